From an optimization exercise on the open Yosys and OpenROAD flow, aimed at small area, a short achievable clock period and few clock cycles; shortcuts taken in it are not production practice. Where RTL was checked, it was by simulation tests only, not by an equivalence proof against the original. Order is by start time. A run may have started before the one above it ended, and the first run may already hold edits. Not every run is shown, and edits may drop behaviour that the tests do not exercise. No functional check of the RTL was part of runs 5, 9, 10, 12, 16, 17, 20 to 22, 30, 31 and 35.

`design/flow/run.sh`:
```
#!/bin/bash
# synth_recipe.tcl (not shown) runs the flow's synth.tcl, then flattens the netlist and writes it again
# the make line also repeats each setting of config.mk as NAME=value (left out here)
make -C /OpenROAD-flow-scripts/flow DESIGN_CONFIG=/design/flow/config.mk WORK_HOME=/design/flow/orfs CLKGATE_MAP_FILE= SYNTH_SCRIPT=/design/flow/synth_recipe.tcl finish
```
`design/flow/constraint.sdc`:
```
create_clock -name core_clock -period 8.0 [get_ports {clk}]
set_input_delay 1.6000 -clock core_clock [delete_from_list [all_inputs] [get_ports {clk}]]
set_output_delay 1.6000 -clock core_clock [all_outputs]
set_load 0.01 [all_outputs]
```
`design/flow/config.mk`:
```
export PLATFORM = sky130hd
export DESIGN_NAME = qr_decode
export DESIGN_NICKNAME = qr_decode
export VERILOG_FILES = /design/flow/design.v
export SDC_FILE = /design/flow/constraint.sdc
export NUM_CORES = 8
export LEC_CHECK = 0
export CAP_MARGIN = 20
export CORE_MARGIN = 2
export CORE_UTILIZATION = 40
export SLEW_MARGIN = 20
```
`design/flow/design.v`:
```
module search(
    input clk,                           
    input srstn,
    input start,               
    input [15:0] sram_rdata,             
    output reg [9:0] sram_raddr,             
    output reg scale,  
    output reg [3:0] find_pos,
    output reg [9:0] find_addr,
    output reg finish
);
parameter IDLE = 2'b00, READ = 2'b01, FIND = 2'b10;
reg finish_nxt;
reg scale_nxt;
reg [9:0] sram_raddr_nxt;
reg [3:0] find_pos_nxt;
reg [9:0] find_addr_nxt;
reg [1:0] state, state_nxt;
reg [1:0] read_cnt, read_cnt_nxt;
reg [9:0] read_offset, read_offset_nxt;
reg [63:0] sram_buf, sram_buf_nxt;
wire [24:0] small_pattern;
wire [24:0] large_pattern;
assign small_pattern = 25'b11111_00001_11101_11101_11101;
assign large_pattern = 25'b11111_11111_00011_00011_10011;
always@(posedge clk) begin
    if(~srstn) begin
        read_offset <= 0;
        read_cnt <= 0;
        state <= IDLE;
        finish <= 0;
        sram_buf <= 0;
        sram_raddr <= 0;
        scale <= 0;
        find_addr <= 0;
        find_pos <= 0;
    end
    else begin
        read_offset <= read_offset_nxt;
        read_cnt <= read_cnt_nxt;
        state <= state_nxt;
        finish <= finish_nxt;
        sram_buf <= sram_buf_nxt;
        sram_raddr <= sram_raddr_nxt;
        scale <= scale_nxt;
        find_addr <= find_addr_nxt;
        find_pos <= find_pos_nxt;
    end
end
always @(*) begin
    case(state)
    IDLE: state_nxt = (start) ? READ : IDLE;
    READ: state_nxt = (finish) ? IDLE: (read_cnt == 2'd3) ? FIND : READ;
    FIND: state_nxt = READ;
    default: state_nxt = IDLE;
    endcase
end
always @(*) begin
    read_offset_nxt = (state == IDLE) ? 10'd0 : ((read_cnt == 2'b00) && (sram_rdata == 0)) ? read_offset + 1'b1 : (read_cnt == 2'd3) ? read_offset + 1'b1 : read_offset;
    sram_buf_nxt = (state == READ) ? {sram_rdata, sram_buf[63:16]} : 0;
    read_cnt_nxt = (state == READ) ? ((read_cnt == 2'b00) && (sram_rdata == 0)) ? 0 : read_cnt + 1'b1 : 0;
end
always @(*) begin
    if(state == READ)
        case(read_cnt)
        2'b00: sram_raddr_nxt = read_offset + 1'b1;
        2'b01: sram_raddr_nxt = read_offset + 6'd32;
        2'b10: sram_raddr_nxt = read_offset + 6'd33;
        default: sram_raddr_nxt = read_offset;
        endcase
    else
        sram_raddr_nxt = read_offset;
end
always @(*) begin
    if({sram_buf[16], sram_buf[3:0], sram_buf[20], sram_buf[7:4], sram_buf[24], sram_buf[11:8], sram_buf[28], sram_buf[15:12], sram_buf[48], sram_buf[35:32]} == small_pattern) begin
        scale_nxt = 1;
        find_addr_nxt = sram_raddr;
        find_pos_nxt = 0;
        finish_nxt = 1;
    end
    else if({sram_buf[17:16], sram_buf[3:1], sram_buf[21:20], sram_buf[7:5], sram_buf[25:24], sram_buf[11:9], sram_buf[29:28], sram_buf[15:13], sram_buf[49:48], sram_buf[35:33]} == small_pattern) begin
        scale_nxt = 1;
        find_addr_nxt = sram_raddr;
        find_pos_nxt = 4'd1;
        finish_nxt = 1;
    end
    else if({sram_buf[18:16], sram_buf[3:2], sram_buf[22:20], sram_buf[7:6], sram_buf[26:24], sram_buf[11:10], sram_buf[30:28], sram_buf[15:14], sram_buf[50:48], sram_buf[35:34]} == small_pattern) begin
        scale_nxt = 1;
        find_addr_nxt = sram_raddr;
        find_pos_nxt = 4'd2;
        finish_nxt = 1;
    end
    else if({sram_buf[19:16], sram_buf[3], sram_buf[23:20], sram_buf[7], sram_buf[27:24], sram_buf[11], sram_buf[31:28], sram_buf[15], sram_buf[51:48], sram_buf[35]} == small_pattern) begin
        scale_nxt = 1;
        find_addr_nxt = sram_raddr;
        find_pos_nxt = 4'd3;
        finish_nxt = 1;
    end
    else if({sram_buf[20], sram_buf[7:4], sram_buf[24], sram_buf[11:8], sram_buf[28], sram_buf[15:12], sram_buf[48], sram_buf[35:32], sram_buf[52], sram_buf[39:36]} == small_pattern) begin
        scale_nxt = 1;
        find_addr_nxt = sram_raddr;
        find_pos_nxt = 4'd4;
        finish_nxt = 1;
    end
    else if({sram_buf[21:20], sram_buf[7:5], sram_buf[25:24], sram_buf[11:9], sram_buf[29:28], sram_buf[15:13], sram_buf[49:48], sram_buf[35:33], sram_buf[53:52], sram_buf[39:37]} == small_pattern) begin
        scale_nxt = 1;
        find_addr_nxt = sram_raddr;
        find_pos_nxt = 4'd5;
        finish_nxt = 1;
    end
    else if({sram_buf[22:20], sram_buf[7:6], sram_buf[26:24], sram_buf[11:10], sram_buf[30:28], sram_buf[15:14], sram_buf[50:48], sram_buf[35:34], sram_buf[54:52], sram_buf[39:38]} == small_pattern) begin
        scale_nxt = 1;
        find_addr_nxt = sram_raddr;
        find_pos_nxt = 4'd6;
        finish_nxt = 1;
    end
    else if({sram_buf[23:20], sram_buf[7], sram_buf[27:24], sram_buf[11], sram_buf[31:28], sram_buf[15], sram_buf[51:48], sram_buf[35], sram_buf[55:52], sram_buf[39]} == small_pattern) begin
        scale_nxt = 1;
        find_addr_nxt = sram_raddr;
        find_pos_nxt = 4'd7;
        finish_nxt = 1;
    end
    else if({sram_buf[24], sram_buf[11:8], sram_buf[28], sram_buf[15:12], sram_buf[48], sram_buf[35:32], sram_buf[52], sram_buf[39:36], sram_buf[56], sram_buf[43:40]} == small_pattern) begin
        scale_nxt = 1;
        find_addr_nxt = sram_raddr;
        find_pos_nxt = 4'd8;
        finish_nxt = 1;
    end
    else if({sram_buf[25:24], sram_buf[11:9], sram_buf[29:28], sram_buf[15:13], sram_buf[49:48], sram_buf[35:33], sram_buf[53:52], sram_buf[39:37], sram_buf[57:56], sram_buf[43:41]} == small_pattern) begin
        scale_nxt = 1;
        find_addr_nxt = sram_raddr;
        find_pos_nxt = 4'd9;
        finish_nxt = 1;
    end
    else if({sram_buf[26:24], sram_buf[11:10], sram_buf[30:28], sram_buf[15:14], sram_buf[50:48], sram_buf[35:34], sram_buf[54:52], sram_buf[39:38], sram_buf[58:56], sram_buf[43:42]} == small_pattern) begin
        scale_nxt = 1;
        find_addr_nxt = sram_raddr;
        find_pos_nxt = 4'd10;
        finish_nxt = 1;
    end
    else if({sram_buf[27:24], sram_buf[11], sram_buf[31:28], sram_buf[15], sram_buf[51:48], sram_buf[35], sram_buf[55:52], sram_buf[39], sram_buf[59:56], sram_buf[43]} == small_pattern) begin
        scale_nxt = 1;
        find_addr_nxt = sram_raddr;
        find_pos_nxt = 4'd11;
        finish_nxt = 1;
    end
    else if({sram_buf[28], sram_buf[15:12], sram_buf[48], sram_buf[35:32], sram_buf[52], sram_buf[39:36], sram_buf[56], sram_buf[43:40], sram_buf[60], sram_buf[47:44]} == small_pattern) begin
        scale_nxt = 1;
        find_addr_nxt = sram_raddr;
        find_pos_nxt = 4'd12;
        finish_nxt = 1;
    end
    else if({sram_buf[29:28], sram_buf[15:13], sram_buf[49:48], sram_buf[35:33], sram_buf[53:52], sram_buf[39:37], sram_buf[57:56], sram_buf[43:41], sram_buf[61:60], sram_buf[47:45]} == small_pattern) begin
        scale_nxt = 1;
        find_addr_nxt = sram_raddr;
        find_pos_nxt = 4'd13;
        finish_nxt = 1;
    end
    else if({sram_buf[30:28], sram_buf[15:14], sram_buf[50:48], sram_buf[35:34], sram_buf[54:52], sram_buf[39:38], sram_buf[58:56], sram_buf[43:42], sram_buf[62:60], sram_buf[47:46]} == small_pattern) begin
        scale_nxt = 1;
        find_addr_nxt = sram_raddr;
        find_pos_nxt = 4'd14;
        finish_nxt = 1;
    end
    else if({sram_buf[31:28], sram_buf[15], sram_buf[51:48], sram_buf[35], sram_buf[55:52], sram_buf[39], sram_buf[59:56], sram_buf[43], sram_buf[63:60], sram_buf[47]} == small_pattern) begin
        scale_nxt = 1;
        find_addr_nxt = sram_raddr;
        find_pos_nxt = 4'd15;
        finish_nxt = 1;
    end
    else if({sram_buf[16], sram_buf[3:0], sram_buf[20], sram_buf[7:4], sram_buf[24], sram_buf[11:8], sram_buf[28], sram_buf[15:12], sram_buf[48], sram_buf[35:32]} == large_pattern) begin
        scale_nxt = 0;
        find_addr_nxt = sram_raddr;
        find_pos_nxt = 0;
        finish_nxt = 1;
    end
    else if({sram_buf[17:16], sram_buf[3:1], sram_buf[21:20], sram_buf[7:5], sram_buf[25:24], sram_buf[11:9], sram_buf[29:28], sram_buf[15:13], sram_buf[49:48], sram_buf[35:33]} == large_pattern) begin
        scale_nxt = 0;
        find_addr_nxt = sram_raddr;
        find_pos_nxt = 4'd1;
        finish_nxt = 1;
    end
    else if({sram_buf[18:16], sram_buf[3:2], sram_buf[22:20], sram_buf[7:6], sram_buf[26:24], sram_buf[11:10], sram_buf[30:28], sram_buf[15:14], sram_buf[50:48], sram_buf[35:34]} == large_pattern) begin
        scale_nxt = 0;
        find_addr_nxt = sram_raddr;
        find_pos_nxt = 4'd2;
        finish_nxt = 1;
    end
    else if({sram_buf[19:16], sram_buf[3], sram_buf[23:20], sram_buf[7], sram_buf[27:24], sram_buf[11], sram_buf[31:28], sram_buf[15], sram_buf[51:48], sram_buf[35]} == large_pattern) begin
        scale_nxt = 0;
        find_addr_nxt = sram_raddr;
        find_pos_nxt = 4'd3;
        finish_nxt = 1;
    end
    else if({sram_buf[20], sram_buf[7:4], sram_buf[24], sram_buf[11:8], sram_buf[28], sram_buf[15:12], sram_buf[48], sram_buf[35:32], sram_buf[52], sram_buf[39:36]} == large_pattern) begin
        scale_nxt = 0;
        find_addr_nxt = sram_raddr;
        find_pos_nxt = 4'd4;
        finish_nxt = 1;
    end
    else if({sram_buf[21:20], sram_buf[7:5], sram_buf[25:24], sram_buf[11:9], sram_buf[29:28], sram_buf[15:13], sram_buf[49:48], sram_buf[35:33], sram_buf[53:52], sram_buf[39:37]} == large_pattern) begin
        scale_nxt = 0;
        find_addr_nxt = sram_raddr;
        find_pos_nxt = 4'd5;
        finish_nxt = 1;
    end
    else if({sram_buf[22:20], sram_buf[7:6], sram_buf[26:24], sram_buf[11:10], sram_buf[30:28], sram_buf[15:14], sram_buf[50:48], sram_buf[35:34], sram_buf[54:52], sram_buf[39:38]} == large_pattern) begin
        scale_nxt = 0;
        find_addr_nxt = sram_raddr;
        find_pos_nxt = 4'd6;
        finish_nxt = 1;
    end
    else if({sram_buf[23:20], sram_buf[7], sram_buf[27:24], sram_buf[11], sram_buf[31:28], sram_buf[15], sram_buf[51:48], sram_buf[35], sram_buf[55:52], sram_buf[39]} == large_pattern) begin
        scale_nxt = 0;
        find_addr_nxt = sram_raddr;
        find_pos_nxt = 4'd7;
        finish_nxt = 1;
    end
    else if({sram_buf[24], sram_buf[11:8], sram_buf[28], sram_buf[15:12], sram_buf[48], sram_buf[35:32], sram_buf[52], sram_buf[39:36], sram_buf[56], sram_buf[43:40]} == large_pattern) begin
        scale_nxt = 0;
        find_addr_nxt = sram_raddr;
        find_pos_nxt = 4'd8;
        finish_nxt = 1;
    end
    else if({sram_buf[25:24], sram_buf[11:9], sram_buf[29:28], sram_buf[15:13], sram_buf[49:48], sram_buf[35:33], sram_buf[53:52], sram_buf[39:37], sram_buf[57:56], sram_buf[43:41]} == large_pattern) begin
        scale_nxt = 0;
        find_addr_nxt = sram_raddr;
        find_pos_nxt = 4'd9;
        finish_nxt = 1;
    end
    else if({sram_buf[26:24], sram_buf[11:10], sram_buf[30:28], sram_buf[15:14], sram_buf[50:48], sram_buf[35:34], sram_buf[54:52], sram_buf[39:38], sram_buf[58:56], sram_buf[43:42]} == large_pattern) begin
        scale_nxt = 0;
        find_addr_nxt = sram_raddr;
        find_pos_nxt = 4'd10;
        finish_nxt = 1;
    end
    else if({sram_buf[27:24], sram_buf[11], sram_buf[31:28], sram_buf[15], sram_buf[51:48], sram_buf[35], sram_buf[55:52], sram_buf[39], sram_buf[59:56], sram_buf[43]} == large_pattern) begin
        scale_nxt = 0;
        find_addr_nxt = sram_raddr;
        find_pos_nxt = 4'd11;
        finish_nxt = 1;
    end
    else if({sram_buf[28], sram_buf[15:12], sram_buf[48], sram_buf[35:32], sram_buf[52], sram_buf[39:36], sram_buf[56], sram_buf[43:40], sram_buf[60], sram_buf[47:44]} == large_pattern) begin
        scale_nxt = 0;
        find_addr_nxt = sram_raddr;
        find_pos_nxt = 4'd12;
        finish_nxt = 1;
    end
    else if({sram_buf[29:28], sram_buf[15:13], sram_buf[49:48], sram_buf[35:33], sram_buf[53:52], sram_buf[39:37], sram_buf[57:56], sram_buf[43:41], sram_buf[61:60], sram_buf[47:45]} == large_pattern) begin
        scale_nxt = 0;
        find_addr_nxt = sram_raddr;
        find_pos_nxt = 4'd13;
        finish_nxt = 1;
    end
    else if({sram_buf[30:28], sram_buf[15:14], sram_buf[50:48], sram_buf[35:34], sram_buf[54:52], sram_buf[39:38], sram_buf[58:56], sram_buf[43:42], sram_buf[62:60], sram_buf[47:46]} == large_pattern) begin
        scale_nxt = 0;
        find_addr_nxt = sram_raddr;
        find_pos_nxt = 4'd14;
        finish_nxt = 1;
    end
    else if({sram_buf[31:28], sram_buf[15], sram_buf[51:48], sram_buf[35], sram_buf[55:52], sram_buf[39], sram_buf[59:56], sram_buf[43], sram_buf[63:60], sram_buf[47]} == large_pattern) begin
        scale_nxt = 0;
        find_addr_nxt = sram_raddr;
        find_pos_nxt = 4'd15;
        finish_nxt = 1;
    end
    else begin
        scale_nxt = scale;
        find_addr_nxt = find_addr;
        find_pos_nxt = find_pos;
        finish_nxt = 0;
    end
end
endmodule
module rotate(
    input clk,                           
    input srstn,
    input start,               
    input [15:0] sram_rdata,             
    input scale,
    input [3:0] find_pos,
    input [9:0] find_addr,
    output reg [9:0] sram_raddr,
    output reg [3:0] rotate,           
    output reg [9:0] get_addr,
    output reg [3:0] get_pos,
    output reg finish
);
parameter IDLE=1'b0, FIND_ROTATE=1'b1;
reg [9:0] sram_raddr_nxt;
reg [9:0] get_addr_nxt;
reg [3:0] get_pos_nxt;
reg [3:0] rotate_nxt;  
reg finish_nxt;
reg state, state_nxt;
reg [3:0] find_cnt, find_cnt_nxt;
reg [63:0] sram_buf, sram_buf_nxt;
reg start_buf;
wire [9:0] read_left, read_right, read_diag_right, read_diag_left, read_down;
wire [24:0] small_pattern;
wire [24:0] large_pattern;
assign small_pattern = 25'b11111_00001_11101_11101_11101;
assign large_pattern = 25'b11111_11111_00011_00011_10011;
assign read_left  = (scale) ? (find_pos[1]) ? find_addr-3'd4 : find_addr-3'd5 : find_addr-4'd9;
assign read_right = (scale) ? (find_pos[1]) ? find_addr+3'd5 : find_addr+3'd4 : find_addr+4'd9;
assign read_down = (scale) ? (find_pos[3]) ? find_addr+8'd160 : find_addr+8'd128 : find_addr+9'd288;
assign read_diag_left = read_down+read_left-find_addr;
assign read_diag_right = read_down+read_right-find_addr;
always @(posedge clk) begin
    if(~srstn) begin
        rotate <= 0;
        state <= IDLE;
        find_cnt <= 0;
        start_buf <= 0;
        finish <= 0;
        get_addr <= 0;
        get_pos <= 0;
        sram_raddr <= 0;
    end
    else begin
        rotate <= rotate_nxt;
        state <= state_nxt;
        find_cnt <= find_cnt_nxt;
        start_buf <= start;
        finish <= finish_nxt;
        get_addr <= get_addr_nxt;
        get_pos <= get_pos_nxt;
        sram_raddr <= sram_raddr_nxt;
    end
    sram_buf <= sram_buf_nxt;
end
always @(*) begin
    case(state)
    IDLE: state_nxt = (start_buf) ? FIND_ROTATE : IDLE;
    FIND_ROTATE: state_nxt = (find_cnt == 4'd15) ? IDLE : FIND_ROTATE;
    default: state_nxt = IDLE;
    endcase
end
always @(*) begin
    find_cnt_nxt = (state == FIND_ROTATE) ? find_cnt + 1'b1 : 0;
    sram_buf_nxt = {sram_rdata, sram_buf[63:16]};
    finish_nxt =   (find_cnt == 4'd15) ? 1 : 0; 
    get_addr_nxt = (find_cnt == 4'd15)?(rotate == 4'b1100) ? read_left : find_addr : get_addr;
    get_pos_nxt  = (find_cnt == 4'd15)?(rotate == 4'b1100) ? (scale) ? {find_pos[3:2], ~find_pos[1], find_pos[0]} : find_pos: find_pos : get_pos;
end
always @(*) begin
    if(state == FIND_ROTATE)
        case(find_cnt)
        4'd0: sram_raddr_nxt  = read_diag_left+6'd32;
        4'd1: sram_raddr_nxt  = read_diag_left+6'd33;
        4'd2: sram_raddr_nxt  = read_down;
        4'd3: sram_raddr_nxt  = read_down+1'b1;
        4'd4: sram_raddr_nxt  = read_down+6'd32; 
        4'd5: sram_raddr_nxt  = read_down+6'd33; 
        4'd6: sram_raddr_nxt  = read_diag_right;
        4'd7: sram_raddr_nxt  = read_diag_right+1'b1;
        4'd8: sram_raddr_nxt  = read_diag_right+6'd32;
        4'd9: sram_raddr_nxt  = read_diag_right+6'd33;
        4'd10: sram_raddr_nxt = read_right;
        4'd11: sram_raddr_nxt = read_right+1'b1;
        4'd12: sram_raddr_nxt = read_right+6'd32;
        4'd13: sram_raddr_nxt = read_right+6'd33;
        4'd14: sram_raddr_nxt = read_left;
        4'd15: sram_raddr_nxt = read_left;
        endcase
    else if(start_buf)
        sram_raddr_nxt = read_diag_left+1'b1;
    else
        sram_raddr_nxt = read_diag_left;
end
always @(*) begin
    if(state == FIND_ROTATE)
        case(find_cnt[3:2])
        2'b00: begin  
                case({scale, find_pos})
                5'b00000:   if({sram_buf[16], sram_buf[3:0], sram_buf[20], sram_buf[7:4], sram_buf[24], sram_buf[11:8], sram_buf[28], sram_buf[15:12], sram_buf[48], sram_buf[35:32]} == large_pattern)
                                rotate_nxt = {1'b1, rotate[2:0]};
                            else rotate_nxt = rotate;
                5'b00001:   if({sram_buf[17:16], sram_buf[3:1], sram_buf[21:20], sram_buf[7:5], sram_buf[25:24], sram_buf[11:9], sram_buf[29:28], sram_buf[15:13], sram_buf[49:48], sram_buf[35:33]} == large_pattern)
                                rotate_nxt = {1'b1, rotate[2:0]};
                            else rotate_nxt = rotate;
                5'b00010:   if({sram_buf[18:16], sram_buf[3:2], sram_buf[22:20], sram_buf[7:6], sram_buf[26:24], sram_buf[11:10], sram_buf[30:28], sram_buf[15:14], sram_buf[50:48], sram_buf[35:34]} == large_pattern)
                                rotate_nxt = {1'b1, rotate[2:0]};
                            else rotate_nxt = rotate;
                5'b00011:   if({sram_buf[19:16], sram_buf[3], sram_buf[23:20], sram_buf[7], sram_buf[27:24], sram_buf[11], sram_buf[31:28], sram_buf[15], sram_buf[51:48], sram_buf[35]} == large_pattern)
                                rotate_nxt = {1'b1, rotate[2:0]};
                            else rotate_nxt = rotate;
                5'b00100:   if({sram_buf[20], sram_buf[7:4], sram_buf[24], sram_buf[11:8], sram_buf[28], sram_buf[15:12], sram_buf[48], sram_buf[35:32], sram_buf[52], sram_buf[39:36]} == large_pattern) 
                                rotate_nxt = {1'b1, rotate[2:0]};
                            else rotate_nxt = rotate;
                5'b00101:   if({sram_buf[21:20], sram_buf[7:5], sram_buf[25:24], sram_buf[11:9], sram_buf[29:28], sram_buf[15:13], sram_buf[49:48], sram_buf[35:33], sram_buf[53:52], sram_buf[39:37]} == large_pattern) 
                                rotate_nxt = {1'b1, rotate[2:0]};
                            else rotate_nxt = rotate;
                5'b00110:   if({sram_buf[22:20], sram_buf[7:6], sram_buf[26:24], sram_buf[11:10], sram_buf[30:28], sram_buf[15:14], sram_buf[50:48], sram_buf[35:34], sram_buf[54:52], sram_buf[39:38]} == large_pattern) 
                                rotate_nxt = {1'b1, rotate[2:0]};
                            else rotate_nxt = rotate;
                5'b00111:   if({sram_buf[23:20], sram_buf[7], sram_buf[27:24], sram_buf[11], sram_buf[31:28], sram_buf[15], sram_buf[51:48], sram_buf[35], sram_buf[55:52], sram_buf[39]} == large_pattern) 
                                rotate_nxt = {1'b1, rotate[2:0]};
                            else rotate_nxt = rotate;
                5'b01000:   if({sram_buf[24], sram_buf[11:8], sram_buf[28], sram_buf[15:12], sram_buf[48], sram_buf[35:32], sram_buf[52], sram_buf[39:36], sram_buf[56], sram_buf[43:40]} == large_pattern) 
                                rotate_nxt = {1'b1, rotate[2:0]};
                            else rotate_nxt = rotate;
                5'b01001:   if({sram_buf[25:24], sram_buf[11:9], sram_buf[29:28], sram_buf[15:13], sram_buf[49:48], sram_buf[35:33], sram_buf[53:52], sram_buf[39:37], sram_buf[57:56], sram_buf[43:41]} == large_pattern) 
                                rotate_nxt = {1'b1, rotate[2:0]};
                            else rotate_nxt = rotate;
                5'b01010:   if({sram_buf[26:24], sram_buf[11:10], sram_buf[30:28], sram_buf[15:14], sram_buf[50:48], sram_buf[35:34], sram_buf[54:52], sram_buf[39:38], sram_buf[58:56], sram_buf[43:42]} == large_pattern)
                                rotate_nxt = {1'b1, rotate[2:0]};
                            else rotate_nxt = rotate;
                5'b01011:   if({sram_buf[27:24], sram_buf[11], sram_buf[31:28], sram_buf[15], sram_buf[51:48], sram_buf[35], sram_buf[55:52], sram_buf[39], sram_buf[59:56], sram_buf[43]} == large_pattern) 
                                rotate_nxt = {1'b1, rotate[2:0]};
                            else rotate_nxt = rotate;
                5'b01100:   if({sram_buf[28], sram_buf[15:12], sram_buf[48], sram_buf[35:32], sram_buf[52], sram_buf[39:36], sram_buf[56], sram_buf[43:40], sram_buf[60], sram_buf[47:44]} == large_pattern) 
                                rotate_nxt = {1'b1, rotate[2:0]};
                            else rotate_nxt = rotate;
                5'b01101:   if({sram_buf[29:28], sram_buf[15:13], sram_buf[49:48], sram_buf[35:33], sram_buf[53:52], sram_buf[39:37], sram_buf[57:56], sram_buf[43:41], sram_buf[61:60], sram_buf[47:45]} == large_pattern) 
                                rotate_nxt = {1'b1, rotate[2:0]};
                            else rotate_nxt = rotate;
                5'b01110:   if({sram_buf[30:28], sram_buf[15:14], sram_buf[50:48], sram_buf[35:34], sram_buf[54:52], sram_buf[39:38], sram_buf[58:56], sram_buf[43:42], sram_buf[62:60], sram_buf[47:46]} == large_pattern) 
                                rotate_nxt = {1'b1, rotate[2:0]};
                            else rotate_nxt = rotate;
                5'b01111:   if({sram_buf[31:28], sram_buf[15], sram_buf[51:48], sram_buf[35], sram_buf[55:52], sram_buf[39], sram_buf[59:56], sram_buf[43], sram_buf[63:60], sram_buf[47]} == large_pattern) 
                                rotate_nxt = {1'b1, rotate[2:0]};
                            else rotate_nxt = rotate;
                5'b10000:   if({sram_buf[26:24], sram_buf[11:10], sram_buf[30:28], sram_buf[15:14], sram_buf[50:48], sram_buf[35:34], sram_buf[54:52], sram_buf[39:38], sram_buf[58:56], sram_buf[43:42]} == small_pattern)
                                rotate_nxt = {1'b1, rotate[2:0]};  
                            else rotate_nxt = rotate;
                5'b10001:   if({sram_buf[27:24], sram_buf[11], sram_buf[31:28], sram_buf[15], sram_buf[51:48], sram_buf[35], sram_buf[55:52], sram_buf[39], sram_buf[59:56], sram_buf[43]} == small_pattern)
                                rotate_nxt = {1'b1, rotate[2:0]};  
                            else rotate_nxt = rotate;
                5'b10010:   if({sram_buf[24], sram_buf[11:8], sram_buf[28], sram_buf[15:12], sram_buf[48], sram_buf[35:32], sram_buf[52], sram_buf[39:36], sram_buf[56], sram_buf[43:40]} == small_pattern)
                                rotate_nxt = {1'b1, rotate[2:0]};  
                            else rotate_nxt = rotate;
                5'b10011:   if({sram_buf[25:24], sram_buf[11:9], sram_buf[29:28], sram_buf[15:13], sram_buf[49:48], sram_buf[35:33], sram_buf[53:52], sram_buf[39:37], sram_buf[57:56], sram_buf[43:41]} == small_pattern)
                                rotate_nxt = {1'b1, rotate[2:0]};  
                            else rotate_nxt = rotate;
                5'b10100:   if({sram_buf[30:28], sram_buf[15:14], sram_buf[50:48], sram_buf[35:34], sram_buf[54:52], sram_buf[39:38], sram_buf[58:56], sram_buf[43:42], sram_buf[62:60], sram_buf[47:46]} == small_pattern) 
                                rotate_nxt = {1'b1, rotate[2:0]};  
                            else rotate_nxt = rotate;
                5'b10101:   if({sram_buf[31:28], sram_buf[15], sram_buf[51:48], sram_buf[35], sram_buf[55:52], sram_buf[39], sram_buf[59:56], sram_buf[43], sram_buf[63:60], sram_buf[47]} == small_pattern)
                                rotate_nxt = {1'b1, rotate[2:0]};  
                            else rotate_nxt = rotate;
                5'b10110:   if({sram_buf[28], sram_buf[15:12], sram_buf[48], sram_buf[35:32], sram_buf[52], sram_buf[39:36], sram_buf[56], sram_buf[43:40], sram_buf[60], sram_buf[47:44]} == small_pattern)
                                rotate_nxt = {1'b1, rotate[2:0]};  
                            else rotate_nxt = rotate;
                5'b10111:   if({sram_buf[29:28], sram_buf[15:13], sram_buf[49:48], sram_buf[35:33], sram_buf[53:52], sram_buf[39:37], sram_buf[57:56], sram_buf[43:41], sram_buf[61:60], sram_buf[47:45]} == small_pattern)
                                rotate_nxt = {1'b1, rotate[2:0]};  
                            else rotate_nxt = rotate;
                5'b11000:   if({sram_buf[18:16], sram_buf[3:2], sram_buf[22:20], sram_buf[7:6], sram_buf[26:24], sram_buf[11:10], sram_buf[30:28], sram_buf[15:14], sram_buf[50:48], sram_buf[35:34]} == small_pattern)
                                rotate_nxt = {1'b1, rotate[2:0]};  
                            else rotate_nxt = rotate;
                5'b11001:   if({sram_buf[19:16], sram_buf[3], sram_buf[23:20], sram_buf[7], sram_buf[27:24], sram_buf[11], sram_buf[31:28], sram_buf[15], sram_buf[51:48], sram_buf[35]} == small_pattern)
                                rotate_nxt = {1'b1, rotate[2:0]};  
                            else rotate_nxt = rotate;
                5'b11010:   if({sram_buf[16], sram_buf[3:0], sram_buf[20], sram_buf[7:4], sram_buf[24], sram_buf[11:8], sram_buf[28], sram_buf[15:12], sram_buf[48], sram_buf[35:32]} == small_pattern)
                                rotate_nxt = {1'b1, rotate[2:0]};  
                            else rotate_nxt = rotate;
                5'b11011:   if({sram_buf[17:16], sram_buf[3:1], sram_buf[21:20], sram_buf[7:5], sram_buf[25:24], sram_buf[11:9], sram_buf[29:28], sram_buf[15:13], sram_buf[49:48], sram_buf[35:33]} == small_pattern)
                                rotate_nxt = {1'b1, rotate[2:0]};  
                            else rotate_nxt = rotate;
                5'b11100:   if({sram_buf[22:20], sram_buf[7:6], sram_buf[26:24], sram_buf[11:10], sram_buf[30:28], sram_buf[15:14], sram_buf[50:48], sram_buf[35:34], sram_buf[54:52], sram_buf[39:38]} == small_pattern) 
                                rotate_nxt = {1'b1, rotate[2:0]};  
                            else rotate_nxt = rotate;
                5'b11101:   if({sram_buf[23:20], sram_buf[7], sram_buf[27:24], sram_buf[11], sram_buf[31:28], sram_buf[15], sram_buf[51:48], sram_buf[35], sram_buf[55:52], sram_buf[39]} == small_pattern)
                                rotate_nxt = {1'b1, rotate[2:0]};  
                            else rotate_nxt = rotate;
                5'b11110:   if({sram_buf[20], sram_buf[7:4], sram_buf[24], sram_buf[11:8], sram_buf[28], sram_buf[15:12], sram_buf[48], sram_buf[35:32], sram_buf[52], sram_buf[39:36]} == small_pattern)
                                rotate_nxt = {1'b1, rotate[2:0]};  
                            else rotate_nxt = rotate;
                5'b11111:   if({sram_buf[21:20], sram_buf[7:5], sram_buf[25:24], sram_buf[11:9], sram_buf[29:28], sram_buf[15:13], sram_buf[49:48], sram_buf[35:33], sram_buf[53:52], sram_buf[39:37]} == small_pattern)
                                rotate_nxt = {1'b1, rotate[2:0]};  
                            else rotate_nxt = rotate;
                endcase
        end
        2'b01: begin  
        case({scale, find_pos})
                5'b00000:   if({sram_buf[16], sram_buf[3:0], sram_buf[20], sram_buf[7:4], sram_buf[24], sram_buf[11:8], sram_buf[28], sram_buf[15:12], sram_buf[48], sram_buf[35:32]} == large_pattern)
                                rotate_nxt = {rotate[3], 1'b1, rotate[1:0]};
                            else rotate_nxt = rotate;
                5'b00001:   if({sram_buf[17:16], sram_buf[3:1], sram_buf[21:20], sram_buf[7:5], sram_buf[25:24], sram_buf[11:9], sram_buf[29:28], sram_buf[15:13], sram_buf[49:48], sram_buf[35:33]} == large_pattern)
                                rotate_nxt = {rotate[3], 1'b1, rotate[1:0]};
                            else rotate_nxt = rotate;
                5'b00010:   if({sram_buf[18:16], sram_buf[3:2], sram_buf[22:20], sram_buf[7:6], sram_buf[26:24], sram_buf[11:10], sram_buf[30:28], sram_buf[15:14], sram_buf[50:48], sram_buf[35:34]} == large_pattern)
                                rotate_nxt = {rotate[3], 1'b1, rotate[1:0]};
                            else rotate_nxt = rotate;
                5'b00011:   if({sram_buf[19:16], sram_buf[3], sram_buf[23:20], sram_buf[7], sram_buf[27:24], sram_buf[11], sram_buf[31:28], sram_buf[15], sram_buf[51:48], sram_buf[35]} == large_pattern)
                                rotate_nxt = {rotate[3], 1'b1, rotate[1:0]};
                            else rotate_nxt = rotate;
                5'b00100:   if({sram_buf[20], sram_buf[7:4], sram_buf[24], sram_buf[11:8], sram_buf[28], sram_buf[15:12], sram_buf[48], sram_buf[35:32], sram_buf[52], sram_buf[39:36]} == large_pattern) 
                                rotate_nxt = {rotate[3], 1'b1, rotate[1:0]};
                            else rotate_nxt = rotate;
                5'b00101:   if({sram_buf[21:20], sram_buf[7:5], sram_buf[25:24], sram_buf[11:9], sram_buf[29:28], sram_buf[15:13], sram_buf[49:48], sram_buf[35:33], sram_buf[53:52], sram_buf[39:37]} == large_pattern) 
                                rotate_nxt = {rotate[3], 1'b1, rotate[1:0]};
                            else rotate_nxt = rotate;
                5'b00110:   if({sram_buf[22:20], sram_buf[7:6], sram_buf[26:24], sram_buf[11:10], sram_buf[30:28], sram_buf[15:14], sram_buf[50:48], sram_buf[35:34], sram_buf[54:52], sram_buf[39:38]} == large_pattern) 
                                rotate_nxt = {rotate[3], 1'b1, rotate[1:0]};
                            else rotate_nxt = rotate;
                5'b00111:   if({sram_buf[23:20], sram_buf[7], sram_buf[27:24], sram_buf[11], sram_buf[31:28], sram_buf[15], sram_buf[51:48], sram_buf[35], sram_buf[55:52], sram_buf[39]} == large_pattern) 
                                rotate_nxt = {rotate[3], 1'b1, rotate[1:0]};
                            else rotate_nxt = rotate;
                5'b01000:   if({sram_buf[24], sram_buf[11:8], sram_buf[28], sram_buf[15:12], sram_buf[48], sram_buf[35:32], sram_buf[52], sram_buf[39:36], sram_buf[56], sram_buf[43:40]} == large_pattern) 
                                rotate_nxt = {rotate[3], 1'b1, rotate[1:0]};
                            else rotate_nxt = rotate;
                5'b01001:   if({sram_buf[25:24], sram_buf[11:9], sram_buf[29:28], sram_buf[15:13], sram_buf[49:48], sram_buf[35:33], sram_buf[53:52], sram_buf[39:37], sram_buf[57:56], sram_buf[43:41]} == large_pattern) 
                                rotate_nxt = {rotate[3], 1'b1, rotate[1:0]};
                            else rotate_nxt = rotate;
                5'b01010:   if({sram_buf[26:24], sram_buf[11:10], sram_buf[30:28], sram_buf[15:14], sram_buf[50:48], sram_buf[35:34], sram_buf[54:52], sram_buf[39:38], sram_buf[58:56], sram_buf[43:42]} == large_pattern)
                                rotate_nxt = {rotate[3], 1'b1, rotate[1:0]};
                            else rotate_nxt = rotate;
                5'b01011:   if({sram_buf[27:24], sram_buf[11], sram_buf[31:28], sram_buf[15], sram_buf[51:48], sram_buf[35], sram_buf[55:52], sram_buf[39], sram_buf[59:56], sram_buf[43]} == large_pattern) 
                                rotate_nxt = {rotate[3], 1'b1, rotate[1:0]};
                            else rotate_nxt = rotate;
                5'b01100:   if({sram_buf[28], sram_buf[15:12], sram_buf[48], sram_buf[35:32], sram_buf[52], sram_buf[39:36], sram_buf[56], sram_buf[43:40], sram_buf[60], sram_buf[47:44]} == large_pattern) 
                                rotate_nxt = {rotate[3], 1'b1, rotate[1:0]};
                            else rotate_nxt = rotate;
                5'b01101:   if({sram_buf[29:28], sram_buf[15:13], sram_buf[49:48], sram_buf[35:33], sram_buf[53:52], sram_buf[39:37], sram_buf[57:56], sram_buf[43:41], sram_buf[61:60], sram_buf[47:45]} == large_pattern) 
                                rotate_nxt = {rotate[3], 1'b1, rotate[1:0]};
                            else rotate_nxt = rotate;
                5'b01110:   if({sram_buf[30:28], sram_buf[15:14], sram_buf[50:48], sram_buf[35:34], sram_buf[54:52], sram_buf[39:38], sram_buf[58:56], sram_buf[43:42], sram_buf[62:60], sram_buf[47:46]} == large_pattern) 
                                rotate_nxt = {rotate[3], 1'b1, rotate[1:0]};
                            else rotate_nxt = rotate;
                5'b01111:   if({sram_buf[31:28], sram_buf[15], sram_buf[51:48], sram_buf[35], sram_buf[55:52], sram_buf[39], sram_buf[59:56], sram_buf[43], sram_buf[63:60], sram_buf[47]} == large_pattern) 
                                rotate_nxt = {rotate[3], 1'b1, rotate[1:0]};
                            else rotate_nxt = rotate;
                5'b10000:   if({sram_buf[24], sram_buf[11:8], sram_buf[28], sram_buf[15:12], sram_buf[48], sram_buf[35:32], sram_buf[52], sram_buf[39:36], sram_buf[56], sram_buf[43:40]} == small_pattern)
                                rotate_nxt = {rotate[3], 1'b1, rotate[1:0]};  
                            else rotate_nxt = rotate;
                5'b10001:   if({sram_buf[25:24], sram_buf[11:9], sram_buf[29:28], sram_buf[15:13], sram_buf[49:48], sram_buf[35:33], sram_buf[53:52], sram_buf[39:37], sram_buf[57:56], sram_buf[43:41]} == small_pattern)
                                rotate_nxt = {rotate[3], 1'b1, rotate[1:0]};  
                            else rotate_nxt = rotate;
                5'b10010:   if({sram_buf[26:24], sram_buf[11:10], sram_buf[30:28], sram_buf[15:14], sram_buf[50:48], sram_buf[35:34], sram_buf[54:52], sram_buf[39:38], sram_buf[58:56], sram_buf[43:42]} == small_pattern)
                                rotate_nxt = {rotate[3], 1'b1, rotate[1:0]};  
                            else rotate_nxt = rotate;
                5'b10011:   if({sram_buf[27:24], sram_buf[11], sram_buf[31:28], sram_buf[15], sram_buf[51:48], sram_buf[35], sram_buf[55:52], sram_buf[39], sram_buf[59:56], sram_buf[43]} == small_pattern)
                                rotate_nxt = {rotate[3], 1'b1, rotate[1:0]};  
                            else rotate_nxt = rotate;
                5'b10100:   if({sram_buf[28], sram_buf[15:12], sram_buf[48], sram_buf[35:32], sram_buf[52], sram_buf[39:36], sram_buf[56], sram_buf[43:40], sram_buf[60], sram_buf[47:44]} == small_pattern)
                                rotate_nxt = {rotate[3], 1'b1, rotate[1:0]};  
                            else rotate_nxt = rotate;
                5'b10101:   if({sram_buf[29:28], sram_buf[15:13], sram_buf[49:48], sram_buf[35:33], sram_buf[53:52], sram_buf[39:37], sram_buf[57:56], sram_buf[43:41], sram_buf[61:60], sram_buf[47:45]} == small_pattern)
                                rotate_nxt = {rotate[3], 1'b1, rotate[1:0]};  
                            else rotate_nxt = rotate;
                5'b10110:   if({sram_buf[30:28], sram_buf[15:14], sram_buf[50:48], sram_buf[35:34], sram_buf[54:52], sram_buf[39:38], sram_buf[58:56], sram_buf[43:42], sram_buf[62:60], sram_buf[47:46]} == small_pattern)
                                rotate_nxt = {rotate[3], 1'b1, rotate[1:0]};  
                            else rotate_nxt = rotate;
                5'b10111:    if({sram_buf[31:28], sram_buf[15], sram_buf[51:48], sram_buf[35], sram_buf[55:52], sram_buf[39], sram_buf[59:56], sram_buf[43], sram_buf[63:60], sram_buf[47]} == small_pattern)
                                rotate_nxt = {rotate[3], 1'b1, rotate[1:0]};  
                            else rotate_nxt = rotate;
                5'b11000:   if({sram_buf[16], sram_buf[3:0], sram_buf[20], sram_buf[7:4], sram_buf[24], sram_buf[11:8], sram_buf[28], sram_buf[15:12], sram_buf[48], sram_buf[35:32]} == small_pattern)
                                rotate_nxt = {rotate[3], 1'b1, rotate[1:0]};  
                            else rotate_nxt = rotate;
                5'b11001:   if({sram_buf[17:16], sram_buf[3:1], sram_buf[21:20], sram_buf[7:5], sram_buf[25:24], sram_buf[11:9], sram_buf[29:28], sram_buf[15:13], sram_buf[49:48], sram_buf[35:33]} == small_pattern)
                                rotate_nxt = {rotate[3], 1'b1, rotate[1:0]};  
                            else rotate_nxt = rotate;
                5'b11010:   if({sram_buf[18:16], sram_buf[3:2], sram_buf[22:20], sram_buf[7:6], sram_buf[26:24], sram_buf[11:10], sram_buf[30:28], sram_buf[15:14], sram_buf[50:48], sram_buf[35:34]} == small_pattern)
                                rotate_nxt = {rotate[3], 1'b1, rotate[1:0]};  
                            else rotate_nxt = rotate;
                5'b11011:   if({sram_buf[19:16], sram_buf[3], sram_buf[23:20], sram_buf[7], sram_buf[27:24], sram_buf[11], sram_buf[31:28], sram_buf[15], sram_buf[51:48], sram_buf[35]} == small_pattern)
                                rotate_nxt = {rotate[3], 1'b1, rotate[1:0]};  
                            else rotate_nxt = rotate;
                5'b11100:   if({sram_buf[20], sram_buf[7:4], sram_buf[24], sram_buf[11:8], sram_buf[28], sram_buf[15:12], sram_buf[48], sram_buf[35:32], sram_buf[52], sram_buf[39:36]} == small_pattern) 
                                rotate_nxt = {rotate[3], 1'b1, rotate[1:0]};  
                            else rotate_nxt = rotate;
                5'b11101:   if({sram_buf[21:20], sram_buf[7:5], sram_buf[25:24], sram_buf[11:9], sram_buf[29:28], sram_buf[15:13], sram_buf[49:48], sram_buf[35:33], sram_buf[53:52], sram_buf[39:37]} == small_pattern)
                                rotate_nxt = {rotate[3], 1'b1, rotate[1:0]};  
                            else rotate_nxt = rotate;
                5'b11110:   if({sram_buf[22:20], sram_buf[7:6], sram_buf[26:24], sram_buf[11:10], sram_buf[30:28], sram_buf[15:14], sram_buf[50:48], sram_buf[35:34], sram_buf[54:52], sram_buf[39:38]} == small_pattern)
                                rotate_nxt = {rotate[3], 1'b1, rotate[1:0]};  
                            else rotate_nxt = rotate;
                5'b11111:   if({sram_buf[23:20], sram_buf[7], sram_buf[27:24], sram_buf[11], sram_buf[31:28], sram_buf[15], sram_buf[51:48], sram_buf[35], sram_buf[55:52], sram_buf[39]} == small_pattern)
                                rotate_nxt = {rotate[3], 1'b1, rotate[1:0]};  
                            else rotate_nxt = rotate;
                endcase
        end
        2'b10: begin  
        case({scale, find_pos})
                5'b00000:   if({sram_buf[16], sram_buf[3:0], sram_buf[20], sram_buf[7:4], sram_buf[24], sram_buf[11:8], sram_buf[28], sram_buf[15:12], sram_buf[48], sram_buf[35:32]} == large_pattern)
                                rotate_nxt = {rotate[3:2], 1'b1, rotate[0]};
                            else rotate_nxt = rotate;
                5'b00001:   if({sram_buf[17:16], sram_buf[3:1], sram_buf[21:20], sram_buf[7:5], sram_buf[25:24], sram_buf[11:9], sram_buf[29:28], sram_buf[15:13], sram_buf[49:48], sram_buf[35:33]} == large_pattern)
                                rotate_nxt = {rotate[3:2], 1'b1, rotate[0]};
                            else rotate_nxt = rotate;
                5'b00010:   if({sram_buf[18:16], sram_buf[3:2], sram_buf[22:20], sram_buf[7:6], sram_buf[26:24], sram_buf[11:10], sram_buf[30:28], sram_buf[15:14], sram_buf[50:48], sram_buf[35:34]} == large_pattern)
                                rotate_nxt = {rotate[3:2], 1'b1, rotate[0]};
                            else rotate_nxt = rotate;
                5'b00011:   if({sram_buf[19:16], sram_buf[3], sram_buf[23:20], sram_buf[7], sram_buf[27:24], sram_buf[11], sram_buf[31:28], sram_buf[15], sram_buf[51:48], sram_buf[35]} == large_pattern)
                                rotate_nxt = {rotate[3:2], 1'b1, rotate[0]};
                            else rotate_nxt = rotate;
                5'b00100:   if({sram_buf[20], sram_buf[7:4], sram_buf[24], sram_buf[11:8], sram_buf[28], sram_buf[15:12], sram_buf[48], sram_buf[35:32], sram_buf[52], sram_buf[39:36]} == large_pattern) 
                                rotate_nxt = {rotate[3:2], 1'b1, rotate[0]};
                            else rotate_nxt = rotate;
                5'b00101:   if({sram_buf[21:20], sram_buf[7:5], sram_buf[25:24], sram_buf[11:9], sram_buf[29:28], sram_buf[15:13], sram_buf[49:48], sram_buf[35:33], sram_buf[53:52], sram_buf[39:37]} == large_pattern) 
                                rotate_nxt = {rotate[3:2], 1'b1, rotate[0]};
                            else rotate_nxt = rotate;
                5'b00110:   if({sram_buf[22:20], sram_buf[7:6], sram_buf[26:24], sram_buf[11:10], sram_buf[30:28], sram_buf[15:14], sram_buf[50:48], sram_buf[35:34], sram_buf[54:52], sram_buf[39:38]} == large_pattern) 
                                rotate_nxt = {rotate[3:2], 1'b1, rotate[0]};
                            else rotate_nxt = rotate;
                5'b00111:   if({sram_buf[23:20], sram_buf[7], sram_buf[27:24], sram_buf[11], sram_buf[31:28], sram_buf[15], sram_buf[51:48], sram_buf[35], sram_buf[55:52], sram_buf[39]} == large_pattern) 
                                rotate_nxt = {rotate[3:2], 1'b1, rotate[0]};
                            else rotate_nxt = rotate;
                5'b01000:   if({sram_buf[24], sram_buf[11:8], sram_buf[28], sram_buf[15:12], sram_buf[48], sram_buf[35:32], sram_buf[52], sram_buf[39:36], sram_buf[56], sram_buf[43:40]} == large_pattern) 
                                rotate_nxt = {rotate[3:2], 1'b1, rotate[0]};
                            else rotate_nxt = rotate;
                5'b01001:   if({sram_buf[25:24], sram_buf[11:9], sram_buf[29:28], sram_buf[15:13], sram_buf[49:48], sram_buf[35:33], sram_buf[53:52], sram_buf[39:37], sram_buf[57:56], sram_buf[43:41]} == large_pattern) 
                                rotate_nxt = {rotate[3:2], 1'b1, rotate[0]};
                            else rotate_nxt = rotate;
                5'b01010:   if({sram_buf[26:24], sram_buf[11:10], sram_buf[30:28], sram_buf[15:14], sram_buf[50:48], sram_buf[35:34], sram_buf[54:52], sram_buf[39:38], sram_buf[58:56], sram_buf[43:42]} == large_pattern)
                                rotate_nxt = {rotate[3:2], 1'b1, rotate[0]};
                            else rotate_nxt = rotate;
                5'b01011:   if({sram_buf[27:24], sram_buf[11], sram_buf[31:28], sram_buf[15], sram_buf[51:48], sram_buf[35], sram_buf[55:52], sram_buf[39], sram_buf[59:56], sram_buf[43]} == large_pattern) 
                                rotate_nxt = {rotate[3:2], 1'b1, rotate[0]};
                            else rotate_nxt = rotate;
                5'b01100:   if({sram_buf[28], sram_buf[15:12], sram_buf[48], sram_buf[35:32], sram_buf[52], sram_buf[39:36], sram_buf[56], sram_buf[43:40], sram_buf[60], sram_buf[47:44]} == large_pattern) 
                                rotate_nxt = {rotate[3:2], 1'b1, rotate[0]};
                            else rotate_nxt = rotate;
                5'b01101:   if({sram_buf[29:28], sram_buf[15:13], sram_buf[49:48], sram_buf[35:33], sram_buf[53:52], sram_buf[39:37], sram_buf[57:56], sram_buf[43:41], sram_buf[61:60], sram_buf[47:45]} == large_pattern) 
                                rotate_nxt = {rotate[3:2], 1'b1, rotate[0]};
                            else rotate_nxt = rotate;
                5'b01110:   if({sram_buf[30:28], sram_buf[15:14], sram_buf[50:48], sram_buf[35:34], sram_buf[54:52], sram_buf[39:38], sram_buf[58:56], sram_buf[43:42], sram_buf[62:60], sram_buf[47:46]} == large_pattern) 
                                rotate_nxt = {rotate[3:2], 1'b1, rotate[0]};
                            else rotate_nxt = rotate;
                5'b01111:   if({sram_buf[31:28], sram_buf[15], sram_buf[51:48], sram_buf[35], sram_buf[55:52], sram_buf[39], sram_buf[59:56], sram_buf[43], sram_buf[63:60], sram_buf[47]} == large_pattern) 
                                rotate_nxt = {rotate[3:2], 1'b1, rotate[0]};
                            else rotate_nxt = rotate;
                5'b10000:   if({sram_buf[26:24], sram_buf[11:10], sram_buf[30:28], sram_buf[15:14], sram_buf[50:48], sram_buf[35:34], sram_buf[54:52], sram_buf[39:38], sram_buf[58:56], sram_buf[43:42]} == small_pattern)
                                rotate_nxt = {rotate[3:2], 1'b1, rotate[0]};  
                            else rotate_nxt = rotate;
                5'b10001:   if({sram_buf[27:24], sram_buf[11], sram_buf[31:28], sram_buf[15], sram_buf[51:48], sram_buf[35], sram_buf[55:52], sram_buf[39], sram_buf[59:56], sram_buf[43]} == small_pattern)
                                rotate_nxt = {rotate[3:2], 1'b1, rotate[0]};  
                            else rotate_nxt = rotate;
                5'b10010:   if({sram_buf[24], sram_buf[11:8], sram_buf[28], sram_buf[15:12], sram_buf[48], sram_buf[35:32], sram_buf[52], sram_buf[39:36], sram_buf[56], sram_buf[43:40]} == small_pattern)
                                rotate_nxt = {rotate[3:2], 1'b1, rotate[0]};  
                            else rotate_nxt = rotate;
                5'b10011:   if({sram_buf[25:24], sram_buf[11:9], sram_buf[29:28], sram_buf[15:13], sram_buf[49:48], sram_buf[35:33], sram_buf[53:52], sram_buf[39:37], sram_buf[57:56], sram_buf[43:41]} == small_pattern)
                                rotate_nxt = {rotate[3:2], 1'b1, rotate[0]};  
                            else rotate_nxt = rotate;
                5'b10100:   if({sram_buf[30:28], sram_buf[15:14], sram_buf[50:48], sram_buf[35:34], sram_buf[54:52], sram_buf[39:38], sram_buf[58:56], sram_buf[43:42], sram_buf[62:60], sram_buf[47:46]} == small_pattern) 
                                rotate_nxt = {rotate[3:2], 1'b1, rotate[0]};  
                            else rotate_nxt = rotate;
                5'b10101:   if({sram_buf[31:28], sram_buf[15], sram_buf[51:48], sram_buf[35], sram_buf[55:52], sram_buf[39], sram_buf[59:56], sram_buf[43], sram_buf[63:60], sram_buf[47]} == small_pattern)
                                rotate_nxt = {rotate[3:2], 1'b1, rotate[0]};  
                            else rotate_nxt = rotate;
                5'b10110:   if({sram_buf[28], sram_buf[15:12], sram_buf[48], sram_buf[35:32], sram_buf[52], sram_buf[39:36], sram_buf[56], sram_buf[43:40], sram_buf[60], sram_buf[47:44]} == small_pattern)
                                rotate_nxt = {rotate[3:2], 1'b1, rotate[0]};  
                            else rotate_nxt = rotate;
                5'b10111:   if({sram_buf[29:28], sram_buf[15:13], sram_buf[49:48], sram_buf[35:33], sram_buf[53:52], sram_buf[39:37], sram_buf[57:56], sram_buf[43:41], sram_buf[61:60], sram_buf[47:45]} == small_pattern)
                                rotate_nxt = {rotate[3:2], 1'b1, rotate[0]};  
                            else rotate_nxt = rotate;
                5'b11000:   if({sram_buf[18:16], sram_buf[3:2], sram_buf[22:20], sram_buf[7:6], sram_buf[26:24], sram_buf[11:10], sram_buf[30:28], sram_buf[15:14], sram_buf[50:48], sram_buf[35:34]} == small_pattern)
                                rotate_nxt = {rotate[3:2], 1'b1, rotate[0]};  
                            else rotate_nxt = rotate;
                5'b11001:   if({sram_buf[19:16], sram_buf[3], sram_buf[23:20], sram_buf[7], sram_buf[27:24], sram_buf[11], sram_buf[31:28], sram_buf[15], sram_buf[51:48], sram_buf[35]} == small_pattern)
                                rotate_nxt = {rotate[3:2], 1'b1, rotate[0]};  
                            else rotate_nxt = rotate;
                5'b11010:   if({sram_buf[16], sram_buf[3:0], sram_buf[20], sram_buf[7:4], sram_buf[24], sram_buf[11:8], sram_buf[28], sram_buf[15:12], sram_buf[48], sram_buf[35:32]} == small_pattern)
                                rotate_nxt = {rotate[3:2], 1'b1, rotate[0]};  
                            else rotate_nxt = rotate;
                5'b11011:   if({sram_buf[17:16], sram_buf[3:1], sram_buf[21:20], sram_buf[7:5], sram_buf[25:24], sram_buf[11:9], sram_buf[29:28], sram_buf[15:13], sram_buf[49:48], sram_buf[35:33]} == small_pattern)
                                rotate_nxt = {rotate[3:2], 1'b1, rotate[0]};  
                            else rotate_nxt = rotate;
                5'b11100:   if({sram_buf[22:20], sram_buf[7:6], sram_buf[26:24], sram_buf[11:10], sram_buf[30:28], sram_buf[15:14], sram_buf[50:48], sram_buf[35:34], sram_buf[54:52], sram_buf[39:38]} == small_pattern) 
                                rotate_nxt = {rotate[3:2], 1'b1, rotate[0]};  
                            else rotate_nxt = rotate;
                5'b11101:   if({sram_buf[23:20], sram_buf[7], sram_buf[27:24], sram_buf[11], sram_buf[31:28], sram_buf[15], sram_buf[51:48], sram_buf[35], sram_buf[55:52], sram_buf[39]} == small_pattern)
                                rotate_nxt = {rotate[3:2], 1'b1, rotate[0]};  
                            else rotate_nxt = rotate;
                5'b11110:   if({sram_buf[20], sram_buf[7:4], sram_buf[24], sram_buf[11:8], sram_buf[28], sram_buf[15:12], sram_buf[48], sram_buf[35:32], sram_buf[52], sram_buf[39:36]} == small_pattern)
                                rotate_nxt = {rotate[3:2], 1'b1, rotate[0]};  
                            else rotate_nxt = rotate;
                5'b11111:   if({sram_buf[21:20], sram_buf[7:5], sram_buf[25:24], sram_buf[11:9], sram_buf[29:28], sram_buf[15:13], sram_buf[49:48], sram_buf[35:33], sram_buf[53:52], sram_buf[39:37]} == small_pattern)
                                rotate_nxt = {rotate[3:2], 1'b1, rotate[0]};  
                            else rotate_nxt = rotate;
                endcase
        end
        2'b11: begin  
                case({scale, find_pos})
                5'b00000:   if({sram_buf[16], sram_buf[3:0], sram_buf[20], sram_buf[7:4], sram_buf[24], sram_buf[11:8], sram_buf[28], sram_buf[15:12], sram_buf[48], sram_buf[35:32]} == large_pattern)
                                rotate_nxt = {rotate[3:1], 1'b1};
                            else rotate_nxt = rotate;
                5'b00001:   if({sram_buf[17:16], sram_buf[3:1], sram_buf[21:20], sram_buf[7:5], sram_buf[25:24], sram_buf[11:9], sram_buf[29:28], sram_buf[15:13], sram_buf[49:48], sram_buf[35:33]} == large_pattern)
                                rotate_nxt = {rotate[3:1], 1'b1};
                            else rotate_nxt = rotate;
                5'b00010:   if({sram_buf[18:16], sram_buf[3:2], sram_buf[22:20], sram_buf[7:6], sram_buf[26:24], sram_buf[11:10], sram_buf[30:28], sram_buf[15:14], sram_buf[50:48], sram_buf[35:34]} == large_pattern)
                                rotate_nxt = {rotate[3:1], 1'b1};
                            else rotate_nxt = rotate;
                5'b00011:   if({sram_buf[19:16], sram_buf[3], sram_buf[23:20], sram_buf[7], sram_buf[27:24], sram_buf[11], sram_buf[31:28], sram_buf[15], sram_buf[51:48], sram_buf[35]} == large_pattern)
                                rotate_nxt = {rotate[3:1], 1'b1};
                            else rotate_nxt = rotate;
                5'b00100:   if({sram_buf[20], sram_buf[7:4], sram_buf[24], sram_buf[11:8], sram_buf[28], sram_buf[15:12], sram_buf[48], sram_buf[35:32], sram_buf[52], sram_buf[39:36]} == large_pattern) 
                                rotate_nxt = {rotate[3:1], 1'b1};
                            else rotate_nxt = rotate;
                5'b00101:   if({sram_buf[21:20], sram_buf[7:5], sram_buf[25:24], sram_buf[11:9], sram_buf[29:28], sram_buf[15:13], sram_buf[49:48], sram_buf[35:33], sram_buf[53:52], sram_buf[39:37]} == large_pattern) 
                                rotate_nxt = {rotate[3:1], 1'b1};
                            else rotate_nxt = rotate;
                5'b00110:   if({sram_buf[22:20], sram_buf[7:6], sram_buf[26:24], sram_buf[11:10], sram_buf[30:28], sram_buf[15:14], sram_buf[50:48], sram_buf[35:34], sram_buf[54:52], sram_buf[39:38]} == large_pattern) 
                                rotate_nxt = {rotate[3:1], 1'b1};
                            else rotate_nxt = rotate;
                5'b00111:   if({sram_buf[23:20], sram_buf[7], sram_buf[27:24], sram_buf[11], sram_buf[31:28], sram_buf[15], sram_buf[51:48], sram_buf[35], sram_buf[55:52], sram_buf[39]} == large_pattern) 
                                rotate_nxt = {rotate[3:1], 1'b1};
                            else rotate_nxt = rotate;
                5'b01000:   if({sram_buf[24], sram_buf[11:8], sram_buf[28], sram_buf[15:12], sram_buf[48], sram_buf[35:32], sram_buf[52], sram_buf[39:36], sram_buf[56], sram_buf[43:40]} == large_pattern) 
                                rotate_nxt = {rotate[3:1], 1'b1};
                            else rotate_nxt = rotate;
                5'b01001:   if({sram_buf[25:24], sram_buf[11:9], sram_buf[29:28], sram_buf[15:13], sram_buf[49:48], sram_buf[35:33], sram_buf[53:52], sram_buf[39:37], sram_buf[57:56], sram_buf[43:41]} == large_pattern) 
                                rotate_nxt = {rotate[3:1], 1'b1};
                            else rotate_nxt = rotate;
                5'b01010:   if({sram_buf[26:24], sram_buf[11:10], sram_buf[30:28], sram_buf[15:14], sram_buf[50:48], sram_buf[35:34], sram_buf[54:52], sram_buf[39:38], sram_buf[58:56], sram_buf[43:42]} == large_pattern)
                                rotate_nxt = {rotate[3:1], 1'b1};
                            else rotate_nxt = rotate;
                5'b01011:   if({sram_buf[27:24], sram_buf[11], sram_buf[31:28], sram_buf[15], sram_buf[51:48], sram_buf[35], sram_buf[55:52], sram_buf[39], sram_buf[59:56], sram_buf[43]} == large_pattern) 
                                rotate_nxt = {rotate[3:1], 1'b1};
                            else rotate_nxt = rotate;
                5'b01100:   if({sram_buf[28], sram_buf[15:12], sram_buf[48], sram_buf[35:32], sram_buf[52], sram_buf[39:36], sram_buf[56], sram_buf[43:40], sram_buf[60], sram_buf[47:44]} == large_pattern) 
                                rotate_nxt = {rotate[3:1], 1'b1};
                            else rotate_nxt = rotate;
                5'b01101:   if({sram_buf[29:28], sram_buf[15:13], sram_buf[49:48], sram_buf[35:33], sram_buf[53:52], sram_buf[39:37], sram_buf[57:56], sram_buf[43:41], sram_buf[61:60], sram_buf[47:45]} == large_pattern) 
                                rotate_nxt = {rotate[3:1], 1'b1};
                            else rotate_nxt = rotate;
                5'b01110:   if({sram_buf[30:28], sram_buf[15:14], sram_buf[50:48], sram_buf[35:34], sram_buf[54:52], sram_buf[39:38], sram_buf[58:56], sram_buf[43:42], sram_buf[62:60], sram_buf[47:46]} == large_pattern) 
                                rotate_nxt = {rotate[3:1], 1'b1};
                            else rotate_nxt = rotate;
                5'b01111:   if({sram_buf[31:28], sram_buf[15], sram_buf[51:48], sram_buf[35], sram_buf[55:52], sram_buf[39], sram_buf[59:56], sram_buf[43], sram_buf[63:60], sram_buf[47]} == large_pattern) 
                                rotate_nxt = {rotate[3:1], 1'b1};
                            else rotate_nxt = rotate;
                5'b10000:   if({sram_buf[18:16], sram_buf[3:2], sram_buf[22:20], sram_buf[7:6], sram_buf[26:24], sram_buf[11:10], sram_buf[30:28], sram_buf[15:14], sram_buf[50:48], sram_buf[35:34]} == small_pattern)
                                rotate_nxt = {rotate[3:1], 1'b1};  
                            else rotate_nxt = rotate;
                5'b10001:   if({sram_buf[19:16], sram_buf[3], sram_buf[23:20], sram_buf[7], sram_buf[27:24], sram_buf[11], sram_buf[31:28], sram_buf[15], sram_buf[51:48], sram_buf[35]} == small_pattern)
                                rotate_nxt = {rotate[3:1], 1'b1};  
                            else rotate_nxt = rotate;
                5'b10010:   if({sram_buf[16], sram_buf[3:0], sram_buf[20], sram_buf[7:4], sram_buf[24], sram_buf[11:8], sram_buf[28], sram_buf[15:12], sram_buf[48], sram_buf[35:32]} == small_pattern)
                                rotate_nxt = {rotate[3:1], 1'b1};  
                            else rotate_nxt = rotate;
                5'b10011:   if({sram_buf[17:16], sram_buf[3:1], sram_buf[21:20], sram_buf[7:5], sram_buf[25:24], sram_buf[11:9], sram_buf[29:28], sram_buf[15:13], sram_buf[49:48], sram_buf[35:33]} == small_pattern)
                                rotate_nxt = {rotate[3:1], 1'b1};  
                            else rotate_nxt = rotate;
                5'b10100:   if({sram_buf[22:20], sram_buf[7:6], sram_buf[26:24], sram_buf[11:10], sram_buf[30:28], sram_buf[15:14], sram_buf[50:48], sram_buf[35:34], sram_buf[54:52], sram_buf[39:38]} == small_pattern) 
                                rotate_nxt = {rotate[3:1], 1'b1};  
                            else rotate_nxt = rotate;
                5'b10101:   if({sram_buf[23:20], sram_buf[7], sram_buf[27:24], sram_buf[11], sram_buf[31:28], sram_buf[15], sram_buf[51:48], sram_buf[35], sram_buf[55:52], sram_buf[39]} == small_pattern)
                                rotate_nxt = {rotate[3:1], 1'b1};  
                            else rotate_nxt = rotate;
                5'b10110:   if({sram_buf[20], sram_buf[7:4], sram_buf[24], sram_buf[11:8], sram_buf[28], sram_buf[15:12], sram_buf[48], sram_buf[35:32], sram_buf[52], sram_buf[39:36]} == small_pattern)
                                rotate_nxt = {rotate[3:1], 1'b1};  
                            else rotate_nxt = rotate;
                5'b10111:   if({sram_buf[21:20], sram_buf[7:5], sram_buf[25:24], sram_buf[11:9], sram_buf[29:28], sram_buf[15:13], sram_buf[49:48], sram_buf[35:33], sram_buf[53:52], sram_buf[39:37]} == small_pattern)
                                rotate_nxt = {rotate[3:1], 1'b1};  
                            else rotate_nxt = rotate;
                5'b11000:   if({sram_buf[26:24], sram_buf[11:10], sram_buf[30:28], sram_buf[15:14], sram_buf[50:48], sram_buf[35:34], sram_buf[54:52], sram_buf[39:38], sram_buf[58:56], sram_buf[43:42]} == small_pattern)
                                rotate_nxt = {rotate[3:1], 1'b1};  
                            else rotate_nxt = rotate;
                5'b11001:   if({sram_buf[27:24], sram_buf[11], sram_buf[31:28], sram_buf[15], sram_buf[51:48], sram_buf[35], sram_buf[55:52], sram_buf[39], sram_buf[59:56], sram_buf[43]} == small_pattern)
                                rotate_nxt = {rotate[3:1], 1'b1};  
                            else rotate_nxt = rotate;
                5'b11010:   if({sram_buf[24], sram_buf[11:8], sram_buf[28], sram_buf[15:12], sram_buf[48], sram_buf[35:32], sram_buf[52], sram_buf[39:36], sram_buf[56], sram_buf[43:40]} == small_pattern)
                                rotate_nxt = {rotate[3:1], 1'b1};  
                            else rotate_nxt = rotate;
                5'b11011:   if({sram_buf[25:24], sram_buf[11:9], sram_buf[29:28], sram_buf[15:13], sram_buf[49:48], sram_buf[35:33], sram_buf[53:52], sram_buf[39:37], sram_buf[57:56], sram_buf[43:41]} == small_pattern)
                                rotate_nxt = {rotate[3:1], 1'b1};  
                            else rotate_nxt = rotate;
                5'b11100:   if({sram_buf[30:28], sram_buf[15:14], sram_buf[50:48], sram_buf[35:34], sram_buf[54:52], sram_buf[39:38], sram_buf[58:56], sram_buf[43:42], sram_buf[62:60], sram_buf[47:46]} == small_pattern) 
                                rotate_nxt = {rotate[3:1], 1'b1};  
                            else rotate_nxt = rotate;
                5'b11101:   if({sram_buf[31:28], sram_buf[15], sram_buf[51:48], sram_buf[35], sram_buf[55:52], sram_buf[39], sram_buf[59:56], sram_buf[43], sram_buf[63:60], sram_buf[47]} == small_pattern)
                                rotate_nxt = {rotate[3:1], 1'b1};  
                            else rotate_nxt = rotate;
                5'b11110:   if({sram_buf[28], sram_buf[15:12], sram_buf[48], sram_buf[35:32], sram_buf[52], sram_buf[39:36], sram_buf[56], sram_buf[43:40], sram_buf[60], sram_buf[47:44]} == small_pattern)
                                rotate_nxt = {rotate[3:1], 1'b1};  
                            else rotate_nxt = rotate;
                5'b11111:   if({sram_buf[29:28], sram_buf[15:13], sram_buf[49:48], sram_buf[35:33], sram_buf[53:52], sram_buf[39:37], sram_buf[57:56], sram_buf[43:41], sram_buf[61:60], sram_buf[47:45]} == small_pattern)
                                rotate_nxt = {rotate[3:1], 1'b1};  
                            else rotate_nxt = rotate;
                endcase
        end
        endcase
    else if(start_buf)
        rotate_nxt = 0;
    else
        rotate_nxt = rotate;
end
endmodule
module getcode(
    input clk,                           
    input srstn,
    input start,
    input [3:0] rotate,               
    input scale,
    input [3:0] get_pos,
    input [9:0] get_addr,
    input [15:0] sram_rdata,             
    output reg [9:0] sram_raddr,
    output reg load_finish,
    output reg [624:0] out          
);
parameter IDLE=1'b0, READ=1'b1;
reg [9:0] sram_raddr_nxt;
reg load_finish_nxt;
reg start_buf;
reg state, state_nxt;
reg [8:0] read_block_cnt, read_block_cnt_nxt;
reg [1:0] read_row_cnt, read_row_cnt_nxt;
reg [3:0] data;
reg [624:0] sram_buf, sram_buf_nxt;
wire small_last, small_init, large_last, large_init;
assign small_last = (read_block_cnt == 7'd6) | (read_block_cnt == 7'd13) | (read_block_cnt == 7'd20) | (read_block_cnt == 7'd27) | (read_block_cnt == 7'd34) | (read_block_cnt == 7'd41) | (read_block_cnt == 7'd48);
assign large_last = (read_block_cnt == 9'd12) | (read_block_cnt == 9'd25) | (read_block_cnt == 9'd38) | (read_block_cnt == 9'd51) | (read_block_cnt == 9'd64) | (read_block_cnt == 9'd77) | (read_block_cnt == 9'd90) | (read_block_cnt == 9'd103) | (read_block_cnt == 9'd116)| (read_block_cnt == 9'd129)| (read_block_cnt == 9'd142)| (read_block_cnt == 9'd155)| (read_block_cnt == 9'd168);
assign small_init = (read_block_cnt == 7'd0) | (read_block_cnt == 7'd7) | (read_block_cnt == 7'd14) | (read_block_cnt == 7'd21) | (read_block_cnt == 7'd28) | (read_block_cnt == 7'd35) | (read_block_cnt == 7'd42);
assign large_init = (read_block_cnt == 9'd0) | (read_block_cnt == 9'd13) | (read_block_cnt == 9'd26) | (read_block_cnt == 9'd39) | (read_block_cnt == 9'd52) | (read_block_cnt == 9'd65) | (read_block_cnt == 9'd78) | (read_block_cnt == 9'd91) | (read_block_cnt == 9'd104)| (read_block_cnt == 9'd117)| (read_block_cnt == 9'd130)| (read_block_cnt == 9'd143)| (read_block_cnt == 9'd156);
always @(posedge clk) begin
    if(~srstn) begin
        state <= IDLE;
        read_block_cnt <= 0;
        start_buf <= 0;
        load_finish <= 0;
        sram_raddr <= 0;
        read_row_cnt <= 0;
    end
    else begin
        state <= state_nxt;
        read_block_cnt <= read_block_cnt_nxt;
        start_buf <= start;
        load_finish <= load_finish_nxt;
        sram_raddr <= sram_raddr_nxt;
        read_row_cnt <= read_row_cnt_nxt;
    end
    sram_buf <= sram_buf_nxt;
end
always @(*) begin
    case(state)
    IDLE: state_nxt = (start_buf) ? READ : IDLE;
    READ : state_nxt = (load_finish) ? IDLE : READ;
    default: state_nxt = IDLE;
    endcase
end
always @(*) begin
    sram_raddr_nxt = (state == IDLE) ? (start) ? sram_raddr+1'b1 : get_addr : (scale) ? 
                     (small_last)? (read_row_cnt == 2'd3) ? sram_raddr+6'd26 : sram_raddr-3'd6 : sram_raddr + 1'b1 :
                     (large_last)? (read_row_cnt[1]) ? sram_raddr+7'd20 : sram_raddr-4'd12 : sram_raddr + 1'b1;
    read_block_cnt_nxt = (state == READ) ? (scale) ? 
                         (small_last)? (read_row_cnt == 2'd3) ? read_block_cnt + 1'b1 : read_block_cnt-3'd6 : read_block_cnt + 1'b1 :
                         (large_last)? (read_row_cnt[1]) ? read_block_cnt + 1'b1 : read_block_cnt-4'd12 : read_block_cnt + 1'b1 : 0;
    read_row_cnt_nxt   = (state == READ) ? (scale) ? 
                         (small_last)? read_row_cnt + 1'b1 : read_row_cnt : 
                         (large_last)? read_row_cnt + 2'd2 : read_row_cnt : get_pos[3:2];
    load_finish_nxt = (scale) ? (read_block_cnt == 7'd48) ? (get_pos[3:2] == read_row_cnt) ? 1 : 0 : 0 : 
                                (read_block_cnt == 9'd168) ? (get_pos[3:2] == read_row_cnt) ? 1 : 0 : 0;                         
end
always @(*) begin
    case(read_row_cnt)
    2'b00: data = {sram_rdata[0], sram_rdata[1], sram_rdata[2], sram_rdata[3]};
    2'b01: data = {sram_rdata[4], sram_rdata[5], sram_rdata[6], sram_rdata[7]};
    2'b10: data = {sram_rdata[8], sram_rdata[9], sram_rdata[10], sram_rdata[11]};
    2'b11: data = {sram_rdata[12], sram_rdata[13], sram_rdata[14], sram_rdata[15]};
    endcase
end
always @(*) begin
        case({scale, get_pos[1:0]})
        3'b100:  if(small_last)
                    sram_buf_nxt = {sram_buf[623:0], data[3]};
                else
                    sram_buf_nxt = {sram_buf[620:0], data};
        3'b101:  if(small_init)
                    sram_buf_nxt = {sram_buf[621:0], data[2:0]};
                else if(small_last)
                    sram_buf_nxt = {sram_buf[622:0], data[3:2]};
                else
                    sram_buf_nxt = {sram_buf[620:0], data};
        3'b110:  if(small_init)
                    sram_buf_nxt = {sram_buf[622:0], data[1:0]};
                else if(small_last)
                    sram_buf_nxt = {sram_buf[621:0], data[3:1]};
                else
                    sram_buf_nxt = {sram_buf[620:0], data};
        3'b111:  if(small_init)
                    sram_buf_nxt = {sram_buf[623:0], data[0]};
                else
                    sram_buf_nxt = {sram_buf[620:0], data};
        3'b000:  if(large_last)
                    sram_buf_nxt = {sram_buf[623:0], data[3]};
                else
                    sram_buf_nxt = {sram_buf[622:0], data[3], data[1]};
        3'b001:  if(large_last)
                    sram_buf_nxt = {sram_buf[623:0], data[2]};
                else
                    sram_buf_nxt = {sram_buf[622:0], data[2], data[0]};
        3'b010:  if(large_init)
                    sram_buf_nxt = {sram_buf[623:0], data[1]};
                else if(large_last)
                    sram_buf_nxt = {sram_buf[622:0], data[3], data[1]};
                else
                    sram_buf_nxt = {sram_buf[622:0], data[3], data[1]};
        3'b011:  if(large_init)
                    sram_buf_nxt = {sram_buf[623:0], data[0]};
                else if(large_last)
                    sram_buf_nxt = {sram_buf[622:0], data[2], data[0]};
                else
                    sram_buf_nxt = {sram_buf[622:0], data[2], data[0]};
        endcase
end
always @(*) begin
    if(load_finish)
        case(rotate)
        4'b0101: out = sram_buf;
        4'b0110: out = {sram_buf[24], sram_buf[49], sram_buf[74], sram_buf[99], sram_buf[124], sram_buf[149], sram_buf[174], sram_buf[199], sram_buf[224], sram_buf[249], sram_buf[274], sram_buf[299], sram_buf[324], sram_buf[349], sram_buf[374], sram_buf[399], sram_buf[424], sram_buf[449], sram_buf[474], sram_buf[499], sram_buf[524], sram_buf[549], sram_buf[574], sram_buf[599], sram_buf[624], 
                            sram_buf[23], sram_buf[48], sram_buf[73], sram_buf[98], sram_buf[123], sram_buf[148], sram_buf[173], sram_buf[198], sram_buf[223], sram_buf[248], sram_buf[273], sram_buf[298], sram_buf[323], sram_buf[348], sram_buf[373], sram_buf[398], sram_buf[423], sram_buf[448], sram_buf[473], sram_buf[498], sram_buf[523], sram_buf[548], sram_buf[573], sram_buf[598], sram_buf[623], 
                            sram_buf[22], sram_buf[47], sram_buf[72], sram_buf[97], sram_buf[122], sram_buf[147], sram_buf[172], sram_buf[197], sram_buf[222], sram_buf[247], sram_buf[272], sram_buf[297], sram_buf[322], sram_buf[347], sram_buf[372], sram_buf[397], sram_buf[422], sram_buf[447], sram_buf[472], sram_buf[497], sram_buf[522], sram_buf[547], sram_buf[572], sram_buf[597], sram_buf[622], 
                            sram_buf[21], sram_buf[46], sram_buf[71], sram_buf[96], sram_buf[121], sram_buf[146], sram_buf[171], sram_buf[196], sram_buf[221], sram_buf[246], sram_buf[271], sram_buf[296], sram_buf[321], sram_buf[346], sram_buf[371], sram_buf[396], sram_buf[421], sram_buf[446], sram_buf[471], sram_buf[496], sram_buf[521], sram_buf[546], sram_buf[571], sram_buf[596], sram_buf[621], 
                            sram_buf[20], sram_buf[45], sram_buf[70], sram_buf[95], sram_buf[120], sram_buf[145], sram_buf[170], sram_buf[195], sram_buf[220], sram_buf[245], sram_buf[270], sram_buf[295], sram_buf[320], sram_buf[345], sram_buf[370], sram_buf[395], sram_buf[420], sram_buf[445], sram_buf[470], sram_buf[495], sram_buf[520], sram_buf[545], sram_buf[570], sram_buf[595], sram_buf[620], 
                            sram_buf[19], sram_buf[44], sram_buf[69], sram_buf[94], sram_buf[119], sram_buf[144], sram_buf[169], sram_buf[194], sram_buf[219], sram_buf[244], sram_buf[269], sram_buf[294], sram_buf[319], sram_buf[344], sram_buf[369], sram_buf[394], sram_buf[419], sram_buf[444], sram_buf[469], sram_buf[494], sram_buf[519], sram_buf[544], sram_buf[569], sram_buf[594], sram_buf[619], 
                            sram_buf[18], sram_buf[43], sram_buf[68], sram_buf[93], sram_buf[118], sram_buf[143], sram_buf[168], sram_buf[193], sram_buf[218], sram_buf[243], sram_buf[268], sram_buf[293], sram_buf[318], sram_buf[343], sram_buf[368], sram_buf[393], sram_buf[418], sram_buf[443], sram_buf[468], sram_buf[493], sram_buf[518], sram_buf[543], sram_buf[568], sram_buf[593], sram_buf[618], 
                            sram_buf[17], sram_buf[42], sram_buf[67], sram_buf[92], sram_buf[117], sram_buf[142], sram_buf[167], sram_buf[192], sram_buf[217], sram_buf[242], sram_buf[267], sram_buf[292], sram_buf[317], sram_buf[342], sram_buf[367], sram_buf[392], sram_buf[417], sram_buf[442], sram_buf[467], sram_buf[492], sram_buf[517], sram_buf[542], sram_buf[567], sram_buf[592], sram_buf[617], 
                            sram_buf[16], sram_buf[41], sram_buf[66], sram_buf[91], sram_buf[116], sram_buf[141], sram_buf[166], sram_buf[191], sram_buf[216], sram_buf[241], sram_buf[266], sram_buf[291], sram_buf[316], sram_buf[341], sram_buf[366], sram_buf[391], sram_buf[416], sram_buf[441], sram_buf[466], sram_buf[491], sram_buf[516], sram_buf[541], sram_buf[566], sram_buf[591], sram_buf[616], 
                            sram_buf[15], sram_buf[40], sram_buf[65], sram_buf[90], sram_buf[115], sram_buf[140], sram_buf[165], sram_buf[190], sram_buf[215], sram_buf[240], sram_buf[265], sram_buf[290], sram_buf[315], sram_buf[340], sram_buf[365], sram_buf[390], sram_buf[415], sram_buf[440], sram_buf[465], sram_buf[490], sram_buf[515], sram_buf[540], sram_buf[565], sram_buf[590], sram_buf[615], 
                            sram_buf[14], sram_buf[39], sram_buf[64], sram_buf[89], sram_buf[114], sram_buf[139], sram_buf[164], sram_buf[189], sram_buf[214], sram_buf[239], sram_buf[264], sram_buf[289], sram_buf[314], sram_buf[339], sram_buf[364], sram_buf[389], sram_buf[414], sram_buf[439], sram_buf[464], sram_buf[489], sram_buf[514], sram_buf[539], sram_buf[564], sram_buf[589], sram_buf[614], 
                            sram_buf[13], sram_buf[38], sram_buf[63], sram_buf[88], sram_buf[113], sram_buf[138], sram_buf[163], sram_buf[188], sram_buf[213], sram_buf[238], sram_buf[263], sram_buf[288], sram_buf[313], sram_buf[338], sram_buf[363], sram_buf[388], sram_buf[413], sram_buf[438], sram_buf[463], sram_buf[488], sram_buf[513], sram_buf[538], sram_buf[563], sram_buf[588], sram_buf[613], 
                            sram_buf[12], sram_buf[37], sram_buf[62], sram_buf[87], sram_buf[112], sram_buf[137], sram_buf[162], sram_buf[187], sram_buf[212], sram_buf[237], sram_buf[262], sram_buf[287], sram_buf[312], sram_buf[337], sram_buf[362], sram_buf[387], sram_buf[412], sram_buf[437], sram_buf[462], sram_buf[487], sram_buf[512], sram_buf[537], sram_buf[562], sram_buf[587], sram_buf[612], 
                            sram_buf[11], sram_buf[36], sram_buf[61], sram_buf[86], sram_buf[111], sram_buf[136], sram_buf[161], sram_buf[186], sram_buf[211], sram_buf[236], sram_buf[261], sram_buf[286], sram_buf[311], sram_buf[336], sram_buf[361], sram_buf[386], sram_buf[411], sram_buf[436], sram_buf[461], sram_buf[486], sram_buf[511], sram_buf[536], sram_buf[561], sram_buf[586], sram_buf[611], 
                            sram_buf[10], sram_buf[35], sram_buf[60], sram_buf[85], sram_buf[110], sram_buf[135], sram_buf[160], sram_buf[185], sram_buf[210], sram_buf[235], sram_buf[260], sram_buf[285], sram_buf[310], sram_buf[335], sram_buf[360], sram_buf[385], sram_buf[410], sram_buf[435], sram_buf[460], sram_buf[485], sram_buf[510], sram_buf[535], sram_buf[560], sram_buf[585], sram_buf[610], 
                            sram_buf[9], sram_buf[34], sram_buf[59], sram_buf[84], sram_buf[109], sram_buf[134], sram_buf[159], sram_buf[184], sram_buf[209], sram_buf[234], sram_buf[259], sram_buf[284], sram_buf[309], sram_buf[334], sram_buf[359], sram_buf[384], sram_buf[409], sram_buf[434], sram_buf[459], sram_buf[484], sram_buf[509], sram_buf[534], sram_buf[559], sram_buf[584], sram_buf[609], 
                            sram_buf[8], sram_buf[33], sram_buf[58], sram_buf[83], sram_buf[108], sram_buf[133], sram_buf[158], sram_buf[183], sram_buf[208], sram_buf[233], sram_buf[258], sram_buf[283], sram_buf[308], sram_buf[333], sram_buf[358], sram_buf[383], sram_buf[408], sram_buf[433], sram_buf[458], sram_buf[483], sram_buf[508], sram_buf[533], sram_buf[558], sram_buf[583], sram_buf[608], 
                            sram_buf[7], sram_buf[32], sram_buf[57], sram_buf[82], sram_buf[107], sram_buf[132], sram_buf[157], sram_buf[182], sram_buf[207], sram_buf[232], sram_buf[257], sram_buf[282], sram_buf[307], sram_buf[332], sram_buf[357], sram_buf[382], sram_buf[407], sram_buf[432], sram_buf[457], sram_buf[482], sram_buf[507], sram_buf[532], sram_buf[557], sram_buf[582], sram_buf[607], 
                            sram_buf[6], sram_buf[31], sram_buf[56], sram_buf[81], sram_buf[106], sram_buf[131], sram_buf[156], sram_buf[181], sram_buf[206], sram_buf[231], sram_buf[256], sram_buf[281], sram_buf[306], sram_buf[331], sram_buf[356], sram_buf[381], sram_buf[406], sram_buf[431], sram_buf[456], sram_buf[481], sram_buf[506], sram_buf[531], sram_buf[556], sram_buf[581], sram_buf[606], 
                            sram_buf[5], sram_buf[30], sram_buf[55], sram_buf[80], sram_buf[105], sram_buf[130], sram_buf[155], sram_buf[180], sram_buf[205], sram_buf[230], sram_buf[255], sram_buf[280], sram_buf[305], sram_buf[330], sram_buf[355], sram_buf[380], sram_buf[405], sram_buf[430], sram_buf[455], sram_buf[480], sram_buf[505], sram_buf[530], sram_buf[555], sram_buf[580], sram_buf[605], 
                            sram_buf[4], sram_buf[29], sram_buf[54], sram_buf[79], sram_buf[104], sram_buf[129], sram_buf[154], sram_buf[179], sram_buf[204], sram_buf[229], sram_buf[254], sram_buf[279], sram_buf[304], sram_buf[329], sram_buf[354], sram_buf[379], sram_buf[404], sram_buf[429], sram_buf[454], sram_buf[479], sram_buf[504], sram_buf[529], sram_buf[554], sram_buf[579], sram_buf[604], 
                            sram_buf[3], sram_buf[28], sram_buf[53], sram_buf[78], sram_buf[103], sram_buf[128], sram_buf[153], sram_buf[178], sram_buf[203], sram_buf[228], sram_buf[253], sram_buf[278], sram_buf[303], sram_buf[328], sram_buf[353], sram_buf[378], sram_buf[403], sram_buf[428], sram_buf[453], sram_buf[478], sram_buf[503], sram_buf[528], sram_buf[553], sram_buf[578], sram_buf[603], 
                            sram_buf[2], sram_buf[27], sram_buf[52], sram_buf[77], sram_buf[102], sram_buf[127], sram_buf[152], sram_buf[177], sram_buf[202], sram_buf[227], sram_buf[252], sram_buf[277], sram_buf[302], sram_buf[327], sram_buf[352], sram_buf[377], sram_buf[402], sram_buf[427], sram_buf[452], sram_buf[477], sram_buf[502], sram_buf[527], sram_buf[552], sram_buf[577], sram_buf[602], 
                            sram_buf[1], sram_buf[26], sram_buf[51], sram_buf[76], sram_buf[101], sram_buf[126], sram_buf[151], sram_buf[176], sram_buf[201], sram_buf[226], sram_buf[251], sram_buf[276], sram_buf[301], sram_buf[326], sram_buf[351], sram_buf[376], sram_buf[401], sram_buf[426], sram_buf[451], sram_buf[476], sram_buf[501], sram_buf[526], sram_buf[551], sram_buf[576], sram_buf[601], 
                            sram_buf[0], sram_buf[25], sram_buf[50], sram_buf[75], sram_buf[100], sram_buf[125], sram_buf[150], sram_buf[175], sram_buf[200], sram_buf[225], sram_buf[250], sram_buf[275], sram_buf[300], sram_buf[325], sram_buf[350], sram_buf[375], sram_buf[400], sram_buf[425], sram_buf[450], sram_buf[475], sram_buf[500], sram_buf[525], sram_buf[550], sram_buf[575], sram_buf[600]};
        4'b1100: out = {sram_buf[0], sram_buf[1], sram_buf[2], sram_buf[3], sram_buf[4], sram_buf[5], sram_buf[6], sram_buf[7], sram_buf[8], sram_buf[9], sram_buf[10], sram_buf[11], sram_buf[12], sram_buf[13], sram_buf[14], sram_buf[15], sram_buf[16], sram_buf[17], sram_buf[18], sram_buf[19], sram_buf[20], sram_buf[21], sram_buf[22], sram_buf[23], sram_buf[24], 
                            sram_buf[25], sram_buf[26], sram_buf[27], sram_buf[28], sram_buf[29], sram_buf[30], sram_buf[31], sram_buf[32], sram_buf[33], sram_buf[34], sram_buf[35], sram_buf[36], sram_buf[37], sram_buf[38], sram_buf[39], sram_buf[40], sram_buf[41], sram_buf[42], sram_buf[43], sram_buf[44], sram_buf[45], sram_buf[46], sram_buf[47], sram_buf[48], sram_buf[49], 
                            sram_buf[50], sram_buf[51], sram_buf[52], sram_buf[53], sram_buf[54], sram_buf[55], sram_buf[56], sram_buf[57], sram_buf[58], sram_buf[59], sram_buf[60], sram_buf[61], sram_buf[62], sram_buf[63], sram_buf[64], sram_buf[65], sram_buf[66], sram_buf[67], sram_buf[68], sram_buf[69], sram_buf[70], sram_buf[71], sram_buf[72], sram_buf[73], sram_buf[74], 
                            sram_buf[75], sram_buf[76], sram_buf[77], sram_buf[78], sram_buf[79], sram_buf[80], sram_buf[81], sram_buf[82], sram_buf[83], sram_buf[84], sram_buf[85], sram_buf[86], sram_buf[87], sram_buf[88], sram_buf[89], sram_buf[90], sram_buf[91], sram_buf[92], sram_buf[93], sram_buf[94], sram_buf[95], sram_buf[96], sram_buf[97], sram_buf[98], sram_buf[99], 
                            sram_buf[100], sram_buf[101], sram_buf[102], sram_buf[103], sram_buf[104], sram_buf[105], sram_buf[106], sram_buf[107], sram_buf[108], sram_buf[109], sram_buf[110], sram_buf[111], sram_buf[112], sram_buf[113], sram_buf[114], sram_buf[115], sram_buf[116], sram_buf[117], sram_buf[118], sram_buf[119], sram_buf[120], sram_buf[121], sram_buf[122], sram_buf[123], sram_buf[124], 
                            sram_buf[125], sram_buf[126], sram_buf[127], sram_buf[128], sram_buf[129], sram_buf[130], sram_buf[131], sram_buf[132], sram_buf[133], sram_buf[134], sram_buf[135], sram_buf[136], sram_buf[137], sram_buf[138], sram_buf[139], sram_buf[140], sram_buf[141], sram_buf[142], sram_buf[143], sram_buf[144], sram_buf[145], sram_buf[146], sram_buf[147], sram_buf[148], sram_buf[149], 
                            sram_buf[150], sram_buf[151], sram_buf[152], sram_buf[153], sram_buf[154], sram_buf[155], sram_buf[156], sram_buf[157], sram_buf[158], sram_buf[159], sram_buf[160], sram_buf[161], sram_buf[162], sram_buf[163], sram_buf[164], sram_buf[165], sram_buf[166], sram_buf[167], sram_buf[168], sram_buf[169], sram_buf[170], sram_buf[171], sram_buf[172], sram_buf[173], sram_buf[174], 
                            sram_buf[175], sram_buf[176], sram_buf[177], sram_buf[178], sram_buf[179], sram_buf[180], sram_buf[181], sram_buf[182], sram_buf[183], sram_buf[184], sram_buf[185], sram_buf[186], sram_buf[187], sram_buf[188], sram_buf[189], sram_buf[190], sram_buf[191], sram_buf[192], sram_buf[193], sram_buf[194], sram_buf[195], sram_buf[196], sram_buf[197], sram_buf[198], sram_buf[199], 
                            sram_buf[200], sram_buf[201], sram_buf[202], sram_buf[203], sram_buf[204], sram_buf[205], sram_buf[206], sram_buf[207], sram_buf[208], sram_buf[209], sram_buf[210], sram_buf[211], sram_buf[212], sram_buf[213], sram_buf[214], sram_buf[215], sram_buf[216], sram_buf[217], sram_buf[218], sram_buf[219], sram_buf[220], sram_buf[221], sram_buf[222], sram_buf[223], sram_buf[224], 
                            sram_buf[225], sram_buf[226], sram_buf[227], sram_buf[228], sram_buf[229], sram_buf[230], sram_buf[231], sram_buf[232], sram_buf[233], sram_buf[234], sram_buf[235], sram_buf[236], sram_buf[237], sram_buf[238], sram_buf[239], sram_buf[240], sram_buf[241], sram_buf[242], sram_buf[243], sram_buf[244], sram_buf[245], sram_buf[246], sram_buf[247], sram_buf[248], sram_buf[249], 
                            sram_buf[250], sram_buf[251], sram_buf[252], sram_buf[253], sram_buf[254], sram_buf[255], sram_buf[256], sram_buf[257], sram_buf[258], sram_buf[259], sram_buf[260], sram_buf[261], sram_buf[262], sram_buf[263], sram_buf[264], sram_buf[265], sram_buf[266], sram_buf[267], sram_buf[268], sram_buf[269], sram_buf[270], sram_buf[271], sram_buf[272], sram_buf[273], sram_buf[274], 
                            sram_buf[275], sram_buf[276], sram_buf[277], sram_buf[278], sram_buf[279], sram_buf[280], sram_buf[281], sram_buf[282], sram_buf[283], sram_buf[284], sram_buf[285], sram_buf[286], sram_buf[287], sram_buf[288], sram_buf[289], sram_buf[290], sram_buf[291], sram_buf[292], sram_buf[293], sram_buf[294], sram_buf[295], sram_buf[296], sram_buf[297], sram_buf[298], sram_buf[299], 
                            sram_buf[300], sram_buf[301], sram_buf[302], sram_buf[303], sram_buf[304], sram_buf[305], sram_buf[306], sram_buf[307], sram_buf[308], sram_buf[309], sram_buf[310], sram_buf[311], sram_buf[312], sram_buf[313], sram_buf[314], sram_buf[315], sram_buf[316], sram_buf[317], sram_buf[318], sram_buf[319], sram_buf[320], sram_buf[321], sram_buf[322], sram_buf[323], sram_buf[324], 
                            sram_buf[325], sram_buf[326], sram_buf[327], sram_buf[328], sram_buf[329], sram_buf[330], sram_buf[331], sram_buf[332], sram_buf[333], sram_buf[334], sram_buf[335], sram_buf[336], sram_buf[337], sram_buf[338], sram_buf[339], sram_buf[340], sram_buf[341], sram_buf[342], sram_buf[343], sram_buf[344], sram_buf[345], sram_buf[346], sram_buf[347], sram_buf[348], sram_buf[349], 
                            sram_buf[350], sram_buf[351], sram_buf[352], sram_buf[353], sram_buf[354], sram_buf[355], sram_buf[356], sram_buf[357], sram_buf[358], sram_buf[359], sram_buf[360], sram_buf[361], sram_buf[362], sram_buf[363], sram_buf[364], sram_buf[365], sram_buf[366], sram_buf[367], sram_buf[368], sram_buf[369], sram_buf[370], sram_buf[371], sram_buf[372], sram_buf[373], sram_buf[374], 
                            sram_buf[375], sram_buf[376], sram_buf[377], sram_buf[378], sram_buf[379], sram_buf[380], sram_buf[381], sram_buf[382], sram_buf[383], sram_buf[384], sram_buf[385], sram_buf[386], sram_buf[387], sram_buf[388], sram_buf[389], sram_buf[390], sram_buf[391], sram_buf[392], sram_buf[393], sram_buf[394], sram_buf[395], sram_buf[396], sram_buf[397], sram_buf[398], sram_buf[399], 
                            sram_buf[400], sram_buf[401], sram_buf[402], sram_buf[403], sram_buf[404], sram_buf[405], sram_buf[406], sram_buf[407], sram_buf[408], sram_buf[409], sram_buf[410], sram_buf[411], sram_buf[412], sram_buf[413], sram_buf[414], sram_buf[415], sram_buf[416], sram_buf[417], sram_buf[418], sram_buf[419], sram_buf[420], sram_buf[421], sram_buf[422], sram_buf[423], sram_buf[424], 
                            sram_buf[425], sram_buf[426], sram_buf[427], sram_buf[428], sram_buf[429], sram_buf[430], sram_buf[431], sram_buf[432], sram_buf[433], sram_buf[434], sram_buf[435], sram_buf[436], sram_buf[437], sram_buf[438], sram_buf[439], sram_buf[440], sram_buf[441], sram_buf[442], sram_buf[443], sram_buf[444], sram_buf[445], sram_buf[446], sram_buf[447], sram_buf[448], sram_buf[449], 
                            sram_buf[450], sram_buf[451], sram_buf[452], sram_buf[453], sram_buf[454], sram_buf[455], sram_buf[456], sram_buf[457], sram_buf[458], sram_buf[459], sram_buf[460], sram_buf[461], sram_buf[462], sram_buf[463], sram_buf[464], sram_buf[465], sram_buf[466], sram_buf[467], sram_buf[468], sram_buf[469], sram_buf[470], sram_buf[471], sram_buf[472], sram_buf[473], sram_buf[474], 
                            sram_buf[475], sram_buf[476], sram_buf[477], sram_buf[478], sram_buf[479], sram_buf[480], sram_buf[481], sram_buf[482], sram_buf[483], sram_buf[484], sram_buf[485], sram_buf[486], sram_buf[487], sram_buf[488], sram_buf[489], sram_buf[490], sram_buf[491], sram_buf[492], sram_buf[493], sram_buf[494], sram_buf[495], sram_buf[496], sram_buf[497], sram_buf[498], sram_buf[499], 
                            sram_buf[500], sram_buf[501], sram_buf[502], sram_buf[503], sram_buf[504], sram_buf[505], sram_buf[506], sram_buf[507], sram_buf[508], sram_buf[509], sram_buf[510], sram_buf[511], sram_buf[512], sram_buf[513], sram_buf[514], sram_buf[515], sram_buf[516], sram_buf[517], sram_buf[518], sram_buf[519], sram_buf[520], sram_buf[521], sram_buf[522], sram_buf[523], sram_buf[524], 
                            sram_buf[525], sram_buf[526], sram_buf[527], sram_buf[528], sram_buf[529], sram_buf[530], sram_buf[531], sram_buf[532], sram_buf[533], sram_buf[534], sram_buf[535], sram_buf[536], sram_buf[537], sram_buf[538], sram_buf[539], sram_buf[540], sram_buf[541], sram_buf[542], sram_buf[543], sram_buf[544], sram_buf[545], sram_buf[546], sram_buf[547], sram_buf[548], sram_buf[549], 
                            sram_buf[550], sram_buf[551], sram_buf[552], sram_buf[553], sram_buf[554], sram_buf[555], sram_buf[556], sram_buf[557], sram_buf[558], sram_buf[559], sram_buf[560], sram_buf[561], sram_buf[562], sram_buf[563], sram_buf[564], sram_buf[565], sram_buf[566], sram_buf[567], sram_buf[568], sram_buf[569], sram_buf[570], sram_buf[571], sram_buf[572], sram_buf[573], sram_buf[574], 
                            sram_buf[575], sram_buf[576], sram_buf[577], sram_buf[578], sram_buf[579], sram_buf[580], sram_buf[581], sram_buf[582], sram_buf[583], sram_buf[584], sram_buf[585], sram_buf[586], sram_buf[587], sram_buf[588], sram_buf[589], sram_buf[590], sram_buf[591], sram_buf[592], sram_buf[593], sram_buf[594], sram_buf[595], sram_buf[596], sram_buf[597], sram_buf[598], sram_buf[599], 
                            sram_buf[600], sram_buf[601], sram_buf[602], sram_buf[603], sram_buf[604], sram_buf[605], sram_buf[606], sram_buf[607], sram_buf[608], sram_buf[609], sram_buf[610], sram_buf[611], sram_buf[612], sram_buf[613], sram_buf[614], sram_buf[615], sram_buf[616], sram_buf[617], sram_buf[618], sram_buf[619], sram_buf[620], sram_buf[621], sram_buf[622], sram_buf[623], sram_buf[624]};
        4'b0111: out = {sram_buf[0], sram_buf[1], sram_buf[2], sram_buf[3], sram_buf[4], sram_buf[5], sram_buf[6], sram_buf[7], sram_buf[8], sram_buf[9], sram_buf[10], sram_buf[11], sram_buf[12], sram_buf[13], sram_buf[14], sram_buf[15], sram_buf[16], sram_buf[17], sram_buf[18], sram_buf[19], sram_buf[20], sram_buf[21], sram_buf[22], sram_buf[23], sram_buf[24], 
                            sram_buf[25], sram_buf[26], sram_buf[27], sram_buf[28], sram_buf[29], sram_buf[30], sram_buf[31], sram_buf[32], sram_buf[33], sram_buf[34], sram_buf[35], sram_buf[36], sram_buf[37], sram_buf[38], sram_buf[39], sram_buf[40], sram_buf[41], sram_buf[42], sram_buf[43], sram_buf[44], sram_buf[45], sram_buf[46], sram_buf[47], sram_buf[48], sram_buf[49], 
                            sram_buf[50], sram_buf[51], sram_buf[52], sram_buf[53], sram_buf[54], sram_buf[55], sram_buf[56], sram_buf[57], sram_buf[58], sram_buf[59], sram_buf[60], sram_buf[61], sram_buf[62], sram_buf[63], sram_buf[64], sram_buf[65], sram_buf[66], sram_buf[67], sram_buf[68], sram_buf[69], sram_buf[70], sram_buf[71], sram_buf[72], sram_buf[73], sram_buf[74], 
                            sram_buf[75], sram_buf[76], sram_buf[77], sram_buf[78], sram_buf[79], sram_buf[80], sram_buf[81], sram_buf[82], sram_buf[83], sram_buf[84], sram_buf[85], sram_buf[86], sram_buf[87], sram_buf[88], sram_buf[89], sram_buf[90], sram_buf[91], sram_buf[92], sram_buf[93], sram_buf[94], sram_buf[95], sram_buf[96], sram_buf[97], sram_buf[98], sram_buf[99], 
                            sram_buf[100], sram_buf[101], sram_buf[102], sram_buf[103], sram_buf[104], sram_buf[105], sram_buf[106], sram_buf[107], sram_buf[108], sram_buf[109], sram_buf[110], sram_buf[111], sram_buf[112], sram_buf[113], sram_buf[114], sram_buf[115], sram_buf[116], sram_buf[117], sram_buf[118], sram_buf[119], sram_buf[120], sram_buf[121], sram_buf[122], sram_buf[123], sram_buf[124], 
                            sram_buf[125], sram_buf[126], sram_buf[127], sram_buf[128], sram_buf[129], sram_buf[130], sram_buf[131], sram_buf[132], sram_buf[133], sram_buf[134], sram_buf[135], sram_buf[136], sram_buf[137], sram_buf[138], sram_buf[139], sram_buf[140], sram_buf[141], sram_buf[142], sram_buf[143], sram_buf[144], sram_buf[145], sram_buf[146], sram_buf[147], sram_buf[148], sram_buf[149], 
                            sram_buf[150], sram_buf[151], sram_buf[152], sram_buf[153], sram_buf[154], sram_buf[155], sram_buf[156], sram_buf[157], sram_buf[158], sram_buf[159], sram_buf[160], sram_buf[161], sram_buf[162], sram_buf[163], sram_buf[164], sram_buf[165], sram_buf[166], sram_buf[167], sram_buf[168], sram_buf[169], sram_buf[170], sram_buf[171], sram_buf[172], sram_buf[173], sram_buf[174], 
                            sram_buf[175], sram_buf[176], sram_buf[177], sram_buf[178], sram_buf[179], sram_buf[180], sram_buf[181], sram_buf[182], sram_buf[183], sram_buf[184], sram_buf[185], sram_buf[186], sram_buf[187], sram_buf[188], sram_buf[189], sram_buf[190], sram_buf[191], sram_buf[192], sram_buf[193], sram_buf[194], sram_buf[195], sram_buf[196], sram_buf[197], sram_buf[198], sram_buf[199], 
                            sram_buf[200], sram_buf[201], sram_buf[202], sram_buf[203], sram_buf[204], sram_buf[205], sram_buf[206], sram_buf[207], sram_buf[208], sram_buf[209], sram_buf[210], sram_buf[211], sram_buf[212], sram_buf[213], sram_buf[214], sram_buf[215], sram_buf[216], sram_buf[217], sram_buf[218], sram_buf[219], sram_buf[220], sram_buf[221], sram_buf[222], sram_buf[223], sram_buf[224], 
                            sram_buf[225], sram_buf[226], sram_buf[227], sram_buf[228], sram_buf[229], sram_buf[230], sram_buf[231], sram_buf[232], sram_buf[233], sram_buf[234], sram_buf[235], sram_buf[236], sram_buf[237], sram_buf[238], sram_buf[239], sram_buf[240], sram_buf[241], sram_buf[242], sram_buf[243], sram_buf[244], sram_buf[245], sram_buf[246], sram_buf[247], sram_buf[248], sram_buf[249], 
                            sram_buf[250], sram_buf[251], sram_buf[252], sram_buf[253], sram_buf[254], sram_buf[255], sram_buf[256], sram_buf[257], sram_buf[258], sram_buf[259], sram_buf[260], sram_buf[261], sram_buf[262], sram_buf[263], sram_buf[264], sram_buf[265], sram_buf[266], sram_buf[267], sram_buf[268], sram_buf[269], sram_buf[270], sram_buf[271], sram_buf[272], sram_buf[273], sram_buf[274], 
                            sram_buf[275], sram_buf[276], sram_buf[277], sram_buf[278], sram_buf[279], sram_buf[280], sram_buf[281], sram_buf[282], sram_buf[283], sram_buf[284], sram_buf[285], sram_buf[286], sram_buf[287], sram_buf[288], sram_buf[289], sram_buf[290], sram_buf[291], sram_buf[292], sram_buf[293], sram_buf[294], sram_buf[295], sram_buf[296], sram_buf[297], sram_buf[298], sram_buf[299], 
                            sram_buf[300], sram_buf[301], sram_buf[302], sram_buf[303], sram_buf[304], sram_buf[305], sram_buf[306], sram_buf[307], sram_buf[308], sram_buf[309], sram_buf[310], sram_buf[311], sram_buf[312], sram_buf[313], sram_buf[314], sram_buf[315], sram_buf[316], sram_buf[317], sram_buf[318], sram_buf[319], sram_buf[320], sram_buf[321], sram_buf[322], sram_buf[323], sram_buf[324], 
                            sram_buf[325], sram_buf[326], sram_buf[327], sram_buf[328], sram_buf[329], sram_buf[330], sram_buf[331], sram_buf[332], sram_buf[333], sram_buf[334], sram_buf[335], sram_buf[336], sram_buf[337], sram_buf[338], sram_buf[339], sram_buf[340], sram_buf[341], sram_buf[342], sram_buf[343], sram_buf[344], sram_buf[345], sram_buf[346], sram_buf[347], sram_buf[348], sram_buf[349], 
                            sram_buf[350], sram_buf[351], sram_buf[352], sram_buf[353], sram_buf[354], sram_buf[355], sram_buf[356], sram_buf[357], sram_buf[358], sram_buf[359], sram_buf[360], sram_buf[361], sram_buf[362], sram_buf[363], sram_buf[364], sram_buf[365], sram_buf[366], sram_buf[367], sram_buf[368], sram_buf[369], sram_buf[370], sram_buf[371], sram_buf[372], sram_buf[373], sram_buf[374], 
                            sram_buf[375], sram_buf[376], sram_buf[377], sram_buf[378], sram_buf[379], sram_buf[380], sram_buf[381], sram_buf[382], sram_buf[383], sram_buf[384], sram_buf[385], sram_buf[386], sram_buf[387], sram_buf[388], sram_buf[389], sram_buf[390], sram_buf[391], sram_buf[392], sram_buf[393], sram_buf[394], sram_buf[395], sram_buf[396], sram_buf[397], sram_buf[398], sram_buf[399], 
                            sram_buf[400], sram_buf[401], sram_buf[402], sram_buf[403], sram_buf[404], sram_buf[405], sram_buf[406], sram_buf[407], sram_buf[408], sram_buf[409], sram_buf[410], sram_buf[411], sram_buf[412], sram_buf[413], sram_buf[414], sram_buf[415], sram_buf[416], sram_buf[417], sram_buf[418], sram_buf[419], sram_buf[420], sram_buf[421], sram_buf[422], sram_buf[423], sram_buf[424], 
                            sram_buf[425], sram_buf[426], sram_buf[427], sram_buf[428], sram_buf[429], sram_buf[430], sram_buf[431], sram_buf[432], sram_buf[433], sram_buf[434], sram_buf[435], sram_buf[436], sram_buf[437], sram_buf[438], sram_buf[439], sram_buf[440], sram_buf[441], sram_buf[442], sram_buf[443], sram_buf[444], sram_buf[445], sram_buf[446], sram_buf[447], sram_buf[448], sram_buf[449], 
                            sram_buf[450], sram_buf[451], sram_buf[452], sram_buf[453], sram_buf[454], sram_buf[455], sram_buf[456], sram_buf[457], sram_buf[458], sram_buf[459], sram_buf[460], sram_buf[461], sram_buf[462], sram_buf[463], sram_buf[464], sram_buf[465], sram_buf[466], sram_buf[467], sram_buf[468], sram_buf[469], sram_buf[470], sram_buf[471], sram_buf[472], sram_buf[473], sram_buf[474], 
                            sram_buf[475], sram_buf[476], sram_buf[477], sram_buf[478], sram_buf[479], sram_buf[480], sram_buf[481], sram_buf[482], sram_buf[483], sram_buf[484], sram_buf[485], sram_buf[486], sram_buf[487], sram_buf[488], sram_buf[489], sram_buf[490], sram_buf[491], sram_buf[492], sram_buf[493], sram_buf[494], sram_buf[495], sram_buf[496], sram_buf[497], sram_buf[498], sram_buf[499], 
                            sram_buf[500], sram_buf[501], sram_buf[502], sram_buf[503], sram_buf[504], sram_buf[505], sram_buf[506], sram_buf[507], sram_buf[508], sram_buf[509], sram_buf[510], sram_buf[511], sram_buf[512], sram_buf[513], sram_buf[514], sram_buf[515], sram_buf[516], sram_buf[517], sram_buf[518], sram_buf[519], sram_buf[520], sram_buf[521], sram_buf[522], sram_buf[523], sram_buf[524], 
                            sram_buf[525], sram_buf[526], sram_buf[527], sram_buf[528], sram_buf[529], sram_buf[530], sram_buf[531], sram_buf[532], sram_buf[533], sram_buf[534], sram_buf[535], sram_buf[536], sram_buf[537], sram_buf[538], sram_buf[539], sram_buf[540], sram_buf[541], sram_buf[542], sram_buf[543], sram_buf[544], sram_buf[545], sram_buf[546], sram_buf[547], sram_buf[548], sram_buf[549], 
                            sram_buf[550], sram_buf[551], sram_buf[552], sram_buf[553], sram_buf[554], sram_buf[555], sram_buf[556], sram_buf[557], sram_buf[558], sram_buf[559], sram_buf[560], sram_buf[561], sram_buf[562], sram_buf[563], sram_buf[564], sram_buf[565], sram_buf[566], sram_buf[567], sram_buf[568], sram_buf[569], sram_buf[570], sram_buf[571], sram_buf[572], sram_buf[573], sram_buf[574], 
                            sram_buf[575], sram_buf[576], sram_buf[577], sram_buf[578], sram_buf[579], sram_buf[580], sram_buf[581], sram_buf[582], sram_buf[583], sram_buf[584], sram_buf[585], sram_buf[586], sram_buf[587], sram_buf[588], sram_buf[589], sram_buf[590], sram_buf[591], sram_buf[592], sram_buf[593], sram_buf[594], sram_buf[595], sram_buf[596], sram_buf[597], sram_buf[598], sram_buf[599], 
                            sram_buf[600], sram_buf[601], sram_buf[602], sram_buf[603], sram_buf[604], sram_buf[605], sram_buf[606], sram_buf[607], sram_buf[608], sram_buf[609], sram_buf[610], sram_buf[611], sram_buf[612], sram_buf[613], sram_buf[614], sram_buf[615], sram_buf[616], sram_buf[617], sram_buf[618], sram_buf[619], sram_buf[620], sram_buf[621], sram_buf[622], sram_buf[623], sram_buf[624]};
        4'b0011: out = {sram_buf[600], sram_buf[575], sram_buf[550], sram_buf[525], sram_buf[500], sram_buf[475], sram_buf[450], sram_buf[425], sram_buf[400], sram_buf[375], sram_buf[350], sram_buf[325], sram_buf[300], sram_buf[275], sram_buf[250], sram_buf[225], sram_buf[200], sram_buf[175], sram_buf[150], sram_buf[125], sram_buf[100], sram_buf[75], sram_buf[50], sram_buf[25], sram_buf[0], 
                            sram_buf[601], sram_buf[576], sram_buf[551], sram_buf[526], sram_buf[501], sram_buf[476], sram_buf[451], sram_buf[426], sram_buf[401], sram_buf[376], sram_buf[351], sram_buf[326], sram_buf[301], sram_buf[276], sram_buf[251], sram_buf[226], sram_buf[201], sram_buf[176], sram_buf[151], sram_buf[126], sram_buf[101], sram_buf[76], sram_buf[51], sram_buf[26], sram_buf[1], 
                            sram_buf[602], sram_buf[577], sram_buf[552], sram_buf[527], sram_buf[502], sram_buf[477], sram_buf[452], sram_buf[427], sram_buf[402], sram_buf[377], sram_buf[352], sram_buf[327], sram_buf[302], sram_buf[277], sram_buf[252], sram_buf[227], sram_buf[202], sram_buf[177], sram_buf[152], sram_buf[127], sram_buf[102], sram_buf[77], sram_buf[52], sram_buf[27], sram_buf[2], 
                            sram_buf[603], sram_buf[578], sram_buf[553], sram_buf[528], sram_buf[503], sram_buf[478], sram_buf[453], sram_buf[428], sram_buf[403], sram_buf[378], sram_buf[353], sram_buf[328], sram_buf[303], sram_buf[278], sram_buf[253], sram_buf[228], sram_buf[203], sram_buf[178], sram_buf[153], sram_buf[128], sram_buf[103], sram_buf[78], sram_buf[53], sram_buf[28], sram_buf[3], 
                            sram_buf[604], sram_buf[579], sram_buf[554], sram_buf[529], sram_buf[504], sram_buf[479], sram_buf[454], sram_buf[429], sram_buf[404], sram_buf[379], sram_buf[354], sram_buf[329], sram_buf[304], sram_buf[279], sram_buf[254], sram_buf[229], sram_buf[204], sram_buf[179], sram_buf[154], sram_buf[129], sram_buf[104], sram_buf[79], sram_buf[54], sram_buf[29], sram_buf[4], 
                            sram_buf[605], sram_buf[580], sram_buf[555], sram_buf[530], sram_buf[505], sram_buf[480], sram_buf[455], sram_buf[430], sram_buf[405], sram_buf[380], sram_buf[355], sram_buf[330], sram_buf[305], sram_buf[280], sram_buf[255], sram_buf[230], sram_buf[205], sram_buf[180], sram_buf[155], sram_buf[130], sram_buf[105], sram_buf[80], sram_buf[55], sram_buf[30], sram_buf[5], 
                            sram_buf[606], sram_buf[581], sram_buf[556], sram_buf[531], sram_buf[506], sram_buf[481], sram_buf[456], sram_buf[431], sram_buf[406], sram_buf[381], sram_buf[356], sram_buf[331], sram_buf[306], sram_buf[281], sram_buf[256], sram_buf[231], sram_buf[206], sram_buf[181], sram_buf[156], sram_buf[131], sram_buf[106], sram_buf[81], sram_buf[56], sram_buf[31], sram_buf[6], 
                            sram_buf[607], sram_buf[582], sram_buf[557], sram_buf[532], sram_buf[507], sram_buf[482], sram_buf[457], sram_buf[432], sram_buf[407], sram_buf[382], sram_buf[357], sram_buf[332], sram_buf[307], sram_buf[282], sram_buf[257], sram_buf[232], sram_buf[207], sram_buf[182], sram_buf[157], sram_buf[132], sram_buf[107], sram_buf[82], sram_buf[57], sram_buf[32], sram_buf[7], 
                            sram_buf[608], sram_buf[583], sram_buf[558], sram_buf[533], sram_buf[508], sram_buf[483], sram_buf[458], sram_buf[433], sram_buf[408], sram_buf[383], sram_buf[358], sram_buf[333], sram_buf[308], sram_buf[283], sram_buf[258], sram_buf[233], sram_buf[208], sram_buf[183], sram_buf[158], sram_buf[133], sram_buf[108], sram_buf[83], sram_buf[58], sram_buf[33], sram_buf[8], 
                            sram_buf[609], sram_buf[584], sram_buf[559], sram_buf[534], sram_buf[509], sram_buf[484], sram_buf[459], sram_buf[434], sram_buf[409], sram_buf[384], sram_buf[359], sram_buf[334], sram_buf[309], sram_buf[284], sram_buf[259], sram_buf[234], sram_buf[209], sram_buf[184], sram_buf[159], sram_buf[134], sram_buf[109], sram_buf[84], sram_buf[59], sram_buf[34], sram_buf[9], 
                            sram_buf[610], sram_buf[585], sram_buf[560], sram_buf[535], sram_buf[510], sram_buf[485], sram_buf[460], sram_buf[435], sram_buf[410], sram_buf[385], sram_buf[360], sram_buf[335], sram_buf[310], sram_buf[285], sram_buf[260], sram_buf[235], sram_buf[210], sram_buf[185], sram_buf[160], sram_buf[135], sram_buf[110], sram_buf[85], sram_buf[60], sram_buf[35], sram_buf[10], 
                            sram_buf[611], sram_buf[586], sram_buf[561], sram_buf[536], sram_buf[511], sram_buf[486], sram_buf[461], sram_buf[436], sram_buf[411], sram_buf[386], sram_buf[361], sram_buf[336], sram_buf[311], sram_buf[286], sram_buf[261], sram_buf[236], sram_buf[211], sram_buf[186], sram_buf[161], sram_buf[136], sram_buf[111], sram_buf[86], sram_buf[61], sram_buf[36], sram_buf[11], 
                            sram_buf[612], sram_buf[587], sram_buf[562], sram_buf[537], sram_buf[512], sram_buf[487], sram_buf[462], sram_buf[437], sram_buf[412], sram_buf[387], sram_buf[362], sram_buf[337], sram_buf[312], sram_buf[287], sram_buf[262], sram_buf[237], sram_buf[212], sram_buf[187], sram_buf[162], sram_buf[137], sram_buf[112], sram_buf[87], sram_buf[62], sram_buf[37], sram_buf[12], 
                            sram_buf[613], sram_buf[588], sram_buf[563], sram_buf[538], sram_buf[513], sram_buf[488], sram_buf[463], sram_buf[438], sram_buf[413], sram_buf[388], sram_buf[363], sram_buf[338], sram_buf[313], sram_buf[288], sram_buf[263], sram_buf[238], sram_buf[213], sram_buf[188], sram_buf[163], sram_buf[138], sram_buf[113], sram_buf[88], sram_buf[63], sram_buf[38], sram_buf[13], 
                            sram_buf[614], sram_buf[589], sram_buf[564], sram_buf[539], sram_buf[514], sram_buf[489], sram_buf[464], sram_buf[439], sram_buf[414], sram_buf[389], sram_buf[364], sram_buf[339], sram_buf[314], sram_buf[289], sram_buf[264], sram_buf[239], sram_buf[214], sram_buf[189], sram_buf[164], sram_buf[139], sram_buf[114], sram_buf[89], sram_buf[64], sram_buf[39], sram_buf[14], 
                            sram_buf[615], sram_buf[590], sram_buf[565], sram_buf[540], sram_buf[515], sram_buf[490], sram_buf[465], sram_buf[440], sram_buf[415], sram_buf[390], sram_buf[365], sram_buf[340], sram_buf[315], sram_buf[290], sram_buf[265], sram_buf[240], sram_buf[215], sram_buf[190], sram_buf[165], sram_buf[140], sram_buf[115], sram_buf[90], sram_buf[65], sram_buf[40], sram_buf[15], 
                            sram_buf[616], sram_buf[591], sram_buf[566], sram_buf[541], sram_buf[516], sram_buf[491], sram_buf[466], sram_buf[441], sram_buf[416], sram_buf[391], sram_buf[366], sram_buf[341], sram_buf[316], sram_buf[291], sram_buf[266], sram_buf[241], sram_buf[216], sram_buf[191], sram_buf[166], sram_buf[141], sram_buf[116], sram_buf[91], sram_buf[66], sram_buf[41], sram_buf[16], 
                            sram_buf[617], sram_buf[592], sram_buf[567], sram_buf[542], sram_buf[517], sram_buf[492], sram_buf[467], sram_buf[442], sram_buf[417], sram_buf[392], sram_buf[367], sram_buf[342], sram_buf[317], sram_buf[292], sram_buf[267], sram_buf[242], sram_buf[217], sram_buf[192], sram_buf[167], sram_buf[142], sram_buf[117], sram_buf[92], sram_buf[67], sram_buf[42], sram_buf[17], 
                            sram_buf[618], sram_buf[593], sram_buf[568], sram_buf[543], sram_buf[518], sram_buf[493], sram_buf[468], sram_buf[443], sram_buf[418], sram_buf[393], sram_buf[368], sram_buf[343], sram_buf[318], sram_buf[293], sram_buf[268], sram_buf[243], sram_buf[218], sram_buf[193], sram_buf[168], sram_buf[143], sram_buf[118], sram_buf[93], sram_buf[68], sram_buf[43], sram_buf[18], 
                            sram_buf[619], sram_buf[594], sram_buf[569], sram_buf[544], sram_buf[519], sram_buf[494], sram_buf[469], sram_buf[444], sram_buf[419], sram_buf[394], sram_buf[369], sram_buf[344], sram_buf[319], sram_buf[294], sram_buf[269], sram_buf[244], sram_buf[219], sram_buf[194], sram_buf[169], sram_buf[144], sram_buf[119], sram_buf[94], sram_buf[69], sram_buf[44], sram_buf[19], 
                            sram_buf[620], sram_buf[595], sram_buf[570], sram_buf[545], sram_buf[520], sram_buf[495], sram_buf[470], sram_buf[445], sram_buf[420], sram_buf[395], sram_buf[370], sram_buf[345], sram_buf[320], sram_buf[295], sram_buf[270], sram_buf[245], sram_buf[220], sram_buf[195], sram_buf[170], sram_buf[145], sram_buf[120], sram_buf[95], sram_buf[70], sram_buf[45], sram_buf[20], 
                            sram_buf[621], sram_buf[596], sram_buf[571], sram_buf[546], sram_buf[521], sram_buf[496], sram_buf[471], sram_buf[446], sram_buf[421], sram_buf[396], sram_buf[371], sram_buf[346], sram_buf[321], sram_buf[296], sram_buf[271], sram_buf[246], sram_buf[221], sram_buf[196], sram_buf[171], sram_buf[146], sram_buf[121], sram_buf[96], sram_buf[71], sram_buf[46], sram_buf[21], 
                            sram_buf[622], sram_buf[597], sram_buf[572], sram_buf[547], sram_buf[522], sram_buf[497], sram_buf[472], sram_buf[447], sram_buf[422], sram_buf[397], sram_buf[372], sram_buf[347], sram_buf[322], sram_buf[297], sram_buf[272], sram_buf[247], sram_buf[222], sram_buf[197], sram_buf[172], sram_buf[147], sram_buf[122], sram_buf[97], sram_buf[72], sram_buf[47], sram_buf[22], 
                            sram_buf[623], sram_buf[598], sram_buf[573], sram_buf[548], sram_buf[523], sram_buf[498], sram_buf[473], sram_buf[448], sram_buf[423], sram_buf[398], sram_buf[373], sram_buf[348], sram_buf[323], sram_buf[298], sram_buf[273], sram_buf[248], sram_buf[223], sram_buf[198], sram_buf[173], sram_buf[148], sram_buf[123], sram_buf[98], sram_buf[73], sram_buf[48], sram_buf[23], 
                            sram_buf[624], sram_buf[599], sram_buf[574], sram_buf[549], sram_buf[524], sram_buf[499], sram_buf[474], sram_buf[449], sram_buf[424], sram_buf[399], sram_buf[374], sram_buf[349], sram_buf[324], sram_buf[299], sram_buf[274], sram_buf[249], sram_buf[224], sram_buf[199], sram_buf[174], sram_buf[149], sram_buf[124], sram_buf[99], sram_buf[74], sram_buf[49], sram_buf[24]};
        default: out = 0;
        endcase
    else
        out = 0;
end
endmodule
module demask(
    input clk,
    input srstn,
    input start,
    input [624:0] in,
    output reg finish,
    output reg [223:0] demask_out
);
parameter IDLE = 1'b0, OUT = 1'b1;
reg state, state_nxt;
reg [624:0] pattern, pattern_nxt;
reg [2:0] label;
always @(posedge clk) begin
    if(~srstn) state <= IDLE;
    else state <= state_nxt;
    pattern <= pattern_nxt;
end
always @(*) begin
    case(state)
    IDLE: state_nxt= (start) ? OUT : IDLE;
    OUT: state_nxt = IDLE;
    default: state_nxt = IDLE;
    endcase
end
always @(*) begin
    pattern_nxt = (start) ? in : pattern;
    label = {~pattern[422], pattern[421], ~pattern[420]};
    finish = (state) ? 1 : 0;
end
always @(*) begin
    case(label)
    3'b000: demask_out = {~pattern[0], pattern[1], pattern[25], ~pattern[26], ~pattern[50], pattern[51], pattern[75], ~pattern[76],
                          ~pattern[100], pattern[101], pattern[125], ~pattern[126], ~pattern[150], pattern[151], pattern[175], ~pattern[176],
                          ~pattern[200], pattern[201], pattern[225], ~pattern[226], ~pattern[250], pattern[251], pattern[275], ~pattern[276],
                          ~pattern[300], pattern[301], pattern[325], ~pattern[326], ~pattern[350], pattern[351], pattern[375], ~pattern[376],
                          pattern[377], ~pattern[378], ~pattern[352], pattern[353], pattern[327], ~pattern[328], ~pattern[302], pattern[303],
                          pattern[277], ~pattern[278], ~pattern[252], pattern[253], pattern[227], ~pattern[228], ~pattern[202], pattern[203],
                          pattern[177], ~pattern[178], ~pattern[152], pattern[153], pattern[127], ~pattern[128], ~pattern[102], pattern[103],
                          pattern[77],  ~pattern[78],  ~pattern[52],  pattern[53],  pattern[27],  ~pattern[28],  ~pattern[2],   pattern[3],
                          ~pattern[4], pattern[5], pattern[29], ~pattern[30], ~pattern[54], pattern[55], pattern[79], ~pattern[80],
                          pattern[229], ~pattern[230], ~pattern[254], pattern[255], pattern[279], ~pattern[280], ~pattern[304], pattern[305],
                          pattern[329], ~pattern[330], ~pattern[354], pattern[355], pattern[379], ~pattern[380], pattern[381], ~pattern[382],
                          ~pattern[356], pattern[357], pattern[331], ~pattern[332], ~pattern[306], pattern[307], pattern[281], ~pattern[282],
                          ~pattern[256], pattern[257], pattern[231], ~pattern[232], pattern[81], ~pattern[82], ~pattern[56], pattern[57],
                          pattern[31], ~pattern[32], ~pattern[6], pattern[7], ~pattern[8], pattern[9], pattern[33], ~pattern[34],
                          ~pattern[58], pattern[59], pattern[83], ~pattern[84], pattern[109], ~pattern[134], pattern[159], ~pattern[184],
                          pattern[209], pattern[233], ~pattern[234], ~pattern[258], pattern[259], pattern[283], ~pattern[284], ~pattern[308],
                          pattern[309], pattern[333], ~pattern[334], ~pattern[358], pattern[359], pattern[383], ~pattern[384], ~pattern[408],
                          pattern[409], pattern[433], ~pattern[434], pattern[483], ~pattern[484], ~pattern[508], pattern[509], pattern[533],
                          ~pattern[534], ~pattern[558], pattern[559], pattern[583], ~pattern[584], ~pattern[608], pattern[609], ~pattern[610],
                          pattern[611], pattern[585], ~pattern[586], ~pattern[560], pattern[561], pattern[535], ~pattern[536], ~pattern[510],
                          pattern[511], pattern[485], ~pattern[486], pattern[435], ~pattern[436], ~pattern[410], pattern[411], pattern[385],
                          ~pattern[386], ~pattern[360], pattern[361], pattern[335], ~pattern[336], ~pattern[310], pattern[311], pattern[285],
                          ~pattern[286], ~pattern[260], pattern[261], pattern[235], ~pattern[236], ~pattern[210], pattern[211], pattern[185],
                          ~pattern[186], ~pattern[160], pattern[161], pattern[135], ~pattern[136], ~pattern[110], pattern[111], pattern[85],
                          ~pattern[86], ~pattern[60], pattern[61], pattern[35], ~pattern[36], ~pattern[10], pattern[11], ~pattern[12],
                          pattern[13], pattern[37], ~pattern[38], ~pattern[62], pattern[63], pattern[87], ~pattern[88], ~pattern[112],
                          pattern[113], pattern[137], ~pattern[138], ~pattern[162], pattern[163], pattern[187], ~pattern[188], ~pattern[212],
                          pattern[213], pattern[237], ~pattern[238], ~pattern[262], pattern[263], pattern[287], ~pattern[288], ~pattern[312]};
    3'b001: demask_out = {~pattern[0], ~pattern[1], pattern[25], pattern[26], ~pattern[50], ~pattern[51], pattern[75], pattern[76],
                          ~pattern[100], ~pattern[101], pattern[125], pattern[126], ~pattern[150], ~pattern[151], pattern[175], pattern[176],
                          ~pattern[200], ~pattern[201], pattern[225], pattern[226], ~pattern[250], ~pattern[251], pattern[275], pattern[276],
                          ~pattern[300], ~pattern[301], pattern[325], pattern[326], ~pattern[350], ~pattern[351], pattern[375], pattern[376],
                          pattern[377], pattern[378], ~pattern[352], ~pattern[353], pattern[327], pattern[328], ~pattern[302], ~pattern[303],
                          pattern[277], pattern[278], ~pattern[252], ~pattern[253], pattern[227], pattern[228], ~pattern[202], ~pattern[203],
                          pattern[177], pattern[178], ~pattern[152], ~pattern[153], pattern[127], pattern[128], ~pattern[102], ~pattern[103],
                          pattern[77],  pattern[78],  ~pattern[52],  ~pattern[53],  pattern[27],  pattern[28],  ~pattern[2],   ~pattern[3],
                          ~pattern[4], ~pattern[5], pattern[29], pattern[30], ~pattern[54], ~pattern[55], pattern[79], pattern[80],
                          pattern[229], pattern[230], ~pattern[254], ~pattern[255], pattern[279], pattern[280], ~pattern[304], ~pattern[305],
                          pattern[329], pattern[330], ~pattern[354], ~pattern[355], pattern[379], pattern[380], pattern[381], pattern[382],
                          ~pattern[356], ~pattern[357], pattern[331], pattern[332], ~pattern[306], ~pattern[307], pattern[281], pattern[282],
                          ~pattern[256], ~pattern[257], pattern[231], pattern[232], pattern[81], pattern[82], ~pattern[56], ~pattern[57],
                          pattern[31], pattern[32], ~pattern[6], ~pattern[7], ~pattern[8], ~pattern[9], pattern[33], pattern[34],
                          ~pattern[58], ~pattern[59], pattern[83], pattern[84], ~pattern[109], pattern[134], ~pattern[159], pattern[184],
                          ~pattern[209], pattern[233], pattern[234], ~pattern[258], ~pattern[259], pattern[283], pattern[284], ~pattern[308],
                          ~pattern[309], pattern[333], pattern[334], ~pattern[358], ~pattern[359], pattern[383], pattern[384], ~pattern[408],
                          ~pattern[409], pattern[433], pattern[434], pattern[483], pattern[484], ~pattern[508], ~pattern[509], pattern[533],
                          pattern[534], ~pattern[558], ~pattern[559], pattern[583], pattern[584], ~pattern[608], ~pattern[609], ~pattern[610],
                          ~pattern[611], pattern[585], pattern[586], ~pattern[560], ~pattern[561], pattern[535], pattern[536], ~pattern[510],
                          ~pattern[511], pattern[485], pattern[486], pattern[435], pattern[436], ~pattern[410], ~pattern[411], pattern[385],
                          pattern[386], ~pattern[360], ~pattern[361], pattern[335], pattern[336], ~pattern[310], ~pattern[311], pattern[285],
                          pattern[286], ~pattern[260], ~pattern[261], pattern[235], pattern[236], ~pattern[210], ~pattern[211], pattern[185],
                          pattern[186], ~pattern[160], ~pattern[161], pattern[135], pattern[136], ~pattern[110], ~pattern[111], pattern[85],
                          pattern[86], ~pattern[60], ~pattern[61], pattern[35], pattern[36], ~pattern[10], ~pattern[11], ~pattern[12],
                          ~pattern[13], pattern[37], pattern[38], ~pattern[62], ~pattern[63], pattern[87], pattern[88], ~pattern[112],
                          ~pattern[113], pattern[137], pattern[138], ~pattern[162], ~pattern[163], pattern[187], pattern[188], ~pattern[212],
                          ~pattern[213], pattern[237], pattern[238], ~pattern[262], ~pattern[263], pattern[287], pattern[288], ~pattern[312]};
    3'b010: demask_out = {~pattern[0],   pattern[1],   ~pattern[25],  pattern[26],  ~pattern[50],  pattern[51],  ~pattern[75],  pattern[76],
                          ~pattern[100], pattern[101], ~pattern[125], pattern[126], ~pattern[150], pattern[151], ~pattern[175], pattern[176],
                          ~pattern[200], pattern[201], ~pattern[225], pattern[226], ~pattern[250], pattern[251], ~pattern[275], pattern[276],
                          ~pattern[300], pattern[301], ~pattern[325], pattern[326], ~pattern[350], pattern[351], ~pattern[375], pattern[376],
                          pattern[377], ~pattern[378], pattern[352], ~pattern[353], pattern[327], ~pattern[328], pattern[302], ~pattern[303],
                          pattern[277], ~pattern[278], pattern[252], ~pattern[253], pattern[227], ~pattern[228], pattern[202], ~pattern[203],
                          pattern[177], ~pattern[178], pattern[152], ~pattern[153], pattern[127], ~pattern[128], pattern[102], ~pattern[103],
                          pattern[77],  ~pattern[78],  pattern[52],  ~pattern[53],  pattern[27],  ~pattern[28],  pattern[2],   ~pattern[3],
                          pattern[4],   pattern[5],   pattern[29],  pattern[30],  pattern[54],  pattern[55],  pattern[79],  pattern[80],
                          pattern[229], pattern[230], pattern[254], pattern[255], pattern[279], pattern[280], pattern[304], pattern[305],
                          pattern[329], pattern[330], pattern[354], pattern[355], pattern[379], pattern[380], ~pattern[381], pattern[382],
                          ~pattern[356], pattern[357], ~pattern[331], pattern[332], ~pattern[306], pattern[307], ~pattern[281], pattern[282],
                          ~pattern[256], pattern[257], ~pattern[231], pattern[232], ~pattern[81],  pattern[82],  ~pattern[56],  pattern[57],
                          ~pattern[31],  pattern[32],  ~pattern[6],   pattern[7],   pattern[8],   ~pattern[9],   pattern[33],  ~pattern[34],
                          pattern[58],  ~pattern[59],  pattern[83],  ~pattern[84],  ~pattern[109], ~pattern[134], ~pattern[159], ~pattern[184],
                          ~pattern[209], pattern[233], ~pattern[234], pattern[258], ~pattern[259], pattern[283], ~pattern[284], pattern[308],
                          ~pattern[309], pattern[333], ~pattern[334], pattern[358], ~pattern[359], pattern[383], ~pattern[384], pattern[408],
                          ~pattern[409], pattern[433],~pattern[434], pattern[483], ~pattern[484], pattern[508], ~pattern[509], pattern[533],
                          ~pattern[534], pattern[558], ~pattern[559], pattern[583], ~pattern[584], pattern[608], ~pattern[609], pattern[610],
                          pattern[611], pattern[585], pattern[586], pattern[560], pattern[561], pattern[535], pattern[536], pattern[510],
                          pattern[511], pattern[485], pattern[486], pattern[435], pattern[436], pattern[410], pattern[411], pattern[385],
                          pattern[386], pattern[360], pattern[361], pattern[335], pattern[336], pattern[310], pattern[311], pattern[285],
                          pattern[286], pattern[260], pattern[261], pattern[235], pattern[236], pattern[210], pattern[211], pattern[185],
                          pattern[186], pattern[160], pattern[161], pattern[135], pattern[136], pattern[110], pattern[111], pattern[85],
                          pattern[86],  pattern[60],  pattern[61],  pattern[35],  pattern[36],  pattern[10],  pattern[11],  ~pattern[12],
                          pattern[13],  ~pattern[37],  pattern[38],  ~pattern[62],  pattern[63],  ~pattern[87],  pattern[88],  ~pattern[112],
                          pattern[113], ~pattern[137], pattern[138], ~pattern[162], pattern[163], ~pattern[187], pattern[188], ~pattern[212],
                          pattern[213], ~pattern[237], pattern[238], ~pattern[262], pattern[263],~pattern[287], pattern[288], ~pattern[312]};
    3'b011: demask_out = {~pattern[0],   pattern[1],   pattern[25],  pattern[26],  pattern[50], ~pattern[51], ~pattern[75],  pattern[76],
                          pattern[100], pattern[101], pattern[125], ~pattern[126], ~pattern[150], pattern[151], pattern[175], pattern[176],
                          pattern[200], ~pattern[201], ~pattern[225], pattern[226], pattern[250], pattern[251], pattern[275], ~pattern[276],
                          ~pattern[300], pattern[301], pattern[325], pattern[326], pattern[350], ~pattern[351], ~pattern[375], pattern[376],
                          pattern[377], ~pattern[378], pattern[352], pattern[353], ~pattern[327], pattern[328], pattern[302], ~pattern[303],
                          pattern[277], pattern[278], ~pattern[252], pattern[253], pattern[227], ~pattern[228], pattern[202], pattern[203],
                          ~pattern[177], pattern[178], pattern[152], ~pattern[153], pattern[127], pattern[128], ~pattern[102], pattern[103],
                          pattern[77],  ~pattern[78],  pattern[52],  pattern[53],  ~pattern[27],  pattern[28],  pattern[2],   ~pattern[3],
                          pattern[4],   pattern[5],   pattern[29],  ~pattern[30], ~pattern[54],  pattern[55],  pattern[79],  pattern[80],
                          pattern[229], pattern[230], pattern[254], ~pattern[255], ~pattern[279], pattern[280], pattern[304], pattern[305],
                          pattern[329], ~pattern[330], ~pattern[354], pattern[355], pattern[379], pattern[380], ~pattern[381], pattern[382],
                          pattern[356], ~pattern[357], pattern[331], pattern[332], ~pattern[306], pattern[307], pattern[281], ~pattern[282],
                          pattern[256], pattern[257], ~pattern[231], pattern[232], ~pattern[81],  pattern[82],  pattern[56],  ~pattern[57],
                          pattern[31],  pattern[32],  ~pattern[6],   pattern[7],   pattern[8],  ~pattern[9],  ~pattern[33],  pattern[34],
                          pattern[58],  pattern[59],  pattern[83],  ~pattern[84],  pattern[109], pattern[134], ~pattern[159], pattern[184],
                          pattern[209], pattern[233], ~pattern[234], ~pattern[258], pattern[259], pattern[283], pattern[284], pattern[308],
                          ~pattern[309], ~pattern[333], pattern[334], pattern[358], pattern[359], pattern[383], ~pattern[384], ~pattern[408],
                          pattern[409], pattern[433], pattern[434], ~pattern[483], pattern[484], pattern[508], pattern[509], pattern[533],
                          ~pattern[534], ~pattern[558], pattern[559], pattern[583], pattern[584], pattern[608], ~pattern[609], pattern[610],
                          pattern[611], ~pattern[585], pattern[586], pattern[560], ~pattern[561], pattern[535], pattern[536], ~pattern[510],
                          pattern[511], pattern[485], ~pattern[486], ~pattern[435], pattern[436], pattern[410], ~pattern[411], pattern[385],
                          pattern[386], ~pattern[360], pattern[361], pattern[335], ~pattern[336], pattern[310], pattern[311], ~pattern[285],
                          pattern[286], pattern[260], ~pattern[261], pattern[235], pattern[236], ~pattern[210], pattern[211], pattern[185],
                          ~pattern[186], pattern[160], pattern[161], ~pattern[135], pattern[136], pattern[110], ~pattern[111], pattern[85],
                          pattern[86],  ~pattern[60],  pattern[61],  pattern[35],  ~pattern[36],  pattern[10],  pattern[11],  ~pattern[12],
                          pattern[13],  pattern[37],  pattern[38],  pattern[62],  ~pattern[63], ~pattern[87],  pattern[88],  pattern[112],
                          pattern[113], pattern[137], ~pattern[138], ~pattern[162], pattern[163], pattern[187], pattern[188], pattern[212],
                          ~pattern[213], ~pattern[237], pattern[238], pattern[262], pattern[263], pattern[287], ~pattern[288], ~pattern[312]};
    3'b100: demask_out = {~pattern[0],   pattern[1],   pattern[25],  ~pattern[26],  pattern[50],  ~pattern[51],  ~pattern[75],  pattern[76],
                          ~pattern[100], pattern[101], pattern[125], ~pattern[126], pattern[150], ~pattern[151], ~pattern[175], pattern[176],
                          ~pattern[200], pattern[201], pattern[225], ~pattern[226], pattern[250], ~pattern[251], ~pattern[275], pattern[276],
                          ~pattern[300], pattern[301], pattern[325], ~pattern[326], pattern[350], ~pattern[351], ~pattern[375], pattern[376],
                          pattern[377], pattern[378], ~pattern[352], ~pattern[353], ~pattern[327], ~pattern[328], pattern[302], pattern[303],
                          pattern[277], pattern[278], ~pattern[252], ~pattern[253], ~pattern[227], ~pattern[228], pattern[202], pattern[203],
                          pattern[177], pattern[178], ~pattern[152], ~pattern[153], ~pattern[127], ~pattern[128], pattern[102], pattern[103],
                          pattern[77],  pattern[78],  ~pattern[52],  ~pattern[53],  ~pattern[27],  ~pattern[28],  pattern[2],   pattern[3],
                          ~pattern[4],   ~pattern[5],   pattern[29],  pattern[30],  pattern[54],  pattern[55],  ~pattern[79],  ~pattern[80],
                          pattern[229], pattern[230], pattern[254], pattern[255], ~pattern[279], ~pattern[280], ~pattern[304], ~pattern[305],
                          pattern[329], pattern[330], pattern[354], pattern[355], ~pattern[379], ~pattern[380], ~pattern[381], pattern[382],
                          pattern[356], ~pattern[357], pattern[331], ~pattern[332], ~pattern[306], pattern[307], ~pattern[281], pattern[282],
                          pattern[256], ~pattern[257], pattern[231], ~pattern[232], ~pattern[81],  pattern[82],  pattern[56],  ~pattern[57],
                          pattern[31],  ~pattern[32],  ~pattern[6],   pattern[7],   pattern[8],   pattern[9],   ~pattern[33],  ~pattern[34],
                          ~pattern[58],  ~pattern[59],  pattern[83],  pattern[84],  pattern[109], ~pattern[134], ~pattern[159], pattern[184],
                          pattern[209], ~pattern[233], ~pattern[234], ~pattern[258], ~pattern[259], pattern[283], pattern[284], pattern[308],
                          pattern[309], ~pattern[333], ~pattern[334], ~pattern[358], ~pattern[359], pattern[383], pattern[384], pattern[408],
                          pattern[409], ~pattern[433], ~pattern[434], pattern[483], pattern[484], pattern[508], pattern[509], ~pattern[533],
                          ~pattern[534], ~pattern[558], ~pattern[559], pattern[583], pattern[584], pattern[608], pattern[609], ~pattern[610],
                          ~pattern[611], ~pattern[585], ~pattern[586], pattern[560], pattern[561], pattern[535], pattern[536], ~pattern[510],
                          ~pattern[511], ~pattern[485], ~pattern[486], pattern[435], pattern[436], ~pattern[410], ~pattern[411], ~pattern[385],
                          ~pattern[386], pattern[360], pattern[361], pattern[335], pattern[336], ~pattern[310], ~pattern[311], ~pattern[285],
                          ~pattern[286], pattern[260], pattern[261], pattern[235], pattern[236], ~pattern[210], ~pattern[211], ~pattern[185],
                          ~pattern[186], pattern[160], pattern[161], pattern[135], pattern[136], ~pattern[110], ~pattern[111], ~pattern[85],
                          ~pattern[86],  pattern[60],  pattern[61],  pattern[35],  pattern[36],  ~pattern[10],  ~pattern[11],  ~pattern[12],
                          pattern[13],  pattern[37],  ~pattern[38],  pattern[62],  ~pattern[63],  ~pattern[87],  pattern[88],  ~pattern[112],
                          pattern[113], pattern[137], ~pattern[138], pattern[162], ~pattern[163], ~pattern[187], pattern[188], ~pattern[212],
                          pattern[213], pattern[237], ~pattern[238], pattern[262], ~pattern[263], ~pattern[287], pattern[288], ~pattern[312]};
    3'b101: demask_out = {~pattern[0],   ~pattern[1],   ~pattern[25],  pattern[26],  ~pattern[50],  pattern[51],  ~pattern[75],  pattern[76],
                          ~pattern[100], pattern[101], ~pattern[125], pattern[126], ~pattern[150], ~pattern[151], ~pattern[175], pattern[176],
                          ~pattern[200], pattern[201], ~pattern[225], pattern[226], ~pattern[250], pattern[251], ~pattern[275], pattern[276],
                          ~pattern[300], ~pattern[301], ~pattern[325], pattern[326], ~pattern[350], pattern[351], ~pattern[375], pattern[376],
                          ~pattern[377], pattern[378], pattern[352], ~pattern[353], pattern[327], pattern[328], ~pattern[302], ~pattern[303],
                          pattern[277], pattern[278], pattern[252], ~pattern[253], ~pattern[227], pattern[228], pattern[202], ~pattern[203],
                          pattern[177], pattern[178], ~pattern[152], ~pattern[153], pattern[127], pattern[128], pattern[102], ~pattern[103],
                          ~pattern[77],  pattern[78],  pattern[52],  ~pattern[53],  pattern[27],  pattern[28],  ~pattern[2],   ~pattern[3],
                          ~pattern[4],   ~pattern[5],   pattern[29],  pattern[30],  pattern[54],  pattern[55],  ~pattern[79],  pattern[80],
                          ~pattern[229], pattern[230], pattern[254], pattern[255], pattern[279], pattern[280], ~pattern[304], ~pattern[305],
                          pattern[329], pattern[330], pattern[354], pattern[355], ~pattern[379], pattern[380], ~pattern[381], pattern[382],
                          ~pattern[356], pattern[357], ~pattern[331], pattern[332], ~pattern[306], ~pattern[307], ~pattern[281], pattern[282],
                          ~pattern[256], pattern[257], ~pattern[231], pattern[232], ~pattern[81],  pattern[82],  ~pattern[56],  pattern[57],
                          ~pattern[31],  pattern[32],  ~pattern[6],   ~pattern[7],   ~pattern[8],   ~pattern[9],   pattern[33],  pattern[34],
                          pattern[58],  ~pattern[59],  ~pattern[83],  pattern[84],  ~pattern[109], pattern[134], ~pattern[159], pattern[184],
                          ~pattern[209], ~pattern[233], pattern[234], pattern[258], ~pattern[259], pattern[283], pattern[284], ~pattern[308],
                          ~pattern[309], pattern[333], pattern[334], pattern[358], ~pattern[359], ~pattern[383], pattern[384], pattern[408],
                          ~pattern[409], pattern[433], pattern[434], pattern[483], pattern[484], pattern[508], ~pattern[509], ~pattern[533],
                          pattern[534], pattern[558], ~pattern[559], pattern[583], pattern[584], ~pattern[608], ~pattern[609], ~pattern[610],
                          ~pattern[611], pattern[585], pattern[586], pattern[560], pattern[561], ~pattern[535], pattern[536], pattern[510],
                          pattern[511], pattern[485], pattern[486], pattern[435], pattern[436], pattern[410], pattern[411], ~pattern[385],
                          pattern[386], pattern[360], pattern[361], pattern[335], pattern[336], ~pattern[310], ~pattern[311], pattern[285],
                          pattern[286], pattern[260], pattern[261], ~pattern[235], pattern[236], pattern[210], pattern[211], pattern[185],
                          pattern[186], ~pattern[160], ~pattern[161], pattern[135], pattern[136], pattern[110], pattern[111], ~pattern[85],
                          pattern[86],  pattern[60],  pattern[61],  pattern[35],  pattern[36],  ~pattern[10],  ~pattern[11],  ~pattern[12],
                          ~pattern[13],  ~pattern[37],  pattern[38],  ~pattern[62],  pattern[63],  ~pattern[87],  pattern[88],  ~pattern[112],
                          pattern[113], ~pattern[137], pattern[138], ~pattern[162], ~pattern[163], ~pattern[187], pattern[188], ~pattern[212],
                          pattern[213], ~pattern[237], pattern[238], ~pattern[262], pattern[263], ~pattern[287], pattern[288], ~pattern[312]};
    3'b110: demask_out = {~pattern[0],   ~pattern[1],   ~pattern[25],  ~pattern[26],  ~pattern[50],  ~pattern[51],  ~pattern[75],  pattern[76],
                          ~pattern[100], pattern[101], ~pattern[125], pattern[126], ~pattern[150], ~pattern[151], ~pattern[175], ~pattern[176],
                          ~pattern[200], ~pattern[201], ~pattern[225], pattern[226], ~pattern[250], pattern[251], ~pattern[275], pattern[276],
                          ~pattern[300], ~pattern[301], ~pattern[325], ~pattern[326], ~pattern[350], ~pattern[351], ~pattern[375], pattern[376],
                          ~pattern[377], pattern[378], pattern[352], ~pattern[353], ~pattern[327], pattern[328], ~pattern[302], ~pattern[303],
                          pattern[277], pattern[278], ~pattern[252], ~pattern[253], ~pattern[227], pattern[228], pattern[202], ~pattern[203],
                          ~pattern[177], pattern[178], ~pattern[152], ~pattern[153], pattern[127], pattern[128], ~pattern[102], ~pattern[103],
                          ~pattern[77],  pattern[78],  pattern[52],  ~pattern[53],  ~pattern[27],  pattern[28],  ~pattern[2],   ~pattern[3],
                          ~pattern[4],   ~pattern[5],   pattern[29],  pattern[30],  ~pattern[54],  pattern[55],  ~pattern[79],  pattern[80],
                          ~pattern[229], pattern[230], pattern[254], ~pattern[255], ~pattern[279], ~pattern[280], ~pattern[304], ~pattern[305],
                          pattern[329], pattern[330], ~pattern[354], pattern[355], ~pattern[379], pattern[380], ~pattern[381], pattern[382],
                          ~pattern[356], ~pattern[357], ~pattern[331], ~pattern[332], ~pattern[306], ~pattern[307], ~pattern[281], pattern[282],
                          ~pattern[256], pattern[257], ~pattern[231], pattern[232], ~pattern[81],  pattern[82],  ~pattern[56],  ~pattern[57],
                          ~pattern[31],  ~pattern[32],  ~pattern[6],   ~pattern[7],   ~pattern[8],   ~pattern[9],   ~pattern[33],  pattern[34],
                          pattern[58],  ~pattern[59],  ~pattern[83],  pattern[84],  ~pattern[109], pattern[134], ~pattern[159], pattern[184],
                          ~pattern[209], ~pattern[233], pattern[234], ~pattern[258], ~pattern[259], pattern[283], pattern[284], ~pattern[308],
                          ~pattern[309], ~pattern[333], pattern[334], pattern[358], ~pattern[359], ~pattern[383], pattern[384], ~pattern[408],
                          ~pattern[409], pattern[433], pattern[434], ~pattern[483], pattern[484], pattern[508], ~pattern[509], ~pattern[533],
                          pattern[534], ~pattern[558], ~pattern[559], pattern[583], pattern[584], ~pattern[608], ~pattern[609], ~pattern[610],
                          ~pattern[611], ~pattern[585], ~pattern[586], pattern[560], ~pattern[561], ~pattern[535], pattern[536], ~pattern[510],
                          pattern[511], pattern[485], pattern[486], ~pattern[435], ~pattern[436], pattern[410], ~pattern[411], ~pattern[385],
                          pattern[386], ~pattern[360], pattern[361], pattern[335], pattern[336], ~pattern[310], ~pattern[311], ~pattern[285],
                          ~pattern[286], pattern[260], ~pattern[261], ~pattern[235], pattern[236], ~pattern[210], pattern[211], pattern[185],
                          pattern[186], ~pattern[160], ~pattern[161], ~pattern[135], ~pattern[136], pattern[110], ~pattern[111], ~pattern[85],
                          pattern[86],  ~pattern[60],  pattern[61],  pattern[35],  pattern[36],  ~pattern[10],  ~pattern[11],  ~pattern[12],
                          ~pattern[13],  ~pattern[37],  ~pattern[38],  ~pattern[62],  ~pattern[63],  ~pattern[87],  pattern[88],  ~pattern[112],
                          pattern[113], ~pattern[137], pattern[138], ~pattern[162], ~pattern[163], ~pattern[187], ~pattern[188], ~pattern[212],
                          ~pattern[213], ~pattern[237], pattern[238], ~pattern[262], pattern[263], ~pattern[287], pattern[288], ~pattern[312]};
    3'b111: demask_out = {~pattern[0],   pattern[1],   pattern[25],  pattern[26],  ~pattern[50],  pattern[51],  pattern[75],  ~pattern[76],
                          ~pattern[100], ~pattern[101], pattern[125], ~pattern[126], ~pattern[150], pattern[151], pattern[175], pattern[176],
                          ~pattern[200], pattern[201], pattern[225], ~pattern[226], ~pattern[250], ~pattern[251], pattern[275], ~pattern[276],
                          ~pattern[300], pattern[301], pattern[325], pattern[326], ~pattern[350], pattern[351], pattern[375], ~pattern[376],
                          pattern[377], ~pattern[378], pattern[352], pattern[353], pattern[327], ~pattern[328], ~pattern[302], pattern[303],
                          ~pattern[277], ~pattern[278], ~pattern[252], pattern[253], pattern[227], ~pattern[228], pattern[202], pattern[203],
                          pattern[177], ~pattern[178], ~pattern[152], pattern[153], ~pattern[127], ~pattern[128], ~pattern[102], pattern[103],
                          pattern[77],  ~pattern[78],  pattern[52],  pattern[53],  pattern[27],  ~pattern[28],  ~pattern[2],   pattern[3],
                          ~pattern[4],   pattern[5],   ~pattern[29],  ~pattern[30],  ~pattern[54],  ~pattern[55],  pattern[79],  ~pattern[80],
                          pattern[229], ~pattern[230], pattern[254], pattern[255], pattern[279], pattern[280], ~pattern[304], pattern[305],
                          ~pattern[329], ~pattern[330], ~pattern[354], ~pattern[355], pattern[379], ~pattern[380], pattern[381], ~pattern[382],
                          ~pattern[356], pattern[357], pattern[331], pattern[332], ~pattern[306], pattern[307], pattern[281], ~pattern[282],
                          ~pattern[256], ~pattern[257], pattern[231], ~pattern[232], pattern[81],  ~pattern[82],  ~pattern[56],  pattern[57],
                          pattern[31],  pattern[32],  ~pattern[6],   pattern[7],   ~pattern[8],   pattern[9],   pattern[33],  ~pattern[34],
                          pattern[58],  pattern[59],  pattern[83],  ~pattern[84],  pattern[109], ~pattern[134], pattern[159], ~pattern[184],
                          pattern[209], pattern[233], ~pattern[234], ~pattern[258], pattern[259], ~pattern[283], ~pattern[284], ~pattern[308],
                          pattern[309], pattern[333], ~pattern[334], pattern[358], pattern[359], pattern[383], ~pattern[384], ~pattern[408],
                          pattern[409], ~pattern[433], ~pattern[434], pattern[483], ~pattern[484], pattern[508], pattern[509], pattern[533],
                          ~pattern[534], ~pattern[558], pattern[559], ~pattern[583], ~pattern[584], ~pattern[608], pattern[609], ~pattern[610],
                          pattern[611], pattern[585], pattern[586], pattern[560], pattern[561], pattern[535], ~pattern[536], ~pattern[510],
                          ~pattern[511], ~pattern[485], ~pattern[486], pattern[435], pattern[436], pattern[410], pattern[411], pattern[385],
                          ~pattern[386], ~pattern[360], ~pattern[361], ~pattern[335], ~pattern[336], ~pattern[310], pattern[311], pattern[285],
                          pattern[286], pattern[260], pattern[261], pattern[235], ~pattern[236], ~pattern[210], ~pattern[211], ~pattern[185],
                          ~pattern[186], ~pattern[160], pattern[161], pattern[135], pattern[136], pattern[110], pattern[111], pattern[85],
                          ~pattern[86],  ~pattern[60],  ~pattern[61],  ~pattern[35],  ~pattern[36],  ~pattern[10],  pattern[11],  ~pattern[12],
                          pattern[13],  pattern[37],  pattern[38],  ~pattern[62],  pattern[63],  pattern[87],  ~pattern[88],  ~pattern[112],
                          ~pattern[113], pattern[137], ~pattern[138], ~pattern[162], pattern[163], pattern[187], pattern[188], ~pattern[212],
                          pattern[213], pattern[237], ~pattern[238], ~pattern[262], ~pattern[263], pattern[287], ~pattern[288], ~pattern[312]};     
    endcase
end
endmodule
module decode(
    input clk,
    input srstn,
    input start,
    input [223:0] in,
    output reg [7:0] code_out,
    output reg valid,
    output reg finish
);
parameter IDLE = 2'b00, DECODE = 2'b01, FIN = 2'b10;
reg [1:0] state, state_nxt;
reg [211:0] code_buf, code_buf_nxt;
reg [4:0] cnt, cnt_nxt;
wire [7:0] wordnum;
assign wordnum = in[219:212];
always @(posedge clk) begin
    if(~srstn) begin
        state <= IDLE;
        cnt <= 0;
    end
    else begin
        state <= state_nxt;
        cnt <= cnt_nxt;
    end
    code_buf <= code_buf_nxt;
end
always @(*) begin
    case(state)
    IDLE: state_nxt = (start) ? DECODE : IDLE;
    DECODE: state_nxt = (cnt == wordnum-1) ? FIN : DECODE;
    FIN: state_nxt = IDLE;
    default: state_nxt = IDLE;
    endcase
end
always @(*) begin
    code_buf_nxt = (start) ? in[211:0] : (state == DECODE) ? {code_buf[203:0], code_buf[211:204]} : 0;
    cnt_nxt = (state == DECODE) ? (cnt == wordnum-1) ? 0 : cnt+1'b1 : 0;
    code_out = (state == DECODE) ? code_buf[211:204] : 0;
    finish = (state == FIN) ? 1 : 0 ;
    valid = (state == DECODE) ? 1 : 0;
end
endmodule
module qr_decode(
    input clk,                           
    input srstn,                         
    input qr_decode_start,               
    input [15:0] sram_rdata,             
    output reg [9:0] sram_raddr,             
    output decode_valid,                 
    output [7:0] decode_jis8_code,       
    output qr_decode_finish              
);
parameter IDLE=2'b00, SEARCH=2'b01, ROTATE=2'b10, GETCODE=2'b11;
wire search_rotate;
wire rotate_getcode;
wire getcode_demask;
wire demask_decode;
wire [9:0] search_raddr, rotate_raddr, getcode_raddr;
wire [624:0] search_out;
wire scale;
wire [3:0] rotate;
wire [3:0] find_pos;
wire [9:0] find_addr;
wire [3:0] get_pos;
wire [9:0] get_addr;
wire[624:0] qrcode;
wire [223:0] demask_out;
reg [1:0] state, state_nxt;
always @(posedge clk) begin
    if(~srstn) state <= IDLE;
    else state <= state_nxt;
end
always @(*) begin
    case(state)
    IDLE: state_nxt = (qr_decode_start) ? SEARCH:IDLE;
    SEARCH: state_nxt = (search_rotate) ? ROTATE:SEARCH;
    ROTATE: state_nxt = (rotate_getcode) ? GETCODE:ROTATE;
    GETCODE: state_nxt = (getcode_demask) ? IDLE : GETCODE;
    default: state_nxt = IDLE;
    endcase
end
always @(*) begin
    case(state)
    IDLE: sram_raddr=0;
    SEARCH: sram_raddr = search_raddr;
    ROTATE: sram_raddr = rotate_raddr;
    GETCODE: sram_raddr = getcode_raddr;
    endcase
end
search search(
    .clk(clk),                         
    .srstn(srstn),
    .start(qr_decode_start),              
    .sram_rdata(sram_rdata),          
    .sram_raddr(search_raddr),            
    .scale(scale),
    .find_pos(find_pos),
    .find_addr(find_addr),
    .finish(search_rotate)
);
rotate rotate_m(
    .clk(clk),                          
    .srstn(srstn),
    .start(search_rotate),            
    .sram_rdata(sram_rdata),            
    .scale(scale),
    .find_pos(find_pos),
    .find_addr(find_addr),
    .sram_raddr(rotate_raddr),
    .rotate(rotate),         
    .get_addr(get_addr),
    .get_pos(get_pos),
    .finish(rotate_getcode)
);
getcode getcode(
    .clk(clk),
    .srstn(srstn),                        
    .start(rotate_getcode),
    .rotate(rotate),              
    .scale(scale),
    .get_pos(get_pos),
    .get_addr(get_addr),
    .sram_rdata(sram_rdata),           
    .sram_raddr(getcode_raddr),
    .load_finish(getcode_demask),
    .out(qrcode)  
);
demask demask(
    .clk(clk),
    .srstn(srstn),
    .start(getcode_demask),
    .in(qrcode),
    .finish(demask_decode),
    .demask_out(demask_out)
);
decode decode(
    .clk(clk),
    .srstn(srstn),
    .start(demask_decode),
    .in(demask_out),
    .code_out(decode_jis8_code),
    .valid(decode_valid),
    .finish(qr_decode_finish)
);
endmodule
```
==> results_dict.tcl, run 1 <==
set metrics [dict create \
    die_width_um 533.9 \
    cts_root_buf "clkbuf_16" \
    synthesis.yosys.warnings 6 \
    nFillCells 29120 \
    vias 129076 \
    dieHeight_um 533.9 \
    critPathTopFamily "compound AO/OA/AOI/OAI gates" \
    worst_r2r_startpoint "search.find_addr[3]" \
    nets 15924 \
    antenna_left 0 \
    fmax_mhz 162.6 \
    critical_path.startpoint_type "register" \
    cpMostUsedCell "inv_1" \
    areaGrowthSynthToFinish_pct 4.470 \
    grt_pass1_vias 115821 \
    outcome "finished clean" \
    setup_violations 0 \
    final-max-slew-violation-count 0 \
    hold_start "rotate_m.sram_buf[18]" \
    track_usage_pct 31.58 \
    startpoint "search.find_addr[3]" \
    grt.overflow.total 0 \
    final_common_cell "nand2_1" \
    max_stage_delay_ns 0.67 \
    slowest_stage "dfxtp_1" \
    crit_buf_inv 3 \
    setup.worst_path.end_class "register" \
    synth_edf_count 223 \
    hold_buffers 0 \
    cts_max_path_buffers 4 \
    ys_seq_area_share_pct 25.07 \
    postSynthNetCount 17716 \
    regToRegSetupSlack_ns 1.85 \
    cp_data_required_time_ns 8.69 \
    netlist_instances 17613 \
    clock-sinks 1295 \
    rsz0062_at_grt "false" \
    crit_fanout 17 \
    antenna_found_initial 17 \
    critPathKind "reg -> reg" \
    crit_chain "inv_1 -> ha_1 -> a211oi_1 -> a211o_1 -> o21ai_0 -> or3_1 -> or3_1 -> xnor2_1 -> fa_1 -> inv_1 -> ha_1 -> inv_1 -> nor3_1 -> a221o_1 -> nor3b_1 -> o22ai_1 -> a21oi_1 -> xor2_1 -> a221oi_1 -> a221oi_1" \
    dpl-instance-area_um2 111700 \
    syn_area_um2 112300 \
    detail_route.iter0.violations 19050 \
    grt_pass1_wl_um 729800 \
    clkTransAtPathRegs_ns 0.06 \
    synthArstFlopShare_pct 0 \
    start_util_pct 40.21 \
    fin_skew_ns 0.1273 \
    relSlewSlack_pct 4.836 \
    core_um2 279400 \
    htreeDepth 4 \
    reg2regPathDepth 20 \
    via_per_inst 6.560 \
    min-delay-path-class "reg -> reg" \
    io_pins 39 \
    layout.cells.non_filler 19677 \
    cp.arrival_ns 6.84 \
    detail_route.drc_violations 0 \
    cts_made_buffers 171 \
    finalCriticalPeriod_ns 6.149 \
    dp_cells 19371 \
    endpoint "rotate_m.sram_raddr[8]" \
    rr_endpoint "rotate_m.sram_raddr[8]" \
    yosysUniqueCellTypes 92 \
    drt_first_pass_iters 13 \
    whs_ns 0.3456 \
    die_area_um2 285100 \
    grt_max_degree 243 \
    clk_latency_ns 0.94 \
    final_cell_mix "5151 x nand2_1, 3125 x a21oi_1, 1067 x dfxtp_1" \
    tightestPinTransition_ns 1.427 \
    hpwl_um 284900 \
    ys_seq_elements 1295 \
    fin_tns_setup_ns 0 \
    drive_above_1_share_pct 3.494 \
    cts_tree "built" \
    postCtsSetupBuffers 0 \
    hold_violations 0 \
    max_cap_viol_count 0 \
    fin_crit_sh_pct 76.87 \
    gp_congestion 0.9689 \
    wire_per_inst_um 24.33 \
    avgSynthCellArea_um2 6.378 \
    path_depth 20 \
    core.rowCount 194 \
    synthFlopType "dfxtp_1" \
    io_buffers 38 \
    design_area_um2 117400 \
    drt-total-wl_um 478700 \
    cts.repair.resized 0 \
]
how the worst min path moves through the flow:
stage	to	slack (ns)	depth (start not counted)
3_3_place_gp	rotate_m.sram_buf[28]	0.33	0
2_1_floorplan	rotate_m.sram_buf[28]	0.32	0
4_1_cts	rotate_m.sram_buf[2]	0.35	0
3_5_place_dp	rotate_m.sram_buf[28]	0.33	0
5_1_grt	rotate_m.sram_buf[2]	0.35	0
6_report	rotate_m.sram_buf[2]	0.35	0
metrics by stage:
step | setup slack (ns) | util (%)
6_report | 1.851 | 42.00
5_1_grt | 1.552 | 42.00
4_1_cts | 1.916 | 41.99
3_5_place_dp | 1.918 | 39.97
3_3_place_gp | 1.876 | 39.97
2_1_floorplan | 1.987 | -
cell usage after synthesis, types with 22 or more instances:
cell	count	area share, %
nand2_1	5153	17
a21oi_1	3127	14
clkbuf_1	2030	6.8
dfxtp_1	1072	19
o21ai_0	860	3.8
nor3_1	669	3.0
o221ai_1	528	4.1
a31oi_1	512	2.9
or4_1	376	2.5
and2_1	334	1.9
mux2i_1	292	2.6
o2111ai_1	249	1.9
nor2_1	245	0.82
a222oi_1	228	2.0
edfxtp_1	223	6.0
a22o_1	193	1.5
xor2_1	173	1.3
xnor2_1	152	1.2
buf_1	130	0.43
nand3_1	116	0.52
ha_1	78	0.87
nor4_1	78	0.43
inv_1	73	0.24
nand4_1	63	0.35
buf_2	49	0.22
nor2b_1	42	0.23
nand2b_1	39	0.22
and3_1	36	0.20
or3_1	33	0.18
a211oi_1	31	0.21
a311oi_1	29	0.23
nand4b_1	23	0.18
nor3b_1	23	0.15
o211ai_1	23	0.15
o22ai_1	23	0.13
mux2_2	22	0.22
registers in the layout (all words and copies together), names as in the netlist, 64 cells and up:
| signal | cells |
|---|---|
| rotate_m.sram_buf | 64 |
| search.sram_buf | 64 |
| decode.code_buf | 212 |
| demask.pattern | 223 |
| getcode.sram_buf | 623 |
layer usage:
layer	global-route usage (%)	wire length (um)
met2	48.40	210600
met3	5.304	51290
met4	14.45	22030
met5	0	66
met1	43.14	194700
cells by family after synthesis:
| group | Yosys count | synth area share (%) |
|---|---|---|
| adders and majority gates | 84 | 0.9757 |
| buffers and inverters | 2294 | 7.725 |
| AOI/OAI and AO/OA | 5972 | 32.21 |
| muxes | 315 | 2.843 |
| DFF | 1295 | 25.07 |
| xor gates and xnor gates | 327 | 2.574 |
| and+or+nand+nor | 7326 | 28.60 |
area by class of cell:
type                            instances  area, um2  area share, %
Multi-Input combinational cell      14024      75700          64.51
Timing Repair Buffer                  246       2861          2.438
Clock inverter                         54      759.5         0.6472
Antenna cell                           11      27.53        0.02346
Inverter                               83      311.5         0.2655
Tap cell                             3724       4659          3.970
Clock buffer                          240       4863          4.144
Sequential cell                      1295      28170          24.00
Testbench counts, summed over its fixed seeds: cycles 164,456.
Power of run 1 is not shown: the default activity estimate is doubtful for this run.
## Run 2: large edit since run 1, in outline
design/flow/design.v: 1411 -> 421 lines; modules unchanged: 0
  qr_decode: edited, 103 -> 421 lines, shown in part
  removed: search, rotate, getcode, demask, decode
==> module qr_decode, changes in run 2, first 36 of 521 lines <==
@@ -1,103 +1,421 @@
 module qr_decode(
-    input clk,                           
-    input srstn,                         
-    input qr_decode_start,               
-    input [15:0] sram_rdata,             
-    output reg [9:0] sram_raddr,             
-    output decode_valid,                 
-    output [7:0] decode_jis8_code,       
-    output qr_decode_finish              
+    input clk,
+    input srstn,
+    input qr_decode_start,
+    input [15:0] sram_rdata,
+    output reg [9:0] sram_raddr,
+    output reg decode_valid,
+    output reg [7:0] decode_jis8_code,
+    output reg qr_decode_finish
 );
-parameter IDLE=2'b00, SEARCH=2'b01, ROTATE=2'b10, GETCODE=2'b11;
-wire search_rotate;
-wire rotate_getcode;
-wire getcode_demask;
-wire demask_decode;
-wire [9:0] search_raddr, rotate_raddr, getcode_raddr;
-wire [624:0] search_out;
-wire scale;
-wire [3:0] rotate;
-wire [3:0] find_pos;
-wire [9:0] find_addr;
-wire [3:0] get_pos;
-wire [9:0] get_addr;
-wire[624:0] qrcode;
-wire [223:0] demask_out;
-reg [1:0] state, state_nxt;
+localparam S_IDLE = 4'd0, S_SCAN = 4'd1, S_RIGHT = 4'd2, S_BLK = 4'd3,
==> results_dict.tcl, run 2 <==
set metrics [dict create \
    critPathTopFamily "compound AO/OA/AOI/OAI gates" \
    synthesis.yosys.warnings 1 \
    core_um2 32780 \
    synth_edf_count 108 \
    cts_root_buf "clkbuf_16" \
    netlist.top_cell.by_area "edfxtp_1" \
    nFillCells 3257 \
    areaGrowthSynthToFinish_pct 11.65 \
    final-max-slew-violation-count 0 \
    synthAdderAreaFrac_pct 12.64 \
    io_pins 39 \
    max_stage_delay_ns 0.34 \
    hold_violations 0 \
    wire_per_inst_um 19.04 \
    synth_top_area_share_pct 24.23 \
    final_common_cell "nor2_1" \
    synthFlopType "edfxtp_1" \
    dpl-instance-area_um2 14210 \
    core.rowCount 66 \
    regMostFlops "sram_raddr" \
    syn_area_um2 13380 \
    gp_congestion 0.9320 \
    netlist_instances 1555 \
    grt_max_degree 39 \
    outcome "finished clean" \
    fin_tns_setup_ns 0 \
    reg2regPathDepth 36 \
    drt-total-wl_um 38620 \
    crit_buf_inv 4 \
    worst_r2r_startpoint "cR[1]" \
    num_antenna_cells 0 \
    largest_reg_flops 10 \
    drt_first_pass_iters 5 \
    start_util_pct 40.83 \
    die_area_um2 34940 \
    regToRegSetupSlack_ns 0.59 \
    hold_buffers 0 \
    max_cap_viol_count 0 \
    clk_latency_ns 0.44 \
    pre_cts_slack_ns -0.005516 \
    synth-compound-area-share_pct 22.56 \
    dieHeight_um 186.9 \
    hold_end "hR[1]" \
    hold_path_depth 0 \
    synth-xor-area-share_pct 5.731 \
    die_width_um 186.9 \
    crit_fanout 8 \
    clkTransAtPathRegs_ns 0.07 \
    setup.worst_path.end_class "register" \
    critical_path.startpoint_type "register" \
    io_buffers 38 \
    ys_seq_area_share_pct 28.42 \
    hpwl_um 29190 \
    synthSimpleGateAreaFrac_pct 19.59 \
    drive_above_1_share_pct 8.008 \
    cp_data_required_time_ns 8.15 \
    synthMuxAreaShare_pct 5.207 \
    cp.arrival_ns 7.57 \
    htreeDepth 4 \
    via_per_inst 5.936 \
    detail_route.iter0.violations 1180 \
    grt_pass1_wl_um 61430 \
    utilization_pct 45.58 \
    tightestPinTransition_ns 1.003 \
    cts_max_path_buffers 2 \
    fmax_mhz 134.9 \
    grt_pass1_vias 11604 \
    design_area_um2 14940 \
    slowest_stage "ha_1" \
    fin_crit_sh_pct 92.68 \
    grt.overflow.total 0 \
    detail_route.drc_violations 0 \
    clock-sinks 136 \
    ys_seq_elements 136 \
    yosysMostFrequentCell "nor2_1" \
    relSlewSlack_pct 32.50 \
    rr_endpoint "nn[0]" \
    antenna_left 0 \
    antenna_found_initial 0 \
    critPathKind "reg -> reg" \
    postSynthNetCount 1702 \
    synthArstFlopShare_pct 0 \
    min-delay-path-class "reg -> reg" \
    cts_tree "built" \
    avgSynthCellArea_um2 8.607 \
    cts_made_buffers 17 \
    synth_top_family_by_area "compound AO/OA/AOI/OAI gates" \
    vias 12038 \
    setup_violations 0 \
    track_usage_pct 21.56 \
    hold_start "sram_raddr[6]" \
    yosysUniqueCellTypes 105 \
    finalCriticalPeriod_ns 7.414 \
    worst_slack_ns 0.5858 \
    synthTopCellsByCount "143 x nor2_1, 131 x inv_1, 122 x nand2_1" \
    fin_skew_ns 0.01197 \
    nets 1720 \
    final_cell_mix "143 x nor2_1, 130 x inv_1, 122 x nand2_1" \
    synthTopCellsByArea "edfxtp_1 24%, ha_1 11%, dfxtp_1 4.2%" \
    cpMostUsedCell "ha_1" \
]
==> run 2: how the worst max path moves through the flow <==
stage / from / end / slack, ns / cells after the start
2_1_floorplan: cR[2] / decode_jis8_code[0] / 0.48 / 37
4_1_cts: cR[1] / nn[0] / 0.09 / 34
5_1_grt: cR[1] / decode_jis8_code[0] / -0.11 / 37
6_report: cR[1] / nn[0] / 0.59 / 36
3_5_place_dp: cR[1] / nn[0] / -0.006 / 34
3_3_place_gp: cR[1] / nn[0] / 0.33 / 34
==> run 2: metal layers <==
metal	part of all wire (%)	track usage (%)	wire [um]
met5	0	0	0
met4	2.2	6.929	854
met3	4.2	2.814	1626
met2	49	37.98	19040
met1	44	27.29	17100
==> run 2: kinds of logic after synthesis <==
family,count (synthesis)
AO/OA/AOI/OAI,434
flip-flops,136
multiplexers,54
buffers and inverters,200
adder cells (fa/ha/maj),128
XOR/XNOR,86
AND/OR/NAND/NOR,517
==> run 2: worst reg2reg max path: cells and delay by family, from the launching register on <==
kind                     cells  cell delay, ns
adder cells (fa/ha/maj)      9            2.12
AND/OR/NAND/NOR              4            0.69
XOR/XNOR                     4            0.69
flip-flops                   1            0.32
multiplexers                 2            0.58
AO/OA/AOI/OAI               13            2.21
buffers and inverters        4            0.51
==> run 2: final cells by class <==
| class | instances | area (um2) | area share [%] |
|---|---|---|---|
| inverter | 134 | 503.0 | 3.366 |
| clock buffer | 17 | 425.4 | 2.847 |
| tap | 442 | 553.0 | 3.701 |
| timing repair buffer | 65 | 586.8 | 3.927 |
| sequential | 136 | 3804 | 25.45 |
| multi-input combinational | 1219 | 8874 | 59.38 |
| clock inverter | 15 | 197.7 | 1.323 |
==> run 2: timing repair <==
action                     in CTS  in global routing
pin swaps                       0                  1
setup endpoints to repair       2                  6
gates resized for setup         1                 17
gates cloned                    0                  0
setup buffers                   0                  4
==> run 2: metrics by stage <==
stage | cells | hold WS, ns
floorplan | 1555 | 0.5206
global placement | 1992 | 0.5582
detailed placement | 1992 | 0.5672
CTS | 2024 | 0.5736
global route | 2028 | 0.5889
finish | 2028 | 0.5707
Testbench counts for the RTL of run 2, summed over its fixed seeds: cycles 44,252.
Power of run 2 is not shown: the default activity estimate is doubtful for this run.
==> run 3: too many edits to list; what changed since run 2 <==
design/flow/design.v: 421 -> 482 lines; modules unchanged: 0
  qr_decode: edited, 421 -> 482 lines, not shown
--- a/design/flow/config.mk
+++ b/design/flow/config.mk
@@ -5,7 +5,9 @@
 export SDC_FILE = /design/flow/constraint.sdc
 export NUM_CORES = 8
 export LEC_CHECK = 0
+export ABC_CLOCK_PERIOD_IN_PS = 4000
 export CAP_MARGIN = 20
 export CORE_MARGIN = 2
 export CORE_UTILIZATION = 40
+export SETUP_SLACK_MARGIN = 4
 export SLEW_MARGIN = 20
==> results_dict.tcl, run 3 <==
set metrics [dict create \
    htreeDepth 4 \
    antenna_left 0 \
    finalCriticalPeriod_ns 3.990 \
    postSynthNetCount 1728 \
    drive_above_1_share_pct 12.45 \
    setup_violations 0 \
    grt_util_met2_pct 35.87 \
    via_per_inst 5.834 \
    syn_area_um2 13620 \
    grt.overflow.total 0 \
    regToRegSetupSlack_ns 4.16 \
    cts_tree "built" \
    min-delay-path-class "reg -> reg" \
    path_depth 13 \
    clkTransAtPathRegs_ns 0.07 \
    clk_latency_ns 0.45 \
    clock-sinks 156 \
    synth_edf_count 120 \
    crit_chain "buf_2 -> mux4_2 -> a211oi_4 -> a211oi_4 -> o21ai_2 -> nor2b_4 -> clkinv_4 -> o21ai_4 -> nand3_4 -> ha_4 -> mux2i_1 -> a222oi_1 -> o21a_1" \
    utilization_pct 46.40 \
    slowest_stage "mux4_2" \
    dpl-instance-area_um2 14390 \
    rsz0062_at_grt "true" \
    io_buffers 38 \
    relSlewSlack_pct 36.86 \
    grt_max_degree 46 \
    die_width_um 188.6 \
    met1_usage_pct 31.02 \
    critPathTopFamily "compound AO/OA/AOI/OAI gates" \
    worst_r2r_startpoint "nc[0]" \
    yosysMostFrequentCell "nand2_1" \
    crit_buf_inv 2 \
    core_um2 33530 \
    core.rowCount 67 \
    grt_pass1_vias 11723 \
    startpoint "sram_rdata[3]" \
    cts_made_buffers 17 \
    nets 1773 \
    cpMostUsedCell "a211oi_4" \
    use_met3_pct 2.906 \
    synthArstFlopShare_pct 0 \
    whs_ns 0.4202 \
    fin_tns_setup_ns 0 \
    detail_route.iter0.violations 1155 \
    drt_first_pass_iters 5 \
    start_util_pct 40.63 \
    ys_seq_area_share_pct 31.74 \
    synth_top_area_share_pct 26.45 \
    dieHeight_um 188.6 \
    reg2regPathDepth 14 \
    hpwl_um 29640 \
    outcome "finished clean" \
    cts_root_buf "clkbuf_16" \
    design_area_um2 15560 \
    track_usage_pct 22.60 \
    netlist.top_cell.by_area "edfxtp_1" \
    fin_crit_sh_pct 49.87 \
    yosysUniqueCellTypes 90 \
    critical_path.startpoint_type "input pin" \
    detail_route.drc_violations 0 \
    netlist_instances 1588 \
    vias 12217 \
    avgSynthCellArea_um2 8.580 \
    antenna_found_initial 0 \
    synthTopCellsByCount "154 x nand2_1, 132 x nor2_1, 120 x edfxtp_1" \
    drt-total-wl_um 40370 \
    synthFlopType "edfxtp_1" \
    fin_skew_ns 0.01493 \
    die_area_um2 35550 \
    ys_seq_elements 156 \
    crit_fanout 4 \
    fmax_mhz 250.6 \
    hold_violations 0 \
    final-max-slew-violation-count 0 \
    io_pins 39 \
    num_antenna_cells 0 \
    top_regs "sram_raddr x10, acc x9, colacc x8" \
    cp.arrival_ns 4.38 \
    cp_data_required_time_ns 8.39 \
    tightestPinTransition_ns 0.9461 \
    max_cap_viol_count 0 \
    hold_buffers 0 \
    top_usage_layer "met2" \
    largest_reg_flops 10 \
    critPathKind "in -> reg" \
    final_common_cell "nand2_1" \
    final_cell_mix "152 x nand2_1, 131 x nor2_1, 120 x edfxtp_1" \
    gp_congestion 0.9368 \
    grt_pass1_wl_um 63710 \
    areaGrowthSynthToFinish_pct 14.19 \
    setup.worst_path.end_class "register" \
    synthTopCellsByArea "edfxtp_1 26%, ha_1 11%, dfxtp_1 5.3%" \
    synthesis.yosys.warnings 1 \
    rr_endpoint "mR1" \
    regMostFlops "sram_raddr" \
    max_stage_delay_ns 0.50 \
    wire_per_inst_um 19.28 \
    cts_max_path_buffers 2 \
]
-- run 3: worst min path at each step --
stage                       from     to  cells after the start
after floorplan           ft1[0]  ft[0]                      0
after CTS                    mR1     mR                      0
final                        mR1     mR                      0
after global placement    ft1[1]  ft[1]                      0
after detailed placement     mR1     mR                      0
after global routing         mR1     mR                      0
-- run 3: metal layers --
layer,vias to the layer above,wire length [um]
met1,5852,18140
met3,80,2522
met5,-,0
li1,5858,-
met2,427,18350
met4,0,1358
-- run 3: stage by stage --
| stage | setup WS, ns | std cells |
|---|---|---|
| 6_report | 4.010 | 2094 |
| 5_1_grt | 3.878 | 2094 |
| 4_1_cts | 3.958 | 2077 |
| 3_5_place_dp | 2.359 | 2013 |
| 3_3_place_gp | 2.458 | 2013 |
| 2_1_floorplan | 3.887 | 1588 |
-- run 3: final cells by class --
type | instances | area (um2)
clock inverter | 15 | 185.2
fill | 3261 | 17970
inverter | 123 | 467.9
tap | 448 | 560.5
multi-input combinational | 1235 | 8722
sequential | 156 | 4335
timing repair buffer | 100 | 860.8
clock buffer | 17 | 425.4
-- run 3: worst reg2reg max path, cell delays in order, from the launching register on --
cell and delay, ns:
edfxtp_1 0.41, inv_1 0.21, ha_2 0.35, o21ai_4 0.11
buf_4 0.18, a31oi_1 0.32, inv_1 0.19, ha_1 0.31
or4_1 0.57, mux2i_1 0.15, a221oi_1 0.10, nor3_2 0.24
nor2_1 0.09, o211a_1 0.22, a2bb2oi_1 0.14
-- run 3: timing repair --
| item | in CTS | in global routing |
|---|---|---|
| setup buffers | 32 | 17 |
| endpoints found under the hold margin | 0 | 0 |
| pin swaps | 16 | 16 |
| endpoints found under the setup margin | 73 | 20 |
| resized for setup | 84 | 41 |
-- run 3: cells by family (layout without fill, tap and decap cells) --
logic type	Yosys count	after routing	share of synthesized area (%)
xor+xnor	118	118	7.586
mux	55	55	4.922
flops	156	156	31.74
buf+inv	197	255	5.519
fa+ha+maj	121	121	11.44
compound gates	437	437	20.71
simple gates	504	504	18.08
Testbench counts for the RTL of run 3, summed over its fixed seeds: cycles 39,409.
Power of run 3 is not shown: the default activity estimate is doubtful for this run.
## Run 4: large edit since run 3, in outline
design/flow/design.v: 482 -> 479 lines; modules unchanged: 0
  qr_decode: edited, 482 -> 479 lines, not shown
==> design/flow/config.mk (replaced) <==
export PLATFORM = sky130hd
export DESIGN_NAME = qr_decode
export DESIGN_NICKNAME = qr_decode
export VERILOG_FILES = /design/flow/design.v
export SDC_FILE = /design/flow/constraint.sdc
export NUM_CORES = 8
export LEC_CHECK = 0
export ABC_AREA = 1
export ABC_CLOCK_PERIOD_IN_PS = 3000
export CAP_MARGIN = 20
export CORE_MARGIN = 2
export CORE_UTILIZATION = 40
export SETUP_SLACK_MARGIN = 5
export SLEW_MARGIN = 20
==> results_dict.tcl, run 4 <==
set metrics [dict create \
    wire_per_inst_um 17.50 \
    synthesis.yosys.warnings 1 \
    tightestPinTransition_ns 1.216 \
    synthTopCellsByCount "374 x nand2_1, 289 x inv_1, 185 x nor2_1" \
    areaGrowthSynthToFinish_pct 22.08 \
    setup_violations 0 \
    synth_edf_count 65 \
    cts_root_buf "clkbuf_16" \
    outcome "finished clean" \
    drt-total-wl_um 43360 \
    hold_violations 0 \
    hold_buffers 0 \
    avgSynthCellArea_um2 6.947 \
    rsz0062_at_grt "true" \
    dieHeight_um 184.8 \
    max_cap_viol_count 0 \
    critical_path.startpoint_type "register" \
    ys_seq_elements 156 \
    num_antenna_cells 0 \
    relSlewSlack_pct 18.17 \
    synthArstFlopShare_pct 0 \
    clkTransAtPathRegs_ns 0.07 \
    crit_chain "clkinvlp_4 -> ha_4 -> nand2_2 -> fa_2 -> fa_2 -> inv_2 -> a31oi_4 -> or2_4 -> nand2_4 -> nor2_2 -> a31oi_1 -> o21ai_1 -> nor3_1 -> nand3_1 -> nand2_1 -> inv_1" \
    cp_data_required_time_ns 8.34 \
    clock-sinks 156 \
    htreeDepth 4 \
    hpwl_um 31670 \
    netlist_instances 1883 \
    start_util_pct 40.41 \
    largest_reg_flops 10 \
    setup.worst_path.end_class "register" \
    critPathKind "reg -> reg" \
    cts_made_buffers 17 \
    worst_r2r_startpoint "rot[0]" \
    final_cell_mix "358 x nand2_1, 245 x inv_1, 164 x nor2_1" \
    fin_skew_ns 0.01138 \
    slowest_stage "edfxtp_1" \
    grt_max_degree 27 \
    regToRegSetupSlack_ns 4.95 \
    top_regs "sram_raddr x10, acc x9, colacc x8" \
    die_width_um 184.8 \
    synthTopCellsByArea "edfxtp_1 15%, dfxtp_1 14%, nand2_1 11%" \
    clk_latency_ns 0.44 \
    core.rowCount 66 \
    antenna_left 0 \
    fin_tns_setup_ns 0 \
    reg2regPathDepth 16 \
    io_pins 39 \
    grt.overflow.total 0 \
    cts_max_path_buffers 2 \
    hold_start "mL1" \
    min-delay-path-class "reg -> reg" \
    io_buffers 38 \
    nFillCells 3221 \
    grt_pass1_vias 12753 \
    netlist.top_cell.by_area "edfxtp_1" \
    postSynthNetCount 2018 \
    die_area_um2 34170 \
    core_um2 32370 \
    detail_route.iter0.violations 1196 \
    rr_endpoint "sram_raddr[2]" \
    dp_cells 2326 \
    final_common_cell "nand2_1" \
    cts_tree "built" \
    via_per_inst 5.443 \
    regMostFlops "sram_raddr" \
    max_stage_delay_ns 0.43 \
    syn_area_um2 13080 \
    hold_end "mL" \
    vias 13483 \
    detail_route.drc_violations 0 \
    track_usage_pct 25.31 \
    fin_crit_sh_pct 38.12 \
    crit_fanout 5 \
    ys_seq_area_share_pct 28.85 \
    finalCriticalPeriod_ns 3.049 \
    gp_congestion 0.9172 \
    drive_above_1_share_pct 19.41 \
    synthFlopType "dfxtp_1" \
    final-max-slew-violation-count 0 \
    grt_pass1_wl_um 67740 \
    cp.arrival_ns 3.39 \
    synth_top_area_share_pct 14.92 \
    cpMostUsedCell "fa_2" \
    drt_first_pass_iters 7 \
    nets 2157 \
    hold_path_depth 0 \
    yosysMostFrequentCell "nand2_1" \
    fmax_mhz 327.9 \
    antenna_found_initial 0 \
    yosysUniqueCellTypes 63 \
    layout.cells.non_filler 2477 \
]
run 4: critical path, delay by kind of cell (launching register included):
kind | cells | cell delay, ns
DFF | 1 | 0.43
and+or+nand+nor | 7 | 0.83
AOI/OAI and AO/OA | 3 | 0.36
buffers and inverters | 3 | 0.28
adders and majority gates | 3 | 1.04
run 4: routing by layer:
layer,part of all wire (%),global-route usage [%],wire length [um]
met1,44,33.78,19250
met2,46,41.23,20010
met3,5.9,3.559,2540
met4,3.6,10.13,1559
met5,0,0,0
run 4: through the flow:
stage | utilization, % | hold slack, ns | cell area [um2] | setup WS, ns
floorplan | - | 0.3096 | 13160 | 4.979
global placement | 42.96 | 0.3107 | 13910 | 3.736
detailed placement | 42.96 | 0.3150 | 13910 | 3.705
CTS | 47.31 | 0.3294 | 15320 | 4.888
global route | 49.34 | 0.3384 | 15970 | 4.765
finish | 49.34 | 0.3271 | 15970 | 4.951
run 4: cells by family after synthesis:
kind of cell	count (synthesis)	synth area share, %
buf+inv	349	10.42
xor+xnor	76	5.146
fa+ha+maj	116	11.44
simple gates	814	27.46
compound gates	371	16.61
flops	156	28.85
mux	1	0.07652
run 4: cell type report:
| cell class | instances | area [um2] | share of cell area (%) |
|---|---|---|---|
| clock buffer | 21 | 471.7 | 2.954 |
| inverter | 307 | 1206 | 7.553 |
| tap | 442 | 553.0 | 3.463 |
| timing repair buffer | 160 | 1272 | 7.968 |
| sequential | 156 | 3832 | 24.00 |
| clock inverter | 11 | 90.09 | 0.5641 |
| multi-input combinational | 1380 | 8544 | 53.50 |
run 4: worst max-delay path by stage:
stage,startpoint,endpoint
2_1_floorplan,state[3],sram_raddr[2]
3_3_place_gp,sram_rdata[14],xb[3]
3_5_place_dp,sram_rdata[9],xb[4]
4_1_cts,state[3],sram_raddr[2]
5_1_grt,rot[0],sram_raddr[2]
6_report,rot[0],sram_raddr[2]
run 4: timing repair:
action / in CTS / in global routing
cloned: 2 / 0
resized for setup: 173 / 140
pin swaps: 33 / 58
setup endpoints to repair: 95 / 69
buffers inserted: 63 / 54
Testbench counts for the RTL of run 4, summed over its fixed seeds: cycles 39,409.
Power of run 4 is not shown: the default activity estimate is doubtful for this run.
==> run 5: changes to the inputs <==
--- a/design/flow/design.v
+++ b/design/flow/design.v
@@ -23,7 +23,7 @@
 reg [7:0] colacc, colacc_n, rowacc, rowacc_n;
 reg [6:0] xa, xa_n, ya, ya_n, xb, xb_n;
 reg sL, sL_n, sR, sR_n;
-reg tl, tl_n, pneg, pneg_n;
+reg tl, tl_n;
 reg [1:0] rot, rot_n;
 reg [2:0] m, m_n;
 reg first, first_n;
@@ -127,12 +127,8 @@
 wire [6:0] xR_c = {hC2, 3'b000} + {4'd0, lcol};
 wire [6:0] xR1 = xR_c - 7'd1;
 wire [6:0] yB1 = yB_c + 7'd1;
-wire [6:0] y0_c = (ya < yB_c) ? ya : yB_c;
-wire [6:0] dspan = xb - xa;
-wire d49 = (dspan == 7'd49);
-wire d24 = (dspan == 7'd24);
-wire [6:0] xbm24 = xb - 7'd24;
-wire [6:0] xbm49 = xb - 7'd49;
+wire [2:0] yLo = {ya[2] ^ hRm1[0], ya[1:0]};
+wire [6:0] y0_c = (yLo < frow) ? ya : yB_c;
 wire [4:0] c1 = {hA, 1'b0};
 wire [4:0] wlo = (c1 <= 5'd14) ? 5'd2 : c1 - 5'd12;
 wire [4:0] whi = (c1 >= 5'd18) ? 5'd30 : c1 + 5'd12;
@@ -199,7 +195,9 @@
 wire fB = rot[1] ? ({1'b0, plowB} + {1'b0, svv}) > 3'd3 : plowB < svv;
 wire cinx = (state == S_DATA) & negx;
 wire ciny = (state == S_DATA) & negy;
-wire [8:0] px = {2'b00, xa} + {{2{OX[6]}}, OX} + {8'd0, cinx};
+wire bsx = (state == S_DEC2 && !tl) || (state == S_PROBE && tl);
+wire [8:0] px = {2'b00, bsx ? xb : xa} + {{2{OX[6]}}, OX} + {8'd0, cinx};
+wire spaneq = (px[7:0] == {1'b0, xb});
 wire [8:0] py = {2'b00, ya} + {{2{OY[6]}}, OY} + {8'd0, ciny};
 reg [1:0] lx, ly;
 always @(*) begin
@@ -236,7 +234,7 @@
     colacc_n = ((cnt == 3'd0 || cnt == 3'd4) ? 8'd0 : colacc) | (cnt[0] ? {wcol, 4'd0} : {4'd0, wcol});
     rowacc_n = ((cnt == 3'd0 || cnt == 3'd4) ? 8'd0 : rowacc) | (cnt[1] ? {wrow, 4'd0} : {4'd0, wrow});
     xa_n = xa; ya_n = ya; xb_n = xb;
-    sL_n = sL; sR_n = sR; tl_n = tl; pneg_n = pneg;
+    sL_n = sL; sR_n = sR; tl_n = tl;
     rot_n = rot; m_n = m; first_n = 1'b0;
     strA_n = strA; strB_n = strB;
     OX_n = mOX; OY_n = mOY;
@@ -315,6 +313,7 @@
         sL_n = pbit;
         xb_n = xR_c;
         ya_n = y0_c;
+        OX_n = pbit ? 7'd49 : 7'd24;
         raddr_n = {yB1[6:2], xR1[6:2]};
         bsel_n = {yB1[1:0], xR1[1:0]};
         oor_n = 1'b0;
@@ -323,62 +322,46 @@
     S_RING1: begin
         state_n = S_DEC2;
         sR_n = pbit;
-        if (pbit) begin
-            if (sL & d49) begin
-                cnt_n = 3'd0;
-                OX_n = 7'd10;
-                OY_n = 7'd8;
-                pneg_n = 1'b0;
-            end else begin
-                tl_n = 1'b0;
-                cnt_n = 3'd4;
-                xa_n = xbm49;
-                pneg_n = xb < 7'd49;
-                xb_n = xa;
-                sL_n = 1'b1;
-                sR_n = sL;
-                OX_n = 7'd0;
-                OY_n = 7'd49;
-            end
+        if (pbit == sL && spaneq) begin
+            cnt_n = 3'd0;
+            tl_n = 1'b1;
+            OX_n = sL ? 7'd10 : 7'd5;
+            OY_n = sL ? 7'd8 : 7'd4;
+        end else if (sL & ~pbit) begin
+            tl_n = 1'b1;
+            cnt_n = 3'd4;
+            OX_n = 7'd49;
+            OY_n = 7'd49;
         end else begin
-            pneg_n = 1'b0;
-            if (~sL & d24) begin
-                cnt_n = 3'd0;
-                OX_n = 7'd5;
-                OY_n = 7'd4;
-            end else if (sL) begin
-                tl_n = 1'b1;
-                cnt_n = 3'd4;
-                xb_n = xbm24;
-                OX_n = 7'd49;
-                OY_n = 7'd49;
-            end else begin
-                tl_n = 1'b0;
-                cnt_n = 3'd4;
-                xa_n = xbm24;
-                pneg_n = xb < 7'd24;
-                xb_n = xa;
-                OX_n = 7'd0;
-                OY_n = 7'd24;
-            end
+            tl_n = 1'b0;
+            cnt_n = 3'd4;
+            sL_n = pbit;
+            sR_n = sL;
+            OX_n = pbit ? 7'h4F : 7'h68;       
+            OY_n = pbit ? 7'd49 : 7'd24;
         end
     end
     S_DEC2: begin
         stage2 = 1'b1;
-        if (cnt[2])
+        if (cnt[2]) begin
             state_n = S_PROBE;
-        else begin
+            OX_n = 7'h68;                       
+            if (!tl) begin
+                xa_n = px[6:0];
+                xb_n = xa;
+            end
+        end else begin
             state_n = S_ROT;
             OX_n = sL ? 7'd38 : 7'd19;
             OY_n = sL ? 7'd8 : 7'd4;
         end
     end
     S_PROBE: begin
-        if (pbit & ~pneg)
+        if (pbit)
             rot_n = tl ? 2'd3 : 2'd2;
         else begin
             rot_n = tl ? 2'd2 : 2'd3;
-            xa_n = xb;
+            xa_n = tl ? px[6:0] : xb;
             sL_n = sR;
         end
         state_n = S_DATA;
@@ -467,7 +450,7 @@
     hA <= hA_n; hR <= hR_n; hC <= hC_n; hC2 <= hC2_n; cnt <= cnt_n;
     colacc <= colacc_n; rowacc <= rowacc_n;
     xa <= xa_n; ya <= ya_n; xb <= xb_n;
-    sL <= sL_n; sR <= sR_n; tl <= tl_n; pneg <= pneg_n;
+    sL <= sL_n; sR <= sR_n; tl <= tl_n;
     rot <= rot_n; m <= m_n; first <= first_n;
     strA <= strA_n; strB <= strB_n;
     OX <= OX_n; OY <= OY_n;
==> design/flow/flow/run.sh (new file) <==
#!/bin/bash
# Layout flow: the standard flow, except that after the standard synthesis
# the combinational logic is mapped again without the adder cells (half and
# full adders), which are slower and larger here than plain gates. Every
# flip-flop instance of the standard synthesis is kept as it is (blackboxed
# during the remap), so the registers keep their names and cell types.
set -euo pipefail
P=${FLOW_PLATFORM:-sky130hd}
R=orfs/results/$P/qr_decode/base
L=orfs/logs/$P/qr_decode/base
YOSYS=${YOSYS_EXE:-$(command -v yosys || echo "$FLOW_HOME/../tools/install/yosys/bin/yosys")}
LIB=$FLOW_HOME/platforms/$P/lib/sky130_fd_sc_hd__tt_025C_1v80.lib

# 1. standard synthesis
bash standard.sh synth > flow_1_synth.log 2>&1

# 2. remap the combinational logic with the same abc command the synthesis used
cp "$R/1_2_yosys.v" flow_std_netlist.v
ABCLINE=$(grep -m1 '^abc -script' "$L/1_2_yosys.log")
{
  echo "read_liberty -ignore_miss_func $LIB"
  echo "read_verilog flow_std_netlist.v"
  echo "hierarchy -top $FLOW_TOP"
  grep -oE 'sky130_fd_sc_hd__[a-z0-9_]+' flow_std_netlist.v | sort -u | grep -E '__(e?dfx|df|dl|sdf|conb)' | sed 's/^/blackbox /'
  echo "flatten"
  echo "opt_clean"
  echo "$ABCLINE"
  echo "rename -hide w:*.*"
  echo "opt_clean -purge"
  echo "hilomap -singleton -hicell sky130_fd_sc_hd__conb_1 HI -locell sky130_fd_sc_hd__conb_1 LO"
  echo "insbuf -buf sky130_fd_sc_hd__buf_4 A X"
  echo "tee -o flow_remap_stat.txt stat -liberty $LIB"
  echo "write_verilog -noattr -nohex -nodec flow_remapped.v"
} > flow_remap.ys
"$YOSYS" -s flow_remap.ys > flow_2_remap.log 2>&1
# the written netlist, read back against the cell library, must be clean
"$YOSYS" -p "read_liberty -lib $LIB; read_verilog flow_remapped.v; hierarchy -top $FLOW_TOP; check -assert" > flow_2_check.log 2>&1

grep -oE 'sky130_fd_sc_hd__e?dfx[a-z]*_[0-9]+ [^ ]+' flow_std_netlist.v | sort > flow_ff_std.txt
grep -oE 'sky130_fd_sc_hd__e?dfx[a-z]*_[0-9]+ [^ ]+' flow_remapped.v | sort > flow_ff_new.txt
cmp flow_ff_std.txt flow_ff_new.txt

# 3. the rest of the standard flow from the remapped netlist
cp flow_remapped.v "$R/1_2_yosys.v"
touch "$R/1_2_yosys.v"
bash standard.sh > flow_3_layout.log 2>&1
==> design/flow/standard.sh (new file) <==
#!/bin/bash
# synth_recipe.tcl (not shown) runs the flow's synth.tcl, then flattens the netlist and writes it again
# the make line also repeats each setting of config.mk as NAME=value (left out here)
make -C /OpenROAD-flow-scripts/flow DESIGN_CONFIG=/design/flow/config.mk WORK_HOME=/design/flow/orfs CLKGATE_MAP_FILE= SYNTH_SCRIPT=/design/flow/synth_recipe.tcl "${@:-finish}"
removed: design/flow/run.sh
==> results_dict.tcl, run 5 <==
set metrics [dict create \
    io_pins 39 \
    nets 1922 \
    startpoint "sram_rdata[2]" \
    track_usage_pct 25.81 \
    via_per_inst 5.518 \
    fin_tns_setup_ns 0 \
    grt_util_met2_pct 40.71 \
    drive_above_1_share_pct 18.32 \
    outcome "finished clean" \
    areaGrowthSynthToFinish_pct 22.39 \
    fin_crit_sh_pct 38.34 \
    fmax_mhz 326.0 \
    vias 12692 \
    clk_latency_ns 0.46 \
    nFillCells 2881 \
    final_cell_mix "380 x nand2_1, 242 x inv_1, 215 x nor2_1" \
    crit_fanout 6 \
    cts_max_path_buffers 2 \
    grt_pass1_wl_um 62470 \
    avgSynthCellArea_um2 6.455 \
    cp_data_required_time_ns 8.29 \
    final_common_cell "nand2_1" \
    core.rowCount 62 \
    postSynthNetCount 1819 \
    synthesis.yosys.warnings 1 \
    antenna_left 0 \
    dieHeight_um 174.4 \
    critPathKind "in -> reg" \
    clock-sinks 155 \
    num_antenna_cells 0 \
    core_um2 28630 \
    regMostFlops "sram_raddr" \
    critical_path.startpoint_type "input pin" \
    tightestPinTransition_ns 1.081 \
    hpwl_um 29300 \
    io_buffers 38 \
    cts_root_buf "clkbuf_16" \
    drt-total-wl_um 39570 \
    die_area_um2 30430 \
    cts_made_buffers 17 \
    hold_start "two1" \
    worst_r2r_startpoint "cnt[0]" \
    clkTransAtPathRegs_ns 0.07 \
    fin_skew_ns 0.01915 \
    top_usage_layer "met2" \
    syn_area_um2 11620 \
    largest_reg_flops 10 \
    detail_route.iter0.violations 1360 \
    htreeDepth 4 \
    antenna_found_initial 1 \
    min-delay-path-class "reg -> reg" \
    hold_violations 0 \
    drt_first_pass_iters 8 \
    grt_pass1_vias 11741 \
    met1_usage_pct 35.71 \
    cp.arrival_ns 3.36 \
    finalCriticalPeriod_ns 3.068 \
    final-max-slew-violation-count 0 \
    wire_per_inst_um 17.20 \
    use_met3_pct 4.812 \
    cts_tree "built" \
    top_regs "sram_raddr x10, acc x9, colacc x8" \
    start_util_pct 40.59 \
    detail_route.drc_violations 0 \
    die_width_um 174.4 \
    setup_violations 0 \
    grt.overflow.total 0 \
    rsz0062_at_grt "true" \
    netlist_instances 1800 \
    grt_max_degree 21 \
    setup.worst_path.end_class "register" \
    relSlewSlack_pct 27.14 \
    max_cap_viol_count 0 \
    gp_congestion 0.9283 \
]
[run 5: changes by cell type in the layout (fill, tap and decap cells not counted), sizes merged, moves of 15 or more]
cell,delta
o22ai,-17
inv,-15
ha,-110
buf,-28
nor2,+58
nand3,-23
xor2,-29
nand2,+24
o21ai,+18
[run 5: area by class of cell]
cell class              count  area [um2]  share of cell area [%]
multi-input cells        1315        7182                   50.50
clock buffers              20       446.7                   3.141
flip-flops and latches    155        3789                   26.64
repair inverters            2       11.26                 0.07918
clock inverters            12       135.1                  0.9502
repair buffers            127        1069                   7.514
well taps                 384       480.5                   3.379
inverters                 285        1109                   7.795
[run 5: worst max-delay path, cell delays in order]
cell and delay (ns):
buf_8 0.10, nand4_1 0.09, nand2_1 0.09, nor4_2 0.30
o2111ai_2 0.18, nand3_4 0.19, buf_4 0.17, clkinvlp_4 0.18
a211oi_2 0.25, o211ai_1 0.20
[run 5: repair_timing]
item | CTS | global route
resized for setup | 169 | 116
pin swaps | 25 | 53
cloned | 3 | 0
hold buffers | 0 | 0
setup endpoints to repair | 76 | 54
setup buffers | 53 | 28
[run 5: final timing paths]
path,endpoint,slack (ns),depth (start not counted)
setup / recovery,OX[1],4.93,10
hold / removal,two,0.32,0
setup reg to reg,ya[4],5.08,6
hold reg to reg,two,0.32,0
[run 5: stage by stage]
step | area, um2 | hold WS [ns] | util, % | setup slack (ns) | std cells
floorplan | 11710 | 0.3096 | - | 4.914 | 1800
global placement | 12370 | 0.3105 | 43.21 | 3.931 | 2183
detailed placement | 12370 | 0.3121 | 43.21 | 3.902 | 2183
CTS | 13680 | 0.3199 | 47.78 | 4.960 | 2271
global route | 14220 | 0.3299 | 49.68 | 4.848 | 2300
finish | 14220 | 0.3162 | 49.68 | 4.932 | 2300
[run 5: layer usage]
| metal | up-vias | routed length [um] | share of wire, % |
|---|---|---|---|
| met1 | 5940 | 17860 | 45 |
| met3 | 67 | 2904 | 7.3 |
| met4 | 2 | 877 | 2.2 |
| li1 | 6214 | - | - |
| met2 | 469 | 17910 | 45 |
| met5 | - | 13 | 0.033 |
Power of run 5 is not shown: the default activity estimate is doubtful for this run.
==> run 6: changes to the inputs <==
--- a/design/flow/design.v
+++ b/design/flow/design.v
@@ -325,8 +325,8 @@
         if (pbit == sL && spaneq) begin
             cnt_n = 3'd0;
             tl_n = 1'b1;
-            OX_n = sL ? 7'd10 : 7'd5;
-            OY_n = sL ? 7'd8 : 7'd4;
+            OX_n = sL ? 7'd10 : 7'd5;      
+            OY_n = sL ? 7'd40 : 7'd20;
         end else if (sL & ~pbit) begin
             tl_n = 1'b1;
             cnt_n = 3'd4;
@@ -352,8 +352,8 @@
             end
         end else begin
             state_n = S_ROT;
-            OX_n = sL ? 7'd38 : 7'd19;
-            OY_n = sL ? 7'd8 : 7'd4;
+            OX_n = sL ? 7'd38 : 7'd19;     
+            OY_n = sL ? 7'd40 : 7'd20;
         end
     end
     S_PROBE: begin
@@ -369,9 +369,9 @@
     S_ROT: begin
         cnt_n = cnt + 3'd1;
         stage2 = 1'b1;
-        OX_n = sL ? 7'd10 : 7'd5;
-        OY_n = sL ? 7'd40 : 7'd20;
-        rot_n = (cnt == 3'd0) ? 2'd2 : (cnt == 3'd1) ? 2'd3 : {1'b0, pbit};
+        OX_n = sL ? 7'd10 : 7'd5;          
+        OY_n = sL ? 7'd8 : 7'd4;
+        rot_n = (cnt == 3'd0) ? 2'd1 : (cnt == 3'd1) ? 2'd0 : {1'b1, ~pbit};
         state_n = (pbit || cnt == 3'd2) ? S_DATA : S_ROT;
     end
     S_DATA: begin
==> results_dict.tcl, run 6 <==
set metrics [dict create \
    outcome "finished clean" \
    drt-total-wl_um 39080 \
    max_stage_delay_ns 0.28 \
    clkTransAtPathRegs_ns 0.08 \
    cts_max_path_buffers 2 \
    cts_made_buffers 17 \
    relSlewSlack_pct 14.44 \
    tightestPinTransition_ns 1.272 \
    htreeDepth 4 \
    fin_crit_sh_pct 39.18 \
    gp_congestion 0.9528 \
    rsz0062_at_grt "true" \
    hpwl_um 28310 \
    dieHeight_um 172.0 \
    die_area_um2 29570 \
    final_cell_mix "401 x nand2_1, 216 x inv_1, 209 x nor2_1" \
    core_um2 27780 \
    max_cap_viol_count 0 \
    slowest_stage "nor4_1" \
    fin_tns_setup_ns 0 \
    fmax_mhz 319.1 \
    io_pins 39 \
    setup_violations 0 \
    top_regs "sram_raddr x10, acc x9, colacc x8" \
    core.rowCount 61 \
    wire_per_inst_um 17.21 \
    clock-sinks 155 \
    nets 1899 \
    reg2regPathDepth 21 \
    cp_data_required_time_ns 8.15 \
    num_antenna_cells 0 \
    die_width_um 172.0 \
    areaGrowthSynthToFinish_pct 25.19 \
    grt_pass1_wl_um 59910 \
    critical_path.startpoint_type "input pin" \
    start_util_pct 40.62 \
    syn_area_um2 11290 \
    crit_fanout 5 \
    largest_reg_flops 10 \
    crit_chain "buf_2 -> inv_2 -> nor4_1 -> nor4_2 -> nand4_1 -> nand3_4 -> buf_12 -> nand2_4 -> inv_2 -> or2_4 -> nand3_4 -> nand3_4 -> a21oi_2" \
    antenna_left 0 \
    hold_path_depth 0 \
    avgSynthCellArea_um2 6.409 \
    hold_buffers 0 \
    detail_route.iter0.violations 1145 \
    cts_tree "built" \
    fin_skew_ns 0.01813 \
    vias 12479 \
    setup.worst_path.end_class "register" \
    clk_latency_ns 0.45 \
    grt_pass1_vias 11226 \
    whs_ns 0.3163 \
    detail_route.drc_violations 0 \
    utilization_pct 50.86 \
    synthesis.yosys.warnings 1 \
    grt_max_degree 23 \
    cp.arrival_ns 3.28 \
    regMostFlops "sram_raddr" \
    hold_violations 0 \
    drt_first_pass_iters 6 \
    final_common_cell "nand2_1" \
    netlist_instances 1761 \
    drive_above_1_share_pct 19.65 \
    grt.overflow.total 0 \
    critPathKind "in -> reg" \
    io_buffers 38 \
    finalCriticalPeriod_ns 3.134 \
    via_per_inst 5.495 \
    track_usage_pct 25.97 \
    cts_root_buf "clkbuf_16" \
    antenna_found_initial 0 \
    cpMostUsedCell "nand3_4" \
    final-max-slew-violation-count 0 \
    min-delay-path-class "reg -> reg" \
    postSynthNetCount 1780 \
]
[run 6: worst paths after layout]
check | start | endpoint | slack, ns
worst max-delay path | sram_rdata[2] | sL | 4.87
worst min-delay path | mL1 | mL | 0.32
worst max register to register | state[3] | OX[0] | 5.01
worst min register to register | mL1 | mL | 0.32
[run 6: what timing repair did]
| item | CTS | global route |
|---|---|---|
| buffers inserted | 65 | 32 |
| resized for setup | 185 | 147 |
| pin swaps | 27 | 57 |
| cloned | 1 | 0 |
| endpoints found under the setup margin | 77 | 52 |
[run 6: layout make-up]
type                       instances  area, um2
fill                            2834      13650
clock buffer                      17      425.4
inverter                         259       1018
sequential                       155       3807
multi-input combinational       1304       6970
tap                              378      473.0
timing repair inverter             1      5.005
timing repair buffer             142       1247
clock inverter                    15      181.4
[run 6: per-stage QoR]
step | cells | setup WS, ns | area, um2
3_3_place_gp | 2141 | 3.514 | 12080
3_5_place_dp | 2141 | 3.427 | 12080
6_report | 2271 | 4.866 | 14130
4_1_cts | 2239 | 4.948 | 13390
5_1_grt | 2271 | 4.781 | 14130
2_1_floorplan | 1761 | 4.824 | 11370
[run 6: layer usage]
metal,GRT usage [%],part of all wire [%]
met5,0,0
met4,7.015,2.3
met3,4.120,7.2
met2,41.07,45
met1,36.79,45
[run 6: worst max-delay path, delay by kind of cell]
| family | cells | cell delay [ns] |
|---|---|---|
| AOI/OAI and AO/OA | 1 | 0.16 |
| buffers and inverters | 4 | 0.37 |
| and+or+nand+nor | 8 | 1.14 |
Testbench counts for the RTL of run 6, summed over its fixed seeds: cycles 39,330.
Power of run 6 is not shown: the default activity estimate is doubtful for this run.
==> run 7: changes to the inputs <==
--- a/design/flow/flow/run.sh
+++ b/design/flow/flow/run.sh
@@ -12,7 +12,7 @@
 LIB=$FLOW_HOME/platforms/$P/lib/sky130_fd_sc_hd__tt_025C_1v80.lib
 
 # 1. standard synthesis
-bash standard.sh synth > flow_1_synth.log 2>&1
+bash standard.sh SETUP_SLACK_MARGIN=5.4 synth > flow_1_synth.log 2>&1
 
 # 2. remap the combinational logic with the same abc command the synthesis used
 cp "$R/1_2_yosys.v" flow_std_netlist.v
@@ -43,4 +43,4 @@
 # 3. the rest of the standard flow from the remapped netlist
 cp flow_remapped.v "$R/1_2_yosys.v"
 touch "$R/1_2_yosys.v"
-bash standard.sh > flow_3_layout.log 2>&1
+bash standard.sh SETUP_SLACK_MARGIN=5.4 finish > flow_3_layout.log 2>&1
==> results_dict.tcl, run 7 <==
set metrics [dict create \
    drive_above_1_share_pct 28.36 \
    rsz0062_at_grt "true" \
    nets 1970 \
    fin_crit_sh_pct 38.34 \
    hpwl_um 28080 \
    cp.arrival_ns 3.21 \
    cts_made_buffers 17 \
    fin_skew_ns 0.01561 \
    hold_violations 0 \
    relSlewSlack_pct 34.56 \
    vias 12947 \
    wire_per_inst_um 17.32 \
    fmax_mhz 326.0 \
    gp_congestion 0.9504 \
    setup_violations 0 \
    cts_root_buf "clkbuf_16" \
    largest_reg_flops 10 \
    whs_ns 0.3270 \
    postSynthNetCount 1780 \
    netlist_instances 1761 \
    max_cap_viol_count 0 \
    grt_pass1_wl_um 60620 \
    syn_area_um2 11290 \
    cts_max_path_buffers 2 \
    outcome "finished clean" \
    antenna_found_initial 0 \
    tightestPinTransition_ns 0.9713 \
    grt.overflow.total 0 \
    max_stage_delay_ns 0.32 \
    cp_data_required_time_ns 8.14 \
    regToRegSetupSlack_ns 5.04 \
    critical_path.startpoint_type "input pin" \
    cpMostUsedCell "nand3_4" \
    htreeDepth 4 \
    die_area_um2 29570 \
    final-max-slew-violation-count 0 \
    core.rowCount 61 \
    io_pins 39 \
    num_antenna_cells 0 \
    grt_pass1_vias 11516 \
    grt_max_degree 23 \
    nFillCells 2686 \
    critPathKind "in -> reg" \
    detail_route.drc_violations 0 \
    clkTransAtPathRegs_ns 0.07 \
    clk_latency_ns 0.44 \
    slowest_stage "nor4_2" \
    via_per_inst 5.528 \
    avgSynthCellArea_um2 6.409 \
    antenna_left 0 \
    min-delay-path-class "reg -> reg" \
    final_cell_mix "356 x nand2_1, 214 x inv_1, 196 x nor2_1" \
    drt_first_pass_iters 5 \
    core_um2 27780 \
    top_regs "sram_raddr x10, acc x9, colacc x8" \
    die_width_um 172.0 \
    fin_tns_setup_ns 0 \
    track_usage_pct 26.32 \
    cts_tree "built" \
    start_util_pct 40.62 \
    clock-sinks 155 \
    setup.worst_path.end_class "register" \
    crit_chain "buf_6 -> nand4_1 -> o21ai_1 -> nor4_2 -> o2111ai_2 -> nand3_4 -> nor2_4 -> or2_4 -> nand3_4 -> nand3_4 -> a21oi_2" \
    detail_route.iter0.violations 1270 \
    synthesis.yosys.warnings 1 \
    io_buffers 38 \
    areaGrowthSynthToFinish_pct 35.33 \
    crit_fanout 4 \
    final_common_cell "nand2_1" \
    regMostFlops "sram_raddr" \
    dieHeight_um 172.0 \
    finalCriticalPeriod_ns 3.067 \
    drt-total-wl_um 40570 \
]
run 7: repair_timing:
item                                   in CTS  in global routing
gates cloned                                2                  0
endpoints found under the hold margin       0                  0
buffers inserted                          105                 59
pin swaps                                  65                110
setup endpoints to repair                  93                 73
resized for setup                         325                229
hold buffers                                0                  0
run 7: area by class of cell:
| cell class | instances | area [um2] | area share [%] |
|---|---|---|---|
| flip-flops and latches | 155 | 3829 | 25.07 |
| multi-input cells | 1305 | 7507 | 49.15 |
| repair inverters | 1 | 6.256 | 0.04096 |
| repair buffers | 212 | 1795 | 11.76 |
| inverters | 259 | 1026 | 6.717 |
| clock buffers | 17 | 425.4 | 2.785 |
| clock inverters | 15 | 211.5 | 1.384 |
| well taps | 378 | 473.0 | 3.097 |
run 7: path summary, 6_finish.rpt:
kind | start | end | cells after the start
worst min register to register | mL1 | mL | 0
worst max-delay path | sram_rdata[13] | sL | 11
worst max register to register | state[3] | cnt[2] | 20
worst min-delay path | mL1 | mL | 0
run 7: per-stage QoR:
stage	cell area (um2)	cells	setup WS (ns)	utilization (%)
finish	15270	2342	4.933	54.98
global route	15270	2342	4.835	54.98
CTS	14080	2283	4.946	50.68
detailed placement	12170	2144	3.776	43.80
global placement	12170	2144	3.801	43.80
floorplan	11450	1761	4.824	-
run 7: layer usage:
metal,routed length (um),up-vias,GRT usage [%]
met1,18200,6068,36.42
met3,2725,78,4.051
met4,1016,0,8.001
li1,-,6259,-
met5,0,-,0
met2,18620,542,42.34
run 7: critical path, delay by kind of cell:
kind,cells,cell delay [ns]
and+or+nand+nor,7,1.09
AOI/OAI and AO/OA,3,0.43
buffers and inverters,1,0.09
Power of run 7 is not shown: the default activity estimate is doubtful for this run.
==> run 8: changes to the inputs <==
--- a/design/flow/flow/run.sh
+++ b/design/flow/flow/run.sh
@@ -12,11 +12,11 @@
 LIB=$FLOW_HOME/platforms/$P/lib/sky130_fd_sc_hd__tt_025C_1v80.lib
 
 # 1. standard synthesis
-bash standard.sh SETUP_SLACK_MARGIN=5.4 synth > flow_1_synth.log 2>&1
+bash standard.sh synth > flow_1_synth.log 2>&1
 
 # 2. remap the combinational logic with the same abc command the synthesis used
 cp "$R/1_2_yosys.v" flow_std_netlist.v
-ABCLINE=$(grep -m1 '^abc -script' "$L/1_2_yosys.log")
+ABCLINE=$(grep -m1 '^abc -script' "$L/1_2_yosys.log" | sed 's/abc_area.script/abc_speed.script/')
 {
   echo "read_liberty -ignore_miss_func $LIB"
   echo "read_verilog flow_std_netlist.v"
@@ -43,4 +43,4 @@
 # 3. the rest of the standard flow from the remapped netlist
 cp flow_remapped.v "$R/1_2_yosys.v"
 touch "$R/1_2_yosys.v"
-bash standard.sh SETUP_SLACK_MARGIN=5.4 finish > flow_3_layout.log 2>&1
+bash standard.sh > flow_3_layout.log 2>&1
==> results_dict.tcl, run 8 <==
set metrics [dict create \
    hold_buffers 0 \
    clk_latency_ns 0.44 \
    min-delay-path-class "reg -> reg" \
    rsz0062_at_grt "true" \
    max_stage_delay_ns 0.29 \
    critical_path.startpoint_type "input pin" \
    design_area_um2 15360 \
    wire_per_inst_um 20.52 \
    gp_congestion 0.9011 \
    clkTransAtPathRegs_ns 0.06 \
    outcome "finished clean" \
    dp_cells 1870 \
    grt_max_degree 32 \
    antenna_left 0 \
    top_regs "sram_raddr x10, acc x9, colacc x8" \
    cpMostUsedCell "buf_6" \
    grt.overflow.total 0 \
    final_common_cell "nand2_1" \
    setup.worst_path.end_class "register" \
    cts_tree "built" \
    drt_first_pass_iters 6 \
    fin_tns_setup_ns 0 \
    cts_root_buf "clkbuf_16" \
    cts_max_path_buffers 2 \
    dieHeight_um 177.6 \
    drt-total-wl_um 41680 \
    nets 1647 \
    max_cap_viol_count 0 \
    io_buffers 38 \
    critPathKind "in -> reg" \
    regToRegSetupSlack_ns 4.69 \
    num_antenna_cells 0 \
    htreeDepth 4 \
    io_pins 39 \
    cp.arrival_ns 3.47 \
    critPathTopFamily "compound AO/OA/AOI/OAI gates" \
    detail_route.drc_violations 0 \
    detail_route.iter0.violations 1401 \
    dpl-instance-area_um2 12730 \
    avgSynthCellArea_um2 7.796 \
    syn_area_um2 12050 \
    crit_buf_inv 4 \
    netlist_instances 1546 \
    fmax_mhz 300.9 \
    start_util_pct 40.67 \
    grt_pass1_vias 11602 \
    slowest_stage "a211oi_4" \
    final-max-slew-violation-count 0 \
    fin_skew_ns 0.008643 \
    hpwl_um 27620 \
    die_area_um2 31540 \
    crit_chain "buf_8 -> mux2_4 -> nand2_2 -> o21ai_1 -> a22oi_1 -> o31ai_2 -> o211ai_1 -> buf_6 -> clkinvlp_4 -> a211oi_4 -> buf_6" \
    regMostFlops "sram_raddr" \
    layout.cells.non_filler 2031 \
    synthesis.yosys.warnings 1 \
    largest_reg_flops 10 \
    final_cell_mix "165 x nand2_1, 161 x nor2_1, 119 x o21ai_0" \
    fin_crit_sh_pct 41.54 \
    hold_violations 0 \
    via_per_inst 6.142 \
    setup_violations 0 \
    cts_made_buffers 17 \
    crit_fanout 6 \
    core.rowCount 63 \
    drive_above_1_share_pct 25.29 \
    postSynthNetCount 1565 \
    vias 12475 \
    antenna_found_initial 0 \
    die_width_um 177.6 \
    clock-sinks 155 \
    grt_pass1_wl_um 64180 \
    core_um2 29640 \
    tightestPinTransition_ns 1.083 \
    finalCriticalPeriod_ns 3.324 \
    areaGrowthSynthToFinish_pct 27.44 \
    track_usage_pct 25.79 \
    relSlewSlack_pct 27.26 \
    cp_data_required_time_ns 8.15 \
]
run 8: final timing paths:
path / cells after the start / to / startpoint
setup reg to reg: 13 / tl / state[3]
setup / recovery: 11 / xa[3] / sram_rdata[5]
hold reg to reg: 0 / mR / mR1
hold / removal: 0 / mR / mR1
run 8: stage by stage:
stage / hold slack, ns / setup slack (ns) / util, %
after global placement: 0.3123 / 3.437 / 42.94
after global routing: 0.3290 / 4.584 / 51.82
after CTS: 0.3273 / 4.729 / 49.57
final: 0.3263 / 4.676 / 51.82
after detailed placement: 0.3121 / 3.355 / 42.94
after floorplan: 0.3096 / 4.606 / -
run 8: final cells by class:
class | count | area, um2
clock buffer | 19 | 464.2
clock inverter | 13 | 170.2
fill | 2785 | 14280
inverter | 55 | 219.0
multi-input combinational | 1218 | 8554
sequential | 155 | 3825
tap | 390 | 488.0
timing repair buffer | 180 | 1633
timing repair inverter | 1 | 6.256
run 8: layer usage:
| metal | track usage [%] | share of wire, % | wire (um) | vias to the layer above |
|---|---|---|---|---|
| met5 | 0 | 0 | 0 | - |
| met4 | 9.358 | 3.4 | 1426 | 0 |
| met3 | 4.991 | 7.7 | 3228 | 104 |
| met2 | 42.15 | 47 | 19630 | 620 |
| met1 | 33.78 | 42 | 17390 | 5946 |
| li1 | - | - | - | 5805 |
run 8: timing repair:
item                       CTS  global route
resized for setup          298            76
pin swaps                   51            58
buffers inserted            91            33
cloned                       2             2
setup endpoints to repair   98            64
run 8: worst reg2reg max path, delay by kind of cell, from the launching register on:
family | cells | cell delay (ns)
flip-flops | 1 | 0.38
AO/OA/AOI/OAI | 1 | 0.31
multiplexers | 2 | 0.51
adder cells (fa/ha/maj) | 1 | 0.18
buffers and inverters | 5 | 0.67
XOR/XNOR | 1 | 0.17
AND/OR/NAND/NOR | 3 | 0.85
Power of run 8 is not shown: the default activity estimate is doubtful for this run.
==> run 9: changes to the inputs <==
--- a/design/flow/design.v
+++ b/design/flow/design.v
@@ -17,10 +17,18 @@
 reg [3:0] bsel, bsel_n;         
 reg [3:0] bselL, bselL_n;       
 reg oor, oor_n;                 
-reg [3:0] hA, hA_n;             
-reg [3:0] hR, hR_n, hC, hC_n, hC2, hC2_n;    
+reg [15:0] SA;
+reg [14:0] SB;
+wire srch = (state <= 4'd5);
+wire [3:0] hA = SA[15:12];       
+wire [3:0] hR = SA[11:8];        
+wire [3:0] hC = SA[7:4];         
+wire [3:0] hC2 = SA[3:0];
+reg [3:0] hA_n, hR_n, hC_n, hC2_n;
 reg [2:0] cnt, cnt_n;
-reg [7:0] colacc, colacc_n, rowacc, rowacc_n;
+wire [7:0] colacc = SB[14:7];
+wire [7:0] rowacc = {1'b0, SB[6:0]};
+reg [7:0] colacc_n, rowacc_n;
 reg [6:0] xa, xa_n, ya, ya_n, xb, xb_n;
 reg sL, sL_n, sR, sR_n;
 reg tl, tl_n;
@@ -33,13 +41,21 @@
 reg [1:0] ft1, ft1_n, tg1, tg1_n;
 reg pv, pv_n, two, two_n, mR, mR_n, mL, mL_n;
 reg [1:0] ft, ft_n, tg, tg_n;      
-reg [4:0] nc, nc_n, nr, nr_n;
-reg nh, nh_n;
-reg [1:0] late, late_n;
-reg [8:0] acc, acc_n;
-reg [2:0] nacc, nacc_n;
-reg [4:0] rem, rem_n;
-reg gotn, gotn_n, capn, capn_n;
+wire [4:0] nc = SA[15:11];
+wire [4:0] nr = SA[10:6];
+wire nh = SA[5];
+wire [1:0] late = SA[4:3];
+reg [4:0] nc_n, nr_n;
+reg nh_n;
+reg [1:0] late_n;
+wire [8:0] acc = SB[14:6];
+wire [2:0] nacc = SA[2:0];
+wire [4:0] rem = SB[5:1];
+wire gotn = SB[0];
+reg [8:0] acc_n;
+reg [2:0] nacc_n;
+reg [4:0] rem_n;
+reg gotn_n, capn, capn_n;
 reg valid_n, fin_n;
 function [15:0] dec16;
     input [3:0] v;
@@ -447,8 +463,9 @@
 end
 always @(posedge clk) begin
     bsel <= bsel_n; bselL <= bselL_n; oor <= oor_n;
-    hA <= hA_n; hR <= hR_n; hC <= hC_n; hC2 <= hC2_n; cnt <= cnt_n;
-    colacc <= colacc_n; rowacc <= rowacc_n;
+    cnt <= cnt_n;
+    SA <= srch ? {hA_n, hR_n, hC_n, hC2_n} : {nc_n, nr_n, nh_n, late_n, nacc_n};
+    SB <= srch ? {colacc_n, rowacc_n[6:0]} : {acc_n, rem_n, gotn_n};
     xa <= xa_n; ya <= ya_n; xb <= xb_n;
     sL <= sL_n; sR <= sR_n; tl <= tl_n;
     rot <= rot_n; m <= m_n; first <= first_n;
@@ -456,7 +473,6 @@
     OX <= OX_n; OY <= OY_n;
     pv1 <= pv1_n; two1 <= two1_n; ft1 <= ft1_n; mR1 <= mR1_n; mL1 <= mL1_n; tg1 <= tg1_n;
     pv <= pv_n; two <= two_n; ft <= ft_n; mR <= mR_n; mL <= mL_n; tg <= tg_n;
-    nc <= nc_n; nr <= nr_n; nh <= nh_n; late <= late_n;
-    acc <= acc_n; nacc <= nacc_n; rem <= rem_n; gotn <= gotn_n; capn <= capn_n;
+    capn <= capn_n;
 end
 endmodule
--- a/design/flow/flow/run.sh
+++ b/design/flow/flow/run.sh
@@ -16,7 +16,7 @@
 
 # 2. remap the combinational logic with the same abc command the synthesis used
 cp "$R/1_2_yosys.v" flow_std_netlist.v
-ABCLINE=$(grep -m1 '^abc -script' "$L/1_2_yosys.log" | sed 's/abc_area.script/abc_speed.script/')
+ABCLINE=$(grep -m1 '^abc -script' "$L/1_2_yosys.log")
 {
   echo "read_liberty -ignore_miss_func $LIB"
   echo "read_verilog flow_std_netlist.v"
==> results_dict.tcl, run 9 <==
set metrics [dict create \
    relSlewSlack_pct 29.46 \
    tightestPinTransition_ns 1.054 \
    drt-total-wl_um 45650 \
    nets 1911 \
    endpoint "decode_jis8_code[1]" \
    fin_tns_setup_ns 0 \
    via_per_inst 5.924 \
    cts_made_buffers 17 \
    dieHeight_um 168.8 \
    regToRegSetupSlack_ns 4.98 \
    io_buffers 38 \
    critPathKind "reg -> out" \
    finalCriticalPeriod_ns 3.144 \
    vias 13305 \
    detail_route.iter0.violations 1592 \
    track_usage_pct 31.54 \
    final_cell_mix "364 x nand2_1, 231 x inv_1, 203 x nor2_1" \
    die_width_um 168.8 \
    setup_violations 0 \
    min-delay-path-class "reg -> reg" \
    cp_data_required_time_ns 6.40 \
    areaGrowthSynthToFinish_pct 27.51 \
    pre_cts_slack_ns 3.634 \
    cts_root_buf "clkbuf_16" \
    avgSynthCellArea_um2 6.207 \
    antenna_left 0 \
    worst_r2r_startpoint "SA[4]" \
    drive_above_1_share_pct 20.31 \
    fin_skew_ns 0.01313 \
    cts_tree "built" \
    startpoint "SA[0]" \
    postSynthNetCount 1769 \
    hpwl_um 33520 \
    crit_fanout 17 \
    setup.worst_path.end_class "primary output" \
    clk_latency_ns 0.44 \
    grt_pass1_wl_um 69420 \
    io_pins 39 \
    regMostFlops "SA" \
    rsz0062_at_grt "true" \
    top_regs "SA x16, SB x15, sram_raddr x10" \
    hold_violations 0 \
    core_um2 26800 \
    die_area_um2 28490 \
    detail_route.drc_violations 0 \
    fin_crit_sh_pct 39.30 \
    antenna_found_initial 0 \
    whs_ns 0.3263 \
    clock-sinks 124 \
    reg2regPathDepth 11 \
    synthesis.yosys.warnings 1 \
    outcome "finished clean" \
    netlist_instances 1750 \
    htreeDepth 4 \
    gp_congestion 0.9782 \
    grt_pass1_vias 12099 \
    wire_per_inst_um 20.33 \
    cp.arrival_ns 1.54 \
    critical_path.startpoint_type "register" \
    final_common_cell "nand2_1" \
    core.rowCount 60 \
    hold_start "mR1" \
    num_antenna_cells 0 \
    grt_max_degree 24 \
    worst_slack_ns 4.856 \
    final-max-slew-violation-count 0 \
    syn_area_um2 10860 \
    drt_first_pass_iters 6 \
    cts_max_path_buffers 2 \
    largest_reg_flops 16 \
    grt.overflow.total 0 \
    max_cap_viol_count 0 \
    rr_endpoint "state[1]" \
    clkTransAtPathRegs_ns 0.07 \
    start_util_pct 40.53 \
    fmax_mhz 318.1 \
]
run 9: layer usage:
metal	share of wire (%)	routed length, um	up-vias	track usage, %
met5	0	0	-	0
met4	4.9	2248	0	13.31
met3	9.8	4471	154	4.536
met2	42	19350	793	47.63
met1	43	19580	6166	45.00
li1	-	-	6192	-
run 9: critical path: stages, from the launching register on:
cell and delay, ns:
edfxtp_1 0.45, buf_12 0.19, o21ai_4 0.19, clkdlybuf4s15_2 0.25
run 9: cell type report:
class                   count  area [um2]
well taps                 341       426.7
fillers                  2660       12950
inverters                 275        1094
flip-flops and latches    124        3171
clock inverters            15       210.2
multi-input cells        1295        7046
clock buffers              17       425.4
repair buffers            179        1479
run 9: worst min path at each step:
stage	to	slack, ns	cells past startpoint
after floorplan	ft[0]	0.31	0
after global placement	two	0.31	0
after detailed placement	mL	0.32	0
after CTS	mL	0.33	0
after global routing	mL	0.33	0
final	mR	0.33	0
run 9: per-stage QoR:
| step | cell area, um2 | util, % | cells |
|---|---|---|---|
| after floorplan | 10950 | - | 1750 |
| after global placement | 11560 | 43.12 | 2079 |
| after detailed placement | 11560 | 43.12 | 2079 |
| after CTS | 13120 | 48.94 | 2204 |
| after global routing | 13850 | 51.68 | 2246 |
| final | 13850 | 51.68 | 2246 |
run 9: repair_timing:
item	in CTS	in global routing
buffers inserted	93	41
gates cloned	0	1
gates resized for setup	210	122
pin swaps	21	33
hold buffers	0	0
endpoints found under the setup margin	76	58
Power of run 9 is not shown: the default activity estimate is doubtful for this run.
==> run 10: changes to the inputs <==
--- a/design/flow/design.v
+++ b/design/flow/design.v
@@ -209,6 +209,39 @@
 wire [1:0] plowB = sL ? plow : plow + 2'd2;
 wire fA = rot[1] ? ({1'b0, plow} + {1'b0, svv}) > 3'd3 : plow < svv;
 wire fB = rot[1] ? ({1'b0, plowB} + {1'b0, svv}) > 3'd3 : plowB < svv;
+reg [1:0] cR3, cL3;
+reg cRd, cLd;
+always @(*) begin
+    case (nc[4:1])
+        4'd12: begin cR3 = 2'd0; cRd = 1'b0; cL3 = 2'd2; cLd = 1'b1; end    
+        4'd11: begin cR3 = 2'd1; cRd = 1'b1; cL3 = 2'd0; cLd = 1'b1; end    
+        4'd10: begin cR3 = 2'd2; cRd = 1'b0; cL3 = 2'd1; cLd = 1'b0; end    
+        4'd9:  begin cR3 = 2'd0; cRd = 1'b0; cL3 = 2'd2; cLd = 1'b1; end    
+        4'd8:  begin cR3 = 2'd1; cRd = 1'b1; cL3 = 2'd0; cLd = 1'b1; end    
+        4'd7:  begin cR3 = 2'd2; cRd = 1'b0; cL3 = 2'd1; cLd = 1'b0; end    
+        default: begin cR3 = 2'd0; cRd = 1'b0; cL3 = 2'd2; cLd = 1'b1; end  
+    endcase
+end
+wire [1:0] r3 = mod3(nr);
+wire zR = (r3 == 2'd0) || (cR3 == 2'd0);
+wire zL = (r3 == 2'd0) || (cL3 == 2'd0);
+wire oR = (r3 == cR3) && !zR;
+wire oL = (r3 == cL3) && !zL;
+wire sR3 = (r3 == 2'd0 && cR3 == 2'd0) || (r3[0] && cR3[1]) || (r3[1] && cR3[0]);
+wire sL3 = (r3 == 2'd0 && cL3 == 2'd0) || (r3[0] && cL3[1]) || (r3[1] && cL3[0]);
+reg mRc, mLc;
+always @(*) begin
+    case (m)     
+        3'd0: begin mRc = ~nr[0];             mLc = nr[0]; end
+        3'd1: begin mRc = ~nr[0];             mLc = ~nr[0]; end
+        3'd2: begin mRc = (cR3 == 2'd0);      mLc = (cL3 == 2'd0); end
+        3'd3: begin mRc = sR3;                mLc = sL3; end
+        3'd4: begin mRc = ~(nr[1] ^ cRd);     mLc = ~(nr[1] ^ cLd); end
+        3'd5: begin mRc = zR;                 mLc = ~nr[0] & zL; end
+        3'd6: begin mRc = ~oR;                mLc = ~(nr[0] ^ oL); end
+        default: begin mRc = ~(nr[0] ^ oR);   mLc = nr[0] ^ oL; end
+    endcase
+end
 wire cinx = (state == S_DATA) & negx;
 wire ciny = (state == S_DATA) & negy;
 wire bsx = (state == S_DEC2 && !tl) || (state == S_PROBE && tl);
@@ -257,8 +290,8 @@
     pv1_n = 1'b0;
     two1_n = !fmt && !nh && !nstr;
     ft1_n = !fmt ? 2'd0 : (nc == 5'd4) ? 2'd1 : (nc == 5'd3) ? 2'd2 : 2'd3;
-    mR1_n = mbit(m, nr, mc);
-    mL1_n = mbit(m, nr, nc - 5'd1);
+    mR1_n = nh ? mLc : mRc;
+    mL1_n = mLc;
     tg1_n = (late == 2'd0) ? 2'd0 : nh ? 2'd3 : (nr == 5'd22) ? 2'd1 : 2'd2;
     pv_n = 1'b0; two_n = two1; ft_n = ft1; mR_n = mR1; mL_n = mL1; tg_n = tg1;
     late_n = (late != 2'd0) ? late - 2'd1 : 2'd0;
==> results_dict.tcl, run 10 <==
set metrics [dict create \
    outcome "finished clean" \
    hpwl_um 32160 \
    clkTransAtPathRegs_ns 0.06 \
    avgSynthCellArea_um2 6.172 \
    regMostFlops "SA" \
    top_layer_used "met4" \
    htreeDepth 4 \
    postSynthNetCount 1707 \
    clock-sinks 124 \
    detail_route.drc_violations 0 \
    fin_crit_sh_pct 39.43 \
    hold_end "ft[0]" \
    core.rowCount 59 \
    areaGrowthSynthToFinish_pct 32.76 \
    worst_r2r_startpoint "SB[10]" \
    fmax_mhz 317.0 \
    wire_per_inst_um 20.27 \
    cts_root_buf "clkbuf_16" \
    vias 12701 \
    gp_congestion 0.9588 \
    critical_path.startpoint_type "input pin" \
    largest_reg_flops 16 \
    grt.overflow.total 0 \
    cpMostUsedCell "nand4_1" \
    cts_made_buffers 17 \
    die_width_um 165.4 \
    cp_data_required_time_ns 8.33 \
    met3_length_um 3768 \
    syn_area_um2 10420 \
    netlist_instances 1688 \
    clk_latency_ns 0.43 \
    io_buffers 38 \
    synthesis.yosys.warnings 1 \
    num_antenna_cells 0 \
    via_per_inst 5.778 \
    pre_cts_slack_ns 3.372 \
    regToRegSetupSlack_ns 5.03 \
    tightestPinTransition_ns 1.076 \
    wl_met1_um 18270 \
    rr_endpoint "sram_raddr[1]" \
    fin_skew_ns 0.01512 \
    worst_slack_ns 4.845 \
    grt_pass1_wl_um 65090 \
    cts_tree "built" \
    slowest_stage "a31oi_4" \
    startpoint "sram_rdata[8]" \
    nFillCells 2588 \
    final_common_cell "nand2_1" \
    final-max-slew-violation-count 0 \
    io_pins 39 \
    finalCriticalPeriod_ns 3.155 \
    drive_above_1_share_pct 21.95 \
    max_stage_delay_ns 0.21 \
    max_cap_viol_count 0 \
    fin_tns_setup_ns 0 \
    start_util_pct 40.32 \
    final_cell_mix "372 x nand2_1, 225 x inv_1, 194 x nor2_1" \
    reg2regPathDepth 16 \
    hold_start "ft1[0]" \
    setup.worst_path.end_class "register" \
    hold_path_depth 0 \
    drt_first_pass_iters 6 \
    antenna_found_initial 0 \
    nets 1869 \
    rsz0062_at_grt "true" \
    dr_wl_met2_um 20630 \
    drt-total-wl_um 44550 \
    grt_max_degree 22 \
    hold_violations 0 \
    detail_route.iter0.violations 1413 \
    setup_violations 0 \
    relSlewSlack_pct 27.50 \
    cts_max_path_buffers 2 \
    crit_fanout 6 \
    top_regs "SA x16, SB x15, sram_raddr x10" \
    crit_chain "buf_8 -> inv_12 -> nand4_1 -> inv_2 -> nand4_1 -> buf_6 -> buf_4 -> a31oi_4 -> nor2_4 -> a31oi_1 -> o21ai_1 -> a21oi_1 -> o211ai_1 -> nand2_1 -> inv_1" \
    antenna_left 0 \
    critPathKind "in -> reg" \
    dieHeight_um 165.4 \
    track_usage_pct 31.54 \
    grt_pass1_vias 11467 \
    min-delay-path-class "reg -> reg" \
    hold_buffers 0 \
    cp.arrival_ns 3.48 \
    die_area_um2 27350 \
    core_um2 25840 \
]
-- run 10: stage by stage --
step,area (um2),util [%],hold WS (ns),cells
3_5_place_dp,11140,43.11,0.3128,2015
5_1_grt,13830,53.54,0.3317,2198
2_1_floorplan,10540,-,0.3096,1688
6_report,13830,53.54,0.3264,2198
4_1_cts,12810,49.58,0.3266,2149
3_3_place_gp,11140,43.11,0.3101,2015
-- run 10: final cells by class --
| type | instances | area (um2) | share of cell area (%) |
|---|---|---|---|
| multi-input cells | 1244 | 6784 | 49.05 |
| flip-flops and latches | 124 | 3172 | 22.93 |
| repair buffers | 192 | 1715 | 12.40 |
| inverters | 269 | 1099 | 7.942 |
| clock buffers | 18 | 450.4 | 3.256 |
| well taps | 335 | 419.2 | 3.030 |
| clock inverters | 14 | 182.7 | 1.321 |
| repair inverters | 2 | 10.01 | 0.07237 |
-- run 10: critical path: cells and delay by family --
family / cells / cell delay [ns]
compound gates: 5 / 0.69
buf+inv: 6 / 0.65
simple gates: 4 / 0.53
-- run 10: what timing repair did --
action                     4_1_cts  5_1_grt
setup buffers                   99       46
gates cloned                     3        3
resized for setup              206      189
pin swaps                       35       47
setup endpoints to repair       76       62
-- run 10: worst max path at each step --
| stage | endpoint | cells after the start |
|---|---|---|
| floorplan | xa[0] | 8 |
| global placement | sL | 13 |
| detailed placement | sL | 13 |
| CTS | sram_raddr[4] | 11 |
| global route | sram_raddr[1] | 15 |
| finish | sram_raddr[7] | 15 |
-- run 10: routing by layer --
layer  track usage [%]  vias to the layer above
li1                  -                     5977
met1             40.82                     5906
met2             52.41                      672
met3             5.095                      146
met4             12.85                        0
met5                 0                        -
Power of run 10 is not shown: the default activity estimate is doubtful for this run.
==> run 11: changes to the inputs <==
--- a/design/flow/design.v
+++ b/design/flow/design.v
@@ -314,8 +314,8 @@
     S_IDLE, S_SCANA: begin
         if (state == S_SCANA || qr_decode_start) begin
             hA_n = acol[4:1];
-            state_n = nz ? S_SCANB : S_SCANA;
-            raddr_n = nz ? sa_hit : sa_miss;
+            state_n = S_SCANA;
+            raddr_n = sa_miss;
         end
     end
     S_SCANB: begin
@@ -323,16 +323,14 @@
         hC_n = acol[4:1];
         hC2_n = 4'd15;
         cnt_n = 3'd0;
-        if (nz)
-            state_n = (acol == 5'd30) ? S_BLK : S_RIGHT;
-        raddr_n = nz ? sb_hit : sb_miss;
+        raddr_n = sb_miss;
     end
     S_RIGHT: begin
         hC2_n = nz ? acol[4:1] : hC;
         cnt_n = 3'd0;
-        if (nz || rdone)
+        if (rdone)
             state_n = S_BLK;
-        raddr_n = (nz || rdone) ? blk0 : rt_miss;
+        raddr_n = rdone ? blk0 : rt_miss;
     end
     S_BLK: begin
         cnt_n = cnt + 3'd1;
@@ -421,7 +419,7 @@
         OX_n = sL ? 7'd10 : 7'd5;          
         OY_n = sL ? 7'd8 : 7'd4;
         rot_n = (cnt == 3'd0) ? 2'd1 : (cnt == 3'd1) ? 2'd0 : {1'b1, ~pbit};
-        state_n = (pbit || cnt == 3'd2) ? S_DATA : S_ROT;
+        state_n = (cnt == 3'd2) ? S_DATA : S_ROT;    
     end
     S_DATA: begin
         stage2 = 1'b1;
@@ -481,15 +479,27 @@
     if (fin_n || (state == S_IDLE && !qr_decode_start))
         raddr_n = ADDR0;
 end
+wire scanning = (state == S_SCANA) || (state == S_IDLE && qr_decode_start) ||
+                (state == S_SCANB) || (state == S_RIGHT);
+wire scanhit = nz & scanning;
+wire [9:0] raddr_hit = (state == S_SCANB) ? sb_hit : (state == S_RIGHT) ? blk0 : sa_hit;
+wire [3:0] state_hit = (state == S_SCANB) ? ((acol == 5'd30) ? S_BLK : S_RIGHT) :
+                       (state == S_RIGHT) ? S_BLK : S_SCANB;
+wire rothit = pbit & (state == S_ROT);
 always @(posedge clk) begin
     if (~srstn) begin
         state <= S_IDLE;
         sram_raddr <= ADDR0;
+    end else begin
+        state <= scanhit ? state_hit : rothit ? S_DATA : state_n;
+        sram_raddr <= scanhit ? raddr_hit : raddr_n;
+    end
+end
+always @(posedge clk) begin
+    if (~srstn) begin
         decode_valid <= 1'b0;
         qr_decode_finish <= 1'b0;
     end else begin
-        state <= state_n;
-        sram_raddr <= raddr_n;
         decode_valid <= valid_n;
         qr_decode_finish <= fin_n;
     end
==> results_dict.tcl, run 11 <==
set metrics [dict create \
    outcome "finished clean" \
    top_regs "SA x16, SB x15, sram_raddr x10" \
    finalCriticalPeriod_ns 3.050 \
    final_common_cell "nand2_1" \
    critPathTopFamily "buffers and inverters" \
    core_um2 26130 \
    cts_max_path_buffers 2 \
    detail_route.drc_violations 0 \
    dieHeight_um 167.6 \
    nets 1858 \
    wire_per_inst_um 20.00 \
    synthesis.yosys.warnings 1 \
    max_stage_delay_ns 0.39 \
    syn_area_um2 10700 \
    grt_pass1_vias 11445 \
    max_cap_viol_count 0 \
    hpwl_um 33190 \
    cp_data_required_time_ns 6.40 \
    setup_violations 0 \
    core.rowCount 59 \
    fin_skew_ns 0.009196 \
    critPathKind "reg -> out" \
    vias 12666 \
    slowest_stage "edfxtp_1" \
    crit_fanout 11 \
    hold_buffers 0 \
    drt_first_pass_iters 5 \
    clkTransAtPathRegs_ns 0.06 \
    drive_above_1_share_pct 18.41 \
    grt_pass1_wl_um 66210 \
    rsz0062_at_grt "true" \
    die_area_um2 28080 \
    hold_violations 0 \
    grt_max_degree 26 \
    detail_route.iter0.violations 1678 \
    cp.arrival_ns 1.45 \
    cts_tree "built" \
    gp_congestion 0.9967 \
    tightestPinTransition_ns 1.039 \
    clk_latency_ns 0.43 \
    track_usage_pct 30.54 \
    fmax_mhz 327.9 \
    fin_tns_setup_ns 0 \
    drt-total-wl_um 43740 \
    min-delay-path-class "reg -> reg" \
    cts_root_buf "clkbuf_16" \
    io_buffers 38 \
    antenna_found_initial 0 \
    relSlewSlack_pct 30.46 \
    antenna_left 0 \
    cts_made_buffers 17 \
    num_antenna_cells 0 \
    critical_path.startpoint_type "register" \
    fin_crit_sh_pct 38.12 \
    start_util_pct 40.96 \
    regMostFlops "SA" \
    crit_buf_inv 2 \
    final_cell_mix "406 x nand2_1, 221 x inv_1, 199 x nor2_1" \
    setup.worst_path.end_class "primary output" \
    final-max-slew-violation-count 0 \
    nFillCells 2708 \
    postSynthNetCount 1751 \
    via_per_inst 5.791 \
    htreeDepth 4 \
    largest_reg_flops 16 \
    grt.overflow.total 0 \
    areaGrowthSynthToFinish_pct 23.60 \
    clock-sinks 124 \
    crit_chain "buf_4 -> nand2_1 -> o21ai_4 -> clkdlybuf4s15_2" \
    io_pins 39 \
    avgSynthCellArea_um2 6.179 \
    netlist_instances 1732 \
    die_width_um 167.6 \
]
-- run 11: timing repair --
action,in CTS,in global routing
cloned,1,1
pin swaps,21,34
setup buffers,49,41
setup endpoints to repair,85,56
resized for setup,172,124
-- run 11: worst paths after layout --
kind,from,end,slack (ns),depth (start not counted)
worst max-delay path,SA[0],decode_jis8_code[4],4.95,4
worst min register to register,tg1[1],tg[1],0.33,0
worst max register to register,state[1],cnt[2],5.12,17
worst min-delay path,tg1[1],tg[1],0.33,0
-- run 11: final cells by class --
type | count | area (um2) | share of cell area [%]
Multi-Input combinational cell | 1292 | 6858 | 51.84
Timing Repair Buffer | 136 | 1155 | 8.730
Tap cell | 335 | 419.2 | 3.168
Clock inverter | 13 | 142.6 | 1.078
Inverter | 268 | 1051 | 7.945
Sequential cell | 124 | 3171 | 23.97
Clock buffer | 19 | 432.9 | 3.272
-- run 11: per-stage QoR --
step | hold WS, ns | std cells | cell area [um2] | worst slack [ns] | util (%)
after floorplan | 0.3096 | 1732 | 10810 | 4.695 | -
after global placement | 0.3108 | 2063 | 11430 | 3.548 | 43.72
after CTS | 0.3262 | 2145 | 12580 | 4.918 | 48.13
final | 0.3268 | 2187 | 13230 | 4.950 | 50.62
after global routing | 0.3285 | 2187 | 13230 | 4.891 | 50.62
after detailed placement | 0.3121 | 2063 | 11430 | 3.506 | 43.72
-- run 11: metal layers --
layer,track usage (%),routed length [um]
met3,5.058,4032
met1,41.18,18370
met4,14.18,2181
met2,47.93,19150
met5,0,0
-- run 11: worst reg2reg max path, delay by kind of cell, from the launching register on --
family	cells	cell delay, ns
simple gates	14	1.74
flops	1	0.43
compound gates	2	0.29
buf+inv	1	0.16
Testbench counts for the RTL of run 11, summed over its fixed seeds: cycles 39,330.
Power of run 11 is not shown: the default activity estimate is doubtful for this run.
==> run 12: changes to the inputs <==
--- a/design/flow/design.v
+++ b/design/flow/design.v
@@ -153,14 +153,25 @@
 wire [4:0] aRow1 = arow + 5'd1;
 wire [9:0] sa_miss = (acol >= 5'd23) ? {aRow1, (aRow1[1:0] == 2'd0) ? 5'd8 : {2'b00, aRow1[1:0], 1'b0}}
                                       : {arow, acol + 5'd8};
+wire [4:0] r1 = SB[4:0];
+function known;
+    input [4:0] c, r, hr;
+    known = (c[2:1] == r[1:0]) && (r < hr);
+endfunction
 wire [4:0] sbrow = (arow <= 5'd6) ? 5'd2 : arow - 5'd4 + {4'd0, arow[0]};
-wire [9:0] sa_hit = {sbrow, (acol <= 5'd14) ? 5'd2 : acol - 5'd12};
-wire [9:0] sb_miss = (acol == whi) ? {arow + 5'd2, wlo} : {arow, acol + 5'd2};
+wire [4:0] sbcol = (acol <= 5'd14) ? 5'd2 : acol - 5'd12;
+wire [9:0] sa_hit = {sbrow, known(sbcol, sbrow, arow) ? sbcol + 5'd2 : sbcol};
+wire [4:0] cn1 = acol + 5'd2;
+wire [5:0] cn = known(cn1, arow, r1) ? {1'b0, acol} + 6'd4 : {1'b0, acol} + 6'd2;
+wire [4:0] rn = arow + 5'd2;
+wire [9:0] sb_miss = (cn > {1'b0, whi}) ? {rn, known(wlo, rn, r1) ? wlo + 5'd2 : wlo} : {arow, cn[4:0]};
 wire [9:0] sb_hit = (acol == 5'd30) ? {arow - 5'd1, 5'd29}
                                     : {arow, (acol >= 5'd18) ? 5'd30 : acol + 5'd12};
-wire rdone = (acol[4:1] == hC + 4'd1);
+wire [4:0] cp1 = acol - 5'd2;
+wire [4:0] cp = known(cp1, arow, r1) ? acol - 5'd4 : cp1;
+wire rdone = (cp[4:1] <= hC);
 wire [9:0] blk0 = {hRm1, hCm1};
-wire [9:0] rt_miss = {arow, acol - 5'd2};
+wire [9:0] rt_miss = {arow, cp};
 reg [4:0] ncR, nrr;
 always @(*) begin
     ncR = nc;
@@ -314,11 +325,13 @@
     S_IDLE, S_SCANA: begin
         if (state == S_SCANA || qr_decode_start) begin
             hA_n = acol[4:1];
+            rowacc_n[4:0] = arow;
             state_n = S_SCANA;
             raddr_n = sa_miss;
         end
     end
     S_SCANB: begin
+        rowacc_n[4:0] = r1;
         hR_n = arow[4:1];
         hC_n = acol[4:1];
         hC2_n = 4'd15;
@@ -326,6 +339,7 @@
         raddr_n = sb_miss;
     end
     S_RIGHT: begin
+        rowacc_n[4:0] = r1;
         hC2_n = nz ? acol[4:1] : hC;
         cnt_n = 3'd0;
         if (rdone)
==> results_dict.tcl, run 12 <==
set metrics [dict create \
    cts_root_buf "clkbuf_16" \
    cp_data_required_time_ns 8.32 \
    antenna_found_initial 0 \
    setup_violations 0 \
    start_util_pct 40.59 \
    grt.overflow.total 0 \
    regMostFlops "SA" \
    core_um2 27710 \
    final_cell_mix "433 x nand2_1, 221 x inv_1, 179 x nor2_1" \
    cts_made_buffers 17 \
    setup.worst_path.end_class "register" \
    tightestPinTransition_ns 0.9191 \
    reg2regPathDepth 13 \
    core.rowCount 61 \
    via_per_inst 5.773 \
    io_pins 39 \
    cp.arrival_ns 3.48 \
    htreeDepth 4 \
    clock-sinks 124 \
    synthesis.yosys.warnings 1 \
    max_stage_delay_ns 0.36 \
    critPathKind "in -> reg" \
    final_common_cell "nand2_1" \
    postSynthNetCount 1855 \
    grt_pass1_vias 12280 \
    die_area_um2 29470 \
    netlist_instances 1836 \
    max_cap_viol_count 0 \
    gp_congestion 1.027 \
    cts_tree "built" \
    nets 1972 \
    detail_route.drc_violations 0 \
    rsz0062_at_grt "true" \
    hold_violations 0 \
    min-delay-path-class "reg -> reg" \
    grt_max_degree 27 \
    wire_per_inst_um 21.01 \
    top_regs "SA x16, SB x15, sram_raddr x10" \
    clkTransAtPathRegs_ns 0.06 \
    num_antenna_cells 0 \
    drive_above_1_share_pct 20.14 \
    path_depth 13 \
    dieHeight_um 171.7 \
    fmax_mhz 316.4 \
    drt_first_pass_iters 6 \
    hold_path_depth 0 \
    critical_path.startpoint_type "input pin" \
    track_usage_pct 32.95 \
    slowest_stage "nor4_4" \
    die_width_um 171.7 \
    drt-total-wl_um 49260 \
    final-max-slew-violation-count 0 \
    finalCriticalPeriod_ns 3.160 \
    avgSynthCellArea_um2 6.124 \
    io_buffers 38 \
    critPathTopFamily "simple AND/OR/NAND/NOR gates" \
    crit_chain "buf_12 -> nor4_4 -> inv_2 -> nor4_4 -> inv_2 -> nand2_4 -> nand4_1 -> clkinv_2 -> nand3_2 -> nor3_2 -> nand3_1 -> o21ai_1 -> nand2_1" \
    relSlewSlack_pct 38.08 \
    syn_area_um2 11240 \
    crit_fanout 7 \
    fin_tns_setup_ns 0 \
    cts_max_path_buffers 2 \
    hpwl_um 36890 \
    outcome "finished clean" \
    fin_skew_ns 0.01467 \
    clk_latency_ns 0.44 \
    areaGrowthSynthToFinish_pct 25.74 \
    vias 13533 \
    crit_buf_inv 4 \
    antenna_left 0 \
    largest_reg_flops 16 \
    grt_pass1_wl_um 72910 \
    fin_crit_sh_pct 39.50 \
    detail_route.iter0.violations 1309 \
]
run 12: timing repair:
item / in CTS / in global routing
gates cloned: 1 / 1
buffers inserted: 56 / 48
hold endpoints to repair: 0 / 0
hold buffers: 0 / 0
endpoints found under the setup margin: 82 / 53
pin swaps: 34 / 41
gates resized for setup: 218 / 133
run 12: path summary, 6_finish.rpt:
| path | startpoint | end | slack, ns |
|---|---|---|---|
| setup / recovery | sram_rdata[10] | sram_raddr[1] | 4.84 |
| hold / removal | ft1[1] | ft[1] | 0.33 |
| setup reg to reg | SB[0] | sram_raddr[6] | 4.96 |
| hold reg to reg | ft1[1] | ft[1] | 0.33 |
run 12: metrics by stage:
stage	cell area, um2	instances	utilization [%]	setup slack [ns]	hold slack, ns
2_1_floorplan	11340	1836	-	4.648	0.3096
3_3_place_gp	12000	2206	43.32	3.347	0.3111
3_5_place_dp	12000	2206	43.32	3.309	0.3121
4_1_cts	13310	2295	48.03	4.816	0.3238
5_1_grt	14140	2344	51.03	4.721	0.3264
6_report	14140	2344	51.03	4.840	0.3253
run 12: metal layers:
| metal | part of all wire (%) | vias up | GRT usage, % |
|---|---|---|---|
| li1 | - | 6426 | - |
| met1 | 40 | 6244 | 42.07 |
| met2 | 46 | 714 | 53.85 |
| met3 | 8.5 | 149 | 4.924 |
| met4 | 5.9 | 0 | 17.13 |
| met5 | 0 | - | 0 |
run 12: layout make-up:
cell class,count,area (um2)
clock buffers,17,425.4
fillers,2850,13570
repair buffers,151,1313
well taps,378,473.0
inverters,272,1046
clock inverters,15,162.7
flip-flops and latches,124,3171
multi-input cells,1387,7548
Power of run 12 is not shown: the default activity estimate is doubtful for this run.
==> run 13: changes to the inputs <==
--- a/design/flow/design.v
+++ b/design/flow/design.v
@@ -153,25 +153,14 @@
 wire [4:0] aRow1 = arow + 5'd1;
 wire [9:0] sa_miss = (acol >= 5'd23) ? {aRow1, (aRow1[1:0] == 2'd0) ? 5'd8 : {2'b00, aRow1[1:0], 1'b0}}
                                       : {arow, acol + 5'd8};
-wire [4:0] r1 = SB[4:0];
-function known;
-    input [4:0] c, r, hr;
-    known = (c[2:1] == r[1:0]) && (r < hr);
-endfunction
 wire [4:0] sbrow = (arow <= 5'd6) ? 5'd2 : arow - 5'd4 + {4'd0, arow[0]};
-wire [4:0] sbcol = (acol <= 5'd14) ? 5'd2 : acol - 5'd12;
-wire [9:0] sa_hit = {sbrow, known(sbcol, sbrow, arow) ? sbcol + 5'd2 : sbcol};
-wire [4:0] cn1 = acol + 5'd2;
-wire [5:0] cn = known(cn1, arow, r1) ? {1'b0, acol} + 6'd4 : {1'b0, acol} + 6'd2;
-wire [4:0] rn = arow + 5'd2;
-wire [9:0] sb_miss = (cn > {1'b0, whi}) ? {rn, known(wlo, rn, r1) ? wlo + 5'd2 : wlo} : {arow, cn[4:0]};
+wire [9:0] sa_hit = {sbrow, (acol <= 5'd14) ? 5'd2 : acol - 5'd12};
+wire [9:0] sb_miss = (acol == whi) ? {arow + 5'd2, wlo} : {arow, acol + 5'd2};
 wire [9:0] sb_hit = (acol == 5'd30) ? {arow - 5'd1, 5'd29}
                                     : {arow, (acol >= 5'd18) ? 5'd30 : acol + 5'd12};
-wire [4:0] cp1 = acol - 5'd2;
-wire [4:0] cp = known(cp1, arow, r1) ? acol - 5'd4 : cp1;
-wire rdone = (cp[4:1] <= hC);
+wire rdone = (acol[4:1] == hC + 4'd1);
 wire [9:0] blk0 = {hRm1, hCm1};
-wire [9:0] rt_miss = {arow, cp};
+wire [9:0] rt_miss = {arow, acol - 5'd2};
 reg [4:0] ncR, nrr;
 always @(*) begin
     ncR = nc;
@@ -325,13 +314,11 @@
     S_IDLE, S_SCANA: begin
         if (state == S_SCANA || qr_decode_start) begin
             hA_n = acol[4:1];
-            rowacc_n[4:0] = arow;
             state_n = S_SCANA;
             raddr_n = sa_miss;
         end
     end
     S_SCANB: begin
-        rowacc_n[4:0] = r1;
         hR_n = arow[4:1];
         hC_n = acol[4:1];
         hC2_n = 4'd15;
@@ -339,7 +326,6 @@
         raddr_n = sb_miss;
     end
     S_RIGHT: begin
-        rowacc_n[4:0] = r1;
         hC2_n = nz ? acol[4:1] : hC;
         cnt_n = 3'd0;
         if (rdone)
--- a/design/flow/flow/run.sh
+++ b/design/flow/flow/run.sh
@@ -16,7 +16,7 @@
 
 # 2. remap the combinational logic with the same abc command the synthesis used
 cp "$R/1_2_yosys.v" flow_std_netlist.v
-ABCLINE=$(grep -m1 '^abc -script' "$L/1_2_yosys.log")
+ABCLINE=$(grep -m1 '^abc -script' "$L/1_2_yosys.log" | sed "s#-script [^ ]*#-script $PWD/flow/abc_remap.script#")
 {
   echo "read_liberty -ignore_miss_func $LIB"
   echo "read_verilog flow_std_netlist.v"
==> design/flow/flow/abc_remap.script (new file) <==
strash
ifraig
dc2
dch -f
map -B 0.9
topo
stime -c
buffer -c
upsize -c
dnsize -c
==> results_dict.tcl, run 13 <==
set metrics [dict create \
    min-delay-path-class "reg -> reg" \
    slowest_stage "nor4_4" \
    cts_tree "built" \
    wire_per_inst_um 20.64 \
    cp.arrival_ns 3.45 \
    critPathKind "in -> reg" \
    whs_ns 0.3250 \
    synthesis.yosys.warnings 1 \
    pre_cts_slack_ns 3.297 \
    die_area_um2 26930 \
    fin_crit_sh_pct 39.30 \
    avgSynthCellArea_um2 6.294 \
    grt.overflow.total 0 \
    areaGrowthSynthToFinish_pct 27.75 \
    core.rowCount 58 \
    drt-total-wl_um 43220 \
    setup.worst_path.end_class "register" \
    fmax_mhz 318.0 \
    vias 12320 \
    antenna_found_initial 0 \
    cts_made_buffers 17 \
    clkTransAtPathRegs_ns 0.06 \
    num_antenna_cells 0 \
    htreeDepth 4 \
    cp_data_required_time_ns 8.31 \
    netlist_instances 1629 \
    startpoint "sram_rdata[12]" \
    fin_tns_setup_ns 0 \
    finalCriticalPeriod_ns 3.144 \
    start_util_pct 40.71 \
    track_usage_pct 31.20 \
    drive_above_1_share_pct 20.69 \
    max_cap_viol_count 0 \
    hpwl_um 31770 \
    hold_buffers 0 \
    detail_route.drc_violations 0 \
    hold_violations 0 \
    postSynthNetCount 1648 \
    io_pins 39 \
    via_per_inst 5.883 \
    clock-sinks 124 \
    nets 1770 \
    core_um2 25180 \
    cts_root_buf "clkbuf_16" \
    grt_pass1_wl_um 63440 \
    worst_slack_ns 4.856 \
    hold_start "ft1[1]" \
    cts_max_path_buffers 2 \
    clk_latency_ns 0.43 \
    gp_congestion 1.004 \
    crit_chain "buf_8 -> nor4_4 -> inv_1 -> nor4_4 -> a21oi_4 -> buf_6 -> nor2_4 -> o2111ai_2 -> nand3_1 -> nand3_1" \
    tightestPinTransition_ns 1.232 \
    grt_pass1_vias 10870 \
    crit_fanout 7 \
    antenna_left 0 \
    syn_area_um2 10250 \
    largest_reg_flops 16 \
    final_common_cell "nand2_1" \
    worst_r2r_startpoint "SA[12]" \
    setup_violations 0 \
    dieHeight_um 164.1 \
    relSlewSlack_pct 17.55 \
    utilization_pct 52.01 \
    critical_path.startpoint_type "input pin" \
    rsz0062_at_grt "true" \
    io_buffers 38 \
    final_cell_mix "343 x nand2_1, 193 x inv_1, 183 x nor2_1" \
    regMostFlops "SA" \
    die_width_um 164.1 \
    outcome "finished clean" \
    final-max-slew-violation-count 0 \
    top_regs "SA x16, SB x15, sram_raddr x10" \
    grt_max_degree 23 \
    max_stage_delay_ns 0.40 \
    drt_first_pass_iters 6 \
    fin_skew_ns 0.01530 \
    detail_route.iter0.violations 1317 \
]
==> run 13: path summary, 6_finish.rpt <==
check	end	slack (ns)	cells past startpoint
setup / recovery	sram_raddr[1]	4.86	10
hold / removal	ft[1]	0.32	0
setup reg to reg	mR1	5.00	11
hold reg to reg	ft[1]	0.32	0
==> run 13: final cells by class <==
class                   count  area [um2]
clock buffers              19       464.2
clock inverters            13       103.9
fillers                  2550       12080
multi-input cells        1223        6758
repair buffers            146        1237
well taps                 330       412.9
inverters                 239       950.9
flip-flops and latches    124        3171
==> run 13: per-stage QoR <==
| stage | cell area (um2) | cells |
|---|---|---|
| after CTS | 12330 | 2053 |
| after detailed placement | 10980 | 1958 |
| after global routing | 13100 | 2094 |
| after floorplan | 10340 | 1629 |
| final | 13100 | 2094 |
| after global placement | 10980 | 1958 |
==> run 13: repair_timing <==
item	CTS	global route
gates resized for setup	208	140
buffers inserted	62	40
pin swaps	29	55
setup endpoints to repair	95	56
cloned	1	1
==> run 13: routing by layer <==
layer	vias to the layer above	global-route usage, %	routed length (um)
met5	-	0	0
met4	0	13.88	1880
met3	116	5.606	4124
met2	730	46.65	18610
met1	5699	43.77	18610
li1	5775	-	-
==> run 13: worst max-delay path, delay by kind of cell <==
kind                   cells  cell delay, ns
AND/OR/NAND/NOR            5            1.20
buffers and inverters      3            0.38
AO/OA/AOI/OAI              2            0.27
Testbench counts for the RTL of run 13, summed over its fixed seeds: cycles 39,330.
Power of run 13 is not shown: the default activity estimate is doubtful for this run.
==> run 14: changes to the inputs <==
--- a/design/flow/flow/run.sh
+++ b/design/flow/flow/run.sh
@@ -16,7 +16,7 @@
 
 # 2. remap the combinational logic with the same abc command the synthesis used
 cp "$R/1_2_yosys.v" flow_std_netlist.v
-ABCLINE=$(grep -m1 '^abc -script' "$L/1_2_yosys.log" | sed "s#-script [^ ]*#-script $PWD/flow/abc_remap.script#")
+ABCLINE=$(grep -m1 '^abc -script' "$L/1_2_yosys.log")
 {
   echo "read_liberty -ignore_miss_func $LIB"
   echo "read_verilog flow_std_netlist.v"
--- a/design/flow/config.mk
+++ b/design/flow/config.mk
@@ -9,6 +9,6 @@
 export ABC_CLOCK_PERIOD_IN_PS = 3000
 export CAP_MARGIN = 20
 export CORE_MARGIN = 2
-export CORE_UTILIZATION = 40
+export CORE_UTILIZATION = 55
 export SETUP_SLACK_MARGIN = 5
 export SLEW_MARGIN = 20
removed: design/flow/flow/abc_remap.script
==> results_dict.tcl, run 14 <==
set metrics [dict create \
    grt_pass1_wl_um 65450 \
    crit_buf_inv 3 \
    grt_max_degree 26 \
    fin_tns_setup_ns 0 \
    final_cell_mix "401 x nand2_1, 224 x inv_1, 197 x nor2_1" \
    htreeDepth 4 \
    antenna_found_initial 0 \
    synthesis.yosys.warnings 1 \
    crit_fanout 6 \
    cp_data_required_time_ns 6.40 \
    regToRegSetupSlack_ns 5.05 \
    top_regs "SA x16, SB x15, sram_raddr x10" \
    nets 1863 \
    dp_cells 1991 \
    largest_reg_flops 16 \
    die_width_um 143.5 \
    fin_crit_sh_pct 38.62 \
    dpl-instance-area_um2 11320 \
    setup.worst_path.end_class "primary output" \
    cts_root_buf "clkbuf_16" \
    fmax_mhz 323.7 \
    hpwl_um 32130 \
    track_usage_pct 41.92 \
    core_um2 19270 \
    wire_per_inst_um 20.75 \
    multi_input_area_um2 6892 \
    design_area_um2 13300 \
    cts_made_buffers 17 \
    postSynthNetCount 1751 \
    seqCellArea_um2 3162 \
    nFillCells 1714 \
    via_per_inst 6.223 \
    areaGrowthSynthToFinish_pct 24.27 \
    hold_buffers 0 \
    tightestPinTransition_ns 1.024 \
    grt_pass1_vias 11828 \
    setup_violations 0 \
    start_util_pct 55.54 \
    drt-total-wl_um 44040 \
    cp.arrival_ns 1.49 \
    final-max-slew-violation-count 0 \
    vias 13205 \
    gp_congestion 1.090 \
    cpMostUsedCell "buf_6" \
    max_stage_delay_ns 0.48 \
    detail_route.iter0.violations 1979 \
    max_cap_viol_count 0 \
    drive_above_1_share_pct 18.74 \
    avgSynthCellArea_um2 6.179 \
    hold_violations 0 \
    critPathKind "reg -> out" \
    slowest_stage "edfxtp_1" \
    regMostFlops "SA" \
    clock-sinks 124 \
    outcome "finished clean" \
    crit_chain "buf_6 -> buf_6 -> o21ai_4 -> buf_6" \
    utilization_pct 69.02 \
    io_pins 39 \
    relSlewSlack_pct 31.48 \
    detail_route.drc_violations 0 \
    critPathTopFamily "flip-flops" \
    finalCriticalPeriod_ns 3.090 \
    clk_latency_ns 0.44 \
    clkTransAtPathRegs_ns 0.06 \
    rsz0062_at_grt "true" \
    fin_skew_ns 0.009223 \
    grt.overflow.total 0 \
    antenna_left 0 \
    cts_tree "built" \
    io_buffers 38 \
    core.rowCount 51 \
    cts_max_path_buffers 2 \
    critical_path.startpoint_type "register" \
    num_antenna_cells 0 \
    drt_first_pass_iters 6 \
    min-delay-path-class "reg -> reg" \
    syn_area_um2 10700 \
    final_common_cell "nand2_1" \
    layout.cells.non_filler 2122 \
    netlist_instances 1732 \
    die_area_um2 20590 \
    dieHeight_um 143.5 \
]
run 14: metrics by stage:
stage / worst slack (ns) / hold WS, ns
global placement: 3.751 / 0.3099
CTS: 4.950 / 0.3260
finish: 4.910 / 0.3244
global route: 4.787 / 0.3291
detailed placement: 3.707 / 0.3121
floorplan: 4.695 / 0.3096
run 14: worst paths after layout:
kind | end | from | cells past startpoint
worst min-delay path | ft[1] | ft1[1] | 0
worst min register to register | ft[1] | ft1[1] | 0
worst max-delay path | decode_jis8_code[0] | SA[0] | 4
worst max register to register | sram_raddr[8] | state[1] | 15
run 14: area by class of cell:
| class | count | area share [%] |
|---|---|---|
| clock buffers | 19 | 3.255 |
| clock inverters | 13 | 1.308 |
| inverters | 268 | 7.977 |
| multi-input cells | 1291 | 51.82 |
| flip-flops and latches | 124 | 23.77 |
| well taps | 265 | 2.493 |
| repair buffers | 142 | 9.379 |
run 14: layer usage:
metal,track usage (%),share of wire (%)
met3,11.43,12
met4,30.50,9.5
met1,50.16,36
met5,0,0
met2,64.74,43
run 14: repair_timing:
item	in CTS	in global routing
gates resized for setup	184	134
endpoints found under the setup margin	91	68
pin swaps	27	33
buffers inserted	57	41
gates cloned	0	1
Power of run 14 is not shown: the default activity estimate is doubtful for this run.
==> run 15: changes to the inputs <==
--- a/design/flow/config.mk
+++ b/design/flow/config.mk
@@ -9,6 +9,8 @@
 export ABC_CLOCK_PERIOD_IN_PS = 3000
 export CAP_MARGIN = 20
 export CORE_MARGIN = 2
-export CORE_UTILIZATION = 55
+export CORE_UTILIZATION = 40
+export CTS_CLUSTER_DIAMETER = 120
+export CTS_CLUSTER_SIZE = 40
 export SETUP_SLACK_MARGIN = 5
 export SLEW_MARGIN = 20
==> results_dict.tcl, run 15 <==
set metrics [dict create \
    outcome "finished clean" \
    final_common_cell "nand2_1" \
    min-delay-path-class "reg -> reg" \
    hold_path_depth 0 \
    seqCellArea_um2 3171 \
    drive_above_1_share_pct 18.41 \
    via_per_inst 5.791 \
    clk_latency_ns 0.43 \
    regToRegSetupSlack_ns 5.12 \
    rr_endpoint "cnt[2]" \
    fin_crit_sh_pct 38.12 \
    core.rowCount 59 \
    grt_pass1_wl_um 66210 \
    cts_root_buf "clkbuf_16" \
    detail_route.drc_violations 0 \
    syn_area_um2 10700 \
    track_usage_pct 30.54 \
    io_pins 39 \
    top_regs "SA x16, SB x15, sram_raddr x10" \
    num_antenna_cells 0 \
    fmax_mhz 327.9 \
    nets 1858 \
    critPathKind "reg -> out" \
    regMostFlops "SA" \
    wire_per_inst_um 20.00 \
    setup_violations 0 \
    critical_path.startpoint_type "register" \
    clkTransAtPathRegs_ns 0.06 \
    postSynthNetCount 1751 \
    nFillCells 2708 \
    cts_max_path_buffers 2 \
    worst_r2r_startpoint "state[1]" \
    grt.overflow.total 0 \
    setup.worst_path.end_class "primary output" \
    htreeDepth 4 \
    synthesis.yosys.warnings 1 \
    fin_skew_ns 0.009196 \
    hold_violations 0 \
    reg2regPathDepth 17 \
    fin_tns_setup_ns 0 \
    hpwl_um 33190 \
    cts_tree "built" \
    grt_max_degree 26 \
    antenna_found_initial 0 \
    finalCriticalPeriod_ns 3.050 \
    final-max-slew-violation-count 0 \
    largest_reg_flops 16 \
    final_cell_mix "406 x nand2_1, 221 x inv_1, 199 x nor2_1" \
    die_width_um 167.6 \
    rsz0062_at_grt "true" \
    antenna_left 0 \
    dieHeight_um 167.6 \
    drt_first_pass_iters 5 \
    netlist_instances 1732 \
    detail_route.iter0.violations 1678 \
    hold_buffers 0 \
    tightestPinTransition_ns 1.039 \
    cts_made_buffers 17 \
    io_buffers 38 \
    areaGrowthSynthToFinish_pct 23.60 \
    vias 12666 \
    core_um2 26130 \
    gp_congestion 0.9967 \
    grt_pass1_vias 11445 \
    hold_end "tg[1]" \
    relSlewSlack_pct 30.46 \
    cp.arrival_ns 1.45 \
    crit_fanout 11 \
    hold_start "tg1[1]" \
    start_util_pct 40.96 \
    die_area_um2 28080 \
    clock-sinks 124 \
    avgSynthCellArea_um2 6.179 \
    cp_data_required_time_ns 6.40 \
    multi_input_area_um2 6858 \
    max_cap_viol_count 0 \
    drt-total-wl_um 43740 \
]
-- run 15: worst max-delay path, stage by stage (launching register included) --
cell and delay (ns):
edfxtp_1 0.39, buf_4 0.20, nand2_1 0.11, o21ai_4 0.08, clkdlybuf4s15_2 0.23
-- run 15: how the worst max path moves through the flow --
stage / from / endpoint
2_1_floorplan: sram_rdata[4] / sram_raddr[1]
3_3_place_gp: sram_rdata[8] / sram_raddr[9]
3_5_place_dp: sram_rdata[8] / sram_raddr[5]
4_1_cts: state[0] / cnt[2]
5_1_grt: state[1] / cnt[2]
6_report: SA[0] / decode_jis8_code[4]
-- run 15: timing repair --
action | in CTS | in global routing
buffers inserted | 49 | 41
gates resized for setup | 172 | 124
endpoints found under the setup margin | 85 | 56
cloned | 1 | 1
pin swaps | 21 | 34
-- run 15: per-stage QoR --
stage                     instance area, um2  setup WS, ns  util (%)  hold WS (ns)  std cells
after floorplan                        10810         4.695         -        0.3096       1732
after global placement                 11430         3.548     43.72        0.3108       2063
after detailed placement               11430         3.506     43.72        0.3121       2063
after CTS                              12580         4.918     48.13        0.3262       2145
after global routing                   13230         4.891     50.62        0.3285       2187
final                                  13230         4.950     50.62        0.3268       2187
-- run 15: metal layers --
metal	part of all wire (%)	wire (um)	GRT usage (%)	vias up
met3	9.2	4032	5.058	126
met4	5.0	2181	14.18	0
met1	42	18370	41.18	5834
met5	0	0	0	-
met2	44	19150	47.93	684
li1	-	-	-	6022
-- run 15: cell type report --
| type | instances | area share [%] |
|---|---|---|
| clock buffers | 19 | 3.272 |
| clock inverters | 13 | 1.078 |
| inverters | 268 | 7.945 |
| multi-input cells | 1292 | 51.84 |
| flip-flops and latches | 124 | 23.97 |
| well taps | 335 | 3.168 |
| repair buffers | 136 | 8.730 |
Power of run 15 is not shown: the default activity estimate is doubtful for this run.
==> run 16: changes to the inputs <==
--- a/design/flow/design.v
+++ b/design/flow/design.v
@@ -66,7 +66,9 @@
 wire lbit = |(sram_rdata & dec16(bselL));
 wire [3:0] wcol = sram_rdata[3:0] | sram_rdata[7:4] | sram_rdata[11:8] | sram_rdata[15:12];
 wire [3:0] wrow = {|sram_rdata[15:12], |sram_rdata[11:8], |sram_rdata[7:4], |sram_rdata[3:0]};
-assign decode_jis8_code = nacc[0] ? acc[8:1] : acc[7:0];
+reg rt, rt_n;
+assign decode_jis8_code = acc[7:0];
+wire [8:0] accb = rt ? {8'd0, acc[8]} : acc;
 function [2:0] ffs8;   
     input [7:0] v;
     casez (v)
@@ -150,10 +152,18 @@
 wire [4:0] whi = (c1 >= 5'd18) ? 5'd30 : c1 + 5'd12;
 wire [4:0] arow = sram_raddr[9:5];
 wire [4:0] acol = sram_raddr[4:0];
-wire [4:0] aRow1 = arow + 5'd1;
-wire [9:0] sa_miss = (acol >= 5'd23) ? {aRow1, (aRow1[1:0] == 2'd0) ? 5'd8 : {2'b00, aRow1[1:0], 1'b0}}
-                                      : {arow, acol + 5'd8};
-wire [4:0] sbrow = (arow <= 5'd6) ? 5'd2 : arow - 5'd4 + {4'd0, arow[0]};
+reg [4:0] cst;           
+always @(*) begin
+    case (acol)
+        5'd2, 5'd12, 5'd22: cst = 5'd4;
+        5'd4, 5'd14, 5'd24: cst = 5'd6;
+        5'd6, 5'd16, 5'd26: cst = 5'd8;
+        5'd8, 5'd18, 5'd28: cst = 5'd10;
+        default:            cst = 5'd2;
+    endcase
+end
+wire [9:0] sa_miss = (acol >= 5'd21) ? {arow + 5'd1, cst} : {arow, acol + 5'd10};
+wire [4:0] sbrow = (arow <= 5'd7) ? 5'd2 : arow - 5'd5 + {4'd0, ~arow[0]};
 wire [9:0] sa_hit = {sbrow, (acol <= 5'd14) ? 5'd2 : acol - 5'd12};
 wire [9:0] sb_miss = (acol == whi) ? {arow + 5'd2, wlo} : {arow, acol + 5'd2};
 wire [9:0] sb_hit = (acol == 5'd30) ? {arow - 5'd1, 5'd29}
@@ -306,7 +316,7 @@
     end else if (!nh && nstr) begin
         nc_n = nc; nr_n = nr; nh_n = 1'b1;
     end
-    acc_n = acc; nacc_n = nacc; rem_n = rem; gotn_n = gotn; capn_n = 1'b0;
+    acc_n = acc; rt_n = rt; nacc_n = nacc; rem_n = rem; gotn_n = gotn; capn_n = 1'b0;
     valid_n = 1'b0; fin_n = 1'b0;
     b1 = 1'b0; b2 = 1'b0; tot = 4'd0; accs = acc;
     stage2 = 1'b0; issue = 1'b0;
@@ -442,12 +452,17 @@
             end else begin
                 b1 = b1 ^ mRl;
                 b2 = b2 ^ mLl;
-                accs = two ? {acc[6:0], b1, b2} : {acc[7:0], b1};
+                accs = two ? {accb[6:0], b1, b2} : {accb[7:0], b1};
                 acc_n = accs;
+                rt_n = 1'b0;
                 tot = {1'b0, nacc} + (two ? 4'd2 : 4'd1);
                 nacc_n = tot[2:0];
                 if (tot[3]) begin
                     nacc_n = {2'b00, tot[0]};
+                    if (tot[0]) begin
+                        acc_n = {accs[0], accs[8:1]};
+                        rt_n = 1'b1;
+                    end
                     if (!gotn) begin
                         gotn_n = 1'b1;
                         capn_n = 1'b1;
@@ -470,7 +485,7 @@
     if (state == S_PROBE || state == S_ROT) begin
         first_n = 1'b1;
         nc_n = 5'd4; nr_n = 5'd8; nh_n = 1'b0; late_n = 2'd0;
-        nacc_n = 3'd0; gotn_n = 1'b0;
+        nacc_n = 3'd0; gotn_n = 1'b0; rt_n = 1'b0;
     end
     if (issue)
         pv1_n = 1'b1;
@@ -516,6 +531,6 @@
     OX <= OX_n; OY <= OY_n;
     pv1 <= pv1_n; two1 <= two1_n; ft1 <= ft1_n; mR1 <= mR1_n; mL1 <= mL1_n; tg1 <= tg1_n;
     pv <= pv_n; two <= two_n; ft <= ft_n; mR <= mR_n; mL <= mL_n; tg <= tg_n;
-    capn <= capn_n;
+    capn <= capn_n; rt <= rt_n;
 end
 endmodule
--- a/design/flow/config.mk
+++ b/design/flow/config.mk
@@ -10,7 +10,5 @@
 export CAP_MARGIN = 20
 export CORE_MARGIN = 2
 export CORE_UTILIZATION = 40
-export CTS_CLUSTER_DIAMETER = 120
-export CTS_CLUSTER_SIZE = 40
 export SETUP_SLACK_MARGIN = 5
 export SLEW_MARGIN = 20
==> results_dict.tcl, run 16 <==
set metrics [dict create \
    layout.cells.non_filler 2207 \
    hold_violations 0 \
    final_common_cell "nand2_1" \
    num_antenna_cells 0 \
    design_area_um2 13430 \
    postSynthNetCount 1784 \
    antenna_left 0 \
    nets 1872 \
    detail_route.iter0.violations 1420 \
    dp_cells 2089 \
    final-max-slew-violation-count 0 \
    dpl-instance-area_um2 11640 \
    min-delay-path-class "reg -> reg" \
    cp_data_required_time_ns 8.34 \
    core.rowCount 60 \
    netlist_instances 1765 \
    start_util_pct 40.78 \
    clk_latency_ns 0.45 \
    top_regs "SA x16, SB x15, sram_raddr x10" \
    drt-total-wl_um 44560 \
    critical_path.startpoint_type "input pin" \
    die_area_um2 28820 \
    synthesis.yosys.warnings 1 \
    nFillCells 2793 \
    fin_crit_sh_pct 40.53 \
    io_pins 39 \
    wire_per_inst_um 20.19 \
    whs_ns 0.3262 \
    hpwl_um 33650 \
    clock-sinks 128 \
    crit_fanout 6 \
    drt_first_pass_iters 6 \
    rsz0062_at_grt "true" \
    detail_route.drc_violations 0 \
    grt_max_degree 24 \
    htreeDepth 4 \
    relSlewSlack_pct 42.04 \
    antenna_found_initial 0 \
    setup_violations 0 \
    cp.arrival_ns 3.58 \
    cts_made_buffers 17 \
    setup.worst_path.end_class "register" \
    final_cell_mix "407 x nand2_1, 218 x inv_1, 191 x nor2_1" \
    grt.overflow.total 0 \
    finalCriticalPeriod_ns 3.242 \
    fin_tns_setup_ns 0 \
    core_um2 26950 \
    outcome "finished clean" \
    grt_pass1_vias 11775 \
    critPathKind "in -> reg" \
    cts_max_path_buffers 2 \
    tightestPinTransition_ns 0.8678 \
    regMostFlops "SA" \
    clkTransAtPathRegs_ns 0.07 \
    via_per_inst 5.872 \
    max_cap_viol_count 0 \
    dieHeight_um 169.8 \
    cts_root_buf "clkbuf_16" \
    vias 12959 \
    track_usage_pct 30.59 \
    fin_skew_ns 0.01965 \
    gp_congestion 0.9847 \
    drive_above_1_share_pct 16.67 \
    fmax_mhz 308.5 \
    avgSynthCellArea_um2 6.226 \
    grt_pass1_wl_um 67320 \
    cts_tree "built" \
    areaGrowthSynthToFinish_pct 22.19 \
    largest_reg_flops 16 \
    syn_area_um2 10990 \
    die_width_um 169.8 \
    io_buffers 38 \
]
run 16: cell count changes in the layout (fill, tap and decap cells not counted), sizes merged, moves of 5 or more:
cell,delta
nand3,+31
nand2,-11
o2111ai,-5
buf,-10
dlygate4sd2,+6
clkinv,-9
nor3,-14
xor2,+6
o211ai,+7
run 16: stage by stage:
step                      worst slack [ns]  util, %
after floorplan                      4.861        -
after global placement               3.224    43.20
after detailed placement             3.136    43.20
after CTS                            4.847    47.53
after global routing                 4.621    49.82
final                                4.758    49.82
run 16: layout make-up:
class | instances | area, um2 | share of cell area, %
clock inverter | 11 | 97.59 | 0.7268
inverter | 264 | 1057 | 7.874
clock buffer | 21 | 503.0 | 3.746
tap | 341 | 426.7 | 3.177
multi-input combinational | 1315 | 6949 | 51.75
sequential | 128 | 3252 | 24.22
timing repair buffer | 127 | 1142 | 8.507
run 16: final timing paths:
check / startpoint / end / slack (ns) / cells after the start
hold / removal: tg1[0] / tg[0] / 0.33 / 0
setup / recovery: sram_rdata[13] / cst[3] / 4.76 / 14
hold reg to reg: tg1[0] / tg[0] / 0.33 / 0
setup reg to reg: SB[11] / cst[3] / 4.84 / 15
run 16: worst max-delay path, stage by stage:
cell        delay, ns
buf_8            0.10
inv_4            0.05
nand4_1          0.16
nor2_2           0.19
nand3_4          0.13
nand3b_1         0.20
clkinvlp_4       0.24
a21oi_2          0.19
o21ai_2          0.08
a21oi_2          0.22
buf_4            0.16
o21ai_0          0.10
nand3_1          0.10
nand2_1          0.05
run 16: metal layers:
layer	GRT usage [%]	part of all wire, %	up-vias
li1	-	-	6113
met1	40.39	42	6056
met2	49.60	45	650
met3	5.504	8.3	140
met4	12.15	4.5	0
met5	0	0	-
run 16: what timing repair did:
action                                  CTS  global route
setup buffers                            55            31
resized for setup                       164           105
pin swaps                                20            20
endpoints found under the setup margin   82            48
hold buffers                              0             0
endpoints found under the hold margin     0             0
Power of run 16 is not shown: the default activity estimate is doubtful for this run.
==> run 17: changes to the inputs <==
--- a/design/flow/design.v
+++ b/design/flow/design.v
@@ -152,18 +152,10 @@
 wire [4:0] whi = (c1 >= 5'd18) ? 5'd30 : c1 + 5'd12;
 wire [4:0] arow = sram_raddr[9:5];
 wire [4:0] acol = sram_raddr[4:0];
-reg [4:0] cst;           
-always @(*) begin
-    case (acol)
-        5'd2, 5'd12, 5'd22: cst = 5'd4;
-        5'd4, 5'd14, 5'd24: cst = 5'd6;
-        5'd6, 5'd16, 5'd26: cst = 5'd8;
-        5'd8, 5'd18, 5'd28: cst = 5'd10;
-        default:            cst = 5'd2;
-    endcase
-end
-wire [9:0] sa_miss = (acol >= 5'd21) ? {arow + 5'd1, cst} : {arow, acol + 5'd10};
-wire [4:0] sbrow = (arow <= 5'd7) ? 5'd2 : arow - 5'd5 + {4'd0, ~arow[0]};
+wire [4:0] aRow1 = arow + 5'd1;
+wire [9:0] sa_miss = (acol >= 5'd23) ? {aRow1, (aRow1[1:0] == 2'd0) ? 5'd8 : {2'b00, aRow1[1:0], 1'b0}}
+                                      : {arow, acol + 5'd8};
+wire [4:0] sbrow = (arow <= 5'd6) ? 5'd2 : arow - 5'd4 + {4'd0, arow[0]};
 wire [9:0] sa_hit = {sbrow, (acol <= 5'd14) ? 5'd2 : acol - 5'd12};
 wire [9:0] sb_miss = (acol == whi) ? {arow + 5'd2, wlo} : {arow, acol + 5'd2};
 wire [9:0] sb_hit = (acol == 5'd30) ? {arow - 5'd1, 5'd29}
==> results_dict.tcl, run 17 <==
set metrics [dict create \
    dieHeight_um 167.4 \
    min-delay-path-class "reg -> reg" \
    cts_made_buffers 17 \
    postSynthNetCount 1741 \
    final_common_cell "nand2_1" \
    antenna_left 0 \
    startpoint "sram_rdata[11]" \
    final_cell_mix "379 x nand2_1, 228 x inv_1, 198 x nor2_1" \
    areaGrowthSynthToFinish_pct 27.10 \
    largest_reg_flops 16 \
    hold_start "tg1[0]" \
    cts_max_path_buffers 2 \
    htreeDepth 4 \
    relSlewSlack_pct 35.42 \
    io_pins 39 \
    clk_latency_ns 0.44 \
    nets 1873 \
    syn_area_um2 10680 \
    cts_root_buf "clkbuf_16" \
    top_regs "SA x16, SB x15, sram_raddr x10" \
    hold_violations 0 \
    fmax_mhz 329.4 \
    critPathKind "in -> reg" \
    worst_r2r_startpoint "state[1]" \
    track_usage_pct 30.61 \
    antenna_found_initial 2 \
    detail_route.iter0.violations 1527 \
    die_area_um2 28030 \
    avgSynthCellArea_um2 6.204 \
    netlist_instances 1722 \
    synthesis.yosys.warnings 1 \
    max_cap_viol_count 0 \
    clock-sinks 125 \
    hpwl_um 32990 \
    critical_path.startpoint_type "input pin" \
    outcome "finished clean" \
    fin_crit_sh_pct 37.94 \
    setup_violations 0 \
    finalCriticalPeriod_ns 3.036 \
    via_per_inst 5.805 \
    setup.worst_path.end_class "register" \
    clkTransAtPathRegs_ns 0.06 \
    gp_congestion 0.9880 \
    final-max-slew-violation-count 0 \
    wire_per_inst_um 19.80 \
    cp.arrival_ns 3.19 \
    vias 12782 \
    fin_skew_ns 0.01236 \
    grt_pass1_vias 11678 \
    start_util_pct 40.88 \
    drive_above_1_share_pct 18.53 \
    core.rowCount 59 \
    rsz0062_at_grt "true" \
    grt.overflow.total 0 \
    drt-total-wl_um 43610 \
    cts_tree "built" \
    num_antenna_cells 0 \
    regMostFlops "SA" \
    grt_max_degree 26 \
    fin_tns_setup_ns 0 \
    core_um2 26130 \
    io_buffers 38 \
    crit_fanout 8 \
    drt_first_pass_iters 21 \
    detail_route.drc_violations 0 \
    die_width_um 167.4 \
    cp_data_required_time_ns 8.15 \
    tightestPinTransition_ns 0.9651 \
    grt_pass1_wl_um 66600 \
]
## run 17: layer usage
layer	routed length, um	share of wire (%)	GRT usage [%]
met1	18410	42	40.88
met2	19490	45	48.69
met3	3580	8.2	4.656
met4	2099	4.8	14.59
met5	25	0.057	0
## run 17: timing repair
item | in CTS | in global routing
setup endpoints to repair | 80 | 53
setup buffers | 63 | 56
hold buffers | 0 | 0
gates resized for setup | 135 | 152
pin swaps | 35 | 49
## run 17: area by class of cell
type                    count  area [um2]
repair buffers            162        1388
clock buffers              17       425.4
inverters                 269        1066
clock inverters            15       182.7
fillers                  2663       12550
well taps                 335       419.2
multi-input cells        1279        6902
flip-flops and latches    125        3197
## run 17: path summary, 6_finish.rpt
check,to,slack (ns),depth (start not counted)
setup / recovery,xa[1],4.96,10
hold / removal,tg[0],0.32,0
setup reg to reg,sram_raddr[8],5.02,15
hold reg to reg,tg[0],0.32,0
## run 17: per-stage QoR
step                      hold WS (ns)  setup WS, ns  cells  cell area, um2  utilization (%)
final                           0.3230         4.964   2202           13580            51.96
after floorplan                 0.3096         4.662   1722           10780                -
after detailed placement        0.3144         3.607   2051           11390            43.57
after CTS                       0.3210         4.889   2146           12700            48.60
after global placement          0.3110         3.662   2051           11390            43.57
after global routing            0.3281         4.843   2202           13580            51.96
## run 17: critical path, stage by stage
cell and delay, ns:
buf_6 0.11, nand4_1 0.11, o21ai_2 0.07, nor3_2 0.19
o2111ai_2 0.17, nand3_4 0.27, buf_12 0.15, inv_8 0.05
a221oi_4 0.29, buf_12 0.16
Power of run 17 is not shown: the default activity estimate is doubtful for this run.
==> run 18: changes to the inputs <==
--- a/design/flow/design.v
+++ b/design/flow/design.v
@@ -152,10 +152,9 @@
 wire [4:0] whi = (c1 >= 5'd18) ? 5'd30 : c1 + 5'd12;
 wire [4:0] arow = sram_raddr[9:5];
 wire [4:0] acol = sram_raddr[4:0];
-wire [4:0] aRow1 = arow + 5'd1;
-wire [9:0] sa_miss = (acol >= 5'd23) ? {aRow1, (aRow1[1:0] == 2'd0) ? 5'd8 : {2'b00, aRow1[1:0], 1'b0}}
-                                      : {arow, acol + 5'd8};
-wire [4:0] sbrow = (arow <= 5'd6) ? 5'd2 : arow - 5'd4 + {4'd0, arow[0]};
+wire [4:0] cst = (acol == 5'd30) ? 5'd2 : acol - 5'd18;
+wire [9:0] sa_miss = (acol >= 5'd21) ? {arow + 5'd1, cst} : {arow, acol + 5'd10};
+wire [4:0] sbrow = (arow <= 5'd7) ? 5'd2 : arow - 5'd5 + {4'd0, ~arow[0]};
 wire [9:0] sa_hit = {sbrow, (acol <= 5'd14) ? 5'd2 : acol - 5'd12};
 wire [9:0] sb_miss = (acol == whi) ? {arow + 5'd2, wlo} : {arow, acol + 5'd2};
 wire [9:0] sb_hit = (acol == 5'd30) ? {arow - 5'd1, 5'd29}
==> results_dict.tcl, run 18 <==
set metrics [dict create \
    htreeDepth 4 \
    detail_route.iter0.violations 1343 \
    cts_made_buffers 17 \
    largest_reg_flops 16 \
    final_common_cell "nand2_1" \
    rsz0062_at_grt "true" \
    setup.worst_path.end_class "register" \
    top_regs "SA x16, SB x15, sram_raddr x10" \
    avgSynthCellArea_um2 6.255 \
    relSlewSlack_pct 48.77 \
    syn_area_um2 10830 \
    fmax_mhz 330.9 \
    max_cap_viol_count 0 \
    hold_buffers 0 \
    regMostFlops "SA" \
    postSynthNetCount 1751 \
    cp.arrival_ns 3.17 \
    hpwl_um 33020 \
    io_buffers 38 \
    detail_route.drc_violations 0 \
    drt-total-wl_um 43310 \
    cts_tree "built" \
    die_width_um 168.6 \
    clkTransAtPathRegs_ns 0.06 \
    crit_fanout 8 \
    track_usage_pct 30.15 \
    outcome "finished clean" \
    grt_max_degree 27 \
    setup_violations 0 \
    grt_pass1_vias 11833 \
    grt_pass1_wl_um 66590 \
    final-max-slew-violation-count 0 \
    drive_above_1_share_pct 15.25 \
    vias 12746 \
    critical_path.startpoint_type "input pin" \
    io_pins 39 \
    die_area_um2 28420 \
    gp_congestion 1.005 \
    fin_crit_sh_pct 37.77 \
    via_per_inst 5.868 \
    drt_first_pass_iters 5 \
    areaGrowthSynthToFinish_pct 20.46 \
    clock-sinks 125 \
    dieHeight_um 168.6 \
    cp_data_required_time_ns 8.15 \
    final_cell_mix "367 x nand2_1, 223 x inv_1, 212 x nor2_1" \
    grt.overflow.total 0 \
    nets 1835 \
    wire_per_inst_um 19.94 \
    cts_root_buf "clkbuf_16" \
    min-delay-path-class "reg -> reg" \
    start_util_pct 40.42 \
    core.rowCount 60 \
    tightestPinTransition_ns 0.7656 \
    antenna_left 0 \
    netlist_instances 1732 \
    antenna_found_initial 2 \
    fin_skew_ns 0.01460 \
    finalCriticalPeriod_ns 3.022 \
    cts_max_path_buffers 2 \
    synthesis.yosys.warnings 1 \
    fin_tns_setup_ns 0 \
    clk_latency_ns 0.45 \
    critPathKind "in -> reg" \
    hold_violations 0 \
    core_um2 26800 \
]
run 18: layer usage:
layer | track usage, % | routed length [um] | share of wire [%] | vias to the layer above
li1 | - | - | - | 6031
met1 | 39.08 | 18220 | 42 | 5897
met2 | 48.86 | 19500 | 45 | 695
met3 | 5.518 | 3622 | 8.4 | 123
met4 | 14.02 | 1966 | 4.5 | 0
met5 | 0 | 0 | 0 | -
run 18: final timing paths:
path	cells past startpoint	from	to	slack (ns)
hold reg to reg	0	ft1[0]	ft[0]	0.32
hold / removal	0	ft1[0]	ft[0]	0.32
setup reg to reg	11	cnt[0]	sram_raddr[3]	5.11
setup / recovery	11	sram_rdata[15]	sL	4.98
run 18: worst max-delay path, cell delays in order:
cell	delay, ns
dlygate4sd2_1	0.29
inv_1	0.08
o2111ai_1	0.20
nand3b_1	0.15
buf_12	0.18
nand2_2	0.08
inv_2	0.06
or2_4	0.24
nand3_4	0.11
nand2_4	0.07
a21oi_2	0.13
run 18: cell type report:
class | count | area [um2]
Clock buffer | 24 | 566.8
Inverter | 259 | 1005
Tap cell | 341 | 426.7
Timing Repair Buffer | 120 | 1011
Multi-Input combinational cell | 1293 | 6784
Antenna cell | 2 | 5.005
Fill cell | 2816 | 13750
Sequential cell | 125 | 3191
Clock inverter | 8 | 62.56
run 18: repair_timing:
item                                    in CTS  in global routing
buffers inserted                            37                 38
gates cloned                                 1                  0
endpoints found under the setup margin      75                 54
gates resized for setup                    111                 96
pin swaps                                   16                 32
run 18: per-stage QoR:
| step | util [%] | hold slack, ns | instance area (um2) | worst slack, ns | cells |
|---|---|---|---|---|---|
| 4_1_cts | 46.90 | 0.3152 | 12570 | 4.853 | 2132 |
| 3_3_place_gp | 42.87 | 0.3104 | 11490 | 3.541 | 2062 |
| 6_report | 48.70 | 0.3197 | 13050 | 4.978 | 2172 |
| 5_1_grt | 48.68 | 0.3195 | 13050 | 4.913 | 2170 |
| 2_1_floorplan | - | 0.3096 | 10910 | 4.865 | 1732 |
| 3_5_place_dp | 42.87 | 0.3121 | 11490 | 3.527 | 2062 |
Testbench counts for the RTL of run 18, summed over its fixed seeds: cycles 38,313.
Power of run 18 is not shown: the default activity estimate is doubtful for this run.
==> run 19: changes to the inputs <==
--- a/design/flow/flow/run.sh
+++ b/design/flow/flow/run.sh
@@ -16,7 +16,7 @@
 
 # 2. remap the combinational logic with the same abc command the synthesis used
 cp "$R/1_2_yosys.v" flow_std_netlist.v
-ABCLINE=$(grep -m1 '^abc -script' "$L/1_2_yosys.log")
+ABCLINE=$(grep -m1 '^abc -script' "$L/1_2_yosys.log" | sed "s#-script [^ ]*#-script $PWD/flow/abc_remap.script#")
 {
   echo "read_liberty -ignore_miss_func $LIB"
   echo "read_verilog flow_std_netlist.v"
==> design/flow/flow/abc_remap.script (new file) <==
strash
ifraig
dc2
&get -n
&dch -f
&nf -R 1000
&put
topo
stime -c
buffer -c
upsize -c
dnsize -c
==> results_dict.tcl, run 19 <==
set metrics [dict create \
    outcome "finished clean" \
    relSlewSlack_pct 31.94 \
    dieHeight_um 164.2 \
    max_cap_viol_count 0 \
    num_antenna_cells 0 \
    track_usage_pct 29.28 \
    hpwl_um 27620 \
    wire_per_inst_um 22.79 \
    grt_max_degree 42 \
    fin_tns_setup_ns 0 \
    largest_reg_flops 16 \
    fin_skew_ns 0.01146 \
    final_cell_mix "167 x nand2_1, 143 x nor2_1, 124 x buf_4" \
    cts_root_buf "clkbuf_16" \
    cts_made_buffers 17 \
    regMostFlops "SA" \
    min-delay-path-class "reg -> reg" \
    top_regs "SA x16, SB x15, sram_raddr x10" \
    detail_route.drc_violations 0 \
    reg2regPathDepth 20 \
    netlist_instances 1348 \
    postSynthNetCount 1367 \
    hold_path_depth 0 \
    tightestPinTransition_ns 1.012 \
    final-max-slew-violation-count 0 \
    cts_tree "built" \
    antenna_left 0 \
    crit_buf_inv 1 \
    fmax_mhz 247.4 \
    critPathKind "reg -> reg" \
    io_buffers 38 \
    detail_route.iter0.violations 1611 \
    grt_pass1_vias 10228 \
    die_width_um 164.2 \
    setup_violations 0 \
    nets 1460 \
    areaGrowthSynthToFinish_pct 26.54 \
    antenna_found_initial 0 \
    max_stage_delay_ns 0.36 \
    core_um2 25180 \
    drt_first_pass_iters 7 \
    start_util_pct 40.74 \
    via_per_inst 6.339 \
    avgSynthCellArea_um2 7.611 \
    syn_area_um2 10260 \
    critical_path.startpoint_type "register" \
    htreeDepth 4 \
    finalCriticalPeriod_ns 4.042 \
    drive_above_1_share_pct 23.87 \
    grt.overflow.total 0 \
    drt-total-wl_um 40670 \
    cp.arrival_ns 4.17 \
    die_area_um2 26950 \
    rsz0062_at_grt "true" \
    clk_latency_ns 0.44 \
    fin_crit_sh_pct 50.52 \
    clkTransAtPathRegs_ns 0.07 \
    synthesis.yosys.warnings 1 \
    path_depth 20 \
    crit_chain "nand2b_4 -> nor3_4 -> a21oi_4 -> mux2_4 -> and2_4 -> nor2_2 -> maj3_2 -> maj3_2 -> maj3_2 -> nor2_4 -> a21oi_4 -> a21oi_4 -> xnor2_4 -> xor2_2 -> nor2_4 -> nor2b_4 -> nor2_2 -> and2_4 -> inv_2 -> a211oi_2" \
    vias 11308 \
    hold_buffers 0 \
    core.rowCount 58 \
    gp_congestion 1.015 \
    clock-sinks 125 \
    cp_data_required_time_ns 8.13 \
    final_common_cell "nand2_1" \
    crit_fanout 5 \
    io_pins 39 \
    setup.worst_path.end_class "register" \
    critPathTopFamily "simple AND/OR/NAND/NOR gates" \
    cts_max_path_buffers 2 \
    slowest_stage "dfxtp_4" \
    grt_pass1_wl_um 59950 \
    hold_violations 0 \
]
[run 19: stage by stage]
step	hold slack [ns]	setup slack, ns	util [%]	instances	cell area, um2
3_5_place_dp	0.3121	3.319	43.04	1627	10840
5_1_grt	0.3142	3.817	51.56	1784	12980
4_1_cts	0.3143	3.918	49.10	1741	12360
3_3_place_gp	0.3122	3.485	43.04	1627	10840
2_1_floorplan	0.3096	3.947	-	1348	10390
6_report	0.3165	3.958	51.56	1784	12980
[run 19: final timing paths]
path	startpoint	slack, ns	to
hold / removal	two1	0.32	two
setup / recovery	state[2]	3.96	sL
setup reg to reg	state[2]	3.96	sL
hold reg to reg	two1	0.32	two
[run 19: cell type report]
type / instances / area (um2)
Tap cell: 330 / 412.9
Clock inverter: 14 / 120.1
Sequential cell: 125 / 3209
Inverter: 24 / 98.84
Fill cell: 2361 / 12200
Multi-Input combinational cell: 1097 / 7182
Timing Repair Buffer: 176 / 1509
Clock buffer: 18 / 450.4
[run 19: per-layer routing]
| metal | vias to the layer above | wire length, um | GRT usage (%) |
|---|---|---|---|
| li1 | 5117 | - | - |
| met4 | 0 | 1916 | 12.64 |
| met3 | 153 | 3823 | 4.823 |
| met1 | 5283 | 16980 | 40.45 |
| met5 | - | 0 | 0 |
| met2 | 755 | 17950 | 44.98 |
[run 19: timing repair]
item,CTS,global route
gates cloned,1,2
setup buffers,81,41
pin swaps,41,44
gates resized for setup,165,81
setup endpoints to repair,82,43
Power of run 19 is not shown: the default activity estimate is doubtful for this run.
==> run 20: changes to the inputs <==
--- a/design/flow/design.v
+++ b/design/flow/design.v
@@ -281,8 +281,8 @@
     oor_n = (px[8:7] != 2'b00) || (py[8:7] != 2'b00);
     hA_n = hA; hR_n = hR; hC_n = hC; hC2_n = hC2;
     cnt_n = cnt;
-    colacc_n = ((cnt == 3'd0 || cnt == 3'd4) ? 8'd0 : colacc) | (cnt[0] ? {wcol, 4'd0} : {4'd0, wcol});
-    rowacc_n = ((cnt == 3'd0 || cnt == 3'd4) ? 8'd0 : rowacc) | (cnt[1] ? {wrow, 4'd0} : {4'd0, wrow});
+    colacc_n = ((cnt == 3'd4) ? 8'd0 : colacc) | (cnt[0] ? {wcol, 4'd0} : {4'd0, wcol});
+    rowacc_n = ((cnt == 3'd4) ? 8'd0 : rowacc) | (cnt[1] ? {wrow, 4'd0} : {4'd0, wrow});
     xa_n = xa; ya_n = ya; xb_n = xb;
     sL_n = sL; sR_n = sR; tl_n = tl;
     rot_n = rot; m_n = m; first_n = 1'b0;
@@ -320,6 +320,8 @@
         end
     end
     S_SCANB: begin
+        colacc_n = {wcol, 4'd0};
+        rowacc_n = {wrow, 4'd0};
         hR_n = arow[4:1];
         hC_n = acol[4:1];
         hC2_n = 4'd15;
@@ -327,6 +329,8 @@
         raddr_n = sb_miss;
     end
     S_RIGHT: begin
+        colacc_n = colacc;
+        rowacc_n = rowacc;
         hC2_n = nz ? acol[4:1] : hC;
         cnt_n = 3'd0;
         if (rdone)
@@ -342,8 +346,10 @@
         case (cnt)
             3'd0: raddr_n = {hRm1, hC, 1'b0};
             3'd1: raddr_n = {hR, 1'b0, hCm1};
-            3'd2: raddr_n = {hR, 1'b0, hC, 1'b0};
-            3'd3: raddr_n = {hRm1, hC2, 1'b0};
+            3'd2: begin
+                raddr_n = {hRm1, hC2, 1'b0};
+                cnt_n = 3'd4;
+            end
             3'd4: raddr_n = {hRm1, hC2, 1'b1};
             3'd5: raddr_n = {hR, 1'b0, hC2, 1'b0};
             3'd6: begin
--- a/design/flow/flow/run.sh
+++ b/design/flow/flow/run.sh
@@ -16,7 +16,7 @@
 
 # 2. remap the combinational logic with the same abc command the synthesis used
 cp "$R/1_2_yosys.v" flow_std_netlist.v
-ABCLINE=$(grep -m1 '^abc -script' "$L/1_2_yosys.log" | sed "s#-script [^ ]*#-script $PWD/flow/abc_remap.script#")
+ABCLINE=$(grep -m1 '^abc -script' "$L/1_2_yosys.log")
 {
   echo "read_liberty -ignore_miss_func $LIB"
   echo "read_verilog flow_std_netlist.v"
removed: design/flow/flow/abc_remap.script
==> results_dict.tcl, run 20 <==
set metrics [dict create \
    outcome "finished clean" \
    grt_pass1_wl_um 67560 \
    max_cap_viol_count 0 \
    via_per_inst 5.789 \
    setup.worst_path.end_class "register" \
    critPathTopFamily "buffers and inverters" \
    finalCriticalPeriod_ns 3.136 \
    dieHeight_um 169.9 \
    relSlewSlack_pct 44.69 \
    drt-total-wl_um 45240 \
    pre_cts_slack_ns 3.356 \
    cp_data_required_time_ns 8.13 \
    slowest_stage "a2111oi_4" \
    crit_fanout 7 \
    cp.arrival_ns 3.27 \
    crit_chain "buf_2 -> inv_12 -> nor2_1 -> nor4_2 -> nand4_1 -> nand3b_1 -> buf_6 -> buf_12 -> buf_6 -> nor2_4 -> a2111oi_4 -> buf_6" \
    track_usage_pct 30.59 \
    final_cell_mix "406 x nand2_1, 230 x inv_1, 218 x nor2_1" \
    io_buffers 38 \
    areaGrowthSynthToFinish_pct 25.39 \
    rsz0062_at_grt "true" \
    hold_violations 0 \
    gp_congestion 0.9613 \
    clock-sinks 125 \
    core_um2 26950 \
    start_util_pct 40.84 \
    netlist_instances 1790 \
    final-max-slew-violation-count 0 \
    tightestPinTransition_ns 0.8221 \
    nets 1940 \
    cts_tree "built" \
    critPathKind "in -> reg" \
    vias 13171 \
    fmax_mhz 318.8 \
    num_antenna_cells 0 \
    fin_crit_sh_pct 39.20 \
    die_area_um2 28860 \
    final_common_cell "nand2_1" \
    cts_max_path_buffers 2 \
    io_pins 39 \
    drive_above_1_share_pct 18.87 \
    crit_buf_inv 6 \
    htreeDepth 4 \
    grt.overflow.total 0 \
    grt_pass1_vias 11912 \
    detail_route.iter0.violations 1489 \
    hpwl_um 34040 \
    antenna_found_initial 0 \
    grt_max_degree 25 \
    cpMostUsedCell "buf_6" \
    postSynthNetCount 1809 \
    cts_root_buf "clkbuf_16" \
    die_width_um 169.9 \
    synthesis.yosys.warnings 1 \
    cts_made_buffers 17 \
    regMostFlops "SA" \
    wire_per_inst_um 19.89 \
    avgSynthCellArea_um2 6.148 \
    critical_path.startpoint_type "input pin" \
    syn_area_um2 11010 \
    top_regs "SA x16, SB x15, sram_raddr x10" \
    drt_first_pass_iters 5 \
    core.rowCount 60 \
    detail_route.drc_violations 0 \
    clk_latency_ns 0.43 \
    antenna_left 0 \
    hold_buffers 0 \
    fin_tns_setup_ns 0 \
    largest_reg_flops 16 \
    min-delay-path-class "reg -> reg" \
    setup_violations 0 \
    fin_skew_ns 0.01542 \
    max_stage_delay_ns 0.28 \
    worst_slack_ns 4.864 \
    clkTransAtPathRegs_ns 0.06 \
]
## run 20: cell types whose count changed in the layout (fill, tap and decap cells not counted), moves of 21 or more
cell / previous run / this run
nand3_1: 31 / 126
inv_1: 20 / 230
nor2b_1: 21 / 0
nor2_1: 143 / 218
xnor2_1: 53 / 5
nand2_1: 167 / 406
o21ai_0: 84 / 153
a21oi_1: 111 / 83
inv_2: 2 / 23
## run 20: layer usage
metal | vias up | GRT usage (%) | share of wire (%)
li1 | 6246 | - | -
met4 | 0 | 10.22 | 3.1
met5 | - | 0 | 0
met2 | 663 | 48.80 | 45
met1 | 6184 | 42.02 | 43
met3 | 78 | 5.186 | 8.9
## run 20: worst paths after layout
kind | from | endpoint | slack (ns) | cells after the start
setup / recovery | sram_rdata[5] | xa[5] | 4.86 | 12
hold / removal | mR1 | mR | 0.33 | 0
hold reg to reg | mR1 | mR | 0.33 | 0
setup reg to reg | bsel[1] | sL | 5.05 | 16
## run 20: timing repair
item	CTS	global route
gates cloned	1	1
resized for setup	143	109
pin swaps	32	45
setup buffers	51	69
endpoints found under the setup margin	88	57
## run 20: area by class of cell
type / count / area [um2]
fill: 2761 / 13150
clock buffer: 19 / 464.2
multi-input combinational: 1333 / 7009
clock inverter: 13 / 125.1
tap: 341 / 426.7
timing repair buffer: 171 / 1479
sequential: 125 / 3191
inverter: 273 / 1105
## run 20: through the flow
stage               cells  instance area (um2)  utilization [%]  hold slack (ns)
global route         2275                13800            51.20           0.3312
CTS                  2205                12930            47.99           0.3258
finish               2275                13800            51.20           0.3263
global placement     2121                11720            43.49           0.3108
detailed placement   2121                11720            43.49           0.3121
floorplan            1790                11120                -           0.3096
Power of run 20 is not shown: the default activity estimate is doubtful for this run.
==> run 21: changes to the inputs <==
--- a/design/flow/config.mk
+++ b/design/flow/config.mk
@@ -12,3 +12,4 @@
 export CORE_UTILIZATION = 40
 export SETUP_SLACK_MARGIN = 5
 export SLEW_MARGIN = 20
+export TNS_END_PERCENT = 0
==> results_dict.tcl, run 21 <==
set metrics [dict create \
    hold_start "tg1[0]" \
    gp_congestion 1.006 \
    grt_pass1_wl_um 66560 \
    cts_root_buf "clkbuf_16" \
    antenna_found_initial 0 \
    min-delay-path-class "reg -> reg" \
    start_util_pct 40.84 \
    detail_route.drc_violations 0 \
    largest_reg_flops 16 \
    wire_per_inst_um 19.67 \
    syn_area_um2 11010 \
    clock-sinks 125 \
    core.rowCount 60 \
    max_cap_viol_count 0 \
    regToRegSetupSlack_ns 4.94 \
    critical_path.startpoint_type "input pin" \
    via_per_inst 5.798 \
    io_pins 39 \
    cts_max_path_buffers 2 \
    clkTransAtPathRegs_ns 0.07 \
    nets 1876 \
    final-max-slew-violation-count 0 \
    final_cell_mix "411 x nand2_1, 235 x inv_1, 230 x nor2_1" \
    die_area_um2 28860 \
    die_width_um 169.9 \
    finalCriticalPeriod_ns 3.160 \
    hold_violations 0 \
    worst_r2r_startpoint "state[1]" \
    setup_violations 0 \
    critPathKind "in -> reg" \
    postSynthNetCount 1809 \
    drive_above_1_share_pct 13.05 \
    core_um2 26950 \
    fmax_mhz 316.5 \
    tightestPinTransition_ns 0.9039 \
    num_antenna_cells 0 \
    reg2regPathDepth 12 \
    track_usage_pct 30.04 \
    grt_max_degree 25 \
    cp.arrival_ns 3.49 \
    max_stage_delay_ns 0.35 \
    areaGrowthSynthToFinish_pct 17.09 \
    clk_latency_ns 0.44 \
    fin_skew_ns 0.009881 \
    setup.worst_path.end_class "register" \
    nFillCells 2840 \
    htreeDepth 4 \
    hold_end "tg[0]" \
    crit_chain "buf_4 -> inv_12 -> nand4_1 -> nor4_4 -> buf_6 -> buf_6 -> clkinvlp_4 -> o31ai_4 -> nor2_4 -> inv_2 -> a21oi_2 -> nand3_1 -> nand2_1" \
    hpwl_um 33500 \
    fin_tns_setup_ns 0 \
    drt_first_pass_iters 5 \
    cpMostUsedCell "buf_6" \
    antenna_left 0 \
    final_common_cell "nand2_1" \
    rsz0062_at_grt "true" \
    cts_made_buffers 17 \
    slowest_stage "nor4_4" \
    whs_ns 0.3230 \
    drt-total-wl_um 43490 \
    dieHeight_um 169.9 \
    rr_endpoint "sram_raddr[6]" \
    cp_data_required_time_ns 8.33 \
    grt_pass1_vias 11706 \
    fin_crit_sh_pct 39.49 \
    vias 12820 \
    hold_path_depth 0 \
    io_buffers 38 \
    regMostFlops "SA" \
    netlist_instances 1790 \
    crit_fanout 6 \
    grt.overflow.total 0 \
    cts_tree "built" \
    relSlewSlack_pct 39.52 \
    outcome "finished clean" \
    avgSynthCellArea_um2 6.148 \
    synthesis.yosys.warnings 1 \
    detail_route.iter0.violations 1555 \
    top_regs "SA x16, SB x15, sram_raddr x10" \
]
[run 21: layer usage]
layer / share of wire (%) / routed length [um] / GRT usage (%) / vias to the layer above
li1: - / - / - / 6114
met1: 44 / 19020 / 41.27 / 5970
met2: 44 / 19140 / 47.58 / 649
met3: 8.7 / 3799 / 5.070 / 87
met4: 3.5 / 1527 / 10.81 / 0
met5: 0 / 0 / 0 / -
[run 21: worst max-delay path, delay by kind of cell]
| family | cells | cell delay [ns] |
|---|---|---|
| simple gates | 5 | 0.81 |
| buf+inv | 6 | 0.67 |
| compound gates | 2 | 0.39 |
[run 21: layout make-up]
| type | instances | area, um2 | share of cell area (%) |
|---|---|---|---|
| clock buffers | 17 | 425.4 | 3.301 |
| clock inverters | 15 | 163.9 | 1.272 |
| inverters | 273 | 1067 | 8.282 |
| multi-input cells | 1333 | 6761 | 52.47 |
| flip-flops and latches | 125 | 3166 | 24.57 |
| well taps | 341 | 426.7 | 3.311 |
| repair buffers | 107 | 875.8 | 6.797 |
[run 21: repair_timing]
item,CTS,global route
resized for setup,50,71
setup endpoints to repair,80,83
setup buffers,24,38
hold buffers,0,0
pin swaps,17,27
[run 21: metrics by stage]
step / instance area [um2] / setup slack (ns) / instances / utilization [%]
floorplan: 11070 / 4.780 / 1790 / -
global placement: 11640 / 3.492 / 2117 / 43.19
detailed placement: 11640 / 3.449 / 2117 / 43.19
CTS: 12500 / 4.758 / 2173 / 46.39
global route: 12890 / 4.773 / 2211 / 47.81
finish: 12890 / 4.840 / 2211 / 47.81
[run 21: worst max path at each step]
stage | start | endpoint | slack [ns] | depth (start not counted)
after floorplan | sram_rdata[5] | xa[0] | 4.78 | 8
after global placement | sram_rdata[5] | sram_raddr[6] | 3.49 | 13
after detailed placement | sram_rdata[5] | sL | 3.45 | 11
after CTS | sram_rdata[13] | sL | 4.76 | 12
after global routing | sram_rdata[5] | sram_raddr[6] | 4.77 | 14
final | sram_rdata[5] | sram_raddr[8] | 4.84 | 13
Power of run 21 is not shown: the default activity estimate is doubtful for this run.
==> run 22: changes to the inputs <==
--- a/design/flow/config.mk
+++ b/design/flow/config.mk
@@ -12,4 +12,4 @@
 export CORE_UTILIZATION = 40
 export SETUP_SLACK_MARGIN = 5
 export SLEW_MARGIN = 20
-export TNS_END_PERCENT = 0
+export TNS_END_PERCENT = 10
==> results_dict.tcl, run 22 <==
set metrics [dict create \
    outcome "finished clean" \
    setup.worst_path.end_class "primary output" \
    relSlewSlack_pct 39.88 \
    final-max-slew-violation-count 0 \
    grt_max_degree 25 \
    hold_violations 0 \
    min-delay-path-class "reg -> reg" \
    grt_pass1_wl_um 66860 \
    crit_fanout 7 \
    detail_route.drc_violations 0 \
    vias 13107 \
    critPathKind "reg -> out" \
    antenna_found_initial 0 \
    crit_buf_inv 1 \
    drt-total-wl_um 44840 \
    core.rowCount 60 \
    multi_input_area_um2 6977 \
    fin_crit_sh_pct 39.43 \
    synthesis.yosys.warnings 1 \
    die_width_um 169.9 \
    nFillCells 2791 \
    cts_root_buf "clkbuf_16" \
    dp_cells 2117 \
    max_cap_viol_count 0 \
    cts_max_path_buffers 2 \
    rsz0062_at_grt "true" \
    cp.arrival_ns 1.55 \
    postSynthNetCount 1809 \
    via_per_inst 5.807 \
    clk_latency_ns 0.45 \
    io_buffers 38 \
    cts_tree "built" \
    layout.cells.non_filler 2257 \
    crit_chain "clkdlybuf4s50_1" \
    drive_above_1_share_pct 16.70 \
    start_util_pct 40.84 \
    critPathTopFamily "buffers and inverters" \
    setup_violations 0 \
    cp_data_required_time_ns 6.40 \
    tightestPinTransition_ns 0.8984 \
    core_um2 26950 \
    netlist_instances 1790 \
    avgSynthCellArea_um2 6.148 \
    top_regs "SA x16, SB x15, sram_raddr x10" \
    wire_per_inst_um 19.86 \
    slowest_stage "clkdlybuf4s50_1" \
    drt_first_pass_iters 6 \
    syn_area_um2 11010 \
    grt.overflow.total 0 \
    htreeDepth 4 \
    max_stage_delay_ns 0.60 \
    dieHeight_um 169.9 \
    track_usage_pct 30.19 \
    clock-sinks 125 \
    io_pins 39 \
    finalCriticalPeriod_ns 3.155 \
    cts_made_buffers 17 \
    seqCellArea_um2 3174 \
    regMostFlops "SA" \
    num_antenna_cells 0 \
    final_cell_mix "403 x nand2_1, 232 x inv_1, 224 x nor2_1" \
    gp_congestion 1.006 \
    largest_reg_flops 16 \
    fin_skew_ns 0.01835 \
    die_area_um2 28860 \
    grt_pass1_vias 11758 \
    nets 1922 \
    fmax_mhz 317.0 \
    hpwl_um 33500 \
    final_common_cell "nand2_1" \
    critical_path.startpoint_type "register" \
    fin_tns_setup_ns 0 \
    areaGrowthSynthToFinish_pct 22.34 \
    antenna_left 0 \
    clkTransAtPathRegs_ns 0.07 \
    detail_route.iter0.violations 1639 \
]
[run 22: what timing repair did]
action                     CTS  global route
setup endpoints to repair   80            77
gates cloned                 0             4
resized for setup          104            91
hold buffers                 0             0
buffers inserted            34            70
pin swaps                   25            26
[run 22: final timing paths]
check | from | endpoint | slack (ns) | depth (start not counted)
setup reg to reg | state[2] | sram_raddr[2] | 4.94 | 9
hold reg to reg | tg1[0] | tg[0] | 0.33 | 0
setup / recovery | SB[10] | decode_jis8_code[4] | 4.85 | 1
hold / removal | tg1[0] | tg[0] | 0.33 | 0
[run 22: cell type report]
| cell class | count | share of cell area, % |
|---|---|---|
| multi-input combinational | 1336 | 51.82 |
| sequential | 125 | 23.58 |
| timing repair buffer | 150 | 9.098 |
| inverter | 273 | 7.964 |
| tap | 341 | 3.169 |
| clock buffer | 17 | 3.160 |
| clock inverter | 15 | 1.217 |
[run 22: routing by layer]
layer	global-route usage, %	share of wire, %	vias to the layer above
met5	0	0	-
met4	10.93	3.5	0
met3	4.977	9.3	102
met2	47.60	44	712
met1	41.70	43	6080
li1	-	-	6213
[run 22: per-stage QoR]
stage	setup slack (ns)	cell area, um2	hold WS [ns]	utilization, %
after floorplan	4.780	11070	0.3096	-
after detailed placement	3.449	11640	0.3121	43.19
after global routing	4.814	13460	0.3324	49.96
final	4.845	13460	0.3257	49.96
after global placement	3.492	11640	0.3108	43.19
after CTS	4.780	12620	0.3224	46.84
Power of run 22 is not shown: the default activity estimate is doubtful for this run.
==> run 23: changes to the inputs <==
--- a/design/flow/design.v
+++ b/design/flow/design.v
@@ -281,8 +281,8 @@
     oor_n = (px[8:7] != 2'b00) || (py[8:7] != 2'b00);
     hA_n = hA; hR_n = hR; hC_n = hC; hC2_n = hC2;
     cnt_n = cnt;
-    colacc_n = ((cnt == 3'd4) ? 8'd0 : colacc) | (cnt[0] ? {wcol, 4'd0} : {4'd0, wcol});
-    rowacc_n = ((cnt == 3'd4) ? 8'd0 : rowacc) | (cnt[1] ? {wrow, 4'd0} : {4'd0, wrow});
+    colacc_n = ((cnt == 3'd0 || cnt == 3'd4) ? 8'd0 : colacc) | (cnt[0] ? {wcol, 4'd0} : {4'd0, wcol});
+    rowacc_n = ((cnt == 3'd0 || cnt == 3'd4) ? 8'd0 : rowacc) | (cnt[1] ? {wrow, 4'd0} : {4'd0, wrow});
     xa_n = xa; ya_n = ya; xb_n = xb;
     sL_n = sL; sR_n = sR; tl_n = tl;
     rot_n = rot; m_n = m; first_n = 1'b0;
@@ -320,8 +320,6 @@
         end
     end
     S_SCANB: begin
-        colacc_n = {wcol, 4'd0};
-        rowacc_n = {wrow, 4'd0};
         hR_n = arow[4:1];
         hC_n = acol[4:1];
         hC2_n = 4'd15;
@@ -329,8 +327,6 @@
         raddr_n = sb_miss;
     end
     S_RIGHT: begin
-        colacc_n = colacc;
-        rowacc_n = rowacc;
         hC2_n = nz ? acol[4:1] : hC;
         cnt_n = 3'd0;
         if (rdone)
@@ -346,10 +342,8 @@
         case (cnt)
             3'd0: raddr_n = {hRm1, hC, 1'b0};
             3'd1: raddr_n = {hR, 1'b0, hCm1};
-            3'd2: begin
-                raddr_n = {hRm1, hC2, 1'b0};
-                cnt_n = 3'd4;
-            end
+            3'd2: raddr_n = {hR, 1'b0, hC, 1'b0};
+            3'd3: raddr_n = {hRm1, hC2, 1'b0};
             3'd4: raddr_n = {hRm1, hC2, 1'b1};
             3'd5: raddr_n = {hR, 1'b0, hC2, 1'b0};
             3'd6: begin
--- a/design/flow/config.mk
+++ b/design/flow/config.mk
@@ -12,4 +12,4 @@
 export CORE_UTILIZATION = 40
 export SETUP_SLACK_MARGIN = 5
 export SLEW_MARGIN = 20
-export TNS_END_PERCENT = 10
+export TNS_END_PERCENT = 0
==> results_dict.tcl, run 23 <==
set metrics [dict create \
    track_usage_pct 29.78 \
    setup.worst_path.end_class "primary output" \
    cts_tree "built" \
    hpwl_um 32720 \
    clkTransAtPathRegs_ns 0.07 \
    max_stage_delay_ns 0.58 \
    die_width_um 168.6 \
    crit_chain "clkdlybuf4s50_1" \
    drt_first_pass_iters 8 \
    htreeDepth 4 \
    crit_fanout 9 \
    dieHeight_um 168.6 \
    relSlewSlack_pct 47.38 \
    final-max-slew-violation-count 0 \
    cp.arrival_ns 1.49 \
    reg2regPathDepth 11 \
    met1_usage_pct 39.79 \
    setup_violations 0 \
    critPathKind "reg -> out" \
    use_met3_pct 4.793 \
    die_area_um2 28420 \
    antenna_left 0 \
    finalCriticalPeriod_ns 3.086 \
    largest_reg_flops 16 \
    critPathTopFamily "buffers and inverters" \
    antenna_found_initial 0 \
    io_buffers 38 \
    detail_route.iter0.violations 1254 \
    cts_root_buf "clkbuf_16" \
    outcome "finished clean" \
    nFillCells 2796 \
    worst_slack_ns 4.914 \
    postSynthNetCount 1751 \
    max_cap_viol_count 0 \
    syn_area_um2 10830 \
    grt_max_degree 27 \
    wire_per_inst_um 19.85 \
    avgSynthCellArea_um2 6.255 \
    slowest_stage "clkdlybuf4s50_1" \
    clk_latency_ns 0.44 \
    top_usage_layer "met2" \
    vias 12447 \
    pre_cts_slack_ns 3.593 \
    synthesis.yosys.warnings 1 \
    seqCellArea_um2 3169 \
    hold_violations 0 \
    drt-total-wl_um 42750 \
    grt_pass1_wl_um 65560 \
    final_cell_mix "373 x nand2_1, 230 x inv_1, 213 x nor2_1" \
    via_per_inst 5.779 \
    start_util_pct 40.42 \
    fin_crit_sh_pct 38.57 \
    min-delay-path-class "reg -> reg" \
    regMostFlops "SA" \
    grt_pass1_vias 11514 \
    fin_skew_ns 0.01970 \
    core_um2 26800 \
    cts_max_path_buffers 2 \
    areaGrowthSynthToFinish_pct 17.38 \
    fin_tns_setup_ns 0 \
    multi_input_area_um2 6714 \
    critical_path.startpoint_type "register" \
    detail_route.drc_violations 0 \
    nets 1819 \
    tightestPinTransition_ns 0.7893 \
    drive_above_1_share_pct 13.07 \
    num_antenna_cells 0 \
    grt_util_met2_pct 48.15 \
    final_common_cell "nand2_1" \
    clock-sinks 125 \
    grt.overflow.total 0 \
    cts_made_buffers 17 \
    gp_congestion 1.009 \
    hold_path_depth 0 \
    cp_data_required_time_ns 6.40 \
    core.rowCount 60 \
    fmax_mhz 324.1 \
    io_pins 39 \
    hold_buffers 0 \
    path_depth 1 \
    netlist_instances 1732 \
    rsz0062_at_grt "true" \
    top_regs "SA x16, SB x15, sram_raddr x10" \
    crit_buf_inv 1 \
]
==> run 23: path summary, 6_finish.rpt <==
check | from | slack, ns | endpoint
worst min-delay path | two1 | 0.32 | two
worst max register to register | state[2] | 5.02 | sram_raddr[3]
worst min register to register | two1 | 0.32 | two
worst max-delay path | sram_raddr[6] | 4.91 | sram_raddr[6]
==> run 23: final cells by class <==
| type | instances | share of cell area, % |
|---|---|---|
| multi-input combinational | 1293 | 52.79 |
| sequential | 125 | 24.92 |
| inverter | 259 | 7.861 |
| timing repair buffer | 104 | 6.562 |
| clock buffer | 18 | 3.375 |
| tap | 341 | 3.355 |
| clock inverter | 14 | 1.131 |
==> run 23: worst reg2reg max path, cell delays in order, from the launching register on <==
cell	delay, ns
dfxtp_2	0.37
nor2_1	0.18
nand2_1	0.38
nor2_4	0.40
clkinvlp_4	0.38
nor2_1	0.32
inv_1	0.18
o221ai_1	0.18
nor3_1	0.06
o21ai_0	0.15
o21ai_0	0.15
a21oi_1	0.13
==> run 23: per-stage QoR <==
step,instance area (um2),cells,utilization (%),hold WS [ns]
floorplan,10910,1732,-,0.3096
detailed placement,11480,2061,42.82,0.3121
finish,12720,2154,47.45,0.3246
global placement,11480,2061,42.82,0.3101
CTS,12270,2112,45.79,0.3254
global route,12720,2154,47.45,0.3219
==> run 23: layer usage <==
metal	up-vias	wire length, um	part of all wire (%)
li1	5974	-	-
met4	0	1678	3.9
met1	5778	18270	43
met5	-	0	0
met2	596	19350	45
met3	99	3446	8.1
==> run 23: what timing repair did <==
item / CTS / global route
buffers inserted: 19 / 41
setup endpoints to repair: 77 / 79
gates resized for setup: 53 / 81
gates cloned: 0 / 1
pin swaps: 14 / 22
Testbench counts for the RTL of run 23, summed over its fixed seeds: cycles 38,313.
Power of run 23 is not shown: the default activity estimate is doubtful for this run.
==> run 24: changes to the inputs <==
--- a/design/flow/config.mk
+++ b/design/flow/config.mk
@@ -10,6 +10,7 @@
 export CAP_MARGIN = 20
 export CORE_MARGIN = 2
 export CORE_UTILIZATION = 40
+export GPL_ROUTABILITY_DRIVEN = 0
 export SETUP_SLACK_MARGIN = 5
 export SLEW_MARGIN = 20
 export TNS_END_PERCENT = 0
==> results_dict.tcl, run 24 <==
set metrics [dict create \
    avgSynthCellArea_um2 6.255 \
    core_um2 26800 \
    grt.overflow.total 0 \
    fmax_mhz 322.6 \
    setup_violations 0 \
    fin_crit_sh_pct 38.75 \
    tightestPinTransition_ns 0.7964 \
    max_stage_delay_ns 0.58 \
    hold_violations 0 \
    dr_wl_met2_um 18570 \
    critPathTopFamily "buffers and inverters" \
    io_buffers 38 \
    postSynthNetCount 1751 \
    setup.worst_path.end_class "primary output" \
    nets 1814 \
    final_common_cell "nand2_1" \
    crit_buf_inv 1 \
    detail_route.iter0.violations 1653 \
    via_per_inst 5.918 \
    antenna_left 0 \
    top_layer_used "met4" \
    slowest_stage "clkdlybuf4s50_1" \
    die_width_um 168.6 \
    start_util_pct 40.42 \
    cts_tree "built" \
    clkTransAtPathRegs_ns 0.07 \
    fin_skew_ns 0.01573 \
    grt_pass1_vias 11541 \
    finalCriticalPeriod_ns 3.100 \
    nFillCells 2766 \
    utilization_pct 47.46 \
    wire_per_inst_um 19.50 \
    met3_length_um 4045 \
    drt_first_pass_iters 6 \
    cp_data_required_time_ns 6.40 \
    netlist_instances 1732 \
    core.rowCount 60 \
    final_cell_mix "371 x nand2_1, 227 x inv_1, 213 x nor2_1" \
    max_cap_viol_count 0 \
    relSlewSlack_pct 46.91 \
    regMostFlops "SA" \
    drive_above_1_share_pct 13.00 \
    clk_latency_ns 0.45 \
    crit_chain "clkdlybuf4s50_1" \
    cts_max_path_buffers 2 \
    largest_reg_flops 16 \
    drt-total-wl_um 41930 \
    critical_path.startpoint_type "register" \
    syn_area_um2 10830 \
    antenna_found_initial 1 \
    min-delay-path-class "reg -> reg" \
    io_pins 39 \
    final-max-slew-violation-count 0 \
    hpwl_um 31650 \
    critPathKind "reg -> out" \
    top_regs "SA x16, SB x15, sram_raddr x10" \
    areaGrowthSynthToFinish_pct 17.40 \
    dieHeight_um 168.6 \
    fin_tns_setup_ns 0 \
    cts_made_buffers 17 \
    track_usage_pct 28.74 \
    hold_buffers 0 \
    cp.arrival_ns 1.50 \
    cts_root_buf "clkbuf_16" \
    crit_fanout 9 \
    outcome "finished clean" \
    die_area_um2 28420 \
    htreeDepth 4 \
    clock-sinks 125 \
    wl_met1_um 17610 \
    grt_max_degree 27 \
    rsz0062_at_grt "true" \
    vias 12724 \
    grt_pass1_wl_um 64060 \
    synthesis.yosys.warnings 1 \
    detail_route.drc_violations 0 \
]
-- run 24: layout make-up --
| class | instances | area (um2) | share of cell area (%) |
|---|---|---|---|
| clock inverters | 13 | 117.6 | 0.9247 |
| well taps | 341 | 426.7 | 3.354 |
| diodes | 1 | 2.502 | 0.01967 |
| multi-input cells | 1293 | 6714 | 52.78 |
| repair buffers | 99 | 815.8 | 6.414 |
| flip-flops and latches | 125 | 3166 | 24.89 |
| inverters | 259 | 1002 | 7.879 |
| clock buffers | 19 | 475.5 | 3.738 |
-- run 24: routing by layer --
metal,track usage [%],up-vias
met3,5.495,126
met5,0,-
met4,11.73,0
met2,45.05,768
li1,-,5974
met1,38.98,5856
-- run 24: worst paths after layout --
| path | start | endpoint | slack [ns] | cells after the start |
|---|---|---|---|---|
| setup / recovery | sram_raddr[6] | sram_raddr[6] | 4.90 | 1 |
| hold / removal | ft1[1] | ft[1] | 0.33 | 0 |
| setup reg to reg | state[0] | cnt[2] | 4.94 | 19 |
| hold reg to reg | ft1[1] | ft[1] | 0.33 | 0 |
-- run 24: what timing repair did --
action                     4_1_cts  5_1_grt
cloned                           0        1
setup endpoints to repair       79       72
pin swaps                       14       19
resized for setup               45       90
buffers inserted                17       38
-- run 24: metrics by stage --
stage | instance area [um2] | setup slack [ns] | cells | hold WS (ns)
after floorplan | 10910 | 4.865 | 1732 | 0.3096
after global placement | 11480 | 3.623 | 2061 | 0.3111
after detailed placement | 11480 | 3.544 | 2061 | 0.3157
after CTS | 12250 | 4.817 | 2110 | 0.3275
after global routing | 12720 | 4.808 | 2149 | 0.3340
final | 12720 | 4.900 | 2150 | 0.3256
Power of run 24 is not shown: the default activity estimate is doubtful for this run.
==> run 25: changes to the inputs <==
--- a/design/flow/config.mk
+++ b/design/flow/config.mk
@@ -10,7 +10,7 @@
 export CAP_MARGIN = 20
 export CORE_MARGIN = 2
 export CORE_UTILIZATION = 40
-export GPL_ROUTABILITY_DRIVEN = 0
+export PLACE_DENSITY = 0.7
 export SETUP_SLACK_MARGIN = 5
 export SLEW_MARGIN = 20
 export TNS_END_PERCENT = 0
==> results_dict.tcl, run 25 <==
set metrics [dict create \
    cts_tree "built" \
    drt_first_pass_iters 9 \
    regToRegSetupSlack_ns 5.03 \
    critPathKind "reg -> out" \
    nets 1829 \
    drt-total-wl_um 42480 \
    fin_tns_setup_ns 0 \
    clock-sinks 125 \
    antenna_left 0 \
    via_per_inst 5.949 \
    crit_chain "clkdlybuf4s50_1" \
    gp_congestion 1.097 \
    finalCriticalPeriod_ns 3.090 \
    max_stage_delay_ns 0.60 \
    final_common_cell "nand2_1" \
    regMostFlops "SA" \
    io_buffers 38 \
    final-max-slew-violation-count 0 \
    hold_end "mR" \
    htreeDepth 4 \
    drive_above_1_share_pct 14.15 \
    crit_buf_inv 1 \
    start_util_pct 40.42 \
    fin_crit_sh_pct 38.63 \
    fin_skew_ns 0.01183 \
    critical_path.startpoint_type "register" \
    relSlewSlack_pct 37.60 \
    die_area_um2 28420 \
    top_regs "SA x16, SB x15, sram_raddr x10" \
    hold_path_depth 0 \
    setup.worst_path.end_class "primary output" \
    worst_r2r_startpoint "state[2]" \
    vias 12879 \
    outcome "finished clean" \
    critPathTopFamily "buffers and inverters" \
    synthesis.yosys.warnings 1 \
    detail_route.iter0.violations 1666 \
    hold_violations 0 \
    die_width_um 168.6 \
    cp_data_required_time_ns 6.40 \
    clkTransAtPathRegs_ns 0.07 \
    hold_buffers 0 \
    netlist_instances 1732 \
    cts_root_buf "clkbuf_16" \
    rr_endpoint "sram_raddr[3]" \
    fmax_mhz 323.6 \
    cts_made_buffers 17 \
    grt_pass1_vias 11474 \
    rsz0062_at_grt "true" \
    utilization_pct 47.75 \
    areaGrowthSynthToFinish_pct 18.11 \
    clk_latency_ns 0.43 \
    core_um2 26800 \
    largest_reg_flops 16 \
    detail_route.drc_violations 0 \
    cts_max_path_buffers 2 \
    hpwl_um 32320 \
    hold_start "mR1" \
    grt_max_degree 27 \
    grt_pass1_wl_um 64110 \
    track_usage_pct 28.98 \
    min-delay-path-class "reg -> reg" \
    worst_slack_ns 4.910 \
    setup_violations 0 \
    slowest_stage "clkdlybuf4s50_1" \
    pre_cts_slack_ns 3.491 \
    final_cell_mix "369 x nand2_1, 223 x inv_1, 214 x nor2_1" \
    crit_fanout 5 \
    syn_area_um2 10830 \
    max_cap_viol_count 0 \
    dieHeight_um 168.6 \
    core.rowCount 60 \
    io_pins 39 \
    reg2regPathDepth 11 \
    wire_per_inst_um 19.62 \
    grt.overflow.total 0 \
    postSynthNetCount 1751 \
    avgSynthCellArea_um2 6.255 \
    cp.arrival_ns 1.49 \
    tightestPinTransition_ns 0.9361 \
    antenna_found_initial 1 \
]
## run 25: final cells by class
type / instances / area, um2
multi-input cells: 1293 / 6696
repair buffers: 113 / 917.1
repair inverters: 1 / 5.005
flip-flops and latches: 125 / 3172
diodes: 1 / 2.502
clock inverters: 15 / 141.4
inverters: 259 / 1010
clock buffers: 17 / 425.4
fillers: 2735 / 14000
well taps: 341 / 426.7
## run 25: through the flow
step	cell area [um2]	instances	hold slack [ns]
floorplan	10910	1732	0.3096
global placement	11480	2061	0.3108
detailed placement	11480	2061	0.3121
CTS	12310	2113	0.3240
global route	12790	2164	0.3296
finish	12800	2165	0.3257
## run 25: how the worst max path moves through the flow
stage	startpoint	end	slack [ns]	cells after the start
global placement	sram_rdata[9]	sL	3.52	12
detailed placement	sram_rdata[4]	xa[1]	3.49	8
global route	rot[0]	xa[6]	4.82	15
finish	sram_raddr[9]	sram_raddr[9]	4.91	1
floorplan	sram_rdata[10]	sram_raddr[8]	4.86	13
CTS	SB[12]	sram_raddr[0]	4.82	12
## run 25: timing repair
action | in CTS | in global routing
pin swaps | 15 | 23
resized for setup | 60 | 92
endpoints found under the setup margin | 78 | 65
gates cloned | 0 | 2
setup buffers | 20 | 49
## run 25: layer usage
metal | GRT usage [%] | part of all wire, %
met1 | 38.67 | 42
met5 | 0 | 0.038
met3 | 4.489 | 9.3
met4 | 12.74 | 4.8
met2 | 46.59 | 44
Power of run 25 is not shown: the default activity estimate is doubtful for this run.
==> run 26: changes to the inputs <==
--- a/design/flow/design.v
+++ b/design/flow/design.v
@@ -192,7 +192,7 @@
 wire [1:0] svv = sL ? 2'd2 : 2'd1;    
 wire fmt = (nc <= 5'd4);
 wire nstr = nc[1] ? strB : strA;
-wire [4:0] mc = (nh && !fmt) ? nc - 5'd1 : nc;
+wire [4:0] mc = nh ? nc - 5'd1 : nc;
 wire [4:0] ax = rot[0] ? nr : mc;
 wire [4:0] ay = rot[0] ? mc : nr;
 wire negx = rot[0] ^ rot[1];
@@ -289,8 +289,8 @@
     strA_n = strA; strB_n = strB;
     OX_n = mOX; OY_n = mOY;
     pv1_n = 1'b0;
-    two1_n = !fmt && !nh && !nstr;
-    ft1_n = !fmt ? 2'd0 : (nc == 5'd4) ? 2'd1 : (nc == 5'd3) ? 2'd2 : 2'd3;
+    two1_n = (nc != 5'd2) && !nh && !nstr;
+    ft1_n = !fmt ? 2'd0 : (nc == 5'd2) ? 2'd3 : nh ? 2'd2 : 2'd1;
     mR1_n = nh ? mLc : mRc;
     mL1_n = mLc;
     tg1_n = (late == 2'd0) ? 2'd0 : nh ? 2'd3 : (nr == 5'd22) ? 2'd1 : 2'd2;
@@ -299,11 +299,14 @@
     nc_n = ncR; nr_n = nrr; nh_n = lonext;
     if (fmt) begin
         nr_n = nr; nh_n = 1'b0;
-        if (nc == 5'd2) begin
+        if (nc == 5'd2)
+            nc_n = 5'd4;
+        else if (!nh && nstr)
+            nh_n = 1'b1;
+        else begin
             nc_n = 5'd24; nr_n = 5'd22;
             late_n = 2'd2;
-        end else
-            nc_n = nc - 5'd1;
+        end
     end else if (!nh && nstr) begin
         nc_n = nc; nr_n = nr; nh_n = 1'b1;
     end
@@ -436,6 +439,7 @@
             b2 = lbit;
             if (ft == 2'd1) begin
                 m_n[0] = ~b1;
+                if (two) m_n[1] = b2;
             end else if (ft == 2'd2) begin
                 m_n[1] = b1;
             end else if (ft == 2'd3) begin
@@ -475,7 +479,7 @@
     endcase
     if (state == S_PROBE || state == S_ROT) begin
         first_n = 1'b1;
-        nc_n = 5'd4; nr_n = 5'd8; nh_n = 1'b0; late_n = 2'd0;
+        nc_n = 5'd2; nr_n = 5'd8; nh_n = 1'b0; late_n = 2'd0;
         nacc_n = 3'd0; gotn_n = 1'b0; rt_n = 1'b0;
     end
     if (issue)
==> results_dict.tcl, run 26 <==
set metrics [dict create \
    critPathKind "reg -> out" \
    detail_route.drc_violations 0 \
    vias 12600 \
    io_pins 39 \
    crit_fanout 7 \
    cp.arrival_ns 1.53 \
    crit_buf_inv 1 \
    nets 1806 \
    core_um2 26130 \
    synthesis.yosys.warnings 1 \
    syn_area_um2 10690 \
    tightestPinTransition_ns 0.9799 \
    critPathTopFamily "buffers and inverters" \
    gp_congestion 1.015 \
    fin_skew_ns 0.01206 \
    rsz0062_at_grt "true" \
    relSlewSlack_pct 34.43 \
    via_per_inst 5.899 \
    hold_buffers 0 \
    path_depth 1 \
    cts_tree "built" \
    top_regs "SA x16, SB x15, sram_raddr x10" \
    rr_endpoint "sram_raddr[4]" \
    final_common_cell "nand2_1" \
    clk_latency_ns 0.43 \
    cts_made_buffers 17 \
    pre_cts_slack_ns 3.469 \
    max_cap_viol_count 0 \
    min-delay-path-class "reg -> reg" \
    drt-total-wl_um 40880 \
    critical_path.startpoint_type "register" \
    finalCriticalPeriod_ns 3.131 \
    grt_max_degree 28 \
    antenna_found_initial 2 \
    slowest_stage "clkdlybuf4s50_1" \
    wire_per_inst_um 19.14 \
    hold_violations 0 \
    fin_crit_sh_pct 39.14 \
    areaGrowthSynthToFinish_pct 17.62 \
    die_area_um2 28040 \
    final-max-slew-violation-count 0 \
    setup.worst_path.end_class "primary output" \
    netlist_instances 1708 \
    postSynthNetCount 1727 \
    antenna_left 0 \
    fmax_mhz 319.4 \
    startpoint "sram_raddr[9]" \
    setup_violations 0 \
    dieHeight_um 167.5 \
    worst_slack_ns 4.869 \
    drive_above_1_share_pct 12.89 \
    htreeDepth 4 \
    clkTransAtPathRegs_ns 0.07 \
    seqCellArea_um2 3167 \
    crit_chain "clkdlybuf4s50_1" \
    detail_route.iter0.violations 1670 \
    cts_max_path_buffers 2 \
    io_buffers 38 \
    final_cell_mix "365 x nand2_1, 223 x inv_1, 213 x nor2_1" \
    endpoint "sram_raddr[9]" \
    worst_r2r_startpoint "state[1]" \
    nFillCells 2699 \
    drt_first_pass_iters 6 \
    whs_ns 0.3258 \
    core.rowCount 59 \
    fin_tns_setup_ns 0 \
    cts_root_buf "clkbuf_16" \
    largest_reg_flops 16 \
    die_width_um 167.5 \
    hold_start "two1" \
    regMostFlops "SA" \
    hpwl_um 31690 \
    outcome "finished clean" \
    grt.overflow.total 0 \
    start_util_pct 40.90 \
    grt_pass1_vias 11362 \
    cp_data_required_time_ns 6.40 \
    track_usage_pct 28.75 \
    regToRegSetupSlack_ns 5.01 \
    max_stage_delay_ns 0.60 \
    clock-sinks 125 \
    avgSynthCellArea_um2 6.257 \
    reg2regPathDepth 13 \
    grt_pass1_wl_um 63240 \
    multi_input_area_um2 6548 \
]
-- run 26: per-stage QoR --
stage | instance area [um2] | utilization [%] | cells
finish | 12570 | 48.10 | 2136
global placement | 11370 | 43.49 | 2040
floorplan | 10750 | - | 1708
detailed placement | 11370 | 43.49 | 2040
CTS | 12290 | 47.02 | 2106
global route | 12570 | 48.10 | 2136
-- run 26: what timing repair did --
action                                  in CTS  in global routing
resized for setup                           73                 74
pin swaps                                   14                 15
endpoints found under the setup margin      85                 77
setup buffers                               34                 29
gates cloned                                 0                  0
-- run 26: how the worst min path moves through the flow --
stage | slack, ns | depth (start not counted) | endpoint
6_report | 0.33 | 0 | two
5_1_grt | 0.33 | 0 | two
4_1_cts | 0.33 | 0 | two
3_5_place_dp | 0.31 | 0 | ft[1]
3_3_place_gp | 0.31 | 0 | tg[1]
2_1_floorplan | 0.31 | 0 | ft[0]
-- run 26: layout make-up --
class | count | share of cell area (%)
Sequential cell | 125 | 25.19
Clock inverter | 13 | 0.8062
Clock buffer | 19 | 3.643
Tap cell | 335 | 3.334
Multi-Input combinational cell | 1275 | 52.09
Timing Repair Buffer | 105 | 6.569
Antenna cell | 1 | 0.01991
Inverter | 263 | 8.351
-- run 26: per-layer routing --
metal,GRT usage [%],part of all wire (%)
met1,40.02,42
met2,44.60,44
met3,3.853,9.8
met4,12.74,4.3
met5,0,0.024
Testbench counts for the RTL of run 26, summed over its fixed seeds: cycles 38,111.
Power of run 26 is not shown: the default activity estimate is doubtful for this run.
==> run 27: changes to the inputs <==
--- a/design/flow/design.v
+++ b/design/flow/design.v
@@ -10,7 +10,7 @@
 );
 localparam S_IDLE = 4'd0, S_SCANA = 4'd1, S_SCANB = 4'd2, S_RIGHT = 4'd3,
            S_BLK = 4'd4, S_RING0 = 4'd5, S_RING1 = 4'd6, S_DEC2 = 4'd7,
-           S_PROBE = 4'd8, S_ROT = 4'd9, S_DATA = 4'd10;
+           S_PROBE = 4'd8, S_ROT = 4'd9, S_DATA = 4'd10, S_DATA0 = 4'd11;
 localparam [9:0] ADDR0 = {5'd1, 5'd2};
 reg [3:0] state, state_n;
 reg [9:0] raddr_n;
@@ -29,13 +29,12 @@
 wire [7:0] colacc = SB[14:7];
 wire [7:0] rowacc = {1'b0, SB[6:0]};
 reg [7:0] colacc_n, rowacc_n;
-reg [6:0] xa, xa_n, ya, ya_n, xb, xb_n;
+reg [6:0] xa, xa_n, ya, ya_n, xb_n;
+wire [6:0] xb = SA[6:0];          
 reg sL, sL_n, sR, sR_n;
 reg tl, tl_n;
 reg [1:0] rot, rot_n;
 reg [2:0] m, m_n;
-reg first, first_n;
-reg strA, strA_n, strB, strB_n;    
 reg [6:0] OX, OX_n, OY, OY_n;      
 reg pv1, pv1_n, two1, two1_n, mR1, mR1_n, mL1, mL1_n;
 reg [1:0] ft1, ft1_n, tg1, tg1_n;
@@ -206,10 +205,10 @@
 wire [6:0] k24 = sL ? 7'd48 : 7'd24;
 wire [6:0] Ox = xa + (negx ? k24 : 7'd0) + {6'd0, oc & ~rot[0]};
 wire [6:0] Oy = ya + (negy ? k24 : 7'd0) + {6'd0, oc & rot[0]};
-wire [1:0] plow = pbase[1:0] + {1'b0, oc};
-wire [1:0] plowB = sL ? plow : plow + 2'd2;
-wire fA = rot[1] ? ({1'b0, plow} + {1'b0, svv}) > 3'd3 : plow < svv;
-wire fB = rot[1] ? ({1'b0, plowB} + {1'b0, svv}) > 3'd3 : plowB < svv;
+wire [1:0] qlow = rot[0] ? ya[1:0] : xa[1:0];
+wire [1:0] qlowB = sL ? qlow : qlow + 2'd2;
+wire strA = rot[1] ? ({1'b0, qlow} + {1'b0, svv}) > 3'd3 : qlow < svv;
+wire strB = rot[1] ? ({1'b0, qlowB} + {1'b0, svv}) > 3'd3 : qlowB < svv;
 reg [1:0] cR3, cL3;
 reg cRd, cLd;
 always @(*) begin
@@ -243,8 +242,8 @@
         default: begin mRc = ~(nr[0] ^ oR);   mLc = nr[0] ^ oL; end
     endcase
 end
-wire cinx = (state == S_DATA) & negx;
-wire ciny = (state == S_DATA) & negy;
+wire cinx = (state >= S_DATA) & negx;
+wire ciny = (state >= S_DATA) & negy;
 wire bsx = (state == S_DEC2 && !tl) || (state == S_PROBE && tl);
 wire [8:0] px = {2'b00, bsx ? xb : xa} + {{2{OX[6]}}, OX} + {8'd0, cinx};
 wire spaneq = (px[7:0] == {1'b0, xb});
@@ -285,8 +284,7 @@
     rowacc_n = ((cnt == 3'd0 || cnt == 3'd4) ? 8'd0 : rowacc) | (cnt[1] ? {wrow, 4'd0} : {4'd0, wrow});
     xa_n = xa; ya_n = ya; xb_n = xb;
     sL_n = sL; sR_n = sR; tl_n = tl;
-    rot_n = rot; m_n = m; first_n = 1'b0;
-    strA_n = strA; strB_n = strB;
+    rot_n = rot; m_n = m;
     OX_n = mOX; OY_n = mOY;
     pv1_n = 1'b0;
     two1_n = (nc != 5'd2) && !nh && !nstr;
@@ -415,7 +413,7 @@
             xa_n = tl ? px[6:0] : xb;
             sL_n = sR;
         end
-        state_n = S_DATA;
+        state_n = S_DATA0;
     end
     S_ROT: begin
         cnt_n = cnt + 3'd1;
@@ -423,17 +421,18 @@
         OX_n = sL ? 7'd10 : 7'd5;          
         OY_n = sL ? 7'd8 : 7'd4;
         rot_n = (cnt == 3'd0) ? 2'd1 : (cnt == 3'd1) ? 2'd0 : {1'b1, ~pbit};
-        state_n = (cnt == 3'd2) ? S_DATA : S_ROT;    
+        state_n = (cnt == 3'd2) ? S_DATA0 : S_ROT;   
+    end
+    S_DATA0: begin
+        stage2 = 1'b1;
+        issue = 1'b1;
+        xa_n = Ox;
+        ya_n = Oy;
+        state_n = S_DATA;
     end
     S_DATA: begin
         stage2 = 1'b1;
         issue = 1'b1;
-        if (first) begin
-            xa_n = Ox;
-            ya_n = Oy;
-            strA_n = fA;
-            strB_n = fB;
-        end
         if (pv) begin
             b1 = pbit;
             b2 = lbit;
@@ -478,7 +477,6 @@
     end
     endcase
     if (state == S_PROBE || state == S_ROT) begin
-        first_n = 1'b1;
         nc_n = 5'd2; nr_n = 5'd8; nh_n = 1'b0; late_n = 2'd0;
         nacc_n = 3'd0; gotn_n = 1'b0; rt_n = 1'b0;
     end
@@ -501,7 +499,7 @@
         state <= S_IDLE;
         sram_raddr <= ADDR0;
     end else begin
-        state <= scanhit ? state_hit : rothit ? S_DATA : state_n;
+        state <= scanhit ? state_hit : rothit ? S_DATA0 : state_n;
         sram_raddr <= scanhit ? raddr_hit : raddr_n;
     end
 end
@@ -517,12 +515,12 @@
 always @(posedge clk) begin
     bsel <= bsel_n; bselL <= bselL_n; oor <= oor_n;
     cnt <= cnt_n;
-    SA <= srch ? {hA_n, hR_n, hC_n, hC2_n} : {nc_n, nr_n, nh_n, late_n, nacc_n};
+    SA <= (state < S_RING0) ? {hA_n, hR_n, hC_n, hC2_n} :
+          (state <= S_DEC2) ? {9'd0, xb_n} : {nc_n, nr_n, nh_n, late_n, nacc_n};
     SB <= srch ? {colacc_n, rowacc_n[6:0]} : {acc_n, rem_n, gotn_n};
-    xa <= xa_n; ya <= ya_n; xb <= xb_n;
+    xa <= xa_n; ya <= ya_n;
     sL <= sL_n; sR <= sR_n; tl <= tl_n;
-    rot <= rot_n; m <= m_n; first <= first_n;
-    strA <= strA_n; strB <= strB_n;
+    rot <= rot_n; m <= m_n;
     OX <= OX_n; OY <= OY_n;
     pv1 <= pv1_n; two1 <= two1_n; ft1 <= ft1_n; mR1 <= mR1_n; mL1 <= mL1_n; tg1 <= tg1_n;
     pv <= pv_n; two <= two_n; ft <= ft_n; mR <= mR_n; mL <= mL_n; tg <= tg_n;
==> results_dict.tcl, run 27 <==
set metrics [dict create \
    io_buffers 38 \
    max_cap_viol_count 0 \
    largest_reg_flops 16 \
    final_cell_mix "358 x nand2_1, 233 x inv_1, 212 x nor2_1" \
    vias 12606 \
    core_um2 25840 \
    grt.overflow.total 0 \
    cts_root_buf "clkbuf_16" \
    track_usage_pct 30.91 \
    die_width_um 165.4 \
    drt_first_pass_iters 6 \
    crit_fanout 9 \
    start_util_pct 40.34 \
    via_per_inst 6.014 \
    critical_path.startpoint_type "register" \
    avgSynthCellArea_um2 6.121 \
    outcome "finished clean" \
    areaGrowthSynthToFinish_pct 16.53 \
    gp_congestion 1.019 \
    critPathKind "reg -> out" \
    clkTransAtPathRegs_ns 0.06 \
    core.rowCount 59 \
    cts_max_path_buffers 2 \
    tightestPinTransition_ns 0.8761 \
    regToRegSetupSlack_ns 4.94 \
    fin_crit_sh_pct 40.36 \
    antenna_found_initial 0 \
    hold_violations 0 \
    finalCriticalPeriod_ns 3.228 \
    syn_area_um2 10420 \
    detail_route.iter0.violations 2024 \
    netlist_instances 1703 \
    hpwl_um 32640 \
    cts_tree "built" \
    htreeDepth 4 \
    min-delay-path-class "reg -> reg" \
    fin_skew_ns 0.01511 \
    top_regs "SA x16, SB x15, sram_raddr x10" \
    nets 1767 \
    fmax_mhz 309.7 \
    fin_tns_setup_ns 0 \
    crit_buf_inv 1 \
    setup.worst_path.end_class "primary output" \
    drive_above_1_share_pct 10.68 \
    grt_pass1_wl_um 64170 \
    relSlewSlack_pct 41.05 \
    wire_per_inst_um 20.19 \
    clk_latency_ns 0.43 \
    cts_made_buffers 17 \
    rsz0062_at_grt "true" \
    final-max-slew-violation-count 0 \
    die_area_um2 27370 \
    setup_violations 0 \
    crit_chain "clkdlybuf4s50_1" \
    detail_route.drc_violations 0 \
    dieHeight_um 165.4 \
    max_stage_delay_ns 0.62 \
    antenna_left 0 \
    cp_data_required_time_ns 6.40 \
    cp.arrival_ns 1.63 \
    io_pins 39 \
    nFillCells 2732 \
    multi_input_area_um2 6628 \
    final_common_cell "nand2_1" \
    synthesis.yosys.warnings 1 \
    seqCellArea_um2 2830 \
    clock-sinks 113 \
    slowest_stage "clkdlybuf4s50_1" \
    whs_ns 0.3245 \
    postSynthNetCount 1722 \
    grt_max_degree 23 \
    grt_pass1_vias 11276 \
    regMostFlops "SA" \
    drt-total-wl_um 42330 \
    critPathTopFamily "buffers and inverters" \
    num_antenna_cells 0 \
]
[run 27: cell count changes in the layout (fill, tap and decap cells not counted), moves of 9 or more]
| cell | before | now |
|---|---|---|
| dlygate4sd2_1 | 1 | 10 |
| clkbuf_2 | 11 | 0 |
| o211ai_1 | 18 | 30 |
| inv_1 | 223 | 233 |
| a21oi_1 | 86 | 95 |
| nand2_2 | 18 | 28 |
| buf_4 | 65 | 39 |
| edfxtp_1 | 65 | 56 |
| xor2_1 | 31 | 22 |
[run 27: per-layer routing]
metal	GRT usage, %	vias to the layer above	part of all wire (%)
li1	-	5849	-
met1	40.48	5710	40
met2	45.36	851	41
met3	5.769	196	10
met4	22.49	0	8.2
met5	0	-	0
[run 27: final cells by class]
cell class	count	area share, %
Tap cell	335	3.451
Clock inverter	8	0.4223
Timing Repair Buffer	80	5.871
Clock buffer	24	4.223
Multi-Input combinational cell	1277	54.56
Sequential cell	113	23.30
Inverter	259	8.169
[run 27: stage by stage]
stage | cells | setup slack [ns] | utilization [%] | cell area [um2]
after floorplan | 1703 | 4.837 | - | 10460
after global placement | 2027 | 3.392 | 42.71 | 11040
after detailed placement | 2027 | 3.341 | 42.71 | 11040
after CTS | 2083 | 4.791 | 46.12 | 11920
after global routing | 2096 | 4.699 | 47.01 | 12150
final | 2096 | 4.772 | 47.01 | 12150
[run 27: worst paths after layout]
check             endpoint          start  cells after the start
max          sram_raddr[6]  sram_raddr[6]                      1
min                     mL            mL1                      0
max reg2reg          OX[2]       state[3]                     17
min reg2reg             mL            mL1                      0
[run 27: what timing repair did]
item,CTS,global route
pin swaps,11,10
resized for setup,50,35
hold buffers,0,0
setup endpoints to repair,108,107
hold endpoints to repair,0,0
buffers inserted,24,13
Testbench counts for the RTL of run 27, summed over its fixed seeds: cycles 38,111.
Power of run 27 is not shown: the default activity estimate is doubtful for this run.
==> run 28: changes to the inputs <==
--- a/design/flow/flow/run.sh
+++ b/design/flow/flow/run.sh
@@ -43,4 +43,4 @@
 # 3. the rest of the standard flow from the remapped netlist
 cp flow_remapped.v "$R/1_2_yosys.v"
 touch "$R/1_2_yosys.v"
-bash standard.sh > flow_3_layout.log 2>&1
+bash standard.sh 'BUFFER_PORTS_ARGS=-buffer_cell sky130_fd_sc_hd__buf_4' finish > flow_3_layout.log 2>&1
==> results_dict.tcl, run 28 <==
set metrics [dict create \
    hpwl_um 33100 \
    crit_chain "buf_4 -> nor2_4 -> inv_1 -> nor2_1 -> inv_1 -> nor2_2 -> nor3_1 -> nand2_1 -> nor2_1 -> inv_1 -> nand3_1 -> o311ai_0 -> a21oi_1 -> nor2_1" \
    htreeDepth 4 \
    synthesis.yosys.warnings 1 \
    crit_buf_inv 4 \
    rsz0062_at_grt "true" \
    cp_data_required_time_ns 8.31 \
    drt-total-wl_um 42990 \
    track_usage_pct 31.13 \
    syn_area_um2 10420 \
    min-delay-path-class "reg -> reg" \
    postSynthNetCount 1722 \
    avgSynthCellArea_um2 6.121 \
    setup.worst_path.end_class "register" \
    critPathKind "reg -> reg" \
    crit_fanout 12 \
    worst_r2r_startpoint "state[3]" \
    die_area_um2 27370 \
    critPathTopFamily "simple AND/OR/NAND/NOR gates" \
    final_cell_mix "363 x nand2_1, 235 x inv_1, 216 x nor2_1" \
    nFillCells 2746 \
    die_width_um 165.4 \
    num_antenna_cells 0 \
    clock-sinks 113 \
    cts_root_buf "clkbuf_16" \
    io_pins 39 \
    startpoint "state[3]" \
    drt_first_pass_iters 8 \
    gp_congestion 1.066 \
    grt_pass1_wl_um 64180 \
    cp.arrival_ns 3.41 \
    wire_per_inst_um 20.43 \
    cts_made_buffers 17 \
    fmax_mhz 322.5 \
    core.rowCount 59 \
    drive_above_1_share_pct 12.04 \
    critical_path.startpoint_type "register" \
    slowest_stage "nor3_1" \
    nets 1775 \
    detail_route.drc_violations 0 \
    regMostFlops "SA" \
    netlist_instances 1703 \
    grt_max_degree 23 \
    antenna_left 0 \
    fin_crit_sh_pct 38.75 \
    grt.overflow.total 0 \
    tightestPinTransition_ns 0.7664 \
    areaGrowthSynthToFinish_pct 15.41 \
    dieHeight_um 165.4 \
    start_util_pct 40.34 \
    via_per_inst 6.018 \
    outcome "finished clean" \
    max_cap_viol_count 0 \
    clkTransAtPathRegs_ns 0.06 \
    final-max-slew-violation-count 0 \
    grt_pass1_vias 11173 \
    cts_tree "built" \
    hold_violations 0 \
    detail_route.iter0.violations 1863 \
    setup_violations 0 \
    fin_tns_setup_ns 0 \
    hold_start "mL1" \
    final_common_cell "nand2_1" \
    fin_skew_ns 0.01132 \
    io_buffers 38 \
    max_stage_delay_ns 0.48 \
    vias 12661 \
    cts_max_path_buffers 2 \
    antenna_found_initial 0 \
    largest_reg_flops 16 \
    core_um2 25840 \
    clk_latency_ns 0.44 \
    relSlewSlack_pct 48.72 \
    finalCriticalPeriod_ns 3.100 \
    top_regs "SA x16, SB x15, sram_raddr x10" \
]
run 28: changes by cell type in the layout (fill, tap and decap cells not counted), sizes merged, moves of 3 or more:
cell,delta
buf,+45
clkbuf,-4
clkdlybuf4s50,-24
dlymetal6s2s,-4
dlygate4sd2,-10
clkinv,+3
run 28: area by class of cell:
class                           count  area [um2]  share of cell area, %
Multi-Input combinational cell   1278        6568                  54.59
Inverter                          259       992.2                  8.248
Timing Repair Buffer               87       665.6                  5.533
Clock inverter                     12       117.6                 0.9776
Tap cell                          335       419.2                  3.484
Sequential cell                   113        2831                  23.54
Clock buffer                       20       436.7                  3.630
run 28: path summary, 6_finish.rpt:
check / to / slack, ns / cells past startpoint
setup / recovery: sram_raddr[4] / 4.90 / 14
setup reg to reg: sram_raddr[4] / 4.90 / 14
hold / removal: mL / 0.33 / 0
hold reg to reg: mL / 0.33 / 0
run 28: through the flow:
stage | utilization, % | hold WS (ns) | setup slack [ns] | cell area, um2 | instances
floorplan | - | 0.3096 | 4.837 | 10460 | 1703
global placement | 42.34 | 0.3113 | 3.728 | 10940 | 2027
detailed placement | 42.34 | 0.3150 | 3.664 | 10940 | 2027
CTS | 45.19 | 0.3276 | 4.896 | 11680 | 2073
global route | 46.56 | 0.3265 | 4.880 | 12030 | 2104
finish | 46.56 | 0.3252 | 4.900 | 12030 | 2104
run 28: routing by layer:
| metal | up-vias | share of wire, % | GRT usage (%) |
|---|---|---|---|
| met4 | 0 | 6.4 | 18.10 |
| met3 | 143 | 11 | 6.568 |
| met1 | 5783 | 40 | 40.44 |
| met5 | - | 0 | 0 |
| met2 | 849 | 43 | 47.73 |
| li1 | 5886 | - | - |
run 28: repair_timing:
action                                  CTS  global route
endpoints found under the hold margin     0             0
endpoints found under the setup margin   79            79
pin swaps                                 2             6
resized for setup                        16            33
setup buffers                            14            30
cloned                                    0             1
hold buffers                              0             0
Power of run 28 is not shown: the default activity estimate is doubtful for this run.
==> run 29: changes to the inputs <==
--- a/design/flow/flow/run.sh
+++ b/design/flow/flow/run.sh
@@ -43,4 +43,4 @@
 # 3. the rest of the standard flow from the remapped netlist
 cp flow_remapped.v "$R/1_2_yosys.v"
 touch "$R/1_2_yosys.v"
-bash standard.sh 'BUFFER_PORTS_ARGS=-buffer_cell sky130_fd_sc_hd__buf_4' finish > flow_3_layout.log 2>&1
+bash standard.sh 'BUFFER_PORTS_ARGS=-buffer_cell sky130_fd_sc_hd__buf_8' finish > flow_3_layout.log 2>&1
==> results_dict.tcl, run 29 <==
set metrics [dict create \
    outcome "finished clean" \
    die_width_um 165.4 \
    critical_path.startpoint_type "register" \
    htreeDepth 4 \
    clk_latency_ns 0.44 \
    hold_path_depth 0 \
    avgSynthCellArea_um2 6.121 \
    core.rowCount 59 \
    finalCriticalPeriod_ns 3.276 \
    cp_data_required_time_ns 8.36 \
    hold_violations 0 \
    worst_slack_ns 4.724 \
    max_cap_viol_count 0 \
    io_buffers 38 \
    nets 1738 \
    cts_made_buffers 17 \
    regMostFlops "SA" \
    multi_input_area_um2 6460 \
    netlist_instances 1703 \
    slowest_stage "nor2_1" \
    tightestPinTransition_ns 1.010 \
    fmax_mhz 305.3 \
    grt.overflow.total 0 \
    wire_per_inst_um 20.10 \
    clkTransAtPathRegs_ns 0.06 \
    drt-total-wl_um 41550 \
    track_usage_pct 30.23 \
    dieHeight_um 165.4 \
    critPathTopFamily "simple AND/OR/NAND/NOR gates" \
    pre_cts_slack_ns 3.743 \
    antenna_found_initial 0 \
    start_util_pct 40.34 \
    min-delay-path-class "reg -> reg" \
    setup.worst_path.end_class "register" \
    detail_route.iter0.violations 1765 \
    final-max-slew-violation-count 0 \
    hold_buffers 0 \
    top_regs "SA x16, SB x15, sram_raddr x10" \
    critPathKind "reg -> reg" \
    fin_tns_setup_ns 0 \
    max_stage_delay_ns 0.77 \
    largest_reg_flops 16 \
    nFillCells 2746 \
    seqCellArea_um2 2824 \
    detail_route.drc_violations 0 \
    worst_r2r_startpoint "state[2]" \
    fin_crit_sh_pct 40.95 \
    core_um2 25840 \
    drt_first_pass_iters 6 \
    grt_pass1_wl_um 62180 \
    antenna_left 0 \
    areaGrowthSynthToFinish_pct 14.50 \
    relSlewSlack_pct 32.40 \
    crit_buf_inv 4 \
    synthesis.yosys.warnings 1 \
    hpwl_um 32960 \
    grt_pass1_vias 10847 \
    via_per_inst 5.915 \
    reg2regPathDepth 14 \
    crit_fanout 12 \
    io_pins 39 \
    gp_congestion 1.015 \
    die_area_um2 27370 \
    cts_max_path_buffers 2 \
    clock-sinks 113 \
    rsz0062_at_grt "true" \
    fin_skew_ns 0.01636 \
    rr_endpoint "sram_raddr[4]" \
    hold_end "ft[0]" \
    final_common_cell "nand2_1" \
    regToRegSetupSlack_ns 4.72 \
    num_antenna_cells 0 \
    drive_above_1_share_pct 9.296 \
    cts_root_buf "clkbuf_16" \
    vias 12227 \
    postSynthNetCount 1722 \
    cts_tree "built" \
    final_cell_mix "366 x nand2_1, 240 x inv_1, 219 x nor2_1" \
    grt_max_degree 23 \
    crit_chain "inv_2 -> nor2_4 -> inv_1 -> nor2_1 -> inv_1 -> nor2_1 -> nor3_1 -> nand2_1 -> nor2_2 -> inv_1 -> nand3_1 -> o311ai_0 -> a21oi_1 -> nor2_1" \
    setup_violations 0 \
    syn_area_um2 10420 \
    hold_start "ft1[0]" \
    cp.arrival_ns 3.64 \
]
## run 29: worst register-to-register path, cell delays in order (launching register included)
cell      delay (ns)
dfxtp_1         0.49
inv_2           0.08
nor2_4          0.18
inv_1           0.14
nor2_1          0.14
inv_1           0.11
nor2_1          0.77
nor3_1          0.25
nand2_1         0.18
nor2_2          0.11
inv_1           0.24
nand3_1         0.16
o311ai_0        0.15
a21oi_1         0.11
nor2_1          0.09
## run 29: final cells by class
class | count | area share, %
inverter | 259 | 8.219
clock inverter | 15 | 1.321
multi-input combinational | 1277 | 54.13
timing repair buffer | 51 | 5.598
clock buffer | 17 | 3.564
sequential | 113 | 23.66
tap | 335 | 3.512
## run 29: worst max-delay path by stage
stage | slack [ns] | from | depth (start not counted) | end
after global placement | 3.74 | sram_rdata[3] | 10 | sram_raddr[3]
after detailed placement | 3.74 | sram_rdata[3] | 10 | sram_raddr[0]
final | 4.72 | state[2] | 14 | sram_raddr[4]
after CTS | 4.86 | state[0] | 9 | SB[3]
after global routing | 4.67 | state[3] | 19 | cnt[2]
after floorplan | 4.84 | sram_rdata[14] | 8 | xa[0]
## run 29: layer usage
layer / vias up / GRT usage, % / wire, um
li1: 5804 / - / -
met1: 5521 / 39.20 / 17130
met2: 766 / 46.50 / 17850
met3: 136 / 5.569 / 3905
met4: 0 / 18.69 / 2665
met5: - / 0 / 0
## run 29: through the flow
step           instances  cell area (um2)  utilization, %  hold WS (ns)
6_report            2067            11940           46.19        0.3221
5_1_grt             2067            11940           46.19        0.3311
4_1_cts             2064            11910           46.09        0.3255
3_5_place_dp        2029            11240           43.51        0.3121
3_3_place_gp        2029            11240           43.51        0.3105
2_1_floorplan       1703            10460               -        0.3096
## run 29: what timing repair did
item | in CTS | in global routing
endpoints found under the setup margin | 75 | 93
gates resized for setup | 15 | 2
setup buffers | 3 | 3
pin swaps | 1 | 0
Power of run 29 is not shown: the default activity estimate is doubtful for this run.
==> run 30: changes to the inputs <==
--- a/design/flow/design.v
+++ b/design/flow/design.v
@@ -37,8 +37,13 @@
 reg [2:0] m, m_n;
 reg [6:0] OX, OX_n, OY, OY_n;      
 reg pv1, pv1_n, two1, two1_n, mR1, mR1_n, mL1, mL1_n;
+reg k11, k11_n, k31, k31_n, qd1, qd1_n;    
 reg [1:0] ft1, ft1_n, tg1, tg1_n;
 reg pv, pv_n, two, two_n, mR, mR_n, mL, mL_n;
+reg k1, k1_n, k3, k3_n, qd, qd_n;
+reg [3:0] cache, cache_n;        
+reg xp, xp_n;                    
+reg mLp, mLp_n;                  
 reg [1:0] ft, ft_n, tg, tg_n;      
 wire [4:0] nc = SA[15:11];
 wire [4:0] nr = SA[10:6];
@@ -61,7 +66,15 @@
     dec16 = 16'd1 << v;
 endfunction
 wire nz = |sram_rdata;
-wire pbit = |(sram_rdata & dec16(bsel)) & ~oor;
+wire [1:0] dbk = qd ? (sL ? 2'd2 : 2'd3) : (sL ? 2'd2 : 2'd1);
+wire [3:0] bselP = rot[0] ? {bsel[3:2], bsel[1:0] + dbk} : {bsel[3:2] + dbk, bsel[1:0]};
+wire [3:0] bselE = (k3 && pv) ? bselP : bsel;
+wire pbit = |(sram_rdata & dec16(bselE)) & ~oor;
+wire [1:0] ridx = rot[0] ? bsel[1:0] : bsel[3:2];
+wire cbit = cache[ridx];
+wire [3:0] cline = rot[0] ? sram_rdata[{bsel[3:2], 2'b00} +: 4]
+                          : {sram_rdata[{2'b11, bsel[1:0]}], sram_rdata[{2'b10, bsel[1:0]}],
+                             sram_rdata[{2'b01, bsel[1:0]}], sram_rdata[{2'b00, bsel[1:0]}]};
 wire lbit = |(sram_rdata & dec16(bselL));
 wire [3:0] wcol = sram_rdata[3:0] | sram_rdata[7:4] | sram_rdata[11:8] | sram_rdata[15:12];
 wire [3:0] wrow = {|sram_rdata[15:12], |sram_rdata[11:8], |sram_rdata[7:4], |sram_rdata[3:0]};
@@ -191,7 +204,7 @@
 wire [1:0] svv = sL ? 2'd2 : 2'd1;    
 wire fmt = (nc <= 5'd4);
 wire nstr = nc[1] ? strB : strA;
-wire [4:0] mc = nh ? nc - 5'd1 : nc;
+wire [4:0] mc = (nh || xp) ? nc - 5'd1 : nc;
 wire [4:0] ax = rot[0] ? nr : mc;
 wire [4:0] ay = rot[0] ? mc : nr;
 wire negx = rot[0] ^ rot[1];
@@ -242,6 +255,15 @@
         default: begin mRc = ~(nr[0] ^ oR);   mLc = nr[0] ^ oL; end
     endcase
 end
+wire plain1 = ~nc[1] ? !(nr == 5'd9 && (nc == 5'd24 || nc == 5'd20)) && nr != 5'd0 &&
+                       !(nc == 5'd20 && nr == 5'd21) && nr != 5'd7
+                     : nr != 5'd24 && !(nc == 5'd18 && nr == 5'd15) && !(nc == 5'd14 && nr == 5'd5);
+wire rneg = rot[0] ^ rot[1];
+wire [1:0] svr = sL ? {nr[0], 1'b0} : nr[1:0];
+wire [1:0] rlow = (rot[0] ? xa[1:0] : ya[1:0]) + (rneg ? -svr : svr);
+wire qdpos = nc[1] ^ rneg;           
+wire rsame = qdpos ? ({1'b0, rlow} + {1'b0, svv}) <= 3'd3 : rlow >= svv;
+wire crossok = plain1 && !lonext && rsame;
 wire cinx = (state >= S_DATA) & negx;
 wire ciny = (state >= S_DATA) & negy;
 wire bsx = (state == S_DEC2 && !tl) || (state == S_PROBE && tl);
@@ -287,14 +309,18 @@
     rot_n = rot; m_n = m;
     OX_n = mOX; OY_n = mOY;
     pv1_n = 1'b0;
-    two1_n = (nc != 5'd2) && !nh && !nstr;
+    two1_n = ((nc != 5'd2) && !nh && !nstr) || (xp && !fmt);
+    k11_n = !fmt && !xp && !nh && nstr;
+    k31_n = !fmt && xp;
+    qd1_n = qdpos;
+    mLp_n = mLc;
     ft1_n = !fmt ? 2'd0 : (nc == 5'd2) ? 2'd3 : nh ? 2'd2 : 2'd1;
-    mR1_n = nh ? mLc : mRc;
-    mL1_n = mLc;
+    mR1_n = xp ? mLp : nh ? mLc : mRc;
+    mL1_n = xp ? mRc : mLc;
     tg1_n = (late == 2'd0) ? 2'd0 : nh ? 2'd3 : (nr == 5'd22) ? 2'd1 : 2'd2;
-    pv_n = 1'b0; two_n = two1; ft_n = ft1; mR_n = mR1; mL_n = mL1; tg_n = tg1;
+    pv_n = 1'b0; two_n = two1; k1_n = k11; k3_n = k31; qd_n = qd1; cache_n = cache; ft_n = ft1; mR_n = mR1; mL_n = mL1; tg_n = tg1;
     late_n = (late != 2'd0) ? late - 2'd1 : 2'd0;
-    nc_n = ncR; nr_n = nrr; nh_n = lonext;
+    nc_n = ncR; nr_n = nrr; nh_n = lonext; xp_n = 1'b0;
     if (fmt) begin
         nr_n = nr; nh_n = 1'b0;
         if (nc == 5'd2)
@@ -305,8 +331,12 @@
             nc_n = 5'd24; nr_n = 5'd22;
             late_n = 2'd2;
         end
-    end else if (!nh && nstr) begin
-        nc_n = nc; nr_n = nr; nh_n = 1'b1;
+    end else if (xp || (!nh && nstr)) begin
+        if (crossok && (late == 2'd0)) begin
+            nc_n = nc; nr_n = nrr; nh_n = 1'b0; xp_n = 1'b1;
+        end else begin
+            nc_n = nc; nr_n = nr; nh_n = 1'b1;
+        end
     end
     acc_n = acc; rt_n = rt; nacc_n = nacc; rem_n = rem; gotn_n = gotn; capn_n = 1'b0;
     valid_n = 1'b0; fin_n = 1'b0;
@@ -435,7 +465,8 @@
         issue = 1'b1;
         if (pv) begin
             b1 = pbit;
-            b2 = lbit;
+            b2 = k3 ? cbit : lbit;
+            if (k1) cache_n = cline;
             if (ft == 2'd1) begin
                 m_n[0] = ~b1;
                 if (two) m_n[1] = b2;
@@ -477,7 +508,7 @@
     end
     endcase
     if (state == S_PROBE || state == S_ROT) begin
-        nc_n = 5'd2; nr_n = 5'd8; nh_n = 1'b0; late_n = 2'd0;
+        nc_n = 5'd2; nr_n = 5'd8; nh_n = 1'b0; late_n = 2'd0; xp_n = 1'b0;
         nacc_n = 3'd0; gotn_n = 1'b0; rt_n = 1'b0;
     end
     if (issue)
@@ -522,8 +553,8 @@
     sL <= sL_n; sR <= sR_n; tl <= tl_n;
     rot <= rot_n; m <= m_n;
     OX <= OX_n; OY <= OY_n;
-    pv1 <= pv1_n; two1 <= two1_n; ft1 <= ft1_n; mR1 <= mR1_n; mL1 <= mL1_n; tg1 <= tg1_n;
-    pv <= pv_n; two <= two_n; ft <= ft_n; mR <= mR_n; mL <= mL_n; tg <= tg_n;
+    pv1 <= pv1_n; two1 <= two1_n; k11 <= k11_n; k31 <= k31_n; qd1 <= qd1_n; ft1 <= ft1_n; mR1 <= mR1_n; mL1 <= mL1_n; tg1 <= tg1_n;
+    pv <= pv_n; two <= two_n; k1 <= k1_n; k3 <= k3_n; qd <= qd_n; cache <= cache_n; xp <= xp_n; mLp <= mLp_n; ft <= ft_n; mR <= mR_n; mL <= mL_n; tg <= tg_n;
     capn <= capn_n; rt <= rt_n;
 end
 endmodule
--- a/design/flow/flow/run.sh
+++ b/design/flow/flow/run.sh
@@ -43,4 +43,4 @@
 # 3. the rest of the standard flow from the remapped netlist
 cp flow_remapped.v "$R/1_2_yosys.v"
 touch "$R/1_2_yosys.v"
-bash standard.sh 'BUFFER_PORTS_ARGS=-buffer_cell sky130_fd_sc_hd__buf_8' finish > flow_3_layout.log 2>&1
+bash standard.sh 'BUFFER_PORTS_ARGS=-buffer_cell sky130_fd_sc_hd__buf_4' finish > flow_3_layout.log 2>&1
==> results_dict.tcl, run 30 <==
set metrics [dict create \
    tightestPinTransition_ns 1.033 \
    outcome "finished clean" \
    rr_endpoint "SA[6]" \
    final_cell_mix "461 x nand2_1, 259 x inv_1, 225 x nor2_1" \
    grt_pass1_wl_um 69490 \
    finalCriticalPeriod_ns 3.061 \
    dieHeight_um 173.2 \
    wire_per_inst_um 19.79 \
    avgSynthCellArea_um2 6.019 \
    vias 13616 \
    htreeDepth 4 \
    hold_start "mR1" \
    fmax_mhz 326.7 \
    crit_chain "clkinvlp_4 -> nand2_1 -> nand2_2 -> o21ai_0 -> xor2_1 -> xor2_1 -> nor2_1 -> o21ai_0 -> nand3_1 -> nand2_1 -> inv_1 -> nor4_1" \
    detail_route.iter0.violations 2049 \
    relSlewSlack_pct 30.62 \
    die_area_um2 30000 \
    final-max-slew-violation-count 0 \
    gp_congestion 1.013 \
    use_met3_pct 5.417 \
    hold_violations 0 \
    largest_reg_flops 16 \
    antenna_found_initial 1 \
    critPathKind "reg -> reg" \
    critical_path.startpoint_type "register" \
    drt_first_pass_iters 7 \
    fin_crit_sh_pct 38.26 \
    hold_buffers 0 \
    grt_max_degree 35 \
    cp.arrival_ns 3.17 \
    grt_pass1_vias 12354 \
    track_usage_pct 29.79 \
    met1_usage_pct 39.35 \
    start_util_pct 40.89 \
    cts_root_buf "clkbuf_16" \
    slowest_stage "edfxtp_1" \
    drt-total-wl_um 45980 \
    whs_ns 0.3287 \
    cts_tree "built" \
    fin_skew_ns 0.01743 \
    antenna_left 0 \
    cts_made_buffers 17 \
    via_per_inst 5.861 \
    multi_input_area_um2 7117 \
    io_pins 39 \
    hold_path_depth 0 \
    grt_util_met2_pct 45.53 \
    cts_max_path_buffers 2 \
    core_um2 28010 \
    seqCellArea_um2 3114 \
    crit_buf_inv 2 \
    setup_violations 0 \
    max_stage_delay_ns 0.46 \
    drive_above_1_share_pct 9.871 \
    core.rowCount 61 \
    hpwl_um 35770 \
    cp_data_required_time_ns 8.11 \
    io_buffers 38 \
    path_depth 12 \
    regMostFlops "SA" \
    netlist_instances 1903 \
    top_usage_layer "met2" \
    crit_fanout 13 \
    areaGrowthSynthToFinish_pct 13.17 \
    top_regs "SA x16, SB x15, sram_raddr x10" \
    final_common_cell "nand2_1" \
    clkTransAtPathRegs_ns 0.07 \
    hold_end "mR" \
    grt.overflow.total 0 \
    syn_area_um2 11450 \
    nFillCells 2949 \
    dp_cells 2265 \
    min-delay-path-class "reg -> reg" \
    rsz0062_at_grt "true" \
    fin_tns_setup_ns 0 \
    worst_r2r_startpoint "rot[1]" \
    detail_route.drc_violations 0 \
    num_antenna_cells 0 \
    layout.cells.non_filler 2323 \
    regToRegSetupSlack_ns 4.94 \
    critPathTopFamily "simple AND/OR/NAND/NOR gates" \
    clk_latency_ns 0.45 \
    nets 1951 \
    max_cap_viol_count 0 \
    reg2regPathDepth 12 \
    postSynthNetCount 1922 \
    die_width_um 173.2 \
    clock-sinks 125 \
    setup.worst_path.end_class "register" \
    synthesis.yosys.warnings 1 \
]
-- run 30: worst reg2reg max path, delay by kind of cell, from the launching register on --
kind                   cells  cell delay, ns
AND/OR/NAND/NOR            6            0.96
buffers and inverters      2            0.39
XOR/XNOR                   2            0.45
flip-flops                 1            0.46
AO/OA/AOI/OAI              2            0.46
-- run 30: per-stage QoR --
| stage | setup WS, ns | utilization [%] | area (um2) |
|---|---|---|---|
| floorplan | 4.953 | - | 11480 |
| global placement | 4.218 | 42.91 | 12020 |
| detailed placement | 4.214 | 42.91 | 12020 |
| CTS | 4.967 | 45.62 | 12780 |
| global route | 4.814 | 46.28 | 12960 |
| finish | 4.939 | 46.28 | 12960 |
-- run 30: area by class of cell --
class | count | share of cell area [%]
clock buffers | 17 | 3.282
inverters | 285 | 8.465
flip-flops and latches | 125 | 24.03
multi-input cells | 1431 | 54.90
well taps | 378 | 3.649
clock inverters | 15 | 1.371
repair buffers | 71 | 4.266
repair inverters | 1 | 0.03861
-- run 30: worst max-delay path by stage --
stage | startpoint | endpoint | slack [ns]
finish | rot[1] | SA[6] | 4.94
global route | sram_rdata[4] | sram_raddr[0] | 4.81
CTS | rot[1] | cnt[2] | 4.97
detailed placement | sram_rdata[6] | cnt[2] | 4.21
global placement | sL | cnt[2] | 4.22
floorplan | sram_rdata[11] | sram_raddr[0] | 4.95
-- run 30: repair_timing --
action / in CTS / in global routing
endpoints found under the setup margin: 87 / 61
pin swaps: 2 / 6
buffers inserted: 11 / 14
gates resized for setup: 21 / 33
gates cloned: 1 / 0
-- run 30: per-layer routing --
layer	vias up	wire, um
li1	6414	-
met4	0	2698
met5	-	0
met1	6171	18860
met3	145	4764
met2	886	19670
Power of run 30 is not shown: the default activity estimate is doubtful for this run.
==> run 31: changes to the inputs <==
--- a/design/flow/config.mk
+++ b/design/flow/config.mk
@@ -10,7 +10,7 @@
 export CAP_MARGIN = 20
 export CORE_MARGIN = 2
 export CORE_UTILIZATION = 40
-export PLACE_DENSITY = 0.7
+export PLACE_DENSITY = 0.6
 export SETUP_SLACK_MARGIN = 5
 export SLEW_MARGIN = 20
 export TNS_END_PERCENT = 0
==> results_dict.tcl, run 31 <==
set metrics [dict create \
    critical_path.startpoint_type "input pin" \
    nets 1961 \
    finalCriticalPeriod_ns 3.162 \
    cts_made_buffers 17 \
    gp_congestion 1.001 \
    drive_above_1_share_pct 10.33 \
    top_regs "SA x16, SB x15, sram_raddr x10" \
    cts_tree "built" \
    io_buffers 38 \
    die_width_um 173.2 \
    start_util_pct 40.89 \
    grt_pass1_wl_um 72800 \
    syn_area_um2 11450 \
    antenna_left 0 \
    rsz0062_at_grt "true" \
    setup.worst_path.end_class "register" \
    cp.arrival_ns 3.52 \
    antenna_found_initial 0 \
    pre_cts_slack_ns 4.219 \
    io_pins 39 \
    cp_data_required_time_ns 8.36 \
    netlist_instances 1903 \
    final-max-slew-violation-count 0 \
    fin_skew_ns 0.01307 \
    worst_slack_ns 4.838 \
    areaGrowthSynthToFinish_pct 14.34 \
    htreeDepth 4 \
    cts_root_buf "clkbuf_16" \
    outcome "finished clean" \
    detail_route.drc_violations 0 \
    num_antenna_cells 0 \
    dieHeight_um 173.2 \
    via_per_inst 5.805 \
    postSynthNetCount 1922 \
    avgSynthCellArea_um2 6.019 \
    grt_max_degree 33 \
    max_cap_viol_count 0 \
    critPathKind "in -> reg" \
    clk_latency_ns 0.44 \
    final_cell_mix "462 x nand2_1, 262 x inv_1, 223 x nor2_1" \
    drt-total-wl_um 48140 \
    fmax_mhz 316.2 \
    detail_route.iter0.violations 1882 \
    wire_per_inst_um 20.63 \
    setup_violations 0 \
    hpwl_um 36920 \
    final_common_cell "nand2_1" \
    cts_max_path_buffers 2 \
    fin_tns_setup_ns 0 \
    clock-sinks 125 \
    grt_pass1_vias 12266 \
    core_um2 28010 \
    clkTransAtPathRegs_ns 0.07 \
    grt.overflow.total 0 \
    track_usage_pct 31.32 \
    tightestPinTransition_ns 1.063 \
    min-delay-path-class "reg -> reg" \
    drt_first_pass_iters 6 \
    fin_crit_sh_pct 39.53 \
    vias 13542 \
    die_area_um2 30000 \
    core.rowCount 61 \
    nFillCells 2996 \
    hold_violations 0 \
    relSlewSlack_pct 28.59 \
    crit_fanout 7 \
    hold_buffers 0 \
    largest_reg_flops 16 \
    synthesis.yosys.warnings 1 \
    regMostFlops "SA" \
]
-- run 31: cell count changes in the layout (fill, tap and decap cells not counted), sizes merged --
cell | before | now
inv | 287 | 280
clkinvlp | 6 | 9
clkbuf | 17 | 21
buf | 71 | 81
-- run 31: area by class of cell --
type / instances / area [um2] / area share [%]
Inverter: 285 / 1110 / 8.474
Sequential cell: 125 / 3117 / 23.80
Multi-Input combinational cell: 1431 / 7143 / 54.54
Timing Repair inverter: 1 / 5.005 / 0.03822
Timing Repair Buffer: 81 / 640.6 / 4.892
Clock buffer: 21 / 493.0 / 3.764
Clock inverter: 11 / 115.1 / 0.8790
Tap cell: 378 / 473.0 / 3.611
-- run 31: worst paths after layout --
path	to	slack, ns	startpoint	cells past startpoint
min reg2reg	ft[0]	0.32	ft1[0]	0
min	ft[0]	0.32	ft1[0]	0
max	sram_raddr[2]	4.84	qr_decode_start	11
max reg2reg	SA[6]	4.99	SA[6]	10
-- run 31: what timing repair did --
| item | CTS | global route |
|---|---|---|
| gates resized for setup | 22 | 34 |
| gates cloned | 1 | 0 |
| setup buffers | 13 | 22 |
| setup endpoints to repair | 71 | 70 |
| pin swaps | 3 | 8 |
-- run 31: worst max-delay path, stage by stage --
cell and delay, ns:
buf_4 0.09, nor2_1 0.03, nor2_1 0.56, nand2_1 0.28
o21ai_0 0.30, o21ai_0 0.15, o2111ai_1 0.12, nor2_1 0.07
o21ai_0 0.11, nand2_1 0.07, a21oi_1 0.13
-- run 31: through the flow --
| step | std cells | hold slack (ns) | area [um2] | utilization [%] |
|---|---|---|---|---|
| 2_1_floorplan | 1903 | 0.3096 | 11480 | - |
| 3_3_place_gp | 2265 | 0.3108 | 12020 | 42.91 |
| 3_5_place_dp | 2265 | 0.3121 | 12020 | 42.91 |
| 4_1_cts | 2311 | 0.3162 | 12810 | 45.75 |
| 5_1_grt | 2333 | 0.3305 | 13100 | 46.75 |
| 6_report | 2333 | 0.3194 | 13100 | 46.75 |
-- run 31: routing by layer --
layer | vias to the layer above | track usage (%) | routed length, um
met5 | - | 0 | 0
met4 | 0 | 14.48 | 2708
met3 | 148 | 5.110 | 4181
met2 | 750 | 49.70 | 21080
met1 | 6224 | 41.73 | 20170
li1 | 6420 | - | -
Power of run 31 is not shown: the default activity estimate is doubtful for this run.
==> run 32: changes to the inputs <==
==> design/flow/design.v: back to that of run 27 <==
--- a/design/flow/config.mk
+++ b/design/flow/config.mk
@@ -10,7 +10,6 @@
 export CAP_MARGIN = 20
 export CORE_MARGIN = 2
 export CORE_UTILIZATION = 40
-export PLACE_DENSITY = 0.6
 export SETUP_SLACK_MARGIN = 5
 export SLEW_MARGIN = 20
 export TNS_END_PERCENT = 0
==> results_dict.tcl, run 32 <==
set metrics [dict create \
    setup.worst_path.end_class "register" \
    max_cap_viol_count 0 \
    outcome "finished clean" \
    nFillCells 2787 \
    cp_data_required_time_ns 8.36 \
    dpl-instance-area_um2 10950 \
    critical_path.startpoint_type "input pin" \
    tightestPinTransition_ns 0.8358 \
    crit_fanout 9 \
    slowest_stage "nor2_2" \
    grt_pass1_vias 11133 \
    fin_skew_ns 0.01095 \
    core_um2 25840 \
    finalCriticalPeriod_ns 3.125 \
    rsz0062_at_grt "true" \
    nets 1766 \
    io_pins 39 \
    fin_crit_sh_pct 39.06 \
    fmax_mhz 320.1 \
    via_per_inst 5.926 \
    top_regs "SA x16, SB x15, sram_raddr x10" \
    syn_area_um2 10420 \
    cts_tree "built" \
    core.rowCount 59 \
    regMostFlops "SA" \
    gp_congestion 1.063 \
    final_cell_mix "364 x nand2_1, 234 x inv_1, 216 x nor2_1" \
    critPathTopFamily "simple AND/OR/NAND/NOR gates" \
    fin_tns_setup_ns 0 \
    synthesis.yosys.warnings 1 \
    cp.arrival_ns 3.48 \
    areaGrowthSynthToFinish_pct 14.69 \
    drt_first_pass_iters 6 \
    cts_made_buffers 17 \
    detail_route.iter0.violations 1410 \
    clock-sinks 113 \
    netlist_instances 1703 \
    drt-total-wl_um 43580 \
    postSynthNetCount 1722 \
    detail_route.drc_violations 0 \
    hold_violations 0 \
    grt_max_degree 23 \
    start_util_pct 40.34 \
    grt_pass1_wl_um 65720 \
    setup_violations 0 \
    max_stage_delay_ns 0.38 \
    clkTransAtPathRegs_ns 0.06 \
    avgSynthCellArea_um2 6.121 \
    cts_max_path_buffers 2 \
    crit_buf_inv 3 \
    htreeDepth 4 \
    hold_buffers 0 \
    track_usage_pct 31.95 \
    final-max-slew-violation-count 0 \
    relSlewSlack_pct 44.02 \
    hpwl_um 34200 \
    io_buffers 38 \
    wire_per_inst_um 20.80 \
    dieHeight_um 165.4 \
    grt.overflow.total 0 \
    clk_latency_ns 0.43 \
    num_antenna_cells 0 \
    largest_reg_flops 16 \
    critPathKind "in -> reg" \
    die_width_um 165.4 \
    design_area_um2 11960 \
    antenna_found_initial 0 \
    cts_root_buf "clkbuf_16" \
    final_common_cell "nand2_1" \
    vias 12416 \
    drive_above_1_share_pct 11.70 \
    min-delay-path-class "reg -> reg" \
    crit_chain "buf_4 -> nor4_4 -> inv_1 -> nor2_1 -> nand2_4 -> nand2_4 -> inv_1 -> nor2_2 -> a21oi_1 -> a21oi_1" \
    antenna_left 0 \
    die_area_um2 27370 \
]
==> run 32: what timing repair did <==
action | 4_1_cts | 5_1_grt
pin swaps | 1 | 7
hold endpoints to repair | 0 | 0
cloned | 0 | 1
resized for setup | 16 | 29
buffers inserted | 8 | 26
setup endpoints to repair | 87 | 72
==> run 32: metrics by stage <==
step | util [%] | cells | setup slack, ns | hold slack [ns]
after floorplan | - | 1703 | 4.837 | 0.3096
after global placement | 42.37 | 2028 | 3.721 | 0.3126
after detailed placement | 42.37 | 2028 | 3.647 | 0.3121
after CTS | 45.09 | 2068 | 4.799 | 0.3250
after global routing | 46.27 | 2095 | 4.802 | 0.3341
final | 46.27 | 2095 | 4.875 | 0.3253
==> run 32: worst paths after layout <==
| path | depth (start not counted) | endpoint | slack, ns | from |
|---|---|---|---|---|
| worst min-delay path | 0 | ft[0] | 0.33 | ft1[0] |
| worst max register to register | 15 | sram_raddr[9] | 4.96 | SA[1] |
| worst min register to register | 0 | ft[0] | 0.33 | ft1[0] |
| worst max-delay path | 10 | sram_raddr[0] | 4.88 | sram_rdata[3] |
==> run 32: cell type report <==
| type | instances | area (um2) | area share (%) |
|---|---|---|---|
| sequential | 113 | 2831 | 23.68 |
| inverter | 259 | 998.5 | 8.352 |
| timing repair buffer | 78 | 585.6 | 4.898 |
| clock buffer | 20 | 479.2 | 4.008 |
| clock inverter | 12 | 100.1 | 0.8373 |
| multi-input combinational | 1278 | 6541 | 54.71 |
| tap | 335 | 419.2 | 3.506 |
==> run 32: per-layer routing <==
layer | global-route usage (%) | part of all wire [%]
met5 | 0 | 0
met4 | 15.83 | 5.3
met3 | 6.244 | 8.8
met2 | 49.43 | 44
met1 | 42.52 | 42
Testbench counts for the RTL of run 32, summed over its fixed seeds: cycles 38,111.
Power of run 32 is not shown: the default activity estimate is doubtful for this run.
==> run 33: changes to the inputs <==
--- a/design/flow/flow/run.sh
+++ b/design/flow/flow/run.sh
@@ -16,7 +16,7 @@
 
 # 2. remap the combinational logic with the same abc command the synthesis used
 cp "$R/1_2_yosys.v" flow_std_netlist.v
-ABCLINE=$(grep -m1 '^abc -script' "$L/1_2_yosys.log")
+ABCLINE=$(grep -m1 '^abc -script' "$L/1_2_yosys.log" | sed "s#-script [^ ]*#-script $PWD/flow/abc_remap.script#")
 {
   echo "read_liberty -ignore_miss_func $LIB"
   echo "read_verilog flow_std_netlist.v"
==> design/flow/flow/abc_remap.script (new file) <==
strash
ifraig
dc2
dch -f
map -a
topo
stime -c
buffer -c
upsize -c
dnsize -c
==> results_dict.tcl, run 33 <==
set metrics [dict create \
    areaGrowthSynthToFinish_pct 19.17 \
    nets 1615 \
    relSlewSlack_pct 27.76 \
    htreeDepth 4 \
    slowest_stage "dfxtp_4" \
    critPathKind "reg -> reg" \
    via_per_inst 6.113 \
    postSynthNetCount 1549 \
    outcome "finished clean" \
    hold_violations 0 \
    worst_slack_ns 4.444 \
    critical_path.startpoint_type "register" \
    pre_cts_slack_ns 3.710 \
    critPathTopFamily "simple AND/OR/NAND/NOR gates" \
    largest_reg_flops 16 \
    cts_max_path_buffers 2 \
    clkTransAtPathRegs_ns 0.06 \
    die_width_um 160.4 \
    crit_buf_inv 4 \
    top_regs "SA x16, SB x15, sram_raddr x10" \
    crit_chain "buf_4 -> nor2_4 -> inv_2 -> nor2_4 -> nand2_2 -> o21ai_4 -> buf_6 -> nand2_4 -> o21ai_4 -> xor2_2 -> nand3_2 -> o21a_4 -> o21ai_4 -> nand2_2 -> nand2_2 -> nand3_4 -> a21oi_1 -> nor4_4 -> nand3_2 -> inv_2 -> nand2_2 -> nand3_2 -> a211oi_2" \
    final_common_cell "nor2_1" \
    finalCriticalPeriod_ns 3.556 \
    cpMostUsedCell "nand2_2" \
    core.rowCount 57 \
    seqCellArea_um2 2838 \
    cts_made_buffers 17 \
    netlist_instances 1530 \
    final_cell_mix "257 x nor2_1, 212 x nand2_1, 203 x inv_1" \
    hold_buffers 0 \
    hpwl_um 32450 \
    fin_crit_sh_pct 44.45 \
    start_util_pct 40.47 \
    final-max-slew-violation-count 0 \
    antenna_found_initial 0 \
    min-delay-path-class "reg -> reg" \
    io_buffers 38 \
    crit_fanout 4 \
    wire_per_inst_um 22.29 \
    clk_latency_ns 0.44 \
    grt_pass1_vias 10778 \
    max_cap_viol_count 0 \
    antenna_left 0 \
    cts_root_buf "clkbuf_16" \
    fin_tns_setup_ns 0 \
    io_pins 39 \
    grt_pass1_wl_um 63830 \
    fin_skew_ns 0.01751 \
    gp_congestion 1.029 \
    drt_first_pass_iters 6 \
    drive_above_1_share_pct 13.92 \
    rsz0062_at_grt "true" \
    vias 11816 \
    grt_max_degree 23 \
    num_antenna_cells 0 \
    setup.worst_path.end_class "register" \
    synthesis.yosys.warnings 1 \
    cts_tree "built" \
    regMostFlops "SA" \
    dieHeight_um 160.4 \
    core_um2 24180 \
    cp_data_required_time_ns 8.12 \
    syn_area_um2 9784 \
    detail_route.iter0.violations 1687 \
    clock-sinks 113 \
    die_area_um2 25730 \
    fmax_mhz 281.2 \
    cp.arrival_ns 3.68 \
    multi_input_area_um2 6166 \
    setup_violations 0 \
    nFillCells 2487 \
    drt-total-wl_um 43080 \
    tightestPinTransition_ns 1.084 \
    grt.overflow.total 0 \
    max_stage_delay_ns 0.36 \
    track_usage_pct 32.53 \
    avgSynthCellArea_um2 6.395 \
    detail_route.drc_violations 0 \
]
[run 33: final timing paths]
check                 from     to  slack [ns]  depth (start not counted)
hold reg to reg     ft1[0]  ft[0]        0.32                          0
setup / recovery  state[0]     sL        4.44                         23
hold / removal      ft1[0]  ft[0]        0.32                          0
setup reg to reg  state[0]     sL        4.44                         23
[run 33: through the flow]
step	area [um2]	instances	hold slack, ns	util [%]
after floorplan	9883	1530	0.3096	-
after global placement	10380	1848	0.3117	42.94
after detailed placement	10380	1848	0.3121	42.94
after CTS	11450	1921	0.3184	47.37
after global routing	11660	1933	0.3279	48.23
final	11660	1933	0.3207	48.23
[run 33: area by class of cell]
type,instances,share of cell area [%]
clock buffers,18,3.863
flip-flops and latches,113,24.34
well taps,324,3.477
clock inverters,14,1.416
repair buffers,98,6.374
multi-input cells,1137,52.88
inverters,229,7.651
[run 33: routing by layer]
metal | part of all wire [%] | track usage [%]
met1 | 41 | 43.12
met2 | 43 | 49.49
met3 | 11 | 7.774
met4 | 5.8 | 16.46
met5 | 0 | 0
[run 33: what timing repair did]
action | CTS | global route
setup buffers | 41 | 12
pin swaps | 19 | 22
setup endpoints to repair | 95 | 102
gates resized for setup | 44 | 30
[run 33: worst register-to-register path: stages (launching register included)]
cell and delay (ns):
dfxtp_4 0.36, buf_4 0.15, nor2_4 0.11, inv_2 0.07, nor2_4 0.13, nand2_2 0.08
o21ai_4 0.12, buf_6 0.18, nand2_4 0.06, o21ai_4 0.09, xor2_2 0.19, nand3_2 0.12
o21a_4 0.15, o21ai_4 0.18, nand2_2 0.10, nand2_2 0.09, nand3_4 0.09, a21oi_1 0.28
nor4_4 0.10, nand3_2 0.13, inv_2 0.06, nand2_2 0.10, nand3_2 0.11, a211oi_2 0.22
Power of run 33 is not shown: the default activity estimate is doubtful for this run.
==> run 34: changes to the inputs <==
==> design/flow/flow/abc_remap.script (replaced) <==
strash
ifraig
dc2
dch -f
map -B 0.9
topo
stime -c
buffer -c
upsize -c
dnsize -c
==> results_dict.tcl, run 34 <==
set metrics [dict create \
    cts_tree "built" \
    cts_max_path_buffers 2 \
    regMostFlops "SA" \
    critPathKind "in -> reg" \
    worst_r2r_startpoint "SA[4]" \
    cp_data_required_time_ns 8.31 \
    detail_route.iter0.violations 1544 \
    setup_violations 0 \
    min-delay-path-class "reg -> reg" \
    tightestPinTransition_ns 0.8927 \
    gp_congestion 1.034 \
    hpwl_um 32080 \
    core.rowCount 57 \
    areaGrowthSynthToFinish_pct 15.75 \
    track_usage_pct 31.20 \
    critical_path.startpoint_type "input pin" \
    cts_root_buf "clkbuf_16" \
    cts_made_buffers 17 \
    io_buffers 38 \
    grt_pass1_wl_um 62140 \
    io_pins 39 \
    clk_latency_ns 0.44 \
    outcome "finished clean" \
    detail_route.drc_violations 0 \
    max_cap_viol_count 0 \
    fin_skew_ns 0.01481 \
    via_per_inst 5.931 \
    cp.arrival_ns 3.44 \
    grt.overflow.total 0 \
    vias 11821 \
    crit_fanout 7 \
    die_area_um2 26340 \
    antenna_left 0 \
    grt_max_degree 19 \
    antenna_found_initial 1 \
    hold_violations 0 \
    grt_pass1_vias 10799 \
    dp_cells 1924 \
    core_um2 24460 \
    start_util_pct 40.98 \
    final_cell_mix "341 x nand2_1, 237 x inv_1, 187 x nor2_1" \
    setup.worst_path.end_class "register" \
    regToRegSetupSlack_ns 4.93 \
    top_regs "SA x16, SB x15, sram_raddr x10" \
    final-max-slew-violation-count 0 \
    crit_chain "buf_4 -> nor4_4 -> inv_2 -> nor4_4 -> buf_6 -> inv_2 -> o21ai_4 -> clkinv_4 -> nor2_4 -> inv_2 -> nor4_1 -> o21ai_1 -> o21ai_1 -> o211ai_1" \
    drt-total-wl_um 41640 \
    layout.cells.non_filler 1993 \
    fin_tns_setup_ns 0 \
    startpoint "sram_rdata[3]" \
    fin_crit_sh_pct 39.13 \
    postSynthNetCount 1622 \
    die_width_um 162.3 \
    rsz0062_at_grt "true" \
    clkTransAtPathRegs_ns 0.07 \
    drive_above_1_share_pct 11.45 \
    fmax_mhz 319.5 \
    endpoint "sram_raddr[1]" \
    max_stage_delay_ns 0.27 \
    htreeDepth 4 \
    nFillCells 2566 \
    finalCriticalPeriod_ns 3.130 \
    synthesis.yosys.warnings 1 \
    slowest_stage "nor4_4" \
    clock-sinks 113 \
    hold_buffers 0 \
    hold_start "ft1[1]" \
    nets 1674 \
    avgSynthCellArea_um2 6.254 \
    relSlewSlack_pct 39.86 \
    dieHeight_um 162.3 \
    syn_area_um2 10020 \
    cpMostUsedCell "inv_2" \
    drt_first_pass_iters 6 \
    final_common_cell "nand2_1" \
    rr_endpoint "cnt[2]" \
    largest_reg_flops 16 \
    reg2regPathDepth 16 \
    netlist_instances 1603 \
    wire_per_inst_um 20.89 \
]
## run 34: worst min path at each step
stage	end	slack (ns)	cells past startpoint
global route	mR	0.33	0
global placement	mL	0.31	0
detailed placement	tg[1]	0.31	0
finish	ft[1]	0.33	0
floorplan	ft[0]	0.31	0
CTS	ft[1]	0.32	0
## run 34: timing repair
action | 4_1_cts | 5_1_grt
gates resized for setup | 25 | 22
cloned | 1 | 0
pin swaps | 3 | 4
endpoints found under the setup margin | 59 | 54
buffers inserted | 21 | 14
## run 34: layout make-up
class                   instances  area, um2  share of cell area [%]
multi-input cells            1181       6148                   52.99
flip-flops and latches        113       2833                   24.41
inverters                     258      994.7                   8.572
repair buffers                 83      628.1                   5.413
clock buffers                  17      425.4                   3.666
well taps                     324      405.4                   3.494
clock inverters                15      161.4                   1.391
repair inverters                1      5.005                 0.04313
diodes                          1      2.502                 0.02157
## run 34: metal layers
metal	up-vias	track usage (%)	wire length, um
li1	5548	-	-
met3	139	7.354	4453
met1	5398	40.50	16750
met4	0	17.30	2653
met5	-	0	0
met2	736	47.79	17780
## run 34: worst max-delay path: cells and delay by family
kind                   cells  cell delay [ns]
AND/OR/NAND/NOR            4             0.80
buffers and inverters      6             0.61
AO/OA/AOI/OAI              4             0.41
## run 34: through the flow
step	setup WS [ns]	hold WS, ns	cell area [um2]	util [%]
after floorplan	4.636	0.3096	10060	-
after global placement	4.023	0.3099	10580	43.25
after detailed placement	3.977	0.3121	10580	43.25
after CTS	4.867	0.3236	11420	46.68
after global routing	4.737	0.3320	11600	47.42
final	4.870	0.3253	11600	47.43
Power of run 34 is not shown: the default activity estimate is doubtful for this run.
==> run 35: changes to the inputs <==
==> design/flow/design.v: back to that of run 30 <==
==> results_dict.tcl, run 35 <==
set metrics [dict create \
    num_antenna_cells 0 \
    cts_max_path_buffers 2 \
    hold_buffers 0 \
    antenna_found_initial 1 \
    hold_violations 0 \
    grt.overflow.total 0 \
    fin_skew_ns 0.01521 \
    startpoint "sram_rdata[10]" \
    max_stage_delay_ns 0.38 \
    fin_crit_sh_pct 38.46 \
    start_util_pct 40.77 \
    clock-sinks 125 \
    final_cell_mix "390 x nand2_1, 252 x inv_1, 215 x nor2_1" \
    detail_route.iter0.violations 1962 \
    gp_congestion 1.003 \
    drt_first_pass_iters 6 \
    netlist_instances 1806 \
    drive_above_1_share_pct 13.58 \
    whs_ns 0.3269 \
    critical_path.startpoint_type "input pin" \
    fin_tns_setup_ns 0 \
    final_common_cell "nand2_1" \
    outcome "finished clean" \
    hpwl_um 35550 \
    reg2regPathDepth 14 \
    finalCriticalPeriod_ns 3.077 \
    die_width_um 170.0 \
    grt_max_degree 30 \
    clk_latency_ns 0.44 \
    relSlewSlack_pct 33.14 \
    worst_r2r_startpoint "SA[4]" \
    largest_reg_flops 16 \
    cp.arrival_ns 3.43 \
    cts_root_buf "clkbuf_16" \
    cts_made_buffers 17 \
    areaGrowthSynthToFinish_pct 18.60 \
    setup.worst_path.end_class "register" \
    wire_per_inst_um 21.00 \
    grt_pass1_wl_um 69920 \
    critPathKind "in -> reg" \
    clkTransAtPathRegs_ns 0.07 \
    io_buffers 38 \
    critPathTopFamily "simple AND/OR/NAND/NOR gates" \
    cts_tree "built" \
    postSynthNetCount 1825 \
    crit_fanout 7 \
    avgSynthCellArea_um2 6.102 \
    slowest_stage "nor4_4" \
    die_area_um2 28890 \
    seqCellArea_um2 3115 \
    detail_route.drc_violations 0 \
    grt_pass1_vias 11833 \
    final-max-slew-violation-count 0 \
    core.rowCount 60 \
    dieHeight_um 170.0 \
    path_depth 14 \
    syn_area_um2 11020 \
    cp_data_required_time_ns 8.36 \
    hold_start "two1" \
    track_usage_pct 31.80 \
    max_cap_viol_count 0 \
    fmax_mhz 325.0 \
    antenna_left 0 \
    crit_chain "buf_4 -> nor4_4 -> inv_2 -> nor2_4 -> nand3_4 -> o21ai_4 -> inv_4 -> nor2_1 -> o21ai_0 -> nand2_1 -> nor2_1 -> inv_2 -> nand2_1 -> a41oi_1" \
    crit_buf_inv 4 \
    drt-total-wl_um 46750 \
    vias 13371 \
    htreeDepth 4 \
    nets 1891 \
    core_um2 27030 \
    io_pins 39 \
    top_regs "SA x16, SB x15, sram_raddr x10" \
    via_per_inst 6.007 \
    synthesis.yosys.warnings 1 \
    regMostFlops "SA" \
    multi_input_area_um2 6983 \
    tightestPinTransition_ns 0.9944 \
    nFillCells 2744 \
    rsz0062_at_grt "true" \
    min-delay-path-class "reg -> reg" \
    setup_violations 0 \
    hold_path_depth 0 \
]
[run 35: cell types whose count changed in the layout (fill, tap and decap cells not counted), moves of 6 or more]
cell,change
a21oi_1,+16
buf_4,+16
dfxtp_1,+6
inv_1,+15
nand2_1,+49
nand2_2,+8
nand3_1,+21
nand4_1,+8
nor2_1,+28
nor2_2,+6
o21ai_0,+18
o221ai_1,-12
[run 35: final cells by class]
cell class                 instances  share of cell area, %
clock inverter                    15                  1.101
sequential                       125                  23.84
timing repair buffer             106                  6.778
tap                              341                  3.265
clock buffer                      17                  3.255
multi-input combinational       1342                  53.43
timing repair inverter             2                0.07659
inverter                         278                  8.253
[run 35: worst paths after layout]
check	end	slack [ns]
setup / recovery	sram_raddr[6]	4.92
setup reg to reg	sram_raddr[5]	4.95
hold / removal	two	0.33
hold reg to reg	two	0.33
[run 35: per-stage QoR]
step	util (%)	cell area (um2)	setup WS, ns	std cells
floorplan	-	11060	4.758	1806
detailed placement	42.76	11560	3.698	2131
CTS	45.70	12350	4.722	2181
finish	48.36	13070	4.923	2226
global route	48.36	13070	4.832	2226
global placement	42.76	11560	3.778	2131
[run 35: per-layer routing]
layer / GRT usage [%] / share of wire (%)
met2: 48.29 / 43
met1: 44.00 / 41
met3: 6.698 / 12
met5: 0 / 0
met4: 12.71 / 4.6
[run 35: timing repair]
action | CTS | global route
endpoints found under the setup margin | 84 | 89
resized for setup | 21 | 106
setup buffers | 16 | 43
pin swaps | 2 | 17
cloned | 2 | 2
Power of run 35 is not shown: the default activity estimate is doubtful for this run.
==> run 36: changes to the inputs <==
==> design/flow/design.v: back to that of run 27 <==
==> design/flow/flow/abc_remap.script (replaced) <==
strash
ifraig
dc2
dch -f
map -B 0.9
strash
dch -f
map -B 0.9
topo
stime -c
buffer -c
upsize -c
dnsize -c
==> results_dict.tcl, run 36 <==
set metrics [dict create \
    outcome "finished clean" \
    syn_area_um2 10010 \
    gp_congestion 1.039 \
    grt_pass1_vias 10843 \
    use_met3_pct 5.822 \
    cts_tree "built" \
    final_cell_mix "328 x nand2_1, 242 x inv_1, 207 x nor2_1" \
    crit_fanout 8 \
    cts_root_buf "clkbuf_16" \
    vias 11865 \
    core.rowCount 57 \
    dieHeight_um 162.2 \
    critical_path.startpoint_type "input pin" \
    drive_above_1_share_pct 13.20 \
    min-delay-path-class "reg -> reg" \
    relSlewSlack_pct 36.48 \
    rsz0062_at_grt "true" \
    met1_usage_pct 41.00 \
    hold_start "mL1" \
    hold_path_depth 0 \
    io_pins 39 \
    whs_ns 0.3273 \
    setup_violations 0 \
    nets 1703 \
    max_cap_viol_count 0 \
    track_usage_pct 31.83 \
    io_buffers 38 \
    hpwl_um 33010 \
    avgSynthCellArea_um2 6.224 \
    netlist_instances 1608 \
    dpl-instance-area_um2 10610 \
    htreeDepth 4 \
    clk_latency_ns 0.43 \
    cts_max_path_buffers 2 \
    rr_endpoint "sram_raddr[6]" \
    detail_route.drc_violations 0 \
    largest_reg_flops 16 \
    fmax_mhz 327.4 \
    finalCriticalPeriod_ns 3.054 \
    clkTransAtPathRegs_ns 0.06 \
    clock-sinks 113 \
    core_um2 24460 \
    synthesis.yosys.warnings 1 \
    fin_crit_sh_pct 38.17 \
    postSynthNetCount 1627 \
    regToRegSetupSlack_ns 4.96 \
    detail_route.iter0.violations 1505 \
    worst_slack_ns 4.946 \
    num_antenna_cells 0 \
    via_per_inst 5.871 \
    reg2regPathDepth 10 \
    nFillCells 2588 \
    crit_chain "buf_4 -> inv_1 -> nor3_2 -> a311oi_2 -> nand3_1 -> nand3_4 -> inv_8 -> nor2_4 -> or2_4 -> nand3_2 -> nand2_2 -> a21oi_2" \
    fin_skew_ns 0.01450 \
    max_stage_delay_ns 0.23 \
    critPathTopFamily "simple AND/OR/NAND/NOR gates" \
    die_width_um 162.2 \
    grt_pass1_wl_um 63700 \
    critPathKind "in -> reg" \
    antenna_found_initial 0 \
    areaGrowthSynthToFinish_pct 17.98 \
    crit_buf_inv 3 \
    grt_util_met2_pct 50.85 \
    top_usage_layer "met2" \
    tightestPinTransition_ns 0.9441 \
    top_regs "SA x16, SB x15, sram_raddr x10" \
    start_util_pct 40.91 \
    fin_tns_setup_ns 0 \
    slowest_stage "or2_4" \
    cts_made_buffers 17 \
    drt-total-wl_um 42340 \
    wire_per_inst_um 20.95 \
    cp_data_required_time_ns 8.14 \
    setup.worst_path.end_class "register" \
    drt_first_pass_iters 6 \
    final_common_cell "nand2_1" \
    worst_r2r_startpoint "SA[0]" \
    grt.overflow.total 0 \
    grt_max_degree 21 \
    hold_violations 0 \
    regMostFlops "SA" \
    final-max-slew-violation-count 0 \
    antenna_left 0 \
    die_area_um2 26300 \
    hold_end "mL" \
    multi_input_area_um2 6182 \
    pre_cts_slack_ns 4.244 \
    design_area_um2 11810 \
    seqCellArea_um2 2830 \
    cp.arrival_ns 3.19 \
]
-- run 36: changes by cell type in the layout (fill, tap and decap cells not counted), sizes merged, moves of 6 or more --
cell,before,now
a21oi,110,95
nor3,36,30
o21ai,184,177
nand3,124,97
nand4,32,12
nand2,409,343
o211ai,28,16
nor2,239,224
dfxtp,65,57
o221ai,9,21
inv,278,257
-- run 36: per-stage QoR --
stage               std cells  util (%)
CTS                      1966     45.89
detailed placement       1932     43.37
global placement         1932     43.37
finish                   2021     48.27
global route             2021     48.27
floorplan                1608         -
-- run 36: cell type report --
type,instances,share of cell area [%]
multi-input combinational,1187,52.36
clock buffer,21,4.080
inverter,264,8.742
tap,324,3.433
timing repair buffer,101,6.559
sequential,113,23.97
clock inverter,11,0.8583
-- run 36: layer usage --
layer	vias to the layer above	part of all wire (%)
met5	-	0
met4	0	5.4
met3	126	8.9
met2	646	44
met1	5501	41
li1	5592	-
-- run 36: worst max path at each step --
stage	from	to	slack (ns)	cells after the start
global route	sram_rdata[10]	SB[7]	4.84	11
floorplan	sram_rdata[8]	sL	4.92	10
finish	sram_rdata[12]	sL	4.95	12
global placement	sram_rdata[14]	SB[14]	4.36	9
detailed placement	sram_rdata[14]	SB[14]	4.24	9
CTS	state[3]	cnt[2]	4.70	19
-- run 36: timing repair --
item                       in CTS  in global routing
buffers inserted                2                 55
gates resized for setup         3                 49
hold endpoints to repair        0                  0
pin swaps                       0                 15
setup endpoints to repair      48                 74
hold buffers                    0                  0
Testbench counts for the RTL of run 36, summed over its fixed seeds: cycles 38,111.
Power of run 36 is not shown: the default activity estimate is doubtful for this run.

==> port drivers added, routing unchanged <==
The results above use ideal ports. As a check the final layouts listed here were re-extracted and re-timed, cells and wires unchanged. Step 1, drivers: a clkbuf_16 drives clk and a buf_2 each remaining input, both assumed. Step 2 adds t to the input delays and takes it off the output delays; t is the mean of the earliest and latest rising clock arrival at the registers after step 1. Input paths then give back, and output paths get back, about the clock's delay inside the block. Three values: no drivers, after step 1, after step 2; two values: the first two.
run	shift t [ns]	slack for setup (ns)	worst setup path at the end	clock arrival spread, ns	pins driven straight from the clock port
run 1	0.978	1.851 / 1.851 / 1.851	register to register	0.130 / 0.130	1
run 2	0.483	0.586 / 0.586 / 0.586	register to register	0.012 / 0.012	1
run 3	0.494	4.010 / 4.034 / 3.540	input to register	0.015 / 0.015	1
run 4	0.488	4.951 / 4.951 / 4.538	input to register	0.014 / 0.013	1
run 5	0.490	4.932 / 4.937 / 4.447	input to register	0.019 / 0.019	1
run 6	0.487	4.866 / 4.886 / 4.399	input to register	0.020 / 0.019	1
run 7	0.483	4.933 / 4.952 / 4.469	input to register	0.016 / 0.016	1
run 8	0.484	4.676 / 4.689 / 4.204	input to register	0.008 / 0.009	1
run 9	0.483	4.856 / 4.805 / 4.430	input to register	0.013 / 0.013	1
run 10	0.475	4.845 / 4.856 / 4.381	input to register	0.015 / 0.016	1
run 11	0.478	4.950 / 4.902 / 4.555	input to register	0.009 / 0.009	1
run 12	0.477	4.840 / 4.838 / 4.360	input to register	0.015 / 0.015	1
run 13	0.472	4.856 / 4.863 / 4.391	input to register	0.015 / 0.016	1
run 14	0.480	4.910 / 4.863 / 4.460	input to register	0.009 / 0.009	1
run 15	0.478	4.950 / 4.902 / 4.555	input to register	0.009 / 0.009	1
run 16	0.487	4.758 / 4.769 / 4.281	input to register	0.020 / 0.021	1
run 17	0.482	4.964 / 4.973 / 4.497	input to register	0.014 / 0.014	1
run 18	0.488	4.978 / 4.995 / 4.507	input to register	0.015 / 0.015	1
run 19	0.481	3.958 / 3.958 / 3.958	register to register	0.012 / 0.011	1
run 20	0.471	4.864 / 4.869 / 4.399	input to register	0.016 / 0.015	1
run 21	0.482	4.840 / 4.796 / 4.386	input to register	0.011 / 0.011	1
run 22	0.489	4.845 / 4.794 / 4.496	input to register	0.018 / 0.019	1
run 23	0.479	4.914 / 4.865 / 4.467	input to register	0.019 / 0.020	1
run 24	0.492	4.900 / 4.850 / 4.459	input to register	0.016 / 0.016	1
run 25	0.475	4.910 / 4.862 / 4.513	input to register	0.014 / 0.014	1
run 26	0.474	4.869 / 4.823 / 4.500	input to register	0.016 / 0.015	1
run 27	0.475	4.772 / 4.725 / 4.336	input to register	0.015 / 0.015	1
run 28	0.484	4.900 / 4.900 / 4.511	input to register	0.011 / 0.011	1
run 29	0.477	4.724 / 4.724 / 4.347	input to register	0.017 / 0.016	1
run 30	0.490	4.939 / 4.939 / 4.516	input to register	0.018 / 0.018	1
run 31	0.482	4.837 / 4.864 / 4.381	input to register	0.013 / 0.013	1
run 32	0.476	4.875 / 4.904 / 4.427	input to register	0.011 / 0.011	1
run 33	0.477	4.444 / 4.444 / 4.109	input to register	0.017 / 0.018	1
run 34	0.479	4.870 / 4.891 / 4.412	input to register	0.016 / 0.016	1
run 35	0.482	4.923 / 4.943 / 4.461	input to register	0.015 / 0.015	1
run 36	0.476	4.946 / 4.960 / 4.486	input to register	0.015 / 0.014	1
After both steps setup and hold are still met in every run listed. The setup slack of run 5, which loses most, moves by +0.005 ns with the drivers and by -0.485 ns with both steps.
